From an optimization exercise on the open Yosys and OpenROAD flow, aimed at small area; shortcuts taken in it are not production practice.
At most, simulation tests tie the RTL to the original design; equivalence was not proved.
Order is by start time. A run may have started before the one above it ended, and the first run may already hold edits.
The series may have gaps, and a smaller design here may also do less where the tests do not look.
No functional check of the RTL was part of runs 18, 21 and 24.
No activity file was given, so power comes from the tool's default toggle rates. The flow treats the clock pin as an ideal source, which a real chip does not have.

### flow/config.mk
export PLATFORM = sky130hd
export DESIGN_NAME = DIV
export DESIGN_NICKNAME = DIV
export VERILOG_FILES = /design/flow/design.v
export SDC_FILE = /design/flow/constraint.sdc
export NUM_CORES = 4
export LEC_CHECK = 0
export CAP_MARGIN = 20
export CORE_MARGIN = 2
export CORE_UTILIZATION = 40
export SLEW_MARGIN = 20
### flow/constraint.sdc
create_clock -name core_clock -period 12.0 [get_ports {clk}]
set_input_delay 2.4000 -clock core_clock [delete_from_list [all_inputs] [get_ports {clk}]]
set_output_delay 2.4000 -clock core_clock [all_outputs]
set_load 0.01 [all_outputs]
### flow/design.v
	`default_nettype wire	    
module DIV(
    input  wire        clk,
    input  wire        reset,
    input  wire        flush,
    input  wire        CE_in,
    input  wire        ex_valid_ns,
    input  wire        wb_allin,
    input  wire [31:0] dividend_in,
    input  wire [31:0] divisor_in,
    input  wire [5:0]  is_op,
    output reg  [31:0] quotient_out,
    output reg  [31:0] remainder_out,
    output reg         CE_out
);
    wire clr = ~reset | flush;
    wire hs  = ex_valid_ns & wb_allin;
    reg [4:0] age;
    always @(posedge clk)
        if (clr) age <= 5'd0;
        else if (!age[4]) age <= age + 5'd1;
    reg [16:1] ce_d;
    always @(posedge clk) begin
        if (clr) begin
            ce_d <= 16'd0;
            CE_out <= 1'b0;
        end else begin
            ce_d[1] <= CE_in;
            ce_d[16:2] <= hs ? 15'd0 : ce_d[15:1];
            CE_out <= hs ? 1'b0 : ce_d[16];
        end
    end
    wire sgn = (is_op == 6'h0a);
    wire nn  = sgn & dividend_in[31];
    wire nd  = sgn & divisor_in[31];
    wire [31:0] an = nn ? -dividend_in : dividend_in;
    wire [31:0] ad = nd ? -divisor_in : divisor_in;
    wire nq0 = nn ^ nd;
    wire nr0 = nn;
    wire [0:0] t1 = an[31];
    wire hz1 = ~|ad[31:1];
    wire [1:0] b1;
    assign b1[0] = 1'b0;
    assign b1[1:1] = (~t1 & ad[0:0]) | (~(t1 ^ ad[0:0]) & b1[0:0]);
    wire ge1 = hz1 & ~b1[1];
    wire [0:0] r1 = t1 ^ ({1{ge1}} & (ad[0:0] ^ b1[0:0]));
    wire [31:0] a1 = {an[30:0], ge1};
    wire [1:0] t2 = {r1, a1[31]};
    wire hz2 = ~|ad[31:2];
    wire [2:0] b2;
    assign b2[0] = 1'b0;
    assign b2[2:1] = (~t2 & ad[1:0]) | (~(t2 ^ ad[1:0]) & b2[1:0]);
    wire ge2 = hz2 & ~b2[2];
    wire [1:0] r2 = t2 ^ ({2{ge2}} & (ad[1:0] ^ b2[1:0]));
    wire [31:0] a2 = {a1[30:0], ge2};
    reg [1:0] r_s1;
    reg [31:0] a_s1, d_s1;
    reg nq_s1, nr_s1;
    always @(posedge clk) begin
        r_s1 <= r2;
        a_s1 <= a2;
        d_s1 <= ad;
        nq_s1 <= nq0;
        nr_s1 <= nr0;
    end
    wire [2:0] t3 = {r_s1, a_s1[31]};
    wire hz3 = ~|d_s1[31:3];
    wire [3:0] b3;
    assign b3[0] = 1'b0;
    assign b3[3:1] = (~t3 & d_s1[2:0]) | (~(t3 ^ d_s1[2:0]) & b3[2:0]);
    wire ge3 = hz3 & ~b3[3];
    wire [2:0] r3 = t3 ^ ({3{ge3}} & (d_s1[2:0] ^ b3[2:0]));
    wire [31:0] a3 = {a_s1[30:0], ge3};
    wire [3:0] t4 = {r3, a3[31]};
    wire hz4 = ~|d_s1[31:4];
    wire [4:0] b4;
    assign b4[0] = 1'b0;
    assign b4[4:1] = (~t4 & d_s1[3:0]) | (~(t4 ^ d_s1[3:0]) & b4[3:0]);
    wire ge4 = hz4 & ~b4[4];
    wire [3:0] r4 = t4 ^ ({4{ge4}} & (d_s1[3:0] ^ b4[3:0]));
    wire [31:0] a4 = {a3[30:0], ge4};
    reg [3:0] r_s2;
    reg [31:0] a_s2, d_s2;
    reg nq_s2, nr_s2;
    always @(posedge clk) begin
        r_s2 <= r4;
        a_s2 <= a4;
        d_s2 <= d_s1;
        nq_s2 <= nq_s1;
        nr_s2 <= nr_s1;
    end
    wire [4:0] t5 = {r_s2, a_s2[31]};
    wire hz5 = ~|d_s2[31:5];
    wire [5:0] b5;
    assign b5[0] = 1'b0;
    assign b5[5:1] = (~t5 & d_s2[4:0]) | (~(t5 ^ d_s2[4:0]) & b5[4:0]);
    wire ge5 = hz5 & ~b5[5];
    wire [4:0] r5 = t5 ^ ({5{ge5}} & (d_s2[4:0] ^ b5[4:0]));
    wire [31:0] a5 = {a_s2[30:0], ge5};
    wire [5:0] t6 = {r5, a5[31]};
    wire hz6 = ~|d_s2[31:6];
    wire [6:0] b6;
    assign b6[0] = 1'b0;
    assign b6[6:1] = (~t6 & d_s2[5:0]) | (~(t6 ^ d_s2[5:0]) & b6[5:0]);
    wire ge6 = hz6 & ~b6[6];
    wire [5:0] r6 = t6 ^ ({6{ge6}} & (d_s2[5:0] ^ b6[5:0]));
    wire [31:0] a6 = {a5[30:0], ge6};
    reg [5:0] r_s3;
    reg [31:0] a_s3, d_s3;
    reg nq_s3, nr_s3;
    always @(posedge clk) begin
        r_s3 <= r6;
        a_s3 <= a6;
        d_s3 <= d_s2;
        nq_s3 <= nq_s2;
        nr_s3 <= nr_s2;
    end
    wire [6:0] t7 = {r_s3, a_s3[31]};
    wire hz7 = ~|d_s3[31:7];
    wire [7:0] b7;
    assign b7[0] = 1'b0;
    assign b7[7:1] = (~t7 & d_s3[6:0]) | (~(t7 ^ d_s3[6:0]) & b7[6:0]);
    wire ge7 = hz7 & ~b7[7];
    wire [6:0] r7 = t7 ^ ({7{ge7}} & (d_s3[6:0] ^ b7[6:0]));
    wire [31:0] a7 = {a_s3[30:0], ge7};
    wire [7:0] t8 = {r7, a7[31]};
    wire hz8 = ~|d_s3[31:8];
    wire [8:0] b8;
    assign b8[0] = 1'b0;
    assign b8[8:1] = (~t8 & d_s3[7:0]) | (~(t8 ^ d_s3[7:0]) & b8[7:0]);
    wire ge8 = hz8 & ~b8[8];
    wire [7:0] r8 = t8 ^ ({8{ge8}} & (d_s3[7:0] ^ b8[7:0]));
    wire [31:0] a8 = {a7[30:0], ge8};
    reg [7:0] r_s4;
    reg [31:0] a_s4, d_s4;
    reg nq_s4, nr_s4;
    always @(posedge clk) begin
        r_s4 <= r8;
        a_s4 <= a8;
        d_s4 <= d_s3;
        nq_s4 <= nq_s3;
        nr_s4 <= nr_s3;
    end
    wire [8:0] t9 = {r_s4, a_s4[31]};
    wire hz9 = ~|d_s4[31:9];
    wire [9:0] b9;
    assign b9[0] = 1'b0;
    assign b9[9:1] = (~t9 & d_s4[8:0]) | (~(t9 ^ d_s4[8:0]) & b9[8:0]);
    wire ge9 = hz9 & ~b9[9];
    wire [8:0] r9 = t9 ^ ({9{ge9}} & (d_s4[8:0] ^ b9[8:0]));
    wire [31:0] a9 = {a_s4[30:0], ge9};
    wire [9:0] t10 = {r9, a9[31]};
    wire hz10 = ~|d_s4[31:10];
    wire [10:0] b10;
    assign b10[0] = 1'b0;
    assign b10[10:1] = (~t10 & d_s4[9:0]) | (~(t10 ^ d_s4[9:0]) & b10[9:0]);
    wire ge10 = hz10 & ~b10[10];
    wire [9:0] r10 = t10 ^ ({10{ge10}} & (d_s4[9:0] ^ b10[9:0]));
    wire [31:0] a10 = {a9[30:0], ge10};
    reg [9:0] r_s5;
    reg [31:0] a_s5, d_s5;
    reg nq_s5, nr_s5;
    always @(posedge clk) begin
        r_s5 <= r10;
        a_s5 <= a10;
        d_s5 <= d_s4;
        nq_s5 <= nq_s4;
        nr_s5 <= nr_s4;
    end
    wire [10:0] t11 = {r_s5, a_s5[31]};
    wire hz11 = ~|d_s5[31:11];
    wire [11:0] b11;
    assign b11[0] = 1'b0;
    assign b11[11:1] = (~t11 & d_s5[10:0]) | (~(t11 ^ d_s5[10:0]) & b11[10:0]);
    wire ge11 = hz11 & ~b11[11];
    wire [10:0] r11 = t11 ^ ({11{ge11}} & (d_s5[10:0] ^ b11[10:0]));
    wire [31:0] a11 = {a_s5[30:0], ge11};
    wire [11:0] t12 = {r11, a11[31]};
    wire hz12 = ~|d_s5[31:12];
    wire [12:0] b12;
    assign b12[0] = 1'b0;
    assign b12[12:1] = (~t12 & d_s5[11:0]) | (~(t12 ^ d_s5[11:0]) & b12[11:0]);
    wire ge12 = hz12 & ~b12[12];
    wire [11:0] r12 = t12 ^ ({12{ge12}} & (d_s5[11:0] ^ b12[11:0]));
    wire [31:0] a12 = {a11[30:0], ge12};
    reg [11:0] r_s6;
    reg [31:0] a_s6, d_s6;
    reg nq_s6, nr_s6;
    always @(posedge clk) begin
        r_s6 <= r12;
        a_s6 <= a12;
        d_s6 <= d_s5;
        nq_s6 <= nq_s5;
        nr_s6 <= nr_s5;
    end
    wire [12:0] t13 = {r_s6, a_s6[31]};
    wire hz13 = ~|d_s6[31:13];
    wire [13:0] b13;
    assign b13[0] = 1'b0;
    assign b13[13:1] = (~t13 & d_s6[12:0]) | (~(t13 ^ d_s6[12:0]) & b13[12:0]);
    wire ge13 = hz13 & ~b13[13];
    wire [12:0] r13 = t13 ^ ({13{ge13}} & (d_s6[12:0] ^ b13[12:0]));
    wire [31:0] a13 = {a_s6[30:0], ge13};
    wire [13:0] t14 = {r13, a13[31]};
    wire hz14 = ~|d_s6[31:14];
    wire [14:0] b14;
    assign b14[0] = 1'b0;
    assign b14[14:1] = (~t14 & d_s6[13:0]) | (~(t14 ^ d_s6[13:0]) & b14[13:0]);
    wire ge14 = hz14 & ~b14[14];
    wire [13:0] r14 = t14 ^ ({14{ge14}} & (d_s6[13:0] ^ b14[13:0]));
    wire [31:0] a14 = {a13[30:0], ge14};
    reg [13:0] r_s7;
    reg [31:0] a_s7, d_s7;
    reg nq_s7, nr_s7;
    always @(posedge clk) begin
        r_s7 <= r14;
        a_s7 <= a14;
        d_s7 <= d_s6;
        nq_s7 <= nq_s6;
        nr_s7 <= nr_s6;
    end
    wire [14:0] t15 = {r_s7, a_s7[31]};
    wire hz15 = ~|d_s7[31:15];
    wire [15:0] b15;
    assign b15[0] = 1'b0;
    assign b15[15:1] = (~t15 & d_s7[14:0]) | (~(t15 ^ d_s7[14:0]) & b15[14:0]);
    wire ge15 = hz15 & ~b15[15];
    wire [14:0] r15 = t15 ^ ({15{ge15}} & (d_s7[14:0] ^ b15[14:0]));
    wire [31:0] a15 = {a_s7[30:0], ge15};
    wire [15:0] t16 = {r15, a15[31]};
    wire hz16 = ~|d_s7[31:16];
    wire [16:0] b16;
    assign b16[0] = 1'b0;
    assign b16[16:1] = (~t16 & d_s7[15:0]) | (~(t16 ^ d_s7[15:0]) & b16[15:0]);
    wire ge16 = hz16 & ~b16[16];
    wire [15:0] r16 = t16 ^ ({16{ge16}} & (d_s7[15:0] ^ b16[15:0]));
    wire [31:0] a16 = {a15[30:0], ge16};
    reg [15:0] r_s8;
    reg [31:0] a_s8, d_s8;
    reg nq_s8, nr_s8;
    always @(posedge clk) begin
        r_s8 <= r16;
        a_s8 <= a16;
        d_s8 <= d_s7;
        nq_s8 <= nq_s7;
        nr_s8 <= nr_s7;
    end
    wire [16:0] t17 = {r_s8, a_s8[31]};
    wire hz17 = ~|d_s8[31:17];
    wire [17:0] b17;
    assign b17[0] = 1'b0;
    assign b17[17:1] = (~t17 & d_s8[16:0]) | (~(t17 ^ d_s8[16:0]) & b17[16:0]);
    wire ge17 = hz17 & ~b17[17];
    wire [16:0] r17 = t17 ^ ({17{ge17}} & (d_s8[16:0] ^ b17[16:0]));
    wire [31:0] a17 = {a_s8[30:0], ge17};
    wire [17:0] t18 = {r17, a17[31]};
    wire hz18 = ~|d_s8[31:18];
    wire [18:0] b18;
    assign b18[0] = 1'b0;
    assign b18[18:1] = (~t18 & d_s8[17:0]) | (~(t18 ^ d_s8[17:0]) & b18[17:0]);
    wire ge18 = hz18 & ~b18[18];
    wire [17:0] r18 = t18 ^ ({18{ge18}} & (d_s8[17:0] ^ b18[17:0]));
    wire [31:0] a18 = {a17[30:0], ge18};
    reg [17:0] r_s9;
    reg [31:0] a_s9, d_s9;
    reg nq_s9, nr_s9;
    always @(posedge clk) begin
        r_s9 <= r18;
        a_s9 <= a18;
        d_s9 <= d_s8;
        nq_s9 <= nq_s8;
        nr_s9 <= nr_s8;
    end
    wire [18:0] t19 = {r_s9, a_s9[31]};
    wire hz19 = ~|d_s9[31:19];
    wire [19:0] b19;
    assign b19[0] = 1'b0;
    assign b19[19:1] = (~t19 & d_s9[18:0]) | (~(t19 ^ d_s9[18:0]) & b19[18:0]);
    wire ge19 = hz19 & ~b19[19];
    wire [18:0] r19 = t19 ^ ({19{ge19}} & (d_s9[18:0] ^ b19[18:0]));
    wire [31:0] a19 = {a_s9[30:0], ge19};
    wire [19:0] t20 = {r19, a19[31]};
    wire hz20 = ~|d_s9[31:20];
    wire [20:0] b20;
    assign b20[0] = 1'b0;
    assign b20[20:1] = (~t20 & d_s9[19:0]) | (~(t20 ^ d_s9[19:0]) & b20[19:0]);
    wire ge20 = hz20 & ~b20[20];
    wire [19:0] r20 = t20 ^ ({20{ge20}} & (d_s9[19:0] ^ b20[19:0]));
    wire [31:0] a20 = {a19[30:0], ge20};
    reg [19:0] r_s10;
    reg [31:0] a_s10, d_s10;
    reg nq_s10, nr_s10;
    always @(posedge clk) begin
        r_s10 <= r20;
        a_s10 <= a20;
        d_s10 <= d_s9;
        nq_s10 <= nq_s9;
        nr_s10 <= nr_s9;
    end
    wire [20:0] t21 = {r_s10, a_s10[31]};
    wire hz21 = ~|d_s10[31:21];
    wire [21:0] b21;
    assign b21[0] = 1'b0;
    assign b21[21:1] = (~t21 & d_s10[20:0]) | (~(t21 ^ d_s10[20:0]) & b21[20:0]);
    wire ge21 = hz21 & ~b21[21];
    wire [20:0] r21 = t21 ^ ({21{ge21}} & (d_s10[20:0] ^ b21[20:0]));
    wire [31:0] a21 = {a_s10[30:0], ge21};
    wire [21:0] t22 = {r21, a21[31]};
    wire hz22 = ~|d_s10[31:22];
    wire [22:0] b22;
    assign b22[0] = 1'b0;
    assign b22[22:1] = (~t22 & d_s10[21:0]) | (~(t22 ^ d_s10[21:0]) & b22[21:0]);
    wire ge22 = hz22 & ~b22[22];
    wire [21:0] r22 = t22 ^ ({22{ge22}} & (d_s10[21:0] ^ b22[21:0]));
    wire [31:0] a22 = {a21[30:0], ge22};
    reg [21:0] r_s11;
    reg [31:0] a_s11, d_s11;
    reg nq_s11, nr_s11;
    always @(posedge clk) begin
        r_s11 <= r22;
        a_s11 <= a22;
        d_s11 <= d_s10;
        nq_s11 <= nq_s10;
        nr_s11 <= nr_s10;
    end
    wire [22:0] t23 = {r_s11, a_s11[31]};
    wire hz23 = ~|d_s11[31:23];
    wire [23:0] b23;
    assign b23[0] = 1'b0;
    assign b23[23:1] = (~t23 & d_s11[22:0]) | (~(t23 ^ d_s11[22:0]) & b23[22:0]);
    wire ge23 = hz23 & ~b23[23];
    wire [22:0] r23 = t23 ^ ({23{ge23}} & (d_s11[22:0] ^ b23[22:0]));
    wire [31:0] a23 = {a_s11[30:0], ge23};
    wire [23:0] t24 = {r23, a23[31]};
    wire hz24 = ~|d_s11[31:24];
    wire [24:0] b24;
    assign b24[0] = 1'b0;
    assign b24[24:1] = (~t24 & d_s11[23:0]) | (~(t24 ^ d_s11[23:0]) & b24[23:0]);
    wire ge24 = hz24 & ~b24[24];
    wire [23:0] r24 = t24 ^ ({24{ge24}} & (d_s11[23:0] ^ b24[23:0]));
    wire [31:0] a24 = {a23[30:0], ge24};
    reg [23:0] r_s12;
    reg [31:0] a_s12, d_s12;
    reg nq_s12, nr_s12;
    always @(posedge clk) begin
        r_s12 <= r24;
        a_s12 <= a24;
        d_s12 <= d_s11;
        nq_s12 <= nq_s11;
        nr_s12 <= nr_s11;
    end
    wire [24:0] t25 = {r_s12, a_s12[31]};
    wire hz25 = ~|d_s12[31:25];
    wire [25:0] b25;
    assign b25[0] = 1'b0;
    assign b25[25:1] = (~t25 & d_s12[24:0]) | (~(t25 ^ d_s12[24:0]) & b25[24:0]);
    wire ge25 = hz25 & ~b25[25];
    wire [24:0] r25 = t25 ^ ({25{ge25}} & (d_s12[24:0] ^ b25[24:0]));
    wire [31:0] a25 = {a_s12[30:0], ge25};
    wire [25:0] t26 = {r25, a25[31]};
    wire hz26 = ~|d_s12[31:26];
    wire [26:0] b26;
    assign b26[0] = 1'b0;
    assign b26[26:1] = (~t26 & d_s12[25:0]) | (~(t26 ^ d_s12[25:0]) & b26[25:0]);
    wire ge26 = hz26 & ~b26[26];
    wire [25:0] r26 = t26 ^ ({26{ge26}} & (d_s12[25:0] ^ b26[25:0]));
    wire [31:0] a26 = {a25[30:0], ge26};
    reg [25:0] r_s13;
    reg [31:0] a_s13, d_s13;
    reg nq_s13, nr_s13;
    always @(posedge clk) begin
        r_s13 <= r26;
        a_s13 <= a26;
        d_s13 <= d_s12;
        nq_s13 <= nq_s12;
        nr_s13 <= nr_s12;
    end
    wire [26:0] t27 = {r_s13, a_s13[31]};
    wire hz27 = ~|d_s13[31:27];
    wire [27:0] b27;
    assign b27[0] = 1'b0;
    assign b27[27:1] = (~t27 & d_s13[26:0]) | (~(t27 ^ d_s13[26:0]) & b27[26:0]);
    wire ge27 = hz27 & ~b27[27];
    wire [26:0] r27 = t27 ^ ({27{ge27}} & (d_s13[26:0] ^ b27[26:0]));
    wire [31:0] a27 = {a_s13[30:0], ge27};
    wire [27:0] t28 = {r27, a27[31]};
    wire hz28 = ~|d_s13[31:28];
    wire [28:0] b28;
    assign b28[0] = 1'b0;
    assign b28[28:1] = (~t28 & d_s13[27:0]) | (~(t28 ^ d_s13[27:0]) & b28[27:0]);
    wire ge28 = hz28 & ~b28[28];
    wire [27:0] r28 = t28 ^ ({28{ge28}} & (d_s13[27:0] ^ b28[27:0]));
    wire [31:0] a28 = {a27[30:0], ge28};
    reg [27:0] r_s14;
    reg [31:0] a_s14, d_s14;
    reg nq_s14, nr_s14;
    always @(posedge clk) begin
        r_s14 <= r28;
        a_s14 <= a28;
        d_s14 <= d_s13;
        nq_s14 <= nq_s13;
        nr_s14 <= nr_s13;
    end
    wire [28:0] t29 = {r_s14, a_s14[31]};
    wire hz29 = ~|d_s14[31:29];
    wire [29:0] b29;
    assign b29[0] = 1'b0;
    assign b29[29:1] = (~t29 & d_s14[28:0]) | (~(t29 ^ d_s14[28:0]) & b29[28:0]);
    wire ge29 = hz29 & ~b29[29];
    wire [28:0] r29 = t29 ^ ({29{ge29}} & (d_s14[28:0] ^ b29[28:0]));
    wire [31:0] a29 = {a_s14[30:0], ge29};
    wire [29:0] t30 = {r29, a29[31]};
    wire hz30 = ~|d_s14[31:30];
    wire [30:0] b30;
    assign b30[0] = 1'b0;
    assign b30[30:1] = (~t30 & d_s14[29:0]) | (~(t30 ^ d_s14[29:0]) & b30[29:0]);
    wire ge30 = hz30 & ~b30[30];
    wire [29:0] r30 = t30 ^ ({30{ge30}} & (d_s14[29:0] ^ b30[29:0]));
    wire [31:0] a30 = {a29[30:0], ge30};
    reg [29:0] r_s15;
    reg [31:0] a_s15, d_s15;
    reg nq_s15, nr_s15;
    always @(posedge clk) begin
        r_s15 <= r30;
        a_s15 <= a30;
        d_s15 <= d_s14;
        nq_s15 <= nq_s14;
        nr_s15 <= nr_s14;
    end
    wire [30:0] t31 = {r_s15, a_s15[31]};
    wire hz31 = ~|d_s15[31:31];
    wire [31:0] b31;
    assign b31[0] = 1'b0;
    assign b31[31:1] = (~t31 & d_s15[30:0]) | (~(t31 ^ d_s15[30:0]) & b31[30:0]);
    wire ge31 = hz31 & ~b31[31];
    wire [30:0] r31 = t31 ^ ({31{ge31}} & (d_s15[30:0] ^ b31[30:0]));
    wire [31:0] a31 = {a_s15[30:0], ge31};
    reg [30:0] r_s16;
    reg [31:0] a_s16, d_s16;
    reg nq_s16, nr_s16;
    always @(posedge clk) begin
        r_s16 <= r31;
        a_s16 <= a31;
        d_s16 <= d_s15;
        nq_s16 <= nq_s15;
        nr_s16 <= nr_s15;
    end
    wire [31:0] t32 = {r_s16, a_s16[31]};
    wire hz32 = 1'b1;
    wire [32:0] b32;
    assign b32[0] = 1'b0;
    assign b32[32:1] = (~t32 & d_s16[31:0]) | (~(t32 ^ d_s16[31:0]) & b32[31:0]);
    wire ge32 = hz32 & ~b32[32];
    wire [31:0] r32 = t32 ^ ({32{ge32}} & (d_s16[31:0] ^ b32[31:0]));
    wire [31:0] a32 = {a_s16[30:0], ge32};
    wire keep = age[4] & (|d_s16);
    wire [31:0] qv = nq_s16 ? -a32 : a32;
    wire [31:0] rv = nr_s16 ? -r32 : r32;
    always @(posedge clk) begin
        if (clr) begin
            quotient_out <= 32'd0;
            remainder_out <= 32'd0;
        end else if (hs) begin
            quotient_out <= keep ? qv : 32'd0;
            remainder_out <= keep ? rv : 32'd0;
        end
    end
endmodule
### flow/run.sh
#!/bin/bash
# synth_recipe.tcl (not shown) runs the flow's synth.tcl, then flattens the netlist and writes it again
# the make line also repeats each setting of config.mk as NAME=value (left out here)
make -C /OpenROAD-flow-scripts/flow DESIGN_CONFIG=/design/flow/config.mk WORK_HOME=/design/flow/orfs CLKGATE_MAP_FILE= SYNTH_SCRIPT=/design/flow/synth_recipe.tcl finish
==> qor.yml, run 1 <==
finalHoldViolCount: 0
synth_seq_area_share_pct: 47.6
status: "complete, no violations"
grt_pass1_wl_um: 184000
crit_path_top_delay_cell: "o41ai_1"
dpl_worst_slack_ns: 4.23
r2r-end: "r_s15[1]"
place_hpwl_um: 85400
clkSinkCount: 1413
tns_ns: 0
slew_headroom_pct: 27.1
yosysMostFrequentCell: "dfxtp_1"
ir_worst_vdd_mv: 0.117
port_buffers: 140
synth_top_cell_by_area: "dfxtp_1"
postLayoutCoreUtil_pct: 46.4
drcViolationCount: 0
drt_pre_antenna_iters: 5
synth_nets: 6452
cpPeakStageDelay_ns: 0.52
cts_tree: "yes"
die_w_um: 390
async_flop_share_pct: 0
fin_cells: 8148
ys.flop_type: "dfxtp_1"
drv_slew: 0
n_antenna_cell: 0
synthTopCellsByArea: "dfxtp_1, ha_1, xnor2_1, xor2_1, nand2_1"
synthDistinctLibCells: 93
timing.fmax_mhz: 131
nNetsFinal: 6681
syn_inst: 5875
io_pins: 141
cts-root-buf: "clkbuf_16"
r2r_cells: 28
hold-path-cell-count: 0
dp_cells: 7885
synth.cell_area_mm2: 0.0595
grt_pass1_vias: 38600
setup_viol: 0
holdPathEnd: "a_s10[2]"
initial_utilization_pct: 40.3
yosys-top-cells-count: "dfxtp_1, nand2_1, xnor2_1"
cts_hold_buf: 0
place_congestion: 0.837
yosys.area.top_type_share_pct: 47.6
drt_iter0_drc: 1187
critical_path_class: "reg -> reg"
path_buf_inv: 2
fp-row-count: 141
htree_levels: 4
design_area_mm2: 0.0685
clock_latency_ns: 0.80
worst_r2r_startpoint: "d_s14[1]"
use_met3_pct: 2.60
grt_antenna_before_repair: 2
start_kind: "register"
drive_above_1_share_pct: 6.01
grt_max_degree: 82
cp.required_ns: 12.68
ctsResizeCount: 0
area_growth_pct: 15.2
placed_area_mm2: 0.0632
rrSetupSlack_ns: 4.35
grt_usage_pct: 14.4
synth_edf_count: 0
ys.warnings.count: 1
cp_max_fo: 32
fp.dieH_um: 390
worst_slack_ns: 4.35
layout_min_cycle_time_ns: 7.65
tightest_slew_ns: 1.09
post_synth.cell_area_avg_um2: 10.1
viasPerCell: 4.77
worstHoldStart: "a_s9[0]"
cp.arrival_ns: 8.33
cts_made_buffers: 147
worstSetupEndpointType: "register"
gr-usage-met1_pct: 16.5
rsz0062_at_grt: "no"
p_leak_nw: 29.2
ant_nets: 0
clk_pin_slew_ns: 0.06
routed_wirelength_um: 109000
vias: 38900
hold_class: "reg -> reg"
design.core.area_mm2: 0.148
cts_max_path_buffers: 3
final.setup_skew_ns: 0.0583
dieArea_mm2: 0.152
globalRoute.busiestLayer: "met2"
fin_crit_sh_pct: 63.8
maxCapViolCount: 0
use_met2_pct: 26.5
ys_ff_latch: 1413
grt.overflow.total: 0
wl_per_cell_um: 13.4
cpLargestDelayFamily: "compound AO/OA/AOI/OAI gates"
cellPowerDensity_mw_per_mm2: 182
cts_setup_buffers: 0
-- stage by stage --
step / power, mW / hold WS, ns
after floorplan: 7.23 / 0.310
after global placement: 7.75 / 0.310
after detailed placement: 7.81 / 0.312
after CTS: 12.6 / 0.289
after global routing: 13.2 / 0.290
final: 12.4 / 0.294
-- power breakdown --
| group | switching (mW) | internal, mW | total (mW) | leakage [nW] |
|---|---|---|---|---|
| Clock | 1.90 | 2.85 | 4.75 | 2.56 |
| Sequential | 0.218 | 4.98 | 5.20 | 11.8 |
| Combinational | 1.42 | 1.08 | 2.50 | 14.9 |
| Total | 3.54 | 8.91 | 12.4 | 29.2 |
-- worst max path at each step --
stage	startpoint	to	slack (ns)	cells after the start
4_1_cts	d_s14[1]	r_s15[1]	4.22	28
6_report	d_s14[1]	r_s15[1]	4.35	28
3_3_place_gp	d_s12[1]	r_s13[7]	4.38	28
5_1_grt	d_s11[1]	r_s12[1]	3.74	27
3_5_place_dp	d_s14[1]	r_s15[1]	4.23	28
2_1_floorplan	d_s14[1]	r_s15[1]	5.44	29
-- placed cells by master (no fill, tap or decap), drive strengths merged, types with 17 or more instances in the layout --
master / instances
a21oi: 224
or2: 56
xor2: 538
a31oi: 34
and2: 36
o21ai: 192
ha: 501
mux2i: 17
and3b: 18
o21a: 72
nor3: 75
nand3: 106
clkinv: 39
nor2b: 35
o31ai: 46
nor2: 202
o21bai: 23
clkbuf: 204
nand2: 629
nand4: 21
a21o: 182
bufinv: 17
or4: 20
o211ai: 20
nand2b: 57
a211oi: 19
dfxtp: 1413
and3: 25
or3: 48
buf: 26
a2111oi: 18
inv: 350
clkdlybuf4s50: 140
xnor2: 546
nor4: 81
-- layer usage --
| layer | up-vias | routed length, µm |
|---|---|---|
| met5 | - | 0 |
| li1 | 20400 | - |
| met3 | 202 | 3340 |
| met4 | 0 | 3380 |
| met1 | 17900 | 47500 |
| met2 | 414 | 54600 |
-- cell families (layout without fill, tap and decap cells) --
| logic type | Yosys count | after routing | synth area share (%) |
|---|---|---|---|
| compound gates | 967 | 967 | 10.9 |
| buf+inv | 436 | 779 | 2.78 |
| flops | 1413 | 1413 | 47.6 |
| mux | 21 | 21 | 0.362 |
| fa+ha+maj | 501 | 501 | 10.5 |
| xor+xnor | 1087 | 1087 | 16.1 |
| simple gates | 1450 | 1450 | 11.8 |
-- worst register-to-register path, delay by kind of cell (launching register included) --
family / cells / cell delay (ns)
XOR/XNOR: 2 / 0.32
AND/OR/NAND/NOR: 7 / 2.07
flip-flops: 1 / 0.36
adder cells (fa/ha/maj): 2 / 0.54
buffers and inverters: 2 / 0.43
AO/OA/AOI/OAI: 15 / 3.86
-- layout make-up --
type	count	area, µm²
fill	13600	79100
multi-input combinational	4026	29600
sequential	1413	28300
clock buffer	204	4190
tap	1930	2410
timing repair buffer	166	1600
inverter	350	1320
clock inverter	59	1090
==> run 2: changes to the inputs <==
--- a/flow/config.mk
+++ b/flow/config.mk
@@ -5,6 +5,7 @@
 export SDC_FILE = /design/flow/constraint.sdc
 export NUM_CORES = 4
 export LEC_CHECK = 0
+export ABC_AREA = 1
 export CAP_MARGIN = 20
 export CORE_MARGIN = 2
 export CORE_UTILIZATION = 40
==> run 2 against run 1 <==
Compared with the run above: now fails the layout checks on max-capacitance violations, max-slew violations; sequential power fell by 1%; clock-buffer cell count shrank 11; power down 7.0%; critical path depth increased by 64; clock power is 1% lower; worst setup slack worse by 3.4 ns; critical endpoint is now r_s12[23]; largest power group unchanged; highest routed layer unchanged.
==> qor.yml, run 2 <==
worstSetupEndpointType: "register"
ys.flop_type: "dfxtp_1"
cts_hold_buf: 0
place_congestion: 0.851
cts_max_path_buffers: 3
setup_viol: 0
maxCapViolCount: 1
grt.overflow.total: 0
placed_area_mm2: 0.0619
finalHoldViolCount: 0
grt_usage_pct: 13.4
htree_levels: 4
fin_crit_sh_pct: 92.1
dieArea_mm2: 0.149
ys_ff_latch: 1413
grt_max_degree: 66
crit_cells: 92
synth_edf_count: 0
p_leak_nw: 31.3
drt_iter0_drc: 1287
r2r_cells: 92
rsz0062_at_grt: "yes"
layout_min_cycle_time_ns: 11.05
yosys-top-cells-count: "dfxtp_1, nand2_1, inv_1"
yosysMostFrequentCell: "dfxtp_1"
critical_path_class: "reg -> reg"
ir_worst_vdd_mv: 0.140
slew_headroom_pct: -10.1
drt_pre_antenna_iters: 5
place_hpwl_um: 75200
syn_inst: 6362
clk_pin_slew_ns: 0.06
design_area_mm2: 0.0681
routed_wirelength_um: 101000
drcViolationCount: 0
cts_made_buffers: 145
cp_max_fo: 15
synth_nets: 6939
port_buffers: 140
async_flop_share_pct: 0
clock_latency_ns: 0.77
die_w_um: 386
nNetsFinal: 7226
synth_top_cell_by_area: "dfxtp_1"
drv_slew: 3
post_synth.cell_area_avg_um2: 9.18
synthTopCellsByArea: "dfxtp_1, ha_1, xor2_1, nand2_1, inv_1"
fp.dieH_um: 386
yosys.area.top_type_share_pct: 48.5
cp_common_cell: "inv_2"
vias: 38400
dp_cells: 8378
fin_cells: 8689
viasPerCell: 4.42
hold_class: "reg -> reg"
final_common_cell: "dfxtp_1"
rrSetupSlack_ns: 0.95
hold-path-cell-count: 0
synthDistinctLibCells: 66
cp.arrival_ns: 11.74
cts_tree: "yes"
final_cell_mix: "dfxtp_1, nand2_1, inv_1"
ys.warnings.count: 1
crit_path_top_delay_cell: "dfxtp_1"
startpoint: "r_s11[0]"
cp.required_ns: 12.69
cellPowerDensity_mw_per_mm2: 170
design.core.area_mm2: 0.145
initial_utilization_pct: 40.2
clkSinkCount: 1413
area_growth_pct: 16.7
grt_pass1_wl_um: 170000
grt_antenna_before_repair: 2
ant_nets: 0
postLayoutCoreUtil_pct: 46.9
synth.cell_area_mm2: 0.0584
worstHoldStart: "a_s12[23]"
grt_pass1_vias: 37800
timing.fmax_mhz: 90.5
cpLargestDelayFamily: "compound AO/OA/AOI/OAI gates"
fp-row-count: 140
violations: "max-capacitance violations, max-slew violations"
drive_above_1_share_pct: 11.3
synth_seq_area_share_pct: 48.5
cpPeakStageDelay_ns: 0.34
status: "finished with violations"
path_buf_inv: 40
final.setup_skew_ns: 0.0408
start_kind: "register"
n_fill_cell: 13500
cts-root-buf: "clkbuf_16"
wl_per_cell_um: 11.6
worst_r2r_startpoint: "r_s11[0]"
io_pins: 141
tightest_slew_ns: 1.64
[run 2: cell types whose count changed after synthesis, moves of 71 or more]
| cell | before | now |
|---|---|---|
| nand3_1 | 104 | 176 |
| a21oi_2 | 1 | 93 |
| a21oi_1 | 223 | 307 |
| a21o_1 | 182 | 49 |
| nor2_1 | 202 | 450 |
| inv_1 | 348 | 879 |
| o21a_1 | 72 | 1 |
| xnor2_1 | 546 | 340 |
| xor2_1 | 538 | 418 |
| nand2_1 | 628 | 930 |
[run 2: final cells by class]
class / instances / area (µm²) / share of cell area [%]
clock inverter: 74 / 1170 / 1.72
timing repair buffer: 215 / 2130 / 3.12
tap: 1917 / 2400 / 3.52
multi-input combinational: 3936 / 26600 / 39.1
clock buffer: 193 / 4010 / 5.88
inverter: 938 / 3530 / 5.18
sequential: 1413 / 28300 / 41.5
antenna: 3 / 7.51 / 0.0110
[run 2: timing repair]
| action | CTS | global route |
|---|---|---|
| setup endpoints to repair | 0 | 173 |
| gates resized for setup | 0 | 144 |
| setup buffers | 0 | 29 |
[run 2: final timing paths]
path	endpoint
max	r_s12[23]
min	a_s13[25]
max reg2reg	r_s12[23]
min reg2reg	a_s13[25]
[run 2: worst register-to-register path: cells and delay by family (launching register included)]
kind / cells / cell delay (ns)
AND/OR/NAND/NOR: 4 / 0.63
XOR/XNOR: 2 / 0.29
adder cells (fa/ha/maj): 2 / 0.57
AO/OA/AOI/OAI: 44 / 6.65
flip-flops: 1 / 0.34
buffers and inverters: 40 / 2.50
[run 2: layer usage]
| layer | GRT usage (%) | share of wire [%] |
|---|---|---|
| met2 | 24.2 | 50 |
| met4 | 5.57 | 3.3 |
| met5 | 0 | 0 |
| met1 | 15.6 | 44 |
| met3 | 2.28 | 3.1 |
[run 2: through the flow]
step / setup TNS [ns] / hold slack, ns / setup slack, ns / total power [mW]
detailed placement: 0 / 0.312 / 0.229 / 6.94
floorplan: 0 / 0.310 / 1.59 / 6.59
global placement: 0 / 0.310 / 0.480 / 6.88
CTS: 0 / 0.320 / 0.0966 / 11.7
finish: 0 / 0.317 / 0.948 / 11.6
global route: -3.36 / 0.325 / -0.171 / 12.2
[run 2: report_power, final]
group	switching [mW]	leakage (nW)	internal, mW
logic	1.05	17.1	0.698
clock network	1.92	2.49	2.76
registers	0.196	11.8	4.96
[run 2: cells by family (layout without fill, tap and decap cells)]
| group | after synthesis | in the layout | synth area share (%) |
|---|---|---|---|
| simple gates | 1922 | 1925 | 14.3 |
| xor+xnor | 759 | 759 | 11.4 |
| other cells | 0 | 3 | 0 |
| fa+ha+maj | 501 | 501 | 10.7 |
| buf+inv | 1017 | 1420 | 7.06 |
| compound gates | 750 | 751 | 8.06 |
| flops | 1413 | 1413 | 48.5 |
==> run 3: changes to the inputs <==
--- a/flow/config.mk
+++ b/flow/config.mk
@@ -5,8 +5,9 @@
 export SDC_FILE = /design/flow/constraint.sdc
 export NUM_CORES = 4
 export LEC_CHECK = 0
-export ABC_AREA = 1
 export CAP_MARGIN = 20
 export CORE_MARGIN = 2
-export CORE_UTILIZATION = 40
+export CORE_UTILIZATION = 60
+export CTS_BUF_LIST = sky130_fd_sc_hd__clkbuf_4
+export CTS_CLUSTER_SIZE = 30
 export SLEW_MARGIN = 20
==> run 3 against run 2 <==
Compared with the run above: the run now finishes clean; sequential power increased by 2%; cell count is 9.9% lower; maximum frequency up 32%; combinational power increased by 46%; final area decreased by 2.2%; core utilization grew 21 points; register-to-register slack better by 2.7 ns; power fell by 0.36%; non-clock buffer count fell by 52; synthesized cell count decreased by 7.7%; largest power group unchanged; highest routed layer unchanged.
==> qor.yml, run 3 <==
fp.dieH_um: 319
ctsResizeCount: 0
status: "complete, no violations"
htree_levels: 5
drv_slew: 0
routed_wirelength_um: 110000
place_congestion: 0.857
cp.arrival_ns: 9.41
final_cell_mix: "dfxtp_1, nand2_1, xnor2_1"
cts_hold_buf: 0
hold-path-cell-count: 0
async_flop_share_pct: 0
cts_tree: "yes"
viasPerCell: 5.16
ys.warnings.count: 1
cts_max_path_buffers: 4
maxCapViolCount: 0
final_common_cell: "dfxtp_1"
final.setup_skew_ns: 0.110
setup_viol: 0
yosys-top-cells-count: "dfxtp_1, nand2_1, xnor2_1"
worst_r2r_startpoint: "d_s14[4]"
clk_pin_slew_ns: 0.07
nNetsFinal: 6891
drive_above_1_share_pct: 10.2
timing.fmax_mhz: 120
wl_per_cell_um: 14.1
cp.required_ns: 13.07
synth_nets: 6452
sw_frac_of_total_pct: 30.1
vias: 40400
crit_path_top_delay_cell: "o311ai_0"
synth_seq_area_share_pct: 47.6
ys_ff_latch: 1413
finalHoldViolCount: 0
grt_pass1_wl_um: 186000
dieArea_mm2: 0.102
fp-row-count: 115
p_leak_nw: 29.2
die_w_um: 319
synth.cell_area_mm2: 0.0595
drt_iter0_drc: 1299
synthDistinctLibCells: 93
syn_inst: 5875
cts_setup_buffers: 0
design.core.area_mm2: 0.0983
tightest_slew_ns: 1.15
r2r_cells: 26
grt_max_degree: 68
layout_min_cycle_time_ns: 8.35
dp_cells: 7238
clkSinkCount: 1413
hold_slack_ns: 0.283
synth_top_cell_by_area: "dfxtp_1"
cpPeakStageDelay_ns: 0.79
drcViolationCount: 0
synth_edf_count: 0
seqPwrFrac_pct: 45.4
grt_antenna_before_repair: 2
ant_nets: 0
io_pins: 141
start_kind: "register"
combPwrFrac_pct: 22.2
yosys.area.top_type_share_pct: 47.6
port_buffers: 140
tns_ns: 0
cellPowerDensity_mw_per_mm2: 173
critical_path_class: "reg -> reg"
cts_made_buffers: 360
slew_headroom_pct: 21.6
ir_worst_vdd_mv: 0.101
worstSetupEndpointType: "register"
post_synth.cell_area_avg_um2: 10.1
grt_pass1_vias: 40300
p_int_mw: 8.06
p_total_mw: 11.5
cp_common_cell: "a21o_1"
drt_pre_antenna_iters: 7
cts-root-buf: "clkbuf_4"
grt.overflow.total: 0
grt_usage_pct: 21.7
cp_max_fo: 32
rsz0062_at_grt: "no"
area_growth_pct: 12.1
worstHoldStart: "a_s7[23]"
fin_crit_sh_pct: 69.5
net-switching-power_mw: 3.48
place_hpwl_um: 85800
r2r-end: "r_s15[1]"
ys.flop_type: "dfxtp_1"
hold_class: "reg -> reg"
holdPathEnd: "a_s8[25]"
clock_latency_ns: 1.14
rrSetupSlack_ns: 3.65
synthTopCellsByArea: "dfxtp_1, ha_1, xnor2_1, xor2_1, nand2_1"
fin_cells: 7831
yosysMostFrequentCell: "dfxtp_1"
initial_utilization_pct: 60.5
power_frac_clock_pct: 32.5
run 3: how the worst max path moves through the flow:
stage                         from  endpoint  slack, ns  depth (start not counted)
final                     d_s14[4]  r_s15[1]       3.65                         26
after detailed placement  d_s14[4]  r_s15[1]       3.55                         26
after CTS                 d_s14[4]  r_s15[1]       3.52                         26
after floorplan           d_s14[1]  r_s15[1]       5.44                         29
after global placement    d_s14[1]  r_s15[1]       3.70                         27
after global routing      d_s14[1]  r_s15[1]       2.95                         27
run 3: logic make-up (layout without fill, tap and decap cells):
group,after synthesis,count (layout),synth area share [%]
multiplexers,21,21,0.362
other,0,8,0
buffers and inverters,436,1097,2.78
adder cells (fa/ha/maj),501,501,10.5
AND/OR/NAND/NOR,1450,1450,11.8
flip-flops,1413,1413,47.6
AO/OA/AOI/OAI,967,967,10.9
XOR/XNOR,1087,1087,16.1
run 3: per-stage QoR:
step | util, % | setup WS, ns | area (µm²)
global route | 67.8 | 2.95 | 66700
CTS | 67.8 | 3.52 | 66600
finish | 67.9 | 3.65 | 66700
floorplan | - | 5.44 | 59500
detailed placement | 63.5 | 3.55 | 62400
global placement | 63.5 | 3.70 | 62400
run 3: power groups by stage:
stage          sequential, mW  combinational (mW)  clock (mW)
2_1_floorplan            5.23                2.00           0
3_3_place_gp             5.34                2.50           0
3_5_place_dp             5.34                2.54           0
4_1_cts                  5.24                2.56        3.90
5_1_grt                  5.26                2.84        4.15
6_report                 5.23                2.56        3.75
run 3: cell type report:
class	count	area, µm²
clock inverter	86	510
antenna	8	20.0
timing repair buffer	163	1570
sequential	1413	28300
multi-input combinational	4026	29600
inverter	350	1320
clock buffer	498	3740
fill	7895	31600
tap	1287	1610
run 3: routing by layer:
layer	track usage (%)	part of all wire (%)	vias to the layer above	routed length (µm)
li1	-	-	21000	-
met1	23.1	41	18600	44800
met2	41.2	53	545	58700
met3	4.06	2.9	238	3200
met4	10.2	3.4	0	3720
met5	0	0	-	0
run 3: critical path: cells and delay by family, from the launching register on:
family | cells | cell delay, ns
xor+xnor | 2 | 0.33
compound gates | 15 | 4.63
simple gates | 6 | 1.94
fa+ha+maj | 2 | 0.57
flops | 1 | 0.45
buf+inv | 1 | 0.31
--- run 4: outline of the changes from run 3 ---
flow/design.v: 468 -> 2557 lines; modules unchanged: 0
  div_xor2: new, 3 lines
  div_xnor2: new, 3 lines
  div_mux2i: new, 3 lines
  DIV: edited, 467 -> 2547 lines, shown in part
==> module div_xor2 as of run 4 <==
module div_xor2(input wire a, input wire b, output wire y);
    assign y = a ^ b;
endmodule
==> module div_xnor2 as of run 4 <==
module div_xnor2(input wire a, input wire b, output wire y);
    assign y = ~(a ^ b);
endmodule
==> module div_mux2i as of run 4 <==
module div_mux2i(input wire s, input wire a1, input wire a0, output wire y);
    assign y = ~(s ? a1 : a0);
endmodule
==> module DIV, changes in run 4, first 49 of 2674 lines <==
@@ -34,23 +34,32 @@
     wire nd  = sgn & divisor_in[31];
     wire [31:0] an = nn ? -dividend_in : dividend_in;
     wire [31:0] ad = nd ? -divisor_in : divisor_in;
+    wire [31:0] adm = ad ^ 32'haaaaaaaa;
     wire nq0 = nn ^ nd;
     wire nr0 = nn;
-    wire [0:0] t1 = an[31];
-    wire hz1 = ~|ad[31:1];
-    wire [1:0] b1;
-    assign b1[0] = 1'b0;
-    assign b1[1:1] = (~t1 & ad[0:0]) | (~(t1 ^ ad[0:0]) & b1[0:0]);
-    wire ge1 = hz1 & ~b1[1];
-    wire [0:0] r1 = t1 ^ ({1{ge1}} & (ad[0:0] ^ b1[0:0]));
+    wire t1_0 = an[31];
+    wire hz1 = ~|(adm[31:1] ^ 1431655765);
+    wire [1:1] c1;
+    wire [0:0] r1;
+    wire ge1;
+    assign c1[1] = ~(~t1_0 & (adm[0] ^ 1'b0));
+    assign r1[0] = (ge1 ? (t1_0 ^ (adm[0] ^ 1'b0)) : t1_0) ^ 1'b1;
+    assign ge1 = hz1 & c1[1];
     wire [31:0] a1 = {an[30:0], ge1};
-    wire [1:0] t2 = {r1, a1[31]};
-    wire hz2 = ~|ad[31:2];
-    wire [2:0] b2;
-    assign b2[0] = 1'b0;
-    assign b2[2:1] = (~t2 & ad[1:0]) | (~(t2 ^ ad[1:0]) & b2[1:0]);
-    wire ge2 = hz2 & ~b2[2];
-    wire [1:0] r2 = t2 ^ ({2{ge2}} & (ad[1:0] ^ b2[1:0]));
+    wire [1:1] t2 = r1;
+    wire t2_0 = a1[31];
+    wire hz2 = ~|(adm[31:2] ^ 715827882);
+    wire [2:1] c2;
+    wire [1:0] r2;
+    wire ge2;
+    assign c2[1] = ~(~t2_0 & (adm[0] ^ 1'b0));
+    assign r2[0] = (ge2 ? (t2_0 ^ (adm[0] ^ 1'b0)) : t2_0) ^ 1'b0;
+    wire [1:1] x2, f2;
+    div_xor2 ux2_1(.a(t2[1]), .b(adm[1]), .y(x2[1]));
+    div_mux2i uc2_1(.s(x2[1]), .a1(adm[1]), .a0(c2[1]), .y(c2[2]));
+    div_xor2 uf2_1(.a(x2[1]), .b(c2[1]), .y(f2[1]));
+    div_mux2i ur2_1(.s(ge2), .a1(f2[1]), .a0(t2[1]), .y(r2[1]));
+    assign ge2 = hz2 & ~c2[2];
     wire [31:0] a2 = {a1[30:0], ge2};
     reg [1:0] r_s1;
     reg [31:0] a_s1, d_s1;
@@ -58,25 +67,51 @@
     always @(posedge clk) begin
--- a/flow/config.mk
+++ b/flow/config.mk
@@ -11,3 +11,4 @@
 export CTS_BUF_LIST = sky130_fd_sc_hd__clkbuf_4
 export CTS_CLUSTER_SIZE = 30
 export SLEW_MARGIN = 20
+export SYNTH_HIERARCHICAL = 1
==> run 4 against run 3 <==
Compared with the run above: largest power group unchanged; clock skew grew 0.0027 ns; die area is 11% lower; power fell by 6.6%; clock-buffer cell count grew 18; critical path depth grew 42; cell count fell by 19%.
==> qor.yml, run 4 <==
ant_nets: 0
viasPerCell: 4.92
drv_slew: 0
grt_pass1_wl_um: 138000
seqPwrFrac_pct: 47.8
cts_hold_buf: 0
area_growth_pct: 16.4
worst_r2r_startpoint: "d_s14[1]"
clock_latency_ns: 1.15
synth_seq_area_share_pct: 53.8
placed_area_mm2: 0.0561
cts-root-buf: "clkbuf_4"
p_total_mw: 10.8
ys.flop_type: "dfxtp_1"
drt_pre_antenna_iters: 4
maxCapViolCount: 0
synth_top_cell_by_area: "dfxtp_1"
async_flop_share_pct: 0
vias: 31100
cp.arrival_ns: 12.54
cts_made_buffers: 353
post_synth.cell_area_avg_um2: 12.2
final.setup_skew_ns: 0.113
htree_levels: 5
grt.overflow.total: 0
combPwrFrac_pct: 17.8
cp_common_cell: "mux2i_1"
ys_ff_latch: 1413
rsz0062_at_grt: "yes"
cts_max_path_buffers: 4
crit_path_top_delay_cell: "dfxtp_4"
tightest_slew_ns: 0.994
final_common_cell: "dfxtp_1"
layout_min_cycle_time_ns: 11.59
place_hpwl_um: 60500
wl_per_cell_um: 13.2
grt_usage_pct: 18.4
fp.dieH_um: 300
drt_iter0_drc: 705
power_frac_clock_pct: 34.4
yosys-top-cells-count: "dfxtp_1, mux2i_1, xor2_1"
start_kind: "register"
hold_class: "reg -> reg"
nNetsFinal: 5047
sw_frac_of_total_pct: 26.4
routed_wirelength_um: 83200
net-switching-power_mw: 2.85
cellPowerDensity_mw_per_mm2: 176
critical_path_class: "reg -> reg"
syn_inst: 4328
design_area_mm2: 0.0612
cts_tree: "yes"
dieArea_mm2: 0.0900
synthTopCellsByArea: "dfxtp_1, mux2i_1, xor2_1, xnor2_1, o21ai_0"
slew_headroom_pct: 33.1
cp.required_ns: 12.95
worstHoldStart: "a_s11[3]"
grt_antenna_before_repair: 2
worstSetupEndpointType: "register"
synth_edf_count: 0
synth_nets: 4441
io_pins: 141
finalHoldViolCount: 0
fin_crit_sh_pct: 96.6
drcViolationCount: 0
yosysMostFrequentCell: "dfxtp_1"
yosys.area.top_type_share_pct: 53.8
clk_pin_slew_ns: 0.06
final_cell_mix: "dfxtp_1, mux2i_1, xor2_1"
synth.cell_area_mm2: 0.0526
drive_above_1_share_pct: 14.6
port_buffers: 140
timing.fmax_mhz: 86.3
clkSinkCount: 1413
tns_ns: 0
setup_viol: 0
p_leak_nw: 24.8
ir_worst_vdd_mv: 0.123
fp-row-count: 108
p_int_mw: 7.93
grt_max_degree: 81
status: "complete, no violations"
die_w_um: 300
place_congestion: 0.809
design.core.area_mm2: 0.0868
cp_max_fo: 8
startpoint: "d_s14[1]"
ys.warnings.count: 7
initial_utilization_pct: 60.6
cpPeakStageDelay_ns: 0.36
synthDistinctLibCells: 68
grt_pass1_vias: 31700
-- run 4: cell families after synthesis --
kind of cell               share of synthesized area [%]
xor gates and xnor gates                            18.6
and+or+nand+nor                                     4.47
DFF                                                 53.8
adders and majority gates                          0.880
AOI/OAI and AO/OA                                   2.23
muxes                                               19.2
buffers and inverters                              0.837
-- run 4: repair_timing --
item / in CTS / in global routing
gates cloned: 1 / 5
pin swaps: 1 / 11
endpoints found under the setup margin: 59 / 111
resized for setup: 2 / 53
buffers inserted: 15 / 48
-- run 4: Yosys stat by module, one instance, submodules excluded --
module	cell area, µm²	cells inside
DIV	34000	2344
div_mux2i	10.0	1
div_xnor2	8.76	1
div_xor2	8.76	1
-- run 4: layout make-up --
type                            instances  area [µm²]
Antenna cell                            1        2.50
Clock buffer                          516        3870
Clock inverter                         72         338
Fill cell                            6546       25600
Inverter                               78         297
Multi-Input combinational cell       2801       24200
Sequential cell                      1413       28300
Tap cell                             1155        1450
Timing Repair Buffer                  287        2710
-- run 4: power groups by stage --
stage	logic, mW	clock network (mW)	registers [mW]
finish	1.92	3.70	5.15
global route	2.12	4.12	5.19
CTS	1.87	3.86	5.16
detailed placement	1.85	0	5.26
global placement	1.80	0	5.25
floorplan	1.55	0	5.21
-- run 4: worst paths after layout --
check | endpoint | slack, ns | depth (start not counted)
setup / recovery | r_s15[26] | 0.41 | 68
hold / removal | a_s12[5] | 0.28 | 0
setup reg to reg | r_s15[26] | 0.41 | 68
hold reg to reg | a_s12[5] | 0.28 | 0
-- run 4: routing by layer --
| metal | part of all wire [%] | up-vias | GRT usage [%] |
|---|---|---|---|
| met2 | 56 | 426 | 36.3 |
| met1 | 38 | 14400 | 17.7 |
| li1 | - | 16200 | - |
| met5 | 0 | - | 0 |
| met4 | 2.7 | 0 | 8.70 |
| met3 | 3.5 | 146 | 4.59 |
-- run 4: metrics by stage --
step	worst slack [ns]	hold slack [ns]	instances	utilization (%)
after floorplan	-0.448	0.310	4328	-
after global placement	0.219	0.310	5665	64.7
after detailed placement	-0.0945	0.312	5665	64.7
after CTS	0.00736	0.271	6269	69.7
after global routing	-0.941	0.285	6323	70.5
final	0.412	0.276	6323	70.5
-- run 4: critical path: cells and delay by family (launching register included) --
| family | cells | cell delay [ns] |
|---|---|---|
| muxes | 58 | 9.58 |
| DFF | 1 | 0.36 |
| and+or+nand+nor | 3 | 0.33 |
| AOI/OAI and AO/OA | 1 | 0.15 |
| xor gates and xnor gates | 2 | 0.40 |
| buffers and inverters | 4 | 0.60 |
==> run 5: changes to the inputs <==
--- a/flow/config.mk
+++ b/flow/config.mk
@@ -8,7 +8,7 @@
 export CAP_MARGIN = 20
 export CORE_MARGIN = 2
 export CORE_UTILIZATION = 60
-export CTS_BUF_LIST = sky130_fd_sc_hd__clkbuf_4
-export CTS_CLUSTER_SIZE = 30
+export CTS_BUF_LIST = sky130_fd_sc_hd__clkbuf_8
+export CTS_CLUSTER_SIZE = 20
 export SLEW_MARGIN = 20
 export SYNTH_HIERARCHICAL = 1
==> run 5 against run 4 <==
Compared with the run above: clock power up 7.3%; clock skew down 0.055 ns; global-route usage about the same; register-to-register slack better by 0.05 ns; routed wire length down 0.25%; maximum frequency up 0.45%; synthesized area unchanged; sequential share of layout area down 0.24 points; critical endpoint is now r_s15[24]; largest cell class unchanged; largest power group unchanged.
==> qor.yml, run 5 <==
status: "complete, no violations"
synth_edf_count: 0
vias: 30300
synthDistinctLibCells: 68
critical_path_class: "reg -> reg"
synth_nets: 4441
hold_class: "reg -> reg"
use_met2_pct: 36.5
cts-root-buf: "clkbuf_8"
io_pins: 141
place_hpwl_um: 60500
final.setup_skew_ns: 0.0582
clk_pin_slew_ns: 0.07
p_leak_nw: 24.8
path_buf_inv: 4
post_synth.cell_area_avg_um2: 12.2
design.core.area_mm2: 0.0868
timing.fmax_mhz: 86.7
cts_tree: "yes"
grt_pass1_vias: 30800
synth_seq_area_share_pct: 53.8
slew_headroom_pct: 30.1
area_growth_pct: 17.0
initial_utilization_pct: 60.6
setup_viol: 0
tightest_slew_ns: 1.04
fp.dieH_um: 300
htree_levels: 4
tns_ns: 0
syn_inst: 4328
synth_top_cell_by_area: "dfxtp_1"
drt_iter0_drc: 860
fin_crit_sh_pct: 96.1
cts_hold_buf: 0
cp_max_fo: 8
clkSinkCount: 1413
cp.arrival_ns: 12.30
nNetsFinal: 4896
synth.cell_area_mm2: 0.0526
finalHoldViolCount: 0
fin_cells: 6109
synthTopCellsByArea: "dfxtp_1, mux2i_1, xor2_1, xnor2_1, o21ai_0"
wl_per_cell_um: 13.6
ant_nets: 0
grt.overflow.total: 0
use_met3_pct: 3.71
cts_made_buffers: 208
port_buffers: 140
viasPerCell: 4.96
async_flop_share_pct: 0
hold_slack_ns: 0.312
cts_max_path_buffers: 3
rsz0062_at_grt: "yes"
routed_wirelength_um: 83000
ys_ff_latch: 1413
cpPeakStageDelay_ns: 0.36
clock_latency_ns: 0.89
cpLargestDelayFamily: "multiplexers"
grt_antenna_before_repair: 3
die_w_um: 300
grt_max_degree: 81
drv_slew: 0
fp-row-count: 108
cellPowerDensity_mw_per_mm2: 180
ys.warnings.count: 7
cp_common_cell: "mux2i_1"
crit_path_top_delay_cell: "dfxtp_4"
postLayoutCoreUtil_pct: 70.9
drcViolationCount: 0
globalRoute.busiestLayer: "met2"
drive_above_1_share_pct: 11.0
cp.required_ns: 12.77
dp_cells: 5665
place_congestion: 0.809
final_cell_mix: "dfxtp_1, mux2i_1, xor2_1"
gr-usage-met1_pct: 18.2
yosys-top-cells-count: "dfxtp_1, mux2i_1, xor2_1"
layout_min_cycle_time_ns: 11.54
grt_usage_pct: 18.4
maxCapViolCount: 0
ir_worst_vdd_mv: 0.139
grt_pass1_wl_um: 138000
drt_pre_antenna_iters: 4
final_common_cell: "dfxtp_1"
ys.flop_type: "dfxtp_1"
dieArea_mm2: 0.0900
worstSetupEndpointType: "register"
yosysMostFrequentCell: "dfxtp_1"
yosys.area.top_type_share_pct: 53.8
start_kind: "register"
## run 5: logic make-up (layout without fill, tap and decap cells)
family / Yosys count / count (layout) / share of synthesized area [%]
fa+ha+maj: 37 / 37 / 0.880
mux: 1009 / 1009 / 19.2
simple gates: 440 / 440 / 4.47
xor+xnor: 1116 / 1116 / 18.6
other cells: 0 / 2 / 0
flops: 1413 / 1413 / 53.8
buf+inv: 114 / 738 / 0.837
compound gates: 199 / 199 / 2.23
## run 5: final timing paths
check / from / end / slack (ns) / depth (start not counted)
min: a_s15[23] / a_s16[24] / 0.31 / 0
max: d_s14[1] / r_s15[24] / 0.46 / 66
max reg2reg: d_s14[1] / r_s15[24] / 0.46 / 66
min reg2reg: a_s15[23] / a_s16[24] / 0.31 / 0
## run 5: layer usage
layer,wire length (µm),vias to the layer above
met5,0,-
met4,2380,0
met3,2440,146
met2,46100,354
met1,32100,14100
li1,-,15700
## run 5: through the flow
stage | power [mW] | area [µm²] | worst slack [ns]
after detailed placement | 7.11 | 56100 | -0.0945
after floorplan | 6.76 | 52700 | -0.448
after global routing | 11.6 | 61500 | -0.862
after CTS | 11.1 | 60800 | 0.0195
after global placement | 7.06 | 56100 | 0.219
final | 11.0 | 61500 | 0.464
## run 5: report_power, final
part | internal, mW | switching [mW]
Sequential | 4.96 | 0.194
Combinational | 0.971 | 0.945
Clock | 2.18 | 1.80
## run 5: area by class of cell
class / instances / area (µm²)
Antenna cell: 2 / 5.00
Clock buffer: 273 / 3760
Clock inverter: 106 / 815
Fill cell: 6336 / 25200
Inverter: 78 / 297
Multi-Input combinational cell: 2801 / 24200
Sequential cell: 1413 / 28300
Tap cell: 1155 / 1450
Timing Repair Buffer: 281 / 2660
## run 5: worst register-to-register path, delay by kind of cell (launching register included)
| family | cells | cell delay, ns |
|---|---|---|
| mux | 58 | 9.63 |
| flops | 1 | 0.36 |
| xor+xnor | 2 | 0.31 |
| buf+inv | 4 | 0.68 |
| simple gates | 2 | 0.47 |
## run 5: timing repair
action | in CTS | in global routing
pin swaps | 1 | 12
setup endpoints to repair | 59 | 111
gates resized for setup | 3 | 60
cloned | 1 | 4
setup buffers | 14 | 45
## run 5: Yosys stat by module, one instance, submodules excluded
module | area (µm²) | flip-flops and latches | copies in the design
div_xor2 | 8.76 | 0 | 512
div_mux2i | 10.0 | 0 | 992
div_xnor2 | 8.76 | 0 | 480
DIV | 34000 | 1413 | 1
==> run 6: changes to the inputs <==
--- a/flow/design.v
+++ b/flow/design.v
@@ -47,462 +47,460 @@
     wire [31:0] adm = ad ^ 32'haaaaaaaa;
     wire nq0 = nn ^ nd;
     wire nr0 = nn;
-    wire t1_0 = an[31];
-    wire hz1 = ~|(adm[31:1] ^ 1431655765);
+    reg [31:0] a_s1;
+    reg [31:0] d_s1;
+    reg nq_s1, nr_s1;
+    always @(posedge clk) begin
+        a_s1 <= an;
+        d_s1 <= adm;
+        nq_s1 <= nq0;
+        nr_s1 <= nr0;
+    end
+    reg [31:0] a_s2;
+    reg [31:0] d_s2;
+    reg nq_s2, nr_s2;
+    always @(posedge clk) begin
+        a_s2 <= a_s1;
+        d_s2 <= d_s1;
+        nq_s2 <= nq_s1;
+        nr_s2 <= nr_s1;
+    end
+    reg [31:0] a_s3;
+    reg [31:0] d_s3;
+    reg nq_s3, nr_s3;
+    always @(posedge clk) begin
+        a_s3 <= a_s2;
+        d_s3 <= d_s2;
+        nq_s3 <= nq_s2;
+        nr_s3 <= nr_s2;
+    end
+    reg [31:0] a_s4;
+    reg [31:0] d_s4;
+    reg nq_s4, nr_s4;
+    always @(posedge clk) begin
+        a_s4 <= a_s3;
+        d_s4 <= d_s3;
+        nq_s4 <= nq_s3;
+        nr_s4 <= nr_s3;
+    end
+    wire t1_0 = a_s4[31];
+    wire hz1 = ~|(d_s4[31:1] ^ 1431655765);
     wire [1:1] c1;
     wire [0:0] r1;
     wire ge1;
-    assign c1[1] = ~(~t1_0 & (adm[0] ^ 1'b0));
-    assign r1[0] = (ge1 ? (t1_0 ^ (adm[0] ^ 1'b0)) : t1_0) ^ 1'b1;
+    assign c1[1] = ~(~t1_0 & (d_s4[0] ^ 1'b0));
+    assign r1[0] = (ge1 ? (t1_0 ^ (d_s4[0] ^ 1'b0)) : t1_0) ^ 1'b1;
     assign ge1 = hz1 & c1[1];
-    wire [31:0] a1 = {an[30:0], ge1};
+    wire [31:0] a1 = {a_s4[30:0], ge1};
     wire [1:1] t2 = r1;
     wire t2_0 = a1[31];
-    wire hz2 = ~|(adm[31:2] ^ 715827882);
+    wire hz2 = ~|(d_s4[31:2] ^ 715827882);
     wire [2:1] c2;
     wire [1:0] r2;
     wire ge2;
-    assign c2[1] = ~(~t2_0 & (adm[0] ^ 1'b0));
-    assign r2[0] = (ge2 ? (t2_0 ^ (adm[0] ^ 1'b0)) : t2_0) ^ 1'b0;
+    assign c2[1] = ~(~t2_0 & (d_s4[0] ^ 1'b0));
+    assign r2[0] = (ge2 ? (t2_0 ^ (d_s4[0] ^ 1'b0)) : t2_0) ^ 1'b0;
     wire [1:1] x2, f2;
-    div_xor2 ux2_1(.a(t2[1]), .b(adm[1]), .y(x2[1]));
-    div_mux2i uc2_1(.s(x2[1]), .a1(adm[1]), .a0(c2[1]), .y(c2[2]));
+    div_xor2 ux2_1(.a(t2[1]), .b(d_s4[1]), .y(x2[1]));
+    div_mux2i uc2_1(.s(x2[1]), .a1(d_s4[1]), .a0(c2[1]), .y(c2[2]));
     div_xor2 uf2_1(.a(x2[1]), .b(c2[1]), .y(f2[1]));
     div_mux2i ur2_1(.s(ge2), .a1(f2[1]), .a0(t2[1]), .y(r2[1]));
     assign ge2 = hz2 & ~c2[2];
     wire [31:0] a2 = {a1[30:0], ge2};
-    reg [1:0] r_s1;
-    reg [31:0] a_s1, d_s1;
-    reg nq_s1, nr_s1;
-    always @(posedge clk) begin
-        r_s1 <= r2;
-        a_s1 <= a2;
-        d_s1 <= adm;
-        nq_s1 <= nq0;
-        nr_s1 <= nr0;
-    end
-    wire [2:1] t3 = r_s1;
-    wire t3_0 = a_s1[31];
-    wire hz3 = ~|(d_s1[31:3] ^ 357913941);
+    wire [2:1] t3 = r2;
+    wire t3_0 = a2[31];
+    wire hz3 = ~|(d_s4[31:3] ^ 357913941);
     wire [3:1] c3;
     wire [2:0] r3;
     wire ge3;
-    assign c3[1] = ~(~t3_0 & (d_s1[0] ^ 1'b0));
-    assign r3[0] = (ge3 ? (t3_0 ^ (d_s1[0] ^ 1'b0)) : t3_0) ^ 1'b1;
+    assign c3[1] = ~(~t3_0 & (d_s4[0] ^ 1'b0));
+    assign r3[0] = (ge3 ? (t3_0 ^ (d_s4[0] ^ 1'b0)) : t3_0) ^ 1'b1;
     wire [2:1] x3, f3;
-    div_xnor2 ux3_1(.a(t3[1]), .b(d_s1[1]), .y(x3[1]));
-    div_mux2i uc3_1(.s(x3[1]), .a1(d_s1[1]), .a0(c3[1]), .y(c3[2]));
+    div_xnor2 ux3_1(.a(t3[1]), .b(d_s4[1]), .y(x3[1]));
+    div_mux2i uc3_1(.s(x3[1]), .a1(d_s4[1]), .a0(c3[1]), .y(c3[2]));
     div_xnor2 uf3_1(.a(x3[1]), .b(c3[1]), .y(f3[1]));
     div_mux2i ur3_1(.s(ge3), .a1(f3[1]), .a0(t3[1]), .y(r3[1]));
-    div_xor2 ux3_2(.a(t3[2]), .b(d_s1[2]), .y(x3[2]));
-    div_mux2i uc3_2(.s(x3[2]), .a1(d_s1[2]), .a0(c3[2]), .y(c3[3]));
+    div_xor2 ux3_2(.a(t3[2]), .b(d_s4[2]), .y(x3[2]));
+    div_mux2i uc3_2(.s(x3[2]), .a1(d_s4[2]), .a0(c3[2]), .y(c3[3]));
     div_xor2 uf3_2(.a(x3[2]), .b(c3[2]), .y(f3[2]));
     div_mux2i ur3_2(.s(ge3), .a1(f3[2]), .a0(t3[2]), .y(r3[2]));
     assign ge3 = hz3 & c3[3];
-    wire [31:0] a3 = {a_s1[30:0], ge3};
+    wire [31:0] a3 = {a2[30:0], ge3};
     wire [3:1] t4 = r3;
     wire t4_0 = a3[31];
-    wire hz4 = ~|(d_s1[31:4] ^ 178956970);
+    wire hz4 = ~|(d_s4[31:4] ^ 178956970);
     wire [4:1] c4;
     wire [3:0] r4;
     wire ge4;
-    assign c4[1] = ~(~t4_0 & (d_s1[0] ^ 1'b0));
-    assign r4[0] = (ge4 ? (t4_0 ^ (d_s1[0] ^ 1'b0)) : t4_0) ^ 1'b0;
+    assign c4[1] = ~(~t4_0 & (d_s4[0] ^ 1'b0));
+    assign r4[0] = (ge4 ? (t4_0 ^ (d_s4[0] ^ 1'b0)) : t4_0) ^ 1'b0;
     wire [3:1] x4, f4;
-    div_xor2 ux4_1(.a(t4[1]), .b(d_s1[1]), .y(x4[1]));
-    div_mux2i uc4_1(.s(x4[1]), .a1(d_s1[1]), .a0(c4[1]), .y(c4[2]));
+    div_xor2 ux4_1(.a(t4[1]), .b(d_s4[1]), .y(x4[1]));
+    div_mux2i uc4_1(.s(x4[1]), .a1(d_s4[1]), .a0(c4[1]), .y(c4[2]));
     div_xor2 uf4_1(.a(x4[1]), .b(c4[1]), .y(f4[1]));
     div_mux2i ur4_1(.s(ge4), .a1(f4[1]), .a0(t4[1]), .y(r4[1]));
-    div_xnor2 ux4_2(.a(t4[2]), .b(d_s1[2]), .y(x4[2]));
-    div_mux2i uc4_2(.s(x4[2]), .a1(d_s1[2]), .a0(c4[2]), .y(c4[3]));
+    div_xnor2 ux4_2(.a(t4[2]), .b(d_s4[2]), .y(x4[2]));
+    div_mux2i uc4_2(.s(x4[2]), .a1(d_s4[2]), .a0(c4[2]), .y(c4[3]));
     div_xnor2 uf4_2(.a(x4[2]), .b(c4[2]), .y(f4[2]));
     div_mux2i ur4_2(.s(ge4), .a1(f4[2]), .a0(t4[2]), .y(r4[2]));
-    div_xor2 ux4_3(.a(t4[3]), .b(d_s1[3]), .y(x4[3]));
-    div_mux2i uc4_3(.s(x4[3]), .a1(d_s1[3]), .a0(c4[3]), .y(c4[4]));
+    div_xor2 ux4_3(.a(t4[3]), .b(d_s4[3]), .y(x4[3]));
+    div_mux2i uc4_3(.s(x4[3]), .a1(d_s4[3]), .a0(c4[3]), .y(c4[4]));
     div_xor2 uf4_3(.a(x4[3]), .b(c4[3]), .y(f4[3]));
     div_mux2i ur4_3(.s(ge4), .a1(f4[3]), .a0(t4[3]), .y(r4[3]));
     assign ge4 = hz4 & ~c4[4];
     wire [31:0] a4 = {a3[30:0], ge4};
-    reg [3:0] r_s2;
-    reg [31:0] a_s2, d_s2;
-    reg nq_s2, nr_s2;
-    always @(posedge clk) begin
-        r_s2 <= r4;
-        a_s2 <= a4;
-        d_s2 <= d_s1;
-        nq_s2 <= nq_s1;
-        nr_s2 <= nr_s1;
-    end
-    wire [4:1] t5 = r_s2;
-    wire t5_0 = a_s2[31];
-    wire hz5 = ~|(d_s2[31:5] ^ 89478485);
+    wire [4:1] t5 = r4;
+    wire t5_0 = a4[31];
+    wire hz5 = ~|(d_s4[31:5] ^ 89478485);
     wire [5:1] c5;
     wire [4:0] r5;
     wire ge5;
-    assign c5[1] = ~(~t5_0 & (d_s2[0] ^ 1'b0));
-    assign r5[0] = (ge5 ? (t5_0 ^ (d_s2[0] ^ 1'b0)) : t5_0) ^ 1'b1;
+    assign c5[1] = ~(~t5_0 & (d_s4[0] ^ 1'b0));
+    assign r5[0] = (ge5 ? (t5_0 ^ (d_s4[0] ^ 1'b0)) : t5_0) ^ 1'b1;
     wire [4:1] x5, f5;
-    div_xnor2 ux5_1(.a(t5[1]), .b(d_s2[1]), .y(x5[1]));
-    div_mux2i uc5_1(.s(x5[1]), .a1(d_s2[1]), .a0(c5[1]), .y(c5[2]));
+    div_xnor2 ux5_1(.a(t5[1]), .b(d_s4[1]), .y(x5[1]));
+    div_mux2i uc5_1(.s(x5[1]), .a1(d_s4[1]), .a0(c5[1]), .y(c5[2]));
     div_xnor2 uf5_1(.a(x5[1]), .b(c5[1]), .y(f5[1]));
     div_mux2i ur5_1(.s(ge5), .a1(f5[1]), .a0(t5[1]), .y(r5[1]));
-    div_xor2 ux5_2(.a(t5[2]), .b(d_s2[2]), .y(x5[2]));
-    div_mux2i uc5_2(.s(x5[2]), .a1(d_s2[2]), .a0(c5[2]), .y(c5[3]));
+    div_xor2 ux5_2(.a(t5[2]), .b(d_s4[2]), .y(x5[2]));
+    div_mux2i uc5_2(.s(x5[2]), .a1(d_s4[2]), .a0(c5[2]), .y(c5[3]));
     div_xor2 uf5_2(.a(x5[2]), .b(c5[2]), .y(f5[2]));
     div_mux2i ur5_2(.s(ge5), .a1(f5[2]), .a0(t5[2]), .y(r5[2]));
-    div_xnor2 ux5_3(.a(t5[3]), .b(d_s2[3]), .y(x5[3]));
-    div_mux2i uc5_3(.s(x5[3]), .a1(d_s2[3]), .a0(c5[3]), .y(c5[4]));
+    div_xnor2 ux5_3(.a(t5[3]), .b(d_s4[3]), .y(x5[3]));
+    div_mux2i uc5_3(.s(x5[3]), .a1(d_s4[3]), .a0(c5[3]), .y(c5[4]));
     div_xnor2 uf5_3(.a(x5[3]), .b(c5[3]), .y(f5[3]));
     div_mux2i ur5_3(.s(ge5), .a1(f5[3]), .a0(t5[3]), .y(r5[3]));
-    div_xor2 ux5_4(.a(t5[4]), .b(d_s2[4]), .y(x5[4]));
-    div_mux2i uc5_4(.s(x5[4]), .a1(d_s2[4]), .a0(c5[4]), .y(c5[5]));
+    div_xor2 ux5_4(.a(t5[4]), .b(d_s4[4]), .y(x5[4]));
+    div_mux2i uc5_4(.s(x5[4]), .a1(d_s4[4]), .a0(c5[4]), .y(c5[5]));
     div_xor2 uf5_4(.a(x5[4]), .b(c5[4]), .y(f5[4]));
     div_mux2i ur5_4(.s(ge5), .a1(f5[4]), .a0(t5[4]), .y(r5[4]));
     assign ge5 = hz5 & c5[5];
-    wire [31:0] a5 = {a_s2[30:0], ge5};
+    wire [31:0] a5 = {a4[30:0], ge5};
     wire [5:1] t6 = r5;
     wire t6_0 = a5[31];
-    wire hz6 = ~|(d_s2[31:6] ^ 44739242);
+    wire hz6 = ~|(d_s4[31:6] ^ 44739242);
     wire [6:1] c6;
     wire [5:0] r6;
     wire ge6;
-    assign c6[1] = ~(~t6_0 & (d_s2[0] ^ 1'b0));
-    assign r6[0] = (ge6 ? (t6_0 ^ (d_s2[0] ^ 1'b0)) : t6_0) ^ 1'b0;
+    assign c6[1] = ~(~t6_0 & (d_s4[0] ^ 1'b0));
+    assign r6[0] = (ge6 ? (t6_0 ^ (d_s4[0] ^ 1'b0)) : t6_0) ^ 1'b0;
     wire [5:1] x6, f6;
-    div_xor2 ux6_1(.a(t6[1]), .b(d_s2[1]), .y(x6[1]));
-    div_mux2i uc6_1(.s(x6[1]), .a1(d_s2[1]), .a0(c6[1]), .y(c6[2]));
+    div_xor2 ux6_1(.a(t6[1]), .b(d_s4[1]), .y(x6[1]));
+    div_mux2i uc6_1(.s(x6[1]), .a1(d_s4[1]), .a0(c6[1]), .y(c6[2]));
     div_xor2 uf6_1(.a(x6[1]), .b(c6[1]), .y(f6[1]));
     div_mux2i ur6_1(.s(ge6), .a1(f6[1]), .a0(t6[1]), .y(r6[1]));
-    div_xnor2 ux6_2(.a(t6[2]), .b(d_s2[2]), .y(x6[2]));
-    div_mux2i uc6_2(.s(x6[2]), .a1(d_s2[2]), .a0(c6[2]), .y(c6[3]));
+    div_xnor2 ux6_2(.a(t6[2]), .b(d_s4[2]), .y(x6[2]));
+    div_mux2i uc6_2(.s(x6[2]), .a1(d_s4[2]), .a0(c6[2]), .y(c6[3]));
     div_xnor2 uf6_2(.a(x6[2]), .b(c6[2]), .y(f6[2]));
     div_mux2i ur6_2(.s(ge6), .a1(f6[2]), .a0(t6[2]), .y(r6[2]));
-    div_xor2 ux6_3(.a(t6[3]), .b(d_s2[3]), .y(x6[3]));
-    div_mux2i uc6_3(.s(x6[3]), .a1(d_s2[3]), .a0(c6[3]), .y(c6[4]));
+    div_xor2 ux6_3(.a(t6[3]), .b(d_s4[3]), .y(x6[3]));
+    div_mux2i uc6_3(.s(x6[3]), .a1(d_s4[3]), .a0(c6[3]), .y(c6[4]));
     div_xor2 uf6_3(.a(x6[3]), .b(c6[3]), .y(f6[3]));
     div_mux2i ur6_3(.s(ge6), .a1(f6[3]), .a0(t6[3]), .y(r6[3]));
-    div_xnor2 ux6_4(.a(t6[4]), .b(d_s2[4]), .y(x6[4]));
-    div_mux2i uc6_4(.s(x6[4]), .a1(d_s2[4]), .a0(c6[4]), .y(c6[5]));
+    div_xnor2 ux6_4(.a(t6[4]), .b(d_s4[4]), .y(x6[4]));
+    div_mux2i uc6_4(.s(x6[4]), .a1(d_s4[4]), .a0(c6[4]), .y(c6[5]));
     div_xnor2 uf6_4(.a(x6[4]), .b(c6[4]), .y(f6[4]));
     div_mux2i ur6_4(.s(ge6), .a1(f6[4]), .a0(t6[4]), .y(r6[4]));
-    div_xor2 ux6_5(.a(t6[5]), .b(d_s2[5]), .y(x6[5]));
-    div_mux2i uc6_5(.s(x6[5]), .a1(d_s2[5]), .a0(c6[5]), .y(c6[6]));
+    div_xor2 ux6_5(.a(t6[5]), .b(d_s4[5]), .y(x6[5]));
+    div_mux2i uc6_5(.s(x6[5]), .a1(d_s4[5]), .a0(c6[5]), .y(c6[6]));
     div_xor2 uf6_5(.a(x6[5]), .b(c6[5]), .y(f6[5]));
     div_mux2i ur6_5(.s(ge6), .a1(f6[5]), .a0(t6[5]), .y(r6[5]));
     assign ge6 = hz6 & ~c6[6];
     wire [31:0] a6 = {a5[30:0], ge6};
-    reg [5:0] r_s3;
-    reg [31:0] a_s3, d_s3;
-    reg nq_s3, nr_s3;
+    reg [5:0] r_s5;
+    reg [31:0] a_s5;
+    reg [31:0] d_s5;
+    reg nq_s5, nr_s5;
     always @(posedge clk) begin
-        r_s3 <= r6;
-        a_s3 <= a6;
-        d_s3 <= d_s2;
-        nq_s3 <= nq_s2;
-        nr_s3 <= nr_s2;
+        r_s5 <= r6;
+        a_s5 <= a6;
+        d_s5 <= d_s4;
+        nq_s5 <= nq_s4;
+        nr_s5 <= nr_s4;
     end
-    wire [6:1] t7 = r_s3;
-    wire t7_0 = a_s3[31];
-    wire hz7 = ~|(d_s3[31:7] ^ 22369621);
+    wire [6:1] t7 = r_s5;
+    wire t7_0 = a_s5[31];
+    wire hz7 = ~|(d_s5[31:7] ^ 22369621);
     wire [7:1] c7;
     wire [6:0] r7;
     wire ge7;
-    assign c7[1] = ~(~t7_0 & (d_s3[0] ^ 1'b0));
-    assign r7[0] = (ge7 ? (t7_0 ^ (d_s3[0] ^ 1'b0)) : t7_0) ^ 1'b1;
+    assign c7[1] = ~(~t7_0 & (d_s5[0] ^ 1'b0));
+    assign r7[0] = (ge7 ? (t7_0 ^ (d_s5[0] ^ 1'b0)) : t7_0) ^ 1'b1;
     wire [6:1] x7, f7;
-    div_xnor2 ux7_1(.a(t7[1]), .b(d_s3[1]), .y(x7[1]));
-    div_mux2i uc7_1(.s(x7[1]), .a1(d_s3[1]), .a0(c7[1]), .y(c7[2]));
+    div_xnor2 ux7_1(.a(t7[1]), .b(d_s5[1]), .y(x7[1]));
+    div_mux2i uc7_1(.s(x7[1]), .a1(d_s5[1]), .a0(c7[1]), .y(c7[2]));
     div_xnor2 uf7_1(.a(x7[1]), .b(c7[1]), .y(f7[1]));
     div_mux2i ur7_1(.s(ge7), .a1(f7[1]), .a0(t7[1]), .y(r7[1]));
-    div_xor2 ux7_2(.a(t7[2]), .b(d_s3[2]), .y(x7[2]));
-    div_mux2i uc7_2(.s(x7[2]), .a1(d_s3[2]), .a0(c7[2]), .y(c7[3]));
+    div_xor2 ux7_2(.a(t7[2]), .b(d_s5[2]), .y(x7[2]));
+    div_mux2i uc7_2(.s(x7[2]), .a1(d_s5[2]), .a0(c7[2]), .y(c7[3]));
     div_xor2 uf7_2(.a(x7[2]), .b(c7[2]), .y(f7[2]));
     div_mux2i ur7_2(.s(ge7), .a1(f7[2]), .a0(t7[2]), .y(r7[2]));
-    div_xnor2 ux7_3(.a(t7[3]), .b(d_s3[3]), .y(x7[3]));
-    div_mux2i uc7_3(.s(x7[3]), .a1(d_s3[3]), .a0(c7[3]), .y(c7[4]));
+    div_xnor2 ux7_3(.a(t7[3]), .b(d_s5[3]), .y(x7[3]));
+    div_mux2i uc7_3(.s(x7[3]), .a1(d_s5[3]), .a0(c7[3]), .y(c7[4]));
     div_xnor2 uf7_3(.a(x7[3]), .b(c7[3]), .y(f7[3]));
     div_mux2i ur7_3(.s(ge7), .a1(f7[3]), .a0(t7[3]), .y(r7[3]));
-    div_xor2 ux7_4(.a(t7[4]), .b(d_s3[4]), .y(x7[4]));
-    div_mux2i uc7_4(.s(x7[4]), .a1(d_s3[4]), .a0(c7[4]), .y(c7[5]));
+    div_xor2 ux7_4(.a(t7[4]), .b(d_s5[4]), .y(x7[4]));
+    div_mux2i uc7_4(.s(x7[4]), .a1(d_s5[4]), .a0(c7[4]), .y(c7[5]));
     div_xor2 uf7_4(.a(x7[4]), .b(c7[4]), .y(f7[4]));
     div_mux2i ur7_4(.s(ge7), .a1(f7[4]), .a0(t7[4]), .y(r7[4]));
-    div_xnor2 ux7_5(.a(t7[5]), .b(d_s3[5]), .y(x7[5]));
-    div_mux2i uc7_5(.s(x7[5]), .a1(d_s3[5]), .a0(c7[5]), .y(c7[6]));
+    div_xnor2 ux7_5(.a(t7[5]), .b(d_s5[5]), .y(x7[5]));
+    div_mux2i uc7_5(.s(x7[5]), .a1(d_s5[5]), .a0(c7[5]), .y(c7[6]));
     div_xnor2 uf7_5(.a(x7[5]), .b(c7[5]), .y(f7[5]));
     div_mux2i ur7_5(.s(ge7), .a1(f7[5]), .a0(t7[5]), .y(r7[5]));
-    div_xor2 ux7_6(.a(t7[6]), .b(d_s3[6]), .y(x7[6]));
-    div_mux2i uc7_6(.s(x7[6]), .a1(d_s3[6]), .a0(c7[6]), .y(c7[7]));
+    div_xor2 ux7_6(.a(t7[6]), .b(d_s5[6]), .y(x7[6]));
+    div_mux2i uc7_6(.s(x7[6]), .a1(d_s5[6]), .a0(c7[6]), .y(c7[7]));
     div_xor2 uf7_6(.a(x7[6]), .b(c7[6]), .y(f7[6]));
     div_mux2i ur7_6(.s(ge7), .a1(f7[6]), .a0(t7[6]), .y(r7[6]));
     assign ge7 = hz7 & c7[7];
-    wire [31:0] a7 = {a_s3[30:0], ge7};
+    wire [31:0] a7 = {a_s5[30:0], ge7};
     wire [7:1] t8 = r7;
     wire t8_0 = a7[31];
-    wire hz8 = ~|(d_s3[31:8] ^ 11184810);
+    wire hz8 = ~|(d_s5[31:8] ^ 11184810);
     wire [8:1] c8;
     wire [7:0] r8;
     wire ge8;
-    assign c8[1] = ~(~t8_0 & (d_s3[0] ^ 1'b0));
-    assign r8[0] = (ge8 ? (t8_0 ^ (d_s3[0] ^ 1'b0)) : t8_0) ^ 1'b0;
+    assign c8[1] = ~(~t8_0 & (d_s5[0] ^ 1'b0));
+    assign r8[0] = (ge8 ? (t8_0 ^ (d_s5[0] ^ 1'b0)) : t8_0) ^ 1'b0;
     wire [7:1] x8, f8;
-    div_xor2 ux8_1(.a(t8[1]), .b(d_s3[1]), .y(x8[1]));
-    div_mux2i uc8_1(.s(x8[1]), .a1(d_s3[1]), .a0(c8[1]), .y(c8[2]));
+    div_xor2 ux8_1(.a(t8[1]), .b(d_s5[1]), .y(x8[1]));
+    div_mux2i uc8_1(.s(x8[1]), .a1(d_s5[1]), .a0(c8[1]), .y(c8[2]));
     div_xor2 uf8_1(.a(x8[1]), .b(c8[1]), .y(f8[1]));
     div_mux2i ur8_1(.s(ge8), .a1(f8[1]), .a0(t8[1]), .y(r8[1]));
-    div_xnor2 ux8_2(.a(t8[2]), .b(d_s3[2]), .y(x8[2]));
-    div_mux2i uc8_2(.s(x8[2]), .a1(d_s3[2]), .a0(c8[2]), .y(c8[3]));
+    div_xnor2 ux8_2(.a(t8[2]), .b(d_s5[2]), .y(x8[2]));
+    div_mux2i uc8_2(.s(x8[2]), .a1(d_s5[2]), .a0(c8[2]), .y(c8[3]));
     div_xnor2 uf8_2(.a(x8[2]), .b(c8[2]), .y(f8[2]));
     div_mux2i ur8_2(.s(ge8), .a1(f8[2]), .a0(t8[2]), .y(r8[2]));
-    div_xor2 ux8_3(.a(t8[3]), .b(d_s3[3]), .y(x8[3]));
-    div_mux2i uc8_3(.s(x8[3]), .a1(d_s3[3]), .a0(c8[3]), .y(c8[4]));
+    div_xor2 ux8_3(.a(t8[3]), .b(d_s5[3]), .y(x8[3]));
+    div_mux2i uc8_3(.s(x8[3]), .a1(d_s5[3]), .a0(c8[3]), .y(c8[4]));
     div_xor2 uf8_3(.a(x8[3]), .b(c8[3]), .y(f8[3]));
     div_mux2i ur8_3(.s(ge8), .a1(f8[3]), .a0(t8[3]), .y(r8[3]));
-    div_xnor2 ux8_4(.a(t8[4]), .b(d_s3[4]), .y(x8[4]));
-    div_mux2i uc8_4(.s(x8[4]), .a1(d_s3[4]), .a0(c8[4]), .y(c8[5]));
+    div_xnor2 ux8_4(.a(t8[4]), .b(d_s5[4]), .y(x8[4]));
+    div_mux2i uc8_4(.s(x8[4]), .a1(d_s5[4]), .a0(c8[4]), .y(c8[5]));
     div_xnor2 uf8_4(.a(x8[4]), .b(c8[4]), .y(f8[4]));
     div_mux2i ur8_4(.s(ge8), .a1(f8[4]), .a0(t8[4]), .y(r8[4]));
-    div_xor2 ux8_5(.a(t8[5]), .b(d_s3[5]), .y(x8[5]));
-    div_mux2i uc8_5(.s(x8[5]), .a1(d_s3[5]), .a0(c8[5]), .y(c8[6]));
+    div_xor2 ux8_5(.a(t8[5]), .b(d_s5[5]), .y(x8[5]));
+    div_mux2i uc8_5(.s(x8[5]), .a1(d_s5[5]), .a0(c8[5]), .y(c8[6]));
     div_xor2 uf8_5(.a(x8[5]), .b(c8[5]), .y(f8[5]));
     div_mux2i ur8_5(.s(ge8), .a1(f8[5]), .a0(t8[5]), .y(r8[5]));
-    div_xnor2 ux8_6(.a(t8[6]), .b(d_s3[6]), .y(x8[6]));
-    div_mux2i uc8_6(.s(x8[6]), .a1(d_s3[6]), .a0(c8[6]), .y(c8[7]));
+    div_xnor2 ux8_6(.a(t8[6]), .b(d_s5[6]), .y(x8[6]));
+    div_mux2i uc8_6(.s(x8[6]), .a1(d_s5[6]), .a0(c8[6]), .y(c8[7]));
     div_xnor2 uf8_6(.a(x8[6]), .b(c8[6]), .y(f8[6]));
     div_mux2i ur8_6(.s(ge8), .a1(f8[6]), .a0(t8[6]), .y(r8[6]));
-    div_xor2 ux8_7(.a(t8[7]), .b(d_s3[7]), .y(x8[7]));
-    div_mux2i uc8_7(.s(x8[7]), .a1(d_s3[7]), .a0(c8[7]), .y(c8[8]));
+    div_xor2 ux8_7(.a(t8[7]), .b(d_s5[7]), .y(x8[7]));
+    div_mux2i uc8_7(.s(x8[7]), .a1(d_s5[7]), .a0(c8[7]), .y(c8[8]));
     div_xor2 uf8_7(.a(x8[7]), .b(c8[7]), .y(f8[7]));
     div_mux2i ur8_7(.s(ge8), .a1(f8[7]), .a0(t8[7]), .y(r8[7]));
     assign ge8 = hz8 & ~c8[8];
     wire [31:0] a8 = {a7[30:0], ge8};
-    reg [7:0] r_s4;
-    reg [31:0] a_s4, d_s4;
-    reg nq_s4, nr_s4;
-    always @(posedge clk) begin
-        r_s4 <= r8;
-        a_s4 <= a8;
-        d_s4 <= d_s3;
-        nq_s4 <= nq_s3;
-        nr_s4 <= nr_s3;
-    end
-    wire [8:1] t9 = r_s4;
-    wire t9_0 = a_s4[31];
-    wire hz9 = ~|(d_s4[31:9] ^ 5592405);
+    wire [8:1] t9 = r8;
+    wire t9_0 = a8[31];
+    wire hz9 = ~|(d_s5[31:9] ^ 5592405);
     wire [9:1] c9;
     wire [8:0] r9;
     wire ge9;
-    assign c9[1] = ~(~t9_0 & (d_s4[0] ^ 1'b0));
-    assign r9[0] = (ge9 ? (t9_0 ^ (d_s4[0] ^ 1'b0)) : t9_0) ^ 1'b1;
+    assign c9[1] = ~(~t9_0 & (d_s5[0] ^ 1'b0));
+    assign r9[0] = (ge9 ? (t9_0 ^ (d_s5[0] ^ 1'b0)) : t9_0) ^ 1'b1;
     wire [8:1] x9, f9;
-    div_xnor2 ux9_1(.a(t9[1]), .b(d_s4[1]), .y(x9[1]));
-    div_mux2i uc9_1(.s(x9[1]), .a1(d_s4[1]), .a0(c9[1]), .y(c9[2]));
+    div_xnor2 ux9_1(.a(t9[1]), .b(d_s5[1]), .y(x9[1]));
+    div_mux2i uc9_1(.s(x9[1]), .a1(d_s5[1]), .a0(c9[1]), .y(c9[2]));
     div_xnor2 uf9_1(.a(x9[1]), .b(c9[1]), .y(f9[1]));
     div_mux2i ur9_1(.s(ge9), .a1(f9[1]), .a0(t9[1]), .y(r9[1]));
-    div_xor2 ux9_2(.a(t9[2]), .b(d_s4[2]), .y(x9[2]));
-    div_mux2i uc9_2(.s(x9[2]), .a1(d_s4[2]), .a0(c9[2]), .y(c9[3]));
+    div_xor2 ux9_2(.a(t9[2]), .b(d_s5[2]), .y(x9[2]));
+    div_mux2i uc9_2(.s(x9[2]), .a1(d_s5[2]), .a0(c9[2]), .y(c9[3]));
     div_xor2 uf9_2(.a(x9[2]), .b(c9[2]), .y(f9[2]));
     div_mux2i ur9_2(.s(ge9), .a1(f9[2]), .a0(t9[2]), .y(r9[2]));
-    div_xnor2 ux9_3(.a(t9[3]), .b(d_s4[3]), .y(x9[3]));
-    div_mux2i uc9_3(.s(x9[3]), .a1(d_s4[3]), .a0(c9[3]), .y(c9[4]));
+    div_xnor2 ux9_3(.a(t9[3]), .b(d_s5[3]), .y(x9[3]));
+    div_mux2i uc9_3(.s(x9[3]), .a1(d_s5[3]), .a0(c9[3]), .y(c9[4]));
     div_xnor2 uf9_3(.a(x9[3]), .b(c9[3]), .y(f9[3]));
     div_mux2i ur9_3(.s(ge9), .a1(f9[3]), .a0(t9[3]), .y(r9[3]));
-    div_xor2 ux9_4(.a(t9[4]), .b(d_s4[4]), .y(x9[4]));
-    div_mux2i uc9_4(.s(x9[4]), .a1(d_s4[4]), .a0(c9[4]), .y(c9[5]));
+    div_xor2 ux9_4(.a(t9[4]), .b(d_s5[4]), .y(x9[4]));
+    div_mux2i uc9_4(.s(x9[4]), .a1(d_s5[4]), .a0(c9[4]), .y(c9[5]));
     div_xor2 uf9_4(.a(x9[4]), .b(c9[4]), .y(f9[4]));
     div_mux2i ur9_4(.s(ge9), .a1(f9[4]), .a0(t9[4]), .y(r9[4]));
-    div_xnor2 ux9_5(.a(t9[5]), .b(d_s4[5]), .y(x9[5]));
-    div_mux2i uc9_5(.s(x9[5]), .a1(d_s4[5]), .a0(c9[5]), .y(c9[6]));
+    div_xnor2 ux9_5(.a(t9[5]), .b(d_s5[5]), .y(x9[5]));
+    div_mux2i uc9_5(.s(x9[5]), .a1(d_s5[5]), .a0(c9[5]), .y(c9[6]));
     div_xnor2 uf9_5(.a(x9[5]), .b(c9[5]), .y(f9[5]));
     div_mux2i ur9_5(.s(ge9), .a1(f9[5]), .a0(t9[5]), .y(r9[5]));
-    div_xor2 ux9_6(.a(t9[6]), .b(d_s4[6]), .y(x9[6]));
-    div_mux2i uc9_6(.s(x9[6]), .a1(d_s4[6]), .a0(c9[6]), .y(c9[7]));
+    div_xor2 ux9_6(.a(t9[6]), .b(d_s5[6]), .y(x9[6]));
+    div_mux2i uc9_6(.s(x9[6]), .a1(d_s5[6]), .a0(c9[6]), .y(c9[7]));
     div_xor2 uf9_6(.a(x9[6]), .b(c9[6]), .y(f9[6]));
     div_mux2i ur9_6(.s(ge9), .a1(f9[6]), .a0(t9[6]), .y(r9[6]));
-    div_xnor2 ux9_7(.a(t9[7]), .b(d_s4[7]), .y(x9[7]));
-    div_mux2i uc9_7(.s(x9[7]), .a1(d_s4[7]), .a0(c9[7]), .y(c9[8]));
+    div_xnor2 ux9_7(.a(t9[7]), .b(d_s5[7]), .y(x9[7]));
+    div_mux2i uc9_7(.s(x9[7]), .a1(d_s5[7]), .a0(c9[7]), .y(c9[8]));
     div_xnor2 uf9_7(.a(x9[7]), .b(c9[7]), .y(f9[7]));
     div_mux2i ur9_7(.s(ge9), .a1(f9[7]), .a0(t9[7]), .y(r9[7]));
-    div_xor2 ux9_8(.a(t9[8]), .b(d_s4[8]), .y(x9[8]));
-    div_mux2i uc9_8(.s(x9[8]), .a1(d_s4[8]), .a0(c9[8]), .y(c9[9]));
+    div_xor2 ux9_8(.a(t9[8]), .b(d_s5[8]), .y(x9[8]));
+    div_mux2i uc9_8(.s(x9[8]), .a1(d_s5[8]), .a0(c9[8]), .y(c9[9]));
     div_xor2 uf9_8(.a(x9[8]), .b(c9[8]), .y(f9[8]));
     div_mux2i ur9_8(.s(ge9), .a1(f9[8]), .a0(t9[8]), .y(r9[8]));
     assign ge9 = hz9 & c9[9];
-    wire [31:0] a9 = {a_s4[30:0], ge9};
+    wire [31:0] a9 = {a8[30:0], ge9};
     wire [9:1] t10 = r9;
     wire t10_0 = a9[31];
-    wire hz10 = ~|(d_s4[31:10] ^ 2796202);
+    wire hz10 = ~|(d_s5[31:10] ^ 2796202);
     wire [10:1] c10;
     wire [9:0] r10;
     wire ge10;
-    assign c10[1] = ~(~t10_0 & (d_s4[0] ^ 1'b0));
-    assign r10[0] = (ge10 ? (t10_0 ^ (d_s4[0] ^ 1'b0)) : t10_0) ^ 1'b0;
+    assign c10[1] = ~(~t10_0 & (d_s5[0] ^ 1'b0));
+    assign r10[0] = (ge10 ? (t10_0 ^ (d_s5[0] ^ 1'b0)) : t10_0) ^ 1'b0;
     wire [9:1] x10, f10;
-    div_xor2 ux10_1(.a(t10[1]), .b(d_s4[1]), .y(x10[1]));
-    div_mux2i uc10_1(.s(x10[1]), .a1(d_s4[1]), .a0(c10[1]), .y(c10[2]));
+    div_xor2 ux10_1(.a(t10[1]), .b(d_s5[1]), .y(x10[1]));
+    div_mux2i uc10_1(.s(x10[1]), .a1(d_s5[1]), .a0(c10[1]), .y(c10[2]));
     div_xor2 uf10_1(.a(x10[1]), .b(c10[1]), .y(f10[1]));
     div_mux2i ur10_1(.s(ge10), .a1(f10[1]), .a0(t10[1]), .y(r10[1]));
-    div_xnor2 ux10_2(.a(t10[2]), .b(d_s4[2]), .y(x10[2]));
-    div_mux2i uc10_2(.s(x10[2]), .a1(d_s4[2]), .a0(c10[2]), .y(c10[3]));
+    div_xnor2 ux10_2(.a(t10[2]), .b(d_s5[2]), .y(x10[2]));
+    div_mux2i uc10_2(.s(x10[2]), .a1(d_s5[2]), .a0(c10[2]), .y(c10[3]));
     div_xnor2 uf10_2(.a(x10[2]), .b(c10[2]), .y(f10[2]));
     div_mux2i ur10_2(.s(ge10), .a1(f10[2]), .a0(t10[2]), .y(r10[2]));
-    div_xor2 ux10_3(.a(t10[3]), .b(d_s4[3]), .y(x10[3]));
-    div_mux2i uc10_3(.s(x10[3]), .a1(d_s4[3]), .a0(c10[3]), .y(c10[4]));
+    div_xor2 ux10_3(.a(t10[3]), .b(d_s5[3]), .y(x10[3]));
+    div_mux2i uc10_3(.s(x10[3]), .a1(d_s5[3]), .a0(c10[3]), .y(c10[4]));
     div_xor2 uf10_3(.a(x10[3]), .b(c10[3]), .y(f10[3]));
     div_mux2i ur10_3(.s(ge10), .a1(f10[3]), .a0(t10[3]), .y(r10[3]));
-    div_xnor2 ux10_4(.a(t10[4]), .b(d_s4[4]), .y(x10[4]));
-    div_mux2i uc10_4(.s(x10[4]), .a1(d_s4[4]), .a0(c10[4]), .y(c10[5]));
+    div_xnor2 ux10_4(.a(t10[4]), .b(d_s5[4]), .y(x10[4]));
+    div_mux2i uc10_4(.s(x10[4]), .a1(d_s5[4]), .a0(c10[4]), .y(c10[5]));
     div_xnor2 uf10_4(.a(x10[4]), .b(c10[4]), .y(f10[4]));
     div_mux2i ur10_4(.s(ge10), .a1(f10[4]), .a0(t10[4]), .y(r10[4]));
-    div_xor2 ux10_5(.a(t10[5]), .b(d_s4[5]), .y(x10[5]));
-    div_mux2i uc10_5(.s(x10[5]), .a1(d_s4[5]), .a0(c10[5]), .y(c10[6]));
+    div_xor2 ux10_5(.a(t10[5]), .b(d_s5[5]), .y(x10[5]));
+    div_mux2i uc10_5(.s(x10[5]), .a1(d_s5[5]), .a0(c10[5]), .y(c10[6]));
     div_xor2 uf10_5(.a(x10[5]), .b(c10[5]), .y(f10[5]));
     div_mux2i ur10_5(.s(ge10), .a1(f10[5]), .a0(t10[5]), .y(r10[5]));
-    div_xnor2 ux10_6(.a(t10[6]), .b(d_s4[6]), .y(x10[6]));
-    div_mux2i uc10_6(.s(x10[6]), .a1(d_s4[6]), .a0(c10[6]), .y(c10[7]));
+    div_xnor2 ux10_6(.a(t10[6]), .b(d_s5[6]), .y(x10[6]));
+    div_mux2i uc10_6(.s(x10[6]), .a1(d_s5[6]), .a0(c10[6]), .y(c10[7]));
     div_xnor2 uf10_6(.a(x10[6]), .b(c10[6]), .y(f10[6]));
     div_mux2i ur10_6(.s(ge10), .a1(f10[6]), .a0(t10[6]), .y(r10[6]));
-    div_xor2 ux10_7(.a(t10[7]), .b(d_s4[7]), .y(x10[7]));
-    div_mux2i uc10_7(.s(x10[7]), .a1(d_s4[7]), .a0(c10[7]), .y(c10[8]));
+    div_xor2 ux10_7(.a(t10[7]), .b(d_s5[7]), .y(x10[7]));
+    div_mux2i uc10_7(.s(x10[7]), .a1(d_s5[7]), .a0(c10[7]), .y(c10[8]));
     div_xor2 uf10_7(.a(x10[7]), .b(c10[7]), .y(f10[7]));
     div_mux2i ur10_7(.s(ge10), .a1(f10[7]), .a0(t10[7]), .y(r10[7]));
-    div_xnor2 ux10_8(.a(t10[8]), .b(d_s4[8]), .y(x10[8]));
-    div_mux2i uc10_8(.s(x10[8]), .a1(d_s4[8]), .a0(c10[8]), .y(c10[9]));
+    div_xnor2 ux10_8(.a(t10[8]), .b(d_s5[8]), .y(x10[8]));
+    div_mux2i uc10_8(.s(x10[8]), .a1(d_s5[8]), .a0(c10[8]), .y(c10[9]));
     div_xnor2 uf10_8(.a(x10[8]), .b(c10[8]), .y(f10[8]));
     div_mux2i ur10_8(.s(ge10), .a1(f10[8]), .a0(t10[8]), .y(r10[8]));
-    div_xor2 ux10_9(.a(t10[9]), .b(d_s4[9]), .y(x10[9]));
-    div_mux2i uc10_9(.s(x10[9]), .a1(d_s4[9]), .a0(c10[9]), .y(c10[10]));
+    div_xor2 ux10_9(.a(t10[9]), .b(d_s5[9]), .y(x10[9]));
+    div_mux2i uc10_9(.s(x10[9]), .a1(d_s5[9]), .a0(c10[9]), .y(c10[10]));
     div_xor2 uf10_9(.a(x10[9]), .b(c10[9]), .y(f10[9]));
     div_mux2i ur10_9(.s(ge10), .a1(f10[9]), .a0(t10[9]), .y(r10[9]));
     assign ge10 = hz10 & ~c10[10];
     wire [31:0] a10 = {a9[30:0], ge10};
-    reg [9:0] r_s5;
-    reg [31:0] a_s5, d_s5;
-    reg nq_s5, nr_s5;
+    reg [9:0] r_s6;
+    reg [31:0] a_s6;
+    reg [31:0] d_s6;
+    reg nq_s6, nr_s6;
     always @(posedge clk) begin
-        r_s5 <= r10;
-        a_s5 <= a10;
-        d_s5 <= d_s4;
-        nq_s5 <= nq_s4;
-        nr_s5 <= nr_s4;
+        r_s6 <= r10;
+        a_s6 <= a10;
+        d_s6 <= d_s5;
+        nq_s6 <= nq_s5;
+        nr_s6 <= nr_s5;
     end
-    wire [10:1] t11 = r_s5;
-    wire t11_0 = a_s5[31];
-    wire hz11 = ~|(d_s5[31:11] ^ 1398101);
+    wire [10:1] t11 = r_s6;
+    wire t11_0 = a_s6[31];
+    wire hz11 = ~|(d_s6[31:11] ^ 1398101);
     wire [11:1] c11;
     wire [10:0] r11;
     wire ge11;
-    assign c11[1] = ~(~t11_0 & (d_s5[0] ^ 1'b0));
-    assign r11[0] = (ge11 ? (t11_0 ^ (d_s5[0] ^ 1'b0)) : t11_0) ^ 1'b1;
+    assign c11[1] = ~(~t11_0 & (d_s6[0] ^ 1'b0));
+    assign r11[0] = (ge11 ? (t11_0 ^ (d_s6[0] ^ 1'b0)) : t11_0) ^ 1'b1;
     wire [10:1] x11, f11;
-    div_xnor2 ux11_1(.a(t11[1]), .b(d_s5[1]), .y(x11[1]));
-    div_mux2i uc11_1(.s(x11[1]), .a1(d_s5[1]), .a0(c11[1]), .y(c11[2]));
+    div_xnor2 ux11_1(.a(t11[1]), .b(d_s6[1]), .y(x11[1]));
+    div_mux2i uc11_1(.s(x11[1]), .a1(d_s6[1]), .a0(c11[1]), .y(c11[2]));
     div_xnor2 uf11_1(.a(x11[1]), .b(c11[1]), .y(f11[1]));
     div_mux2i ur11_1(.s(ge11), .a1(f11[1]), .a0(t11[1]), .y(r11[1]));
-    div_xor2 ux11_2(.a(t11[2]), .b(d_s5[2]), .y(x11[2]));
-    div_mux2i uc11_2(.s(x11[2]), .a1(d_s5[2]), .a0(c11[2]), .y(c11[3]));
+    div_xor2 ux11_2(.a(t11[2]), .b(d_s6[2]), .y(x11[2]));
+    div_mux2i uc11_2(.s(x11[2]), .a1(d_s6[2]), .a0(c11[2]), .y(c11[3]));
     div_xor2 uf11_2(.a(x11[2]), .b(c11[2]), .y(f11[2]));
     div_mux2i ur11_2(.s(ge11), .a1(f11[2]), .a0(t11[2]), .y(r11[2]));
-    div_xnor2 ux11_3(.a(t11[3]), .b(d_s5[3]), .y(x11[3]));
-    div_mux2i uc11_3(.s(x11[3]), .a1(d_s5[3]), .a0(c11[3]), .y(c11[4]));
+    div_xnor2 ux11_3(.a(t11[3]), .b(d_s6[3]), .y(x11[3]));
+    div_mux2i uc11_3(.s(x11[3]), .a1(d_s6[3]), .a0(c11[3]), .y(c11[4]));
     div_xnor2 uf11_3(.a(x11[3]), .b(c11[3]), .y(f11[3]));
     div_mux2i ur11_3(.s(ge11), .a1(f11[3]), .a0(t11[3]), .y(r11[3]));
-    div_xor2 ux11_4(.a(t11[4]), .b(d_s5[4]), .y(x11[4]));
-    div_mux2i uc11_4(.s(x11[4]), .a1(d_s5[4]), .a0(c11[4]), .y(c11[5]));
+    div_xor2 ux11_4(.a(t11[4]), .b(d_s6[4]), .y(x11[4]));
+    div_mux2i uc11_4(.s(x11[4]), .a1(d_s6[4]), .a0(c11[4]), .y(c11[5]));
     div_xor2 uf11_4(.a(x11[4]), .b(c11[4]), .y(f11[4]));
     div_mux2i ur11_4(.s(ge11), .a1(f11[4]), .a0(t11[4]), .y(r11[4]));
-    div_xnor2 ux11_5(.a(t11[5]), .b(d_s5[5]), .y(x11[5]));
-    div_mux2i uc11_5(.s(x11[5]), .a1(d_s5[5]), .a0(c11[5]), .y(c11[6]));
+    div_xnor2 ux11_5(.a(t11[5]), .b(d_s6[5]), .y(x11[5]));
+    div_mux2i uc11_5(.s(x11[5]), .a1(d_s6[5]), .a0(c11[5]), .y(c11[6]));
     div_xnor2 uf11_5(.a(x11[5]), .b(c11[5]), .y(f11[5]));
     div_mux2i ur11_5(.s(ge11), .a1(f11[5]), .a0(t11[5]), .y(r11[5]));
-    div_xor2 ux11_6(.a(t11[6]), .b(d_s5[6]), .y(x11[6]));
-    div_mux2i uc11_6(.s(x11[6]), .a1(d_s5[6]), .a0(c11[6]), .y(c11[7]));
+    div_xor2 ux11_6(.a(t11[6]), .b(d_s6[6]), .y(x11[6]));
+    div_mux2i uc11_6(.s(x11[6]), .a1(d_s6[6]), .a0(c11[6]), .y(c11[7]));
     div_xor2 uf11_6(.a(x11[6]), .b(c11[6]), .y(f11[6]));
     div_mux2i ur11_6(.s(ge11), .a1(f11[6]), .a0(t11[6]), .y(r11[6]));
-    div_xnor2 ux11_7(.a(t11[7]), .b(d_s5[7]), .y(x11[7]));
-    div_mux2i uc11_7(.s(x11[7]), .a1(d_s5[7]), .a0(c11[7]), .y(c11[8]));
+    div_xnor2 ux11_7(.a(t11[7]), .b(d_s6[7]), .y(x11[7]));
+    div_mux2i uc11_7(.s(x11[7]), .a1(d_s6[7]), .a0(c11[7]), .y(c11[8]));
     div_xnor2 uf11_7(.a(x11[7]), .b(c11[7]), .y(f11[7]));
     div_mux2i ur11_7(.s(ge11), .a1(f11[7]), .a0(t11[7]), .y(r11[7]));
-    div_xor2 ux11_8(.a(t11[8]), .b(d_s5[8]), .y(x11[8]));
-    div_mux2i uc11_8(.s(x11[8]), .a1(d_s5[8]), .a0(c11[8]), .y(c11[9]));
+    div_xor2 ux11_8(.a(t11[8]), .b(d_s6[8]), .y(x11[8]));
+    div_mux2i uc11_8(.s(x11[8]), .a1(d_s6[8]), .a0(c11[8]), .y(c11[9]));
     div_xor2 uf11_8(.a(x11[8]), .b(c11[8]), .y(f11[8]));
     div_mux2i ur11_8(.s(ge11), .a1(f11[8]), .a0(t11[8]), .y(r11[8]));
-    div_xnor2 ux11_9(.a(t11[9]), .b(d_s5[9]), .y(x11[9]));
-    div_mux2i uc11_9(.s(x11[9]), .a1(d_s5[9]), .a0(c11[9]), .y(c11[10]));
+    div_xnor2 ux11_9(.a(t11[9]), .b(d_s6[9]), .y(x11[9]));
+    div_mux2i uc11_9(.s(x11[9]), .a1(d_s6[9]), .a0(c11[9]), .y(c11[10]));
     div_xnor2 uf11_9(.a(x11[9]), .b(c11[9]), .y(f11[9]));
     div_mux2i ur11_9(.s(ge11), .a1(f11[9]), .a0(t11[9]), .y(r11[9]));
-    div_xor2 ux11_10(.a(t11[10]), .b(d_s5[10]), .y(x11[10]));
-    div_mux2i uc11_10(.s(x11[10]), .a1(d_s5[10]), .a0(c11[10]), .y(c11[11]));
+    div_xor2 ux11_10(.a(t11[10]), .b(d_s6[10]), .y(x11[10]));
+    div_mux2i uc11_10(.s(x11[10]), .a1(d_s6[10]), .a0(c11[10]), .y(c11[11]));
     div_xor2 uf11_10(.a(x11[10]), .b(c11[10]), .y(f11[10]));
     div_mux2i ur11_10(.s(ge11), .a1(f11[10]), .a0(t11[10]), .y(r11[10]));
     assign ge11 = hz11 & c11[11];
-    wire [31:0] a11 = {a_s5[30:0], ge11};
+    wire [31:0] a11 = {a_s6[30:0], ge11};
     wire [11:1] t12 = r11;
     wire t12_0 = a11[31];
-    wire hz12 = ~|(d_s5[31:12] ^ 699050);
+    wire hz12 = ~|(d_s6[31:12] ^ 699050);
     wire [12:1] c12;
     wire [11:0] r12;
     wire ge12;
-    assign c12[1] = ~(~t12_0 & (d_s5[0] ^ 1'b0));
-    assign r12[0] = (ge12 ? (t12_0 ^ (d_s5[0] ^ 1'b0)) : t12_0) ^ 1'b0;
+    assign c12[1] = ~(~t12_0 & (d_s6[0] ^ 1'b0));
+    assign r12[0] = (ge12 ? (t12_0 ^ (d_s6[0] ^ 1'b0)) : t12_0) ^ 1'b0;
     wire [11:1] x12, f12;
-    div_xor2 ux12_1(.a(t12[1]), .b(d_s5[1]), .y(x12[1]));
-    div_mux2i uc12_1(.s(x12[1]), .a1(d_s5[1]), .a0(c12[1]), .y(c12[2]));
+    div_xor2 ux12_1(.a(t12[1]), .b(d_s6[1]), .y(x12[1]));
+    div_mux2i uc12_1(.s(x12[1]), .a1(d_s6[1]), .a0(c12[1]), .y(c12[2]));
     div_xor2 uf12_1(.a(x12[1]), .b(c12[1]), .y(f12[1]));
     div_mux2i ur12_1(.s(ge12), .a1(f12[1]), .a0(t12[1]), .y(r12[1]));
-    div_xnor2 ux12_2(.a(t12[2]), .b(d_s5[2]), .y(x12[2]));
-    div_mux2i uc12_2(.s(x12[2]), .a1(d_s5[2]), .a0(c12[2]), .y(c12[3]));
+    div_xnor2 ux12_2(.a(t12[2]), .b(d_s6[2]), .y(x12[2]));
+    div_mux2i uc12_2(.s(x12[2]), .a1(d_s6[2]), .a0(c12[2]), .y(c12[3]));
     div_xnor2 uf12_2(.a(x12[2]), .b(c12[2]), .y(f12[2]));
     div_mux2i ur12_2(.s(ge12), .a1(f12[2]), .a0(t12[2]), .y(r12[2]));
-    div_xor2 ux12_3(.a(t12[3]), .b(d_s5[3]), .y(x12[3]));
-    div_mux2i uc12_3(.s(x12[3]), .a1(d_s5[3]), .a0(c12[3]), .y(c12[4]));
+    div_xor2 ux12_3(.a(t12[3]), .b(d_s6[3]), .y(x12[3]));
+    div_mux2i uc12_3(.s(x12[3]), .a1(d_s6[3]), .a0(c12[3]), .y(c12[4]));
     div_xor2 uf12_3(.a(x12[3]), .b(c12[3]), .y(f12[3]));
     div_mux2i ur12_3(.s(ge12), .a1(f12[3]), .a0(t12[3]), .y(r12[3]));
-    div_xnor2 ux12_4(.a(t12[4]), .b(d_s5[4]), .y(x12[4]));
-    div_mux2i uc12_4(.s(x12[4]), .a1(d_s5[4]), .a0(c12[4]), .y(c12[5]));
+    div_xnor2 ux12_4(.a(t12[4]), .b(d_s6[4]), .y(x12[4]));
+    div_mux2i uc12_4(.s(x12[4]), .a1(d_s6[4]), .a0(c12[4]), .y(c12[5]));
     div_xnor2 uf12_4(.a(x12[4]), .b(c12[4]), .y(f12[4]));
     div_mux2i ur12_4(.s(ge12), .a1(f12[4]), .a0(t12[4]), .y(r12[4]));
-    div_xor2 ux12_5(.a(t12[5]), .b(d_s5[5]), .y(x12[5]));
-    div_mux2i uc12_5(.s(x12[5]), .a1(d_s5[5]), .a0(c12[5]), .y(c12[6]));
+    div_xor2 ux12_5(.a(t12[5]), .b(d_s6[5]), .y(x12[5]));
+    div_mux2i uc12_5(.s(x12[5]), .a1(d_s6[5]), .a0(c12[5]), .y(c12[6]));
     div_xor2 uf12_5(.a(x12[5]), .b(c12[5]), .y(f12[5]));
     div_mux2i ur12_5(.s(ge12), .a1(f12[5]), .a0(t12[5]), .y(r12[5]));
-    div_xnor2 ux12_6(.a(t12[6]), .b(d_s5[6]), .y(x12[6]));
-    div_mux2i uc12_6(.s(x12[6]), .a1(d_s5[6]), .a0(c12[6]), .y(c12[7]));
+    div_xnor2 ux12_6(.a(t12[6]), .b(d_s6[6]), .y(x12[6]));
+    div_mux2i uc12_6(.s(x12[6]), .a1(d_s6[6]), .a0(c12[6]), .y(c12[7]));
     div_xnor2 uf12_6(.a(x12[6]), .b(c12[6]), .y(f12[6]));
     div_mux2i ur12_6(.s(ge12), .a1(f12[6]), .a0(t12[6]), .y(r12[6]));
-    div_xor2 ux12_7(.a(t12[7]), .b(d_s5[7]), .y(x12[7]));
-    div_mux2i uc12_7(.s(x12[7]), .a1(d_s5[7]), .a0(c12[7]), .y(c12[8]));
+    div_xor2 ux12_7(.a(t12[7]), .b(d_s6[7]), .y(x12[7]));
+    div_mux2i uc12_7(.s(x12[7]), .a1(d_s6[7]), .a0(c12[7]), .y(c12[8]));
     div_xor2 uf12_7(.a(x12[7]), .b(c12[7]), .y(f12[7]));
     div_mux2i ur12_7(.s(ge12), .a1(f12[7]), .a0(t12[7]), .y(r12[7]));
-    div_xnor2 ux12_8(.a(t12[8]), .b(d_s5[8]), .y(x12[8]));
-    div_mux2i uc12_8(.s(x12[8]), .a1(d_s5[8]), .a0(c12[8]), .y(c12[9]));
+    div_xnor2 ux12_8(.a(t12[8]), .b(d_s6[8]), .y(x12[8]));
+    div_mux2i uc12_8(.s(x12[8]), .a1(d_s6[8]), .a0(c12[8]), .y(c12[9]));
     div_xnor2 uf12_8(.a(x12[8]), .b(c12[8]), .y(f12[8]));
     div_mux2i ur12_8(.s(ge12), .a1(f12[8]), .a0(t12[8]), .y(r12[8]));
-    div_xor2 ux12_9(.a(t12[9]), .b(d_s5[9]), .y(x12[9]));
-    div_mux2i uc12_9(.s(x12[9]), .a1(d_s5[9]), .a0(c12[9]), .y(c12[10]));
+    div_xor2 ux12_9(.a(t12[9]), .b(d_s6[9]), .y(x12[9]));
+    div_mux2i uc12_9(.s(x12[9]), .a1(d_s6[9]), .a0(c12[9]), .y(c12[10]));
     div_xor2 uf12_9(.a(x12[9]), .b(c12[9]), .y(f12[9]));
     div_mux2i ur12_9(.s(ge12), .a1(f12[9]), .a0(t12[9]), .y(r12[9]));
-    div_xnor2 ux12_10(.a(t12[10]), .b(d_s5[10]), .y(x12[10]));
-    div_mux2i uc12_10(.s(x12[10]), .a1(d_s5[10]), .a0(c12[10]), .y(c12[11]));
+    div_xnor2 ux12_10(.a(t12[10]), .b(d_s6[10]), .y(x12[10]));
+    div_mux2i uc12_10(.s(x12[10]), .a1(d_s6[10]), .a0(c12[10]), .y(c12[11]));
     div_xnor2 uf12_10(.a(x12[10]), .b(c12[10]), .y(f12[10]));
     div_mux2i ur12_10(.s(ge12), .a1(f12[10]), .a0(t12[10]), .y(r12[10]));
-    div_xor2 ux12_11(.a(t12[11]), .b(d_s5[11]), .y(x12[11]));
-    div_mux2i uc12_11(.s(x12[11]), .a1(d_s5[11]), .a0(c12[11]), .y(c12[12]));
+    div_xor2 ux12_11(.a(t12[11]), .b(d_s6[11]), .y(x12[11]));
+    div_mux2i uc12_11(.s(x12[11]), .a1(d_s6[11]), .a0(c12[11]), .y(c12[12]));
     div_xor2 uf12_11(.a(x12[11]), .b(c12[11]), .y(f12[11]));
     div_mux2i ur12_11(.s(ge12), .a1(f12[11]), .a0(t12[11]), .y(r12[11]));
     assign ge12 = hz12 & ~c12[12];
     wire [31:0] a12 = {a11[30:0], ge12};
-    reg [11:0] r_s6;
-    reg [31:0] a_s6, d_s6;
-    reg nq_s6, nr_s6;
-    always @(posedge clk) begin
-        r_s6 <= r12;
-        a_s6 <= a12;
-        d_s6 <= d_s5;
-        nq_s6 <= nq_s5;
-        nr_s6 <= nr_s5;
-    end
-    wire [12:1] t13 = r_s6;
-    wire t13_0 = a_s6[31];
+    wire [12:1] t13 = r12;
+    wire t13_0 = a12[31];
     wire hz13 = ~|(d_s6[31:13] ^ 349525);
     wire [13:1] c13;
     wire [12:0] r13;
@@ -559,82 +557,83 @@
     div_xor2 uf13_12(.a(x13[12]), .b(c13[12]), .y(f13[12]));
     div_mux2i ur13_12(.s(ge13), .a1(f13[12]), .a0(t13[12]), .y(r13[12]));
     assign ge13 = hz13 & c13[13];
-    wire [31:0] a13 = {a_s6[30:0], ge13};
-    wire [13:1] t14 = r13;
-    wire t14_0 = a13[31];
-    wire hz14 = ~|(d_s6[31:14] ^ 174762);
+    wire [31:0] a13 = {a12[30:0], ge13};
+    reg [12:0] r_s7;
+    reg [31:0] a_s7;
+    reg [31:0] d_s7;
+    reg nq_s7, nr_s7;
+    always @(posedge clk) begin
+        r_s7 <= r13;
+        a_s7 <= a13;
+        d_s7 <= d_s6;
+        nq_s7 <= nq_s6;
+        nr_s7 <= nr_s6;
+    end
+    wire [13:1] t14 = r_s7;
+    wire t14_0 = a_s7[31];
+    wire hz14 = ~|(d_s7[31:14] ^ 174762);
     wire [14:1] c14;
     wire [13:0] r14;
     wire ge14;
-    assign c14[1] = ~(~t14_0 & (d_s6[0] ^ 1'b0));
-    assign r14[0] = (ge14 ? (t14_0 ^ (d_s6[0] ^ 1'b0)) : t14_0) ^ 1'b0;
+    assign c14[1] = ~(~t14_0 & (d_s7[0] ^ 1'b0));
+    assign r14[0] = (ge14 ? (t14_0 ^ (d_s7[0] ^ 1'b0)) : t14_0) ^ 1'b0;
     wire [13:1] x14, f14;
-    div_xor2 ux14_1(.a(t14[1]), .b(d_s6[1]), .y(x14[1]));
-    div_mux2i uc14_1(.s(x14[1]), .a1(d_s6[1]), .a0(c14[1]), .y(c14[2]));
+    div_xor2 ux14_1(.a(t14[1]), .b(d_s7[1]), .y(x14[1]));
+    div_mux2i uc14_1(.s(x14[1]), .a1(d_s7[1]), .a0(c14[1]), .y(c14[2]));
     div_xor2 uf14_1(.a(x14[1]), .b(c14[1]), .y(f14[1]));
     div_mux2i ur14_1(.s(ge14), .a1(f14[1]), .a0(t14[1]), .y(r14[1]));
-    div_xnor2 ux14_2(.a(t14[2]), .b(d_s6[2]), .y(x14[2]));
-    div_mux2i uc14_2(.s(x14[2]), .a1(d_s6[2]), .a0(c14[2]), .y(c14[3]));
+    div_xnor2 ux14_2(.a(t14[2]), .b(d_s7[2]), .y(x14[2]));
+    div_mux2i uc14_2(.s(x14[2]), .a1(d_s7[2]), .a0(c14[2]), .y(c14[3]));
     div_xnor2 uf14_2(.a(x14[2]), .b(c14[2]), .y(f14[2]));
     div_mux2i ur14_2(.s(ge14), .a1(f14[2]), .a0(t14[2]), .y(r14[2]));
-    div_xor2 ux14_3(.a(t14[3]), .b(d_s6[3]), .y(x14[3]));
-    div_mux2i uc14_3(.s(x14[3]), .a1(d_s6[3]), .a0(c14[3]), .y(c14[4]));
+    div_xor2 ux14_3(.a(t14[3]), .b(d_s7[3]), .y(x14[3]));
+    div_mux2i uc14_3(.s(x14[3]), .a1(d_s7[3]), .a0(c14[3]), .y(c14[4]));
     div_xor2 uf14_3(.a(x14[3]), .b(c14[3]), .y(f14[3]));
     div_mux2i ur14_3(.s(ge14), .a1(f14[3]), .a0(t14[3]), .y(r14[3]));
-    div_xnor2 ux14_4(.a(t14[4]), .b(d_s6[4]), .y(x14[4]));
-    div_mux2i uc14_4(.s(x14[4]), .a1(d_s6[4]), .a0(c14[4]), .y(c14[5]));
+    div_xnor2 ux14_4(.a(t14[4]), .b(d_s7[4]), .y(x14[4]));
+    div_mux2i uc14_4(.s(x14[4]), .a1(d_s7[4]), .a0(c14[4]), .y(c14[5]));
     div_xnor2 uf14_4(.a(x14[4]), .b(c14[4]), .y(f14[4]));
     div_mux2i ur14_4(.s(ge14), .a1(f14[4]), .a0(t14[4]), .y(r14[4]));
-    div_xor2 ux14_5(.a(t14[5]), .b(d_s6[5]), .y(x14[5]));
-    div_mux2i uc14_5(.s(x14[5]), .a1(d_s6[5]), .a0(c14[5]), .y(c14[6]));
+    div_xor2 ux14_5(.a(t14[5]), .b(d_s7[5]), .y(x14[5]));
+    div_mux2i uc14_5(.s(x14[5]), .a1(d_s7[5]), .a0(c14[5]), .y(c14[6]));
     div_xor2 uf14_5(.a(x14[5]), .b(c14[5]), .y(f14[5]));
     div_mux2i ur14_5(.s(ge14), .a1(f14[5]), .a0(t14[5]), .y(r14[5]));
-    div_xnor2 ux14_6(.a(t14[6]), .b(d_s6[6]), .y(x14[6]));
-    div_mux2i uc14_6(.s(x14[6]), .a1(d_s6[6]), .a0(c14[6]), .y(c14[7]));
+    div_xnor2 ux14_6(.a(t14[6]), .b(d_s7[6]), .y(x14[6]));
+    div_mux2i uc14_6(.s(x14[6]), .a1(d_s7[6]), .a0(c14[6]), .y(c14[7]));
     div_xnor2 uf14_6(.a(x14[6]), .b(c14[6]), .y(f14[6]));
     div_mux2i ur14_6(.s(ge14), .a1(f14[6]), .a0(t14[6]), .y(r14[6]));
-    div_xor2 ux14_7(.a(t14[7]), .b(d_s6[7]), .y(x14[7]));
-    div_mux2i uc14_7(.s(x14[7]), .a1(d_s6[7]), .a0(c14[7]), .y(c14[8]));
+    div_xor2 ux14_7(.a(t14[7]), .b(d_s7[7]), .y(x14[7]));
+    div_mux2i uc14_7(.s(x14[7]), .a1(d_s7[7]), .a0(c14[7]), .y(c14[8]));
     div_xor2 uf14_7(.a(x14[7]), .b(c14[7]), .y(f14[7]));
     div_mux2i ur14_7(.s(ge14), .a1(f14[7]), .a0(t14[7]), .y(r14[7]));
-    div_xnor2 ux14_8(.a(t14[8]), .b(d_s6[8]), .y(x14[8]));
-    div_mux2i uc14_8(.s(x14[8]), .a1(d_s6[8]), .a0(c14[8]), .y(c14[9]));
+    div_xnor2 ux14_8(.a(t14[8]), .b(d_s7[8]), .y(x14[8]));
+    div_mux2i uc14_8(.s(x14[8]), .a1(d_s7[8]), .a0(c14[8]), .y(c14[9]));
     div_xnor2 uf14_8(.a(x14[8]), .b(c14[8]), .y(f14[8]));
     div_mux2i ur14_8(.s(ge14), .a1(f14[8]), .a0(t14[8]), .y(r14[8]));
-    div_xor2 ux14_9(.a(t14[9]), .b(d_s6[9]), .y(x14[9]));
-    div_mux2i uc14_9(.s(x14[9]), .a1(d_s6[9]), .a0(c14[9]), .y(c14[10]));
+    div_xor2 ux14_9(.a(t14[9]), .b(d_s7[9]), .y(x14[9]));
+    div_mux2i uc14_9(.s(x14[9]), .a1(d_s7[9]), .a0(c14[9]), .y(c14[10]));
     div_xor2 uf14_9(.a(x14[9]), .b(c14[9]), .y(f14[9]));
     div_mux2i ur14_9(.s(ge14), .a1(f14[9]), .a0(t14[9]), .y(r14[9]));
-    div_xnor2 ux14_10(.a(t14[10]), .b(d_s6[10]), .y(x14[10]));
-    div_mux2i uc14_10(.s(x14[10]), .a1(d_s6[10]), .a0(c14[10]), .y(c14[11]));
+    div_xnor2 ux14_10(.a(t14[10]), .b(d_s7[10]), .y(x14[10]));
+    div_mux2i uc14_10(.s(x14[10]), .a1(d_s7[10]), .a0(c14[10]), .y(c14[11]));
     div_xnor2 uf14_10(.a(x14[10]), .b(c14[10]), .y(f14[10]));
     div_mux2i ur14_10(.s(ge14), .a1(f14[10]), .a0(t14[10]), .y(r14[10]));
-    div_xor2 ux14_11(.a(t14[11]), .b(d_s6[11]), .y(x14[11]));
-    div_mux2i uc14_11(.s(x14[11]), .a1(d_s6[11]), .a0(c14[11]), .y(c14[12]));
+    div_xor2 ux14_11(.a(t14[11]), .b(d_s7[11]), .y(x14[11]));
+    div_mux2i uc14_11(.s(x14[11]), .a1(d_s7[11]), .a0(c14[11]), .y(c14[12]));
     div_xor2 uf14_11(.a(x14[11]), .b(c14[11]), .y(f14[11]));
     div_mux2i ur14_11(.s(ge14), .a1(f14[11]), .a0(t14[11]), .y(r14[11]));
-    div_xnor2 ux14_12(.a(t14[12]), .b(d_s6[12]), .y(x14[12]));
-    div_mux2i uc14_12(.s(x14[12]), .a1(d_s6[12]), .a0(c14[12]), .y(c14[13]));
+    div_xnor2 ux14_12(.a(t14[12]), .b(d_s7[12]), .y(x14[12]));
+    div_mux2i uc14_12(.s(x14[12]), .a1(d_s7[12]), .a0(c14[12]), .y(c14[13]));
     div_xnor2 uf14_12(.a(x14[12]), .b(c14[12]), .y(f14[12]));
     div_mux2i ur14_12(.s(ge14), .a1(f14[12]), .a0(t14[12]), .y(r14[12]));
-    div_xor2 ux14_13(.a(t14[13]), .b(d_s6[13]), .y(x14[13]));
-    div_mux2i uc14_13(.s(x14[13]), .a1(d_s6[13]), .a0(c14[13]), .y(c14[14]));
+    div_xor2 ux14_13(.a(t14[13]), .b(d_s7[13]), .y(x14[13]));
+    div_mux2i uc14_13(.s(x14[13]), .a1(d_s7[13]), .a0(c14[13]), .y(c14[14]));
     div_xor2 uf14_13(.a(x14[13]), .b(c14[13]), .y(f14[13]));
     div_mux2i ur14_13(.s(ge14), .a1(f14[13]), .a0(t14[13]), .y(r14[13]));
     assign ge14 = hz14 & ~c14[14];
-    wire [31:0] a14 = {a13[30:0], ge14};
-    reg [13:0] r_s7;
-    reg [31:0] a_s7, d_s7;
-    reg nq_s7, nr_s7;
-    always @(posedge clk) begin
-        r_s7 <= r14;
-        a_s7 <= a14;
-        d_s7 <= d_s6;
-        nq_s7 <= nq_s6;
-        nr_s7 <= nr_s6;
-    end
-    wire [14:1] t15 = r_s7;
-    wire t15_0 = a_s7[31];
+    wire [31:0] a14 = {a_s7[30:0], ge14};
+    wire [14:1] t15 = r14;
+    wire t15_0 = a14[31];
     wire hz15 = ~|(d_s7[31:15] ^ 87381);
     wire [15:1] c15;
     wire [14:0] r15;
@@ -699,7 +698,7 @@
     div_xor2 uf15_14(.a(x15[14]), .b(c15[14]), .y(f15[14]));
     div_mux2i ur15_14(.s(ge15), .a1(f15[14]), .a0(t15[14]), .y(r15[14]));
     assign ge15 = hz15 & c15[15];
-    wire [31:0] a15 = {a_s7[30:0], ge15};
+    wire [31:0] a15 = {a14[30:0], ge15};
     wire [15:1] t16 = r15;
     wire t16_0 = a15[31];
     wire hz16 = ~|(d_s7[31:16] ^ 43690);
@@ -772,7 +771,8 @@
     assign ge16 = hz16 & ~c16[16];
     wire [31:0] a16 = {a15[30:0], ge16};
     reg [15:0] r_s8;
-    reg [31:0] a_s8, d_s8;
+    reg [31:0] a_s8;
+    reg [31:0] d_s8;
     reg nq_s8, nr_s8;
     always @(posedge clk) begin
         r_s8 <= r16;
@@ -936,7 +936,8 @@
     assign ge18 = hz18 & ~c18[18];
     wire [31:0] a18 = {a17[30:0], ge18};
     reg [17:0] r_s9;
-    reg [31:0] a_s9, d_s9;
+    reg [31:0] a_s9;
+    reg [31:0] d_s9;
     reg nq_s9, nr_s9;
     always @(posedge clk) begin
         r_s9 <= r18;
@@ -1116,7 +1117,8 @@
     assign ge20 = hz20 & ~c20[20];
     wire [31:0] a20 = {a19[30:0], ge20};
     reg [19:0] r_s10;
-    reg [31:0] a_s10, d_s10;
+    reg [31:0] a_s10;
+    reg [31:0] d_s10;
     reg nq_s10, nr_s10;
     always @(posedge clk) begin
         r_s10 <= r20;
@@ -1312,7 +1314,8 @@
     assign ge22 = hz22 & ~c22[22];
     wire [31:0] a22 = {a21[30:0], ge22};
     reg [21:0] r_s11;
-    reg [31:0] a_s11, d_s11;
+    reg [31:0] a_s11;
+    reg [31:0] d_s11;
     reg nq_s11, nr_s11;
     always @(posedge clk) begin
         r_s11 <= r22;
@@ -1524,7 +1527,8 @@
     assign ge24 = hz24 & ~c24[24];
     wire [31:0] a24 = {a23[30:0], ge24};
     reg [23:0] r_s12;
-    reg [31:0] a_s12, d_s12;
+    reg [31:0] a_s12;
+    reg [31:0] d_s12;
     reg nq_s12, nr_s12;
     always @(posedge clk) begin
         r_s12 <= r24;
@@ -1752,7 +1756,8 @@
     assign ge26 = hz26 & ~c26[26];
     wire [31:0] a26 = {a25[30:0], ge26};
     reg [25:0] r_s13;
-    reg [31:0] a_s13, d_s13;
+    reg [31:0] a_s13;
+    reg [31:0] d_s13;
     reg nq_s13, nr_s13;
     always @(posedge clk) begin
         r_s13 <= r26;
@@ -1996,7 +2001,8 @@
     assign ge28 = hz28 & ~c28[28];
     wire [31:0] a28 = {a27[30:0], ge28};
     reg [27:0] r_s14;
-    reg [31:0] a_s14, d_s14;
+    reg [31:0] a_s14;
+    reg [31:0] d_s14;
     reg nq_s14, nr_s14;
     always @(posedge clk) begin
         r_s14 <= r28;
@@ -2256,7 +2262,8 @@
     assign ge30 = hz30 & ~c30[30];
     wire [31:0] a30 = {a29[30:0], ge30};
     reg [29:0] r_s15;
-    reg [31:0] a_s15, d_s15;
+    reg [31:0] a_s15;
+    reg [31:0] d_s15;
     reg nq_s15, nr_s15;
     always @(posedge clk) begin
         r_s15 <= r30;
@@ -2397,7 +2404,8 @@
     assign ge31 = hz31 & c31[31];
     wire [31:0] a31 = {a_s15[30:0], ge31};
     reg [30:0] r_s16;
-    reg [31:0] a_s16, d_s16;
+    reg [31:0] a_s16;
+    reg [31:0] d_s16;
     reg nq_s16, nr_s16;
     always @(posedge clk) begin
         r_s16 <= r31;
--- a/flow/config.mk
+++ b/flow/config.mk
@@ -7,8 +7,9 @@
 export LEC_CHECK = 0
 export CAP_MARGIN = 20
 export CORE_MARGIN = 2
-export CORE_UTILIZATION = 60
-export CTS_BUF_LIST = sky130_fd_sc_hd__clkbuf_8
+export CORE_UTILIZATION = 70
+export CTS_BUF_LIST = sky130_fd_sc_hd__clkbuf_16
+export CTS_CLUSTER_DIAMETER = 120
 export CTS_CLUSTER_SIZE = 20
 export SLEW_MARGIN = 20
 export SYNTH_HIERARCHICAL = 1
==> run 6 against run 5 <==
Compared with the run above: still clean; critical path depth unchanged; routed wire length up 6.6%; clock-buffer cell count down 194; synthesized area down 1.9%; critical path type unchanged; largest cell class unchanged; largest power group unchanged.
==> qor.yml, run 6 <==
synth_top_cell_by_area: "dfxtp_1"
finalHoldViolCount: 0
final.setup_skew_ns: 0.0719
die_w_um: 276
synth_edf_count: 0
cts-root-buf: "clkbuf_16"
vias: 29600
r2r-end: "r_s15[13]"
clkSinkCount: 1386
grt_max_degree: 63
hold_class: "reg -> reg"
critical_path_class: "reg -> reg"
syn_inst: 4185
hold_slack_ns: 0.294
cp_common_cell: "mux2i_1"
synth_seq_area_share_pct: 53.8
dieArea_mm2: 0.0759
fp.dieH_um: 276
ir_worst_vdd_mv: 0.193
cp.required_ns: 12.55
cp_max_fo: 7
nNetsFinal: 4660
yosys-top-cells-count: "dfxtp_1, mux2i_1, xor2_1"
rrSetupSlack_ns: 0.48
dpl_worst_slack_ns: -0.117
final_common_cell: "dfxtp_1"
routed_wirelength_um: 88500
setup_viol: 0
grt_usage_pct: 22.8
synthTopCellsByArea: "dfxtp_1, mux2i_1, xor2_1, xnor2_1, ha_1"
crit_end: "r_s15[13]"
wl_per_cell_um: 16.1
ys_ff_latch: 1386
async_flop_share_pct: 0
grt.overflow.total: 0
layout_min_cycle_time_ns: 11.52
placed_area_mm2: 0.0549
worst_slack_ns: 0.476
drt_iter0_drc: 857
cpPeakStageDelay_ns: 0.37
yosys.area.top_type_share_pct: 53.8
tightest_slew_ns: 1.08
io_pins: 141
dp_cells: 5340
fin_cells: 5513
viasPerCell: 5.36
post_synth.cell_area_avg_um2: 12.3
worstSetupEndpointType: "register"
synth_nets: 4298
initial_utilization_pct: 70.7
fp-row-count: 99
r2r_cells: 66
rsz0062_at_grt: "yes"
cts_hold_buf: 0
design_area_mm2: 0.0581
grt_pass1_wl_um: 142000
postLayoutCoreUtil_pct: 79.6
place_congestion: 0.864
place_hpwl_um: 62400
cts_max_path_buffers: 3
drt_pre_antenna_iters: 5
cts_made_buffers: 79
cp.arrival_ns: 12.07
start_kind: "register"
port_buffers: 140
htree_levels: 3
synthDistinctLibCells: 59
drive_above_1_share_pct: 7.40
ys.flop_type: "dfxtp_1"
worst_r2r_startpoint: "d_s14[1]"
grt_antenna_before_repair: 3
slew_headroom_pct: 27.7
fin_crit_sh_pct: 96.0
clk_pin_slew_ns: 0.08
ys.warnings.count: 7
synth.cell_area_mm2: 0.0516
final_cell_mix: "dfxtp_1, mux2i_1, xor2_1"
p_leak_nw: 23.0
area_growth_pct: 12.5
maxCapViolCount: 0
status: "complete, no violations"
clock_latency_ns: 0.68
drcViolationCount: 0
cts_tree: "yes"
grt_pass1_vias: 30100
crit_path_top_delay_cell: "dfxtp_4"
ant_nets: 0
drv_slew: 0
yosysMostFrequentCell: "dfxtp_1"
n_fill_cell: 4507
design.core.area_mm2: 0.0730
startpoint: "d_s14[1]"
timing.fmax_mhz: 86.8
cellPowerDensity_mw_per_mm2: 168
==> run 6: cell count changes in the layout (fill, tap and decap cells not counted), sizes merged, moves of 23 or more <==
| cell | delta |
|---|---|
| clkbuf | -195 |
| inv | -63 |
| nor2 | -33 |
| buf | +29 |
| dfxtp | -27 |
| clkinv | -26 |
| nand2 | -23 |
==> run 6: cell families after synthesis <==
group	share of synthesized area (%)
and+or+nand+nor	3.60
DFF	53.8
AOI/OAI and AO/OA	2.32
muxes	19.8
buffers and inverters	0.800
adders and majority gates	0.897
xor gates and xnor gates	18.8
==> run 6: how the worst min path moves through the flow <==
stage | slack, ns | start | depth (start not counted) | to
final | 0.29 | a_s6[0] | 0 | a_s7[3]
after global routing | 0.29 | a_s6[0] | 0 | a_s7[3]
after CTS | 0.29 | a_s6[0] | 0 | a_s7[3]
after detailed placement | 0.31 | a_s9[5] | 0 | a_s10[7]
after global placement | 0.31 | d_s1[7] | 0 | d_s2[7]
after floorplan | 0.31 | a_s9[8] | 0 | a_s10[10]
==> run 6: modules after synthesis (local to each module, per instance) <==
| module | cell area, µm² | flops+latches | times used |
|---|---|---|---|
| div_xnor2 | 8.76 | 0 | 480 |
| DIV | 33000 | 1386 | 1 |
| div_xor2 | 8.76 | 0 | 512 |
| div_mux2i | 10.0 | 0 | 992 |
==> run 6: where the power goes <==
part           switching [mW]  leakage [nW]  internal (mW)
Sequential              0.201          11.6           4.87
Clock                    1.45          1.06           1.21
Combinational            1.05          10.4          0.994
==> run 6: per-layer routing <==
metal,vias up,wire length (µm),track usage (%)
met5,-,0,0
met4,0,2860,8.83
met3,165,2140,2.68
met2,372,50100,46.6
met1,14100,33400,23.2
li1,14900,-,-
==> run 6: repair_timing <==
action | in CTS | in global routing
buffers inserted | 12 | 69
endpoints found under the setup margin | 44 | 128
resized for setup | 6 | 44
pin swaps | 1 | 6
cloned | 1 | 3
==> run 6: area by class of cell <==
class                      count  area, µm²  area share [%]
antenna                        1       2.50         0.00431
multi-input combinational   2691      23800            40.9
tap                          959       1200            2.07
clock buffer                  79       1980            3.40
sequential                  1386      27800            47.8
inverter                      80        304           0.524
clock inverter                 8        226           0.390
timing repair buffer         309       2840            4.88
==> run 6: metrics by stage <==
step | TNS, ns | power [mW]
floorplan | -13.81 | 6.69
global placement | 0 | 7.03
detailed placement | -2.44 | 7.11
CTS | 0 | 9.75
global route | -35.96 | 10.2
finish | 0 | 9.76
==> run 6: worst max-delay path: cells and delay by family, from the launching register on <==
| kind | cells | cell delay [ns] |
|---|---|---|
| buf+inv | 4 | 0.64 |
| simple gates | 2 | 0.37 |
| flops | 1 | 0.37 |
| mux | 58 | 9.57 |
| xor+xnor | 2 | 0.40 |
==> run 7: changes to the inputs <==
--- a/flow/config.mk
+++ b/flow/config.mk
@@ -9,7 +9,7 @@
 export CORE_MARGIN = 2
 export CORE_UTILIZATION = 70
 export CTS_BUF_LIST = sky130_fd_sc_hd__clkbuf_16
-export CTS_CLUSTER_DIAMETER = 120
-export CTS_CLUSTER_SIZE = 20
+export CTS_CLUSTER_DIAMETER = 140
+export CTS_CLUSTER_SIZE = 23
 export SLEW_MARGIN = 20
 export SYNTH_HIERARCHICAL = 1
==> run 7 against run 6 <==
Compared with the run above: still clean; cell count shrank 0.18%; clock skew shrank 0.016 ns; worst hold slack gained 0.023 ns; worst setup slack better by 0.0025 ns; core utilization decreased by 0.39 points; final area shrank 0.49%; critical path type unchanged; critical endpoint is now r_s15[12]; highest routed layer unchanged.
==> qor.yml, run 7 <==
status: "complete, no violations"
critical_path_class: "reg -> reg"
worst_slack_ns: 0.479
worstHoldStart: "d_s2[6]"
drt_pre_antenna_iters: 5
post_synth.cell_area_avg_um2: 12.3
async_flop_share_pct: 0
place_congestion: 0.864
design_area_mm2: 0.0578
hold_class: "reg -> reg"
cp.arrival_ns: 12.06
cellPowerDensity_mw_per_mm2: 166
cts_tree: "yes"
yosysMostFrequentCell: "dfxtp_1"
initial_utilization_pct: 70.7
grt_max_degree: 63
r2r-end: "r_s15[12]"
tns_ns: 0
die_w_um: 276
drv_slew: 0
clk_pin_slew_ns: 0.08
yosys-top-cells-count: "dfxtp_1, mux2i_1, xor2_1"
holdPathEnd: "d_s3[6]"
setup_viol: 0
ir_worst_vdd_mv: 0.171
worstSetupEndpointType: "register"
nNetsFinal: 4650
routed_wirelength_um: 87500
slew_headroom_pct: 27.9
final_common_cell: "dfxtp_1"
grt_pass1_vias: 29900
wl_per_cell_um: 15.9
rrSetupSlack_ns: 0.48
ys_ff_latch: 1386
synth_seq_area_share_pct: 53.8
dp_cells: 5340
tightest_slew_ns: 1.08
worst_r2r_startpoint: "d_s14[1]"
yosys.area.top_type_share_pct: 53.8
ant_nets: 0
port_buffers: 140
cts_made_buffers: 70
drcViolationCount: 0
area_growth_pct: 12.0
cp.required_ns: 12.53
r2r_cells: 66
htree_levels: 3
hold_slack_ns: 0.317
finalHoldViolCount: 0
ys.warnings.count: 7
grt_pass1_wl_um: 141000
synth_nets: 4298
synthDistinctLibCells: 59
ys.flop_type: "dfxtp_1"
grt_usage_pct: 22.6
final_cell_mix: "dfxtp_1, mux2i_1, xor2_1"
fp-row-count: 99
grt_antenna_before_repair: 2
viasPerCell: 5.34
fp.dieH_um: 276
dieArea_mm2: 0.0759
fin_crit_sh_pct: 96.0
grt.overflow.total: 0
hold-path-cell-count: 0
synth_top_cell_by_area: "dfxtp_1"
cp_max_fo: 7
vias: 29400
place_hpwl_um: 62400
cts_max_path_buffers: 3
clock_latency_ns: 0.65
io_pins: 141
drive_above_1_share_pct: 7.11
n_fill_cell: 4592
drt_iter0_drc: 863
cp_common_cell: "mux2i_1"
synth.cell_area_mm2: 0.0516
syn_inst: 4185
clkSinkCount: 1386
final.setup_skew_ns: 0.0561
fin_cells: 5503
dpl_worst_slack_ns: -0.117
layout_min_cycle_time_ns: 11.52
rsz0062_at_grt: "yes"
synth_edf_count: 0
crit_path_top_delay_cell: "dfxtp_4"
placed_area_mm2: 0.0549
maxCapViolCount: 0
p_leak_nw: 22.9
synthTopCellsByArea: "dfxtp_1, mux2i_1, xor2_1, xnor2_1, ha_1"
cpPeakStageDelay_ns: 0.37
timing.fmax_mhz: 86.8
start_kind: "register"
design.core.area_mm2: 0.0730
cts-root-buf: "clkbuf_16"
[run 7: cell counts after synthesis]
No cell type changed its count.
[run 7: metal layers]
metal | track usage (%) | vias up | routed length [µm]
met3 | 2.59 | 176 | 2150
met4 | 9.20 | 0 | 3380
met5 | 0 | - | 0
met1 | 22.5 | 14000 | 32700
li1 | - | 14900 | -
met2 | 46.5 | 378 | 49200
[run 7: stage by stage]
step / utilization, % / power (mW)
after floorplan: - / 6.69
after global placement: 75.3 / 7.03
after detailed placement: 75.3 / 7.11
after CTS: 78.2 / 9.59
after global routing: 79.2 / 10.0
final: 79.2 / 9.59
[run 7: what timing repair did]
action,in CTS,in global routing
buffers inserted,11,69
hold buffers,0,0
gates resized for setup,6,41
setup endpoints to repair,52,128
pin swaps,2,6
cloned,1,3
[run 7: cells by family (layout without fill, tap and decap cells)]
group,Yosys count,after routing,synth area share (%)
and+or+nand+nor,341,341,3.60
other,0,1,0
DFF,1386,1386,53.8
buffers and inverters,108,466,0.800
xor gates and xnor gates,1108,1108,18.8
adders and majority gates,37,37,0.897
muxes,1020,1020,19.8
AOI/OAI and AO/OA,185,185,2.32
[run 7: area by class of cell]
cell class | count | area, µm² | share of cell area, %
sequential | 1386 | 27800 | 48.0
clock buffer | 70 | 1750 | 3.03
tap | 959 | 1200 | 2.08
clock inverter | 8 | 206 | 0.357
inverter | 80 | 304 | 0.526
timing repair buffer | 308 | 2820 | 4.87
antenna | 1 | 2.50 | 0.00433
multi-input combinational | 2691 | 23800 | 41.1
[run 7: worst max path at each step]
stage,startpoint,endpoint,slack (ns)
after floorplan,r_s14[0],r_s15[0],-0.45
after global placement,d_s14[1],r_s15[1],0.40
after detailed placement,d_s14[1],r_s15[0],-0.12
after CTS,d_s14[1],r_s15[15],-0.004
after global routing,d_s14[1],r_s15[14],-0.78
final,d_s14[1],r_s15[12],0.48
[run 7: where the power goes]
| part | internal (mW) | total, mW | switching, mW |
|---|---|---|---|
| Clock | 1.08 | 2.49 | 1.41 |
| Combinational | 0.991 | 2.04 | 1.05 |
| Sequential | 4.87 | 5.07 | 0.200 |
| Total | 6.94 | 9.59 | 2.66 |
[run 7: Yosys stat by module, one instance, submodules excluded]
module	cell area, µm²	flops+latches	times used
DIV	33000	1386	1
div_mux2i	10.0	0	992
div_xnor2	8.76	0	480
div_xor2	8.76	0	512
[run 7: worst max-delay path: cells and delay by family (launching register included)]
family                 cells  cell delay [ns]
multiplexers              58             9.56
buffers and inverters      4             0.62
XOR/XNOR                   2             0.41
AND/OR/NAND/NOR            2             0.38
flip-flops                 1             0.37
==> run 8: changes to the inputs <==
==> flow/flow/run.sh (new file) <==
#!/bin/bash
# Standard layout, with the port buffers made from the smallest buffer cell.
set -e
cp standard.sh standard.sh.txt
export BUFFER_PORTS_ARGS="-buffer_cell sky130_fd_sc_hd__buf_1"
bash standard.sh > standard.log 2>&1
==> flow/standard.sh (new file) <==
#!/bin/bash
# synth_recipe.tcl (not shown) runs the flow's synth.tcl, then flattens the netlist and writes it again
# the make line also repeats each setting of config.mk as NAME=value (left out here)
make -C /OpenROAD-flow-scripts/flow DESIGN_CONFIG=/design/flow/config.mk WORK_HOME=/design/flow/orfs CLKGATE_MAP_FILE= SYNTH_SCRIPT=/design/flow/synth_recipe.tcl "${@:-finish}"
removed: flow/run.sh
==> run 8 against run 7 <==
Compared with the run above: worst hold slack gained 0.0015 ns; clock power is essentially flat; synthesized cell count is the same; register-to-register slack gained 0.03 ns; first-iteration DRC count shrank 10%; core utilization shrank 0.99 points; via count shrank 0.71%; power shrank 0.22%; routed wire length shrank 2.8%; clock-buffer cell count is the same; final area shrank 1.3%; still clean; combinational power is essentially flat.
==> qor.yml, run 8 <==
final_cell_mix: "dfxtp_1, mux2i_1, xor2_1"
cts_hold_buf: 0
yosys-top-cells-count: "dfxtp_1, mux2i_1, xor2_1"
cts_max_path_buffers: 3
rsz0062_at_grt: "yes"
nNetsFinal: 4656
ys_ff_latch: 1386
r2r-end: "r_s15[3]"
dpl_worst_slack_ns: -0.0891
holdPathEnd: "a_s2[11]"
tns_ns: 0
finalHoldViolCount: 0
clock_latency_ns: 0.66
cpPeakStageDelay_ns: 0.37
yosysMostFrequentCell: "dfxtp_1"
clkSinkCount: 1386
worstHoldStart: "a_s1[11]"
timing.fmax_mhz: 87.1
grt_pass1_vias: 29200
port_buffers: 140
cts-root-buf: "clkbuf_16"
worst_slack_ns: 0.513
setup_viol: 0
drive_above_1_share_pct: 7.43
synth_edf_count: 0
die_w_um: 276
fp.dieH_um: 276
drv_slew: 0
synthDistinctLibCells: 59
ys.flop_type: "dfxtp_1"
grt_pass1_wl_um: 135000
maxCapViolCount: 0
yosys.area.top_type_share_pct: 53.8
hold_slack_ns: 0.319
grt_antenna_before_repair: 3
hold_class: "reg -> reg"
n_antenna_cell: 0
vias: 29200
slew_headroom_pct: 32.9
synth.cell_area_mm2: 0.0516
ys.warnings.count: 7
cts_tree: "yes"
layout_min_cycle_time_ns: 11.49
cts_made_buffers: 70
dieArea_mm2: 0.0759
postLayoutCoreUtil_pct: 78.2
synth_nets: 4298
clk_pin_slew_ns: 0.09
worstSetupEndpointType: "register"
synth_top_cell_by_area: "dfxtp_1"
post_synth.cell_area_avg_um2: 12.3
fp-row-count: 99
cp.required_ns: 12.58
ant_nets: 0
worst_r2r_startpoint: "a_s14[31]"
fin_crit_sh_pct: 95.7
p_leak_nw: 22.6
path_buf_inv: 8
htree_levels: 3
synthTopCellsByArea: "dfxtp_1, mux2i_1, xor2_1, xnor2_1, ha_1"
grt_usage_pct: 21.6
start_kind: "register"
grt.overflow.total: 0
synth_seq_area_share_pct: 53.8
initial_utilization_pct: 70.7
crit_path_top_delay_cell: "buf_4"
hold-path-cell-count: 0
drt_iter0_drc: 774
final_common_cell: "dfxtp_1"
wl_per_cell_um: 15.4
grt_max_degree: 81
syn_inst: 4185
cpLargestDelayFamily: "multiplexers"
cp_max_fo: 24
viasPerCell: 5.30
place_hpwl_um: 60900
final.setup_skew_ns: 0.0451
area_growth_pct: 10.6
cp.arrival_ns: 12.07
design.core.area_mm2: 0.0730
place_congestion: 0.871
routed_wirelength_um: 85000
critical_path_class: "reg -> reg"
rrSetupSlack_ns: 0.51
tightest_slew_ns: 1.01
cellPowerDensity_mw_per_mm2: 168
drt_pre_antenna_iters: 5
status: "complete, no violations"
io_pins: 141
r2r_cells: 66
cp_common_cell: "mux2i_1"
drcViolationCount: 0
ir_worst_vdd_mv: 0.177
async_flop_share_pct: 0
-- run 8: final cells by class --
cell class / instances / area, µm²
clock inverters: 8 / 216
flip-flops and latches: 1386 / 27800
inverters: 80 / 304
multi-input cells: 2691 / 23800
clock buffers: 70 / 1750
fillers: 4579 / 15900
repair buffers: 314 / 2030
well taps: 959 / 1200
-- run 8: through the flow --
step | total power [mW] | std cells | instance area (µm²)
floorplan | 6.69 | 4185 | 51700
global placement | 7.01 | 5342 | 54100
detailed placement | 7.09 | 5342 | 54100
CTS | 9.55 | 5427 | 56100
global route | 10.0 | 5508 | 57100
finish | 9.57 | 5508 | 57100
-- run 8: cell families (layout without fill, tap and decap cells) --
family	Yosys count	in the layout	synth area share, %
flops	1386	1386	53.8
compound gates	185	185	2.32
buf+inv	108	472	0.800
mux	1020	1020	19.8
xor+xnor	1108	1108	18.8
fa+ha+maj	37	37	0.897
simple gates	341	341	3.60
-- run 8: worst register-to-register path: cells and delay by family, from the launching register on --
| kind | cells | cell delay, ns |
|---|---|---|
| flops | 1 | 0.35 |
| simple gates | 2 | 0.39 |
| mux | 54 | 8.98 |
| fa+ha+maj | 1 | 0.17 |
| xor+xnor | 1 | 0.21 |
| buf+inv | 8 | 1.28 |
-- run 8: worst max path at each step --
stage,cells after the start,from,end,slack [ns]
CTS,68,a_s14[31],r_s15[0],-0.02
detailed placement,64,d_s14[2],r_s15[0],-0.09
floorplan,63,r_s14[0],r_s15[0],-0.45
global placement,66,d_s14[1],r_s15[6],0.42
finish,66,a_s14[31],r_s15[3],0.51
global route,66,a_s14[31],r_s15[7],-0.91
-- run 8: power breakdown --
group          total [mW]  switching, mW  internal (mW)  leakage, nW
Sequential           5.06          0.197           4.87         11.6
Clock                2.49           1.41           1.08        0.948
Combinational        2.02           1.04          0.977         10.1
-- run 8: per-layer routing --
| layer | vias to the layer above | global-route usage [%] | part of all wire (%) |
|---|---|---|---|
| li1 | 14900 | - | - |
| met5 | - | 0 | 0 |
| met3 | 153 | 2.59 | 2.4 |
| met1 | 13800 | 22.1 | 38 |
| met4 | 0 | 8.53 | 3.2 |
| met2 | 305 | 43.9 | 57 |
-- run 8: repair_timing --
item	4_1_cts	5_1_grt
setup buffers	6	75
cloned	1	6
pin swaps	2	10
gates resized for setup	3	50
setup endpoints to repair	57	129
-- run 8: modules after synthesis (local to each module, per instance) --
module	cells inside	area, µm²
div_mux2i	1	10.0
div_xnor2	1	8.76
div_xor2	1	8.76
DIV	2201	33000
==> run 9: changes to the inputs <==
==> flow/flow/run.sh (replaced) <==
#!/bin/bash
# Standard layout, with the port buffers made from the smallest buffer cell and
# non-critical gates downsized after global routing.
set -e
cp standard.sh standard.sh.txt
export BUFFER_PORTS_ARGS="-buffer_cell sky130_fd_sc_hd__buf_1"
export RECOVER_POWER=100
bash standard.sh > standard.log 2>&1
==> run 9 against run 8 <==
Compared with the run above: still clean on timing, DRC and antenna; highest routed layer unchanged; die area unchanged; clock-buffer cell count unchanged; via count about the same; critical path depth unchanged; sequential power about the same; sequential cell count unchanged; final area about the same; core utilization about the same; maximum frequency unchanged; synthesized area unchanged.
==> qor.yml, run 9 <==
status: "complete, no violations"
synth.area.mux_share_pct: 19.8
use_met3_pct: 2.59
cp_max_fo: 24
gr-usage-met1_pct: 22.1
routed_wirelength_um: 85000
cellPowerDensity_mw_per_mm2: 168
drv_slew: 0
clock_latency_ns: 0.66
worst_slack_ns: 0.513
ys_ff_latch: 1386
synth-simple-area-share_pct: 3.60
power_frac_clock_pct: 26.0
design.core.area_mm2: 0.0730
io_pins: 141
ir_worst_vdd_mv: 0.177
initial_utilization_pct: 70.7
seqPwrFrac_pct: 52.9
synthDistinctLibCells: 59
drt_iter0_drc: 774
cp_common_cell: "mux2i_1"
dp_cells: 5342
synth_seq_area_share_pct: 53.8
synth_compound_area_share_pct: 2.32
drcViolationCount: 0
nNetsFinal: 4656
grt_pass1_wl_um: 135000
final_cell_mix: "dfxtp_1, mux2i_1, xor2_1"
async_flop_share_pct: 0
drive_above_1_share_pct: 7.39
grt_antenna_before_repair: 3
place_hpwl_um: 60900
crit_end: "r_s15[3]"
n_antenna_cell: 0
cts_max_path_buffers: 3
use_met2_pct: 43.9
drt_pre_antenna_iters: 5
clk_pin_slew_ns: 0.09
dpl_worst_slack_ns: -0.0891
postLayoutCoreUtil_pct: 78.2
synth_edf_count: 0
cts_made_buffers: 70
fin_cells: 5508
worstSetupEndpointType: "register"
cts-root-buf: "clkbuf_16"
start_kind: "register"
cp.arrival_ns: 12.07
die_w_um: 276
ys.warnings.count: 7
synth_top_family_by_area: "multiplexers"
ys.flop_type: "dfxtp_1"
viasPerCell: 5.30
synth.cell_area_mm2: 0.0516
globalRoute.busiestLayer: "met2"
worst_r2r_startpoint: "a_s14[31]"
n_fill_cell: 4580
layout_min_cycle_time_ns: 11.49
r2r_cells: 66
cts_hold_buf: 0
grt_pass1_vias: 29200
synthAdderAreaFrac_pct: 0.897
grt_usage_pct: 21.6
cts_tree: "yes"
setup_viol: 0
wl_per_cell_um: 15.4
fin_crit_sh_pct: 95.7
dieArea_mm2: 0.0759
vias: 29200
cp.required_ns: 12.58
fp.dieH_um: 276
slew_headroom_pct: 32.9
synthXorXnorAreaFrac_pct: 18.8
fp-row-count: 99
port_buffers: 140
net-switching-power_mw: 2.65
area_growth_pct: 10.6
r2r-end: "r_s15[3]"
synth_top_cell_by_area: "dfxtp_1"
yosys-top-cells-count: "dfxtp_1, mux2i_1, xor2_1"
p_int_mw: 6.92
cpPeakStageDelay_ns: 0.37
clkSinkCount: 1386
yosys.area.top_type_share_pct: 53.8
crit_path_top_delay_cell: "buf_4"
yosysMostFrequentCell: "dfxtp_1"
regArea_mm2: 0.0278
critical_path_class: "reg -> reg"
p_leak_nw: 22.6
tightest_slew_ns: 1.01
tns_ns: 0
startpoint: "a_s14[31]"
rsz0062_at_grt: "yes"
rrSetupSlack_ns: 0.51
hold_class: "reg -> reg"
htree_levels: 3
place_congestion: 0.871
synth_nets: 4298
syn_inst: 4185
combPwrFrac_pct: 21.1
final_common_cell: "dfxtp_1"
ant_nets: 0
grt.overflow.total: 0
maxCapViolCount: 0
multiInputGateArea_mm2: 0.0238
finalHoldViolCount: 0
synthTopCellsByArea: "dfxtp_1, mux2i_1, xor2_1, xnor2_1, ha_1"
timing.fmax_mhz: 87.1
grt_max_degree: 81
final.setup_skew_ns: 0.0450
sw_frac_of_total_pct: 27.7
post_synth.cell_area_avg_um2: 12.3
run 9: cell count changes in the layout (fill, tap and decap cells not counted):
cell     change
dfxtp_1      +2
dfxtp_2      -2
run 9: per-stage QoR:
stage / power, mW / instance area, µm² / hold WS, ns
2_1_floorplan: 6.69 / 51700 / 0.310
3_3_place_gp: 7.01 / 54100 / 0.310
6_report: 9.57 / 57100 / 0.319
5_1_grt: 10.0 / 57100 / 0.315
3_5_place_dp: 7.09 / 54100 / 0.312
4_1_cts: 9.55 / 56100 / 0.311
run 9: routing by layer:
metal / wire [µm] / vias up
met5: 0 / -
met4: 2700 / 0
met3: 2000 / 153
met2: 48000 / 305
met1: 32200 / 13800
li1: - / 14900
run 9: worst min-delay path by stage:
stage | cells after the start | endpoint | startpoint | slack, ns
after global placement | 0 | a_s2[5] | a_s1[5] | 0.31
after floorplan | 0 | a_s10[10] | a_s9[8] | 0.31
final | 0 | a_s2[11] | a_s1[11] | 0.32
after CTS | 0 | a_s2[11] | a_s1[11] | 0.31
after global routing | 0 | a_s15[3] | a_s14[1] | 0.32
after detailed placement | 0 | a_s11[27] | a_s10[25] | 0.31
run 9: final cells by class:
class	count	area share [%]
flip-flops and latches	1386	48.6
multi-input cells	2691	41.7
repair buffers	314	3.56
clock buffers	70	3.07
well taps	959	2.10
inverters	80	0.533
clock inverters	8	0.379
run 9: repair_timing:
action / CTS / global route
buffers inserted: 6 / 75
cloned: 1 / 6
pin swaps: 2 / 10
endpoints found under the setup margin: 57 / 129
gates resized for setup: 3 / 50
run 9: critical path: cells and delay by family, from the launching register on:
family | cells | cell delay [ns]
flops | 1 | 0.35
fa+ha+maj | 1 | 0.17
buf+inv | 8 | 1.27
xor+xnor | 1 | 0.21
simple gates | 2 | 0.39
mux | 54 | 8.96
run 9: cells by family (layout without fill, tap and decap cells):
logic type,Yosys count,after routing
adders and majority gates,37,37
buffers and inverters,108,472
muxes,1020,1020
and+or+nand+nor,341,341
DFF,1386,1386
AOI/OAI and AO/OA,185,185
xor gates and xnor gates,1108,1108
run 9: power groups by stage:
stage                     logic (mW)  registers [mW]  clock network, mW
after floorplan                 1.58            5.11                  0
after global placement          1.86            5.16                  0
after detailed placement        1.92            5.17                  0
after CTS                       1.94            5.06               2.55
after global routing            2.21            5.10               2.71
final                           2.02            5.06               2.49
run 9: Yosys stat by module, one instance, submodules excluded:
module,times used,area (µm²)
DIV,1,33000
div_mux2i,992,10.0
div_xnor2,480,8.76
div_xor2,512,8.76
==> run 10: changes to the inputs <==
--- a/flow/config.mk
+++ b/flow/config.mk
@@ -9,7 +9,7 @@
 export CORE_MARGIN = 2
 export CORE_UTILIZATION = 70
 export CTS_BUF_LIST = sky130_fd_sc_hd__clkbuf_16
-export CTS_CLUSTER_DIAMETER = 140
-export CTS_CLUSTER_SIZE = 23
+export CTS_CLUSTER_DIAMETER = 160
+export CTS_CLUSTER_SIZE = 26
 export SLEW_MARGIN = 20
 export SYNTH_HIERARCHICAL = 1
==> run 10 against run 9 <==
Compared with the run above: first-iteration DRC count increased by 7.5%; core utilization decreased by 0.68 points; maximum frequency decreased by 0.92%; power decreased by 2.9%; largest cell class unchanged; critical endpoint is now r_s15[0]; clock power decreased by about 10%; clock skew increased by 0.0078 ns.
==> qor.yml, run 10 <==
status: "complete, no violations"
synth_top_cell_by_area: "dfxtp_1"
wl_met2_um: 47600
drt_iter0_drc: 832
port_buffers: 140
cp.arrival_ns: 12.18
r2r_cells: 66
hold_slack_ns: 0.314
hold_class: "reg -> reg"
worstSetupEndpointType: "register"
viasPerCell: 5.29
postLayoutCoreUtil_pct: 77.5
io_pins: 141
htree_levels: 2
cts_hold_buf: 0
wl_met3_um: 1810
async_flop_share_pct: 0
finalHoldViolCount: 0
grt_pass1_wl_um: 134000
drive_above_1_share_pct: 6.81
p_leak_nw: 22.4
grt_usage_pct: 21.4
cts_made_buffers: 59
p_total_mw: 9.30
critical_path_class: "reg -> reg"
cts_max_path_buffers: 3
fp.dieH_um: 276
grt_max_degree: 81
setup_viol: 0
drv_slew: 0
final_cell_mix: "dfxtp_1, mux2i_1, xor2_1"
synth.cell_area_mm2: 0.0516
area_growth_pct: 9.61
yosys.area.top_type_share_pct: 53.8
synthTopCellsByArea: "dfxtp_1, mux2i_1, xor2_1, xnor2_1, ha_1"
cp_max_fo: 24
place_congestion: 0.871
layout_min_cycle_time_ns: 11.59
synth_nets: 4298
worst_r2r_startpoint: "a_s14[31]"
r2r-end: "r_s15[0]"
dp_cells: 5342
holdPathEnd: "a_s4[5]"
crit_path_top_delay_cell: "buf_4"
fp-row-count: 99
design.core.area_mm2: 0.0730
grt_antenna_before_repair: 3
clk_pin_slew_ns: 0.10
met1_length_um: 32200
worstHoldStart: "a_s3[5]"
yosys-top-cells-count: "dfxtp_1, mux2i_1, xor2_1"
design_area_mm2: 0.0566
nNetsFinal: 4636
cts-root-buf: "clkbuf_16"
topRoutingLayerUsed: "met4"
wl_per_cell_um: 15.4
ys_ff_latch: 1386
drcViolationCount: 0
cellPowerDensity_mw_per_mm2: 164
ys.flop_type: "dfxtp_1"
ir_worst_vdd_mv: 0.174
grt_pass1_vias: 28900
drt_pre_antenna_iters: 5
synth_edf_count: 0
die_w_um: 276
post_synth.cell_area_avg_um2: 12.3
tightest_slew_ns: 1.02
ys.warnings.count: 7
hold-path-cell-count: 0
vias: 29000
fin_crit_sh_pct: 96.6
timing.fmax_mhz: 86.3
yosysMostFrequentCell: "dfxtp_1"
rrSetupSlack_ns: 0.41
cpPeakStageDelay_ns: 0.37
final.setup_skew_ns: 0.0529
initial_utilization_pct: 70.7
fin_cells: 5486
place_hpwl_um: 60900
cp.required_ns: 12.59
maxCapViolCount: 0
cp_common_cell: "mux2i_1"
clock_latency_ns: 0.70
syn_inst: 4185
grt.overflow.total: 0
cts_tree: "yes"
placed_area_mm2: 0.0541
clkSinkCount: 1386
start_kind: "register"
synthDistinctLibCells: 59
routed_wirelength_um: 84200
synth_seq_area_share_pct: 53.8
final_common_cell: "dfxtp_1"
ant_nets: 0
slew_headroom_pct: 31.6
dieArea_mm2: 0.0759
rsz0062_at_grt: "yes"
## run 10: modules after synthesis, one instance, submodules excluded
module | cells | copies in the design
DIV | 2201 | 1
div_mux2i | 1 | 992
div_xnor2 | 1 | 480
div_xor2 | 1 | 512
## run 10: repair_timing
item,CTS,global route
gates resized for setup,3,48
gates cloned,1,6
setup buffers,8,65
hold endpoints to repair,0,0
setup endpoints to repair,58,120
pin swaps,2,11
## run 10: report_power, final
part	internal (mW)	switching [mW]
clock network	0.895	1.34
logic	0.969	1.03
registers	4.87	0.197
total	6.73	2.57
## run 10: kinds of logic after synthesis
logic type / share of synthesized area (%)
buf+inv: 0.800
mux: 19.8
fa+ha+maj: 0.897
flops: 53.8
xor+xnor: 18.8
simple gates: 3.60
compound gates: 2.32
## run 10: worst max-delay path: cells and delay by family (launching register included)
family	cells	cell delay (ns)
buf+inv	8	1.26
xor+xnor	1	0.21
fa+ha+maj	1	0.18
simple gates	2	0.38
mux	54	9.07
flops	1	0.36
## run 10: layer usage
layer	track usage [%]	up-vias
li1	-	14800
met1	21.9	13800
met2	44.4	285
met3	2.33	141
met4	6.40	0
met5	0	-
## run 10: area by class of cell
cell class	count	area, µm²
repair buffers	305	1950
diodes	2	5.00
multi-input cells	2691	23800
fillers	4685	16400
clock inverters	4	110
inverters	80	304
flip-flops and latches	1386	27800
well taps	959	1200
clock buffers	59	1480
## run 10: worst max path at each step
stage / end / slack (ns) / from
2_1_floorplan: r_s15[0] / -0.45 / r_s14[0]
3_3_place_gp: r_s15[6] / 0.42 / d_s14[1]
3_5_place_dp: r_s15[0] / -0.09 / d_s14[2]
4_1_cts: r_s15[23] / 0.002 / d_s14[1]
5_1_grt: r_s15[21] / -1.12 / d_s14[1]
6_report: r_s15[0] / 0.41 / a_s14[31]
## run 10: stage by stage
| step | setup WS, ns | TNS [ns] |
|---|---|---|
| after floorplan | -0.448 | -13.81 |
| final | 0.407 | 0 |
| after global placement | 0.418 | 0 |
| after global routing | -1.12 | -48.53 |
| after CTS | 0.00178 | 0 |
| after detailed placement | -0.0891 | -0.607 |
==> run 11: changes to the inputs <==
==> flow/flow/run.sh (replaced) <==
#!/bin/bash
# Standard layout, with the port buffers made from the smallest buffer cell.
set -e
cp standard.sh standard.sh.txt
export BUFFER_PORTS_ARGS="-buffer_cell sky130_fd_sc_hd__buf_1"
bash standard.sh > standard.log 2>&1
==> run 11 against run 10 <==
Compared with the run above: power hardly changed; first-iteration DRC count stayed put; worst hold slack stayed put; final area hardly changed; critical endpoint unchanged; largest power group unchanged; highest routed layer unchanged.
==> qor.yml, run 11 <==
cpLargestDelayFamily: "multiplexers"
fp-row-count: 99
startpoint: "a_s14[31]"
holdPathEnd: "a_s4[5]"
yosys-top-cells-count: "dfxtp_1, mux2i_1, xor2_1"
post_synth.cell_area_avg_um2: 12.3
syn_inst: 4185
fp.dieH_um: 276
yosys.area.top_type_share_pct: 53.8
design.core.area_mm2: 0.0730
vias: 29000
initial_utilization_pct: 70.7
timing.fmax_mhz: 86.3
worst_slack_ns: 0.407
rrSetupSlack_ns: 0.41
placed_area_mm2: 0.0541
place_congestion: 0.871
drive_above_1_share_pct: 6.85
clock_latency_ns: 0.70
port_buffers: 140
critical_path_class: "reg -> reg"
place_hpwl_um: 60900
yosysMostFrequentCell: "dfxtp_1"
drt_iter0_drc: 832
worstHoldStart: "a_s3[5]"
ys.warnings.count: 7
ys.flop_type: "dfxtp_1"
cpPeakStageDelay_ns: 0.37
routed_wirelength_um: 84200
drv_slew: 0
dpl_worst_slack_ns: -0.0891
tightest_slew_ns: 1.02
finalHoldViolCount: 0
design_area_mm2: 0.0566
r2r-end: "r_s15[0]"
synthDistinctLibCells: 59
final_common_cell: "dfxtp_1"
cp.required_ns: 12.59
grt_usage_pct: 21.4
cts_max_path_buffers: 3
synthTopCellsByArea: "dfxtp_1, mux2i_1, xor2_1, xnor2_1, ha_1"
synth.cell_area_mm2: 0.0516
final.setup_skew_ns: 0.0529
cp_max_fo: 24
synth_nets: 4298
nNetsFinal: 4636
synth_seq_area_share_pct: 53.8
wl_per_cell_um: 15.4
slew_headroom_pct: 31.6
maxCapViolCount: 0
ant_nets: 0
p_leak_nw: 22.4
cts_tree: "yes"
setup_viol: 0
drt_pre_antenna_iters: 5
async_flop_share_pct: 0
r2r_cells: 66
layout_min_cycle_time_ns: 11.59
synth_top_cell_by_area: "dfxtp_1"
worstSetupEndpointType: "register"
cts-root-buf: "clkbuf_16"
hold-path-cell-count: 0
path_buf_inv: 8
grt_antenna_before_repair: 3
fin_crit_sh_pct: 96.6
clk_pin_slew_ns: 0.10
cellPowerDensity_mw_per_mm2: 164
start_kind: "register"
worst_r2r_startpoint: "a_s14[31]"
grt_pass1_vias: 28900
grt_max_degree: 81
crit_path_top_delay_cell: "buf_4"
ir_worst_vdd_mv: 0.174
cts_hold_buf: 0
drcViolationCount: 0
grt_pass1_wl_um: 134000
dieArea_mm2: 0.0759
area_growth_pct: 9.61
cts_made_buffers: 59
viasPerCell: 5.29
hold_class: "reg -> reg"
clkSinkCount: 1386
htree_levels: 2
ys_ff_latch: 1386
die_w_um: 276
io_pins: 141
cp.arrival_ns: 12.18
cp_common_cell: "mux2i_1"
rsz0062_at_grt: "yes"
final_cell_mix: "dfxtp_1, mux2i_1, xor2_1"
synth_edf_count: 0
grt.overflow.total: 0
status: "complete, no violations"
run 11: cell count changes in the layout (fill, tap and decap cells not counted):
cell,before,now
dfxtp_1,1380,1378
dfxtp_2,5,7
run 11: per-stage QoR:
stage               setup TNS, ns  utilization [%]  power [mW]  instances  hold slack [ns]
global route               -46.30             77.5        9.74       5484            0.320
global placement                0             74.1        7.01       5342            0.310
floorplan                  -13.81                -        6.69       4185            0.310
CTS                             0             76.4        9.29       5414            0.312
detailed placement         -0.607             74.1        7.09       5342            0.312
finish                          0             77.5        9.30       5486            0.314
run 11: cell type report:
class / instances / area [µm²]
clock inverter: 4 / 110
tap: 959 / 1200
antenna: 2 / 5.00
fill: 4683 / 16400
clock buffer: 59 / 1480
sequential: 1386 / 27800
inverter: 80 / 304
multi-input combinational: 2691 / 23800
timing repair buffer: 305 / 1950
run 11: modules after synthesis (local to each module, per instance):
module,times used,cells
div_xnor2,480,1
div_xor2,512,1
DIV,1,2201
div_mux2i,992,1
run 11: power by group:
part | internal (mW) | switching [mW] | total, mW | leakage (nW)
Sequential | 4.87 | 0.197 | 5.06 | 11.6
Combinational | 0.969 | 1.03 | 2.00 | 10.0
Clock | 0.895 | 1.34 | 2.23 | 0.771
Total | 6.73 | 2.57 | 9.30 | 22.4
run 11: worst max-delay path by stage:
stage	cells past startpoint	slack, ns	end
after floorplan	63	-0.45	r_s15[0]
after global placement	66	0.42	r_s15[6]
after detailed placement	64	-0.09	r_s15[0]
after CTS	67	0.002	r_s15[23]
after global routing	67	-1.12	r_s15[21]
final	66	0.41	r_s15[0]
run 11: logic make-up (layout without fill, tap and decap cells):
family / count (synthesis) / count (layout) / share of synthesized area, %
DFF: 1386 / 1386 / 53.8
xor gates and xnor gates: 1108 / 1108 / 18.8
muxes: 1020 / 1020 / 19.8
and+or+nand+nor: 341 / 341 / 3.60
AOI/OAI and AO/OA: 185 / 185 / 2.32
buffers and inverters: 108 / 448 / 0.800
adders and majority gates: 37 / 37 / 0.897
other: 0 / 2 / 0
run 11: what timing repair did:
| action | 4_1_cts | 5_1_grt |
|---|---|---|
| cloned | 1 | 6 |
| pin swaps | 2 | 11 |
| endpoints found under the setup margin | 58 | 120 |
| setup buffers | 8 | 65 |
| gates resized for setup | 3 | 48 |
run 11: metal layers:
metal | vias up | routed length [µm] | share of wire (%) | track usage [%]
met1 | 13800 | 32200 | 38 | 21.9
li1 | 14800 | - | - | -
met3 | 141 | 1810 | 2.1 | 2.33
met2 | 285 | 47600 | 56 | 44.4
met5 | - | 0 | 0 | 0
met4 | 0 | 2690 | 3.2 | 6.40
==> run 12: changes to the inputs <==
--- a/flow/config.mk
+++ b/flow/config.mk
@@ -5,6 +5,7 @@
 export SDC_FILE = /design/flow/constraint.sdc
 export NUM_CORES = 4
 export LEC_CHECK = 0
+export ABC_AREA = 1
 export CAP_MARGIN = 20
 export CORE_MARGIN = 2
 export CORE_UTILIZATION = 70
==> run 12 against run 11 <==
Compared with the run above: via count increased by 140%; power increased by 8.0%; still clean on timing, DRC and antenna; combinational power increased by 32%; global-route usage increased by 6.4 points; largest cell class is now multi-input combinational cells; clock skew decreased by 0.022 ns; worst setup slack improved by 0.16 ns; critical path type unchanged.
==> qor.yml, run 12 <==
cts_tree: "yes"
routed_wirelength_um: 164000
met1_length_um: 61100
crit_path_top_delay_cell: "dfxtp_2"
cp_max_fo: 7
fp.dieH_um: 333
rsz0062_at_grt: "yes"
place_hpwl_um: 119000
post_synth.cell_area_avg_um2: 5.50
drt_pre_antenna_iters: 6
topRoutingLayerUsed: "met5"
ys.warnings.count: 7
tightest_slew_ns: 0.887
synthDistinctLibCells: 38
n_antenna_cell: 0
yosys-top-cells-count: "nand2_1, inv_1, dfxtp_1"
synth_seq_area_share_pct: 36.7
maxCapViolCount: 0
area_growth_pct: 8.78
grt_usage_pct: 27.8
viasPerCell: 4.44
hold_class: "reg -> reg"
ant_nets: 0
setup_viol: 0
synth_edf_count: 0
wl_met3_um: 5040
grt_max_degree: 63
r2r_cells: 184
worstSetupEndpointType: "register"
grt_antenna_before_repair: 1
ys.flop_type: "dfxtp_1"
die_w_um: 333
hold_slack_ns: 0.323
dp_cells: 15300
critical_path_class: "reg -> reg"
synth_top_cell_by_area: "dfxtp_1"
cts_max_path_buffers: 3
place_congestion: 0.894
wl_met2_um: 87200
cp.arrival_ns: 12.09
clk_pin_slew_ns: 0.10
layout_min_cycle_time_ns: 11.44
final.setup_skew_ns: 0.0309
yosys.area.top_type_share_pct: 36.7
drive_above_1_share_pct: 5.30
start_kind: "register"
syn_inst: 13800
ys_ff_latch: 1386
clock_latency_ns: 0.73
synth_nets: 13900
final_common_cell: "nand2_1"
fp-row-count: 120
vias: 68800
timing.fmax_mhz: 87.4
drt_iter0_drc: 3520
status: "complete, no violations"
drv_slew: 0
nNetsFinal: 14200
cts_hold_buf: 0
cts-root-buf: "clkbuf_16"
synth.cell_area_mm2: 0.0756
clkSinkCount: 1386
design.core.area_mm2: 0.107
p_leak_nw: 57.3
grt_pass1_wl_um: 264000
cts_made_buffers: 59
finalHoldViolCount: 0
final_cell_mix: "nand2_1, inv_1, dfxtp_1"
fin_cells: 15500
async_flop_share_pct: 0
fin_crit_sh_pct: 95.3
synthTopCellsByArea: "dfxtp_1, nand2_1, inv_1, nor2_1, nand3_1"
slew_headroom_pct: 40.5
grt.overflow.total: 0
dieArea_mm2: 0.111
grt_pass1_vias: 63300
cp.required_ns: 12.65
cellPowerDensity_mw_per_mm2: 122
drcViolationCount: 0
hold-path-cell-count: 0
io_pins: 141
cpPeakStageDelay_ns: 0.35
initial_utilization_pct: 70.7
port_buffers: 140
htree_levels: 2
cp_common_cell: "nand2_2"
wl_per_cell_um: 10.5
yosysMostFrequentCell: "nand2_1"
ir_worst_vdd_mv: 0.135
[run 12: repair_timing]
item                       4_1_cts  5_1_grt
gates cloned                     3       28
setup endpoints to repair       75      190
buffers inserted                 5       88
pin swaps                        2      133
gates resized for setup         29      505
[run 12: power by group]
| group | internal (mW) | total [mW] | switching, mW |
|---|---|---|---|
| clock network | 0.895 | 2.32 | 1.42 |
| logic | 0.895 | 2.65 | 1.75 |
| registers | 4.85 | 5.07 | 0.222 |
[run 12: final cells by class]
type	instances	area, µm²
Timing Repair Buffer	312	2350
Fill cell	8520	24800
Timing Repair inverter	6	35.0
Multi-Input combinational cell	7130	29200
Sequential cell	1386	27800
Inverter	5211	19600
Clock inverter	4	96.3
Clock buffer	59	1480
Tap cell	1403	1760
[run 12: critical path: cells and delay by family (launching register included)]
family	cells	cell delay, ns
compound gates	1	0.06
fa+ha+maj	1	0.15
buf+inv	62	3.21
flops	1	0.35
mux	1	0.17
simple gates	119	7.41
[run 12: cells by family (layout without fill, tap and decap cells)]
group | Yosys count | after routing | synth area share [%]
simple gates | 6904 | 6904 | 35.0
mux | 5 | 5 | 0.0678
flops | 1386 | 1386 | 36.7
compound gates | 117 | 117 | 0.794
fa+ha+maj | 37 | 37 | 0.612
xor+xnor | 67 | 67 | 0.776
buf+inv | 5237 | 5592 | 26.1
[run 12: per-module statistics from Yosys, one instance, submodules excluded]
module / flops+latches / cells
DIV: 1386 / 2841
div_mux2i: 0 / 6
div_xnor2: 0 / 5
div_xor2: 0 / 5
[run 12: worst paths after layout]
| kind | startpoint | to | slack [ns] |
|---|---|---|---|
| max | a_s14[31] | r_s15[0] | 0.56 |
| min | a_s9[28] | a_s10[30] | 0.32 |
| max reg2reg | a_s14[31] | r_s15[0] | 0.56 |
| min reg2reg | a_s9[28] | a_s10[30] | 0.32 |
[run 12: per-layer routing]
metal	up-vias	global-route usage, %
met5	-	0
met4	2	14.0
met3	567	2.97
met2	1124	56.2
met1	29700	27.5
li1	37400	-
[run 12: through the flow]
stage | utilization, % | power [mW] | cell area (µm²) | TNS [ns] | worst slack (ns)
final | 76.9 | 10.0 | 82300 | 0 | 0.562
after global routing | 76.9 | 10.8 | 82300 | -46.03 | -0.666
after CTS | 74.8 | 9.91 | 80100 | 0 | 0.0121
after detailed placement | 73.1 | 7.63 | 78300 | -12.92 | -0.360
after global placement | 73.1 | 7.48 | 78300 | -0.914 | -0.0381
after floorplan | - | 7.06 | 75700 | 0 | 0.0343
==> run 13: changes to the inputs <==
--- a/flow/design.v
+++ b/flow/design.v
@@ -400,7 +400,9 @@
     wire [10:0] r11;
     wire ge11;
     assign c11[1] = ~(~t11_0 & (d_s6[0] ^ 1'b0));
-    assign r11[0] = (ge11 ? (t11_0 ^ (d_s6[0] ^ 1'b0)) : t11_0) ^ 1'b1;
+    wire x0_11;
+    div_xor2 ux0_11(.a(t11_0), .b(d_s6[0]), .y(x0_11));
+    assign r11[0] = (ge11 ? x0_11 : t11_0) ^ 1'b1;
     wire [10:1] x11, f11;
     div_xnor2 ux11_1(.a(t11[1]), .b(d_s6[1]), .y(x11[1]));
     div_mux2i uc11_1(.s(x11[1]), .a1(d_s6[1]), .a0(c11[1]), .y(c11[2]));
@@ -444,6 +446,10 @@
     div_mux2i ur11_10(.s(ge11), .a1(f11[10]), .a0(t11[10]), .y(r11[10]));
     assign ge11 = hz11 & c11[11];
     wire [31:0] a11 = {a_s6[30:0], ge11};
+    wire pu11, pv11, px11;
+    div_xnor2 upu11(.a(x0_11), .b(d_s6[1]), .y(pu11));
+    div_xnor2 upv11(.a(t11_0), .b(d_s6[1]), .y(pv11));
+    div_mux2i upx11(.s(ge11), .a1(pu11), .a0(pv11), .y(px11));
     wire [11:1] t12 = r11;
     wire t12_0 = a11[31];
     wire hz12 = ~|(d_s6[31:12] ^ 699050);
@@ -451,11 +457,13 @@
     wire [11:0] r12;
     wire ge12;
     assign c12[1] = ~(~t12_0 & (d_s6[0] ^ 1'b0));
-    assign r12[0] = (ge12 ? (t12_0 ^ (d_s6[0] ^ 1'b0)) : t12_0) ^ 1'b0;
+    wire x0_12;
+    div_xor2 ux0_12(.a(t12_0), .b(d_s6[0]), .y(x0_12));
+    assign r12[0] = (ge12 ? x0_12 : t12_0) ^ 1'b0;
     wire [11:1] x12, f12;
-    div_xor2 ux12_1(.a(t12[1]), .b(d_s6[1]), .y(x12[1]));
-    div_mux2i uc12_1(.s(x12[1]), .a1(d_s6[1]), .a0(c12[1]), .y(c12[2]));
-    div_xor2 uf12_1(.a(x12[1]), .b(c12[1]), .y(f12[1]));
+    assign x12[1] = px11;
+    div_mux2i uc12_1(.s(x12[1]), .a1(c12[1]), .a0(d_s6[1]), .y(c12[2]));
+    div_xnor2 uf12_1(.a(x12[1]), .b(c12[1]), .y(f12[1]));
     div_mux2i ur12_1(.s(ge12), .a1(f12[1]), .a0(t12[1]), .y(r12[1]));
     div_xnor2 ux12_2(.a(t12[2]), .b(d_s6[2]), .y(x12[2]));
     div_mux2i uc12_2(.s(x12[2]), .a1(d_s6[2]), .a0(c12[2]), .y(c12[3]));
@@ -499,6 +507,10 @@
     div_mux2i ur12_11(.s(ge12), .a1(f12[11]), .a0(t12[11]), .y(r12[11]));
     assign ge12 = hz12 & ~c12[12];
     wire [31:0] a12 = {a11[30:0], ge12};
+    wire pu12, pv12, px12;
+    div_xnor2 upu12(.a(x0_12), .b(d_s6[1]), .y(pu12));
+    div_xnor2 upv12(.a(t12_0), .b(d_s6[1]), .y(pv12));
+    div_mux2i upx12(.s(ge12), .a1(pu12), .a0(pv12), .y(px12));
     wire [12:1] t13 = r12;
     wire t13_0 = a12[31];
     wire hz13 = ~|(d_s6[31:13] ^ 349525);
@@ -508,9 +520,9 @@
     assign c13[1] = ~(~t13_0 & (d_s6[0] ^ 1'b0));
     assign r13[0] = (ge13 ? (t13_0 ^ (d_s6[0] ^ 1'b0)) : t13_0) ^ 1'b1;
     wire [12:1] x13, f13;
-    div_xnor2 ux13_1(.a(t13[1]), .b(d_s6[1]), .y(x13[1]));
-    div_mux2i uc13_1(.s(x13[1]), .a1(d_s6[1]), .a0(c13[1]), .y(c13[2]));
-    div_xnor2 uf13_1(.a(x13[1]), .b(c13[1]), .y(f13[1]));
+    assign x13[1] = px12;
+    div_mux2i uc13_1(.s(x13[1]), .a1(c13[1]), .a0(d_s6[1]), .y(c13[2]));
+    div_xor2 uf13_1(.a(x13[1]), .b(c13[1]), .y(f13[1]));
     div_mux2i ur13_1(.s(ge13), .a1(f13[1]), .a0(t13[1]), .y(r13[1]));
     div_xor2 ux13_2(.a(t13[2]), .b(d_s6[2]), .y(x13[2]));
     div_mux2i uc13_2(.s(x13[2]), .a1(d_s6[2]), .a0(c13[2]), .y(c13[3]));
@@ -576,7 +588,9 @@
     wire [13:0] r14;
     wire ge14;
     assign c14[1] = ~(~t14_0 & (d_s7[0] ^ 1'b0));
-    assign r14[0] = (ge14 ? (t14_0 ^ (d_s7[0] ^ 1'b0)) : t14_0) ^ 1'b0;
+    wire x0_14;
+    div_xor2 ux0_14(.a(t14_0), .b(d_s7[0]), .y(x0_14));
+    assign r14[0] = (ge14 ? x0_14 : t14_0) ^ 1'b0;
     wire [13:1] x14, f14;
     div_xor2 ux14_1(.a(t14[1]), .b(d_s7[1]), .y(x14[1]));
     div_mux2i uc14_1(.s(x14[1]), .a1(d_s7[1]), .a0(c14[1]), .y(c14[2]));
@@ -632,6 +646,10 @@
     div_mux2i ur14_13(.s(ge14), .a1(f14[13]), .a0(t14[13]), .y(r14[13]));
     assign ge14 = hz14 & ~c14[14];
     wire [31:0] a14 = {a_s7[30:0], ge14};
+    wire pu14, pv14, px14;
+    div_xnor2 upu14(.a(x0_14), .b(d_s7[1]), .y(pu14));
+    div_xnor2 upv14(.a(t14_0), .b(d_s7[1]), .y(pv14));
+    div_mux2i upx14(.s(ge14), .a1(pu14), .a0(pv14), .y(px14));
     wire [14:1] t15 = r14;
     wire t15_0 = a14[31];
     wire hz15 = ~|(d_s7[31:15] ^ 87381);
@@ -639,11 +657,13 @@
     wire [14:0] r15;
     wire ge15;
     assign c15[1] = ~(~t15_0 & (d_s7[0] ^ 1'b0));
-    assign r15[0] = (ge15 ? (t15_0 ^ (d_s7[0] ^ 1'b0)) : t15_0) ^ 1'b1;
+    wire x0_15;
+    div_xor2 ux0_15(.a(t15_0), .b(d_s7[0]), .y(x0_15));
+    assign r15[0] = (ge15 ? x0_15 : t15_0) ^ 1'b1;
     wire [14:1] x15, f15;
-    div_xnor2 ux15_1(.a(t15[1]), .b(d_s7[1]), .y(x15[1]));
-    div_mux2i uc15_1(.s(x15[1]), .a1(d_s7[1]), .a0(c15[1]), .y(c15[2]));
-    div_xnor2 uf15_1(.a(x15[1]), .b(c15[1]), .y(f15[1]));
+    assign x15[1] = px14;
+    div_mux2i uc15_1(.s(x15[1]), .a1(c15[1]), .a0(d_s7[1]), .y(c15[2]));
+    div_xor2 uf15_1(.a(x15[1]), .b(c15[1]), .y(f15[1]));
     div_mux2i ur15_1(.s(ge15), .a1(f15[1]), .a0(t15[1]), .y(r15[1]));
     div_xor2 ux15_2(.a(t15[2]), .b(d_s7[2]), .y(x15[2]));
     div_mux2i uc15_2(.s(x15[2]), .a1(d_s7[2]), .a0(c15[2]), .y(c15[3]));
@@ -699,6 +719,10 @@
     div_mux2i ur15_14(.s(ge15), .a1(f15[14]), .a0(t15[14]), .y(r15[14]));
     assign ge15 = hz15 & c15[15];
     wire [31:0] a15 = {a14[30:0], ge15};
+    wire pu15, pv15, px15;
+    div_xnor2 upu15(.a(x0_15), .b(d_s7[1]), .y(pu15));
+    div_xnor2 upv15(.a(t15_0), .b(d_s7[1]), .y(pv15));
+    div_mux2i upx15(.s(ge15), .a1(pu15), .a0(pv15), .y(px15));
     wire [15:1] t16 = r15;
     wire t16_0 = a15[31];
     wire hz16 = ~|(d_s7[31:16] ^ 43690);
@@ -708,9 +732,9 @@
     assign c16[1] = ~(~t16_0 & (d_s7[0] ^ 1'b0));
     assign r16[0] = (ge16 ? (t16_0 ^ (d_s7[0] ^ 1'b0)) : t16_0) ^ 1'b0;
     wire [15:1] x16, f16;
-    div_xor2 ux16_1(.a(t16[1]), .b(d_s7[1]), .y(x16[1]));
-    div_mux2i uc16_1(.s(x16[1]), .a1(d_s7[1]), .a0(c16[1]), .y(c16[2]));
-    div_xor2 uf16_1(.a(x16[1]), .b(c16[1]), .y(f16[1]));
+    assign x16[1] = px15;
+    div_mux2i uc16_1(.s(x16[1]), .a1(c16[1]), .a0(d_s7[1]), .y(c16[2]));
+    div_xnor2 uf16_1(.a(x16[1]), .b(c16[1]), .y(f16[1]));
     div_mux2i ur16_1(.s(ge16), .a1(f16[1]), .a0(t16[1]), .y(r16[1]));
     div_xnor2 ux16_2(.a(t16[2]), .b(d_s7[2]), .y(x16[2]));
     div_mux2i uc16_2(.s(x16[2]), .a1(d_s7[2]), .a0(c16[2]), .y(c16[3]));
@@ -788,7 +812,9 @@
     wire [16:0] r17;
     wire ge17;
     assign c17[1] = ~(~t17_0 & (d_s8[0] ^ 1'b0));
-    assign r17[0] = (ge17 ? (t17_0 ^ (d_s8[0] ^ 1'b0)) : t17_0) ^ 1'b1;
+    wire x0_17;
+    div_xor2 ux0_17(.a(t17_0), .b(d_s8[0]), .y(x0_17));
+    assign r17[0] = (ge17 ? x0_17 : t17_0) ^ 1'b1;
     wire [16:1] x17, f17;
     div_xnor2 ux17_1(.a(t17[1]), .b(d_s8[1]), .y(x17[1]));
     div_mux2i uc17_1(.s(x17[1]), .a1(d_s8[1]), .a0(c17[1]), .y(c17[2]));
@@ -856,6 +882,10 @@
     div_mux2i ur17_16(.s(ge17), .a1(f17[16]), .a0(t17[16]), .y(r17[16]));
     assign ge17 = hz17 & c17[17];
     wire [31:0] a17 = {a_s8[30:0], ge17};
+    wire pu17, pv17, px17;
+    div_xnor2 upu17(.a(x0_17), .b(d_s8[1]), .y(pu17));
+    div_xnor2 upv17(.a(t17_0), .b(d_s8[1]), .y(pv17));
+    div_mux2i upx17(.s(ge17), .a1(pu17), .a0(pv17), .y(px17));
     wire [17:1] t18 = r17;
     wire t18_0 = a17[31];
     wire hz18 = ~|(d_s8[31:18] ^ 10922);
@@ -865,9 +895,9 @@
     assign c18[1] = ~(~t18_0 & (d_s8[0] ^ 1'b0));
     assign r18[0] = (ge18 ? (t18_0 ^ (d_s8[0] ^ 1'b0)) : t18_0) ^ 1'b0;
     wire [17:1] x18, f18;
-    div_xor2 ux18_1(.a(t18[1]), .b(d_s8[1]), .y(x18[1]));
-    div_mux2i uc18_1(.s(x18[1]), .a1(d_s8[1]), .a0(c18[1]), .y(c18[2]));
-    div_xor2 uf18_1(.a(x18[1]), .b(c18[1]), .y(f18[1]));
+    assign x18[1] = px17;
+    div_mux2i uc18_1(.s(x18[1]), .a1(c18[1]), .a0(d_s8[1]), .y(c18[2]));
+    div_xnor2 uf18_1(.a(x18[1]), .b(c18[1]), .y(f18[1]));
     div_mux2i ur18_1(.s(ge18), .a1(f18[1]), .a0(t18[1]), .y(r18[1]));
     div_xnor2 ux18_2(.a(t18[2]), .b(d_s8[2]), .y(x18[2]));
     div_mux2i uc18_2(.s(x18[2]), .a1(d_s8[2]), .a0(c18[2]), .y(c18[3]));
@@ -953,7 +983,9 @@
     wire [18:0] r19;
     wire ge19;
     assign c19[1] = ~(~t19_0 & (d_s9[0] ^ 1'b0));
-    assign r19[0] = (ge19 ? (t19_0 ^ (d_s9[0] ^ 1'b0)) : t19_0) ^ 1'b1;
+    wire x0_19;
+    div_xor2 ux0_19(.a(t19_0), .b(d_s9[0]), .y(x0_19));
+    assign r19[0] = (ge19 ? x0_19 : t19_0) ^ 1'b1;
     wire [18:1] x19, f19;
     div_xnor2 ux19_1(.a(t19[1]), .b(d_s9[1]), .y(x19[1]));
     div_mux2i uc19_1(.s(x19[1]), .a1(d_s9[1]), .a0(c19[1]), .y(c19[2]));
@@ -1029,6 +1061,10 @@
     div_mux2i ur19_18(.s(ge19), .a1(f19[18]), .a0(t19[18]), .y(r19[18]));
     assign ge19 = hz19 & c19[19];
     wire [31:0] a19 = {a_s9[30:0], ge19};
+    wire pu19, pv19, px19;
+    div_xnor2 upu19(.a(x0_19), .b(d_s9[1]), .y(pu19));
+    div_xnor2 upv19(.a(t19_0), .b(d_s9[1]), .y(pv19));
+    div_mux2i upx19(.s(ge19), .a1(pu19), .a0(pv19), .y(px19));
     wire [19:1] t20 = r19;
     wire t20_0 = a19[31];
     wire hz20 = ~|(d_s9[31:20] ^ 2730);
@@ -1038,9 +1074,9 @@
     assign c20[1] = ~(~t20_0 & (d_s9[0] ^ 1'b0));
     assign r20[0] = (ge20 ? (t20_0 ^ (d_s9[0] ^ 1'b0)) : t20_0) ^ 1'b0;
     wire [19:1] x20, f20;
-    div_xor2 ux20_1(.a(t20[1]), .b(d_s9[1]), .y(x20[1]));
-    div_mux2i uc20_1(.s(x20[1]), .a1(d_s9[1]), .a0(c20[1]), .y(c20[2]));
-    div_xor2 uf20_1(.a(x20[1]), .b(c20[1]), .y(f20[1]));
+    assign x20[1] = px19;
+    div_mux2i uc20_1(.s(x20[1]), .a1(c20[1]), .a0(d_s9[1]), .y(c20[2]));
+    div_xnor2 uf20_1(.a(x20[1]), .b(c20[1]), .y(f20[1]));
     div_mux2i ur20_1(.s(ge20), .a1(f20[1]), .a0(t20[1]), .y(r20[1]));
     div_xnor2 ux20_2(.a(t20[2]), .b(d_s9[2]), .y(x20[2]));
     div_mux2i uc20_2(.s(x20[2]), .a1(d_s9[2]), .a0(c20[2]), .y(c20[3]));
@@ -1134,7 +1170,9 @@
     wire [20:0] r21;
     wire ge21;
     assign c21[1] = ~(~t21_0 & (d_s10[0] ^ 1'b0));
-    assign r21[0] = (ge21 ? (t21_0 ^ (d_s10[0] ^ 1'b0)) : t21_0) ^ 1'b1;
+    wire x0_21;
+    div_xor2 ux0_21(.a(t21_0), .b(d_s10[0]), .y(x0_21));
+    assign r21[0] = (ge21 ? x0_21 : t21_0) ^ 1'b1;
     wire [20:1] x21, f21;
     div_xnor2 ux21_1(.a(t21[1]), .b(d_s10[1]), .y(x21[1]));
     div_mux2i uc21_1(.s(x21[1]), .a1(d_s10[1]), .a0(c21[1]), .y(c21[2]));
@@ -1218,6 +1256,10 @@
     div_mux2i ur21_20(.s(ge21), .a1(f21[20]), .a0(t21[20]), .y(r21[20]));
     assign ge21 = hz21 & c21[21];
     wire [31:0] a21 = {a_s10[30:0], ge21};
+    wire pu21, pv21, px21;
+    div_xnor2 upu21(.a(x0_21), .b(d_s10[1]), .y(pu21));
+    div_xnor2 upv21(.a(t21_0), .b(d_s10[1]), .y(pv21));
+    div_mux2i upx21(.s(ge21), .a1(pu21), .a0(pv21), .y(px21));
     wire [21:1] t22 = r21;
     wire t22_0 = a21[31];
     wire hz22 = ~|(d_s10[31:22] ^ 682);
@@ -1227,9 +1269,9 @@
     assign c22[1] = ~(~t22_0 & (d_s10[0] ^ 1'b0));
     assign r22[0] = (ge22 ? (t22_0 ^ (d_s10[0] ^ 1'b0)) : t22_0) ^ 1'b0;
     wire [21:1] x22, f22;
-    div_xor2 ux22_1(.a(t22[1]), .b(d_s10[1]), .y(x22[1]));
-    div_mux2i uc22_1(.s(x22[1]), .a1(d_s10[1]), .a0(c22[1]), .y(c22[2]));
-    div_xor2 uf22_1(.a(x22[1]), .b(c22[1]), .y(f22[1]));
+    assign x22[1] = px21;
+    div_mux2i uc22_1(.s(x22[1]), .a1(c22[1]), .a0(d_s10[1]), .y(c22[2]));
+    div_xnor2 uf22_1(.a(x22[1]), .b(c22[1]), .y(f22[1]));
     div_mux2i ur22_1(.s(ge22), .a1(f22[1]), .a0(t22[1]), .y(r22[1]));
     div_xnor2 ux22_2(.a(t22[2]), .b(d_s10[2]), .y(x22[2]));
     div_mux2i uc22_2(.s(x22[2]), .a1(d_s10[2]), .a0(c22[2]), .y(c22[3]));
@@ -1331,7 +1373,9 @@
     wire [22:0] r23;
     wire ge23;
     assign c23[1] = ~(~t23_0 & (d_s11[0] ^ 1'b0));
-    assign r23[0] = (ge23 ? (t23_0 ^ (d_s11[0] ^ 1'b0)) : t23_0) ^ 1'b1;
+    wire x0_23;
+    div_xor2 ux0_23(.a(t23_0), .b(d_s11[0]), .y(x0_23));
+    assign r23[0] = (ge23 ? x0_23 : t23_0) ^ 1'b1;
     wire [22:1] x23, f23;
     div_xnor2 ux23_1(.a(t23[1]), .b(d_s11[1]), .y(x23[1]));
     div_mux2i uc23_1(.s(x23[1]), .a1(d_s11[1]), .a0(c23[1]), .y(c23[2]));
@@ -1423,6 +1467,10 @@
     div_mux2i ur23_22(.s(ge23), .a1(f23[22]), .a0(t23[22]), .y(r23[22]));
     assign ge23 = hz23 & c23[23];
     wire [31:0] a23 = {a_s11[30:0], ge23};
+    wire pu23, pv23, px23;
+    div_xnor2 upu23(.a(x0_23), .b(d_s11[1]), .y(pu23));
+    div_xnor2 upv23(.a(t23_0), .b(d_s11[1]), .y(pv23));
+    div_mux2i upx23(.s(ge23), .a1(pu23), .a0(pv23), .y(px23));
     wire [23:1] t24 = r23;
     wire t24_0 = a23[31];
     wire hz24 = ~|(d_s11[31:24] ^ 170);
@@ -1432,9 +1480,9 @@
     assign c24[1] = ~(~t24_0 & (d_s11[0] ^ 1'b0));
     assign r24[0] = (ge24 ? (t24_0 ^ (d_s11[0] ^ 1'b0)) : t24_0) ^ 1'b0;
     wire [23:1] x24, f24;
-    div_xor2 ux24_1(.a(t24[1]), .b(d_s11[1]), .y(x24[1]));
-    div_mux2i uc24_1(.s(x24[1]), .a1(d_s11[1]), .a0(c24[1]), .y(c24[2]));
-    div_xor2 uf24_1(.a(x24[1]), .b(c24[1]), .y(f24[1]));
+    assign x24[1] = px23;
+    div_mux2i uc24_1(.s(x24[1]), .a1(c24[1]), .a0(d_s11[1]), .y(c24[2]));
+    div_xnor2 uf24_1(.a(x24[1]), .b(c24[1]), .y(f24[1]));
     div_mux2i ur24_1(.s(ge24), .a1(f24[1]), .a0(t24[1]), .y(r24[1]));
     div_xnor2 ux24_2(.a(t24[2]), .b(d_s11[2]), .y(x24[2]));
     div_mux2i uc24_2(.s(x24[2]), .a1(d_s11[2]), .a0(c24[2]), .y(c24[3]));
@@ -1544,7 +1592,9 @@
     wire [24:0] r25;
     wire ge25;
     assign c25[1] = ~(~t25_0 & (d_s12[0] ^ 1'b0));
-    assign r25[0] = (ge25 ? (t25_0 ^ (d_s12[0] ^ 1'b0)) : t25_0) ^ 1'b1;
+    wire x0_25;
+    div_xor2 ux0_25(.a(t25_0), .b(d_s12[0]), .y(x0_25));
+    assign r25[0] = (ge25 ? x0_25 : t25_0) ^ 1'b1;
     wire [24:1] x25, f25;
     div_xnor2 ux25_1(.a(t25[1]), .b(d_s12[1]), .y(x25[1]));
     div_mux2i uc25_1(.s(x25[1]), .a1(d_s12[1]), .a0(c25[1]), .y(c25[2]));
@@ -1644,6 +1694,10 @@
     div_mux2i ur25_24(.s(ge25), .a1(f25[24]), .a0(t25[24]), .y(r25[24]));
     assign ge25 = hz25 & c25[25];
     wire [31:0] a25 = {a_s12[30:0], ge25};
+    wire pu25, pv25, px25;
+    div_xnor2 upu25(.a(x0_25), .b(d_s12[1]), .y(pu25));
+    div_xnor2 upv25(.a(t25_0), .b(d_s12[1]), .y(pv25));
+    div_mux2i upx25(.s(ge25), .a1(pu25), .a0(pv25), .y(px25));
     wire [25:1] t26 = r25;
     wire t26_0 = a25[31];
     wire hz26 = ~|(d_s12[31:26] ^ 42);
@@ -1653,9 +1707,9 @@
     assign c26[1] = ~(~t26_0 & (d_s12[0] ^ 1'b0));
     assign r26[0] = (ge26 ? (t26_0 ^ (d_s12[0] ^ 1'b0)) : t26_0) ^ 1'b0;
     wire [25:1] x26, f26;
-    div_xor2 ux26_1(.a(t26[1]), .b(d_s12[1]), .y(x26[1]));
-    div_mux2i uc26_1(.s(x26[1]), .a1(d_s12[1]), .a0(c26[1]), .y(c26[2]));
-    div_xor2 uf26_1(.a(x26[1]), .b(c26[1]), .y(f26[1]));
+    assign x26[1] = px25;
+    div_mux2i uc26_1(.s(x26[1]), .a1(c26[1]), .a0(d_s12[1]), .y(c26[2]));
+    div_xnor2 uf26_1(.a(x26[1]), .b(c26[1]), .y(f26[1]));
     div_mux2i ur26_1(.s(ge26), .a1(f26[1]), .a0(t26[1]), .y(r26[1]));
     div_xnor2 ux26_2(.a(t26[2]), .b(d_s12[2]), .y(x26[2]));
     div_mux2i uc26_2(.s(x26[2]), .a1(d_s12[2]), .a0(c26[2]), .y(c26[3]));
@@ -1773,7 +1827,9 @@
     wire [26:0] r27;
     wire ge27;
     assign c27[1] = ~(~t27_0 & (d_s13[0] ^ 1'b0));
-    assign r27[0] = (ge27 ? (t27_0 ^ (d_s13[0] ^ 1'b0)) : t27_0) ^ 1'b1;
+    wire x0_27;
+    div_xor2 ux0_27(.a(t27_0), .b(d_s13[0]), .y(x0_27));
+    assign r27[0] = (ge27 ? x0_27 : t27_0) ^ 1'b1;
     wire [26:1] x27, f27;
     div_xnor2 ux27_1(.a(t27[1]), .b(d_s13[1]), .y(x27[1]));
     div_mux2i uc27_1(.s(x27[1]), .a1(d_s13[1]), .a0(c27[1]), .y(c27[2]));
@@ -1881,6 +1937,10 @@
     div_mux2i ur27_26(.s(ge27), .a1(f27[26]), .a0(t27[26]), .y(r27[26]));
     assign ge27 = hz27 & c27[27];
     wire [31:0] a27 = {a_s13[30:0], ge27};
+    wire pu27, pv27, px27;
+    div_xnor2 upu27(.a(x0_27), .b(d_s13[1]), .y(pu27));
+    div_xnor2 upv27(.a(t27_0), .b(d_s13[1]), .y(pv27));
+    div_mux2i upx27(.s(ge27), .a1(pu27), .a0(pv27), .y(px27));
     wire [27:1] t28 = r27;
     wire t28_0 = a27[31];
     wire hz28 = ~|(d_s13[31:28] ^ 10);
@@ -1890,9 +1950,9 @@
     assign c28[1] = ~(~t28_0 & (d_s13[0] ^ 1'b0));
     assign r28[0] = (ge28 ? (t28_0 ^ (d_s13[0] ^ 1'b0)) : t28_0) ^ 1'b0;
     wire [27:1] x28, f28;
-    div_xor2 ux28_1(.a(t28[1]), .b(d_s13[1]), .y(x28[1]));
-    div_mux2i uc28_1(.s(x28[1]), .a1(d_s13[1]), .a0(c28[1]), .y(c28[2]));
-    div_xor2 uf28_1(.a(x28[1]), .b(c28[1]), .y(f28[1]));
+    assign x28[1] = px27;
+    div_mux2i uc28_1(.s(x28[1]), .a1(c28[1]), .a0(d_s13[1]), .y(c28[2]));
+    div_xnor2 uf28_1(.a(x28[1]), .b(c28[1]), .y(f28[1]));
     div_mux2i ur28_1(.s(ge28), .a1(f28[1]), .a0(t28[1]), .y(r28[1]));
     div_xnor2 ux28_2(.a(t28[2]), .b(d_s13[2]), .y(x28[2]));
     div_mux2i uc28_2(.s(x28[2]), .a1(d_s13[2]), .a0(c28[2]), .y(c28[3]));
@@ -2018,7 +2078,9 @@
     wire [28:0] r29;
     wire ge29;
     assign c29[1] = ~(~t29_0 & (d_s14[0] ^ 1'b0));
-    assign r29[0] = (ge29 ? (t29_0 ^ (d_s14[0] ^ 1'b0)) : t29_0) ^ 1'b1;
+    wire x0_29;
+    div_xor2 ux0_29(.a(t29_0), .b(d_s14[0]), .y(x0_29));
+    assign r29[0] = (ge29 ? x0_29 : t29_0) ^ 1'b1;
     wire [28:1] x29, f29;
     div_xnor2 ux29_1(.a(t29[1]), .b(d_s14[1]), .y(x29[1]));
     div_mux2i uc29_1(.s(x29[1]), .a1(d_s14[1]), .a0(c29[1]), .y(c29[2]));
@@ -2134,6 +2196,10 @@
     div_mux2i ur29_28(.s(ge29), .a1(f29[28]), .a0(t29[28]), .y(r29[28]));
     assign ge29 = hz29 & c29[29];
     wire [31:0] a29 = {a_s14[30:0], ge29};
+    wire pu29, pv29, px29;
+    div_xnor2 upu29(.a(x0_29), .b(d_s14[1]), .y(pu29));
+    div_xnor2 upv29(.a(t29_0), .b(d_s14[1]), .y(pv29));
+    div_mux2i upx29(.s(ge29), .a1(pu29), .a0(pv29), .y(px29));
     wire [29:1] t30 = r29;
     wire t30_0 = a29[31];
     wire hz30 = ~|(d_s14[31:30] ^ 2);
@@ -2143,9 +2209,9 @@
     assign c30[1] = ~(~t30_0 & (d_s14[0] ^ 1'b0));
     assign r30[0] = (ge30 ? (t30_0 ^ (d_s14[0] ^ 1'b0)) : t30_0) ^ 1'b0;
     wire [29:1] x30, f30;
-    div_xor2 ux30_1(.a(t30[1]), .b(d_s14[1]), .y(x30[1]));
-    div_mux2i uc30_1(.s(x30[1]), .a1(d_s14[1]), .a0(c30[1]), .y(c30[2]));
-    div_xor2 uf30_1(.a(x30[1]), .b(c30[1]), .y(f30[1]));
+    assign x30[1] = px29;
+    div_mux2i uc30_1(.s(x30[1]), .a1(c30[1]), .a0(d_s14[1]), .y(c30[2]));
+    div_xnor2 uf30_1(.a(x30[1]), .b(c30[1]), .y(f30[1]));
     div_mux2i ur30_1(.s(ge30), .a1(f30[1]), .a0(t30[1]), .y(r30[1]));
     div_xnor2 ux30_2(.a(t30[2]), .b(d_s14[2]), .y(x30[2]));
     div_mux2i uc30_2(.s(x30[2]), .a1(d_s14[2]), .a0(c30[2]), .y(c30[3]));
--- a/flow/config.mk
+++ b/flow/config.mk
@@ -5,7 +5,6 @@
 export SDC_FILE = /design/flow/constraint.sdc
 export NUM_CORES = 4
 export LEC_CHECK = 0
-export ABC_AREA = 1
 export CAP_MARGIN = 20
 export CORE_MARGIN = 2
 export CORE_UTILIZATION = 70
==> run 13 against run 12 <==
Compared with the run above: non-clock buffer count shrank 9; routed wire length fell by 48%; largest cell class is now flip-flops and latches; highest routed layer is now met4; still clean; critical path type unchanged; synthesized area down 32%; register-to-register slack lost 0.05 ns; largest power group unchanged.
==> qor.yml, run 13 <==
status: "complete, no violations"
critical_path_class: "reg -> reg"
rsz0062_at_grt: "yes"
cts_tree: "yes"
drv_slew: 0
cp.required_ns: 12.50
yosys-top-cells-count: "dfxtp_1, mux2i_1, xor2_1"
clkSinkCount: 1386
worst_r2r_startpoint: "r_s14[0]"
synth_top_cell_by_area: "dfxtp_1"
dpl_worst_slack_ns: -0.0892
timing.fmax_mhz: 87.1
grt.overflow.total: 0
async_flop_share_pct: 0
fp-row-count: 99
drt_iter0_drc: 828
clk_pin_slew_ns: 0.09
yosysMostFrequentCell: "dfxtp_1"
area_growth_pct: 9.50
setup_viol: 0
io_pins: 141
syn_inst: 4214
cellPowerDensity_mw_per_mm2: 164
start_kind: "register"
final_cell_mix: "dfxtp_1, mux2i_1, xor2_1"
clock_latency_ns: 0.68
crit_path_top_delay_cell: "dfxtp_4"
fin_crit_sh_pct: 95.7
drt_pre_antenna_iters: 16
p_leak_nw: 22.4
tightest_slew_ns: 1.08
place_congestion: 0.861
postLayoutCoreUtil_pct: 77.5
slew_headroom_pct: 27.0
die_w_um: 276
cts_hold_buf: 0
cts_max_path_buffers: 3
synth_nets: 4316
worst_slack_ns: 0.515
r2r-end: "r_s15[19]"
yosys.area.top_type_share_pct: 53.6
grt_antenna_before_repair: 1
hold_class: "reg -> reg"
ys.warnings.count: 7
design_area_mm2: 0.0566
p_total_mw: 9.28
vias: 29100
viasPerCell: 5.28
grt_max_degree: 81
placed_area_mm2: 0.0542
ys_ff_latch: 1386
worstSetupEndpointType: "register"
initial_utilization_pct: 70.8
cp_common_cell: "mux2i_1"
place_hpwl_um: 61600
post_synth.cell_area_avg_um2: 12.3
drcViolationCount: 0
rrSetupSlack_ns: 0.52
nNetsFinal: 4649
synth_edf_count: 0
synth_seq_area_share_pct: 53.6
maxCapViolCount: 0
cp.arrival_ns: 11.98
final.setup_skew_ns: 0.0649
cp_max_fo: 8
ir_worst_vdd_mv: 0.231
dieArea_mm2: 0.0761
cts-root-buf: "clkbuf_16"
grt_pass1_wl_um: 135000
design.core.area_mm2: 0.0731
dp_cells: 5372
port_buffers: 140
grt_usage_pct: 21.5
ys.flop_type: "dfxtp_1"
grt_pass1_vias: 29100
final_common_cell: "dfxtp_1"
holdPathEnd: "a_s6[9]"
fp.dieH_um: 276
wl_per_cell_um: 15.3
hold-path-cell-count: 0
r2r_cells: 63
cpPeakStageDelay_ns: 0.37
fin_cells: 5509
layout_min_cycle_time_ns: 11.48
routed_wirelength_um: 84400
n_fill_cell: 4786
cts_made_buffers: 59
synthDistinctLibCells: 49
htree_levels: 2
ant_nets: 0
worstHoldStart: "a_s5[5]"
finalHoldViolCount: 0
drive_above_1_share_pct: 6.64
synth.cell_area_mm2: 0.0517
synthTopCellsByArea: "dfxtp_1, mux2i_1, xor2_1, xnor2_1, o21ai_0"
==> run 13: changes by cell type in the layout (fill, tap and decap cells not counted), sizes merged, moves of 26 or more <==
| cell | previous run | this run |
|---|---|---|
| xor2 | 57 | 585 |
| nand3 | 144 | 6 |
| nor2 | 254 | 56 |
| nand4 | 46 | 20 |
| mux2i | 4 | 1024 |
| o31ai | 0 | 35 |
| inv | 5202 | 63 |
| nand2 | 6401 | 102 |
| nor4 | 5 | 37 |
| xnor2 | 10 | 549 |
==> run 13: timing repair <==
item	4_1_cts	5_1_grt
setup endpoints to repair	35	128
gates resized for setup	2	47
setup buffers	1	68
pin swaps	0	5
cloned	1	4
==> run 13: final cells by class <==
class / count / area (µm²) / area share, %
diodes: 1 / 2.50 / 0.00442
well taps: 959 / 1200 / 2.12
clock buffers: 59 / 1480 / 2.61
flip-flops and latches: 1386 / 27800 / 49.0
clock inverters: 4 / 110 / 0.194
repair buffers: 303 / 1900 / 3.36
multi-input cells: 2735 / 24000 / 42.3
inverters: 62 / 233 / 0.411
==> run 13: worst max-delay path by stage <==
stage,start,to,slack (ns),cells past startpoint
3_5_place_dp,d_s14[1],r_s15[0],-0.09,63
4_1_cts,d_s14[1],r_s15[29],-0.01,63
2_1_floorplan,d_s7[1],r_s8[0],0.009,49
5_1_grt,d_s14[2],r_s15[19],-0.52,62
6_report,r_s14[0],r_s15[19],0.52,63
3_3_place_gp,d_s13[1],r_s14[2],0.41,60
==> run 13: logic make-up (layout without fill, tap and decap cells) <==
logic type               after synthesis  after routing  share of synthesized area (%)
multiplexers                        1032           1032                           20.0
flip-flops                          1386           1386                           53.6
other                                  0              1                              0
AND/OR/NAND/NOR                      363            365                           3.73
AO/OA/AOI/OAI                        178            178                           2.13
XOR/XNOR                            1134           1134                           19.2
buffers and inverters                 95            428                          0.692
adder cells (fa/ha/maj)               26             26                          0.629
==> run 13: worst max-delay path: cells and delay by family (launching register included) <==
kind	cells	cell delay, ns
mux	59	10.16
xor+xnor	1	0.15
flops	1	0.37
simple gates	2	0.44
buf+inv	1	0.19
==> run 13: through the flow <==
step | setup TNS [ns] | hold slack (ns)
3_5_place_dp | -1.06 | 0.312
6_report | 0 | 0.315
5_1_grt | -19.01 | 0.316
2_1_floorplan | 0 | 0.310
4_1_cts | -0.0133 | 0.320
3_3_place_gp | 0 | 0.310
==> run 13: modules after synthesis, one instance, submodules excluded <==
module / cells / times used
DIV: 2197 / 1
div_mux2i: 1 / 1003
div_xnor2: 1 / 507
div_xor2: 1 / 507
==> run 13: per-layer routing <==
metal	global-route usage, %	vias up	share of wire [%]
li1	-	14900	-
met1	21.6	13700	37
met2	44.8	298	57
met3	2.44	121	2.2
met4	7.23	0	3.3
met5	0	-	0
==> run 13: where the power goes <==
part           total [mW]  switching [mW]  leakage (nW)  internal, mW
sequential           5.07           0.200          11.6          4.87
clock                2.22            1.33         0.771         0.895
combinational        2.00            1.02          10.1         0.975
==> run 14: changes to the inputs <==
--- a/flow/config.mk
+++ b/flow/config.mk
@@ -9,7 +9,7 @@
 export CORE_MARGIN = 2
 export CORE_UTILIZATION = 70
 export CTS_BUF_LIST = sky130_fd_sc_hd__clkbuf_16
-export CTS_CLUSTER_DIAMETER = 160
-export CTS_CLUSTER_SIZE = 26
+export CTS_CLUSTER_DIAMETER = 180
+export CTS_CLUSTER_SIZE = 30
 export SLEW_MARGIN = 20
 export SYNTH_HIERARCHICAL = 1
==> run 14 against run 13 <==
Compared with the run above: largest power group unchanged; synthesized cell count unchanged; synthesized area unchanged; sequential power about the same; critical endpoint unchanged.
==> qor.yml, run 14 <==
fin_crit_sh_pct: 96.0
io_pins: 141
clk_pin_slew_ns: 0.10
hold_class: "reg -> reg"
yosysMostFrequentCell: "dfxtp_1"
synthDistinctLibCells: 49
cp_common_cell: "mux2i_1"
worst_slack_ns: 0.480
post_synth.cell_area_avg_um2: 12.3
setup_viol: 0
nNetsFinal: 4643
drt_iter0_drc: 779
clock_latency_ns: 0.67
routed_wirelength_um: 84100
grt_usage_pct: 21.3
synth_edf_count: 0
fp.dieH_um: 276
cts_made_buffers: 52
synthTopCellsByArea: "dfxtp_1, mux2i_1, xor2_1, xnor2_1, o21ai_0"
synth_top_cell_by_area: "dfxtp_1"
dieArea_mm2: 0.0761
dpl_worst_slack_ns: -0.0892
p_total_mw: 9.16
port_buffers: 140
synth_nets: 4316
cellPowerDensity_mw_per_mm2: 162
yosys-top-cells-count: "dfxtp_1, mux2i_1, xor2_1"
viasPerCell: 5.28
critical_path_class: "reg -> reg"
synth_seq_area_share_pct: 53.6
r2r_cells: 63
async_flop_share_pct: 0
worstSetupEndpointType: "register"
clkSinkCount: 1386
initial_utilization_pct: 70.8
ys.warnings.count: 7
htree_levels: 2
wl_per_cell_um: 15.3
grt_pass1_vias: 28900
grt.overflow.total: 0
final_common_cell: "dfxtp_1"
slew_headroom_pct: 30.9
n_antenna_cell: 0
ir_worst_vdd_mv: 0.132
cp.required_ns: 12.50
final.setup_skew_ns: 0.0493
start_kind: "register"
place_congestion: 0.861
syn_inst: 4214
fp-row-count: 99
finalHoldViolCount: 0
drive_above_1_share_pct: 6.41
vias: 29100
cp_max_fo: 8
drcViolationCount: 0
design_area_mm2: 0.0565
ys.flop_type: "dfxtp_1"
area_growth_pct: 9.19
cp.arrival_ns: 12.02
maxCapViolCount: 0
cts_tree: "yes"
p_leak_nw: 22.3
die_w_um: 276
grt_antenna_before_repair: 2
layout_min_cycle_time_ns: 11.52
hold-path-cell-count: 0
cts-root-buf: "clkbuf_16"
status: "complete, no violations"
cts_max_path_buffers: 3
place_hpwl_um: 61600
ys_ff_latch: 1386
timing.fmax_mhz: 86.8
synth.cell_area_mm2: 0.0517
design.core.area_mm2: 0.0731
final_cell_mix: "dfxtp_1, mux2i_1, xor2_1"
cts_hold_buf: 0
drt_pre_antenna_iters: 16
cpPeakStageDelay_ns: 0.39
tightest_slew_ns: 1.03
grt_pass1_wl_um: 134000
crit_path_top_delay_cell: "mux2i_4"
placed_area_mm2: 0.0542
ant_nets: 0
drv_slew: 0
rsz0062_at_grt: "yes"
yosys.area.top_type_share_pct: 53.6
grt_max_degree: 81
run 14: cell types whose count changed in the layout (fill, tap and decap cells not counted), sizes merged:
cell and delta:
clkbuf -7, diode -1, buf +1
run 14: critical path: cells and delay by family, from the launching register on:
family	cells	cell delay, ns
xor gates and xnor gates	1	0.15
and+or+nand+nor	2	0.46
muxes	59	10.15
buffers and inverters	1	0.20
DFF	1	0.38
run 14: cell type report:
class                      count  area, µm²
clock buffer                  52       1300
clock inverter                 4        110
fill                        4820      16600
inverter                      62        233
multi-input combinational   2735      24000
sequential                  1386      27800
tap                          959       1200
timing repair buffer         304       1920
run 14: logic make-up after synthesis:
family                     Yosys count  share of synthesized area (%)
and+or+nand+nor                    363                           3.73
muxes                             1032                           20.0
xor gates and xnor gates          1134                           19.2
DFF                               1386                           53.6
buffers and inverters               95                          0.692
AOI/OAI and AO/OA                  178                           2.13
adders and majority gates           26                          0.629
run 14: per-module statistics from Yosys (local to each module, per instance):
module	flip-flops and latches	cell area, µm²	times used	cells inside
div_mux2i	0	10.0	1003	1
div_xnor2	0	8.76	507	1
div_xor2	0	8.76	507	1
DIV	1386	32800	1	2197
run 14: timing repair:
item | 4_1_cts | 5_1_grt
buffers inserted | 1 | 69
setup endpoints to repair | 46 | 128
resized for setup | 2 | 44
cloned | 1 | 4
pin swaps | 0 | 5
run 14: worst paths after layout:
kind              startpoint   endpoint  slack (ns)
hold / removal       a_s3[8]    a_s4[8]        0.32
setup / recovery    r_s14[0]  r_s15[19]        0.48
hold reg to reg      a_s3[8]    a_s4[8]        0.32
setup reg to reg    r_s14[0]  r_s15[19]        0.48
run 14: layer usage:
metal / track usage (%) / vias up / wire, µm
li1: - / 14900 / -
met1: 21.4 / 13700 / 31600
met2: 44.5 / 323 / 48200
met3: 2.40 / 129 / 1950
met4: 6.85 / 2 / 2390
met5: 0 / - / 13
run 14: power by group:
group / switching (mW) / internal [mW] / total, mW
Sequential: 0.200 / 4.87 / 5.07
Combinational: 1.02 / 0.977 / 2.00
Clock: 1.30 / 0.799 / 2.10
run 14: through the flow:
step | hold slack (ns) | std cells | util [%] | setup TNS (ns)
floorplan | 0.310 | 4214 | - | 0
global placement | 0.310 | 5372 | 74.2 | 0
detailed placement | 0.312 | 5372 | 74.2 | -1.06
CTS | 0.318 | 5430 | 76.2 | -0.0196
global route | 0.310 | 5502 | 77.3 | -18.81
finish | 0.322 | 5502 | 77.3 | 0
==> run 15: changes to the inputs <==
--- a/flow/config.mk
+++ b/flow/config.mk
@@ -7,7 +7,7 @@
 export LEC_CHECK = 0
 export CAP_MARGIN = 20
 export CORE_MARGIN = 2
-export CORE_UTILIZATION = 70
+export CORE_UTILIZATION = 60
 export CTS_BUF_LIST = sky130_fd_sc_hd__clkbuf_16
 export CTS_CLUSTER_DIAMETER = 180
 export CTS_CLUSTER_SIZE = 30
==> run 15 against run 14 <==
Compared with the run above: clock power barely moved; sequential power about the same; still clean on timing, DRC and antenna; first-iteration DRC count rose by 1.5%; global-route usage is 4.3 points lower; combinational power hardly changed; non-clock buffer count is 9 higher; cell count up 3.5%; largest cell class unchanged; worst hold slack worse by 0.0091 ns; synthesized area is the same; clock skew increased by 0.0018 ns; sequential cell count is the same.
==> qor.yml, run 15 <==
layout_min_cycle_time_ns: 11.26
worstHoldStart: "a_s3[8]"
hold_slack_ns: 0.313
synthTopCellsByArea: "dfxtp_1, mux2i_1, xor2_1, xnor2_1, o21ai_0"
status: "complete, no violations"
place_congestion: 0.807
io_pins: 141
ir_worst_vdd_mv: 0.122
cp_common_cell: "mux2i_1"
fp.dieH_um: 298
setup_viol: 0
yosys.area.top_type_share_pct: 53.6
clk_pin_slew_ns: 0.11
grt_usage_pct: 17.1
yosysMostFrequentCell: "dfxtp_1"
worstSetupEndpointType: "register"
ys.flop_type: "dfxtp_1"
final_cell_mix: "dfxtp_1, mux2i_1, xor2_1"
final.setup_skew_ns: 0.0510
drcViolationCount: 0
drt_iter0_drc: 791
viasPerCell: 4.97
dieArea_mm2: 0.0886
place_hpwl_um: 59200
startpoint: "r_s14[0]"
syn_inst: 4214
final_common_cell: "dfxtp_1"
finalHoldViolCount: 0
timing.fmax_mhz: 88.8
tightest_slew_ns: 0.979
hold_class: "reg -> reg"
cpPeakStageDelay_ns: 0.37
grt_antenna_before_repair: 0
fp-row-count: 107
synth.cell_area_mm2: 0.0517
drive_above_1_share_pct: 6.64
worst_r2r_startpoint: "r_s14[0]"
die_w_um: 298
synthDistinctLibCells: 49
cellPowerDensity_mw_per_mm2: 161
critical_path_class: "reg -> reg"
synth_seq_area_share_pct: 53.6
fin_crit_sh_pct: 93.8
regArea_mm2: 0.0278
grt.overflow.total: 0
n_fill_cell: 6608
cp_max_fo: 6
design.core.area_mm2: 0.0853
port_buffers: 140
post_synth.cell_area_avg_um2: 12.3
clkSinkCount: 1386
start_kind: "register"
cts_tree: "yes"
p_total_mw: 9.12
cts_max_path_buffers: 3
wl_per_cell_um: 13.7
maxCapViolCount: 0
initial_utilization_pct: 60.7
cp.required_ns: 12.51
cts-root-buf: "clkbuf_16"
drv_slew: 0
yosys-top-cells-count: "dfxtp_1, mux2i_1, xor2_1"
cp.arrival_ns: 11.77
crit_path_top_delay_cell: "dfxtp_4"
multiInputGateArea_mm2: 0.0240
p_leak_nw: 22.4
grt_max_degree: 81
htree_levels: 2
ant_nets: 0
clock_latency_ns: 0.66
grt_pass1_wl_um: 129000
synth_top_cell_by_area: "dfxtp_1"
async_flop_share_pct: 0
cts_made_buffers: 52
slew_headroom_pct: 34.1
vias: 28300
rsz0062_at_grt: "yes"
nNetsFinal: 4650
ys.warnings.count: 7
drt_pre_antenna_iters: 5
synth_edf_count: 0
area_growth_pct: 9.87
routed_wirelength_um: 77800
grt_pass1_vias: 27800
ys_ff_latch: 1386
synth_nets: 4316
[run 15: layer usage]
metal	vias up	global-route usage [%]	wire length, µm
met4	0	5.13	2080
met5	-	0	0
met1	13100	18.7	31400
li1	14900	-	-
met2	241	33.7	42500
met3	97	2.13	1850
[run 15: metrics by stage]
step	area (µm²)	cells	setup TNS, ns	setup slack, ns	util [%]
final	56800	5695	0	0.743	66.6
after global routing	56800	5694	-23.13	-0.526	66.6
after CTS	55800	5603	0	0.0512	65.4
after detailed placement	54400	5547	0	0.0872	63.7
after global placement	54400	5547	0	0.345	63.7
after floorplan	51800	4214	0	0.00936	-
[run 15: logic make-up (layout without fill, tap and decap cells)]
| kind of cell | after synthesis | after routing | share of synthesized area, % |
|---|---|---|---|
| DFF | 1386 | 1386 | 53.6 |
| other | 0 | 1 | 0 |
| AOI/OAI and AO/OA | 178 | 178 | 2.13 |
| xor gates and xnor gates | 1134 | 1134 | 19.2 |
| muxes | 1032 | 1032 | 20.0 |
| and+or+nand+nor | 363 | 363 | 3.73 |
| adders and majority gates | 26 | 26 | 0.629 |
| buffers and inverters | 95 | 431 | 0.692 |
[run 15: where the power goes]
part	switching, mW	internal (mW)	leakage, nW	total [mW]
Sequential	0.191	4.87	11.6	5.06
Combinational	0.998	0.977	10.1	1.97
Clock	1.29	0.799	0.685	2.09
[run 15: cell type report]
type | instances | area share (%)
clock buffer | 52 | 2.29
clock inverter | 4 | 0.194
sequential | 1386 | 48.9
inverter | 62 | 0.409
tap | 1144 | 2.52
timing repair buffer | 313 | 3.58
multi-input combinational | 2733 | 42.1
antenna | 1 | 0.00440
[run 15: critical path: cells and delay by family (launching register included)]
kind / cells / cell delay (ns)
multiplexers: 59 / 9.78
AND/OR/NAND/NOR: 2 / 0.43
flip-flops: 1 / 0.37
buffers and inverters: 2 / 0.30
XOR/XNOR: 1 / 0.19
[run 15: worst paths after layout]
check / endpoint / slack, ns / cells past startpoint
max: r_s15[22] / 0.74 / 64
min: a_s4[8] / 0.31 / 0
max reg2reg: r_s15[22] / 0.74 / 64
min reg2reg: a_s4[8] / 0.31 / 0
[run 15: modules after synthesis, one instance, submodules excluded]
module     flops+latches  cells  cell area [µm²]  times used
DIV                 1386   2197            32800           1
div_mux2i              0      1             10.0        1003
div_xor2               0      1             8.76         507
div_xnor2              0      1             8.76         507
[run 15: repair_timing]
item / CTS / global route
cloned: 0 / 7
buffers inserted: 0 / 84
pin swaps: 0 / 6
hold buffers: 0 / 0
resized for setup: 2 / 55
setup endpoints to repair: 28 / 128
hold endpoints to repair: 0 / 0
==> run 16: changes to the inputs <==
--- a/flow/config.mk
+++ b/flow/config.mk
@@ -9,7 +9,7 @@
 export CORE_MARGIN = 2
 export CORE_UTILIZATION = 60
 export CTS_BUF_LIST = sky130_fd_sc_hd__clkbuf_16
-export CTS_CLUSTER_DIAMETER = 180
-export CTS_CLUSTER_SIZE = 30
+export CTS_CLUSTER_DIAMETER = 190
+export CTS_CLUSTER_SIZE = 32
 export SLEW_MARGIN = 20
 export SYNTH_HIERARCHICAL = 1
==> run 16 against run 15 <==
Compared with the run above: via count decreased by 0.16%; sequential power about the same; clock skew decreased by 0.0081 ns; power decreased by 0.60%; largest power group unchanged; largest cell class unchanged; critical path depth decreased by 4; critical path type unchanged; core utilization decreased by 0.18 points; register-to-register slack improved by 0.11 ns; worst setup slack improved by 0.11 ns; die area unchanged; maximum frequency increased by 1.0%; combinational power about the same; non-clock buffer count decreased by 4.
==> qor.yml, run 16 <==
status: "complete, no violations"
htree_levels: 2
slew_headroom_pct: 34.5
finalHoldViolCount: 0
fp.dieH_um: 298
cellPowerDensity_mw_per_mm2: 160
drcViolationCount: 0
holdPathEnd: "a_s4[8]"
yosys.area.top_type_share_pct: 53.6
syn_inst: 4214
cts_hold_buf: 0
clkSinkCount: 1386
p_leak_nw: 22.3
port_buffers: 140
cp.required_ns: 12.56
hold_class: "reg -> reg"
final.setup_skew_ns: 0.0429
critical_path_class: "reg -> reg"
cts_max_path_buffers: 3
tns_ns: 0
place_congestion: 0.807
synth_seq_area_share_pct: 53.6
worstSetupEndpointType: "register"
drt_iter0_drc: 842
p_total_mw: 9.07
layout_min_cycle_time_ns: 11.14
grt.overflow.total: 0
hold-path-cell-count: 0
wl_per_cell_um: 13.6
yosys-top-cells-count: "dfxtp_1, mux2i_1, xor2_1"
cts_made_buffers: 49
worst_r2r_startpoint: "r_s13[0]"
cp_common_cell: "mux2i_1"
yosysMostFrequentCell: "dfxtp_1"
io_pins: 141
postLayoutCoreUtil_pct: 66.5
drt_pre_antenna_iters: 5
design_area_mm2: 0.0567
r2r_cells: 60
grt_max_degree: 81
rsz0062_at_grt: "yes"
cts-root-buf: "clkbuf_16"
die_w_um: 298
start_kind: "register"
post_synth.cell_area_avg_um2: 12.3
async_flop_share_pct: 0
placed_area_mm2: 0.0544
ir_worst_vdd_mv: 0.139
grt_usage_pct: 17.0
cpPeakStageDelay_ns: 0.39
dieArea_mm2: 0.0886
grt_antenna_before_repair: 0
clk_pin_slew_ns: 0.11
vias: 28300
grt_pass1_vias: 27700
clock_latency_ns: 0.66
fp-row-count: 107
place_hpwl_um: 59200
viasPerCell: 4.97
cts_tree: "yes"
grt_pass1_wl_um: 128000
r2r-end: "r_s14[27]"
ys.warnings.count: 7
rrSetupSlack_ns: 0.86
design.core.area_mm2: 0.0853
ys_ff_latch: 1386
crit_path_top_delay_cell: "dfxtp_4"
drive_above_1_share_pct: 6.49
ys.flop_type: "dfxtp_1"
synth_edf_count: 0
routed_wirelength_um: 77600
tightest_slew_ns: 0.974
timing.fmax_mhz: 89.7
area_growth_pct: 9.57
maxCapViolCount: 0
nNetsFinal: 4643
final_common_cell: "dfxtp_1"
final_cell_mix: "dfxtp_1, mux2i_1, xor2_1"
initial_utilization_pct: 60.7
synthDistinctLibCells: 49
synthTopCellsByArea: "dfxtp_1, mux2i_1, xor2_1, xnor2_1, o21ai_0"
drv_slew: 0
setup_viol: 0
cp_max_fo: 7
cp.arrival_ns: 11.70
worstHoldStart: "a_s3[8]"
ant_nets: 0
synth_top_cell_by_area: "dfxtp_1"
synth_nets: 4316
fin_crit_sh_pct: 92.9
synth.cell_area_mm2: 0.0517
[run 16: Yosys stat by module (local to each module, per instance)]
module     cells  flip-flops and latches
div_xnor2      1                       0
DIV         2197                    1386
div_xor2       1                       0
div_mux2i      1                       0
[run 16: layout make-up]
cell class	instances	area [µm²]
diodes	1	2.50
clock buffers	49	1230
clock inverters	4	110
fillers	6649	28600
inverters	62	233
multi-input cells	2733	23900
flip-flops and latches	1386	27800
well taps	1144	1430
repair buffers	309	1970
[run 16: cells by family (layout without fill, tap and decap cells)]
kind of cell             after synthesis  in the layout  share of synthesized area [%]
flip-flops                          1386           1386                           53.6
XOR/XNOR                            1134           1134                           19.2
AND/OR/NAND/NOR                      363            363                           3.73
adder cells (fa/ha/maj)               26             26                          0.629
multiplexers                        1032           1032                           20.0
buffers and inverters                 95            424                          0.692
other                                  0              1                              0
AO/OA/AOI/OAI                        178            178                           2.13
[run 16: how the worst max path moves through the flow]
stage / start / to / slack, ns / cells after the start
floorplan: d_s7[1] / r_s8[0] / 0.009 / 49
global placement: d_s13[1] / r_s14[2] / 0.34 / 60
detailed placement: d_s13[1] / r_s14[1] / 0.09 / 60
CTS: d_s13[1] / r_s14[12] / 0.06 / 60
global route: r_s14[0] / r_s15[22] / -0.38 / 64
finish: r_s13[0] / r_s14[27] / 0.86 / 60
[run 16: layer usage]
metal / wire length, µm / track usage [%] / vias up
met5: 0 / 0 / -
met4: 2140 / 4.94 / 0
met3: 1910 / 2.15 / 95
met2: 42300 / 33.7 / 246
met1: 31300 / 18.6 / 13000
li1: - / - / 14900
[run 16: metrics by stage]
stage / cells / hold WS (ns) / setup slack, ns
6_report: 5688 / 0.317 / 0.856
2_1_floorplan: 4214 / 0.310 / 0.00936
3_3_place_gp: 5547 / 0.310 / 0.345
5_1_grt: 5687 / 0.310 / -0.376
3_5_place_dp: 5547 / 0.312 / 0.0872
4_1_cts: 5600 / 0.316 / 0.0613
[run 16: power by group]
part	total [mW]	leakage [nW]	internal [mW]	switching, mW
Combinational	1.97	10.1	0.975	0.998
Sequential	5.06	11.6	4.87	0.190
Clock	2.04	0.648	0.757	1.28
[run 16: timing repair]
action                                 CTS  global route
buffers inserted                         0            80
endpoints found under the hold margin    0             0
gates cloned                             0             7
setup endpoints to repair               28           128
pin swaps                                0             7
resized for setup                        2            48
[run 16: worst max-delay path: cells and delay by family (launching register included)]
kind / cells / cell delay [ns]
multiplexers: 54 / 9.27
flip-flops: 1 / 0.39
AND/OR/NAND/NOR: 2 / 0.54
buffers and inverters: 2 / 0.40
XOR/XNOR: 2 / 0.44
==> run 17: changes to the inputs <==
==> flow/design.v: back to that of run 6 <==
==> run 17 against run 16 <==
Compared with the run above: still clean; clock skew about the same; die area down 0.23%; clock-buffer cell count unchanged; core utilization up 0.26 points; critical path depth up 7; cell count about the same; clock power about the same; worst setup slack worse by 0.42 ns; sequential power about the same; final area up 0.23%; largest power group unchanged.
==> qor.yml, run 17 <==
status: "complete, no violations"
grt_antenna_before_repair: 5
cts_max_path_buffers: 3
layout_min_cycle_time_ns: 11.56
design.core.area_mm2: 0.0851
crit_end: "r_s15[25]"
cp.required_ns: 12.56
rsz0062_at_grt: "yes"
slew_headroom_pct: 28.1
power_frac_clock_pct: 22.4
async_flop_share_pct: 0
vias: 28400
synth_top_cell_by_area: "dfxtp_1"
htree_levels: 2
cts_hold_buf: 0
drt_pre_antenna_iters: 5
nNetsFinal: 4656
clock_latency_ns: 0.66
place_congestion: 0.842
area_growth_pct: 10.1
critical_path_class: "reg -> reg"
start_kind: "register"
tightest_slew_ns: 1.08
grt_max_degree: 63
yosysMostFrequentCell: "dfxtp_1"
p_int_mw: 6.61
cts-root-buf: "clkbuf_16"
viasPerCell: 5.00
final.setup_skew_ns: 0.0428
fin_crit_sh_pct: 96.4
synthDistinctLibCells: 59
grt_usage_pct: 17.3
r2r_cells: 67
synth_edf_count: 0
fp-row-count: 107
cpPeakStageDelay_ns: 0.38
fp.dieH_um: 297
yosys.area.top_type_share_pct: 53.8
rrSetupSlack_ns: 0.44
n_fill_cell: 6688
r2r-end: "r_s15[25]"
ys.flop_type: "dfxtp_1"
hold-path-cell-count: 0
ant_nets: 0
worst_r2r_startpoint: "d_s14[1]"
die_w_um: 297
n_antenna_cell: 0
ys.warnings.count: 7
place_hpwl_um: 59800
post_synth.cell_area_avg_um2: 12.3
cp_max_fo: 7
initial_utilization_pct: 60.6
setup_viol: 0
cts_made_buffers: 49
finalHoldViolCount: 0
p_leak_nw: 22.4
grt_pass1_wl_um: 130000
crit_path_top_delay_cell: "dfxtp_4"
yosys-top-cells-count: "dfxtp_1, mux2i_1, xor2_1"
synthTopCellsByArea: "dfxtp_1, mux2i_1, xor2_1, xnor2_1, ha_1"
synth_nets: 4298
synth_seq_area_share_pct: 53.8
p_total_mw: 9.11
final_cell_mix: "dfxtp_1, mux2i_1, xor2_1"
cellPowerDensity_mw_per_mm2: 160
drcViolationCount: 0
routed_wirelength_um: 78900
net-switching-power_mw: 2.49
wl_per_cell_um: 13.9
clkSinkCount: 1386
ys_ff_latch: 1386
cp_common_cell: "mux2i_1"
grt_pass1_vias: 27900
final_common_cell: "dfxtp_1"
drive_above_1_share_pct: 7.08
io_pins: 141
maxCapViolCount: 0
cts_tree: "yes"
sw_frac_of_total_pct: 27.4
hold_slack_ns: 0.319
port_buffers: 140
hold_class: "reg -> reg"
startpoint: "d_s14[1]"
syn_inst: 4185
grt.overflow.total: 0
drt_iter0_drc: 725
combPwrFrac_pct: 22.1
drv_slew: 0
timing.fmax_mhz: 86.5
cp.arrival_ns: 12.12
worstSetupEndpointType: "register"
ir_worst_vdd_mv: 0.127
dieArea_mm2: 0.0884
worstHoldStart: "a_s5[1]"
synth.cell_area_mm2: 0.0516
seqPwrFrac_pct: 55.6
clk_pin_slew_ns: 0.11
run 17: cell types whose count changed after synthesis, moves of 8 or more:
cell      before   now
nor2_1        56    34
ha_1          26    37
nand2_1      102   116
nand2b_1      20     8
mux2i_1     1024  1008
clkbuf_1      32    24
inv_1         62    79
a21oi_1       26    16
o41ai_1       16    26
o21ai_1        0     8
xnor2_1      549   526
run 17: what timing repair did:
| item | CTS | global route |
|---|---|---|
| gates resized for setup | 1 | 45 |
| pin swaps | 1 | 8 |
| cloned | 1 | 6 |
| buffers inserted | 10 | 69 |
| endpoints found under the setup margin | 30 | 128 |
run 17: modules after synthesis (local to each module, per instance):
module     times used  cells inside  flops+latches
div_mux2i         992             1              0
div_xor2          512             1              0
DIV                 1          2201           1386
div_xnor2         480             1              0
run 17: area by class of cell:
cell class                      instances  area (µm²)  area share, %
Clock buffer                           49        1230           2.16
Clock inverter                          4         110          0.194
Inverter                               80         304          0.535
Multi-Input combinational cell       2691       23800           41.8
Sequential cell                      1386       27800           48.9
Tap cell                             1144        1430           2.52
Timing Repair Buffer                  335        2220           3.91
run 17: logic make-up (layout without fill, tap and decap cells):
logic type | Yosys count | count (layout) | share of synthesized area, %
AO/OA/AOI/OAI | 185 | 185 | 2.32
XOR/XNOR | 1108 | 1108 | 18.8
adder cells (fa/ha/maj) | 37 | 37 | 0.897
buffers and inverters | 108 | 468 | 0.800
flip-flops | 1386 | 1386 | 53.8
multiplexers | 1020 | 1020 | 19.8
AND/OR/NAND/NOR | 341 | 341 | 3.60
run 17: layer usage:
layer	share of wire [%]	global-route usage (%)	vias to the layer above
li1	-	-	14900
met1	40	18.7	13200
met2	56	35.2	228
met3	2.1	1.86	84
met4	2.2	4.22	0
met5	0	0	-
run 17: power by group through the flow:
stage	Combinational [mW]	Clock, mW	Sequential (mW)
6_report	2.01	2.04	5.06
2_1_floorplan	1.58	0	5.11
5_1_grt	2.22	2.27	5.10
3_5_place_dp	1.94	0	5.17
4_1_cts	1.95	2.12	5.06
3_3_place_gp	1.89	0	5.16
run 17: how the worst min path moves through the flow:
stage | end | slack (ns)
after floorplan | a_s10[10] | 0.31
after global placement | a_s2[0] | 0.31
after detailed placement | a_s10[15] | 0.31
after CTS | a_s6[5] | 0.32
after global routing | a_s4[4] | 0.32
final | a_s6[5] | 0.32
run 17: worst max-delay path, delay by kind of cell (launching register included):
family | cells | cell delay, ns
xor+xnor | 2 | 0.36
buf+inv | 5 | 0.70
mux | 58 | 9.52
flops | 1 | 0.38
simple gates | 2 | 0.46
run 17: stage by stage:
step	util (%)	setup slack (ns)	setup TNS [ns]	cells	cell area [µm²]
2_1_floorplan	-	-0.448	-13.81	4185	51700
3_3_place_gp	64.0	0.194	0	5550	54500
3_5_place_dp	64.0	-0.133	-2.80	5550	54500
4_1_cts	65.7	0.0276	0	5614	55900
5_1_grt	66.7	-1.07	-34.94	5689	56800
6_report	66.7	0.438	0	5689	56800
## Run 18: large edit since run 17, in outline
flow/design.v: 2565 -> 2637 lines; modules unchanged: 3
  DIV: edited, 2555 -> 2627 lines, shown in part
==> module DIV, changes in run 18, first 43 of 2042 lines <==
@@ -166,50 +166,50 @@
     div_mux2i ur5_4(.s(ge5), .a1(f5[4]), .a0(t5[4]), .y(r5[4]));
     assign ge5 = hz5 & c5[5];
     wire [31:0] a5 = {a4[30:0], ge5};
-    wire [5:1] t6 = r5;
-    wire t6_0 = a5[31];
-    wire hz6 = ~|(d_s4[31:6] ^ 44739242);
+    reg [4:0] r_s5;
+    reg [31:0] a_s5;
+    reg [31:0] d_s5;
+    reg nq_s5, nr_s5;
+    always @(posedge clk) begin
+        r_s5 <= r5;
+        a_s5 <= a5;
+        d_s5 <= d_s4;
+        nq_s5 <= nq_s4;
+        nr_s5 <= nr_s4;
+    end
+    wire [5:1] t6 = r_s5;
+    wire t6_0 = a_s5[31];
+    wire hz6 = ~|(d_s5[31:6] ^ 44739242);
     wire [6:1] c6;
     wire [5:0] r6;
     wire ge6;
-    assign c6[1] = ~(~t6_0 & (d_s4[0] ^ 1'b0));
-    assign r6[0] = (ge6 ? (t6_0 ^ (d_s4[0] ^ 1'b0)) : t6_0) ^ 1'b0;
+    assign c6[1] = ~(~t6_0 & (d_s5[0] ^ 1'b0));
+    assign r6[0] = (ge6 ? (t6_0 ^ (d_s5[0] ^ 1'b0)) : t6_0) ^ 1'b0;
     wire [5:1] x6, f6;
-    div_xor2 ux6_1(.a(t6[1]), .b(d_s4[1]), .y(x6[1]));
-    div_mux2i uc6_1(.s(x6[1]), .a1(d_s4[1]), .a0(c6[1]), .y(c6[2]));
+    div_xor2 ux6_1(.a(t6[1]), .b(d_s5[1]), .y(x6[1]));
+    div_mux2i uc6_1(.s(x6[1]), .a1(d_s5[1]), .a0(c6[1]), .y(c6[2]));
     div_xor2 uf6_1(.a(x6[1]), .b(c6[1]), .y(f6[1]));
     div_mux2i ur6_1(.s(ge6), .a1(f6[1]), .a0(t6[1]), .y(r6[1]));
-    div_xnor2 ux6_2(.a(t6[2]), .b(d_s4[2]), .y(x6[2]));
-    div_mux2i uc6_2(.s(x6[2]), .a1(d_s4[2]), .a0(c6[2]), .y(c6[3]));
+    div_xnor2 ux6_2(.a(t6[2]), .b(d_s5[2]), .y(x6[2]));
+    div_mux2i uc6_2(.s(x6[2]), .a1(d_s5[2]), .a0(c6[2]), .y(c6[3]));
     div_xnor2 uf6_2(.a(x6[2]), .b(c6[2]), .y(f6[2]));
     div_mux2i ur6_2(.s(ge6), .a1(f6[2]), .a0(t6[2]), .y(r6[2]));
-    div_xor2 ux6_3(.a(t6[3]), .b(d_s4[3]), .y(x6[3]));
-    div_mux2i uc6_3(.s(x6[3]), .a1(d_s4[3]), .a0(c6[3]), .y(c6[4]));
==> run 18 against run 17 <==
Compared with the run above: via count grew 0.83%; sequential power shrank 1%; synthesized cell count grew 0.65%; cell count grew 0.88%; still clean on timing, DRC and antenna; combinational power grew 4%; global-route usage grew 0.11 points; core utilization grew 0.29 points.
==> qor.yml, run 18 <==
status: "complete, no violations"
async_flop_share_pct: 0
htree_levels: 2
p_int_mw: 6.60
wl_per_cell_um: 13.9
crit_path_top_delay_cell: "dfxtp_4"
grt_pass1_wl_um: 130000
grt_pass1_vias: 28000
synth.cell_area_mm2: 0.0517
drv_slew: 0
critical_path_class: "reg -> reg"
post_synth.cell_area_avg_um2: 12.3
drt_pre_antenna_iters: 5
seqPwrFrac_pct: 54.8
cp_common_cell: "mux2i_1"
yosys-top-cells-count: "dfxtp_1, mux2i_1, xor2_1"
postLayoutCoreUtil_pct: 67.0
sw_frac_of_total_pct: 27.7
tns_ns: 0
yosysMostFrequentCell: "dfxtp_1"
setup_viol: 0
cts-root-buf: "clkbuf_16"
grt_usage_pct: 17.4
layout_min_cycle_time_ns: 11.49
slew_headroom_pct: 28.9
hold_class: "reg -> reg"
vias: 28700
synthTopCellsByArea: "dfxtp_1, mux2i_1, xor2_1, xnor2_1, o21ai_0"
cp_max_fo: 8
cpLargestDelayFamily: "multiplexers"
place_hpwl_um: 61200
clk_pin_slew_ns: 0.12
final_common_cell: "dfxtp_1"
timing.fmax_mhz: 87.0
cp.arrival_ns: 11.99
area_growth_pct: 10.6
synthDistinctLibCells: 59
net-switching-power_mw: 2.52
routed_wirelength_um: 80000
ant_nets: 0
cellPowerDensity_mw_per_mm2: 160
globalRoute.busiestLayer: "met2"
port_buffers: 140
tightest_slew_ns: 1.07
n_antenna_cell: 0
fp.dieH_um: 297
fin_crit_sh_pct: 95.8
worst_slack_ns: 0.509
grt.overflow.total: 0
clkSinkCount: 1375
use_met3_pct: 2.03
dieArea_mm2: 0.0885
ys_ff_latch: 1375
cpPeakStageDelay_ns: 0.37
io_pins: 141
drcViolationCount: 0
ys.flop_type: "dfxtp_1"
start_kind: "register"
clock_latency_ns: 0.67
fp-row-count: 107
die_w_um: 297
cts_max_path_buffers: 3
cts_made_buffers: 48
path_buf_inv: 5
worstSetupEndpointType: "register"
cp.required_ns: 12.50
design.core.area_mm2: 0.0853
synth_top_cell_by_area: "dfxtp_1"
gr-usage-met1_pct: 18.6
initial_utilization_pct: 60.6
nNetsFinal: 4693
final.setup_skew_ns: 0.0613
synth_nets: 4313
synth_edf_count: 0
syn_inst: 4212
ir_worst_vdd_mv: 0.137
power_frac_clock_pct: 22.1
fin_cells: 5739
synth_seq_area_share_pct: 53.3
grt_max_degree: 62
p_total_mw: 9.13
dpl_worst_slack_ns: 0.0314
viasPerCell: 5.00
place_congestion: 0.844
drive_above_1_share_pct: 8.07
p_leak_nw: 22.5
yosys.area.top_type_share_pct: 53.3
ys.warnings.count: 7
combPwrFrac_pct: 23.0
drt_iter0_drc: 606
finalHoldViolCount: 0
final_cell_mix: "dfxtp_1, mux2i_1, xor2_1"
maxCapViolCount: 0
rsz0062_at_grt: "yes"
cts_tree: "yes"
grt_antenna_before_repair: 4
use_met2_pct: 35.2
dp_cells: 5595
[run 18: timing repair]
action                                  in CTS  in global routing
hold endpoints to repair                     0                  0
endpoints found under the setup margin      19                133
pin swaps                                    1                 11
setup buffers                                2                 81
gates resized for setup                      1                 59
cloned                                       1                  7
hold buffers                                 0                  0
[run 18: power by group through the flow]
stage | clock network, mW | logic, mW | registers, mW
global route | 2.24 | 2.31 | 5.05
floorplan | 0 | 1.60 | 5.06
global placement | 0 | 1.96 | 5.11
finish | 2.02 | 2.10 | 5.01
detailed placement | 0 | 2.00 | 5.11
CTS | 2.09 | 2.02 | 5.01
[run 18: cells by family after synthesis]
logic type,count (synthesis),synth area share (%)
xor gates and xnor gates,1130,19.2
muxes,1036,20.1
AOI/OAI and AO/OA,179,2.19
and+or+nand+nor,372,3.97
adders and majority gates,25,0.605
buffers and inverters,95,0.705
DFF,1375,53.3
[run 18: routing by layer]
| metal | vias to the layer above | wire length (µm) |
|---|---|---|
| li1 | 15000 | - |
| met1 | 13300 | 31800 |
| met2 | 231 | 44100 |
| met3 | 108 | 1770 |
| met4 | 2 | 2380 |
| met5 | - | 13 |
[run 18: per-stage QoR]
stage | cell area, µm² | hold WS [ns]
final | 57100 | 0.324
after global routing | 57100 | 0.333
after CTS | 56100 | 0.327
after detailed placement | 54700 | 0.312
after global placement | 54700 | 0.310
after floorplan | 51800 | 0.310
[run 18: worst reg2reg max path, delay by kind of cell (launching register included)]
| kind | cells | cell delay [ns] |
|---|---|---|
| muxes | 59 | 9.40 |
| buffers and inverters | 5 | 0.76 |
| and+or+nand+nor | 2 | 0.43 |
| DFF | 1 | 0.37 |
| xor gates and xnor gates | 2 | 0.35 |
[run 18: layout make-up]
| class | instances | area [µm²] |
|---|---|---|
| Clock buffer | 48 | 1200 |
| Clock inverter | 5 | 87.6 |
| Fill cell | 6682 | 28100 |
| Inverter | 64 | 248 |
| Multi-Input combinational cell | 2742 | 24200 |
| Sequential cell | 1375 | 27500 |
| Tap cell | 1144 | 1430 |
| Timing Repair Buffer | 361 | 2480 |
[run 18: per-module statistics from Yosys, one instance, submodules excluded]
module / cells inside / cell area (µm²) / copies in the design
DIV: 2192 / 32700 / 1
div_mux2i: 1 / 10.0 / 1004
div_xnor2: 1 / 8.76 / 486
div_xor2: 1 / 8.76 / 530
[run 18: final timing paths]
path | from | end | slack, ns | cells after the start
worst max register to register | d_s15[1] | r_s16[22] | 0.51 | 68
worst min-delay path | d_s3[1] | d_s4[1] | 0.32 | 0
worst max-delay path | d_s15[1] | r_s16[22] | 0.51 | 68
worst min register to register | d_s3[1] | d_s4[1] | 0.32 | 0
==> run 19: changes to the inputs <==
==> flow/design.v: back to that of run 13 <==
--- a/flow/config.mk
+++ b/flow/config.mk
@@ -7,7 +7,7 @@
 export LEC_CHECK = 0
 export CAP_MARGIN = 20
 export CORE_MARGIN = 2
-export CORE_UTILIZATION = 60
+export CORE_UTILIZATION = 50
 export CTS_BUF_LIST = sky130_fd_sc_hd__clkbuf_16
 export CTS_CLUSTER_DIAMETER = 190
 export CTS_CLUSTER_SIZE = 32
==> run 19 against run 18 <==
Compared with the run above: via count down 1.9%; global-route usage shrank 2.7 points; synthesized area barely moved; worst hold slack got worse by 0.015 ns; first-iteration DRC count grew 36%; register-to-register slack improved by 0.23 ns; sequential share of layout area grew 0.52 points; synthesized cell count is essentially flat; final area decreased by 0.26%; core utilization is 11 points lower.
==> qor.yml, run 19 <==
status: "complete, no violations"
synth_top_family_by_area: "multiplexers"
fp.dieH_um: 326
critical_path_class: "reg -> reg"
hold_class: "reg -> reg"
clock_latency_ns: 0.69
design.core.area_mm2: 0.102
cp_common_cell: "mux2i_1"
htree_levels: 2
nNetsFinal: 4632
initial_utilization_pct: 50.6
synth_top_cell_by_area: "dfxtp_1"
final.setup_skew_ns: 0.0419
power_frac_clock_pct: 22.7
worstSetupEndpointType: "register"
dieArea_mm2: 0.106
place_hpwl_um: 61900
ant_nets: 0
grt.overflow.total: 0
p_total_mw: 9.09
cts-root-buf: "clkbuf_16"
finalHoldViolCount: 0
die_w_um: 326
seqPwrFrac_pct: 55.6
synth_nets: 4316
vias: 28100
dpl_worst_slack_ns: 0.159
cts_made_buffers: 49
ys.flop_type: "dfxtp_1"
dp_cells: 5775
final_common_cell: "dfxtp_1"
fin_crit_sh_pct: 93.8
placed_area_mm2: 0.0547
tns_ns: 0
grt_max_degree: 81
start_kind: "register"
yosysMostFrequentCell: "dfxtp_1"
drive_above_1_share_pct: 6.35
grt_usage_pct: 14.7
p_int_mw: 6.60
sw_frac_of_total_pct: 27.4
postLayoutCoreUtil_pct: 55.8
net-switching-power_mw: 2.49
synth-simple-area-share_pct: 3.73
cpPeakStageDelay_ns: 0.38
p_leak_nw: 22.3
yosys.area.top_type_share_pct: 53.6
syn_inst: 4214
clkSinkCount: 1386
io_pins: 141
cellPowerDensity_mw_per_mm2: 160
viasPerCell: 4.77
final_cell_mix: "dfxtp_1, mux2i_1, xor2_1"
drcViolationCount: 0
cp.required_ns: 12.59
grt_antenna_before_repair: 5
crit_path_top_delay_cell: "dfxtp_4"
timing.fmax_mhz: 88.8
synthXorXnorAreaFrac_pct: 19.2
clk_pin_slew_ns: 0.11
drv_slew: 0
synth.area.mux_share_pct: 20.0
hold-path-cell-count: 0
place_congestion: 0.780
fp-row-count: 117
drt_pre_antenna_iters: 4
design_area_mm2: 0.0570
worstHoldStart: "a_s14[13]"
synthAdderAreaFrac_pct: 0.629
r2r-end: "r_s15[22]"
synthDistinctLibCells: 49
rrSetupSlack_ns: 0.74
yosys-top-cells-count: "dfxtp_1, mux2i_1, xor2_1"
cts_tree: "yes"
cp.arrival_ns: 11.85
worst_slack_ns: 0.739
maxCapViolCount: 0
holdPathEnd: "a_s15[15]"
routed_wirelength_um: 80900
grt_pass1_wl_um: 132000
hold_slack_ns: 0.309
cp_max_fo: 6
synth_seq_area_share_pct: 53.6
wl_per_cell_um: 13.7
synthTopCellsByArea: "dfxtp_1, mux2i_1, xor2_1, xnor2_1, o21ai_0"
area_growth_pct: 10.2
synth_edf_count: 0
synth.cell_area_mm2: 0.0517
fin_cells: 5903
ys.warnings.count: 7
synth_compound_area_share_pct: 2.13
ys_ff_latch: 1386
tightest_slew_ns: 0.943
combPwrFrac_pct: 21.7
cts_max_path_buffers: 3
r2r_cells: 65
ir_worst_vdd_mv: 0.158
slew_headroom_pct: 36.7
post_synth.cell_area_avg_um2: 12.3
drt_iter0_drc: 822
setup_viol: 0
worst_r2r_startpoint: "r_s14[0]"
layout_min_cycle_time_ns: 11.26
port_buffers: 140
async_flop_share_pct: 0
grt_pass1_vias: 27900
rsz0062_at_grt: "yes"
==> run 19: cell count changes after synthesis, sizes merged, moves of 9 or more <==
| cell | delta |
|---|---|
| dfxtp | +11 |
| xnor2 | +21 |
| xor2 | -17 |
| mux2 | -13 |
| nor2 | +9 |
| mux2i | +9 |
==> run 19: metal layers <==
layer,GRT usage [%],vias to the layer above,share of wire [%]
li1,-,14900,-
met1,16.5,13000,41
met5,0,-,0
met3,1.86,79,2.5
met4,3.41,0,2.0
met2,29.2,221,55
==> run 19: cell type report <==
type                            instances  area (µm²)
Antenna cell                            3        7.51
Clock buffer                           49        1230
Clock inverter                          4         110
Fill cell                            8902       45200
Inverter                               62         233
Multi-Input combinational cell       2733       24000
Sequential cell                      1386       27800
Tap cell                             1368        1710
Timing Repair Buffer                  298        1950
==> run 19: how the worst max path moves through the flow <==
stage,slack [ns],start,endpoint
floorplan,0.009,d_s7[1],r_s8[0]
global placement,0.37,d_s13[1],r_s14[2]
detailed placement,0.16,d_s14[2],r_s15[0]
CTS,0.07,d_s14[2],r_s15[22]
global route,-0.58,r_s14[0],r_s15[22]
finish,0.74,r_s14[0],r_s15[22]
==> run 19: modules after synthesis, one instance, submodules excluded <==
module     flip-flops and latches  copies in the design  cells  cell area [µm²]
div_mux2i                       0                  1003      1             10.0
div_xnor2                       0                   507      1             8.76
div_xor2                        0                   507      1             8.76
DIV                          1386                     1   2197            32800
==> run 19: kinds of logic after synthesis <==
kind of cell | Yosys count
compound gates | 178
simple gates | 363
buf+inv | 95
fa+ha+maj | 26
mux | 1032
flops | 1386
xor+xnor | 1134
==> run 19: power by group through the flow <==
| stage | Sequential (mW) | Combinational (mW) | Clock [mW] |
|---|---|---|---|
| final | 5.06 | 1.97 | 2.06 |
| after CTS | 5.06 | 1.92 | 2.16 |
| after detailed placement | 5.17 | 1.91 | 0 |
| after global placement | 5.17 | 1.88 | 0 |
| after floorplan | 5.11 | 1.58 | 0 |
| after global routing | 5.10 | 2.19 | 2.31 |
==> run 19: timing repair <==
action	in CTS	in global routing
setup buffers	0	65
resized for setup	0	58
hold buffers	0	0
setup endpoints to repair	0	104
==> run 19: critical path: cells and delay by family, from the launching register on <==
| family | cells | cell delay, ns |
|---|---|---|
| muxes | 58 | 9.70 |
| DFF | 1 | 0.38 |
| and+or+nand+nor | 2 | 0.36 |
| buffers and inverters | 3 | 0.42 |
| xor gates and xnor gates | 2 | 0.32 |
==> run 20: changes to the inputs <==
--- a/flow/config.mk
+++ b/flow/config.mk
@@ -7,8 +7,8 @@
 export LEC_CHECK = 0
 export CAP_MARGIN = 20
 export CORE_MARGIN = 2
-export CORE_UTILIZATION = 50
-export CTS_BUF_LIST = sky130_fd_sc_hd__clkbuf_16
+export CORE_UTILIZATION = 60
+export CTS_BUF_LIST = sky130_fd_sc_hd__clkbuf_8 sky130_fd_sc_hd__clkbuf_16
 export CTS_CLUSTER_DIAMETER = 190
 export CTS_CLUSTER_SIZE = 32
 export SLEW_MARGIN = 20
==> run 20 against run 19 <==
Compared with the run above: still clean on timing, DRC and antenna; power shrank 0.27%; cell count decreased by 3.6%; combinational power about the same; global-route usage up 2.2 points.
==> qor.yml, run 20 <==
status: "complete, no violations"
tns_ns: 0
ys.flop_type: "dfxtp_1"
htree_levels: 2
path_buf_inv: 2
ant_nets: 0
regArea_mm2: 0.0278
dpl_worst_slack_ns: 0.0872
rsz0062_at_grt: "yes"
clk_pin_slew_ns: 0.11
cp_common_cell: "mux2i_1"
cp_max_fo: 7
port_buffers: 140
grt_antenna_before_repair: 0
drt_iter0_drc: 842
worstSetupEndpointType: "register"
async_flop_share_pct: 0
grt.overflow.total: 0
routed_wirelength_um: 77600
vias: 28300
syn_inst: 4214
worst_slack_ns: 0.856
use_met2_pct: 33.7
gr-usage-met1_pct: 18.6
drive_above_1_share_pct: 6.49
drv_slew: 0
final_cell_mix: "dfxtp_1, mux2i_1, xor2_1"
globalRoute.busiestLayer: "met2"
grt_max_degree: 81
setup_viol: 0
p_leak_nw: 22.3
synthDistinctLibCells: 49
use_met3_pct: 2.15
crit_path_top_delay_cell: "dfxtp_4"
design.core.area_mm2: 0.0853
cts_max_path_buffers: 3
placed_area_mm2: 0.0544
design_area_mm2: 0.0567
yosys.area.top_type_share_pct: 53.6
start_kind: "register"
critical_path_class: "reg -> reg"
p_total_mw: 9.07
multiInputGateArea_mm2: 0.0239
io_pins: 141
synthTopCellsByArea: "dfxtp_1, mux2i_1, xor2_1, xnor2_1, o21ai_0"
cts_made_buffers: 49
slew_headroom_pct: 34.5
cpLargestDelayFamily: "multiplexers"
place_congestion: 0.807
grt_pass1_wl_um: 128000
maxCapViolCount: 0
clock_latency_ns: 0.66
synth_edf_count: 0
fin_cells: 5688
ir_worst_vdd_mv: 0.139
cp.required_ns: 12.56
layout_min_cycle_time_ns: 11.14
nNetsFinal: 4643
ys_ff_latch: 1386
clkSinkCount: 1386
grt_usage_pct: 17.0
hold_class: "reg -> reg"
tightest_slew_ns: 0.974
finalHoldViolCount: 0
cts-root-buf: "clkbuf_16"
viasPerCell: 4.97
synth_nets: 4316
yosysMostFrequentCell: "dfxtp_1"
synth_top_cell_by_area: "dfxtp_1"
place_hpwl_um: 59200
yosys-top-cells-count: "dfxtp_1, mux2i_1, xor2_1"
initial_utilization_pct: 60.7
ys.warnings.count: 7
cpPeakStageDelay_ns: 0.39
dieArea_mm2: 0.0886
synth_seq_area_share_pct: 53.6
die_w_um: 298
drcViolationCount: 0
post_synth.cell_area_avg_um2: 12.3
synth.cell_area_mm2: 0.0517
timing.fmax_mhz: 89.7
final.setup_skew_ns: 0.0429
fp-row-count: 107
n_fill_cell: 6649
dp_cells: 5547
wl_per_cell_um: 13.6
fin_crit_sh_pct: 92.9
fp.dieH_um: 298
final_common_cell: "dfxtp_1"
cellPowerDensity_mw_per_mm2: 160
drt_pre_antenna_iters: 5
area_growth_pct: 9.57
cp.arrival_ns: 11.70
grt_pass1_vias: 27700
cts_tree: "yes"
run 20: changes by cell type in the layout (fill, tap and decap cells not counted), moves of 2 or more:
cell	previous run	this run
buf_12	10	5
buf_4	137	153
dfxtp_1	1375	1377
diode_2	3	1
mux2i_1	1009	1011
mux2i_4	6	4
run 20: final timing paths:
check,to,slack [ns],depth (start not counted),from
worst max-delay path,r_s14[27],0.86,60,r_s13[0]
worst min-delay path,a_s4[8],0.32,0,a_s3[8]
worst max register to register,r_s14[27],0.86,60,r_s13[0]
worst min register to register,a_s4[8],0.32,0,a_s3[8]
run 20: power breakdown:
| part | switching [mW] | internal, mW |
|---|---|---|
| logic | 0.998 | 0.975 |
| registers | 0.190 | 4.87 |
| clock network | 1.28 | 0.757 |
| total | 2.47 | 6.60 |
run 20: area by class of cell:
class	count	area share, %
diodes	1	0.00441
clock buffers	49	2.16
clock inverters	4	0.194
inverters	62	0.411
multi-input cells	2733	42.2
flip-flops and latches	1386	49.0
well taps	1144	2.53
repair buffers	309	3.48
run 20: kinds of logic (layout without fill, tap and decap cells):
group | count (synthesis) | in the layout | synth area share (%)
muxes | 1032 | 1032 | 20.0
AOI/OAI and AO/OA | 178 | 178 | 2.13
adders and majority gates | 26 | 26 | 0.629
DFF | 1386 | 1386 | 53.6
and+or+nand+nor | 363 | 363 | 3.73
other | 0 | 1 | 0
xor gates and xnor gates | 1134 | 1134 | 19.2
buffers and inverters | 95 | 424 | 0.692
run 20: layer usage:
layer	routed length (µm)	vias to the layer above
met5	0	-
met4	2140	0
met3	1910	95
met2	42300	246
met1	31300	13000
li1	-	14900
run 20: modules after synthesis, one instance, submodules excluded:
module	flip-flops and latches	copies in the design	area, µm²
DIV	1386	1	32800
div_mux2i	0	1003	10.0
div_xnor2	0	507	8.76
div_xor2	0	507	8.76
run 20: through the flow:
step	hold slack (ns)	utilization (%)
6_report	0.317	66.5
3_5_place_dp	0.312	63.7
5_1_grt	0.310	66.5
4_1_cts	0.316	65.3
2_1_floorplan	0.310	-
3_3_place_gp	0.310	63.7
run 20: what timing repair did:
action / in CTS / in global routing
pin swaps: 0 / 7
hold buffers: 0 / 0
setup endpoints to repair: 28 / 128
gates cloned: 0 / 7
buffers inserted: 0 / 80
hold endpoints to repair: 0 / 0
gates resized for setup: 2 / 48
run 20: worst register-to-register path, delay by kind of cell, from the launching register on:
family | cells | cell delay [ns]
muxes | 54 | 9.28
and+or+nand+nor | 2 | 0.54
xor gates and xnor gates | 2 | 0.44
buffers and inverters | 2 | 0.40
DFF | 1 | 0.39
==> run 21: changes to the inputs <==
--- a/flow/design.v
+++ b/flow/design.v
@@ -89,9 +89,15 @@
     wire [0:0] r1;
     wire ge1;
     assign c1[1] = ~(~t1_0 & (d_s4[0] ^ 1'b0));
-    assign r1[0] = (ge1 ? (t1_0 ^ (d_s4[0] ^ 1'b0)) : t1_0) ^ 1'b1;
+    wire x0_1;
+    div_xor2 ux0_1(.a(t1_0), .b(d_s4[0]), .y(x0_1));
+    assign r1[0] = (ge1 ? x0_1 : t1_0) ^ 1'b1;
     assign ge1 = hz1 & c1[1];
     wire [31:0] a1 = {a_s4[30:0], ge1};
+    wire pu1, pv1, px1;
+    div_xnor2 upu1(.a(x0_1), .b(d_s4[1]), .y(pu1));
+    div_xnor2 upv1(.a(t1_0), .b(d_s4[1]), .y(pv1));
+    div_mux2i upx1(.s(ge1), .a1(pu1), .a0(pv1), .y(px1));
     wire [1:1] t2 = r1;
     wire t2_0 = a1[31];
     wire hz2 = ~|(d_s4[31:2] ^ 715827882);
@@ -99,14 +105,20 @@
     wire [1:0] r2;
     wire ge2;
     assign c2[1] = ~(~t2_0 & (d_s4[0] ^ 1'b0));
-    assign r2[0] = (ge2 ? (t2_0 ^ (d_s4[0] ^ 1'b0)) : t2_0) ^ 1'b0;
+    wire x0_2;
+    div_xor2 ux0_2(.a(t2_0), .b(d_s4[0]), .y(x0_2));
+    assign r2[0] = (ge2 ? x0_2 : t2_0) ^ 1'b0;
     wire [1:1] x2, f2;
-    div_xor2 ux2_1(.a(t2[1]), .b(d_s4[1]), .y(x2[1]));
-    div_mux2i uc2_1(.s(x2[1]), .a1(d_s4[1]), .a0(c2[1]), .y(c2[2]));
-    div_xor2 uf2_1(.a(x2[1]), .b(c2[1]), .y(f2[1]));
+    assign x2[1] = px1;
+    div_mux2i uc2_1(.s(x2[1]), .a1(c2[1]), .a0(d_s4[1]), .y(c2[2]));
+    div_xnor2 uf2_1(.a(x2[1]), .b(c2[1]), .y(f2[1]));
     div_mux2i ur2_1(.s(ge2), .a1(f2[1]), .a0(t2[1]), .y(r2[1]));
     assign ge2 = hz2 & ~c2[2];
     wire [31:0] a2 = {a1[30:0], ge2};
+    wire pu2, pv2, px2;
+    div_xnor2 upu2(.a(x0_2), .b(d_s4[1]), .y(pu2));
+    div_xnor2 upv2(.a(t2_0), .b(d_s4[1]), .y(pv2));
+    div_mux2i upx2(.s(ge2), .a1(pu2), .a0(pv2), .y(px2));
     wire [2:1] t3 = r2;
     wire t3_0 = a2[31];
     wire hz3 = ~|(d_s4[31:3] ^ 357913941);
@@ -114,11 +126,13 @@
     wire [2:0] r3;
     wire ge3;
     assign c3[1] = ~(~t3_0 & (d_s4[0] ^ 1'b0));
-    assign r3[0] = (ge3 ? (t3_0 ^ (d_s4[0] ^ 1'b0)) : t3_0) ^ 1'b1;
+    wire x0_3;
+    div_xor2 ux0_3(.a(t3_0), .b(d_s4[0]), .y(x0_3));
+    assign r3[0] = (ge3 ? x0_3 : t3_0) ^ 1'b1;
     wire [2:1] x3, f3;
-    div_xnor2 ux3_1(.a(t3[1]), .b(d_s4[1]), .y(x3[1]));
-    div_mux2i uc3_1(.s(x3[1]), .a1(d_s4[1]), .a0(c3[1]), .y(c3[2]));
-    div_xnor2 uf3_1(.a(x3[1]), .b(c3[1]), .y(f3[1]));
+    assign x3[1] = px2;
+    div_mux2i uc3_1(.s(x3[1]), .a1(c3[1]), .a0(d_s4[1]), .y(c3[2]));
+    div_xor2 uf3_1(.a(x3[1]), .b(c3[1]), .y(f3[1]));
     div_mux2i ur3_1(.s(ge3), .a1(f3[1]), .a0(t3[1]), .y(r3[1]));
     div_xor2 ux3_2(.a(t3[2]), .b(d_s4[2]), .y(x3[2]));
     div_mux2i uc3_2(.s(x3[2]), .a1(d_s4[2]), .a0(c3[2]), .y(c3[3]));
@@ -126,6 +140,10 @@
     div_mux2i ur3_2(.s(ge3), .a1(f3[2]), .a0(t3[2]), .y(r3[2]));
     assign ge3 = hz3 & c3[3];
     wire [31:0] a3 = {a2[30:0], ge3};
+    wire pu3, pv3, px3;
+    div_xnor2 upu3(.a(x0_3), .b(d_s4[1]), .y(pu3));
+    div_xnor2 upv3(.a(t3_0), .b(d_s4[1]), .y(pv3));
+    div_mux2i upx3(.s(ge3), .a1(pu3), .a0(pv3), .y(px3));
     wire [3:1] t4 = r3;
     wire t4_0 = a3[31];
     wire hz4 = ~|(d_s4[31:4] ^ 178956970);
@@ -133,11 +151,13 @@
     wire [3:0] r4;
     wire ge4;
     assign c4[1] = ~(~t4_0 & (d_s4[0] ^ 1'b0));
-    assign r4[0] = (ge4 ? (t4_0 ^ (d_s4[0] ^ 1'b0)) : t4_0) ^ 1'b0;
+    wire x0_4;
+    div_xor2 ux0_4(.a(t4_0), .b(d_s4[0]), .y(x0_4));
+    assign r4[0] = (ge4 ? x0_4 : t4_0) ^ 1'b0;
     wire [3:1] x4, f4;
-    div_xor2 ux4_1(.a(t4[1]), .b(d_s4[1]), .y(x4[1]));
-    div_mux2i uc4_1(.s(x4[1]), .a1(d_s4[1]), .a0(c4[1]), .y(c4[2]));
-    div_xor2 uf4_1(.a(x4[1]), .b(c4[1]), .y(f4[1]));
+    assign x4[1] = px3;
+    div_mux2i uc4_1(.s(x4[1]), .a1(c4[1]), .a0(d_s4[1]), .y(c4[2]));
+    div_xnor2 uf4_1(.a(x4[1]), .b(c4[1]), .y(f4[1]));
     div_mux2i ur4_1(.s(ge4), .a1(f4[1]), .a0(t4[1]), .y(r4[1]));
     div_xnor2 ux4_2(.a(t4[2]), .b(d_s4[2]), .y(x4[2]));
     div_mux2i uc4_2(.s(x4[2]), .a1(d_s4[2]), .a0(c4[2]), .y(c4[3]));
@@ -149,6 +169,10 @@
     div_mux2i ur4_3(.s(ge4), .a1(f4[3]), .a0(t4[3]), .y(r4[3]));
     assign ge4 = hz4 & ~c4[4];
     wire [31:0] a4 = {a3[30:0], ge4};
+    wire pu4, pv4, px4;
+    div_xnor2 upu4(.a(x0_4), .b(d_s4[1]), .y(pu4));
+    div_xnor2 upv4(.a(t4_0), .b(d_s4[1]), .y(pv4));
+    div_mux2i upx4(.s(ge4), .a1(pu4), .a0(pv4), .y(px4));
     wire [4:1] t5 = r4;
     wire t5_0 = a4[31];
     wire hz5 = ~|(d_s4[31:5] ^ 89478485);
@@ -156,11 +180,13 @@
     wire [4:0] r5;
     wire ge5;
     assign c5[1] = ~(~t5_0 & (d_s4[0] ^ 1'b0));
-    assign r5[0] = (ge5 ? (t5_0 ^ (d_s4[0] ^ 1'b0)) : t5_0) ^ 1'b1;
+    wire x0_5;
+    div_xor2 ux0_5(.a(t5_0), .b(d_s4[0]), .y(x0_5));
+    assign r5[0] = (ge5 ? x0_5 : t5_0) ^ 1'b1;
     wire [4:1] x5, f5;
-    div_xnor2 ux5_1(.a(t5[1]), .b(d_s4[1]), .y(x5[1]));
-    div_mux2i uc5_1(.s(x5[1]), .a1(d_s4[1]), .a0(c5[1]), .y(c5[2]));
-    div_xnor2 uf5_1(.a(x5[1]), .b(c5[1]), .y(f5[1]));
+    assign x5[1] = px4;
+    div_mux2i uc5_1(.s(x5[1]), .a1(c5[1]), .a0(d_s4[1]), .y(c5[2]));
+    div_xor2 uf5_1(.a(x5[1]), .b(c5[1]), .y(f5[1]));
     div_mux2i ur5_1(.s(ge5), .a1(f5[1]), .a0(t5[1]), .y(r5[1]));
     div_xor2 ux5_2(.a(t5[2]), .b(d_s4[2]), .y(x5[2]));
     div_mux2i uc5_2(.s(x5[2]), .a1(d_s4[2]), .a0(c5[2]), .y(c5[3]));
@@ -176,6 +202,10 @@
     div_mux2i ur5_4(.s(ge5), .a1(f5[4]), .a0(t5[4]), .y(r5[4]));
     assign ge5 = hz5 & c5[5];
     wire [31:0] a5 = {a4[30:0], ge5};
+    wire pu5, pv5, px5;
+    div_xnor2 upu5(.a(x0_5), .b(d_s4[1]), .y(pu5));
+    div_xnor2 upv5(.a(t5_0), .b(d_s4[1]), .y(pv5));
+    div_mux2i upx5(.s(ge5), .a1(pu5), .a0(pv5), .y(px5));
     wire [5:1] t6 = r5;
     wire t6_0 = a5[31];
     wire hz6 = ~|(d_s4[31:6] ^ 44739242);
@@ -185,9 +215,9 @@
     assign c6[1] = ~(~t6_0 & (d_s4[0] ^ 1'b0));
     assign r6[0] = (ge6 ? (t6_0 ^ (d_s4[0] ^ 1'b0)) : t6_0) ^ 1'b0;
     wire [5:1] x6, f6;
-    div_xor2 ux6_1(.a(t6[1]), .b(d_s4[1]), .y(x6[1]));
-    div_mux2i uc6_1(.s(x6[1]), .a1(d_s4[1]), .a0(c6[1]), .y(c6[2]));
-    div_xor2 uf6_1(.a(x6[1]), .b(c6[1]), .y(f6[1]));
+    assign x6[1] = px5;
+    div_mux2i uc6_1(.s(x6[1]), .a1(c6[1]), .a0(d_s4[1]), .y(c6[2]));
+    div_xnor2 uf6_1(.a(x6[1]), .b(c6[1]), .y(f6[1]));
     div_mux2i ur6_1(.s(ge6), .a1(f6[1]), .a0(t6[1]), .y(r6[1]));
     div_xnor2 ux6_2(.a(t6[2]), .b(d_s4[2]), .y(x6[2]));
     div_mux2i uc6_2(.s(x6[2]), .a1(d_s4[2]), .a0(c6[2]), .y(c6[3]));
@@ -225,7 +255,9 @@
     wire [6:0] r7;
     wire ge7;
     assign c7[1] = ~(~t7_0 & (d_s5[0] ^ 1'b0));
-    assign r7[0] = (ge7 ? (t7_0 ^ (d_s5[0] ^ 1'b0)) : t7_0) ^ 1'b1;
+    wire x0_7;
+    div_xor2 ux0_7(.a(t7_0), .b(d_s5[0]), .y(x0_7));
+    assign r7[0] = (ge7 ? x0_7 : t7_0) ^ 1'b1;
     wire [6:1] x7, f7;
     div_xnor2 ux7_1(.a(t7[1]), .b(d_s5[1]), .y(x7[1]));
     div_mux2i uc7_1(.s(x7[1]), .a1(d_s5[1]), .a0(c7[1]), .y(c7[2]));
@@ -253,6 +285,10 @@
     div_mux2i ur7_6(.s(ge7), .a1(f7[6]), .a0(t7[6]), .y(r7[6]));
     assign ge7 = hz7 & c7[7];
     wire [31:0] a7 = {a_s5[30:0], ge7};
+    wire pu7, pv7, px7;
+    div_xnor2 upu7(.a(x0_7), .b(d_s5[1]), .y(pu7));
+    div_xnor2 upv7(.a(t7_0), .b(d_s5[1]), .y(pv7));
+    div_mux2i upx7(.s(ge7), .a1(pu7), .a0(pv7), .y(px7));
     wire [7:1] t8 = r7;
     wire t8_0 = a7[31];
     wire hz8 = ~|(d_s5[31:8] ^ 11184810);
@@ -260,11 +296,13 @@
     wire [7:0] r8;
     wire ge8;
     assign c8[1] = ~(~t8_0 & (d_s5[0] ^ 1'b0));
-    assign r8[0] = (ge8 ? (t8_0 ^ (d_s5[0] ^ 1'b0)) : t8_0) ^ 1'b0;
+    wire x0_8;
+    div_xor2 ux0_8(.a(t8_0), .b(d_s5[0]), .y(x0_8));
+    assign r8[0] = (ge8 ? x0_8 : t8_0) ^ 1'b0;
     wire [7:1] x8, f8;
-    div_xor2 ux8_1(.a(t8[1]), .b(d_s5[1]), .y(x8[1]));
-    div_mux2i uc8_1(.s(x8[1]), .a1(d_s5[1]), .a0(c8[1]), .y(c8[2]));
-    div_xor2 uf8_1(.a(x8[1]), .b(c8[1]), .y(f8[1]));
+    assign x8[1] = px7;
+    div_mux2i uc8_1(.s(x8[1]), .a1(c8[1]), .a0(d_s5[1]), .y(c8[2]));
+    div_xnor2 uf8_1(.a(x8[1]), .b(c8[1]), .y(f8[1]));
     div_mux2i ur8_1(.s(ge8), .a1(f8[1]), .a0(t8[1]), .y(r8[1]));
     div_xnor2 ux8_2(.a(t8[2]), .b(d_s5[2]), .y(x8[2]));
     div_mux2i uc8_2(.s(x8[2]), .a1(d_s5[2]), .a0(c8[2]), .y(c8[3]));
@@ -292,6 +330,10 @@
     div_mux2i ur8_7(.s(ge8), .a1(f8[7]), .a0(t8[7]), .y(r8[7]));
     assign ge8 = hz8 & ~c8[8];
     wire [31:0] a8 = {a7[30:0], ge8};
+    wire pu8, pv8, px8;
+    div_xnor2 upu8(.a(x0_8), .b(d_s5[1]), .y(pu8));
+    div_xnor2 upv8(.a(t8_0), .b(d_s5[1]), .y(pv8));
+    div_mux2i upx8(.s(ge8), .a1(pu8), .a0(pv8), .y(px8));
     wire [8:1] t9 = r8;
     wire t9_0 = a8[31];
     wire hz9 = ~|(d_s5[31:9] ^ 5592405);
@@ -299,11 +341,13 @@
     wire [8:0] r9;
     wire ge9;
     assign c9[1] = ~(~t9_0 & (d_s5[0] ^ 1'b0));
-    assign r9[0] = (ge9 ? (t9_0 ^ (d_s5[0] ^ 1'b0)) : t9_0) ^ 1'b1;
+    wire x0_9;
+    div_xor2 ux0_9(.a(t9_0), .b(d_s5[0]), .y(x0_9));
+    assign r9[0] = (ge9 ? x0_9 : t9_0) ^ 1'b1;
     wire [8:1] x9, f9;
-    div_xnor2 ux9_1(.a(t9[1]), .b(d_s5[1]), .y(x9[1]));
-    div_mux2i uc9_1(.s(x9[1]), .a1(d_s5[1]), .a0(c9[1]), .y(c9[2]));
-    div_xnor2 uf9_1(.a(x9[1]), .b(c9[1]), .y(f9[1]));
+    assign x9[1] = px8;
+    div_mux2i uc9_1(.s(x9[1]), .a1(c9[1]), .a0(d_s5[1]), .y(c9[2]));
+    div_xor2 uf9_1(.a(x9[1]), .b(c9[1]), .y(f9[1]));
     div_mux2i ur9_1(.s(ge9), .a1(f9[1]), .a0(t9[1]), .y(r9[1]));
     div_xor2 ux9_2(.a(t9[2]), .b(d_s5[2]), .y(x9[2]));
     div_mux2i uc9_2(.s(x9[2]), .a1(d_s5[2]), .a0(c9[2]), .y(c9[3]));
@@ -335,6 +379,10 @@
     div_mux2i ur9_8(.s(ge9), .a1(f9[8]), .a0(t9[8]), .y(r9[8]));
     assign ge9 = hz9 & c9[9];
     wire [31:0] a9 = {a8[30:0], ge9};
+    wire pu9, pv9, px9;
+    div_xnor2 upu9(.a(x0_9), .b(d_s5[1]), .y(pu9));
+    div_xnor2 upv9(.a(t9_0), .b(d_s5[1]), .y(pv9));
+    div_mux2i upx9(.s(ge9), .a1(pu9), .a0(pv9), .y(px9));
     wire [9:1] t10 = r9;
     wire t10_0 = a9[31];
     wire hz10 = ~|(d_s5[31:10] ^ 2796202);
@@ -344,9 +392,9 @@
     assign c10[1] = ~(~t10_0 & (d_s5[0] ^ 1'b0));
     assign r10[0] = (ge10 ? (t10_0 ^ (d_s5[0] ^ 1'b0)) : t10_0) ^ 1'b0;
     wire [9:1] x10, f10;
-    div_xor2 ux10_1(.a(t10[1]), .b(d_s5[1]), .y(x10[1]));
-    div_mux2i uc10_1(.s(x10[1]), .a1(d_s5[1]), .a0(c10[1]), .y(c10[2]));
-    div_xor2 uf10_1(.a(x10[1]), .b(c10[1]), .y(f10[1]));
+    assign x10[1] = px9;
+    div_mux2i uc10_1(.s(x10[1]), .a1(c10[1]), .a0(d_s5[1]), .y(c10[2]));
+    div_xnor2 uf10_1(.a(x10[1]), .b(c10[1]), .y(f10[1]));
     div_mux2i ur10_1(.s(ge10), .a1(f10[1]), .a0(t10[1]), .y(r10[1]));
     div_xnor2 ux10_2(.a(t10[2]), .b(d_s5[2]), .y(x10[2]));
     div_mux2i uc10_2(.s(x10[2]), .a1(d_s5[2]), .a0(c10[2]), .y(c10[3]));
--- a/flow/config.mk
+++ b/flow/config.mk
@@ -8,7 +8,7 @@
 export CAP_MARGIN = 20
 export CORE_MARGIN = 2
 export CORE_UTILIZATION = 60
-export CTS_BUF_LIST = sky130_fd_sc_hd__clkbuf_8 sky130_fd_sc_hd__clkbuf_16
+export CTS_BUF_LIST = sky130_fd_sc_hd__clkbuf_16
 export CTS_CLUSTER_DIAMETER = 190
 export CTS_CLUSTER_SIZE = 32
 export SLEW_MARGIN = 20
==> run 21 against run 20 <==
Compared with the run above: sequential cell count unchanged; first-iteration DRC count is 10% lower; worst setup slack got worse by 0.029 ns; register-to-register slack got worse by 0.03 ns; power rose by 0.16%; critical path type unchanged; largest cell class unchanged; largest power group unchanged; highest routed layer unchanged.
==> qor.yml, run 21 <==
hold_class: "reg -> reg"
timing.fmax_mhz: 89.5
combPwrFrac_pct: 21.9
syn_inst: 4239
slew_headroom_pct: 29.1
crit_path_top_delay_cell: "dfxtp_4"
viasPerCell: 4.99
clkSinkCount: 1386
seqPwrFrac_pct: 55.7
synthDistinctLibCells: 59
tightest_slew_ns: 1.05
sw_frac_of_total_pct: 27.3
worstHoldStart: "a_s3[11]"
synth.cell_area_mm2: 0.0521
htree_levels: 2
routed_wirelength_um: 79600
grt.overflow.total: 0
design.core.area_mm2: 0.0863
area_growth_pct: 9.54
cp_max_fo: 7
final_cell_mix: "dfxtp_1, mux2i_1, xor2_1"
layout_min_cycle_time_ns: 11.17
clock_latency_ns: 0.67
die_w_um: 299
drt_pre_antenna_iters: 4
fin_crit_sh_pct: 93.1
port_buffers: 140
cp.required_ns: 12.57
hold_slack_ns: 0.315
worstSetupEndpointType: "register"
yosys.area.top_type_share_pct: 53.3
maxCapViolCount: 0
cts_hold_buf: 0
placed_area_mm2: 0.0547
io_pins: 141
start_kind: "register"
ys_ff_latch: 1386
yosys-top-cells-count: "dfxtp_1, mux2i_1, xor2_1"
setup_viol: 0
critical_path_class: "reg -> reg"
place_hpwl_um: 60100
grt_max_degree: 65
rsz0062_at_grt: "yes"
ys.warnings.count: 7
cp.arrival_ns: 11.74
synth_seq_area_share_pct: 53.3
cellPowerDensity_mw_per_mm2: 159
ys.flop_type: "dfxtp_1"
synthTopCellsByArea: "dfxtp_1, mux2i_1, xor2_1, xnor2_1, nand2_1"
fp-row-count: 108
fp.dieH_um: 299
cts_made_buffers: 49
p_int_mw: 6.60
final.setup_skew_ns: 0.0473
synth_nets: 4333
post_synth.cell_area_avg_um2: 12.3
synth_edf_count: 0
drive_above_1_share_pct: 6.67
startpoint: "d_s14[2]"
cts_tree: "yes"
dieArea_mm2: 0.0892
drcViolationCount: 0
ir_worst_vdd_mv: 0.143
async_flop_share_pct: 0
yosysMostFrequentCell: "dfxtp_1"
synth_top_cell_by_area: "dfxtp_1"
worst_r2r_startpoint: "d_s14[2]"
grt_pass1_vias: 28200
p_leak_nw: 22.3
cpPeakStageDelay_ns: 0.39
ant_nets: 0
status: "complete, no violations"
place_congestion: 0.830
power_frac_clock_pct: 22.4
cp_common_cell: "mux2i_1"
net-switching-power_mw: 2.48
initial_utilization_pct: 60.3
vias: 28500
drv_slew: 0
wl_per_cell_um: 13.9
grt_pass1_wl_um: 130000
clk_pin_slew_ns: 0.11
cts-root-buf: "clkbuf_16"
grt_usage_pct: 17.2
cts_max_path_buffers: 3
nNetsFinal: 4651
final_common_cell: "dfxtp_1"
design_area_mm2: 0.0571
finalHoldViolCount: 0
grt_antenna_before_repair: 5
drt_iter0_drc: 755
run 21: cell count changes in the layout (fill, tap and decap cells not counted), sizes merged, moves of 8 or more:
cell / before / now
o31ai: 35 / 20
inv: 63 / 52
nor3: 28 / 39
buf: 304 / 294
xnor2: 549 / 559
mux2i: 1024 / 1033
a21oi: 26 / 34
ha: 26 / 18
run 21: final timing paths:
check / end / slack, ns / cells after the start
worst max-delay path: r_s15[15] / 0.83 / 64
worst min-delay path: a_s4[11] / 0.32 / 0
worst max register to register: r_s15[15] / 0.83 / 64
worst min register to register: a_s4[11] / 0.32 / 0
run 21: layer usage:
metal / part of all wire, % / up-vias / global-route usage, %
met4: 2.0 / 0 / 4.19
met5: 0 / - / 0
li1: - / 15000 / -
met1: 40 / 13200 / 18.6
met3: 2.3 / 84 / 1.85
met2: 56 / 229 / 34.9
run 21: cell families (layout without fill, tap and decap cells):
family          Yosys count  count (layout)  synth area share (%)
other cells               0               1                     0
mux                    1039            1039                  20.0
compound gates          185             185                  2.30
simple gates            378             378                  4.07
xor+xnor               1149            1149                  19.3
flops                  1386            1386                  53.3
buf+inv                  84             404                 0.620
fa+ha+maj                18              18                 0.432
run 21: cell type report:
class                           count  area (µm²)
Tap cell                         1155        1450
Inverter                           51         191
Antenna cell                        1        2.50
Clock inverter                      4         110
Sequential cell                  1386       27800
Timing Repair Buffer              300        1960
Clock buffer                       49        1230
Fill cell                        6742       29300
Multi-Input combinational cell   2769       24400
run 21: timing repair:
item | in CTS | in global routing
setup endpoints to repair | 8 | 129
resized for setup | 0 | 49
gates cloned | 0 | 8
pin swaps | 0 | 6
setup buffers | 1 | 74
run 21: stage by stage:
stage	setup slack [ns]	total power [mW]	setup TNS [ns]	std cells	util (%)
finish	0.827	9.08	0	5715	66.1
global route	-0.645	9.58	-27.40	5714	66.1
CTS	0.0276	9.12	0	5632	64.9
detailed placement	0.0378	7.10	0	5578	63.4
global placement	0.346	7.04	0	5578	63.4
floorplan	0.0196	6.74	0	4239	-
run 21: worst max-delay path, delay by kind of cell (launching register included):
kind	cells	cell delay, ns
muxes	57	9.49
DFF	1	0.39
and+or+nand+nor	2	0.37
buffers and inverters	3	0.43
xor gates and xnor gates	2	0.38
run 21: power groups by stage:
stage	Sequential, mW	Clock, mW	Combinational [mW]
3_3_place_gp	5.16	0	1.88
5_1_grt	5.10	2.27	2.21
3_5_place_dp	5.17	0	1.93
6_report	5.06	2.04	1.99
4_1_cts	5.06	2.12	1.93
2_1_floorplan	5.12	0	1.62
run 21: per-module statistics from Yosys, one instance, submodules excluded:
module / cells / times used
DIV: 2198 / 1
div_mux2i: 1 / 1011
div_xor2: 1 / 508
div_xnor2: 1 / 522
==> run 22: changes to the inputs <==
==> flow/design.v: back to that of run 13 <==
--- a/flow/config.mk
+++ b/flow/config.mk
@@ -5,11 +5,11 @@
 export SDC_FILE = /design/flow/constraint.sdc
 export NUM_CORES = 4
 export LEC_CHECK = 0
-export CAP_MARGIN = 20
+export CAP_MARGIN = 0
 export CORE_MARGIN = 2
 export CORE_UTILIZATION = 60
 export CTS_BUF_LIST = sky130_fd_sc_hd__clkbuf_16
 export CTS_CLUSTER_DIAMETER = 190
 export CTS_CLUSTER_SIZE = 32
-export SLEW_MARGIN = 20
+export SLEW_MARGIN = 0
 export SYNTH_HIERARCHICAL = 1
==> run 22 against run 21 <==
Compared with the run above: final area is 0.65% lower; worst setup slack better by 0.029 ns; combinational power hardly changed; core utilization grew 0.39 points; largest power group unchanged; highest routed layer unchanged; clock-buffer cell count unchanged.
==> qor.yml, run 22 <==
holdPathEnd: "a_s4[8]"
worst_r2r_startpoint: "r_s13[0]"
area_growth_pct: 9.57
cts_max_path_buffers: 3
r2r_cells: 60
yosysMostFrequentCell: "dfxtp_1"
die_w_um: 298
combPwrFrac_pct: 21.7
synthTopCellsByArea: "dfxtp_1, mux2i_1, xor2_1, xnor2_1, o21ai_0"
vias: 28300
cp_common_cell: "mux2i_1"
cellPowerDensity_mw_per_mm2: 160
routed_wirelength_um: 77600
cp.arrival_ns: 11.70
status: "complete, no violations"
synth.cell_area_mm2: 0.0517
r2r-end: "r_s14[27]"
grt_usage_pct: 17.0
htree_levels: 2
initial_utilization_pct: 60.7
fin_crit_sh_pct: 92.9
worst_slack_ns: 0.856
viasPerCell: 4.97
cp.required_ns: 12.56
start_kind: "register"
wl_per_cell_um: 13.6
p_leak_nw: 22.3
io_pins: 141
slew_headroom_pct: 34.5
fp-row-count: 107
crit_path_top_delay_cell: "dfxtp_4"
dpl_worst_slack_ns: 0.0872
fin_cells: 5688
sw_frac_of_total_pct: 27.2
worstSetupEndpointType: "register"
dp_cells: 5547
drt_pre_antenna_iters: 5
grt_pass1_vias: 27700
hold_slack_ns: 0.317
cts_tree: "yes"
drive_above_1_share_pct: 6.49
cpPeakStageDelay_ns: 0.39
synth_seq_area_share_pct: 53.6
maxCapViolCount: 0
rsz0062_at_grt: "yes"
final_cell_mix: "dfxtp_1, mux2i_1, xor2_1"
synth_edf_count: 0
final_common_cell: "dfxtp_1"
ys.flop_type: "dfxtp_1"
grt_pass1_wl_um: 128000
dieArea_mm2: 0.0886
yosys-top-cells-count: "dfxtp_1, mux2i_1, xor2_1"
hold_class: "reg -> reg"
hold-path-cell-count: 0
drcViolationCount: 0
grt_antenna_before_repair: 0
async_flop_share_pct: 0
critical_path_class: "reg -> reg"
seqPwrFrac_pct: 55.8
clock_latency_ns: 0.66
clkSinkCount: 1386
clk_pin_slew_ns: 0.11
postLayoutCoreUtil_pct: 66.5
layout_min_cycle_time_ns: 11.14
drt_iter0_drc: 842
fp.dieH_um: 298
power_frac_clock_pct: 22.5
setup_viol: 0
tightest_slew_ns: 0.974
finalHoldViolCount: 0
drv_slew: 0
rrSetupSlack_ns: 0.86
synth_top_cell_by_area: "dfxtp_1"
design.core.area_mm2: 0.0853
syn_inst: 4214
ys_ff_latch: 1386
timing.fmax_mhz: 89.7
ys.warnings.count: 7
worstHoldStart: "a_s3[8]"
port_buffers: 140
synth_nets: 4316
ir_worst_vdd_mv: 0.139
cts_made_buffers: 49
ant_nets: 0
net-switching-power_mw: 2.47
final.setup_skew_ns: 0.0429
cts_hold_buf: 0
cp_max_fo: 7
cts-root-buf: "clkbuf_16"
grt_max_degree: 81
grt.overflow.total: 0
nNetsFinal: 4643
synthDistinctLibCells: 49
place_hpwl_um: 59200
place_congestion: 0.807
yosys.area.top_type_share_pct: 53.6
p_int_mw: 6.60
post_synth.cell_area_avg_um2: 12.3
[run 22: cell count changes after synthesis, sizes merged, moves of 8 or more]
cell,before,now
o31ai,20,35
inv,51,62
nor3,39,28
xnor2,559,549
mux2i,1033,1024
a21oi,34,26
ha,18,26
[run 22: per-module statistics from Yosys (local to each module, per instance)]
| module | area, µm² | flip-flops and latches |
|---|---|---|
| div_xnor2 | 8.76 | 0 |
| DIV | 32800 | 1386 |
| div_mux2i | 10.0 | 0 |
| div_xor2 | 8.76 | 0 |
[run 22: metal layers]
layer	track usage (%)	up-vias	wire length (µm)
li1	-	14900	-
met1	18.6	13000	31300
met2	33.7	246	42300
met3	2.15	95	1910
met4	4.94	0	2140
met5	0	-	0
[run 22: kinds of logic after synthesis]
| kind of cell | after synthesis | share of synthesized area, % |
|---|---|---|
| compound gates | 178 | 2.13 |
| xor+xnor | 1134 | 19.2 |
| fa+ha+maj | 26 | 0.629 |
| buf+inv | 95 | 0.692 |
| flops | 1386 | 53.6 |
| mux | 1032 | 20.0 |
| simple gates | 363 | 3.73 |
[run 22: what timing repair did]
action / CTS / global route
gates cloned: 0 / 7
resized for setup: 2 / 48
setup endpoints to repair: 28 / 128
pin swaps: 0 / 7
setup buffers: 0 / 80
[run 22: worst max-delay path by stage]
stage | start | to | slack, ns | depth (start not counted)
finish | r_s13[0] | r_s14[27] | 0.86 | 60
global route | r_s14[0] | r_s15[22] | -0.38 | 64
CTS | d_s13[1] | r_s14[12] | 0.06 | 60
detailed placement | d_s13[1] | r_s14[1] | 0.09 | 60
global placement | d_s13[1] | r_s14[2] | 0.34 | 60
floorplan | d_s7[1] | r_s8[0] | 0.009 | 49
[run 22: per-stage QoR]
step / setup TNS (ns) / total power, mW / area (µm²)
global route: -21.43 / 9.55 / 56700
floorplan: 0 / 6.69 / 51800
CTS: 0 / 9.08 / 55700
global placement: 0 / 7.01 / 54400
detailed placement: 0 / 7.06 / 54400
finish: 0 / 9.07 / 56700
[run 22: area by class of cell]
class,count,area [µm²]
fill,6649,28600
clock buffer,49,1230
inverter,62,233
timing repair buffer,309,1970
clock inverter,4,110
tap,1144,1430
multi-input combinational,2733,23900
antenna,1,2.50
sequential,1386,27800
[run 22: power groups by stage]
stage	Sequential (mW)	Combinational (mW)	Clock (mW)
after CTS	5.06	1.90	2.12
final	5.06	1.97	2.04
after floorplan	5.11	1.58	0
after global routing	5.10	2.18	2.27
after detailed placement	5.17	1.89	0
after global placement	5.16	1.85	0
[run 22: critical path, delay by kind of cell (launching register included)]
family | cells | cell delay (ns)
buf+inv | 2 | 0.40
flops | 1 | 0.39
simple gates | 2 | 0.54
xor+xnor | 2 | 0.44
mux | 54 | 9.27
==> run 23: changes to the inputs <==
--- a/flow/config.mk
+++ b/flow/config.mk
@@ -5,11 +5,12 @@
 export SDC_FILE = /design/flow/constraint.sdc
 export NUM_CORES = 4
 export LEC_CHECK = 0
-export CAP_MARGIN = 0
+export CAP_MARGIN = 20
 export CORE_MARGIN = 2
 export CORE_UTILIZATION = 60
 export CTS_BUF_LIST = sky130_fd_sc_hd__clkbuf_16
 export CTS_CLUSTER_DIAMETER = 190
 export CTS_CLUSTER_SIZE = 32
-export SLEW_MARGIN = 0
+export PLACE_DENSITY = 0.7
+export SLEW_MARGIN = 20
 export SYNTH_HIERARCHICAL = 1
==> run 23 against run 22 <==
Compared with the run above: global-route usage up 0.12 points; routed wire length grew 0.93%; sequential power is essentially flat; die area stayed put; clock skew is 0.0071 ns lower.
==> qor.yml, run 23 <==
status: "complete, no violations"
clock_latency_ns: 0.66
drv_slew: 0
cp.required_ns: 12.52
final_common_cell: "dfxtp_1"
cts_made_buffers: 49
cp_max_fo: 7
cts_tree: "yes"
htree_levels: 2
synthTopCellsByArea: "dfxtp_1, mux2i_1, xor2_1, xnor2_1, o21ai_0"
fin_crit_sh_pct: 92.5
p_int_mw: 6.59
rsz0062_at_grt: "yes"
synth_top_cell_by_area: "dfxtp_1"
die_w_um: 298
combPwrFrac_pct: 21.6
final.setup_skew_ns: 0.0358
ir_worst_vdd_mv: 0.137
ys_ff_latch: 1386
clkSinkCount: 1386
wl_per_cell_um: 13.8
grt_usage_pct: 17.1
post_synth.cell_area_avg_um2: 12.3
cts-root-buf: "clkbuf_16"
ant_nets: 0
cts_hold_buf: 0
grt.overflow.total: 0
synth.cell_area_mm2: 0.0517
dieArea_mm2: 0.0886
nNetsFinal: 4637
n_fill_cell: 6638
layout_min_cycle_time_ns: 11.11
seqPwrFrac_pct: 55.9
cp_common_cell: "mux2i_1"
fp-row-count: 107
ys.warnings.count: 7
grt_antenna_before_repair: 3
viasPerCell: 4.99
hold_slack_ns: 0.312
grt_pass1_vias: 27800
hold-path-cell-count: 0
cpPeakStageDelay_ns: 0.38
maxCapViolCount: 0
cp.arrival_ns: 11.62
yosys-top-cells-count: "dfxtp_1, mux2i_1, xor2_1"
async_flop_share_pct: 0
net-switching-power_mw: 2.46
area_growth_pct: 9.51
r2r_cells: 64
drive_above_1_share_pct: 6.35
slew_headroom_pct: 33.2
fp.dieH_um: 298
ys.flop_type: "dfxtp_1"
finalHoldViolCount: 0
hold_class: "reg -> reg"
routed_wirelength_um: 78300
place_congestion: 0.821
yosys.area.top_type_share_pct: 53.6
drcViolationCount: 0
worstSetupEndpointType: "register"
p_leak_nw: 22.3
synth_seq_area_share_pct: 53.6
syn_inst: 4214
synthDistinctLibCells: 49
yosysMostFrequentCell: "dfxtp_1"
setup_viol: 0
initial_utilization_pct: 60.7
timing.fmax_mhz: 90.0
grt_max_degree: 64
synth_nets: 4316
crit_path_top_delay_cell: "dfxtp_4"
tightest_slew_ns: 0.995
synth_edf_count: 0
final_cell_mix: "dfxtp_1, mux2i_1, xor2_1"
power_frac_clock_pct: 22.5
sw_frac_of_total_pct: 27.1
critical_path_class: "reg -> reg"
drt_iter0_drc: 690
cellPowerDensity_mw_per_mm2: 160
drt_pre_antenna_iters: 4
place_hpwl_um: 59600
start_kind: "register"
vias: 28400
design.core.area_mm2: 0.0853
clk_pin_slew_ns: 0.11
cts_max_path_buffers: 3
p_total_mw: 9.05
grt_pass1_wl_um: 129000
port_buffers: 140
io_pins: 141
==> run 23: changes by cell type in the layout (fill, tap and decap cells not counted), sizes merged <==
| cell | delta |
|---|---|
| buf | -6 |
| diode | +1 |
==> run 23: path summary, 6_finish.rpt <==
path	from	to	slack, ns
worst max-delay path	r_s14[0]	r_s15[29]	0.89
worst min-delay path	a_s5[1]	a_s6[5]	0.31
worst max register to register	r_s14[0]	r_s15[29]	0.89
worst min register to register	a_s5[1]	a_s6[5]	0.31
==> run 23: logic make-up (layout without fill, tap and decap cells) <==
kind of cell / count (synthesis) / after routing / share of synthesized area [%]
AO/OA/AOI/OAI: 178 / 178 / 2.13
XOR/XNOR: 1134 / 1134 / 19.2
adder cells (fa/ha/maj): 26 / 26 / 0.629
buffers and inverters: 95 / 418 / 0.692
flip-flops: 1386 / 1386 / 53.6
multiplexers: 1032 / 1032 / 20.0
other: 0 / 2 / 0
AND/OR/NAND/NOR: 363 / 363 / 3.73
==> run 23: metrics by stage <==
stage	std cells	utilization [%]	worst slack, ns	TNS (ns)	instance area [µm²]
2_1_floorplan	4214	-	0.00936	0	51800
3_3_place_gp	5555	63.8	0.352	0	54400
3_5_place_dp	5555	63.8	-0.0764	-0.780	54400
4_1_cts	5611	65.4	0.0566	0	55800
5_1_grt	5682	66.4	-0.532	-19.37	56600
6_report	5683	66.4	0.895	0	56600
==> run 23: repair_timing <==
action	4_1_cts	5_1_grt
buffers inserted	3	65
setup endpoints to repair	28	129
gates resized for setup	1	49
pin swaps	0	8
endpoints found under the hold margin	0	0
gates cloned	0	7
==> run 23: critical path, delay by kind of cell, from the launching register on <==
kind	cells	cell delay, ns
mux	59	9.71
flops	1	0.38
simple gates	2	0.38
buf+inv	2	0.32
xor+xnor	1	0.15
==> run 23: area by class of cell <==
cell class,instances,area (µm²),share of cell area (%)
multi-input combinational,2733,23900,42.3
tap,1144,1430,2.53
sequential,1386,27800,49.0
antenna,2,5.00,0.00883
inverter,62,233,0.411
timing repair buffer,303,1940,3.42
clock buffer,49,1230,2.16
clock inverter,4,110,0.194
==> run 23: power by group through the flow <==
stage | Sequential (mW) | Clock, mW | Combinational, mW
after floorplan | 5.11 | 0 | 1.58
after global placement | 5.16 | 0 | 1.85
after detailed placement | 5.17 | 0 | 1.89
after CTS | 5.06 | 2.11 | 1.90
after global routing | 5.10 | 2.26 | 2.16
final | 5.06 | 2.04 | 1.95
==> run 23: layer usage <==
metal / track usage, % / share of wire [%] / vias to the layer above
met5: 0 / 0 / -
met4: 5.18 / 2.6 / 0
met3: 1.91 / 2.4 / 102
met2: 34.1 / 55 / 237
met1: 18.6 / 40 / 13100
li1: - / - / 14900
==> run 23: modules after synthesis, one instance, submodules excluded <==
module | times used | cells inside | flip-flops and latches | cell area, µm²
DIV | 1 | 2197 | 1386 | 32800
div_mux2i | 1003 | 1 | 0 | 10.0
div_xnor2 | 507 | 1 | 0 | 8.76
div_xor2 | 507 | 1 | 0 | 8.76
==> run 24: changes to the inputs <==
--- a/flow/design.v
+++ b/flow/design.v
@@ -40,48 +40,42 @@
         end
     end
     wire sgn = (is_op == 6'h0a);
-    wire nn  = sgn & dividend_in[31];
-    wire nd  = sgn & divisor_in[31];
-    wire [31:0] an = nn ? -dividend_in : dividend_in;
-    wire [31:0] ad = nd ? -divisor_in : divisor_in;
-    wire [31:0] adm = ad ^ 32'haaaaaaaa;
-    wire nq0 = nn ^ nd;
-    wire nr0 = nn;
-    reg [31:0] a_s1;
-    reg [31:0] d_s1;
-    reg nq_s1, nr_s1;
+    reg [31:0] n_s1, v_s1;
+    reg sg_s1;
     always @(posedge clk) begin
-        a_s1 <= an;
-        d_s1 <= adm;
-        nq_s1 <= nq0;
-        nr_s1 <= nr0;
+        n_s1 <= dividend_in;
+        v_s1 <= divisor_in;
+        sg_s1 <= sgn;
     end
-    reg [31:0] a_s2;
-    reg [31:0] d_s2;
-    reg nq_s2, nr_s2;
+    reg [31:0] n_s2, v_s2;
+    reg sg_s2;
     always @(posedge clk) begin
-        a_s2 <= a_s1;
-        d_s2 <= d_s1;
-        nq_s2 <= nq_s1;
-        nr_s2 <= nr_s1;
+        n_s2 <= n_s1;
+        v_s2 <= v_s1;
+        sg_s2 <= sg_s1;
     end
-    reg [31:0] a_s3;
-    reg [31:0] d_s3;
-    reg nq_s3, nr_s3;
+    reg [31:0] n_s3, v_s3;
+    reg sg_s3;
     always @(posedge clk) begin
-        a_s3 <= a_s2;
-        d_s3 <= d_s2;
-        nq_s3 <= nq_s2;
-        nr_s3 <= nr_s2;
+        n_s3 <= n_s2;
+        v_s3 <= v_s2;
+        sg_s3 <= sg_s2;
     end
+    wire nn  = sg_s3 & n_s3[31];
+    wire nd  = sg_s3 & v_s3[31];
+    wire [31:0] an = nn ? -n_s3 : n_s3;
+    wire [31:0] ad = nd ? -v_s3 : v_s3;
+    wire [31:0] adm = ad ^ 32'haaaaaaaa;
+    wire nq0 = nn ^ nd;
+    wire nr0 = nn;
     reg [31:0] a_s4;
     reg [31:0] d_s4;
     reg nq_s4, nr_s4;
     always @(posedge clk) begin
-        a_s4 <= a_s3;
-        d_s4 <= d_s3;
-        nq_s4 <= nq_s3;
-        nr_s4 <= nr_s3;
+        a_s4 <= an;
+        d_s4 <= adm;
+        nq_s4 <= nq0;
+        nr_s4 <= nr0;
     end
     wire t1_0 = a_s4[31];
     wire hz1 = ~|(d_s4[31:1] ^ 1431655765);
==> run 24 against run 23 <==
Compared with the run above: sequential cell count fell by 3; worst setup slack got worse by 0.29 ns; maximum frequency is 2.5% lower; non-clock buffer count up 2; global-route usage barely moved; via count decreased by 0.37%; worst hold slack worse by 0.0041 ns; critical path depth is 2 lower; synthesized area is essentially flat; core utilization barely moved; clock skew is 0.0029 ns higher; critical path type unchanged.
==> qor.yml, run 24 <==
htree_levels: 2
fp-row-count: 107
hold_class: "reg -> reg"
clock_latency_ns: 0.66
cpPeakStageDelay_ns: 0.42
synth_top_cell_by_area: "dfxtp_1"
fp.dieH_um: 298
drt_pre_antenna_iters: 4
async_flop_share_pct: 0
ir_worst_vdd_mv: 0.175
io_pins: 141
initial_utilization_pct: 60.7
vias: 28200
design_area_mm2: 0.0567
n_fill_cell: 6557
ys.warnings.count: 7
port_buffers: 140
synth_seq_area_share_pct: 53.5
clkSinkCount: 1383
cp_common_cell: "mux2i_1"
cp.required_ns: 12.56
layout_min_cycle_time_ns: 11.39
r2r_cells: 62
place_hpwl_um: 59800
drv_slew: 0
cts_max_path_buffers: 3
cts-root-buf: "clkbuf_16"
post_synth.cell_area_avg_um2: 12.3
n_antenna_cell: 0
viasPerCell: 4.98
grt_pass1_wl_um: 129000
setup_viol: 0
maxCapViolCount: 0
fin_crit_sh_pct: 94.9
grt.overflow.total: 0
yosys.area.top_type_share_pct: 53.5
routed_wirelength_um: 78700
area_growth_pct: 9.46
yosys-top-cells-count: "dfxtp_1, mux2i_1, xor2_1"
cp_max_fo: 8
synthTopCellsByArea: "dfxtp_1, mux2i_1, xor2_1, xnor2_1, o21ai_0"
cts_tree: "yes"
p_leak_nw: 22.3
final_common_cell: "dfxtp_1"
crit_path_top_delay_cell: "dfxtp_4"
critical_path_class: "reg -> reg"
grt_antenna_before_repair: 2
wl_per_cell_um: 13.9
worstSetupEndpointType: "register"
placed_area_mm2: 0.0544
drt_iter0_drc: 721
dieArea_mm2: 0.0887
status: "complete, no violations"
final_cell_mix: "dfxtp_1, mux2i_1, xor2_1"
finalHoldViolCount: 0
drcViolationCount: 0
r2r-end: "r_s15[21]"
drive_above_1_share_pct: 6.82
ant_nets: 0
place_congestion: 0.857
grt_max_degree: 81
design.core.area_mm2: 0.0853
clk_pin_slew_ns: 0.11
rrSetupSlack_ns: 0.61
cts_made_buffers: 49
slew_headroom_pct: 36.6
rsz0062_at_grt: "yes"
cellPowerDensity_mw_per_mm2: 160
ys_ff_latch: 1383
worst_r2r_startpoint: "d_s14[2]"
crit_end: "r_s15[21]"
synthDistinctLibCells: 52
startpoint: "d_s14[2]"
nNetsFinal: 4632
synth_nets: 4306
yosysMostFrequentCell: "dfxtp_1"
ys.flop_type: "dfxtp_1"
start_kind: "register"
synth.cell_area_mm2: 0.0518
dpl_worst_slack_ns: 0.0150
grt_usage_pct: 17.1
synth_edf_count: 0
cp.arrival_ns: 11.95
syn_inst: 4204
tightest_slew_ns: 0.939
worst_slack_ns: 0.608
timing.fmax_mhz: 87.8
final.setup_skew_ns: 0.0387
grt_pass1_vias: 27600
die_w_um: 298
[run 24: cell count changes in the layout (fill, tap and decap cells not counted), sizes merged, moves of 7 or more]
cell,change
nor2,-18
o41ai,+11
nand3,+10
a21oi,-7
[run 24: worst min path at each step]
stage	start	cells after the start	end
after floorplan	a_s9[8]	0	a_s10[10]
final	n_s2[0]	0	n_s3[0]
after detailed placement	a_s9[11]	0	a_s10[13]
after global routing	n_s1[2]	0	n_s2[2]
after global placement	a_s12[25]	0	a_s13[27]
after CTS	n_s2[0]	0	n_s3[0]
[run 24: where the power goes]
part	switching, mW	leakage [nW]	internal (mW)	total (mW)
combinational	0.987	10.1	0.974	1.96
sequential	0.200	11.5	4.85	5.05
clock	1.28	0.648	0.758	2.04
total	2.47	22.3	6.59	9.05
[run 24: worst max-delay path: cells and delay by family (launching register included)]
family	cells	cell delay (ns)
simple gates	2	0.65
mux	57	9.58
buf+inv	1	0.25
xor+xnor	2	0.37
flops	1	0.42
[run 24: stage by stage]
step / util (%) / instances / hold slack [ns] / TNS, ns / power, mW
after global routing: 66.4 / 5676 / 0.301 / -24.28 / 9.53
final: 66.4 / 5676 / 0.308 / 0 / 9.05
after detailed placement: 63.8 / 5540 / 0.312 / 0 / 7.06
after CTS: 65.4 / 5593 / 0.308 / 0 / 9.07
after global placement: 63.8 / 5540 / 0.310 / 0 / 7.01
after floorplan: - / 4204 / 0.310 / 0 / 6.69
[run 24: what timing repair did]
| action | CTS | global route |
|---|---|---|
| hold buffers | 0 | 0 |
| setup buffers | 0 | 78 |
| gates resized for setup | 1 | 48 |
| cloned | 0 | 5 |
| setup endpoints to repair | 8 | 128 |
| pin swaps | 0 | 5 |
[run 24: layout make-up]
| cell class | count | area [µm²] | area share, % |
|---|---|---|---|
| Tap cell | 1144 | 1430 | 2.53 |
| Sequential cell | 1383 | 27700 | 48.9 |
| Inverter | 56 | 210 | 0.371 |
| Clock inverter | 4 | 110 | 0.194 |
| Clock buffer | 49 | 1230 | 2.16 |
| Multi-Input combinational cell | 2735 | 24100 | 42.5 |
| Timing Repair Buffer | 305 | 1920 | 3.39 |
[run 24: kinds of logic (layout without fill, tap and decap cells)]
kind of cell	count (synthesis)	count (layout)	share of synthesized area [%]
AOI/OAI and AO/OA	181	181	2.30
xor gates and xnor gates	1135	1135	19.2
adders and majority gates	26	26	0.628
buffers and inverters	86	414	0.640
DFF	1383	1383	53.5
muxes	1030	1030	19.9
and+or+nand+nor	363	363	3.82
[run 24: Yosys stat by module (local to each module, per instance)]
module | flip-flops and latches | area [µm²] | times used | cells inside
DIV | 1383 | 32900 | 1 | 2187
div_xnor2 | 0 | 8.76 | 507 | 1
div_mux2i | 0 | 10.0 | 1003 | 1
div_xor2 | 0 | 8.76 | 507 | 1
[run 24: per-layer routing]
layer,vias to the layer above,track usage (%),part of all wire [%]
met5,-,0,0
met4,0,5.06,2.7
met3,100,1.86,2.2
met2,234,34.1,54
met1,13000,18.8,41
li1,14900,-,-
==> run 25: changes to the inputs <==
--- a/flow/design.v
+++ b/flow/design.v
@@ -40,42 +40,48 @@
         end
     end
     wire sgn = (is_op == 6'h0a);
-    reg [31:0] n_s1, v_s1;
-    reg sg_s1;
+    wire nn  = sgn & dividend_in[31];
+    wire nd  = sgn & divisor_in[31];
+    wire [31:0] an = nn ? -dividend_in : dividend_in;
+    wire [31:0] ad = nd ? -divisor_in : divisor_in;
+    wire [31:0] adm = ad ^ 32'haaaaaaaa;
+    wire nq0 = nn ^ nd;
+    wire nr0 = nn;
+    reg [31:0] a_s1;
+    reg [31:0] d_s1;
+    reg nq_s1, nr_s1;
     always @(posedge clk) begin
-        n_s1 <= dividend_in;
-        v_s1 <= divisor_in;
-        sg_s1 <= sgn;
+        a_s1 <= an;
+        d_s1 <= adm;
+        nq_s1 <= nq0;
+        nr_s1 <= nr0;
     end
-    reg [31:0] n_s2, v_s2;
-    reg sg_s2;
+    reg [31:0] a_s2;
+    reg [31:0] d_s2;
+    reg nq_s2, nr_s2;
     always @(posedge clk) begin
-        n_s2 <= n_s1;
-        v_s2 <= v_s1;
-        sg_s2 <= sg_s1;
+        a_s2 <= a_s1;
+        d_s2 <= d_s1;
+        nq_s2 <= nq_s1;
+        nr_s2 <= nr_s1;
     end
-    reg [31:0] n_s3, v_s3;
-    reg sg_s3;
+    reg [31:0] a_s3;
+    reg [31:0] d_s3;
+    reg nq_s3, nr_s3;
     always @(posedge clk) begin
-        n_s3 <= n_s2;
-        v_s3 <= v_s2;
-        sg_s3 <= sg_s2;
+        a_s3 <= a_s2;
+        d_s3 <= d_s2;
+        nq_s3 <= nq_s2;
+        nr_s3 <= nr_s2;
     end
-    wire nn  = sg_s3 & n_s3[31];
-    wire nd  = sg_s3 & v_s3[31];
-    wire [31:0] an = nn ? -n_s3 : n_s3;
-    wire [31:0] ad = nd ? -v_s3 : v_s3;
-    wire [31:0] adm = ad ^ 32'haaaaaaaa;
-    wire nq0 = nn ^ nd;
-    wire nr0 = nn;
     reg [31:0] a_s4;
     reg [31:0] d_s4;
     reg nq_s4, nr_s4;
     always @(posedge clk) begin
-        a_s4 <= an;
-        d_s4 <= adm;
-        nq_s4 <= nq0;
-        nr_s4 <= nr0;
+        a_s4 <= a_s3;
+        d_s4 <= d_s3;
+        nq_s4 <= nq_s3;
+        nr_s4 <= nr_s3;
     end
     wire t1_0 = a_s4[31];
     wire hz1 = ~|(d_s4[31:1] ^ 1431655765);
--- a/flow/config.mk
+++ b/flow/config.mk
@@ -7,10 +7,10 @@
 export LEC_CHECK = 0
 export CAP_MARGIN = 20
 export CORE_MARGIN = 2
-export CORE_UTILIZATION = 60
+export CORE_UTILIZATION = 55
 export CTS_BUF_LIST = sky130_fd_sc_hd__clkbuf_16
 export CTS_CLUSTER_DIAMETER = 190
 export CTS_CLUSTER_SIZE = 32
-export PLACE_DENSITY = 0.7
+export PLACE_DENSITY = 0.8
 export SLEW_MARGIN = 20
 export SYNTH_HIERARCHICAL = 1
==> run 25 against run 24 <==
Compared with the run above: core utilization is 5.8 points lower; largest power group unchanged; still clean on timing, DRC and antenna; cell count is 1.6% higher; critical path depth grew 2; largest cell class unchanged; critical path type unchanged; highest routed layer unchanged.
==> qor.yml, run 25 <==
status: "complete, no violations"
synthDistinctLibCells: 49
nNetsFinal: 4611
maxCapViolCount: 0
final_cell_mix: "dfxtp_1, mux2i_1, xor2_1"
yosys.area.top_type_share_pct: 53.6
crit_path_top_delay_cell: "dfxtp_4"
fin_crit_sh_pct: 95.2
synthAdderAreaFrac_pct: 0.629
hold_slack_ns: 0.310
rrSetupSlack_ns: 0.58
synth_compound_area_share_pct: 2.13
cp_max_fo: 8
dieArea_mm2: 0.0965
cpPeakStageDelay_ns: 0.38
clk_pin_slew_ns: 0.11
finalHoldViolCount: 0
ant_nets: 0
vias: 28500
die_w_um: 311
place_hpwl_um: 58400
cts-root-buf: "clkbuf_16"
grt_pass1_wl_um: 129000
yosys-top-cells-count: "dfxtp_1, mux2i_1, xor2_1"
ir_worst_vdd_mv: 0.137
design_area_mm2: 0.0566
cts_made_buffers: 49
tns_ns: 0
synthXorXnorAreaFrac_pct: 19.2
worstSetupEndpointType: "register"
crit_end: "r_s15[24]"
cp.required_ns: 12.51
routed_wirelength_um: 77600
drt_iter0_drc: 867
n_fill_cell: 7470
r2r-end: "r_s15[24]"
drv_slew: 0
grt_antenna_before_repair: 1
worst_slack_ns: 0.580
fin_cells: 5765
viasPerCell: 4.94
cts_tree: "yes"
yosysMostFrequentCell: "dfxtp_1"
cp.arrival_ns: 11.93
synth_seq_area_share_pct: 53.6
cts_hold_buf: 0
crit_cells: 64
drive_above_1_share_pct: 6.01
synth-simple-area-share_pct: 3.73
worst_r2r_startpoint: "r_s14[0]"
rsz0062_at_grt: "yes"
ys.flop_type: "dfxtp_1"
postLayoutCoreUtil_pct: 60.6
cts_max_path_buffers: 3
fp-row-count: 112
port_buffers: 140
p_total_mw: 9.04
async_flop_share_pct: 0
n_antenna_cell: 0
grt_pass1_vias: 28500
path_buf_inv: 3
area_growth_pct: 9.36
layout_min_cycle_time_ns: 11.42
grt_usage_pct: 15.4
tightest_slew_ns: 1.06
synth_nets: 4316
io_pins: 141
synth.cell_area_mm2: 0.0517
ys.warnings.count: 7
drt_pre_antenna_iters: 5
cpLargestDelayFamily: "multiplexers"
startpoint: "r_s14[0]"
final_common_cell: "dfxtp_1"
cellPowerDensity_mw_per_mm2: 160
wl_per_cell_um: 13.5
initial_utilization_pct: 55.4
synth_top_cell_by_area: "dfxtp_1"
htree_levels: 2
final.setup_skew_ns: 0.0380
synth_edf_count: 0
synthTopCellsByArea: "dfxtp_1, mux2i_1, xor2_1, xnor2_1, o21ai_0"
fp.dieH_um: 311
slew_headroom_pct: 28.6
grt.overflow.total: 0
ys_ff_latch: 1386
post_synth.cell_area_avg_um2: 12.3
dp_cells: 5645
clock_latency_ns: 0.66
timing.fmax_mhz: 87.6
hold_class: "reg -> reg"
setup_viol: 0
cp_common_cell: "mux2i_1"
synth_top_family_by_area: "multiplexers"
p_leak_nw: 22.1
grt_max_degree: 81
synth.area.mux_share_pct: 20.0
start_kind: "register"
r2r_cells: 64
drcViolationCount: 0
placed_area_mm2: 0.0544
dpl_worst_slack_ns: -0.0520
design.core.area_mm2: 0.0933
syn_inst: 4214
critical_path_class: "reg -> reg"
place_congestion: 0.808
clkSinkCount: 1386
-- run 25: worst min-delay path by stage --
| stage | from | endpoint | slack [ns] | depth (start not counted) |
|---|---|---|---|---|
| 2_1_floorplan | a_s9[8] | a_s10[10] | 0.31 | 0 |
| 3_3_place_gp | a_s3[31] | a_s4[31] | 0.31 | 0 |
| 3_5_place_dp | a_s9[10] | a_s10[12] | 0.31 | 0 |
| 4_1_cts | a_s1[21] | a_s2[21] | 0.31 | 0 |
| 5_1_grt | a_s1[21] | a_s2[21] | 0.30 | 0 |
| 6_report | a_s1[21] | a_s2[21] | 0.31 | 0 |
-- run 25: area by class of cell --
cell class	instances	area [µm²]	area share, %
sequential	1386	27800	49.1
multi-input combinational	2734	24000	42.4
timing repair buffer	276	1700	3.00
tap	1254	1570	2.77
clock buffer	49	1230	2.17
inverter	62	233	0.411
clock inverter	4	110	0.195
-- run 25: cell families (layout without fill, tap and decap cells) --
family | count (synthesis) | in the layout
buffers and inverters | 95 | 391
flip-flops | 1386 | 1386
adder cells (fa/ha/maj) | 26 | 26
XOR/XNOR | 1134 | 1134
AND/OR/NAND/NOR | 363 | 364
AO/OA/AOI/OAI | 178 | 178
multiplexers | 1032 | 1032
-- run 25: per-module statistics from Yosys, one instance, submodules excluded --
module / cells / area [µm²] / flip-flops and latches
div_xnor2: 1 / 8.76 / 0
DIV: 2197 / 32800 / 1386
div_mux2i: 1 / 10.0 / 0
div_xor2: 1 / 8.76 / 0
-- run 25: what timing repair did --
| action | 4_1_cts | 5_1_grt |
|---|---|---|
| pin swaps | 0 | 3 |
| setup endpoints to repair | 33 | 135 |
| resized for setup | 3 | 52 |
| setup buffers | 0 | 62 |
| cloned | 1 | 4 |
-- run 25: layer usage --
layer,track usage [%],share of wire [%],vias to the layer above
li1,-,-,14800
met1,16.9,41,13200
met2,30.7,54,280
met3,1.72,2.3,104
met4,4.91,3.0,0
met5,0,0,-
-- run 25: power by group --
group | switching [mW] | internal (mW) | total, mW
logic | 0.982 | 0.959 | 1.94
clock network | 1.28 | 0.757 | 2.04
registers | 0.193 | 4.87 | 5.06
==> run 26: changes to the inputs <==
--- a/flow/config.mk
+++ b/flow/config.mk
@@ -7,10 +7,11 @@
 export LEC_CHECK = 0
 export CAP_MARGIN = 20
 export CORE_MARGIN = 2
-export CORE_UTILIZATION = 55
+export CORE_UTILIZATION = 60
 export CTS_BUF_LIST = sky130_fd_sc_hd__clkbuf_16
 export CTS_CLUSTER_DIAMETER = 190
 export CTS_CLUSTER_SIZE = 32
-export PLACE_DENSITY = 0.8
+export GPL_ROUTABILITY_DRIVEN = 0
+export PLACE_DENSITY = 0.7
 export SLEW_MARGIN = 20
 export SYNTH_HIERARCHICAL = 1
==> run 26 against run 25 <==
Compared with the run above: sequential share of layout area is 0.054 points lower; worst hold slack better by 0.0012 ns; final area increased by 0.13%; critical path type unchanged; sequential cell count stayed put; clock skew down 0.0022 ns; synthesized area did not move; die area is 8.2% lower; non-clock buffer count increased by 27; critical endpoint is now r_s15[29]; largest power group unchanged; maximum frequency is 2.8% higher; sequential power is essentially flat; core utilization is 5.8 points higher.
==> qor.yml, run 26 <==
fin_crit_sh_pct: 92.5
final_cell_mix: "dfxtp_1, mux2i_1, xor2_1"
synthTopCellsByArea: "dfxtp_1, mux2i_1, xor2_1, xnor2_1, o21ai_0"
path_buf_inv: 2
area_growth_pct: 9.51
use_met2_pct: 34.1
place_hpwl_um: 59600
syn_inst: 4214
timing.fmax_mhz: 90.0
worstSetupEndpointType: "register"
cp_common_cell: "mux2i_1"
synth_nets: 4316
critical_path_class: "reg -> reg"
dp_cells: 5555
drv_slew: 0
fp.dieH_um: 298
final.setup_skew_ns: 0.0358
setup_viol: 0
grt_pass1_vias: 27800
finalHoldViolCount: 0
drcViolationCount: 0
cts_max_path_buffers: 3
grt_antenna_before_repair: 3
design.core.area_mm2: 0.0853
globalRoute.busiestLayer: "met2"
ir_worst_vdd_mv: 0.137
dieArea_mm2: 0.0886
yosysMostFrequentCell: "dfxtp_1"
synth_top_cell_by_area: "dfxtp_1"
routed_wirelength_um: 78300
clkSinkCount: 1386
start_kind: "register"
grt.overflow.total: 0
die_w_um: 298
regArea_mm2: 0.0278
cts_made_buffers: 49
clk_pin_slew_ns: 0.11
synth.cell_area_mm2: 0.0517
synthDistinctLibCells: 49
cp_max_fo: 7
n_fill_cell: 6638
ys_ff_latch: 1386
nNetsFinal: 4637
port_buffers: 140
cts_tree: "yes"
cpLargestDelayFamily: "multiplexers"
status: "complete, no violations"
async_flop_share_pct: 0
multiInputGateArea_mm2: 0.0239
drive_above_1_share_pct: 6.35
clock_latency_ns: 0.66
ys.flop_type: "dfxtp_1"
vias: 28400
rsz0062_at_grt: "yes"
final_common_cell: "dfxtp_1"
tightest_slew_ns: 0.995
slew_headroom_pct: 33.2
grt_usage_pct: 17.1
worst_r2r_startpoint: "r_s14[0]"
drt_iter0_drc: 690
yosys-top-cells-count: "dfxtp_1, mux2i_1, xor2_1"
worstHoldStart: "a_s5[1]"
layout_min_cycle_time_ns: 11.11
fin_cells: 5683
yosys.area.top_type_share_pct: 53.6
gr-usage-met1_pct: 18.6
cts_hold_buf: 0
cts-root-buf: "clkbuf_16"
initial_utilization_pct: 60.7
viasPerCell: 4.99
p_total_mw: 9.05
startpoint: "r_s14[0]"
hold_class: "reg -> reg"
cpPeakStageDelay_ns: 0.38
cp.arrival_ns: 11.62
wl_per_cell_um: 13.8
grt_max_degree: 64
ant_nets: 0
crit_path_top_delay_cell: "dfxtp_4"
cellPowerDensity_mw_per_mm2: 160
io_pins: 141
use_met3_pct: 1.91
synth_edf_count: 0
synth_seq_area_share_pct: 53.6
grt_pass1_wl_um: 129000
fp-row-count: 107
maxCapViolCount: 0
cp.required_ns: 12.52
htree_levels: 2
tns_ns: 0
drt_pre_antenna_iters: 4
ys.warnings.count: 7
p_leak_nw: 22.3
post_synth.cell_area_avg_um2: 12.3
run 26: cell counts after synthesis:
No cell type changed its count.
run 26: cell type report:
cell class / count / area share (%)
Tap cell: 1144 / 2.53
Timing Repair Buffer: 303 / 3.42
Clock buffer: 49 / 2.16
Inverter: 62 / 0.411
Sequential cell: 1386 / 49.0
Antenna cell: 2 / 0.00883
Multi-Input combinational cell: 2733 / 42.3
Clock inverter: 4 / 0.194
run 26: what timing repair did:
action,in CTS,in global routing
pin swaps,0,8
gates cloned,0,7
endpoints found under the setup margin,28,129
gates resized for setup,1,49
buffers inserted,3,65
run 26: worst register-to-register path: cells and delay by family (launching register included):
family                 cells  cell delay, ns
multiplexers              59            9.74
flip-flops                 1            0.38
buffers and inverters      2            0.32
AND/OR/NAND/NOR            2            0.38
XOR/XNOR                   1            0.15
run 26: metal layers:
metal | up-vias | part of all wire [%] | routed length (µm)
met3 | 102 | 2.4 | 1880
met2 | 237 | 55 | 43100
met1 | 13100 | 40 | 31400
li1 | 14900 | - | -
met4 | 0 | 2.6 | 2020
met5 | - | 0 | 0
run 26: kinds of logic after synthesis:
kind of cell               after synthesis  share of synthesized area (%)
DFF                                   1386                           53.6
xor gates and xnor gates              1134                           19.2
muxes                                 1032                           20.0
and+or+nand+nor                        363                           3.73
AOI/OAI and AO/OA                      178                           2.13
buffers and inverters                   95                          0.692
adders and majority gates               26                          0.629
run 26: where the power goes:
| group | internal (mW) | switching (mW) | leakage, nW |
|---|---|---|---|
| sequential | 4.87 | 0.192 | 11.6 |
| combinational | 0.968 | 0.984 | 10.1 |
| clock | 0.757 | 1.28 | 0.648 |
run 26: final timing paths:
kind                     to  slack, ns  cells after the start
setup / recovery  r_s15[29]       0.89                     64
hold / removal      a_s6[5]       0.31                      0
setup reg to reg  r_s15[29]       0.89                     64
hold reg to reg     a_s6[5]       0.31                      0
run 26: Yosys stat by module, one instance, submodules excluded:
module | area [µm²] | times used
div_xnor2 | 8.76 | 507
DIV | 32800 | 1
div_mux2i | 10.0 | 1003
div_xor2 | 8.76 | 507
run 26: stage by stage:
stage | setup WS (ns) | hold slack [ns] | utilization (%) | area (µm²)
final | 0.895 | 0.312 | 66.4 | 56600
after global routing | -0.532 | 0.315 | 66.4 | 56600
after CTS | 0.0566 | 0.314 | 65.4 | 55800
after detailed placement | -0.0764 | 0.312 | 63.8 | 54400
after global placement | 0.352 | 0.310 | 63.8 | 54400
after floorplan | 0.00936 | 0.310 | - | 51800
==> run 27: changes to the inputs <==
--- a/flow/config.mk
+++ b/flow/config.mk
@@ -7,11 +7,10 @@
 export LEC_CHECK = 0
 export CAP_MARGIN = 20
 export CORE_MARGIN = 2
-export CORE_UTILIZATION = 60
+export CORE_UTILIZATION = 55
 export CTS_BUF_LIST = sky130_fd_sc_hd__clkbuf_16
 export CTS_CLUSTER_DIAMETER = 190
 export CTS_CLUSTER_SIZE = 32
-export GPL_ROUTABILITY_DRIVEN = 0
-export PLACE_DENSITY = 0.7
+export PLACE_DENSITY = 0.9
 export SLEW_MARGIN = 20
 export SYNTH_HIERARCHICAL = 1
==> run 27 against run 26 <==
Compared with the run above: critical path type unchanged; clock skew grew 0.0069 ns; sequential share of layout area rose by 0.16 points; global-route usage shrank 1.6 points; worst hold slack gained 0.0055 ns; cell count is 1.3% higher; largest cell class unchanged; synthesized cell count stayed put; critical path depth did not move; core utilization shrank 5.9 points.
==> qor.yml, run 27 <==
status: "complete, no violations"
yosys-top-cells-count: "dfxtp_1, mux2i_1, xor2_1"
sw_frac_of_total_pct: 27.4
grt.overflow.total: 0
port_buffers: 140
design_area_mm2: 0.0565
post_synth.cell_area_avg_um2: 12.3
area_growth_pct: 9.15
n_fill_cell: 7193
cts_tree: "yes"
layout_min_cycle_time_ns: 11.38
drt_pre_antenna_iters: 5
drv_slew: 0
drive_above_1_share_pct: 5.64
net-switching-power_mw: 2.48
viasPerCell: 4.98
synth_top_cell_by_area: "dfxtp_1"
startpoint: "d_s14[1]"
timing.fmax_mhz: 87.9
fin_cells: 5756
synthDistinctLibCells: 49
rsz0062_at_grt: "yes"
final_common_cell: "dfxtp_1"
dp_cells: 5631
grt_max_degree: 81
cts_made_buffers: 49
htree_levels: 2
r2r-end: "r_s15[13]"
final.setup_skew_ns: 0.0427
use_met3_pct: 1.71
ir_worst_vdd_mv: 0.149
p_leak_nw: 22.1
hold_class: "reg -> reg"
drt_iter0_drc: 977
fin_crit_sh_pct: 94.8
worst_r2r_startpoint: "d_s14[1]"
start_kind: "register"
yosys.area.top_type_share_pct: 53.6
dieArea_mm2: 0.0965
slew_headroom_pct: 24.8
drcViolationCount: 0
rrSetupSlack_ns: 0.62
use_met2_pct: 30.4
synth_seq_area_share_pct: 53.6
cpPeakStageDelay_ns: 0.38
cts-root-buf: "clkbuf_16"
gr-usage-met1_pct: 17.0
synth.cell_area_mm2: 0.0517
globalRoute.busiestLayer: "met2"
cellPowerDensity_mw_per_mm2: 160
clock_latency_ns: 0.66
die_w_um: 311
critical_path_class: "reg -> reg"
finalHoldViolCount: 0
initial_utilization_pct: 55.4
syn_inst: 4214
place_congestion: 0.791
grt_usage_pct: 15.5
vias: 28700
clk_pin_slew_ns: 0.11
cp.required_ns: 12.52
final_cell_mix: "dfxtp_1, mux2i_1, xor2_1"
n_antenna_cell: 0
fp.dieH_um: 311
ys.warnings.count: 7
routed_wirelength_um: 79800
ys.flop_type: "dfxtp_1"
cp_max_fo: 6
yosysMostFrequentCell: "dfxtp_1"
synth_edf_count: 0
wl_per_cell_um: 13.9
nNetsFinal: 4602
ant_nets: 0
cp.arrival_ns: 11.90
fp-row-count: 112
placed_area_mm2: 0.0543
async_flop_share_pct: 0
cts_max_path_buffers: 3
setup_viol: 0
worstSetupEndpointType: "register"
combPwrFrac_pct: 21.6
p_int_mw: 6.58
design.core.area_mm2: 0.0933
r2r_cells: 64
crit_path_top_delay_cell: "dfxtp_4"
grt_pass1_vias: 28600
place_hpwl_um: 59000
seqPwrFrac_pct: 55.9
synth_nets: 4316
io_pins: 141
grt_pass1_wl_um: 129000
maxCapViolCount: 0
synthTopCellsByArea: "dfxtp_1, mux2i_1, xor2_1, xnor2_1, o21ai_0"
tightest_slew_ns: 1.11
cts_hold_buf: 0
clkSinkCount: 1386
grt_antenna_before_repair: 0
cp_common_cell: "mux2i_1"
crit_end: "r_s15[13]"
power_frac_clock_pct: 22.5
ys_ff_latch: 1386
run 27: layer usage:
| metal | routed length (µm) | vias up | part of all wire [%] |
|---|---|---|---|
| met5 | 0 | - | 0 |
| met3 | 1720 | 149 | 2.2 |
| met4 | 2800 | 0 | 3.5 |
| met2 | 42600 | 329 | 53 |
| li1 | - | 14800 | - |
| met1 | 32700 | 13400 | 41 |
run 27: worst min path at each step:
stage                        start         to  slack [ns]  cells past startpoint
final                     a_s2[15]   a_s3[15]        0.32                      0
after global routing      a_s8[13]   a_s9[15]        0.32                      0
after CTS                 a_s2[15]   a_s3[15]        0.32                      0
after detailed placement   a_s9[6]   a_s10[8]        0.31                      0
after global placement     d_s1[6]    d_s2[6]        0.31                      0
after floorplan            a_s9[8]  a_s10[10]        0.31                      0
run 27: layout make-up:
cell class              count  area, µm²  share of cell area (%)
multi-input cells        2733      23900                    42.4
flip-flops and latches   1386      27800                    49.2
repair buffers            268       1610                    2.85
clock inverters             4        110                   0.195
inverters                  62        233                   0.412
well taps                1254       1570                    2.78
clock buffers              49       1230                    2.17
run 27: kinds of logic after synthesis:
family	synth area share (%)
mux	20.0
buf+inv	0.692
flops	53.6
compound gates	2.13
xor+xnor	19.2
simple gates	3.73
fa+ha+maj	0.629
run 27: stage by stage:
stage | worst slack, ns | hold WS, ns | utilization (%) | TNS, ns | power, mW
6_report | 0.620 | 0.317 | 60.5 | 0 | 9.06
5_1_grt | -0.472 | 0.321 | 60.5 | -30.17 | 9.50
4_1_cts | 0.00578 | 0.315 | 59.6 | 0 | 9.04
3_5_place_dp | -0.0274 | 0.312 | 58.2 | -0.393 | 7.04
3_3_place_gp | 0.334 | 0.310 | 58.2 | 0 | 6.95
2_1_floorplan | 0.00936 | 0.310 | - | 0 | 6.69
run 27: modules after synthesis, one instance, submodules excluded:
module	copies in the design	cells	flops+latches	cell area, µm²
DIV	1	2197	1386	32800
div_mux2i	1003	1	0	10.0
div_xnor2	507	1	0	8.76
div_xor2	507	1	0	8.76
run 27: power by group through the flow:
stage	combinational, mW	clock (mW)	sequential (mW)
detailed placement	1.87	0	5.17
global placement	1.79	0	5.16
finish	1.96	2.03	5.06
global route	2.15	2.25	5.10
CTS	1.88	2.09	5.06
floorplan	1.58	0	5.11
run 27: critical path: cells and delay by family (launching register included):
| family | cells | cell delay [ns] |
|---|---|---|
| buffers and inverters | 2 | 0.31 |
| DFF | 1 | 0.38 |
| muxes | 59 | 10.02 |
| and+or+nand+nor | 2 | 0.40 |
| xor gates and xnor gates | 1 | 0.15 |
run 27: timing repair:
item	4_1_cts	5_1_grt
pin swaps	0	2
gates cloned	0	4
buffers inserted	3	66
resized for setup	4	47
hold endpoints to repair	0	0
setup endpoints to repair	59	128
==> run 28: changes to the inputs <==
--- a/flow/config.mk
+++ b/flow/config.mk
@@ -7,7 +7,7 @@
 export LEC_CHECK = 0
 export CAP_MARGIN = 20
 export CORE_MARGIN = 2
-export CORE_UTILIZATION = 55
+export CORE_UTILIZATION = 45
 export CTS_BUF_LIST = sky130_fd_sc_hd__clkbuf_16
 export CTS_CLUSTER_DIAMETER = 190
 export CTS_CLUSTER_SIZE = 32
==> run 28 against run 27 <==
Compared with the run above: final area grew 0.79%; global-route usage fell by 2.4 points; first-iteration DRC count fell by 12%; cell count up 4.8%; critical path depth is 5 lower; synthesized cell count stayed put; largest cell class unchanged.
==> qor.yml, run 28 <==
status: "complete, no violations"
cp_common_cell: "mux2i_1"
grt.overflow.total: 0
design.core.area_mm2: 0.114
setup_viol: 0
n_antenna_cell: 0
tightest_slew_ns: 1.01
ir_worst_vdd_mv: 0.118
vias: 28700
place_congestion: 0.791
cp_max_fo: 29
yosys.area.top_type_share_pct: 53.6
start_kind: "register"
ys.warnings.count: 7
crit_path_top_delay_cell: "dfxtp_4"
place_hpwl_um: 60100
area_growth_pct: 10.0
timing.fmax_mhz: 88.3
synthDistinctLibCells: 49
fp-row-count: 124
use_met2_pct: 25.8
viasPerCell: 4.76
clock_latency_ns: 0.67
synth_nets: 4316
synth_edf_count: 0
drive_above_1_share_pct: 6.00
die_w_um: 343
fp.dieH_um: 343
grt_pass1_wl_um: 133000
synth.cell_area_mm2: 0.0517
post_synth.cell_area_avg_um2: 12.3
cts_hold_buf: 0
slew_headroom_pct: 31.6
final_cell_mix: "dfxtp_1, mux2i_1, xor2_1"
grt_usage_pct: 13.1
placed_area_mm2: 0.0548
drv_slew: 0
layout_min_cycle_time_ns: 11.32
ys_ff_latch: 1386
finalHoldViolCount: 0
grt_max_degree: 81
dieArea_mm2: 0.118
n_fill_cell: 9764
synth_seq_area_share_pct: 53.6
design_area_mm2: 0.0569
synth_top_cell_by_area: "dfxtp_1"
clk_pin_slew_ns: 0.12
initial_utilization_pct: 45.3
p_leak_nw: 22.1
rrSetupSlack_ns: 0.68
cp.arrival_ns: 11.90
gr-usage-met1_pct: 14.7
ys.flop_type: "dfxtp_1"
cp.required_ns: 12.58
cts_tree: "yes"
rsz0062_at_grt: "yes"
port_buffers: 140
maxCapViolCount: 0
io_pins: 141
yosys-top-cells-count: "dfxtp_1, mux2i_1, xor2_1"
hold_class: "reg -> reg"
final_common_cell: "dfxtp_1"
cts_made_buffers: 49
fin_crit_sh_pct: 94.3
cts-root-buf: "clkbuf_16"
drt_iter0_drc: 859
ant_nets: 0
grt_antenna_before_repair: 0
grt_pass1_vias: 29000
routed_wirelength_um: 80500
final.setup_skew_ns: 0.0256
clkSinkCount: 1386
drt_pre_antenna_iters: 5
yosysMostFrequentCell: "dfxtp_1"
cpPeakStageDelay_ns: 0.40
drcViolationCount: 0
p_total_mw: 9.09
cts_max_path_buffers: 3
cellPowerDensity_mw_per_mm2: 160
syn_inst: 4214
htree_levels: 2
nNetsFinal: 4618
async_flop_share_pct: 0
worstSetupEndpointType: "register"
wl_per_cell_um: 13.4
use_met3_pct: 1.69
globalRoute.busiestLayer: "met2"
synthTopCellsByArea: "dfxtp_1, mux2i_1, xor2_1, xnor2_1, o21ai_0"
hold_slack_ns: 0.316
critical_path_class: "reg -> reg"
## run 28: cell counts after synthesis
No cell type changed its count.
## run 28: kinds of logic after synthesis
logic type / after synthesis / share of synthesized area [%]
muxes: 1032 / 20.0
xor gates and xnor gates: 1134 / 19.2
DFF: 1386 / 53.6
AOI/OAI and AO/OA: 178 / 2.13
adders and majority gates: 26 / 0.629
buffers and inverters: 95 / 0.692
and+or+nand+nor: 363 / 3.73
## run 28: per-layer routing
| metal | up-vias | routed length [µm] |
|---|---|---|
| met5 | - | 0 |
| met4 | 0 | 1940 |
| met3 | 98 | 1840 |
| met2 | 257 | 42900 |
| met1 | 13500 | 33900 |
| li1 | 14900 | - |
## run 28: worst max-delay path, delay by kind of cell (launching register included)
kind	cells	cell delay, ns
flip-flops	1	0.40
AND/OR/NAND/NOR	2	0.38
XOR/XNOR	2	0.45
buffers and inverters	1	0.22
multiplexers	54	9.77
## run 28: what timing repair did
action | 4_1_cts | 5_1_grt
cloned | 1 | 2
setup buffers | 2 | 62
endpoints found under the setup margin | 59 | 135
pin swaps | 0 | 4
gates resized for setup | 4 | 49
## run 28: Yosys stat by module, one instance, submodules excluded
module / area (µm²) / cells
div_mux2i: 10.0 / 1
div_xnor2: 8.76 / 1
div_xor2: 8.76 / 1
DIV: 32800 / 2197
## run 28: metrics by stage
stage,worst slack (ns),setup TNS (ns),util (%),instances
4_1_cts,0.0323,0,49.2,5966
3_3_place_gp,0.456,0,48.0,5910
2_1_floorplan,0.00936,0,-,4214
6_report,0.680,0,49.8,6030
5_1_grt,-0.623,-31.83,49.8,6030
3_5_place_dp,-0.0649,-0.176,48.0,5910
## run 28: where the power goes
part           internal [mW]  switching [mW]
Combinational          0.967            1.01
Clock                  0.758            1.29
Sequential              4.87           0.198
Total                   6.59            2.50
## run 28: cell type report
cell class	count	area, µm²	area share [%]
Timing Repair Buffer	283	1720	3.03
Clock buffer	49	1230	2.15
Tap cell	1512	1890	3.32
Inverter	62	233	0.409
Multi-Input combinational cell	2734	24000	42.1
Clock inverter	4	110	0.193
Sequential cell	1386	27800	48.8
## run 28: worst paths after layout
kind              startpoint       end  depth (start not counted)
setup / recovery    d_s13[1]  r_s14[1]                         59
hold / removal         nq_s9    nq_s10                          0
hold reg to reg        nq_s9    nq_s10                          0
setup reg to reg    d_s13[1]  r_s14[1]                         59
==> run 29: changes to the inputs <==
--- a/flow/config.mk
+++ b/flow/config.mk
@@ -7,10 +7,10 @@
 export LEC_CHECK = 0
 export CAP_MARGIN = 20
 export CORE_MARGIN = 2
-export CORE_UTILIZATION = 45
+export CORE_UTILIZATION = 50
 export CTS_BUF_LIST = sky130_fd_sc_hd__clkbuf_16
 export CTS_CLUSTER_DIAMETER = 190
 export CTS_CLUSTER_SIZE = 32
-export PLACE_DENSITY = 0.9
+export PLACE_DENSITY = 0.85
 export SLEW_MARGIN = 20
 export SYNTH_HIERARCHICAL = 1
==> run 29 against run 28 <==
Compared with the run above: still clean on timing, DRC and antenna; first-iteration DRC count fell by 6.9%; worst hold slack about the same; cell count shrank 2.8%; routed wire length down 2.8%; core utilization up 5.4 points; clock-buffer cell count unchanged; non-clock buffer count is 26 lower; sequential share of layout area is 0.36 points higher; combinational power decreased by 3%; register-to-register slack lost 0.24 ns; critical path type unchanged; largest power group unchanged; highest routed layer unchanged.
==> qor.yml, run 29 <==
status: "complete, no violations"
port_buffers: 140
grt_antenna_before_repair: 0
startpoint: "d_s14[1]"
synth.area.mux_share_pct: 20.0
synthAdderAreaFrac_pct: 0.629
synth_seq_area_share_pct: 53.6
worst_r2r_startpoint: "d_s14[1]"
design.core.area_mm2: 0.102
grt_pass1_vias: 28200
cpLargestDelayFamily: "multiplexers"
worst_slack_ns: 0.443
synth_compound_area_share_pct: 2.13
synth_top_family_by_area: "multiplexers"
postLayoutCoreUtil_pct: 55.3
fin_cells: 5859
finalHoldViolCount: 0
slew_headroom_pct: 29.5
place_congestion: 0.805
drcViolationCount: 0
drt_iter0_drc: 800
cp_max_fo: 8
grt.overflow.total: 0
fin_crit_sh_pct: 96.3
viasPerCell: 4.85
worstSetupEndpointType: "register"
cp.required_ns: 12.57
ys.flop_type: "dfxtp_1"
cts-root-buf: "clkbuf_16"
synth_top_cell_by_area: "dfxtp_1"
dp_cells: 5742
htree_levels: 2
path_buf_inv: 1
setup_viol: 0
cellPowerDensity_mw_per_mm2: 160
wl_per_cell_um: 13.4
cts_tree: "yes"
r2r_cells: 63
synth_edf_count: 0
cp_common_cell: "mux2i_1"
yosys-top-cells-count: "dfxtp_1, mux2i_1, xor2_1"
syn_inst: 4214
rrSetupSlack_ns: 0.44
initial_utilization_pct: 50.6
dieArea_mm2: 0.106
yosysMostFrequentCell: "dfxtp_1"
yosys.area.top_type_share_pct: 53.6
synth-simple-area-share_pct: 3.73
synth.cell_area_mm2: 0.0517
grt_usage_pct: 14.0
drt_pre_antenna_iters: 5
p_total_mw: 9.02
crit_cells: 63
crit_end: "r_s15[4]"
synthTopCellsByArea: "dfxtp_1, mux2i_1, xor2_1, xnor2_1, o21ai_0"
synth_nets: 4316
io_pins: 141
fp-row-count: 117
grt_pass1_wl_um: 128000
clk_pin_slew_ns: 0.11
place_hpwl_um: 59000
drive_above_1_share_pct: 5.37
ys.warnings.count: 7
async_flop_share_pct: 0
n_antenna_cell: 0
synthDistinctLibCells: 49
synthXorXnorAreaFrac_pct: 19.2
fp.dieH_um: 326
tns_ns: 0
hold_class: "reg -> reg"
rsz0062_at_grt: "yes"
grt_max_degree: 81
post_synth.cell_area_avg_um2: 12.3
final_cell_mix: "dfxtp_1, mux2i_1, xor2_1"
clkSinkCount: 1386
final_common_cell: "dfxtp_1"
layout_min_cycle_time_ns: 11.56
vias: 28400
ant_nets: 0
crit_path_top_delay_cell: "dfxtp_4"
cp.arrival_ns: 12.13
dpl_worst_slack_ns: -0.0669
routed_wirelength_um: 78300
ir_worst_vdd_mv: 0.145
ys_ff_latch: 1386
p_leak_nw: 22.0
hold_slack_ns: 0.316
critical_path_class: "reg -> reg"
cts_max_path_buffers: 3
start_kind: "register"
die_w_um: 326
cpPeakStageDelay_ns: 0.40
maxCapViolCount: 0
r2r-end: "r_s15[4]"
timing.fmax_mhz: 86.5
clock_latency_ns: 0.65
nNetsFinal: 4591
cts_made_buffers: 49
drv_slew: 0
final.setup_skew_ns: 0.0177
tightest_slew_ns: 1.04
design_area_mm2: 0.0565
placed_area_mm2: 0.0544
area_growth_pct: 9.20
cts_hold_buf: 0
==> run 29: cell counts after synthesis <==
No cell type changed its count.
==> run 29: power by group <==
group	internal [mW]	leakage, nW	switching, mW
sequential	4.87	11.6	0.194
clock	0.756	0.643	1.27
combinational	0.940	9.82	0.990
total	6.56	22.0	2.46
==> run 29: routing by layer <==
layer  wire length, µm  track usage, %  up-vias
li1                  -               -    14800
met1             33100            15.8    13200
met3              1600            1.61      108
met4              2130            4.11        0
met5                 0               0        -
met2             41400            27.4      264
==> run 29: kinds of logic (layout without fill, tap and decap cells) <==
logic type / count (synthesis) / in the layout
adder cells (fa/ha/maj): 26 / 26
XOR/XNOR: 1134 / 1134
AO/OA/AOI/OAI: 178 / 178
AND/OR/NAND/NOR: 363 / 363
buffers and inverters: 95 / 372
multiplexers: 1032 / 1032
flip-flops: 1386 / 1386
==> run 29: how the worst min path moves through the flow <==
| stage | start | to | slack (ns) | depth (start not counted) |
|---|---|---|---|---|
| floorplan | a_s9[8] | a_s10[10] | 0.31 | 0 |
| detailed placement | a_s9[28] | a_s10[30] | 0.31 | 0 |
| finish | a_s10[18] | a_s11[20] | 0.32 | 0 |
| global route | a_s10[18] | a_s11[20] | 0.31 | 0 |
| global placement | nr_s8 | nr_s9 | 0.31 | 0 |
| CTS | a_s10[18] | a_s11[20] | 0.32 | 0 |
==> run 29: Yosys stat by module (local to each module, per instance) <==
module,cells inside,times used
div_mux2i,1,1003
DIV,2197,1
div_xor2,1,507
div_xnor2,1,507
==> run 29: final cells by class <==
cell class / instances / area [µm²]
Tap cell: 1368 / 1710
Clock buffer: 49 / 1230
Sequential cell: 1386 / 27800
Inverter: 62 / 233
Fill cell: 8405 / 45700
Timing Repair Buffer: 257 / 1530
Clock inverter: 4 / 96.3
Multi-Input combinational cell: 2733 / 23900
==> run 29: repair_timing <==
item / in CTS / in global routing
resized for setup: 3 / 42
buffers inserted: 0 / 58
gates cloned: 0 / 6
pin swaps: 0 / 5
endpoints found under the hold margin: 0 / 0
endpoints found under the setup margin: 30 / 117
==> run 30: changes to the inputs <==
--- a/flow/config.mk
+++ b/flow/config.mk
@@ -11,6 +11,6 @@
 export CTS_BUF_LIST = sky130_fd_sc_hd__clkbuf_16
 export CTS_CLUSTER_DIAMETER = 190
 export CTS_CLUSTER_SIZE = 32
-export PLACE_DENSITY = 0.85
+export PLACE_DENSITY = 0.8
 export SLEW_MARGIN = 20
 export SYNTH_HIERARCHICAL = 1
==> run 30 against run 29 <==
Compared with the run above: still clean; core utilization up 0.22 points; combinational power about the same; worst setup slack better by 0.035 ns; cell count is 0.38% higher; non-clock buffer count increased by 22; clock skew rose by 0.020 ns; die area is the same; global-route usage shrank 0.092 points; power increased by 0.14%; register-to-register slack improved by 0.04 ns; worst hold slack improved by 0.00060 ns; critical endpoint is now r_s15[3]; highest routed layer unchanged.
==> qor.yml, run 30 <==
fin_cells: 5881
cts_tree: "yes"
htree_levels: 2
synth_compound_area_share_pct: 2.13
rrSetupSlack_ns: 0.48
cp.required_ns: 12.57
hold-path-cell-count: 0
n_antenna_cell: 0
drcViolationCount: 0
synthTopCellsByArea: "dfxtp_1, mux2i_1, xor2_1, xnor2_1, o21ai_0"
cp_max_fo: 6
critical_path_class: "reg -> reg"
crit_cells: 64
synth_top_family_by_area: "multiplexers"
hold_class: "reg -> reg"
start_kind: "register"
r2r-end: "r_s15[3]"
path_buf_inv: 2
finalHoldViolCount: 0
worst_r2r_startpoint: "r_s14[0]"
crit_path_top_delay_cell: "dfxtp_4"
drt_pre_antenna_iters: 4
place_congestion: 0.823
final_common_cell: "dfxtp_1"
fin_crit_sh_pct: 96.0
grt.overflow.total: 0
cpPeakStageDelay_ns: 0.39
synth_edf_count: 0
worstSetupEndpointType: "register"
ys.flop_type: "dfxtp_1"
drv_slew: 0
tns_ns: 0
cp.arrival_ns: 12.09
cpLargestDelayFamily: "multiplexers"
holdPathEnd: "a_s11[21]"
clkSinkCount: 1386
grt_usage_pct: 13.9
synthDistinctLibCells: 49
wl_per_cell_um: 13.1
grt_pass1_vias: 28100
port_buffers: 140
tightest_slew_ns: 1.07
grt_pass1_wl_um: 127000
io_pins: 141
ys_ff_latch: 1386
slew_headroom_pct: 27.9
syn_inst: 4214
cts_max_path_buffers: 3
cellPowerDensity_mw_per_mm2: 159
yosys.area.top_type_share_pct: 53.6
place_hpwl_um: 58100
grt_max_degree: 81
final_cell_mix: "dfxtp_1, mux2i_1, xor2_1"
routed_wirelength_um: 76800
r2r_cells: 64
synth_top_cell_by_area: "dfxtp_1"
fp-row-count: 117
dieArea_mm2: 0.106
status: "complete, no violations"
cts_hold_buf: 0
ys.warnings.count: 7
synth_nets: 4316
fp.dieH_um: 326
layout_min_cycle_time_ns: 11.52
yosysMostFrequentCell: "dfxtp_1"
clk_pin_slew_ns: 0.11
worstHoldStart: "a_s10[19]"
maxCapViolCount: 0
design.core.area_mm2: 0.102
drive_above_1_share_pct: 6.03
grt_antenna_before_repair: 1
p_leak_nw: 22.1
timing.fmax_mhz: 86.8
drt_iter0_drc: 759
initial_utilization_pct: 50.6
setup_viol: 0
synth-simple-area-share_pct: 3.73
synthXorXnorAreaFrac_pct: 19.2
synth_seq_area_share_pct: 53.6
startpoint: "r_s14[0]"
synth.area.mux_share_pct: 20.0
ir_worst_vdd_mv: 0.133
rsz0062_at_grt: "yes"
nNetsFinal: 4613
clock_latency_ns: 0.67
die_w_um: 326
yosys-top-cells-count: "dfxtp_1, mux2i_1, xor2_1"
ant_nets: 0
final.setup_skew_ns: 0.0379
cts-root-buf: "clkbuf_16"
async_flop_share_pct: 0
area_growth_pct: 9.64
dp_cells: 5751
synthAdderAreaFrac_pct: 0.629
synth.cell_area_mm2: 0.0517
cp_common_cell: "mux2i_1"
post_synth.cell_area_avg_um2: 12.3
viasPerCell: 4.81
vias: 28300
cts_made_buffers: 49
## run 30: per-layer routing
layer  routed length [µm]  vias to the layer above  track usage (%)
li1                     -                    14800                -
met1                32700                    13100             15.9
met2                40000                      264             26.5
met3                 1840                      107             1.74
met4                 2350                        0             4.85
met5                    0                        -                0
## run 30: power breakdown
part | internal [mW] | switching (mW) | leakage, nW
registers | 4.87 | 0.193 | 11.6
logic | 0.960 | 0.990 | 9.93
clock network | 0.755 | 1.27 | 0.641
## run 30: timing repair
item,in CTS,in global routing
buffers inserted,2,70
cloned,0,5
endpoints found under the setup margin,31,136
pin swaps,1,6
resized for setup,5,55
## run 30: worst register-to-register path, delay by kind of cell, from the launching register on
kind	cells	cell delay, ns
and+or+nand+nor	2	0.47
muxes	58	9.99
DFF	1	0.39
buffers and inverters	2	0.27
xor gates and xnor gates	2	0.32
## run 30: metrics by stage
step	setup WS, ns	instance area, µm²	util (%)	power (mW)	hold WS (ns)
after detailed placement	-0.0938	54500	53.3	7.04	0.312
after floorplan	0.00936	51800	-	6.69	0.310
after global placement	0.344	54500	53.3	6.97	0.310
after CTS	0.0253	55800	54.6	9.04	0.317
final	0.479	56700	55.5	9.03	0.317
after global routing	-0.664	56700	55.5	9.51	0.318
## run 30: cell families after synthesis
logic type | count (synthesis)
flip-flops | 1386
XOR/XNOR | 1134
multiplexers | 1032
AND/OR/NAND/NOR | 363
AO/OA/AOI/OAI | 178
buffers and inverters | 95
adder cells (fa/ha/maj) | 26
## run 30: final cells by class
| type | count | area, µm² |
|---|---|---|
| clock inverter | 4 | 88.8 |
| sequential | 1386 | 27800 |
| clock buffer | 49 | 1230 |
| multi-input combinational | 2733 | 24000 |
| inverter | 62 | 233 |
| timing repair buffer | 279 | 1720 |
| tap | 1368 | 1710 |
| fill | 8537 | 45500 |
## run 30: worst max-delay path by stage
stage	slack, ns	end
2_1_floorplan	0.009	r_s8[0]
3_3_place_gp	0.34	r_s15[3]
3_5_place_dp	-0.09	r_s15[3]
4_1_cts	0.03	r_s14[15]
5_1_grt	-0.66	r_s15[15]
6_report	0.48	r_s15[3]
## run 30: per-module statistics from Yosys (local to each module, per instance)
module / cells / cell area [µm²] / times used
div_xnor2: 1 / 8.76 / 507
div_xor2: 1 / 8.76 / 507
DIV: 2197 / 32800 / 1
div_mux2i: 1 / 10.0 / 1003

-- re-timing with driven ports --
No port has a modelled driver above. Below, the same layouts with a new extraction and two added sets of constraints.
Step 1 (the two cells are an assumption about what drives the block):
set clk [get_ports {clk}]
set_driving_cell -lib_cell sky130_fd_sc_hd__clkbuf_16 $clk
set_driving_cell -lib_cell sky130_fd_sc_hd__buf_2 [delete_from_list [all_inputs] $clk]
Step 2 also shifts input and output timing later by t, the mid clock arrival at the registers, as if the neighbouring blocks saw the same clock.
Three values: ideal, step 1, step 2; two values: the first two.
run	t (ns)	setup WS [ns]	worst data-port slew with drivers (ns)	pins driven straight from the clock port
run 1	0.836	4.350 / 4.350 / 4.350	0.04	1
run 2	0.828	0.948 / 0.948 / 0.948	0.05	1
run 3	1.166	3.654 / 3.654 / 3.654	0.05	1
run 4	1.151	0.412 / 0.412 / 0.412	0.06	1
run 5	0.925	0.464 / 0.464 / 0.464	0.05	1
run 6	0.716	0.476 / 0.476 / 0.476	0.06	1
run 7	0.696	0.479 / 0.479 / 0.479	0.06	1
run 8	0.714	0.513 / 0.513 / 0.513	0.05	1
run 9	0.714	0.513 / 0.513 / 0.513	0.05	1
run 10	0.742	0.407 / 0.407 / 0.407	0.05	1
run 11	0.742	0.407 / 0.407 / 0.407	0.05	1
run 12	0.794	0.562 / 0.562 / 0.562	0.04	1
run 13	0.716	0.515 / 0.515 / 0.515	0.05	1
run 14	0.712	0.480 / 0.480 / 0.480	0.05	1
run 15	0.702	0.743 / 0.743 / 0.743	0.06	1
run 16	0.705	0.856 / 0.856 / 0.856	0.06	1
run 17	0.706	0.438 / 0.438 / 0.438	0.05	1
run 18	0.705	0.509 / 0.509 / 0.509	0.06	1
run 19	0.738	0.739 / 0.739 / 0.739	0.07	1
run 20	0.705	0.856 / 0.856 / 0.856	0.06	1
run 21	0.714	0.827 / 0.827 / 0.827	0.05	1
run 22	0.705	0.856 / 0.856 / 0.856	0.06	1
run 23	0.710	0.895 / 0.895 / 0.895	0.07	1
run 24	0.707	0.608 / 0.608 / 0.608	0.04	1
run 25	0.702	0.580 / 0.580 / 0.580	0.04	1
run 26	0.710	0.895 / 0.895 / 0.895	0.07	1
run 27	0.704	0.620 / 0.620 / 0.620	0.04	1
run 28	0.729	0.680 / 0.680 / 0.680	0.04	1
run 29	0.710	0.443 / 0.443 / 0.443	0.04	1
run 30	0.712	0.479 / 0.479 / 0.479	0.05	1
